Context: an optimization exercise on an open-source flow, tuned for small area, a short achievable clock period and few clock cycles per item. The choices shown serve that exercise and are no tape-out recipe.
Where RTL was checked, it was by simulation tests only, not by an equivalence proof against the original.
Runs are listed by start time; runs that overlapped did not see each other's results, and the first one shown may already differ from the original design.
The series may have gaps, and a smaller design here may also do less where the tests do not look.
The RTL of runs 3, 4, 20 and 34 was laid out without a check of its function.
In runs 30, 31, 36 and 37 the design's own scripts or RTL, not TritonCTS, make the clock network.
The clock port is modelled as an ideal driver, which makes a skipped or thinned clock tree look cheaper than it is; a real chip needs a root buffer or a tree.
Power figures rest on the tool's default switching activity, not on a simulated workload.

File: flow/design.v
`timescale 1ns/10ps
module IOTDF( clk, rst, in_en, iot_in, fn_sel, busy, valid, iot_out);
    input          clk;
    input          rst;
    input          in_en;
    input  [7:0]   iot_in;
    input  [2:0]   fn_sel;
    output         busy;
    output         valid;
    output [127:0] iot_out;
    reg  [3:0]   cnt;       
    reg  [7:0]   d0;        
    reg  [7:0]   d1;        
    reg  [7:0]   d2;        
    reg          first;     
    reg          g_sel;     
    reg          f_sel;     
    reg          last;      
    reg          o_valid;
    reg  [127:0] o_data;
    assign busy    = 1'b0;
    assign valid   = o_valid;
    assign iot_out = o_data;
    wire start = (cnt == 4'd0);
    wire [11:0] t   = {4'd0, d0} * 12'd5 + {4'd0, d1} * 12'd9 + {4'd0, d2} * 12'd2 + 12'd8;
    wire [7:0]  fir = t[11:4];
    wire        p = o_data[0] & ~first;
    reg  [7:0]  gray;
    integer i;
    always @(*) begin
        gray[7] = p ^ d0[7];
        for (i = 6; i >= 0; i = i - 1) gray[i] = gray[i+1] ^ d0[i];
    end
    wire [7:0] res = ({8{g_sel}} & gray) | ({8{f_sel}} & fir);
    always @(posedge clk) begin
        d0    <= iot_in;
        d1    <= start ? 8'd0 : d0;
        d2    <= start ? 8'd0 : d1;
        first <= start;
        g_sel <= (fn_sel == 3'b001);
        f_sel <= (fn_sel == 3'b010);
        o_data <= {o_data[119:0], res};
        if (rst) begin
            cnt     <= 4'd0;
            last    <= 1'b0;
            o_valid <= 1'b0;
        end else begin
            if (in_en) cnt <= cnt + 4'd1;
            last    <= in_en & (cnt == 4'd15);
            o_valid <= last;
        end
    end
endmodule
File: flow/run.sh
#!/bin/bash
# synth_recipe.tcl (not shown) runs the flow's synth.tcl, then flattens the netlist and writes it again
# the make line also repeats each setting of config.mk as NAME=value (left out here)
make -C /OpenROAD-flow-scripts/flow DESIGN_CONFIG=/design/flow/config.mk WORK_HOME=/design/flow/orfs CLKGATE_MAP_FILE= SYNTH_SCRIPT=/design/flow/synth_recipe.tcl finish
File: flow/config.mk
export PLATFORM = sky130hd
export DESIGN_NAME = IOTDF
export DESIGN_NICKNAME = IOTDF
export VERILOG_FILES = /design/flow/design.v
export SDC_FILE = /design/flow/constraint.sdc
export NUM_CORES = 4
export LEC_CHECK = 0
export CAP_MARGIN = 20
export CORE_MARGIN = 2
export CORE_UTILIZATION = 40
export SLEW_MARGIN = 20
File: flow/constraint.sdc
create_clock -name core_clock -period 5.5 [get_ports {clk}]
set_input_delay 1.1000 -clock core_clock [delete_from_list [all_inputs] [get_ports {clk}]]
set_output_delay 1.1000 -clock core_clock [all_outputs]
set_load 0.01 [all_outputs]
==> flow_metrics.tcl, run 1 <==
set metrics [dict create \
    run_status "timing/DRC/antenna clean" \
    cts_inserted_buffers 17 \
    multi_input_area_mm2 0.00150 \
    layout_common_cells "161 x dfxtp_1, 142 x clkdlybuf4s50_1, 55 x inv_1, 35 x ha_1, 20 x fa_1" \
    cts_tree "done" \
    synth-edff-count 0 \
    synthCells 367 \
    first_pass_iters 4 \
    p_sw_uw 1080 \
    place_hpwl_mm 7.86 \
    async_flop_share_pct 0 \
    regArea_mm2 0.00322 \
    synthFlopType "dfxtp_1" \
    reg2reg_from "d0[2]$_DFF_P_" \
    clkSlewWorstSetupHoldPaths_ns 0.06 \
    area_delta_synth_final_pct 44.0 \
    p_per_area_mw_per_mm2 542 \
    drive_gt1_share_pct 6.36 \
    drv_slew 0 \
    ant_nets 0 \
    p_leak_uw 0.00300 \
    pwr-share-seq_pct 40.7 \
    power.total_uw 3850 \
    post-route-util_pct 59.2 \
    period_needed_ns 4.04 \
    grt_antenna_before_repair 0 \
    worst_slew_pin_slew_ns 0.742 \
    die_h_um 115 \
    via_per_inst 4.41 \
    min_to "o_data[28]$_DFF_P_" \
    worst_ep_required_time_ns 5.79 \
    synth_nets 436 \
    start_util_pct 41.1 \
    hold_depth 0 \
    end_kind "flip-flop" \
    drt-wirelength-per-cell_um 14.5 \
    first_iter_violations 128 \
    fmax_mhz 248 \
    clock_latency_ns 0.41 \
    io_pins 144 \
    cp_max_fo 6 \
    gp_congestion 0.802 \
    yosysWarningCount 1 \
    fin_tns_setup_ns 0 \
    grtUsageTotal_pct 15.8 \
    relSlewSlack_pct 50.5 \
    yosysSeqAreaShare_pct 65.2 \
    r2r_end "o_data[6]$_DFF_P_" \
    drv_cap 0 \
    dieArea_mm2 0.0133 \
    ys_types 40 \
    diodes 0 \
    post_cts_buffers 0 \
    combPwrFrac_pct 29.6 \
    critPathKind "reg -> reg" \
    vdd_drop_max_mv 0.260 \
    rsz0062_at_grt "no" \
    critPathLaunchType "flip-flop" \
    grt_pass1_vias 3038 \
    finalHoldViolations 0 \
    skew_ns 0.00573 \
    cts_buffer_depth 2 \
    finalCritPeriodShare_pct 73.4 \
    place_area_mm2 0.00653 \
    hold_path.class "reg -> reg" \
    cts_sinks 161 \
    grt_pass1_wl_mm 15.6 \
    fin_hold_ws_ns 0.342 \
    place.port_buffers 142 \
    vias 3006 \
    cts_resized 0 \
    gr-total-overflow 0 \
    avgSynthCellArea_um2 13.5 \
    cp_data_arrival_time_ns 4.33 \
    p_int_uw 2770 \
    ys_seq_elements 161 \
    die-width_um 115 \
    fin_nets 593 \
    n_fill_cell 1000 \
    grt_start_max_net_pins 18 \
    r2r_setup_slack_ns 1.46 \
    min-delay-start "o_data[20]$_DFF_P_" \
    rr_worst_depth 12 \
    switching_share_pct 28.0 \
    hold_buffers 0 \
    cts_max_level 4 \
    root_buffer "clkbuf_16" \
    row_count 40 \
    clkPwrFrac_pct 29.7 \
    drc 0 \
    stdcell_area_mm2 0.00711 \
    core_area_mm2 0.0120 \
    wl_mm 9.91 \
    setup_viol_count_final 0 \
    cp-startpoint "d0[2]$_DFF_P_" \
    layout_commonest_cell "dfxtp_1" \
    netlist_area_mm2 0.00494 \
]
## metrics by stage
stage	instances	worst slack, ns
3_3_place_gp	652	1.59
2_1_floorplan	367	1.74
6_report	682	1.46
5_1_grt	682	1.25
3_5_place_dp	652	1.50
4_1_cts	682	1.46
## worst max-delay path by stage
| stage | endpoint | slack, ns | depth (start not counted) |
|---|---|---|---|
| global route | o_data[7]$_DFF_P_ | 1.25 | 12 |
| floorplan | o_data[3]$_DFF_P_ | 1.74 | 15 |
| finish | o_data[6]$_DFF_P_ | 1.46 | 12 |
| global placement | o_data[3]$_DFF_P_ | 1.59 | 15 |
| CTS | o_data[7]$_DFF_P_ | 1.46 | 12 |
| detailed placement | o_data[7]$_DFF_P_ | 1.50 | 12 |
## worst max-delay path, stage by stage, from the launching register on
cell and delay, ns:
dfxtp_1 0.43, ha_1 0.28, fa_1 0.48, inv_1 0.06, fa_1 0.51, fa_1 0.55, inv_1 0.04, ha_1 0.30
inv_1 0.04, o21bai_1 0.36, a2111oi_4 0.17, or2_2 0.34, o311ai_0 0.35
## layout make-up
cell class / count / area share (%)
sequential: 161 / 45.3
multi-input combinational: 146 / 21.1
timing repair buffer: 142 / 20.0
clock buffer: 21 / 6.19
inverter: 56 / 2.96
tap: 147 / 2.59
clock inverter: 9 / 1.88
## sequential cells by signal, indices dropped and copies added (netlist names)
| signal | count |
|---|---|
| o_data | 128 |
| d2 | 8 |
| d1 | 8 |
| o_valid | 1 |
| d0 | 8 |
| cnt | 4 |
| f_sel | 1 |
| last | 1 |
| first | 1 |
| g_sel | 1 |
## power groups by stage
stage	sequential [uW]	clock [uW]	combinational, uW
detailed placement	1600	0	1150
finish	1570	1140	1140
CTS	1580	1170	1160
global placement	1580	0	1160
floorplan	1700	0	391
global route	1600	1220	1250
## cells in the mapped netlist (3+ instances only)
cell | number | area share, %
a21oi_1 | 4 | 0.41
clkbuf_1 | 3 | 0.23
dfxtp_1 | 161 | 65
fa_1 | 20 | 8.1
ha_1 | 35 | 8.9
inv_1 | 55 | 4.2
nand2_1 | 10 | 0.76
nor2_1 | 9 | 0.68
nor2b_1 | 16 | 2.0
nor3b_1 | 4 | 0.61
o21ai_0 | 6 | 0.61
o311ai_0 | 4 | 0.71
xnor2_1 | 7 | 1.2
xor2_1 | 5 | 0.89
## cell families (layout without fill, tap and decap cells)
group,count (synthesis),count (layout),share of synthesized area (%)
flip-flops,161,161,65.2
buffers and inverters,60,228,4.63
adder cells (fa/ha/maj),55,55,17.0
AND/OR/NAND/NOR,51,51,5.75
AO/OA/AOI/OAI,23,23,3.57
XOR/XNOR,15,15,3.57
other,1,1,0.0759
multiplexers,1,1,0.203
## routing by layer
layer,vias up,wire [um],global-route usage [%]
met5,-,0,0
met3,14,688,6.85
met2,98,5050,27.5
met1,1416,4030,17.2
met4,0,151,5.94
li1,1478,-,-
Testbench counts, summed over its fixed seeds: cycles 38,424, blocks 2,400.
==> inputs of run 2 (changes only) <==
--- a/flow/config.mk
+++ b/flow/config.mk
@@ -7,2 +7,3 @@
 export LEC_CHECK = 0
+export ABC_CLOCK_PERIOD_IN_PS = 2000
 export CAP_MARGIN = 20
@@ -10,2 +11,3 @@
 export CORE_UTILIZATION = 40
+export SETUP_SLACK_MARGIN = 3.3
 export SLEW_MARGIN = 20
==> run 2 against run 1 <==
  * Setup slack improved by 0.46 ns
  * Sequential power barely moved
  * Clock skew rose by 0.0051 ns
  * Via count rose by 3.7%
  * Non-clock buffer count rose by 22
  * Power rose by 3.7%
  * Count of clock-buffer cells in the layout fell by 1
  * Still clean
  * Clock power barely moved
==> flow_metrics.tcl, run 2 <==
set metrics [dict create \
    run_status "timing/DRC/antenna clean" \
    grt_antenna_before_repair 0 \
    ys_seq_elements 161 \
    cp_data_arrival_time_ns 3.89 \
    regMostFlops "o_data" \
    cts_max_level 4 \
    rsz0062_at_grt "yes" \
    async_flop_share_pct 0 \
    cts_tree "done" \
    fin_hold_ws_ns 0.342 \
    drc 0 \
    n_fill_cell 999 \
    hold_path.class "reg -> reg" \
    cts_inserted_buffers 17 \
    netlist_area_mm2 0.00494 \
    grtUsageTotal_pct 16.3 \
    synth_adder_area_share_pct 17.0 \
    end_kind "flip-flop" \
    io_pins 144 \
    wl_met2_mm 5.56 \
    vdd_drop_max_mv 0.259 \
    period_needed_ns 3.58 \
    first_pass_iters 4 \
    fin_tns_setup_ns 0 \
    yosysMostFrequentCell "dfxtp_1" \
    synth_mux_area_share_pct 0.203 \
    fin_nets 615 \
    start_util_pct 41.1 \
    first_iter_violations 92 \
    drt-wirelength-per-cell_um 14.9 \
    regArea_mm2 0.00326 \
    synth_area_leaders "dfxtp_1 65%, ha_1 8.9%, fa_1 8.1%" \
    avgSynthCellArea_um2 13.5 \
    synth_area_leader_cell "dfxtp_1" \
    finalHoldViolations 0 \
    layout_commonest_cell "dfxtp_1" \
    clock_latency_ns 0.41 \
    place_hpwl_mm 7.94 \
    synthFlopType "dfxtp_1" \
    row_count 40 \
    critPathKind "reg -> reg" \
    finalCritPeriodShare_pct 65.0 \
    layout_common_cells "148 x dfxtp_1, 127 x dlygate4sd2_1, 43 x inv_1, 24 x ha_1, 20 x fa_1" \
    dr_wl_met3_um 597 \
    vias 3116 \
    setup_viol_count_final 0 \
    hold_depth 0 \
    synth_nets 436 \
    worst_ep_required_time_ns 5.82 \
    p_per_area_mw_per_mm2 536 \
    ys_types 40 \
    drive_gt1_share_pct 19.7 \
    relSlewSlack_pct 50.0 \
    clkSlewWorstSetupHoldPaths_ns 0.07 \
    skew_ns 0.0108 \
    synth-edff-count 0 \
    die_h_um 115 \
    met1_length_mm 4.22 \
    largest_reg_flops 128 \
    fmax_mhz 280 \
    cp_max_fo 6 \
    cts_buffer_depth 2 \
    synth_top_area_share_pct 65.2 \
    hold_buffers 0 \
    worst_slew_pin_slew_ns 0.748 \
    yosysWarningCount 1 \
    ant_nets 0 \
    grt_start_max_net_pins 18 \
    root_buffer "clkbuf_16" \
    critPathLaunchType "flip-flop" \
    gr-total-overflow 0 \
    drv_slew 0 \
    grt_pass1_wl_mm 16.1 \
    synth_top_family_by_area "adder cells" \
    rr_worst_depth 13 \
    highest_layer "met4" \
    drv_cap 0 \
    gp_congestion 0.867 \
    diodes 0 \
    synth-simple-area-share_pct 5.75 \
    p_leak_uw 0.00370 \
    multi_input_area_mm2 0.00176 \
    yosysSeqAreaShare_pct 65.2 \
    wl_mm 10.5 \
    synthCells 367 \
    yosys-top-cells-count "161 x dfxtp_1, 55 x inv_1, 35 x ha_1" \
    core_area_mm2 0.0120 \
    dieArea_mm2 0.0133 \
    via_per_inst 4.41 \
    synth_xor_area_share_pct 3.57 \
    die-width_um 115 \
    place.port_buffers 142 \
    grt_pass1_vias 3181 \
    cts_sinks 161 \
    synth_compound_area_share_pct 3.57 \
    area_delta_synth_final_pct 51.0 \
]
run 2: cell counts after synthesis:
No cell type changed its count.
run 2: logic make-up (layout without fill, tap and decap cells):
group	after synthesis	after routing
AND/OR/NAND/NOR	51	51
flip-flops	161	161
XOR/XNOR	15	15
multiplexers	1	1
buffers and inverters	60	252
other	1	1
adder cells (fa/ha/maj)	55	55
AO/OA/AOI/OAI	23	23
run 2: final cells by class:
class	count	share of cell area [%]
Clock buffer	20	6.12
Clock inverter	12	1.96
Inverter	56	2.85
Multi-Input combinational cell	146	23.5
Sequential cell	161	43.7
Tap cell	147	2.47
Timing Repair Buffer	164	19.4
run 2: worst max-delay path, cell delays in order (launching register included):
cell	delay, ns
dfxtp_4	0.39
ha_4	0.20
fa_1	0.49
inv_2	0.04
fa_1	0.49
fa_1	0.55
inv_2	0.06
ha_4	0.27
inv_4	0.03
o21bai_4	0.17
a2111oi_4	0.09
buf_4	0.17
or2_4	0.29
o311ai_4	0.23
run 2: power by group:
group          leakage, uW  switching [uW]  total [uW]  internal (uW)
Clock             0.000291             467        1170            704
Sequential         0.00133             120        1560           1440
Combinational      0.00209             633        1270            633
Total              0.00370            1220        4000           2780
run 2: timing repair:
item	4_1_cts	5_1_grt
setup endpoints to repair	137	10
gates resized for setup	157	29
buffers inserted	8	14
pin swaps	8	14
run 2: path summary, 6_finish.rpt:
kind / slack [ns] / endpoint / start
max: 1.92 / o_data[7]$_DFF_P_ / d0[2]$_DFF_P_
min: 0.34 / o_data[87]$_DFF_P_ / o_data[79]$_DFF_P_
max reg2reg: 1.92 / o_data[7]$_DFF_P_ / d0[2]$_DFF_P_
min reg2reg: 0.34 / o_data[87]$_DFF_P_ / o_data[79]$_DFF_P_
run 2: stage by stage:
step / setup slack (ns) / power (uW) / utilization (%) / cell area (um2) / std cells
4_1_cts: 1.95 / 3920 / 60.5 / 7260 / 692
3_3_place_gp: 1.96 / 2820 / 55.3 / 6640 / 652
5_1_grt: 1.80 / 4230 / 62.1 / 7460 / 706
3_5_place_dp: 1.92 / 2840 / 55.3 / 6650 / 652
2_1_floorplan: 2.09 / 2160 / - / 5050 / 367
6_report: 1.92 / 4000 / 62.1 / 7460 / 706
run 2: per-layer routing:
layer  vias to the layer above  GRT usage, %
li1                       1518             -
met5                         -             0
met4                         0          6.67
met2                        99          28.9
met3                        10          5.90
met1                      1489          17.7
==> inputs of run 3 (changes only) <==
--- a/flow/design.v
+++ b/flow/design.v
@@ -13,3 +13,3 @@
     reg  [7:0]   d1;        
-    reg  [7:0]   d2;        
+    reg  [11:0]  s;         
     reg          first;     
@@ -24,4 +24,5 @@
     wire start = (cnt == 4'd0);
-    wire [11:0] t   = {4'd0, d0} * 12'd5 + {4'd0, d1} * 12'd9 + {4'd0, d2} * 12'd2 + 12'd8;
+    wire [11:0] t   = {4'd0, d0} * 12'd5 + s;
     wire [7:0]  fir = t[11:4];
+    wire [11:0] s_nxt = {4'd0, d0} * 12'd9 + {4'd0, d1} * 12'd2 + 12'd8;
     wire        p = o_data[0] & ~first;
@@ -37,3 +38,3 @@
         d1    <= start ? 8'd0 : d0;
-        d2    <= start ? 8'd0 : d1;
+        s     <= start ? 12'd8 : s_nxt;
         first <= start;
==> run 3 against run 2 <==
  * Highest routed layer unchanged
  * Global-route usage down 1.1 points
  * Count of clock-buffer cells in the layout grew 1
  * Still clean
  * Sequential power is 5% lower
  * Utilization fell by 0.53 points
  * Non-clock buffer count shrank 5
  * Die area rose by 1.5%
  * Cell area about the same
  * Critical path type unchanged
  * Critical path depth is 1 lower
==> flow_metrics.tcl, run 3 <==
set metrics [dict create \
    r2r_setup_slack_ns 2.58 \
    finalHoldViolations 0 \
    r2r_end "s[11]$_SDFF_PP0_" \
    layout_commonest_cell "dfxtp_1" \
    synth_top_area_share_pct 65.4 \
    critPathLaunchType "flip-flop" \
    synth_nets 450 \
    fin_nets 623 \
    fin_tns_setup_ns 0 \
    hold_buffers 0 \
    die_h_um 116 \
    setup_slack_ns 2.58 \
    grtUsageTotal_pct 15.3 \
    place.port_buffers 142 \
    setup_viol_count_final 0 \
    drc 0 \
    yosysMostFrequentCell "dfxtp_1" \
    layout_common_cells "155 x dfxtp_1, 123 x dlygate4sd2_1, 42 x inv_1, 34 x ha_1, 17 x clkbuf_16" \
    reg_top3 "o_data (128), s (11)" \
    period_needed_ns 2.92 \
    end_kind "flip-flop" \
    vias 3159 \
    start_util_pct 41.4 \
    instances_no_fill 734 \
    core_area_mm2 0.0121 \
    dieArea_mm2 0.0135 \
    rsz0062_at_grt "yes" \
    netlist_area_mm2 0.00502 \
    first_iter_violations 100 \
    finalCritPeriodShare_pct 53.1 \
    area_delta_synth_final_pct 48.6 \
    largest_reg_flops 128 \
    cp_slowest_cell "fa_1" \
    ys_seq_elements 164 \
    place_area_mm2 0.00678 \
    yosys-top-cells-count "164 x dfxtp_1, 47 x inv_1, 43 x ha_1" \
    yosysWarningCount 1 \
    grt_pass1_vias 3122 \
    ys_types 37 \
    synth_area_leaders "dfxtp_1 65%, ha_1 11%, fa_1 5.2%" \
    pre_cts_ws_ns 2.50 \
    cp_common_cell "o21ai_1" \
    critPathKind "reg -> reg" \
    gp_congestion 0.748 \
    clkSlewWorstSetupHoldPaths_ns 0.06 \
    async_flop_share_pct 0 \
    dpl.cell_count 686 \
    synthCells 380 \
    hold_path.class "reg -> reg" \
    grt_start_max_net_pins 21 \
    cp_slowest_stage_delay_ns 0.53 \
    crit_path_end "s[11]$_SDFF_PP0_" \
    cp-startpoint "d0[4]$_DFF_P_" \
    cp_data_arrival_time_ns 3.27 \
    synthFlopType "dfxtp_1" \
    fin_hold_ws_ns 0.340 \
    stdcell_area_mm2 0.00746 \
    row_count 40 \
    place_hpwl_mm 7.57 \
    worst_ep_required_time_ns 5.85 \
    drv_cap 0 \
    fmax_mhz 342 \
    gr-total-overflow 0 \
    diodes 0 \
    p_leak_uw 0.00374 \
    clock_latency_ns 0.41 \
    cts_max_level 4 \
    grt_antenna_before_repair 0 \
    synth_area_leader_cell "dfxtp_1" \
    ant_nets 0 \
    grt_pass1_wl_mm 15.2 \
    first_pass_iters 4 \
    cts_tree "done" \
    vdd_drop_max_mv 0.209 \
    rr_worst_depth 12 \
    cts_buffer_depth 2 \
    io_pins 144 \
    crit_chain "ha_4 > fa_1 > fa_1 > inv_2 > fa_2 > nor2b_2 > o21ai_1 > a21boi_1 > o21ai_1 > a21oi_2 > o21ai_1 > a21oi_1" \
    cp_max_fo 2 \
    drt-wirelength-per-cell_um 13.8 \
    skew_ns 0.00720 \
    drv_slew 0 \
    cts_sinks 164 \
    regMostFlops "o_data" \
    cts_inserted_buffers 17 \
    reg2reg_from "d0[4]$_DFF_P_" \
    p_per_area_mw_per_mm2 469 \
    drive_gt1_share_pct 18.4 \
    wl_mm 10.2 \
    yosysSeqAreaShare_pct 65.4 \
    via_per_inst 4.30 \
    die-width_um 116 \
    synth-edff-count 0 \
    run_status "timing/DRC/antenna clean" \
    root_buffer "clkbuf_16" \
    avgSynthCellArea_um2 13.2 \
]
run 3: changes by cell type after synthesis, moves of 5 or more:
cell | before | now
fa_1 | 20 | 13
nor2_1 | 9 | 15
a21oi_1 | 4 | 9
ha_1 | 35 | 43
nand2_1 | 10 | 5
inv_1 | 55 | 47
run 3: per-layer routing:
metal  GRT usage (%)  wire (um)  vias up
met4            6.19        146        0
met1            16.3       4210     1461
met5               0          0        -
met2            26.3       4900      115
met3            7.11        907       14
li1                -          -     1569
run 3: logic make-up after synthesis:
family / Yosys count / share of synthesized area (%)
xor gates and xnor gates: 21 / 4.56
adders and majority gates: 56 / 15.9
muxes: 1 / 0.200
other: 1 / 0.0747
buffers and inverters: 53 / 4.04
DFF: 164 / 65.4
and+or+nand+nor: 51 / 5.36
AOI/OAI and AO/OA: 33 / 4.41
run 3: critical path: cells and delay by family, from the launching register on:
family | cells | cell delay, ns
AND/OR/NAND/NOR | 1 | 0.13
adder cells (fa/ha/maj) | 4 | 1.55
AO/OA/AOI/OAI | 6 | 0.77
flip-flops | 1 | 0.35
buffers and inverters | 1 | 0.05
run 3: how the worst min path moves through the flow:
| stage | from | end | slack [ns] | cells after the start |
|---|---|---|---|---|
| 3_5_place_dp | o_data[60]$_DFF_P_ | o_data[68]$_DFF_P_ | 0.33 | 0 |
| 5_1_grt | o_data[51]$_DFF_P_ | o_data[59]$_DFF_P_ | 0.35 | 0 |
| 2_1_floorplan | o_data[92]$_DFF_P_ | o_data[100]$_DFF_P_ | 0.38 | 0 |
| 6_report | o_data[60]$_DFF_P_ | o_data[68]$_DFF_P_ | 0.34 | 0 |
| 4_1_cts | o_data[64]$_DFF_P_ | o_data[72]$_DFF_P_ | 0.34 | 0 |
| 3_3_place_gp | o_data[64]$_DFF_P_ | o_data[72]$_DFF_P_ | 0.33 | 0 |
run 3: final cells by class:
type | instances | area, um2
Multi-Input combinational cell | 163 | 1800
Tap cell | 168 | 210
Clock buffer | 21 | 470
Fill cell | 1021 | 4650
Timing Repair Buffer | 159 | 1390
Inverter | 48 | 180
Sequential cell | 164 | 3300
Clock inverter | 11 | 95.1
run 3: power breakdown:
part,switching [uW],internal [uW]
Combinational,455,469
Sequential,85.7,1390
Clock,477,624
run 3: timing repair:
item	CTS	global route
resized for setup	137	28
buffers inserted	6	10
gates cloned	0	0
pin swaps	14	14
setup endpoints to repair	145	22
run 3: metrics by stage:
stage | total power, uW | utilization [%]
2_1_floorplan | 1960 | -
3_3_place_gp | 2400 | 56.0
3_5_place_dp | 2420 | 56.0
4_1_cts | 3430 | 59.9
5_1_grt | 3700 | 61.6
6_report | 3500 | 61.6
==> inputs of run 4 (changes only) <==
==> flow/flow/run.sh (new file) <==
#!/bin/bash
# Standard ORFS layout, except that the port buffers the standard flow's flow inserts
# (one per input and output port) are the smallest buffer, buf_1.
set -euo pipefail
bash standard.sh BUFFER_PORTS_ARGS="-buffer_cell sky130_fd_sc_hd__buf_1" finish > standard.log 2>&1
==> flow/standard.sh (new file) <==
#!/bin/bash
# synth_recipe.tcl (not shown) runs the flow's synth.tcl, then flattens the netlist and writes it again
# the make line also repeats each setting of config.mk as NAME=value (left out here)
make -C /OpenROAD-flow-scripts/flow DESIGN_CONFIG=/design/flow/config.mk WORK_HOME=/design/flow/orfs CLKGATE_MAP_FILE= SYNTH_SCRIPT=/design/flow/synth_recipe.tcl "${@:-finish}"
removed: flow/run.sh
==> run 4 against run 3 <==
  * Still clean
  * Synthesized cell count did not move
  * Sequential power is essentially flat
  * Global-route usage fell by 0.81 points
  * Clock skew is 0.0012 ns higher
  * Area after synthesis is the same
  * Utilization shrank 6.1 points
  * Critical path depth did not move
  * Via count grew 0.70%
  * Register-to-register slack about the same
  * Routed wire length is 6.1% lower
  * Clock power increased by 5%
  * Critical path type unchanged
==> flow_metrics.tcl, run 4 <==
set metrics [dict create \
    synthFlopType "dfxtp_1" \
    hold_path.class "reg -> reg" \
    grt_start_max_net_pins 21 \
    layout_common_cells "155 x dfxtp_1, 142 x buf_1, 43 x inv_1, 35 x ha_1, 17 x clkbuf_16" \
    cp-startpoint "d0[4]$_DFF_P_" \
    row_count 40 \
    reg_top3 "o_data (128), s (11)" \
    async_flop_share_pct 0 \
    netlist_area_mm2 0.00502 \
    avgSynthCellArea_um2 13.2 \
    area_delta_synth_final_pct 33.9 \
    dieArea_mm2 0.0135 \
    cp_max_fo 3 \
    drv_slew 0 \
    core_area_mm2 0.0121 \
    run_status "timing/DRC/antenna clean" \
    grtUsageTotal_pct 14.5 \
    first_pass_iters 4 \
    drt-wirelength-per-cell_um 13.0 \
    grt_antenna_before_repair 0 \
    cts_max_level 4 \
    grt_pass1_vias 3116 \
    place.port_buffers 142 \
    yosysSeqAreaShare_pct 65.4 \
    synth_top_area_share_pct 65.4 \
    io_pins 144 \
    power.total_uw 3410 \
    yosys-top-cells-count "164 x dfxtp_1, 47 x inv_1, 43 x ha_1" \
    synth-edff-count 0 \
    first_iter_violations 124 \
    drive_gt1_share_pct 17.9 \
    via_per_inst 4.34 \
    place_hpwl_mm 6.87 \
    n_fill_cell 1039 \
    critPathLaunchType "flip-flop" \
    synth_area_leaders "dfxtp_1 65%, ha_1 11%, fa_1 5.2%" \
    yosysMostFrequentCell "dfxtp_1" \
    drv_cap 0 \
    root_buffer "clkbuf_16" \
    p_leak_uw 0.00289 \
    crit_chain "ha_4 > fa_1 > fa_1 > inv_2 > fa_2 > nor2b_4 > o21ai_2 > a21boi_2 > o21ai_2 > a21oi_2 > o21ai_1 > a21oi_1" \
    cts_sinks 164 \
    grt_pass1_wl_mm 14.6 \
    skew_ns 0.00841 \
    min-delay-start "o_data[21]$_DFF_P_" \
    cp_slowest_cell "fa_1" \
    cts_inserted_buffers 17 \
    rsz0062_at_grt "yes" \
    end_kind "flip-flop" \
    cts_tree "done" \
    clock_latency_ns 0.42 \
    hold_buffers 0 \
    synth_nets 450 \
    stdcell_area_mm2 0.00672 \
    layout_commonest_cell "dfxtp_1" \
    wl_mm 9.54 \
    die-width_um 116 \
    gr-total-overflow 0 \
    worst_ep_required_time_ns 5.85 \
    cp_slowest_stage_delay_ns 0.53 \
    ys_types 37 \
    place_area_mm2 0.00589 \
    setup_slack_ns 2.58 \
    drc 0 \
    cts_buffer_depth 2 \
    diodes 0 \
    fin_nets 622 \
    die_h_um 116 \
    synth_area_leader_cell "dfxtp_1" \
    finalCritPeriodShare_pct 53.1 \
    ant_nets 0 \
    reg2reg_from "d0[4]$_DFF_P_" \
    start_util_pct 41.4 \
    synthCells 380 \
    largest_reg_flops 128 \
    regMostFlops "o_data" \
    pre_cts_ws_ns 2.49 \
    ys_seq_elements 164 \
    gp_congestion 0.800 \
    yosysWarningCount 1 \
    finalHoldViolations 0 \
    clkSlewWorstSetupHoldPaths_ns 0.07 \
    vias 3181 \
    cp_data_arrival_time_ns 3.27 \
    period_needed_ns 2.92 \
    critPathKind "reg -> reg" \
    vdd_drop_max_mv 0.287 \
    fin_tns_setup_ns 0 \
    setup_viol_count_final 0 \
    p_per_area_mw_per_mm2 507 \
    fmax_mhz 342 \
]
## run 4: timing repair
item / in CTS / in global routing
setup endpoints to repair: 16 / 16
pin swaps: 24 / 12
resized for setup: 13 / 14
buffers inserted: 10 / 5
## run 4: logic make-up (layout without fill, tap and decap cells)
family | Yosys count | after routing | share of synthesized area [%]
flip-flops | 164 | 164 | 65.4
adder cells (fa/ha/maj) | 56 | 56 | 15.9
buffers and inverters | 53 | 238 | 4.04
AND/OR/NAND/NOR | 51 | 51 | 5.36
AO/OA/AOI/OAI | 33 | 33 | 4.41
XOR/XNOR | 21 | 21 | 4.56
other | 1 | 1 | 0.0747
multiplexers | 1 | 1 | 0.200
## run 4: path summary, 6_finish.rpt
path	to	slack, ns	cells past startpoint
max reg2reg	s[11]$_SDFF_PP0_	2.58	12
min reg2reg	o_data[29]$_DFF_P_	0.34	0
min	o_data[29]$_DFF_P_	0.34	0
max	s[11]$_SDFF_PP0_	2.58	12
## run 4: routing by layer
layer | track usage [%] | share of wire [%]
met5 | 0 | 0
met4 | 6.90 | 1.5
met3 | 6.75 | 8.2
met2 | 24.6 | 49
met1 | 15.2 | 41
## run 4: layout make-up
class | instances | area (um2) | area share [%]
repair buffers | 158 | 664 | 9.89
well taps | 168 | 210 | 3.13
flip-flops and latches | 164 | 3310 | 49.2
clock buffers | 19 | 453 | 6.74
multi-input cells | 163 | 1770 | 26.3
clock inverters | 13 | 136 | 2.03
inverters | 48 | 180 | 2.68
## run 4: where the power goes
| part | internal (uW) | total [uW] | switching, uW |
|---|---|---|---|
| Sequential | 1390 | 1490 | 96.5 |
| Clock | 661 | 1150 | 487 |
| Combinational | 344 | 771 | 427 |
## run 4: metrics by stage
stage,utilization (%),std cells,hold slack [ns]
final,55.5,733,0.341
after global routing,55.5,733,0.343
after floorplan,-,380,0.382
after CTS,54.6,728,0.346
after global placement,48.6,686,0.331
after detailed placement,48.6,686,0.333
## run 4: critical path: cells and delay by family (launching register included)
family	cells	cell delay [ns]
adder cells (fa/ha/maj)	4	1.57
AO/OA/AOI/OAI	6	0.73
flip-flops	1	0.36
AND/OR/NAND/NOR	1	0.14
buffers and inverters	1	0.05
==> inputs of run 5 (changes only) <==
--- a/flow/design.v
+++ b/flow/design.v
@@ -24,5 +24,17 @@
     wire start = (cnt == 4'd0);
-    wire [11:0] t   = {4'd0, d0} * 12'd5 + s;
+    wire [5:0] fs = d0[7:2] ^ d0[5:0] ^ s[7:2];
+    wire [5:0] fc = (d0[7:2] & d0[5:0]) | (d0[7:2] & s[7:2]) | (d0[5:0] & s[7:2]);
+    wire [1:0] hs = d0[7:6] ^ s[9:8];
+    wire [1:0] hc = d0[7:6] & s[9:8];
+    wire [11:0] tp = {s[11:10], hs, fs, d0[1:0]};
+    wire [11:0] tq = {1'b0, hc, fc, 1'b0, s[1:0]};
+    wire [11:0] t   = tp + tq;
     wire [7:0]  fir = t[11:4];
-    wire [11:0] s_nxt = {4'd0, d0} * 12'd9 + {4'd0, d1} * 12'd2 + 12'd8;
+    wire [4:0] us = d0[7:3] ^ d0[4:0] ^ d1[6:2];
+    wire [4:0] uc = (d0[7:3] & d0[4:0]) | (d0[7:3] & d1[6:2]) | (d0[4:0] & d1[6:2]);
+    wire       hus = d0[5] ^ d1[7];
+    wire       huc = d0[5] & d1[7];
+    wire [11:0] up = {1'b0, d0[7:6], hus, us, d0[2:0]};
+    wire [11:0] uq = {2'b00, huc, uc, 1'b1, d1[1:0], 1'b0};
+    wire [11:0] s_nxt = up + uq;
     wire        p = o_data[0] & ~first;
--- a/flow/config.mk
+++ b/flow/config.mk
@@ -11,3 +11,3 @@
 export CORE_UTILIZATION = 40
-export SETUP_SLACK_MARGIN = 3.3
+export SETUP_SLACK_MARGIN = 3.5
 export SLEW_MARGIN = 20
==> run 5 against run 4 <==
  * Hold slack worse by 0.0036 ns
  * Largest cell class unchanged
  * Largest power group unchanged
  * Combinational power grew 3.1%
  * Still clean on timing, DRC and antenna
  * Via count fell by 5.7%
  * Critical path depth fell by 4
  * Sequential power hardly changed
  * Cell count decreased by 9.1%
  * Global-route usage up 0.60 points
  * Highest routed layer unchanged
==> flow_metrics.tcl, run 5 <==
set metrics [dict create \
    pwr-share-seq_pct 44.9 \
    dieArea_mm2 0.0126 \
    drv_slew 0 \
    synth_top_area_share_pct 69.8 \
    grt_start_max_net_pins 17 \
    run_status "timing/DRC/antenna clean" \
    fin_nets 558 \
    die-width_um 112 \
    stdcell_area_mm2 0.00681 \
    largest_reg_flops 128 \
    cts_buffer_depth 2 \
    diodes 0 \
    skew_ns 0.00824 \
    r2r_setup_slack_ns 3.04 \
    end_kind "flip-flop" \
    hold_path.class "reg -> reg" \
    avgSynthCellArea_um2 14.1 \
    finalCritPeriodShare_pct 44.7 \
    place_hpwl_mm 6.70 \
    cp.depth 8 \
    gr-total-overflow 0 \
    yosysMostFrequentCell "dfxtp_1" \
    cts_max_level 4 \
    yosysWarningCount 1 \
    grtUsageTotal_pct 15.1 \
    drt-wirelength-per-cell_um 14.9 \
    r2r_end "s[10]$_SDFF_PP0_" \
    cts_inserted_buffers 17 \
    crit_path_end "s[10]$_SDFF_PP0_" \
    layout_common_cells "99 x dfxtp_2, 67 x buf_2, 58 x dfxtp_1, 44 x buf_6, 21 x buf_4" \
    ys_types 49 \
    rsz0062_at_grt "yes" \
    setup_viol_count_final 0 \
    synth_area_leaders "dfxtp_1 70%, ha_1 5.9%, fa_1 5.1%" \
    cts_sinks 164 \
    switching_share_pct 28.8 \
    root_buffer "clkbuf_16" \
    synthFlopType "dfxtp_1" \
    synthCells 333 \
    first_iter_violations 246 \
    combPwrFrac_pct 23.5 \
    vias 3000 \
    min-delay-start "o_data[28]$_DFF_P_" \
    via_per_inst 4.50 \
    yosysSeqAreaShare_pct 69.8 \
    synth_nets 381 \
    grt_antenna_before_repair 0 \
    place.port_buffers 142 \
    first_pass_iters 4 \
    post-route-util_pct 59.4 \
    critPathTopFamily "compound AO/OA/AOI/OAI gates" \
    drv_cap 0 \
    p_int_uw 2400 \
    area_delta_synth_final_pct 44.7 \
    synth-edff-count 0 \
    start_util_pct 41.0 \
    ys_seq_elements 164 \
    critPathKind "reg -> reg" \
    io_pins 144 \
    reg2reg_from "d0[0]$_DFF_P_" \
    wl_mm 9.93 \
    cts_tree "done" \
    cp_data_arrival_time_ns 2.76 \
    cp-startpoint "d0[0]$_DFF_P_" \
    layout_commonest_cell "dfxtp_2" \
    reg_top3 "o_data (128), s (11)" \
    async_flop_share_pct 0 \
    regMostFlops "o_data" \
    crit_chain "fa_1 > a211o_1 > a21o_1 > a21oi_2 > o21bai_1 > o21ba_2 > or4_1 > and4_1" \
    die_h_um 112 \
    core_area_mm2 0.0115 \
    drive_gt1_share_pct 61.2 \
    grt_pass1_vias 2896 \
    cp_slowest_cell "fa_1" \
    power.total_uw 3380 \
    clkSlewWorstSetupHoldPaths_ns 0.07 \
    netlist_area_mm2 0.00470 \
    vdd_drop_max_mv 0.436 \
    p_leak_uw 0.00317 \
    path_buf_inv 0 \
    p_per_area_mw_per_mm2 496 \
    clock_latency_ns 0.41 \
    fin_tns_setup_ns 0 \
    cp_max_fo 3 \
    period_needed_ns 2.46 \
    yosys-top-cells-count "164 x dfxtp_1, 22 x ha_1, 16 x nor2_1" \
    synth_area_leader_cell "dfxtp_1" \
    ant_nets 0 \
    cp_slowest_stage_delay_ns 0.50 \
    drc 0 \
    rr_worst_depth 8 \
    finalHoldViolations 0 \
    worst_ep_required_time_ns 5.80 \
    p_sw_uw 971 \
    row_count 39 \
    clkPwrFrac_pct 31.6 \
    fmax_mhz 407 \
    fin_hold_ws_ns 0.337 \
    gp_congestion 0.779 \
    place_area_mm2 0.00547 \
    critPathLaunchType "flip-flop" \
    grt_pass1_wl_mm 14.5 \
]
## run 5: layout make-up
class | count | area [um2]
repair buffers | 162 | 1120
multi-input cells | 150 | 1490
fillers | 898 | 4660
inverters | 15 | 56.3
flip-flops and latches | 164 | 3430
well taps | 143 | 179
clock inverters | 12 | 95.1
clock buffers | 20 | 437
## run 5: worst min-delay path by stage
| stage | endpoint | slack (ns) | depth (start not counted) |
|---|---|---|---|
| after floorplan | o_data[100]$_DFF_P_ | 0.38 | 0 |
| after global placement | o_data[104]$_DFF_P_ | 0.33 | 0 |
| after detailed placement | o_data[104]$_DFF_P_ | 0.33 | 0 |
| after CTS | o_data[63]$_DFF_P_ | 0.34 | 0 |
| after global routing | o_data[57]$_DFF_P_ | 0.34 | 0 |
| final | o_data[36]$_DFF_P_ | 0.34 | 0 |
## run 5: metal layers
metal / up-vias / track usage (%) / share of wire (%)
met4: 0 / 6.34 / 1.3
met5: - / 0 / 0
li1: 1467 / - / -
met2: 107 / 25.7 / 51
met3: 10 / 6.10 / 5.5
met1: 1416 / 16.7 / 42
## run 5: cell families (layout without fill, tap and decap cells)
group	after synthesis	after routing	synth area share, %
DFF	164	164	69.8
other	1	1	0.0797
muxes	2	2	0.426
adders and majority gates	34	34	11.0
xor gates and xnor gates	20	20	4.87
buffers and inverters	19	209	1.89
and+or+nand+nor	56	56	6.25
AOI/OAI and AO/OA	37	37	5.72
## run 5: power groups by stage
stage               registers [uW]  clock network (uW)  logic [uW]
floorplan                     1560                   0         318
global placement              1490                   0         585
detailed placement            1500                   0         584
CTS                           1480                1080         661
global route                  1540                1140         860
finish                        1520                1070         795
## run 5: stage by stage
stage                     cells  worst slack [ns]
final                       666              3.04
after global routing        666              2.97
after CTS                   658              3.06
after detailed placement    614              2.98
after floorplan             333              3.12
after global placement      614              3.02
## run 5: what timing repair did
item                                    in CTS  in global routing
gates resized for setup                    144                155
setup buffers                               12                  8
gates cloned                                 0                  0
pin swaps                                   10                 18
endpoints found under the setup margin     122                124
hold buffers                                 0                  0
## run 5: worst reg2reg max path, cell delays in order (launching register included)
cell and delay (ns):
dfxtp_2 0.34, fa_1 0.50, a211o_1 0.27, a21o_1 0.20, a21oi_2 0.14, o21bai_1 0.10, o21ba_2 0.22, or4_1 0.38
and4_1 0.20
Testbench counts for the RTL of run 5, summed over its fixed seeds: cycles 38,424, blocks 2,400.
==> inputs of run 6 (changes only) <==
--- a/flow/config.mk
+++ b/flow/config.mk
@@ -11,2 +11,3 @@
 export CORE_UTILIZATION = 40
+export CTS_BUF_LIST = sky130_fd_sc_hd__clkbuf_4 sky130_fd_sc_hd__clkbuf_8
 export SETUP_SLACK_MARGIN = 3.5
==> run 6 against run 5 <==
  * First-iteration DRC count is 26% lower
  * Combinational power up 19%
  * Global-route usage grew 1.9 points
  * Utilization is 5.1 points higher
  * Synthesized cell count unchanged
  * Clock skew is 0.014 ns higher
  * Sequential share of layout area decreased by 3.6 points
  * Count of clock-buffer cells in the layout is the same
  * Area after synthesis unchanged
  * Routed wire length increased by 15%
==> flow_metrics.tcl, run 6 <==
set metrics [dict create \
    run_status "timing/DRC/antenna clean" \
    skew_ns 0.0218 \
    largest_reg_flops 128 \
    yosysWarningCount 1 \
    cp_slowest_cell "fa_1" \
    place_hpwl_mm 6.70 \
    reg2reg_from "d0[4]$_DFF_P_" \
    vias 3130 \
    r2r_setup_slack_ns 3.04 \
    end_kind "flip-flop" \
    finalCritPeriodShare_pct 44.7 \
    area_delta_synth_final_pct 57.3 \
    die-width_um 112 \
    grtUsageTotal_pct 16.9 \
    async_flop_share_pct 0 \
    yosysSeqAreaShare_pct 69.8 \
    worst_ep_required_time_ns 5.83 \
    drc 0 \
    grt_start_max_net_pins 17 \
    dieArea_mm2 0.0126 \
    power.total_uw 3290 \
    synth_area_leaders "dfxtp_1 70%, ha_1 5.9%, fa_1 5.1%" \
    n_fill_cell 804 \
    dpl.cell_count 614 \
    grt_pass1_vias 3073 \
    cp-startpoint "d0[4]$_DFF_P_" \
    fmax_mhz 407 \
    drv_cap 0 \
    instances_no_fill 696 \
    io_pins 144 \
    synth_area_leader_cell "dfxtp_1" \
    p_leak_uw 0.00336 \
    crit_chain "fa_1 > ha_4 > a21o_1 > a21oi_2 > o21bai_1 > o21ba_2 > or4_1 > and4_1" \
    ys_seq_elements 164 \
    gp_congestion 0.779 \
    finalHoldViolations 0 \
    diodes 0 \
    rsz0062_at_grt "yes" \
    synth-edff-count 0 \
    yosysMostFrequentCell "dfxtp_1" \
    gr-total-overflow 0 \
    ys_types 49 \
    crit_path_end "s[10]$_SDFF_PP0_" \
    cts_buffer_depth 2 \
    post-route-util_pct 64.5 \
    cts_inserted_buffers 17 \
    critPathLaunchType "flip-flop" \
    drv_slew 0 \
    root_buffer "clkbuf_8" \
    place.port_buffers 142 \
    drt-wirelength-per-cell_um 16.5 \
    hold_path.class "reg -> reg" \
    layout_commonest_cell "dfxtp_2" \
    fin_tns_setup_ns 0 \
    clock_latency_ns 0.45 \
    synth_top_area_share_pct 69.8 \
    fin_nets 588 \
    drive_gt1_share_pct 68.9 \
    cp_slowest_stage_delay_ns 0.54 \
    period_needed_ns 2.46 \
    synth_nets 381 \
    vdd_drop_max_mv 0.360 \
    ant_nets 0 \
    die_h_um 112 \
    yosys-top-cells-count "164 x dfxtp_1, 22 x ha_1, 16 x nor2_1" \
    synthCells 333 \
    start_util_pct 41.0 \
    cp_max_fo 3 \
    first_iter_violations 182 \
    pre_cts_ws_ns 2.98 \
    cp_data_arrival_time_ns 2.79 \
    first_pass_iters 4 \
    via_per_inst 4.50 \
    wl_mm 11.5 \
    core_area_mm2 0.0115 \
    setup_viol_count_final 0 \
    cts_sinks 164 \
    clkSlewWorstSetupHoldPaths_ns 0.08 \
    cts_max_level 4 \
    critPathKind "reg -> reg" \
    r2r_end "s[10]$_SDFF_PP0_" \
    synthFlopType "dfxtp_1" \
    layout_common_cells "127 x dfxtp_2, 126 x buf_6, 47 x buf_4, 31 x dfxtp_1, 20 x ha_1" \
    avgSynthCellArea_um2 14.1 \
    reg_top3 "o_data (128), s (11)" \
    p_per_area_mw_per_mm2 445 \
    row_count 39 \
    grt_antenna_before_repair 0 \
    cts_tree "done" \
    grt_pass1_wl_mm 16.3 \
    netlist_area_mm2 0.00470 \
    setup_slack_ns 3.04 \
    rr_worst_depth 8 \
    regMostFlops "o_data" \
]
-- run 6: cell counts after synthesis --
No cell type changed its count.
-- run 6: area by class of cell --
cell class	instances	area [um2]	share of cell area [%]
sequential	164	3460	46.8
inverter	15	58.8	0.795
timing repair buffer	192	1870	25.2
multi-input combinational	150	1480	20.0
tap	143	179	2.42
clock buffer	20	256	3.47
clock inverter	12	95.1	1.29
-- run 6: how the worst min path moves through the flow --
stage	startpoint	endpoint	slack [ns]	cells after the start
floorplan	o_data[92]$_DFF_P_	o_data[100]$_DFF_P_	0.38	0
global placement	o_data[96]$_DFF_P_	o_data[104]$_DFF_P_	0.33	0
detailed placement	o_data[96]$_DFF_P_	o_data[104]$_DFF_P_	0.33	0
CTS	o_data[96]$_DFF_P_	o_data[104]$_DFF_P_	0.34	0
global route	o_data[32]$_DFF_P_	o_data[40]$_DFF_P_	0.35	0
finish	o_data[32]$_DFF_P_	o_data[40]$_DFF_P_	0.34	0
-- run 6: critical path: cells and delay by family (launching register included) --
kind            cells  cell delay [ns]
flops               1             0.36
fa+ha+maj           2             0.76
simple gates        2             0.58
compound gates      4             0.65
-- run 6: logic make-up (layout without fill, tap and decap cells) --
family / after synthesis / in the layout / share of synthesized area [%]
AND/OR/NAND/NOR: 56 / 56 / 6.25
adder cells (fa/ha/maj): 34 / 34 / 11.0
multiplexers: 2 / 2 / 0.426
buffers and inverters: 19 / 239 / 1.89
flip-flops: 164 / 164 / 69.8
other: 1 / 1 / 0.0797
AO/OA/AOI/OAI: 37 / 37 / 5.72
XOR/XNOR: 20 / 20 / 4.87
-- run 6: routing by layer --
metal / wire [um] / GRT usage [%] / part of all wire, %
met5: 0 / 0 / 0
met4: 101 / 5.37 / 0.88
met3: 714 / 6.53 / 6.2
met2: 6030 / 29.2 / 53
met1: 4610 / 19.4 / 40
-- run 6: stage by stage --
step	cell area [um2]	hold slack, ns
6_report	7400	0.342
5_1_grt	7400	0.345
4_1_cts	7110	0.340
3_5_place_dp	5470	0.333
3_3_place_gp	5470	0.332
2_1_floorplan	4790	0.382
-- run 6: power by group --
part           internal [uW]  total, uW  leakage [uW]  switching (uW)
Sequential              1410       1550       0.00140             141
Clock                    337        789      0.000181             452
Combinational            556        948       0.00178             392
Total                   2300       3290       0.00336             986
-- run 6: timing repair --
| action | in CTS | in global routing |
|---|---|---|
| setup buffers | 26 | 24 |
| hold buffers | 0 | 0 |
| pin swaps | 9 | 11 |
| resized for setup | 377 | 25 |
| setup endpoints to repair | 142 | 142 |
==> inputs of run 7 (changes only) <==
==> flow/flow/run.sh (replaced) <==
#!/bin/bash
# Standard ORFS layout, except that the port buffers the standard flow's flow inserts
# (one per input and output port) are the smallest buffer, buf_1.
set -euo pipefail
bash standard.sh ADDER_MAP_FILE= BUFFER_PORTS_ARGS="-buffer_cell sky130_fd_sc_hd__buf_1" finish > standard.log 2>&1
--- a/flow/config.mk
+++ b/flow/config.mk
@@ -11,4 +11,4 @@
 export CORE_UTILIZATION = 40
-export CTS_BUF_LIST = sky130_fd_sc_hd__clkbuf_4 sky130_fd_sc_hd__clkbuf_8
-export SETUP_SLACK_MARGIN = 3.5
+export CTS_BUF_LIST = sky130_fd_sc_hd__clkbuf_8
+export SETUP_SLACK_MARGIN = 3.0
 export SLEW_MARGIN = 20
==> run 7 against run 6 <==
  * Clock skew fell by 0.014 ns
  * Flip-flop and latch count did not move
  * Via count rose by 21%
  * Die area rose by 8.4%
  * Power fell by 10%
  * Sequential share of layout area rose by 2.9 points
  * Cell area fell by 10%
  * Maximum frequency fell by 16%
  * Clock power rose by 1%
  * Sequential power fell by 6%
  * Critical path type unchanged
  * Critical endpoint is now o_data[7]$_DFF_P_
==> flow_metrics.tcl, run 7 <==
set metrics [dict create \
    die_h_um 117 \
    area_delta_synth_final_pct 30.3 \
    vdd_drop_max_mv 0.147 \
    place_hpwl_mm 7.33 \
    hold_path.class "reg -> reg" \
    root_buffer "clkbuf_8" \
    cp_slowest_stage_delay_ns 0.45 \
    synth_top_family_by_area "compound AO/OA/AOI/OAI gates" \
    cts_tree "done" \
    synth_nets 453 \
    cp_common_cell "a211oi_2" \
    cts_buffer_depth 2 \
    cts_max_level 4 \
    first_iter_violations 220 \
    reg_top3 "o_data (128), s (11)" \
    fin_tns_setup_ns 0 \
    largest_reg_flops 128 \
    worst_slew_pin_slew_ns 0.825 \
    yosysMostFrequentCell "dfxtp_1" \
    synth_xor_area_share_pct 9.35 \
    grtUsageTotal_pct 16.0 \
    ant_nets 0 \
    via_per_inst 4.71 \
    fin_nets 631 \
    drv_cap 0 \
    clkSlewWorstSetupHoldPaths_ns 0.09 \
    critPathLaunchType "flip-flop" \
    drc 0 \
    synth-simple-area-share_pct 10.0 \
    critPathKind "reg -> reg" \
    r2r_setup_slack_ns 2.57 \
    synthFlopType "dfxtp_1" \
    relSlewSlack_pct 44.4 \
    synth_compound_area_share_pct 11.8 \
    min-delay-start "o_data[31]$_DFF_P_" \
    synthCells 439 \
    grt_pass1_vias 3558 \
    gr-total-overflow 0 \
    crit_chain "xnor3_2 > buf_6 > buf_6 > o22a_1 > o21ai_4 > a32oi_4 > a211oi_2 > a211oi_2 > a211oi_2 > nor3_1 > or4_1" \
    grt_start_max_net_pins 20 \
    hold_buffers 0 \
    n_fill_cell 1128 \
    layout_common_cells "152 x dfxtp_1, 142 x buf_1, 36 x xnor2_1, 28 x nor2_1, 28 x buf_4" \
    vias 3777 \
    grt_pass1_wl_mm 16.6 \
    io_pins 144 \
    cp_slowest_cell "xnor3_2" \
    yosys-top-cells-count "164 x dfxtp_1, 39 x xnor2_1, 30 x nor2_1" \
    gp_congestion 0.869 \
    synth_mux_area_share_pct 0 \
    grt_antenna_before_repair 0 \
    avgSynthCellArea_um2 11.6 \
    netlist_area_mm2 0.00511 \
    run_status "timing/DRC/antenna clean" \
    setup_viol_count_final 0 \
    period_needed_ns 2.93 \
    row_count 41 \
    cts_sinks 164 \
    r2r_end "o_data[7]$_DFF_P_" \
    dieArea_mm2 0.0137 \
    drt-wirelength-per-cell_um 14.0 \
    drive_gt1_share_pct 21.0 \
    die-width_um 117 \
    clock_latency_ns 0.45 \
    yosysWarningCount 1 \
    diodes 0 \
    p_leak_uw 0.00255 \
    p_per_area_mw_per_mm2 442 \
    wl_mm 11.2 \
    finalCritPeriodShare_pct 53.3 \
    fmax_mhz 341 \
    cp_data_arrival_time_ns 3.26 \
    cp_max_fo 6 \
    synth_area_leader_cell "dfxtp_1" \
    skew_ns 0.00809 \
    worst_ep_required_time_ns 5.83 \
    place.port_buffers 142 \
    ys_types 65 \
    rr_worst_depth 11 \
    async_flop_share_pct 0 \
    start_util_pct 40.7 \
    drv_slew 0 \
    min_to "o_data[39]$_DFF_P_" \
    synth-edff-count 0 \
    yosysSeqAreaShare_pct 64.2 \
    reg2reg_from "d0[2]$_DFF_P_" \
    finalHoldViolations 0 \
    synth_top_area_share_pct 64.2 \
    hold_depth 0 \
    first_pass_iters 4 \
    synth_adder_area_share_pct 2.20 \
    power.total_uw 2950 \
    cts_inserted_buffers 17 \
    layout_commonest_cell "dfxtp_1" \
    end_kind "flip-flop" \
    synth_area_leaders "dfxtp_1 64%, xnor2_1 6.7%, nor2_1 2.2%" \
    regMostFlops "o_data" \
    ys_seq_elements 164 \
    rsz0062_at_grt "yes" \
    core_area_mm2 0.0126 \
]
-- run 7: cell types whose count changed in the layout (fill, tap and decap cells not counted), moves of 20 or more --
cell / previous run / this run
buf_1: 13 / 142
ha_1: 20 / 0
buf_6: 126 / 9
dfxtp_1: 31 / 152
dfxtp_2: 127 / 7
xnor2_1: 8 / 36
-- run 7: cell type report --
class / instances / area [um2] / share of cell area [%]
flip-flops and latches: 164 / 3310 / 49.7
multi-input cells: 248 / 1900 / 28.5
repair buffers: 179 / 845 / 12.7
clock buffers: 18 / 248 / 3.72
well taps: 172 / 215 / 3.23
clock inverters: 14 / 116 / 1.75
inverters: 7 / 27.5 / 0.413
-- run 7: cell families (layout without fill, tap and decap cells) --
| logic type | after synthesis | after routing |
|---|---|---|
| other | 1 | 1 |
| XOR/XNOR | 52 | 52 |
| buffers and inverters | 27 | 218 |
| adder cells (fa/ha/maj) | 11 | 11 |
| AO/OA/AOI/OAI | 80 | 80 |
| flip-flops | 164 | 164 |
| AND/OR/NAND/NOR | 104 | 104 |
-- run 7: where the power goes --
part           internal [uW]  total [uW]  switching, uW  leakage [uW]
Clock                    338         797            459      0.000192
Combinational            316         688            372       0.00101
Sequential              1360        1460            105       0.00135
Total                   2010        2950            937       0.00255
-- run 7: stage by stage --
| step | hold slack, ns | instances | worst slack (ns) | area, um2 | util, % |
|---|---|---|---|---|---|
| floorplan | 0.382 | 439 | 2.82 | 5160 | - |
| global placement | 0.330 | 734 | 2.15 | 5820 | 46.3 |
| detailed placement | 0.335 | 734 | 2.08 | 5820 | 46.3 |
| CTS | 0.351 | 789 | 2.64 | 6510 | 51.8 |
| global route | 0.350 | 802 | 2.47 | 6660 | 53.0 |
| finish | 0.348 | 802 | 2.57 | 6660 | 53.0 |
-- run 7: repair_timing --
action	CTS	global route
buffers inserted	23	13
gates resized for setup	45	13
endpoints found under the setup margin	11	11
endpoints found under the hold margin	0	0
pin swaps	33	28
-- run 7: layer usage --
| metal | track usage [%] | wire [um] | up-vias |
|---|---|---|---|
| li1 | - | - | 1853 |
| met1 | 17.5 | 4620 | 1776 |
| met2 | 27.4 | 5630 | 133 |
| met3 | 6.13 | 796 | 15 |
| met4 | 7.29 | 166 | 0 |
| met5 | 0 | 0 | - |
-- run 7: how the worst max path moves through the flow --
| stage | startpoint | to | cells past startpoint |
|---|---|---|---|
| after floorplan | d1[0]$_SDFF_PP0_ | o_data[7]$_DFF_P_ | 12 |
| after global placement | d0[1]$_DFF_P_ | o_data[7]$_DFF_P_ | 11 |
| after detailed placement | d0[1]$_DFF_P_ | o_data[7]$_DFF_P_ | 11 |
| after CTS | s[4]$_SDFF_PP0_ | o_data[7]$_DFF_P_ | 10 |
| after global routing | d0[2]$_DFF_P_ | o_data[7]$_DFF_P_ | 11 |
| final | d0[2]$_DFF_P_ | o_data[7]$_DFF_P_ | 11 |
-- run 7: worst max-delay path, delay by kind of cell (launching register included) --
kind	cells	cell delay, ns
AO/OA/AOI/OAI	6	1.25
AND/OR/NAND/NOR	2	0.48
XOR/XNOR	1	0.45
flip-flops	1	0.38
buffers and inverters	2	0.25
==> inputs of run 8 (changes only) <==
==> flow/flow/run.sh (replaced) <==
#!/bin/bash
# Standard ORFS layout, except that the port buffers the standard flow's flow inserts
# (one per input and output port) are the smallest buffer, buf_1.
set -euo pipefail
bash standard.sh BUFFER_PORTS_ARGS="-buffer_cell sky130_fd_sc_hd__buf_1" finish > standard.log 2>&1
--- a/flow/config.mk
+++ b/flow/config.mk
@@ -11,3 +11,2 @@
 export CORE_UTILIZATION = 40
-export CTS_BUF_LIST = sky130_fd_sc_hd__clkbuf_8
 export SETUP_SLACK_MARGIN = 3.0
==> run 8 against run 7 <==
  * Still clean
  * Count of clock-buffer cells in the layout is 1 higher
  * Via count is 23% lower
  * Sequential share of layout area is 5.0 points higher
==> flow_metrics.tcl, run 8 <==
set metrics [dict create \
    rsz0062_at_grt "yes" \
    p_per_area_mw_per_mm2 515 \
    clock_latency_ns 0.42 \
    worst_ep_required_time_ns 5.81 \
    setup_viol_count_final 0 \
    place_hpwl_mm 6.35 \
    fin_tns_setup_ns 0 \
    avgSynthCellArea_um2 14.1 \
    synthCells 333 \
    vias 2907 \
    via_per_inst 4.47 \
    cts_inserted_buffers 17 \
    core_area_mm2 0.0115 \
    grtUsageTotal_pct 14.2 \
    n_fill_cell 1027 \
    async_flop_share_pct 0 \
    row_count 39 \
    gr-total-overflow 0 \
    period_needed_ns 2.47 \
    place.port_buffers 142 \
    clkSlewWorstSetupHoldPaths_ns 0.06 \
    start_util_pct 41.0 \
    drv_slew 0 \
    drt-wirelength-per-cell_um 13.4 \
    cts_sinks 164 \
    synth_adder_area_share_pct 11.0 \
    synth-edff-count 0 \
    critPathLaunchType "flip-flop" \
    critPathKind "reg -> reg" \
    netlist_area_mm2 0.00470 \
    multi_input_area_mm2 0.00140 \
    diodes 0 \
    synth_top_family_by_area "adder cells" \
    die-width_um 112 \
    regArea_mm2 0.00331 \
    drv_cap 0 \
    first_iter_violations 142 \
    largest_reg_flops 128 \
    synth_xor_area_share_pct 4.87 \
    yosys-top-cells-count "164 x dfxtp_1, 22 x ha_1, 16 x nor2_1" \
    die_h_um 112 \
    cp_max_fo 6 \
    cp_slowest_cell "fa_1" \
    synth_nets 381 \
    cp_slowest_stage_delay_ns 0.55 \
    synth_area_leader_cell "dfxtp_1" \
    root_buffer "clkbuf_16" \
    synth-simple-area-share_pct 6.25 \
    cts_buffer_depth 2 \
    finalHoldViolations 0 \
    finalCritPeriodShare_pct 44.9 \
    end_kind "flip-flop" \
    synth_mux_area_share_pct 0.426 \
    run_status "timing/DRC/antenna clean" \
    yosysSeqAreaShare_pct 69.8 \
    crit_chain "fa_1 > ha_4 > a21o_1 > a21oi_2 > o21bai_1 > o21ba_1 > or4_1 > and4_1" \
    grt_pass1_vias 2831 \
    synth_area_leaders "dfxtp_1 70%, ha_1 5.9%, fa_1 5.1%" \
    grt_pass1_wl_mm 13.7 \
    gp_congestion 0.844 \
    area_delta_synth_final_pct 28.6 \
    drc 0 \
    ant_nets 0 \
    grt_start_max_net_pins 17 \
    reg_top3 "o_data (128), s (11)" \
    drive_gt1_share_pct 12.6 \
    place_area_mm2 0.00539 \
    cp_data_arrival_time_ns 2.77 \
    layout_commonest_cell "dfxtp_1" \
    synth_top_area_share_pct 69.8 \
    p_leak_uw 0.00249 \
    regMostFlops "o_data" \
    grt_antenna_before_repair 0 \
    synth_compound_area_share_pct 5.72 \
    stdcell_area_mm2 0.00605 \
    synthFlopType "dfxtp_1" \
    ys_seq_elements 164 \
    cts_max_level 4 \
    ys_types 49 \
    first_pass_iters 4 \
    yosysWarningCount 1 \
    cts_tree "done" \
    fin_nets 543 \
    hold_path.class "reg -> reg" \
    fmax_mhz 405 \
    wl_mm 8.70 \
    vdd_drop_max_mv 0.376 \
    skew_ns 0.0113 \
    dieArea_mm2 0.0126 \
    layout_common_cells "156 x dfxtp_1, 142 x buf_1, 20 x ha_1, 17 x clkbuf_16, 16 x nor2_1" \
    yosysMostFrequentCell "dfxtp_1" \
    io_pins 144 \
]
## run 8: changes by cell type in the layout (fill, tap and decap cells not counted), sizes merged, moves of 7 or more
cell / previous run / this run
buf: 179 / 147
fa: 0 / 12
ha: 0 / 22
maj3: 11 / 0
nand2: 26 / 9
nand3: 9 / 2
nor2: 30 / 16
o21ai: 15 / 3
xnor2: 40 / 9
## run 8: metrics by stage
step / util (%) / worst slack [ns] / cells / power [uW] / hold WS [ns]
finish: 52.8 / 3.03 / 650 / 3120 / 0.343
global route: 52.8 / 2.94 / 650 / 3280 / 0.350
CTS: 52.1 / 2.95 / 648 / 3120 / 0.347
detailed placement: 47.0 / 2.80 / 614 / 2040 / 0.334
global placement: 47.0 / 2.88 / 614 / 2030 / 0.331
floorplan: - / 3.00 / 333 / 1840 / 0.382
## run 8: final timing paths
| check | start | endpoint | slack (ns) | depth (start not counted) |
|---|---|---|---|---|
| max | d0[1]$_DFF_P_ | s[10]$_SDFF_PP0_ | 3.03 | 8 |
| min | o_data[37]$_DFF_P_ | o_data[45]$_DFF_P_ | 0.34 | 0 |
| max reg2reg | d0[1]$_DFF_P_ | s[10]$_SDFF_PP0_ | 3.03 | 8 |
| min reg2reg | o_data[37]$_DFF_P_ | o_data[45]$_DFF_P_ | 0.34 | 0 |
## run 8: worst max-delay path: cells and delay by family (launching register included)
kind | cells | cell delay (ns)
adder cells (fa/ha/maj) | 2 | 0.77
AO/OA/AOI/OAI | 4 | 0.62
AND/OR/NAND/NOR | 2 | 0.58
flip-flops | 1 | 0.38
## run 8: area by class of cell
class / instances / share of cell area, %
clock buffer: 19 / 7.16
timing repair buffer: 147 / 9.43
sequential: 164 / 54.7
multi-input combinational: 150 / 23.2
tap: 143 / 2.96
clock inverter: 12 / 1.68
inverter: 15 / 0.931
## run 8: per-layer routing
layer	track usage, %	wire length (um)	vias to the layer above	share of wire (%)
met4	5.61	118	0	1.4
li1	-	-	1429	-
met1	15.6	3580	1357	41
met5	0	0	-	0
met2	24.2	4380	110	50
met3	6.32	627	11	7.2
## run 8: power by group
group          internal, uW  switching, uW
clock network           583            470
logic                   252            337
registers              1380           95.7
## run 8: what timing repair did
action / CTS / global route
setup buffers: 3 / 2
pin swaps: 3 / 7
gates resized for setup: 11 / 13
setup endpoints to repair: 8 / 8
hold endpoints to repair: 0 / 0
hold buffers: 0 / 0
## run 8: cells by family (layout without fill, tap and decap cells)
| family | after synthesis | count (layout) |
|---|---|---|
| AO/OA/AOI/OAI | 37 | 37 |
| buffers and inverters | 19 | 193 |
| adder cells (fa/ha/maj) | 34 | 34 |
| flip-flops | 164 | 164 |
| XOR/XNOR | 20 | 20 |
| multiplexers | 2 | 2 |
| other | 1 | 1 |
| AND/OR/NAND/NOR | 56 | 56 |
==> inputs of run 9 (changes only) <==
--- a/flow/config.mk
+++ b/flow/config.mk
@@ -11,2 +11,4 @@
 export CORE_UTILIZATION = 40
+export CTS_CLUSTER_DIAMETER = 100
+export CTS_CLUSTER_SIZE = 50
 export SETUP_SLACK_MARGIN = 3.0
==> run 9 against run 8 <==
  * Die area unchanged
  * Non-clock buffer count unchanged
  * Count of clock-buffer cells in the layout unchanged
  * Sequential power about the same
  * Setup slack unchanged
  * Global-route usage unchanged
  * Largest cell class unchanged
  * Largest power group unchanged
  * Highest routed layer unchanged
==> flow_metrics.tcl, run 9 <==
set metrics [dict create \
    synth_nets 381 \
    cts_buffer_depth 2 \
    cts_sinks 164 \
    row_count 39 \
    critPathLaunchType "flip-flop" \
    synthCells 333 \
    regMostFlops "o_data" \
    fmax_mhz 405 \
    ys_types 49 \
    rsz0062_at_grt "yes" \
    layout_common_cells "156 x dfxtp_1, 142 x buf_1, 20 x ha_1, 17 x clkbuf_16, 16 x nor2_1" \
    fin_hold_ws_ns 0.343 \
    clkSlewWorstSetupHoldPaths_ns 0.06 \
    synth_top_area_share_pct 69.8 \
    netlist_area_mm2 0.00470 \
    reg_top3 "o_data (128), s (11)" \
    period_needed_ns 2.47 \
    first_iter_violations 142 \
    multi_input_area_mm2 0.00140 \
    die-width_um 112 \
    p_sw_uw 903 \
    regArea_mm2 0.00331 \
    ant_nets 0 \
    async_flop_share_pct 0 \
    skew_ns 0.0113 \
    diodes 0 \
    n_fill_cell 1027 \
    area_delta_synth_final_pct 28.6 \
    switching_share_pct 29.0 \
    cp_data_arrival_time_ns 2.77 \
    dpl.cell_count 614 \
    cts_tree "done" \
    grt_start_max_net_pins 17 \
    fin_tns_setup_ns 0 \
    start_util_pct 41.0 \
    yosysWarningCount 1 \
    layout_commonest_cell "dfxtp_1" \
    hold_depth 0 \
    critPathKind "reg -> reg" \
    synth_area_leaders "dfxtp_1 70%, ha_1 5.9%, fa_1 5.1%" \
    gr-total-overflow 0 \
    yosys-top-cells-count "164 x dfxtp_1, 22 x ha_1, 16 x nor2_1" \
    drt-wirelength-per-cell_um 13.4 \
    worst_ep_required_time_ns 5.81 \
    io_pins 144 \
    dieArea_mm2 0.0126 \
    die_h_um 112 \
    drv_slew 0 \
    largest_reg_flops 128 \
    wl_mm 8.70 \
    cp_max_fo 6 \
    synth_area_leader_cell "dfxtp_1" \
    place.port_buffers 142 \
    clkPwrFrac_pct 33.8 \
    root_buffer "clkbuf_16" \
    vdd_drop_max_mv 0.376 \
    grt_antenna_before_repair 0 \
    ys_seq_elements 164 \
    avgSynthCellArea_um2 14.1 \
    setup_viol_count_final 0 \
    p_per_area_mw_per_mm2 515 \
    first_pass_iters 4 \
    finalHoldViolations 0 \
    grtUsageTotal_pct 14.2 \
    p_int_uw 2210 \
    run_status "timing/DRC/antenna clean" \
    vias 2907 \
    gp_congestion 0.844 \
    combPwrFrac_pct 18.9 \
    fin_nets 543 \
    drv_cap 0 \
    core_area_mm2 0.0115 \
    grt_pass1_vias 2831 \
    rr_worst_depth 8 \
    instances_no_fill 650 \
    hold_path.class "reg -> reg" \
    grt_pass1_wl_mm 13.7 \
    yosysSeqAreaShare_pct 69.8 \
    synth-edff-count 0 \
    drive_gt1_share_pct 12.6 \
    cts_max_level 4 \
    clock_latency_ns 0.42 \
    synthFlopType "dfxtp_1" \
    place_hpwl_mm 6.35 \
    yosysMostFrequentCell "dfxtp_1" \
    end_kind "flip-flop" \
    finalCritPeriodShare_pct 44.9 \
    drc 0 \
    cts_inserted_buffers 17 \
    via_per_inst 4.47 \
    p_leak_uw 0.00249 \
    pwr-share-seq_pct 47.3 \
]
run 9: cell counts in the layout (fill, tap and decap cells not counted):
Identical to the previous run, type by type.
run 9: logic make-up after synthesis:
kind of cell,Yosys count,share of synthesized area (%)
AO/OA/AOI/OAI,37,5.72
XOR/XNOR,20,4.87
adder cells (fa/ha/maj),34,11.0
buffers and inverters,19,1.89
flip-flops,164,69.8
multiplexers,2,0.426
other,1,0.0797
AND/OR/NAND/NOR,56,6.25
run 9: final cells by class:
class                   instances  share of cell area, %
repair buffers                147                   9.43
flip-flops and latches        164                   54.7
clock inverters                12                   1.68
well taps                     143                   2.96
inverters                      15                  0.931
multi-input cells             150                   23.2
clock buffers                  19                   7.16
run 9: critical path, stage by stage (launching register included):
cell      delay [ns]
dfxtp_4         0.38
fa_1            0.55
ha_4            0.22
a21o_1          0.17
a21oi_2         0.16
o21bai_1        0.09
o21ba_1         0.20
or4_1           0.38
and4_1          0.20
run 9: worst paths after layout:
kind | startpoint | end | slack, ns
min reg2reg | o_data[37]$_DFF_P_ | o_data[45]$_DFF_P_ | 0.34
max reg2reg | d0[1]$_DFF_P_ | s[10]$_SDFF_PP0_ | 3.03
max | d0[1]$_DFF_P_ | s[10]$_SDFF_PP0_ | 3.03
min | o_data[37]$_DFF_P_ | o_data[45]$_DFF_P_ | 0.34
run 9: power groups by stage:
stage / logic, uW / registers [uW] / clock network [uW]
floorplan: 276 / 1560 / 0
global placement: 535 / 1500 / 0
detailed placement: 536 / 1500 / 0
CTS: 554 / 1480 / 1080
global route: 647 / 1500 / 1130
finish: 589 / 1470 / 1050
run 9: metal layers:
metal / track usage [%] / vias up / wire length, um
met2: 24.2 / 110 / 4380
met4: 5.61 / 0 / 118
met1: 15.6 / 1357 / 3580
li1: - / 1429 / -
met5: 0 / - / 0
met3: 6.32 / 11 / 627
run 9: through the flow:
stage / setup slack (ns) / total power (uW) / area, um2 / util, %
global route: 2.94 / 3280 / 6050 / 52.8
finish: 3.03 / 3120 / 6050 / 52.8
floorplan: 3.00 / 1840 / 4710 / -
CTS: 2.95 / 3120 / 5980 / 52.1
global placement: 2.88 / 2030 / 5390 / 47.0
detailed placement: 2.80 / 2040 / 5390 / 47.0
run 9: repair_timing:
item | in CTS | in global routing
resized for setup | 11 | 13
buffers inserted | 3 | 2
hold buffers | 0 | 0
endpoints found under the setup margin | 8 | 8
pin swaps | 3 | 7
endpoints found under the hold margin | 0 | 0
==> inputs of run 10 (changes only) <==
--- a/flow/config.mk
+++ b/flow/config.mk
@@ -10,5 +10,3 @@
 export CORE_MARGIN = 2
-export CORE_UTILIZATION = 40
-export CTS_CLUSTER_DIAMETER = 100
-export CTS_CLUSTER_SIZE = 50
+export CORE_UTILIZATION = 65
 export SETUP_SLACK_MARGIN = 3.0
==> run 10 against run 9 <==
  * Clock skew decreased by 0.0015 ns
  * Power up 4.0%
  * Hold slack gained 0.0023 ns
  * Non-clock buffer count up 9
==> flow_metrics.tcl, run 10 <==
set metrics [dict create \
    io_pins 144 \
    gr-total-overflow 0 \
    dieArea_mm2 0.00793 \
    ys_types 49 \
    netlist_area_mm2 0.00470 \
    first_pass_iters 4 \
    combPwrFrac_pct 19.6 \
    grtUsageMet3_pct 7.57 \
    critPathKind "reg -> reg" \
    synth_area_leader_cell "dfxtp_1" \
    die-width_um 89.1 \
    period_needed_ns 2.53 \
    fin_tns_setup_ns 0 \
    gp_congestion 0.809 \
    ant_nets 0 \
    cts_inserted_buffers 17 \
    p_int_uw 2270 \
    run_status "timing/DRC/antenna clean" \
    grt_pass1_wl_mm 14.5 \
    avgSynthCellArea_um2 14.1 \
    finalHoldViolations 0 \
    synth_area_leaders "dfxtp_1 70%, ha_1 5.9%, fa_1 5.1%" \
    clkSlewWorstSetupHoldPaths_ns 0.07 \
    via_per_inst 4.95 \
    reg_top3 "o_data (128), s (11)" \
    setup_viol_count_final 0 \
    root_buffer "clkbuf_8" \
    async_flop_share_pct 0 \
    wl_mm 10.2 \
    grt_pass1_vias 2924 \
    rsz0062_at_grt "yes" \
    synth_top_area_share_pct 69.8 \
    power.total_uw 3240 \
    vias 3050 \
    regArea_mm2 0.00331 \
    synthCells 333 \
    diodes 0 \
    pwr-share-seq_pct 45.6 \
    cts_max_level 4 \
    p_sw_uw 975 \
    p_per_area_mw_per_mm2 530 \
    yosys-top-cells-count "164 x dfxtp_1, 22 x ha_1, 16 x nor2_1" \
    n_fill_cell 357 \
    fin_nets 552 \
    clock_latency_ns 0.51 \
    grtUsageMet2_pct 46.9 \
    worst_ep_required_time_ns 5.90 \
    cts_buffer_depth 2 \
    multi_input_area_mm2 0.00141 \
    first_iter_violations 102 \
    clkPwrFrac_pct 34.8 \
    ys_seq_elements 164 \
    die_h_um 89.1 \
    fmax_mhz 395 \
    grt.busiest_layer "met2" \
    cts_tree "done" \
    met1_usage_pct 25.5 \
    critPathLaunchType "flip-flop" \
    grt_antenna_before_repair 0 \
    layout_common_cells "156 x dfxtp_1, 142 x buf_1, 19 x ha_1, 16 x nor2_1, 16 x clkbuf_16" \
    core_area_mm2 0.00714 \
    yosysWarningCount 1 \
    synth_nets 381 \
    drive_gt1_share_pct 15.7 \
    drc 0 \
    place.port_buffers 142 \
    skew_ns 0.00972 \
    p_leak_uw 0.00254 \
    grtUsageTotal_pct 24.9 \
    drt-wirelength-per-cell_um 16.6 \
    regMostFlops "o_data" \
    drv_slew 0 \
    hold_buffers 0 \
    yosysMostFrequentCell "dfxtp_1" \
    hold_path.class "reg -> reg" \
    cp_max_fo 6 \
    layout_commonest_cell "dfxtp_1" \
    synthFlopType "dfxtp_1" \
    cp_data_arrival_time_ns 2.94 \
    start_util_pct 65.9 \
    switching_share_pct 30.1 \
    finalCritPeriodShare_pct 46.1 \
    vdd_drop_max_mv 0.339 \
    synth-edff-count 0 \
    drv_cap 0 \
    cts_sinks 164 \
    place_hpwl_mm 6.53 \
    grt_start_max_net_pins 18 \
    row_count 31 \
    end_kind "flip-flop" \
    yosysSeqAreaShare_pct 69.8 \
    area_delta_synth_final_pct 30.1 \
    largest_reg_flops 128 \
]
## run 10: cell counts after synthesis
No cell type changed its count.
## run 10: logic make-up (layout without fill, tap and decap cells)
family                   Yosys count  count (layout)  share of synthesized area [%]
AO/OA/AOI/OAI                     37              37                           5.72
buffers and inverters             19             203                           1.89
AND/OR/NAND/NOR                   56              56                           6.25
multiplexers                       2               2                          0.426
other                              1               1                         0.0797
adder cells (fa/ha/maj)           34              34                           11.0
flip-flops                       164             164                           69.8
XOR/XNOR                          20              20                           4.87
## run 10: per-layer routing
metal	wire [um]	share of wire, %
met1	3780	37
met4	199	2.0
met2	5630	55
met3	586	5.7
met5	0	0
## run 10: stage by stage
stage          instances  area (um2)  hold WS (ns)  util, %  setup slack [ns]
6_report             616        6120         0.345     85.8              2.97
5_1_grt              616        6120         0.347     85.8              2.86
4_1_cts              605        5990         0.347     84.0              3.01
3_5_place_dp         570        5330         0.335     74.7              2.81
3_3_place_gp         570        5330         0.333     74.7              2.89
2_1_floorplan        333        4710         0.382        -              3.00
## run 10: path summary, 6_finish.rpt
kind | slack, ns | cells past startpoint | start | to
max reg2reg | 2.97 | 8 | d0[3]$_DFF_P_ | s[10]$_SDFF_PP0_
max | 2.97 | 8 | d0[3]$_DFF_P_ | s[10]$_SDFF_PP0_
min | 0.35 | 0 | o_data[18]$_DFF_P_ | o_data[26]$_DFF_P_
min reg2reg | 0.35 | 0 | o_data[18]$_DFF_P_ | o_data[26]$_DFF_P_
## run 10: cell type report
class	instances	share of cell area, %
clock inverters	14	2.78
flip-flops and latches	164	54.0
well taps	99	2.02
inverters	15	0.920
repair buffers	156	10.4
clock buffers	18	6.83
multi-input cells	150	23.0
## run 10: repair_timing
| item | in CTS | in global routing |
|---|---|---|
| resized for setup | 15 | 15 |
| setup endpoints to repair | 10 | 9 |
| gates cloned | 0 | 0 |
| setup buffers | 3 | 11 |
| pin swaps | 2 | 13 |
## run 10: worst max-delay path, stage by stage (launching register included)
cell and delay, ns:
dfxtp_4 0.39, fa_2 0.46, a211o_1 0.27, a21o_1 0.19, a21oi_2 0.16, o21bai_1 0.12
o21ba_2 0.24, or4_4 0.41, and4_1 0.19
## run 10: power groups by stage
stage | Clock [uW] | Sequential [uW] | Combinational [uW]
CTS | 1140 | 1480 | 580
finish | 1130 | 1480 | 634
global placement | 0 | 1490 | 532
detailed placement | 0 | 1500 | 542
global route | 1190 | 1500 | 698
floorplan | 0 | 1560 | 276
==> inputs of run 11 (changes only) <==
==> flow/flow/run.sh (replaced) <==
#!/bin/bash
# The standard ORFS layout with two changes:
#  - synthesis maps all logic with ABC under a delay target (map -D) instead of
#    extracting full/half adder cells first (ADDER_MAP_FILE empty); sizing and
#    buffering are left to OpenROAD's repair steps;
#  - the port buffers are the smallest buffer, buf_1.
# Everything else (synthesis script, floorplan, placement, CTS, routing) is the
# standard flow. Each step's output goes to a log file in this folder.
set -euo pipefail
D=${ABC_D:-1400}
rm -rf scripts_synth
cp -r "$FLOW_HOME/scripts" scripts_synth
cat > scripts_synth/abc_speed.script <<EOS
strash
dch
map -D $D
topo
EOS
bash standard.sh SCRIPTS_DIR="$PWD/scripts_synth" ADDER_MAP_FILE= synth > synth.log 2>&1
bash standard.sh BUFFER_PORTS_ARGS="-buffer_cell sky130_fd_sc_hd__buf_1" finish > layout.log 2>&1
--- a/flow/config.mk
+++ b/flow/config.mk
@@ -10,3 +10,3 @@
 export CORE_MARGIN = 2
-export CORE_UTILIZATION = 65
+export CORE_UTILIZATION = 40
 export SETUP_SLACK_MARGIN = 3.0
==> run 11 against run 10 <==
  * Highest routed layer unchanged
  * Clock skew is 0.0024 ns lower
  * Largest power group unchanged
  * Still clean on timing, DRC and antenna
  * Utilization is 32 points lower
  * Largest cell class unchanged
  * Synthesized cell count is 32% higher
  * Via count is 14% higher
  * Sequential share of layout area is 0.61 points higher
  * Cell area is 1.5% lower
  * Critical path depth is 3 higher
  * Combinational power is 43% lower
  * Setup slack better by 0.11 ns
==> flow_metrics.tcl, run 11 <==
set metrics [dict create \
    vias 3487 \
    hold_buffers 0 \
    finalHoldViolations 0 \
    setup_viol_count_final 0 \
    die_h_um 111 \
    end_kind "flip-flop" \
    reg_top3 "o_data (128), s (11)" \
    drv_slew 0 \
    n_fill_cell 1048 \
    cts_inserted_buffers 17 \
    ys_seq_elements 164 \
    fin_tns_setup_ns 0 \
    grt_pass1_wl_mm 15.7 \
    io_pins 144 \
    worst_ep_required_time_ns 5.81 \
    ys_types 27 \
    first_pass_iters 4 \
    rsz0062_at_grt "yes" \
    yosysSeqAreaShare_pct 71.1 \
    layout_commonest_cell "dfxtp_1" \
    cts_sinks 164 \
    setup_slack_ns 3.08 \
    finalCritPeriodShare_pct 44.0 \
    yosysWarningCount 1 \
    synth_area_leaders "dfxtp_1 71%, nand2_1 4.6%, nor2_1 4.6%" \
    wl_mm 9.77 \
    p_per_area_mw_per_mm2 501 \
    hold_path.class "reg -> reg" \
    netlist_area_mm2 0.00461 \
    grt_start_max_net_pins 18 \
    critPathKind "reg -> reg" \
    cts_tree "done" \
    largest_reg_flops 128 \
    p_int_uw 2220 \
    cts_max_level 4 \
    gp_congestion 0.814 \
    cts_buffer_depth 2 \
    fin_nets 616 \
    combPwrFrac_pct 12.0 \
    clock_latency_ns 0.42 \
    cp_slowest_cell "o41ai_2" \
    p_leak_uw 0.00239 \
    yosysMostFrequentCell "dfxtp_1" \
    drc 0 \
    via_per_inst 4.61 \
    synthCells 440 \
    vdd_drop_max_mv 0.413 \
    yosys-top-cells-count "164 x dfxtp_1, 56 x nand2_1, 56 x nor2_1" \
    area_delta_synth_final_pct 30.7 \
    place.port_buffers 142 \
    grt_pass1_vias 3285 \
    drt-wirelength-per-cell_um 12.9 \
    gr-total-overflow 0 \
    start_util_pct 40.8 \
    crit_chain "nor2_1 > a21oi_1 > a22oi_1 > a21oi_1 > o41ai_2 > a21oi_1 > a21oi_1 > nand3_1 > nand3_1 > a21oi_1 > o22ai_1" \
    relSlewSlack_pct 36.6 \
    avgSynthCellArea_um2 10.5 \
    dieArea_mm2 0.0124 \
    clkPwrFrac_pct 41.9 \
    synth_top_area_share_pct 71.1 \
    skew_ns 0.00728 \
    synth_area_leader_cell "dfxtp_1" \
    regMostFlops "o_data" \
    cp_slowest_stage_delay_ns 0.41 \
    grtUsageTotal_pct 16.2 \
    critPathLaunchType "flip-flop" \
    root_buffer "clkbuf_16" \
    fmax_mhz 413 \
    cp_data_arrival_time_ns 2.73 \
    hold_depth 0 \
    async_flop_share_pct 0 \
    pwr-share-seq_pct 46.1 \
    drv_cap 0 \
    period_needed_ns 2.42 \
    die-width_um 111 \
    post-route-util_pct 53.3 \
    p_sw_uw 801 \
    layout_common_cells "157 x dfxtp_1, 142 x buf_1, 56 x nand2_1, 54 x nor2_1, 37 x clkinv_1" \
    pre_cts_ws_ns 2.76 \
    diodes 0 \
    switching_share_pct 26.5 \
    run_status "timing/DRC/antenna clean" \
    ant_nets 0 \
    synth-edff-count 0 \
    row_count 39 \
    cp_max_fo 15 \
    worst_slew_pin_slew_ns 0.944 \
    grt_antenna_before_repair 0 \
    clkSlewWorstSetupHoldPaths_ns 0.06 \
    cp_common_cell "a21oi_1" \
    core_area_mm2 0.0113 \
    synth_nets 454 \
    rr_worst_depth 11 \
    first_iter_violations 208 \
    drive_gt1_share_pct 9.28 \
    synthFlopType "dfxtp_1" \
    place_hpwl_mm 7.13 \
]
[run 11: final timing paths]
kind / start / end / slack (ns)
hold / removal: o_data[44]$_DFF_P_ / o_data[52]$_DFF_P_ / 0.34
hold reg to reg: o_data[44]$_DFF_P_ / o_data[52]$_DFF_P_ / 0.34
setup / recovery: d0[3]$_DFF_P_ / o_data[6]$_DFF_P_ / 3.08
setup reg to reg: d0[3]$_DFF_P_ / o_data[6]$_DFF_P_ / 3.08
[run 11: what timing repair did]
item | 4_1_cts | 5_1_grt
endpoints found under the hold margin | 0 | 0
setup endpoints to repair | 8 | 10
pin swaps | 0 | 1
resized for setup | 7 | 10
setup buffers | 0 | 2
[run 11: logic make-up (layout without fill, tap and decap cells)]
family | Yosys count | in the layout | synth area share [%]
flops | 164 | 164 | 71.1
simple gates | 155 | 155 | 14.2
compound gates | 61 | 61 | 7.51
buf+inv | 40 | 214 | 3.34
xor+xnor | 16 | 16 | 3.04
fa+ha+maj | 3 | 3 | 0.651
other cells | 1 | 1 | 0.0813
[run 11: final cells by class]
class / instances / area, um2 / area share [%]
Clock buffer: 17 / 425 / 7.05
Multi-Input combinational cell: 236 / 1220 / 20.3
Timing Repair Buffer: 144 / 548 / 9.09
Sequential cell: 164 / 3290 / 54.6
Tap cell: 143 / 179 / 2.97
Inverter: 39 / 150 / 2.49
Clock inverter: 14 / 213 / 3.53
[run 11: layer usage]
metal / up-vias / wire [um] / track usage, %
li1: 1749 / - / -
met1: 1594 / 4090 / 18.3
met2: 126 / 4730 / 26.6
met3: 18 / 734 / 6.86
met4: 0 / 218 / 7.41
met5: - / 0 / 0
[run 11: worst max-delay path, delay by kind of cell, from the launching register on]
family / cells / cell delay, ns
compound gates: 8 / 1.51
flops: 1 / 0.40
simple gates: 3 / 0.41
[run 11: power by group through the flow]
stage / clock [uW] / combinational, uW / sequential (uW)
after floorplan: 0 / 177 / 1460
after global placement: 0 / 352 / 1410
after detailed placement: 0 / 353 / 1420
after CTS: 1290 / 358 / 1400
after global routing: 1350 / 404 / 1410
final: 1270 / 362 / 1390
[run 11: through the flow]
stage	power, uW	hold slack [ns]	instance area (um2)	std cells
finish	3020	0.344	6030	757
global route	3160	0.344	6030	757
CTS	3040	0.347	5990	755
detailed placement	1770	0.335	5330	724
global placement	1770	0.331	5330	724
floorplan	1630	0.382	4610	440
==> inputs of run 12 (changes only) <==
--- a/flow/config.mk
+++ b/flow/config.mk
@@ -11,3 +11,3 @@
 export CORE_UTILIZATION = 40
-export SETUP_SLACK_MARGIN = 3.0
+export SETUP_SLACK_MARGIN = 3.3
 export SLEW_MARGIN = 20
==> run 12 against run 11 <==
  * Critical path depth stayed put
  * Maximum frequency is 14% higher
  * Die area stayed put
  * Flip-flop and latch count stayed put
  * Area after synthesis stayed put
  * Combinational power is about 20% higher
  * Via count is 4.0% higher
  * Hold slack better by 0.0013 ns
  * Sequential power hardly changed
  * Sequential share of layout area is 2.1 points lower
  * Register-to-register slack better by 0.30 ns
  * Clock power is 9% lower
==> flow_metrics.tcl, run 12 <==
set metrics [dict create \
    run_status "timing/DRC/antenna clean" \
    cts_buffer_depth 2 \
    p_leak_uw 0.00250 \
    ant_nets 0 \
    regArea_mm2 0.00331 \
    post-route-util_pct 55.8 \
    layout_commonest_cell "dfxtp_1" \
    vdd_drop_max_mv 0.352 \
    reg_top3 "o_data (128), s (11)" \
    rsz0062_at_grt "yes" \
    critPathTopFamily "compound AO/OA/AOI/OAI gates" \
    end_kind "flip-flop" \
    diodes 0 \
    period_needed_ns 2.12 \
    grt_pass1_wl_mm 15.6 \
    netlist_area_mm2 0.00461 \
    synth-edff-count 0 \
    grt_start_max_net_pins 18 \
    yosysWarningCount 1 \
    die_h_um 111 \
    cp_max_fo 6 \
    synth_area_leader_cell "dfxtp_1" \
    fmax_mhz 471 \
    first_pass_iters 4 \
    p_per_area_mw_per_mm2 470 \
    grtUsageTotal_pct 16.1 \
    yosysSeqAreaShare_pct 71.1 \
    synthFlopType "dfxtp_1" \
    clock_latency_ns 0.42 \
    critPathKind "reg -> reg" \
    cp_slowest_stage_delay_ns 0.38 \
    cts_tree "done" \
    fin_hold_ws_ns 0.345 \
    synth_area_leaders "dfxtp_1 71%, nand2_1 4.6%, nor2_1 4.6%" \
    worst_ep_required_time_ns 5.78 \
    grt_antenna_before_repair 0 \
    cp_slowest_cell "dfxtp_4" \
    fin_tns_setup_ns 0 \
    gr-total-overflow 0 \
    async_flop_share_pct 0 \
    die-width_um 111 \
    stdcell_area_mm2 0.00631 \
    grt.busiest_layer "met2" \
    start_util_pct 40.8 \
    synth_nets 454 \
    area_delta_synth_final_pct 36.8 \
    place_area_mm2 0.00534 \
    yosysMostFrequentCell "dfxtp_1" \
    cp_data_arrival_time_ns 2.40 \
    ys_seq_elements 164 \
    largest_reg_flops 128 \
    n_fill_cell 1000 \
    wl_mm 10.1 \
    finalCritPeriodShare_pct 38.6 \
    multi_input_area_mm2 0.00137 \
    synthCells 440 \
    synth_top_area_share_pct 71.1 \
    avgSynthCellArea_um2 10.5 \
    place.port_buffers 142 \
    dieArea_mm2 0.0124 \
    drc 0 \
    dpl.cell_count 725 \
    place_hpwl_mm 7.15 \
    vias 3628 \
    via_per_inst 4.66 \
    cts_sinks 164 \
    drt-wirelength-per-cell_um 13.0 \
    cts_inserted_buffers 17 \
    layout_common_cells "155 x dfxtp_1, 142 x buf_1, 51 x nand2_1, 48 x nor2_1, 35 x clkinv_1" \
    met1_usage_pct 18.1 \
    hold_path.class "reg -> reg" \
    setup_viol_count_final 0 \
    first_iter_violations 181 \
    yosys-top-cells-count "164 x dfxtp_1, 56 x nand2_1, 56 x nor2_1" \
    gp_congestion 0.817 \
    core_area_mm2 0.0113 \
    drv_slew 0 \
    skew_ns 0.00839 \
    io_pins 144 \
    drive_gt1_share_pct 18.0 \
    root_buffer "clkbuf_16" \
    finalHoldViolations 0 \
    instances_no_fill 778 \
    clkSlewWorstSetupHoldPaths_ns 0.07 \
    ys_types 27 \
    path_buf_inv 1 \
    regMostFlops "o_data" \
    grtUsageMet2_pct 27.2 \
    grtUsageMet3_pct 6.26 \
    drv_cap 0 \
    crit_chain "buf_4 > maj3_1 > o21a_2 > nor2_4 > a21oi_4 > a21oi_2 > nand3_2 > nand2_2 > a21oi_1 > o21ai_1 > nand2_1" \
    grt_pass1_vias 3258 \
    row_count 39 \
    critPathLaunchType "flip-flop" \
    cts_max_level 4 \
    fin_nets 636 \
]
## run 12: what timing repair did
| action | CTS | global route |
|---|---|---|
| resized for setup | 33 | 50 |
| endpoints found under the setup margin | 13 | 9 |
| pin swaps | 5 | 22 |
| hold buffers | 0 | 0 |
| setup buffers | 8 | 13 |
| hold endpoints to repair | 0 | 0 |
## run 12: final cells by class
cell class                 count  share of cell area, %
inverter                      39                   2.46
tap                          143                   2.83
multi-input combinational    236                   21.7
sequential                   164                   52.5
timing repair buffer         164                   11.2
clock buffer                  19                   7.17
clock inverter                13                   2.14
## run 12: cell families (layout without fill, tap and decap cells)
logic type,count (synthesis),in the layout,synth area share [%]
flip-flops,164,164,71.1
AND/OR/NAND/NOR,155,155,14.2
AO/OA/AOI/OAI,61,61,7.51
buffers and inverters,40,235,3.34
XOR/XNOR,16,16,3.04
adder cells (fa/ha/maj),3,3,0.651
other,1,1,0.0813
## run 12: worst reg2reg max path, cell delays in order, from the launching register on
cell,delay [ns]
dfxtp_4,0.38
buf_4,0.14
maj3_1,0.38
o21a_2,0.26
nor2_4,0.14
a21oi_4,0.06
a21oi_2,0.16
nand3_2,0.11
nand2_2,0.10
a21oi_1,0.06
o21ai_1,0.10
nand2_1,0.12
## run 12: path summary, 6_finish.rpt
kind,from,endpoint,slack [ns],depth (start not counted)
worst max-delay path,d0[4]$_DFF_P_,o_data[4]$_DFF_P_,3.38,11
worst min-delay path,o_data[109]$_DFF_P_,o_data[117]$_DFF_P_,0.34,0
worst max register to register,d0[4]$_DFF_P_,o_data[4]$_DFF_P_,3.38,11
worst min register to register,o_data[109]$_DFF_P_,o_data[117]$_DFF_P_,0.34,0
## run 12: stage by stage
| stage | worst slack (ns) | power, uW |
|---|---|---|
| global placement | 2.71 | 1770 |
| floorplan | 3.34 | 1640 |
| detailed placement | 2.68 | 1770 |
| finish | 3.38 | 2970 |
| global route | 3.24 | 3110 |
| CTS | 3.25 | 2950 |
## run 12: layer usage
layer | vias to the layer above | wire length, um | part of all wire, %
met2 | 127 | 5190 | 51
met5 | - | 0 | 0
met3 | 12 | 713 | 7.0
met1 | 1688 | 4080 | 40
li1 | 1801 | - | -
met4 | 0 | 164 | 1.6
## run 12: report_power, final
group	switching [uW]	internal (uW)	leakage, uW	total, uW
logic	266	167	0.000864	433
registers	70.6	1320	0.00135	1390
clock network	484	662	0.000283	1150
==> inputs of run 13 (changes only) <==
--- a/flow/config.mk
+++ b/flow/config.mk
@@ -11,3 +11,3 @@
 export CORE_UTILIZATION = 40
-export SETUP_SLACK_MARGIN = 3.3
+export SETUP_SLACK_MARGIN = 3.45
 export SLEW_MARGIN = 20
==> run 13 against run 12 <==
  * Combinational power grew 22%
  * Largest power group unchanged
  * Sequential power about the same
  * Critical path depth fell by 2
  * Largest cell class unchanged
  * Clock skew shrank 0.0035 ns
  * Flip-flop and latch count is the same
  * Non-clock buffer count increased by 12
  * Utilization is 3.3 points higher
  * First-iteration DRC count increased by 0.55%
  * Synthesized cell count unchanged
==> flow_metrics.tcl, run 13 <==
set metrics [dict create \
    run_status "timing/DRC/antenna clean" \
    clock_latency_ns 0.42 \
    synth_top_area_share_pct 71.1 \
    yosysMostFrequentCell "dfxtp_1" \
    fin_tns_setup_ns 0 \
    rsz0062_at_grt "yes" \
    drt-wirelength-per-cell_um 13.7 \
    fin_nets 648 \
    skew_ns 0.00488 \
    ant_nets 0 \
    hold_depth 0 \
    place.port_buffers 142 \
    synthCells 440 \
    die_h_um 111 \
    min_to "o_data[9]$_DFF_P_" \
    fin_hold_ws_ns 0.341 \
    drv_cap 0 \
    yosysSeqAreaShare_pct 71.1 \
    avgSynthCellArea_um2 10.5 \
    layout_common_cells "137 x dfxtp_1, 76 x clkbuf_2, 46 x nor2_1, 44 x buf_1, 42 x nand2_1" \
    cp_max_fo 6 \
    fmax_mhz 483 \
    area_delta_synth_final_pct 44.8 \
    start_util_pct 40.8 \
    via_per_inst 4.58 \
    netlist_area_mm2 0.00461 \
    pwr-share-seq_pct 46.3 \
    core_area_mm2 0.0113 \
    root_buffer "clkbuf_16" \
    cts_max_level 4 \
    rr_worst_depth 9 \
    switching_share_pct 28.4 \
    first_pass_iters 4 \
    hold_buffers 0 \
    largest_reg_flops 128 \
    dieArea_mm2 0.0124 \
    ys_seq_elements 164 \
    layout_commonest_cell "dfxtp_1" \
    min-delay-start "o_data[1]$_DFF_P_" \
    synth_area_leader_cell "dfxtp_1" \
    combPwrFrac_pct 17.6 \
    stdcell_area_mm2 0.00668 \
    grt_pass1_vias 3432 \
    vdd_drop_max_mv 0.415 \
    yosysWarningCount 1 \
    io_pins 144 \
    r2r_setup_slack_ns 3.43 \
    finalHoldViolations 0 \
    async_flop_share_pct 0 \
    reg_top3 "o_data (128), s (11)" \
    period_needed_ns 2.07 \
    gp_congestion 0.773 \
    post-route-util_pct 59.0 \
    cts_tree "done" \
    reg2reg_from "d0[4]$_DFF_P_" \
    row_count 39 \
    cts_sinks 164 \
    cts_inserted_buffers 17 \
    p_leak_uw 0.00292 \
    instances_no_fill 790 \
    grt_pass1_wl_mm 16.6 \
    first_iter_violations 182 \
    yosys-top-cells-count "164 x dfxtp_1, 56 x nand2_1, 56 x nor2_1" \
    cts_buffer_depth 2 \
    p_per_area_mw_per_mm2 451 \
    grt_antenna_before_repair 0 \
    synth_nets 454 \
    r2r_end "o_data[3]$_DFF_P_" \
    die-width_um 111 \
    place_hpwl_mm 7.05 \
    p_sw_uw 854 \
    critPathKind "reg -> reg" \
    critPathLaunchType "flip-flop" \
    drv_slew 0 \
    ys_types 27 \
    grtUsageTotal_pct 17.2 \
    synthFlopType "dfxtp_1" \
    cp_data_arrival_time_ns 2.36 \
    synth-edff-count 0 \
    p_int_uw 2160 \
    dpl.cell_count 725 \
    drc 0 \
    drive_gt1_share_pct 41.4 \
    synth_area_leaders "dfxtp_1 71%, nand2_1 4.6%, nor2_1 4.6%" \
    place_area_mm2 0.00535 \
    vias 3621 \
    grt_start_max_net_pins 18 \
    finalCritPeriodShare_pct 37.6 \
    clkSlewWorstSetupHoldPaths_ns 0.06 \
    clkPwrFrac_pct 36.1 \
    hold_path.class "reg -> reg" \
    end_kind "flip-flop" \
    regMostFlops "o_data" \
    diodes 0 \
    wl_mm 10.8 \
    worst_ep_required_time_ns 5.79 \
    gr-total-overflow 0 \
    setup_viol_count_final 0 \
]
-- run 13: layout make-up --
type	instances	area [um2]
clock inverters	11	91.3
fillers	947	4640
well taps	143	179
flip-flops and latches	164	3340
multi-input cells	236	1530
clock buffers	21	460
repair buffers	176	932
inverters	39	156
-- run 13: worst max path at each step --
stage               slack, ns  cells past startpoint           from                 to
CTS                      3.40                     13  d0[1]$_DFF_P_  o_data[4]$_DFF_P_
finish                   3.43                      9  d0[4]$_DFF_P_  o_data[3]$_DFF_P_
global route             3.34                     13  d0[1]$_DFF_P_  o_data[4]$_DFF_P_
floorplan                3.46                     11  d0[2]$_DFF_P_  o_data[6]$_DFF_P_
detailed placement       2.90                     12  d0[7]$_DFF_P_  o_data[0]$_DFF_P_
global placement         2.94                     11  d0[2]$_DFF_P_  o_data[4]$_DFF_P_
-- run 13: power groups by stage --
stage	clock, uW	combinational, uW	sequential [uW]
after global placement	0	355	1410
after global routing	1170	571	1410
after detailed placement	0	356	1420
final	1090	529	1390
after CTS	1120	418	1390
after floorplan	0	180	1460
-- run 13: kinds of logic (layout without fill, tap and decap cells) --
logic type	count (synthesis)	in the layout	share of synthesized area, %
adders and majority gates	3	3	0.651
DFF	164	164	71.1
and+or+nand+nor	155	155	14.2
buffers and inverters	40	247	3.34
AOI/OAI and AO/OA	61	61	7.51
xor gates and xnor gates	16	16	3.04
other	1	1	0.0813
-- run 13: repair_timing --
action	CTS	global route
resized for setup	70	167
setup endpoints to repair	32	102
pin swaps	18	37
buffers inserted	20	13
-- run 13: per-layer routing --
layer	track usage, %	vias up	wire [um]
met5	0	-	0
met2	29.4	129	5480
li1	-	1827	-
met4	6.67	0	163
met3	7.29	16	690
met1	19.2	1649	4510
-- run 13: worst max-delay path, stage by stage (launching register included) --
cell and delay, ns:
dfxtp_4 0.37, maj3_2 0.33, o21a_1 0.23, and2_4 0.18, nor2_4 0.16, nand2_2 0.09
o21ai_4 0.21, buf_4 0.15, xnor2_1 0.11, o22ai_1 0.12
-- run 13: metrics by stage --
| step | setup WS (ns) | power (uW) |
|---|---|---|
| finish | 3.43 | 3010 |
| global route | 3.34 | 3160 |
| CTS | 3.40 | 2930 |
| detailed placement | 2.90 | 1780 |
| global placement | 2.94 | 1770 |
| floorplan | 3.46 | 1640 |
==> inputs of run 14 (changes only) <==
--- a/flow/flow/run.sh
+++ b/flow/flow/run.sh
@@ -19,2 +19,2 @@
 bash standard.sh SCRIPTS_DIR="$PWD/scripts_synth" ADDER_MAP_FILE= synth > synth.log 2>&1
-bash standard.sh BUFFER_PORTS_ARGS="-buffer_cell sky130_fd_sc_hd__buf_1" finish > layout.log 2>&1
+bash standard.sh BUFFER_PORTS_ARGS="-buffer_cell sky130_fd_sc_hd__buf_1" CTS_ARGS="-sink_clustering_enable -repair_clock_nets -dont_use_dummy_load -sink_clustering_size 40 -sink_clustering_max_diameter 80" finish > layout.log 2>&1
--- a/flow/config.mk
+++ b/flow/config.mk
@@ -11,3 +11,3 @@
 export CORE_UTILIZATION = 40
-export SETUP_SLACK_MARGIN = 3.45
+export SETUP_SLACK_MARGIN = 3.3
 export SLEW_MARGIN = 20
==> run 14 against run 13 <==
  * Still clean
  * Count of clock-buffer cells in the layout fell by 4
  * Register-to-register slack got worse by 0.07 ns
  * Global-route usage fell by 1.3 points
  * Setup slack got worse by 0.074 ns
  * Die area did not move
  * Cell count fell by 4.1%
  * Hold slack got worse by 0.016 ns
  * Clock skew rose by 0.013 ns
  * Largest cell class unchanged
  * Largest power group unchanged
==> flow_metrics.tcl, run 14 <==
set metrics [dict create \
    ant_nets 0 \
    end_kind "flip-flop" \
    p_leak_uw 0.00240 \
    finalCritPeriodShare_pct 39.0 \
    area_delta_synth_final_pct 31.9 \
    cts_tree "done" \
    cts_sinks 164 \
    yosysWarningCount 1 \
    drc 0 \
    cp_max_fo 7 \
    fin_hold_ws_ns 0.326 \
    grt_pass1_vias 3236 \
    avgSynthCellArea_um2 10.5 \
    wl_mm 10.0 \
    worst_ep_required_time_ns 5.78 \
    hold_path.class "reg -> reg" \
    run_status "timing/DRC/antenna clean" \
    layout_commonest_cell "dfxtp_1" \
    synthCells 440 \
    core_area_mm2 0.0113 \
    clock_latency_ns 0.41 \
    drv_cap 0 \
    cp_slowest_stage_delay_ns 0.38 \
    die_h_um 111 \
    regMostFlops "o_data" \
    first_iter_violations 177 \
    place_hpwl_mm 7.15 \
    diodes 0 \
    synth_top_area_share_pct 71.1 \
    row_count 39 \
    dieArea_mm2 0.0124 \
    synth-edff-count 0 \
    gr-total-overflow 0 \
    synth_nets 454 \
    async_flop_share_pct 0 \
    yosys-top-cells-count "164 x dfxtp_1, 56 x nand2_1, 56 x nor2_1" \
    root_buffer "clkbuf_16" \
    fmax_mhz 466 \
    cp_slowest_cell "dfxtp_4" \
    ys_seq_elements 164 \
    critPathKind "reg -> reg" \
    grt_antenna_before_repair 0 \
    drv_slew 0 \
    place.port_buffers 142 \
    io_pins 144 \
    p_per_area_mw_per_mm2 448 \
    grt_pass1_wl_mm 15.4 \
    critPathLaunchType "flip-flop" \
    crit_chain "buf_6 > maj3_2 > o21a_1 > and2_4 > nor2_4 > nand2_1 > o21ai_2 > nand3_1 > nand2_1 > a21oi_1 > o21ai_1 > o21ai_1" \
    grtUsageTotal_pct 15.9 \
    die-width_um 111 \
    vdd_drop_max_mv 0.343 \
    yosysSeqAreaShare_pct 71.1 \
    fin_tns_setup_ns 0 \
    start_util_pct 40.8 \
    drt-wirelength-per-cell_um 13.2 \
    vias 3585 \
    netlist_area_mm2 0.00461 \
    cp_data_arrival_time_ns 2.43 \
    period_needed_ns 2.14 \
    drive_gt1_share_pct 14.5 \
    hold_buffers 0 \
    gp_congestion 0.817 \
    synth_area_leader_cell "dfxtp_1" \
    via_per_inst 4.73 \
    rsz0062_at_grt "yes" \
    synthFlopType "dfxtp_1" \
    setup_viol_count_final 0 \
    cts_buffer_depth 2 \
    first_pass_iters 4 \
    finalHoldViolations 0 \
    grt_start_max_net_pins 18 \
    yosysMostFrequentCell "dfxtp_1" \
    largest_reg_flops 128 \
    layout_common_cells "155 x dfxtp_1, 142 x buf_1, 51 x nand2_1, 50 x nor2_1, 35 x clkinv_1" \
    cts_inserted_buffers 17 \
    cts_max_level 4 \
    ys_types 27 \
    clkSlewWorstSetupHoldPaths_ns 0.06 \
    skew_ns 0.0179 \
    synth_area_leaders "dfxtp_1 71%, nand2_1 4.6%, nor2_1 4.6%" \
    fin_nets 631 \
    reg_top3 "o_data (128), s (11)" \
]
run 14: cell counts after synthesis:
No cell type changed its count.
run 14: metal layers:
| layer | global-route usage, % | part of all wire (%) |
|---|---|---|
| met5 | 0 | 0 |
| met4 | 6.67 | 2.3 |
| met3 | 6.26 | 7.3 |
| met2 | 27.4 | 51 |
| met1 | 17.6 | 40 |
run 14: area by class of cell:
| class | count | area, um2 |
|---|---|---|
| Fill cell | 1025 | 5230 |
| Sequential cell | 164 | 3310 |
| Multi-Input combinational cell | 236 | 1350 |
| Timing Repair Buffer | 159 | 668 |
| Clock buffer | 17 | 425 |
| Tap cell | 143 | 179 |
| Inverter | 39 | 155 |
run 14: what timing repair did:
item / CTS / global route
pin swaps: 4 / 17
setup endpoints to repair: 13 / 8
gates resized for setup: 37 / 36
buffers inserted: 7 / 9
cloned: 0 / 0
run 14: critical path, delay by kind of cell, from the launching register on:
kind / cells / cell delay [ns]
compound gates: 5 / 0.64
buf+inv: 1 / 0.14
flops: 1 / 0.38
fa+ha+maj: 1 / 0.31
simple gates: 5 / 0.55
run 14: power breakdown:
part	internal [uW]	switching (uW)	leakage, uW
Clock	535	379	0.000209
Combinational	160	262	0.000834
Sequential	1320	71.2	0.00135
Total	2020	712	0.00240
run 14: cell families after synthesis:
family          share of synthesized area [%]
buf+inv                                  3.34
compound gates                           7.51
other cells                            0.0813
xor+xnor                                 3.04
simple gates                             14.2
fa+ha+maj                               0.651
flops                                    71.1
run 14: per-stage QoR:
step	instance area, um2	worst slack [ns]	total power [uW]	instances	utilization [%]
floorplan	4630	3.34	1640	440	-
global placement	5340	2.71	1770	725	47.2
detailed placement	5340	2.68	1770	725	47.2
CTS	5910	3.25	2720	749	52.2
global route	6090	3.23	2870	758	53.8
finish	6090	3.36	2730	758	53.8
run 14: path summary, 6_finish.rpt:
check | from | to | slack, ns | depth (start not counted)
setup / recovery | d0[4]$_DFF_P_ | o_data[5]$_DFF_P_ | 3.36 | 12
hold reg to reg | o_data[11]$_DFF_P_ | o_data[19]$_DFF_P_ | 0.33 | 0
setup reg to reg | d0[4]$_DFF_P_ | o_data[5]$_DFF_P_ | 3.36 | 12
hold / removal | o_data[11]$_DFF_P_ | o_data[19]$_DFF_P_ | 0.33 | 0
==> inputs of run 15 (changes only) <==
--- a/flow/flow/run.sh
+++ b/flow/flow/run.sh
@@ -19,2 +19,2 @@
 bash standard.sh SCRIPTS_DIR="$PWD/scripts_synth" ADDER_MAP_FILE= synth > synth.log 2>&1
-bash standard.sh BUFFER_PORTS_ARGS="-buffer_cell sky130_fd_sc_hd__buf_1" CTS_ARGS="-sink_clustering_enable -repair_clock_nets -dont_use_dummy_load -sink_clustering_size 40 -sink_clustering_max_diameter 80" finish > layout.log 2>&1
+bash standard.sh BUFFER_PORTS_ARGS="-buffer_cell sky130_fd_sc_hd__buf_1" CTS_ARGS="-sink_clustering_enable -repair_clock_nets -dont_use_dummy_load -sink_clustering_size 40 -sink_clustering_max_diameter 80 -root_buf sky130_fd_sc_hd__clkbuf_16 -buf_list sky130_fd_sc_hd__clkbuf_8" finish > layout.log 2>&1
==> run 15 against run 14 <==
  * Still clean
  * Maximum frequency shrank 1.6%
  * Critical path depth increased by 2
  * Flip-flop and latch count unchanged
  * Non-clock buffer count increased by 9
  * Power is 10% lower
  * Register-to-register slack worse by 0.03 ns
  * Clock skew is 0.010 ns higher
  * Synthesized cell count stayed put
  * Cell count up 1.2%
  * Area after synthesis unchanged
  * Via count grew 0.36%
  * Clock power shrank 31%
  * Largest power group unchanged
==> flow_metrics.tcl, run 15 <==
set metrics [dict create \
    yosysWarningCount 1 \
    grt_pass1_wl_mm 15.0 \
    synth_nets 454 \
    synth_top_area_share_pct 71.1 \
    vias 3598 \
    drt-wirelength-per-cell_um 12.9 \
    place_hpwl_mm 7.15 \
    dieArea_mm2 0.0124 \
    core_area_mm2 0.0113 \
    finalCritPeriodShare_pct 39.6 \
    row_count 39 \
    p_leak_uw 0.00237 \
    critPathTopFamily "compound AO/OA/AOI/OAI gates" \
    regMostFlops "o_data" \
    gr-total-overflow 0 \
    fmax_mhz 459 \
    synth_area_leader_cell "dfxtp_1" \
    cts_tree "done" \
    clkSlewWorstSetupHoldPaths_ns 0.09 \
    min_to "o_data[19]$_DFF_P_" \
    yosysSeqAreaShare_pct 71.1 \
    avgSynthCellArea_um2 10.5 \
    cp_slowest_cell "dfxtp_4" \
    min-delay-start "o_data[11]$_DFF_P_" \
    area_delta_synth_final_pct 30.0 \
    pre_cts_ws_ns 2.68 \
    r2r_end "o_data[4]$_DFF_P_" \
    synthFlopType "dfxtp_1" \
    largest_reg_flops 128 \
    ys_types 27 \
    critPathLaunchType "flip-flop" \
    r2r_setup_slack_ns 3.32 \
    grt_start_max_net_pins 18 \
    grt_pass1_vias 3175 \
    hold_buffers 0 \
    grtUsageTotal_pct 15.6 \
    fin_hold_ws_ns 0.313 \
    place_area_mm2 0.00534 \
    hold_depth 0 \
    async_flop_share_pct 0 \
    cts_max_level 4 \
    finalHoldViolations 0 \
    rr_worst_depth 14 \
    die-width_um 111 \
    first_iter_violations 170 \
    drv_cap 0 \
    root_buffer "clkbuf_16" \
    ant_nets 0 \
    crit_chain "buf_4 > nor2_4 > a21oi_1 > a22oi_2 > a21oi_2 > o41ai_2 > buf_4 > a21oi_4 > a21oi_2 > nand3_2 > nand2_1 > a21oi_1 > o21ai_0 > nand2_1" \
    fin_nets 640 \
    cp_data_arrival_time_ns 2.40 \
    synth_area_leaders "dfxtp_1 71%, nand2_1 4.6%, nor2_1 4.6%" \
    io_pins 144 \
    gp_congestion 0.817 \
    hold_path.class "reg -> reg" \
    skew_ns 0.0281 \
    yosysMostFrequentCell "dfxtp_1" \
    cts_sinks 164 \
    layout_commonest_cell "dfxtp_1" \
    stdcell_area_mm2 0.00600 \
    ys_seq_elements 164 \
    start_util_pct 40.8 \
    netlist_area_mm2 0.00461 \
    rsz0062_at_grt "no" \
    p_per_area_mw_per_mm2 408 \
    cp_max_fo 7 \
    cts_inserted_buffers 17 \
    reg_top3 "o_data (128), s (11)" \
    reg2reg_from "d0[1]$_DFF_P_" \
    yosys-top-cells-count "164 x dfxtp_1, 56 x nand2_1, 56 x nor2_1" \
    clock_latency_ns 0.37 \
    n_fill_cell 1029 \
    run_status "timing/DRC/antenna clean" \
    drv_slew 0 \
    diodes 0 \
    period_needed_ns 2.18 \
    synthCells 440 \
    path_buf_inv 2 \
    place.port_buffers 142 \
    synth-edff-count 0 \
    fin_tns_setup_ns 0 \
    die_h_um 111 \
    layout_common_cells "155 x dfxtp_1, 142 x buf_1, 52 x nand2_1, 49 x nor2_1, 34 x clkinv_1" \
    drive_gt1_share_pct 16.8 \
    grt_antenna_before_repair 0 \
    vdd_drop_max_mv 0.245 \
    end_kind "flip-flop" \
    setup_viol_count_final 0 \
    cp_slowest_stage_delay_ns 0.38 \
    drc 0 \
    setup_slack_ns 3.32 \
    via_per_inst 4.69 \
    first_pass_iters 4 \
    worst_ep_required_time_ns 5.72 \
    critPathKind "reg -> reg" \
    cts_buffer_depth 2 \
    wl_mm 9.90 \
    post-route-util_pct 53.0 \
]
[run 15: cell counts after synthesis]
No cell type changed its count.
[run 15: layout make-up]
class                           count  area [um2]  share of cell area, %
Clock buffer                       17         245                   4.09
Inverter                           39         155                   2.59
Multi-Input combinational cell    236        1370                   22.9
Sequential cell                   164        3310                   55.2
Tap cell                          143         179                   2.98
Timing Repair Buffer              168         732                   12.2
[run 15: timing repair]
action / 4_1_cts / 5_1_grt
resized for setup: 31 / 50
setup endpoints to repair: 13 / 10
pin swaps: 2 / 20
setup buffers: 5 / 20
[run 15: through the flow]
| stage | total power (uW) | std cells |
|---|---|---|
| after global routing | 2580 | 767 |
| final | 2450 | 767 |
| after floorplan | 1640 | 440 |
| after global placement | 1770 | 725 |
| after detailed placement | 1770 | 725 |
| after CTS | 2430 | 747 |
[run 15: kinds of logic after synthesis]
logic type | synth area share (%)
DFF | 71.1
and+or+nand+nor | 14.2
AOI/OAI and AO/OA | 7.51
buffers and inverters | 3.34
xor gates and xnor gates | 3.04
adders and majority gates | 0.651
other | 0.0813
[run 15: where the power goes]
group	total (uW)	internal, uW	switching (uW)
clock network	630	291	339
registers	1390	1320	69.5
logic	430	164	266
total	2450	1770	674
[run 15: how the worst max path moves through the flow]
stage                  startpoint           endpoint  slack [ns]  cells past startpoint
finish              d0[1]$_DFF_P_  o_data[4]$_DFF_P_        3.32                     14
global placement    d0[2]$_DFF_P_  o_data[5]$_DFF_P_        2.71                     11
global route        d0[1]$_DFF_P_  o_data[6]$_DFF_P_        3.22                     13
floorplan           d0[6]$_DFF_P_  o_data[5]$_DFF_P_        3.34                     11
detailed placement  d0[2]$_DFF_P_  o_data[5]$_DFF_P_        2.68                     11
CTS                 d0[3]$_DFF_P_  o_data[4]$_DFF_P_        3.26                     13
[run 15: per-layer routing]
metal	part of all wire (%)	track usage (%)
met1	40	17.4
met2	49	26.3
met3	8.3	6.26
met4	2.4	7.00
met5	0	0
==> inputs of run 16 (changes only) <==
--- a/flow/flow/run.sh
+++ b/flow/flow/run.sh
@@ -19,2 +19,2 @@
 bash standard.sh SCRIPTS_DIR="$PWD/scripts_synth" ADDER_MAP_FILE= synth > synth.log 2>&1
-bash standard.sh BUFFER_PORTS_ARGS="-buffer_cell sky130_fd_sc_hd__buf_1" CTS_ARGS="-sink_clustering_enable -repair_clock_nets -dont_use_dummy_load -sink_clustering_size 40 -sink_clustering_max_diameter 80 -root_buf sky130_fd_sc_hd__clkbuf_16 -buf_list sky130_fd_sc_hd__clkbuf_8" finish > layout.log 2>&1
+bash standard.sh BUFFER_PORTS_ARGS="-buffer_cell sky130_fd_sc_hd__buf_1" CTS_ARGS="-sink_clustering_enable -repair_clock_nets -dont_use_dummy_load -sink_clustering_size 40 -sink_clustering_max_diameter 80 -root_buf sky130_fd_sc_hd__clkbuf_16 -buf_list \"sky130_fd_sc_hd__clkbuf_4 sky130_fd_sc_hd__clkbuf_8\"" finish > layout.log 2>&1
==> run 16 against run 15 <==
  * The flow now stops in clock tree synthesis
  * Synthesized cell count stayed put
  * Area after synthesis did not move
==> flow_metrics.tcl, run 16 <==
set metrics [dict create \
    row_count 39 \
    yosysMostFrequentCell "dfxtp_1" \
    gp_congestion 0.817 \
    synthFlopType "dfxtp_1" \
    synth_area_leader_cell "dfxtp_1" \
    synth_adder_area_share_pct 0.651 \
    place_hpwl_mm 7.15 \
    synth_mux_area_share_pct 0 \
    die_h_um 111 \
    place.port_buffers 142 \
    synth_top_area_share_pct 71.1 \
    io_pins 144 \
    yosys-top-cells-count "164 x dfxtp_1, 56 x nand2_1, 56 x nor2_1" \
    tool.error "[ERROR STA-0564] clock_tree_synthesis positional arguments not supported." \
    synth-simple-area-share_pct 14.2 \
    yosysSeqAreaShare_pct 71.1 \
    synth-edff-count 0 \
    synth_compound_area_share_pct 7.51 \
    async_flop_share_pct 0 \
    ys_types 27 \
    synthCells 440 \
    dpl.cell_count 725 \
    synth_xor_area_share_pct 3.04 \
    synth_nets 454 \
    synth_area_leaders "dfxtp_1 71%, nand2_1 4.6%, nor2_1 4.6%" \
    netlist_area_mm2 0.00461 \
    synth_top_family_by_area "simple AND/OR/NAND/NOR gates" \
    start_util_pct 40.8 \
    avgSynthCellArea_um2 10.5 \
    yosysWarningCount 1 \
    die-width_um 111 \
    haltStage "clock tree synthesis" \
    place_area_mm2 0.00534 \
    run_status "did not finish" \
    ys_seq_elements 164 \
]
## run 16: power by group through the flow
| stage | Sequential (uW) | Clock, uW | Combinational, uW |
|---|---|---|---|
| 2_1_floorplan | 1460 | 0 | 178 |
| 3_3_place_gp | 1410 | 0 | 353 |
| 3_5_place_dp | 1420 | 0 | 355 |
## run 16: cell families after synthesis
| family | Yosys count |
|---|---|
| flops | 164 |
| fa+ha+maj | 3 |
| simple gates | 155 |
| xor+xnor | 16 |
| compound gates | 61 |
| other cells | 1 |
| buf+inv | 40 |
## run 16: metrics by stage
stage | total power, uW | setup WS [ns]
floorplan | 1640 | 3.34
global placement | 1770 | 2.71
detailed placement | 1770 | 2.68
## run 16: worst min-delay path by stage
stage                             startpoint                  end  slack [ns]  depth (start not counted)
after detailed placement  o_data[26]$_DFF_P_   o_data[34]$_DFF_P_        0.33                          0
after global placement    o_data[48]$_DFF_P_   o_data[56]$_DFF_P_        0.33                          0
after floorplan           o_data[92]$_DFF_P_  o_data[100]$_DFF_P_        0.38                          0
==> inputs of run 17 (changes only) <==
--- a/flow/flow/run.sh
+++ b/flow/flow/run.sh
@@ -19,2 +19,2 @@
 bash standard.sh SCRIPTS_DIR="$PWD/scripts_synth" ADDER_MAP_FILE= synth > synth.log 2>&1
-bash standard.sh BUFFER_PORTS_ARGS="-buffer_cell sky130_fd_sc_hd__buf_1" CTS_ARGS="-sink_clustering_enable -repair_clock_nets -dont_use_dummy_load -sink_clustering_size 40 -sink_clustering_max_diameter 80 -root_buf sky130_fd_sc_hd__clkbuf_16 -buf_list \"sky130_fd_sc_hd__clkbuf_4 sky130_fd_sc_hd__clkbuf_8\"" finish > layout.log 2>&1
+bash standard.sh BUFFER_PORTS_ARGS="-buffer_cell sky130_fd_sc_hd__buf_1" CTS_ARGS="-sink_clustering_enable -repair_clock_nets -dont_use_dummy_load -sink_clustering_size 40 -sink_clustering_max_diameter 80" finish > layout.log 2>&1
--- a/flow/config.mk
+++ b/flow/config.mk
@@ -10,3 +10,3 @@
 export CORE_MARGIN = 2
-export CORE_UTILIZATION = 40
+export CORE_UTILIZATION = 60
 export SETUP_SLACK_MARGIN = 3.3
==> run 17 against run 16 <==
  * Now clean on timing, DRC and antenna
  * Synthesized cell count stayed put
  * Area after synthesis stayed put
==> flow_metrics.tcl, run 17 <==
set metrics [dict create \
    run_status "timing/DRC/antenna clean" \
    ys_types 27 \
    die_h_um 91.7 \
    reg_top3 "o_data (128), s (11)" \
    drive_gt1_share_pct 15.1 \
    cts_max_level 4 \
    synth_area_leaders "dfxtp_1 71%, nand2_1 4.6%, nor2_1 4.6%" \
    via_per_inst 5.02 \
    synthFlopType "dfxtp_1" \
    critPathLaunchType "flip-flop" \
    drv_slew 0 \
    p_leak_uw 0.00240 \
    synth_mux_area_share_pct 0 \
    synth-simple-area-share_pct 14.2 \
    min-delay-start "o_data[25]$_DFF_P_" \
    yosysSeqAreaShare_pct 71.1 \
    cp_max_fo 12 \
    drv_cap 0 \
    yosysMostFrequentCell "dfxtp_1" \
    regMostFlops "o_data" \
    synth_nets 454 \
    cp-startpoint "d0[4]$_DFF_P_" \
    synth_top_family_by_area "simple AND/OR/NAND/NOR gates" \
    avgSynthCellArea_um2 10.5 \
    gp_congestion 0.821 \
    reg2reg_from "d0[4]$_DFF_P_" \
    fin_tns_setup_ns 0 \
    yosysWarningCount 1 \
    gr-total-overflow 0 \
    clock_latency_ns 0.52 \
    critPathKind "reg -> reg" \
    place_area_mm2 0.00529 \
    cp_data_arrival_time_ns 2.58 \
    yosys-top-cells-count "164 x dfxtp_1, 56 x nand2_1, 56 x nor2_1" \
    p_per_area_mw_per_mm2 451 \
    cts_inserted_buffers 17 \
    drc 0 \
    clkSlewWorstSetupHoldPaths_ns 0.06 \
    place.port_buffers 142 \
    fin_nets 631 \
    grt_pass1_vias 3245 \
    layout_commonest_cell "dfxtp_1" \
    drt-wirelength-per-cell_um 15.1 \
    synth-edff-count 0 \
    synth_xor_area_share_pct 3.04 \
    root_buffer "clkbuf_8" \
    pre_cts_ws_ns 2.95 \
    largest_reg_flops 128 \
    layout_common_cells "155 x dfxtp_1, 140 x buf_1, 50 x nand2_1, 50 x nor2_1, 36 x clkinv_1" \
    rsz0062_at_grt "yes" \
    end_kind "flip-flop" \
    setup_viol_count_final 0 \
    cts_tree "done" \
    grtUsageTotal_pct 25.1 \
    fin_hold_ws_ns 0.320 \
    synthCells 440 \
    async_flop_share_pct 0 \
    synth_top_area_share_pct 71.1 \
    fmax_mhz 456 \
    netlist_area_mm2 0.00461 \
    grt_start_max_net_pins 18 \
    first_iter_violations 126 \
    dieArea_mm2 0.00841 \
    wl_mm 10.8 \
    synth_adder_area_share_pct 0.651 \
    skew_ns 0.0218 \
    synth_compound_area_share_pct 7.51 \
    worst_ep_required_time_ns 5.89 \
    row_count 31 \
    cts_buffer_depth 2 \
    grt_antenna_before_repair 0 \
    start_util_pct 62.9 \
    vdd_drop_max_mv 0.233 \
    die-width_um 91.7 \
    io_pins 144 \
    place_hpwl_mm 7.35 \
    cts_sinks 164 \
    area_delta_synth_final_pct 30.8 \
    grt_pass1_wl_mm 16.1 \
    ys_seq_elements 164 \
    finalCritPeriodShare_pct 39.9 \
    first_pass_iters 5 \
    diodes 0 \
    synth_area_leader_cell "dfxtp_1" \
    core_area_mm2 0.00733 \
    finalHoldViolations 0 \
    hold_path.class "reg -> reg" \
    period_needed_ns 2.20 \
    stdcell_area_mm2 0.00603 \
    vias 3581 \
    ant_nets 0 \
    setup_slack_ns 3.30 \
]
-- run 17: cell counts after synthesis --
No cell type changed its count.
-- run 17: critical path: stages, from the launching register on --
cell and delay (ns):
dfxtp_4 0.38, maj3_1 0.40, o21a_1 0.24, nor2_1 0.19, a21oi_2 0.08, buf_4 0.17, o21ai_4 0.18, nand3_2 0.08
nand2_2 0.09, a21oi_1 0.07, o21ai_1 0.11, o21ai_1 0.08
-- run 17: area by class of cell --
class / instances / area [um2]
Clock buffer: 17 / 414
Timing Repair Buffer: 159 / 667
Inverter: 39 / 150
Fill cell: 448 / 1300
Tap cell: 99 / 124
Multi-Input combinational cell: 236 / 1360
Sequential cell: 164 / 3320
-- run 17: path summary, 6_finish.rpt --
kind                        end  slack, ns  cells past startpoint
max           o_data[5]$_DFF_P_       3.30                     11
min          o_data[33]$_DFF_P_       0.32                      0
max reg2reg   o_data[5]$_DFF_P_       3.30                     11
min reg2reg  o_data[33]$_DFF_P_       0.32                      0
-- run 17: what timing repair did --
item | 4_1_cts | 5_1_grt
setup buffers | 5 | 11
hold buffers | 0 | 0
gates resized for setup | 23 | 52
pin swaps | 3 | 13
endpoints found under the setup margin | 14 | 12
-- run 17: kinds of logic after synthesis --
family	Yosys count
AOI/OAI and AO/OA	61
xor gates and xnor gates	16
adders and majority gates	3
buffers and inverters	40
DFF	164
other	1
and+or+nand+nor	155
-- run 17: per-layer routing --
| metal | share of wire, % | track usage, % | vias to the layer above |
|---|---|---|---|
| met5 | 0 | 0 | - |
| met1 | 40 | 28.1 | 1648 |
| met4 | 2.6 | 10.6 | 0 |
| met3 | 6.5 | 7.56 | 30 |
| met2 | 51 | 44.2 | 138 |
| li1 | - | - | 1765 |
-- run 17: report_power, final --
group	internal, uW	total [uW]	switching, uW
logic	159	434	275
registers	1320	1390	74.4
clock network	513	895	383
-- run 17: stage by stage --
step           total power (uW)  utilization [%]  instances
6_report                   2720             82.3        714
3_3_place_gp               1760             72.1        681
5_1_grt                    2830             82.3        714
2_1_floorplan              1640                -        440
4_1_cts                    2680             79.0        703
3_5_place_dp               1780             72.1        681
==> inputs of run 18 (changes only) <==
--- a/flow/flow/run.sh
+++ b/flow/flow/run.sh
@@ -19,2 +19,2 @@
 bash standard.sh SCRIPTS_DIR="$PWD/scripts_synth" ADDER_MAP_FILE= synth > synth.log 2>&1
-bash standard.sh BUFFER_PORTS_ARGS="-buffer_cell sky130_fd_sc_hd__buf_1" CTS_ARGS="-sink_clustering_enable -repair_clock_nets -dont_use_dummy_load -sink_clustering_size 40 -sink_clustering_max_diameter 80" finish > layout.log 2>&1
+bash standard.sh BUFFER_PORTS_ARGS="-buffer_cell sky130_fd_sc_hd__buf_1" CTS_ARGS="-sink_clustering_enable -repair_clock_nets -dont_use_dummy_load -sink_clustering_size 40 -sink_clustering_max_diameter 80 -root_buf sky130_fd_sc_hd__clkbuf_16 -buf_list {sky130_fd_sc_hd__clkbuf_4 sky130_fd_sc_hd__clkbuf_8}" finish > layout.log 2>&1
--- a/flow/config.mk
+++ b/flow/config.mk
@@ -10,3 +10,3 @@
 export CORE_MARGIN = 2
-export CORE_UTILIZATION = 60
+export CORE_UTILIZATION = 40
 export SETUP_SLACK_MARGIN = 3.3
==> run 18 against run 17 <==
  * Combinational power down 0.9%
  * Register-to-register slack better by 0.02 ns
  * Largest power group unchanged
  * Die area up 48%
  * Clock power down about 30%
  * First-iteration DRC count up 35%
  * Sequential power about the same
  * Flip-flop and latch count unchanged
  * Area after synthesis unchanged
==> flow_metrics.tcl, run 18 <==
set metrics [dict create \
    run_status "timing/DRC/antenna clean" \
    first_iter_violations 170 \
    cts_tree "done" \
    async_flop_share_pct 0 \
    grtUsageTotal_pct 15.6 \
    avgSynthCellArea_um2 10.5 \
    vdd_drop_max_mv 0.245 \
    setup_slack_ns 3.32 \
    cts_max_level 4 \
    io_pins 144 \
    cts_sinks 164 \
    synth_area_leader_cell "dfxtp_1" \
    root_buffer "clkbuf_16" \
    regMostFlops "o_data" \
    clkSlewWorstSetupHoldPaths_ns 0.09 \
    layout_common_cells "155 x dfxtp_1, 142 x buf_1, 52 x nand2_1, 49 x nor2_1, 34 x clkinv_1" \
    synthCells 440 \
    vias 3598 \
    period_needed_ns 2.18 \
    synthFlopType "dfxtp_1" \
    fin_tns_setup_ns 0 \
    place.port_buffers 142 \
    dieArea_mm2 0.0124 \
    place_area_mm2 0.00534 \
    hold_buffers 0 \
    drive_gt1_share_pct 16.8 \
    die_h_um 111 \
    rsz0062_at_grt "no" \
    gr-total-overflow 0 \
    clock_latency_ns 0.37 \
    met1_length_mm 3.97 \
    stdcell_area_mm2 0.00600 \
    drt-wirelength-per-cell_um 12.9 \
    fmax_mhz 459 \
    wl_met2_mm 4.87 \
    yosysWarningCount 1 \
    via_per_inst 4.69 \
    r2r_setup_slack_ns 3.32 \
    end_kind "flip-flop" \
    cp_max_fo 7 \
    synth-edff-count 0 \
    cp_slowest_cell "dfxtp_4" \
    finalHoldViolations 0 \
    largest_reg_flops 128 \
    ys_seq_elements 164 \
    yosysSeqAreaShare_pct 71.1 \
    layout_commonest_cell "dfxtp_1" \
    cts_buffer_depth 2 \
    ant_nets 0 \
    fin_hold_ws_ns 0.313 \
    cp_data_arrival_time_ns 2.40 \
    hold_path.class "reg -> reg" \
    place_hpwl_mm 7.15 \
    critPathKind "reg -> reg" \
    diodes 0 \
    fin_nets 640 \
    worst_ep_required_time_ns 5.72 \
    drv_slew 0 \
    core_area_mm2 0.0113 \
    first_pass_iters 4 \
    synth_nets 454 \
    grt_start_max_net_pins 18 \
    p_per_area_mw_per_mm2 408 \
    finalCritPeriodShare_pct 39.6 \
    grt_pass1_vias 3175 \
    ys_types 27 \
    highest_layer "met4" \
    crit_chain "buf_4 > nor2_4 > a21oi_1 > a22oi_2 > a21oi_2 > o41ai_2 > buf_4 > a21oi_4 > a21oi_2 > nand3_2 > nand2_1 > a21oi_1 > o21ai_0 > nand2_1" \
    skew_ns 0.0281 \
    dr_wl_met3_um 824 \
    setup_viol_count_final 0 \
    netlist_area_mm2 0.00461 \
    yosysMostFrequentCell "dfxtp_1" \
    cp_slowest_stage_delay_ns 0.38 \
    drv_cap 0 \
    row_count 39 \
    synth_top_area_share_pct 71.1 \
    yosys-top-cells-count "164 x dfxtp_1, 56 x nand2_1, 56 x nor2_1" \
    die-width_um 111 \
    start_util_pct 40.8 \
    p_leak_uw 0.00237 \
    drc 0 \
    gp_congestion 0.817 \
    pre_cts_ws_ns 2.68 \
    cts_inserted_buffers 17 \
    wl_mm 9.90 \
    grt_pass1_wl_mm 15.0 \
    reg_top3 "o_data (128), s (11)" \
    grt_antenna_before_repair 0 \
    critPathLaunchType "flip-flop" \
    area_delta_synth_final_pct 30.0 \
    synth_area_leaders "dfxtp_1 71%, nand2_1 4.6%, nor2_1 4.6%" \
]
[run 18: cell counts after synthesis]
No cell type changed its count.
[run 18: layer usage]
metal | track usage [%] | vias to the layer above
li1 | - | 1795
met1 | 17.4 | 1647
met2 | 26.3 | 138
met3 | 6.26 | 18
met4 | 7.00 | 0
met5 | 0 | -
[run 18: critical path, delay by kind of cell (launching register included)]
kind	cells	cell delay (ns)
AND/OR/NAND/NOR	4	0.42
flip-flops	1	0.38
buffers and inverters	2	0.32
AO/OA/AOI/OAI	8	0.91
[run 18: cell families (layout without fill, tap and decap cells)]
logic type,after synthesis,in the layout,share of synthesized area (%)
and+or+nand+nor,155,155,14.2
AOI/OAI and AO/OA,61,61,7.51
xor gates and xnor gates,16,16,3.04
adders and majority gates,3,3,0.651
other,1,1,0.0813
buffers and inverters,40,224,3.34
DFF,164,164,71.1
[run 18: repair_timing]
| item | 4_1_cts | 5_1_grt |
|---|---|---|
| endpoints found under the setup margin | 13 | 10 |
| pin swaps | 2 | 20 |
| setup buffers | 5 | 20 |
| gates resized for setup | 31 | 50 |
[run 18: path summary, 6_finish.rpt]
path,endpoint,cells after the start,start
max,o_data[4]$_DFF_P_,14,d0[1]$_DFF_P_
min,o_data[19]$_DFF_P_,0,o_data[11]$_DFF_P_
max reg2reg,o_data[4]$_DFF_P_,14,d0[1]$_DFF_P_
min reg2reg,o_data[19]$_DFF_P_,0,o_data[11]$_DFF_P_
[run 18: through the flow]
stage               power, uW  cells  utilization, %
CTS                      2430    747            50.4
floorplan                1640    440               -
detailed placement       1770    725            47.2
global placement         1770    725            47.2
global route             2580    767            53.0
finish                   2450    767            53.0
[run 18: layout make-up]
class | count | area [um2]
fillers | 1029 | 5320
flip-flops and latches | 164 | 3310
well taps | 143 | 179
inverters | 39 | 155
repair buffers | 168 | 732
multi-input cells | 236 | 1370
clock buffers | 17 | 245
[run 18: report_power, final]
part	internal, uW	total, uW	switching [uW]	leakage [uW]
logic	164	430	266	0.000886
clock network	291	630	339	0.000127
registers	1320	1390	69.5	0.00135
==> inputs of run 19 (changes only) <==
--- a/flow/config.mk
+++ b/flow/config.mk
@@ -11,3 +11,3 @@
 export CORE_UTILIZATION = 40
-export SETUP_SLACK_MARGIN = 3.3
+export SETUP_SLACK_MARGIN = 3.4
 export SLEW_MARGIN = 20
==> run 19 against run 18 <==
  * Still clean
  * Clock skew fell by 0.0093 ns
  * Cell count rose by 1.4%
  * Power rose by 2.3%
  * Count of clock-buffer cells in the layout did not move
  * Area after synthesis did not move
  * Sequential power barely moved
  * Cell area rose by 3.5%
  * Sequential share of layout area fell by 1.9 points
  * Critical path depth fell by 3
  * First-iteration DRC count fell by 18%
  * Critical path type unchanged
  * Critical endpoint is now o_data[5]$_DFF_P_
  * Largest power group unchanged
==> flow_metrics.tcl, run 19 <==
set metrics [dict create \
    run_status "timing/DRC/antenna clean" \
    first_iter_violations 139 \
    r2r_setup_slack_ns 3.44 \
    finalHoldViolations 0 \
    synth_top_area_share_pct 71.1 \
    hold_path.class "reg -> reg" \
    skew_ns 0.0187 \
    end_kind "flip-flop" \
    stdcell_area_mm2 0.00621 \
    vias 3595 \
    worst_ep_required_time_ns 5.74 \
    place_hpwl_mm 6.92 \
    die_h_um 111 \
    largest_reg_flops 128 \
    crit_chain "maj3_2 > o21a_1 > and2_4 > nor2_4 > nand2_2 > o21ai_4 > nand3_2 > nand2_2 > a21oi_1 > o21ai_1 > o21ai_1" \
    cts_max_level 4 \
    pre_cts_ws_ns 2.87 \
    cp_max_fo 6 \
    grt_start_max_net_pins 18 \
    grt_antenna_before_repair 0 \
    cp_slowest_cell "dfxtp_4" \
    ys_types 27 \
    drv_slew 0 \
    drc 0 \
    gp_congestion 0.762 \
    yosysSeqAreaShare_pct 71.1 \
    hold_buffers 0 \
    clock_latency_ns 0.36 \
    wl_mm 9.86 \
    clkSlewWorstSetupHoldPaths_ns 0.08 \
    min_to "o_data[50]$_DFF_P_" \
    grt_pass1_wl_mm 15.4 \
    rsz0062_at_grt "yes" \
    setup_slack_ns 3.44 \
    yosys-top-cells-count "164 x dfxtp_1, 56 x nand2_1, 56 x nor2_1" \
    cp_data_arrival_time_ns 2.30 \
    vdd_drop_max_mv 0.301 \
    async_flop_share_pct 0 \
    layout_commonest_cell "dfxtp_1" \
    period_needed_ns 2.06 \
    place_area_mm2 0.00534 \
    ys_seq_elements 164 \
    synth_area_leaders "dfxtp_1 71%, nand2_1 4.6%, nor2_1 4.6%" \
    netlist_area_mm2 0.00461 \
    synthFlopType "dfxtp_1" \
    finalCritPeriodShare_pct 37.4 \
    critPathLaunchType "flip-flop" \
    yosysMostFrequentCell "dfxtp_1" \
    via_per_inst 4.62 \
    gr-total-overflow 0 \
    drt-wirelength-per-cell_um 12.7 \
    io_pins 144 \
    row_count 39 \
    drv_cap 0 \
    setup_viol_count_final 0 \
    drive_gt1_share_pct 21.9 \
    fin_tns_setup_ns 0 \
    layout_common_cells "155 x dfxtp_1, 142 x buf_1, 46 x nor2_1, 43 x nand2_1, 36 x buf_4" \
    grtUsageTotal_pct 15.7 \
    place.port_buffers 142 \
    ant_nets 0 \
    regMostFlops "o_data" \
    reg2reg_from "d0[4]$_DFF_P_" \
    rr_worst_depth 11 \
    cts_tree "done" \
    grt_pass1_vias 3315 \
    p_leak_uw 0.00244 \
    synthCells 440 \
    reg_top3 "o_data (128), s (11)" \
    p_per_area_mw_per_mm2 403 \
    start_util_pct 40.8 \
    avgSynthCellArea_um2 10.5 \
    fmax_mhz 486 \
    hold_depth 0 \
    cts_inserted_buffers 17 \
    fin_nets 651 \
    cp_slowest_stage_delay_ns 0.37 \
    synth_area_leader_cell "dfxtp_1" \
    synth_nets 454 \
    r2r_end "o_data[5]$_DFF_P_" \
    critPathKind "reg -> reg" \
    first_pass_iters 4 \
    min-delay-start "o_data[42]$_DFF_P_" \
    cts_sinks 164 \
    synth-edff-count 0 \
    critPathTopFamily "compound AO/OA/AOI/OAI gates" \
    core_area_mm2 0.0113 \
    path_buf_inv 0 \
    dieArea_mm2 0.0124 \
    yosysWarningCount 1 \
    area_delta_synth_final_pct 34.6 \
    die-width_um 111 \
    root_buffer "clkbuf_16" \
    cts_buffer_depth 2 \
    diodes 0 \
]
==> run 19: cell count changes in the layout (fill, tap and decap cells not counted), moves of 3 or more <==
cell,before,now
o22ai_1,7,3
nand2_1,52,43
a21oi_2,7,12
buf_4,25,36
nor3_1,14,11
nor2_1,49,46
a21oi_1,17,10
o22ai_2,1,4
nand2_2,4,13
nor2_2,2,6
nor3_2,0,3
==> run 19: kinds of logic after synthesis <==
| logic type | count (synthesis) | synth area share (%) |
|---|---|---|
| AO/OA/AOI/OAI | 61 | 7.51 |
| XOR/XNOR | 16 | 3.04 |
| adder cells (fa/ha/maj) | 3 | 0.651 |
| buffers and inverters | 40 | 3.34 |
| flip-flops | 164 | 71.1 |
| other | 1 | 0.0813 |
| AND/OR/NAND/NOR | 155 | 14.2 |
==> run 19: report_power, final <==
part | internal (uW) | switching [uW]
registers | 1320 | 68.6
logic | 192 | 288
clock network | 291 | 345
total | 1800 | 702
==> run 19: area by class of cell <==
cell class,instances,area [um2]
Fill cell,996,5110
Sequential cell,164,3310
Timing Repair Buffer,179,815
Clock buffer,17,245
Tap cell,143,179
Inverter,39,154
Multi-Input combinational cell,236,1500
==> run 19: worst register-to-register path, delay by kind of cell (launching register included) <==
kind | cells | cell delay (ns)
compound gates | 5 | 0.67
simple gates | 5 | 0.55
flops | 1 | 0.37
fa+ha+maj | 1 | 0.33
==> run 19: worst max path at each step <==
stage | to | start | depth (start not counted) | slack (ns)
finish | o_data[5]$_DFF_P_ | d0[4]$_DFF_P_ | 11 | 3.44
global route | o_data[0]$_DFF_P_ | o_data[0]$_DFF_P_ | 12 | 3.35
CTS | o_data[5]$_DFF_P_ | d0[6]$_DFF_P_ | 11 | 3.35
detailed placement | o_data[4]$_DFF_P_ | d0[2]$_DFF_P_ | 11 | 2.87
global placement | o_data[4]$_DFF_P_ | d0[2]$_DFF_P_ | 11 | 2.91
floorplan | o_data[5]$_DFF_P_ | d0[6]$_DFF_P_ | 11 | 3.43
==> run 19: through the flow <==
step	hold WS (ns)	std cells	utilization, %	total power [uW]
final	0.332	778	54.9	2500
after floorplan	0.382	440	-	1640
after global routing	0.334	778	54.9	2640
after detailed placement	0.333	725	47.2	1770
after CTS	0.333	755	51.2	2460
after global placement	0.330	725	47.2	1770
==> run 19: routing by layer <==
| layer | vias to the layer above | global-route usage [%] | routed length, um |
|---|---|---|---|
| li1 | 1810 | - | - |
| met1 | 1637 | 17.9 | 4230 |
| met2 | 129 | 26.0 | 4820 |
| met3 | 19 | 6.31 | 630 |
| met4 | 0 | 7.49 | 176 |
| met5 | - | 0 | 0 |
==> run 19: what timing repair did <==
action | 4_1_cts | 5_1_grt
gates resized for setup | 38 | 72
pin swaps | 12 | 29
setup endpoints to repair | 14 | 13
setup buffers | 13 | 23
==> inputs of run 20 (changes only) <==
--- a/flow/design.v
+++ b/flow/design.v
@@ -12,3 +12,4 @@
     reg  [7:0]   d0;        
-    reg  [7:0]   d1;        
+    reg  [7:0]   e0;        
+    reg  [7:0]   e1;        
     reg  [11:0]  s;         
@@ -23,3 +24,4 @@
     assign iot_out = o_data;
-    wire start = (cnt == 4'd0);
+    wire ends = (cnt == 4'd15);    
+    wire clr  = ends | ~in_en;
     wire [5:0] fs = d0[7:2] ^ d0[5:0] ^ s[7:2];
@@ -32,8 +34,8 @@
     wire [7:0]  fir = t[11:4];
-    wire [4:0] us = d0[7:3] ^ d0[4:0] ^ d1[6:2];
-    wire [4:0] uc = (d0[7:3] & d0[4:0]) | (d0[7:3] & d1[6:2]) | (d0[4:0] & d1[6:2]);
-    wire       hus = d0[5] ^ d1[7];
-    wire       huc = d0[5] & d1[7];
-    wire [11:0] up = {1'b0, d0[7:6], hus, us, d0[2:0]};
-    wire [11:0] uq = {2'b00, huc, uc, 1'b1, d1[1:0], 1'b0};
+    wire [4:0] us = e0[7:3] ^ e0[4:0] ^ e1[6:2];
+    wire [4:0] uc = (e0[7:3] & e0[4:0]) | (e0[7:3] & e1[6:2]) | (e0[4:0] & e1[6:2]);
+    wire       hus = e0[5] ^ e1[7];
+    wire       huc = e0[5] & e1[7];
+    wire [11:0] up = {1'b0, e0[7:6], hus, us, e0[2:0]};
+    wire [11:0] uq = {2'b00, huc, uc, 1'b1, e1[1:0], 1'b0};
     wire [11:0] s_nxt = up + uq;
@@ -49,5 +51,6 @@
         d0    <= iot_in;
-        d1    <= start ? 8'd0 : d0;
-        s     <= start ? 12'd8 : s_nxt;
-        first <= start;
+        e0    <= clr ? 8'd0 : iot_in;
+        e1    <= clr ? 8'd0 : e0;
+        s     <= s_nxt;
+        first <= (cnt == 4'd0);
         g_sel <= (fn_sel == 3'b001);
@@ -61,3 +64,3 @@
             if (in_en) cnt <= cnt + 4'd1;
-            last    <= in_en & (cnt == 4'd15);
+            last    <= in_en & ends;
             o_valid <= last;
==> run 20 against run 19 <==
  * Still clean
  * Synthesized cell count increased by 11%
  * Global-route usage decreased by 0.47 points
  * Power increased by 5.0%
  * Clock power increased by 2%
  * Sequential share of layout area decreased by 1.5 points
  * Count of clock-buffer cells in the layout unchanged
  * Die area increased by 6.9%
  * First-iteration DRC count increased by 14%
  * Clock skew increased by 0.0045 ns
  * Cell area increased by 8.8%
  * Setup slack got worse by 0.024 ns
  * Register-to-register slack got worse by 0.02 ns
  * Largest cell class unchanged
==> flow_metrics.tcl, run 20 <==
set metrics [dict create \
    run_status "timing/DRC/antenna clean" \
    critPathKind "reg -> reg" \
    synth_area_leaders "dfxtp_1 70%, nand2_1 5.4%, nor2_1 4.8%" \
    reg_top3 "o_data (128), s (12)" \
    setup_viol_count_final 0 \
    finalCritPeriodShare_pct 37.8 \
    p_leak_uw 0.00264 \
    place_area_mm2 0.00569 \
    rr_worst_depth 15 \
    grt_start_max_net_pins 17 \
    grt_pass1_vias 3461 \
    netlist_area_mm2 0.00494 \
    drc 0 \
    switching_share_pct 28.5 \
    hold_depth 0 \
    layout_commonest_cell "dfxtp_1" \
    hold_path.class "reg -> reg" \
    first_pass_iters 4 \
    synth-edff-count 0 \
    dieArea_mm2 0.0133 \
    relSlewSlack_pct 63.8 \
    cp_max_fo 7 \
    io_pins 144 \
    cts_tree "done" \
    min-delay-start "o_data[69]$_DFF_P_" \
    drt-wirelength-per-cell_um 12.8 \
    die-width_um 115 \
    min_to "o_data[77]$_DFF_P_" \
    end_kind "flip-flop" \
    r2r_end "o_data[6]$_DFF_P_" \
    p_per_area_mw_per_mm2 389 \
    ys_types 30 \
    p_int_uw 1880 \
    vias 3845 \
    row_count 40 \
    place.port_buffers 142 \
    worst_ep_required_time_ns 5.78 \
    clock_latency_ns 0.37 \
    regMostFlops "o_data" \
    yosysMostFrequentCell "dfxtp_1" \
    vdd_drop_max_mv 0.167 \
    r2r_setup_slack_ns 3.42 \
    start_util_pct 41.0 \
    fin_nets 695 \
    yosysSeqAreaShare_pct 70.0 \
    clkPwrFrac_pct 24.8 \
    grt_pass1_wl_mm 15.6 \
    area_delta_synth_final_pct 36.6 \
    diodes 0 \
    hold_buffers 0 \
    cp_data_arrival_time_ns 2.36 \
    layout_common_cells "158 x dfxtp_1, 142 x buf_1, 54 x nand2_1, 47 x nor2_1, 45 x clkinv_1" \
    skew_ns 0.0233 \
    grt_antenna_before_repair 0 \
    gr-total-overflow 0 \
    critPathLaunchType "flip-flop" \
    yosys-top-cells-count "173 x dfxtp_1, 71 x nand2_1, 63 x nor2_1" \
    ant_nets 0 \
    gp_congestion 0.801 \
    wl_mm 10.8 \
    fmax_mhz 481 \
    cts_buffer_depth 2 \
    grtUsageTotal_pct 15.3 \
    cts_max_level 4 \
    yosysWarningCount 1 \
    combPwrFrac_pct 19.8 \
    synthCells 489 \
    via_per_inst 4.54 \
    place_hpwl_mm 7.51 \
    async_flop_share_pct 0 \
    synth_nets 503 \
    period_needed_ns 2.08 \
    finalHoldViolations 0 \
    pwr-share-seq_pct 55.4 \
    core_area_mm2 0.0121 \
    synth_area_leader_cell "dfxtp_1" \
    post-route-util_pct 56.0 \
    synth_top_area_share_pct 70.0 \
    drive_gt1_share_pct 24.2 \
    stdcell_area_mm2 0.00675 \
    p_sw_uw 748 \
    worst_slew_pin_slew_ns 0.542 \
    reg2reg_from "d0[3]$_DFF_P_" \
    first_iter_violations 159 \
    drv_slew 0 \
    cts_sinks 173 \
    avgSynthCellArea_um2 10.1 \
    clkSlewWorstSetupHoldPaths_ns 0.08 \
    largest_reg_flops 128 \
    fin_tns_setup_ns 0 \
    rsz0062_at_grt "yes" \
    cts_inserted_buffers 17 \
    synthFlopType "dfxtp_1" \
    drv_cap 0 \
    ys_seq_elements 173 \
    die_h_um 115 \
    root_buffer "clkbuf_16" \
    cp-startpoint "d0[3]$_DFF_P_" \
]
==> run 20: cell types whose count changed after synthesis, sizes merged, moves of 3 or more <==
| cell | delta |
|---|---|
| clkinv | +15 |
| nand2 | +15 |
| dfxtp | +9 |
| nor2 | +7 |
| o21ai | +7 |
| and2 | -4 |
| o22ai | -4 |
| a21oi | -3 |
| o21a | -3 |
| o21bai | +3 |
==> run 20: logic make-up (layout without fill, tap and decap cells) <==
group | count (synthesis) | in the layout | synth area share [%]
buffers and inverters | 55 | 245 | 4.25
xor gates and xnor gates | 17 | 17 | 3.01
and+or+nand+nor | 178 | 178 | 15.0
other | 1 | 1 | 0.0758
DFF | 173 | 173 | 70.0
AOI/OAI and AO/OA | 64 | 64 | 7.41
adders and majority gates | 1 | 1 | 0.202
==> run 20: critical path, stage by stage (launching register included) <==
cell and delay, ns:
dfxtp_4 0.43, nand2_4 0.06, nand2_2 0.07, o21ai_2 0.06, nand2_2 0.12, nand2_2 0.08, nor2_4 0.14, nor2_4 0.06
buf_6 0.13, a21oi_4 0.17, o31ai_4 0.10, nand2_1 0.09, nand4_1 0.13, a21oi_2 0.16, o21ai_1 0.08, o21ai_1 0.12
==> run 20: cell type report <==
type | instances | area (um2)
clock buffers | 17 | 245
fillers | 1080 | 5310
inverters | 54 | 205
multi-input cells | 261 | 1810
flip-flops and latches | 173 | 3500
well taps | 168 | 210
repair buffers | 174 | 785
==> run 20: routing by layer <==
metal	global-route usage (%)	wire length (um)	up-vias
met3	5.80	673	19
met1	16.7	4420	1763
met4	6.99	234	0
met5	0	0	-
li1	-	-	1943
met2	26.2	5520	120
==> run 20: how the worst max path moves through the flow <==
stage                     cells after the start  slack [ns]                end
final                                        15        3.42  o_data[6]$_DFF_P_
after floorplan                              11        3.40  o_data[7]$_DFF_P_
after global routing                         12        3.29  o_data[7]$_DFF_P_
after CTS                                    11        3.41  o_data[7]$_DFF_P_
after detailed placement                     12        2.94  o_data[4]$_DFF_P_
after global placement                       12        3.00  o_data[4]$_DFF_P_
==> run 20: timing repair <==
action | 4_1_cts | 5_1_grt
pin swaps | 10 | 57
resized for setup | 46 | 127
setup buffers | 8 | 24
setup endpoints to repair | 10 | 15
==> run 20: through the flow <==
| step | setup slack [ns] | instances | power (uW) | hold slack, ns |
|---|---|---|---|---|
| final | 3.42 | 847 | 2630 | 0.323 |
| after global routing | 3.29 | 847 | 2770 | 0.321 |
| after CTS | 3.41 | 823 | 2520 | 0.320 |
| after detailed placement | 2.94 | 798 | 1820 | 0.335 |
| after global placement | 3.00 | 798 | 1810 | 0.330 |
| after floorplan | 3.40 | 489 | 1680 | 0.368 |
==> run 20: power groups by stage <==
| stage | clock (uW) | sequential, uW | combinational, uW |
|---|---|---|---|
| after floorplan | 0 | 1520 | 161 |
| after global placement | 0 | 1480 | 331 |
| after global routing | 727 | 1470 | 569 |
| after detailed placement | 0 | 1480 | 333 |
| final | 651 | 1460 | 521 |
| after CTS | 678 | 1450 | 386 |
==> inputs of run 21 (changes only) <==
--- a/flow/design.v
+++ b/flow/design.v
@@ -12,4 +12,3 @@
     reg  [7:0]   d0;        
-    reg  [7:0]   e0;        
-    reg  [7:0]   e1;        
+    reg  [7:0]   d1;        
     reg  [11:0]  s;         
@@ -24,4 +23,3 @@
     assign iot_out = o_data;
-    wire ends = (cnt == 4'd15);    
-    wire clr  = ends | ~in_en;
+    wire start = (cnt == 4'd0);
     wire [5:0] fs = d0[7:2] ^ d0[5:0] ^ s[7:2];
@@ -34,8 +32,8 @@
     wire [7:0]  fir = t[11:4];
-    wire [4:0] us = e0[7:3] ^ e0[4:0] ^ e1[6:2];
-    wire [4:0] uc = (e0[7:3] & e0[4:0]) | (e0[7:3] & e1[6:2]) | (e0[4:0] & e1[6:2]);
-    wire       hus = e0[5] ^ e1[7];
-    wire       huc = e0[5] & e1[7];
-    wire [11:0] up = {1'b0, e0[7:6], hus, us, e0[2:0]};
-    wire [11:0] uq = {2'b00, huc, uc, 1'b1, e1[1:0], 1'b0};
+    wire [4:0] us = d0[7:3] ^ d0[4:0] ^ d1[6:2];
+    wire [4:0] uc = (d0[7:3] & d0[4:0]) | (d0[7:3] & d1[6:2]) | (d0[4:0] & d1[6:2]);
+    wire       hus = d0[5] ^ d1[7];
+    wire       huc = d0[5] & d1[7];
+    wire [11:0] up = {1'b0, d0[7:6], hus, us, d0[2:0]};
+    wire [11:0] uq = {2'b00, huc, uc, 1'b1, d1[1:0], 1'b0};
     wire [11:0] s_nxt = up + uq;
@@ -51,6 +49,5 @@
         d0    <= iot_in;
-        e0    <= clr ? 8'd0 : iot_in;
-        e1    <= clr ? 8'd0 : e0;
-        s     <= s_nxt;
-        first <= (cnt == 4'd0);
+        d1    <= start ? 8'd0 : d0;
+        s     <= start ? 12'd8 : s_nxt;
+        first <= start;
         g_sel <= (fn_sel == 3'b001);
@@ -64,3 +61,3 @@
             if (in_en) cnt <= cnt + 4'd1;
-            last    <= in_en & ends;
+            last    <= in_en & (cnt == 4'd15);
             o_valid <= last;
--- a/flow/config.mk
+++ b/flow/config.mk
@@ -9,5 +9,5 @@
 export CAP_MARGIN = 20
-export CORE_MARGIN = 2
-export CORE_UTILIZATION = 40
-export SETUP_SLACK_MARGIN = 3.4
+export CORE_AREA = 2.3 2.72 109.02 108.8
+export DIE_AREA = 0 0 111.405 111.405
+export SETUP_SLACK_MARGIN = 3.35
 export SLEW_MARGIN = 20
==> run 21 against run 20 <==
  * Maximum frequency fell by 2.5%
  * Critical path type unchanged
  * Area after synthesis shrank 6.7%
  * Die area shrank 6.5%
  * Cell area decreased by 10%
  * Power decreased by 5.8%
  * First-iteration DRC count rose by 12%
  * Count of clock-buffer cells in the layout unchanged
==> flow_metrics.tcl, run 21 <==
set metrics [dict create \
    yosysMostFrequentCell "dfxtp_1" \
    grt_antenna_before_repair 0 \
    fmax_mhz 468 \
    ys_seq_elements 164 \
    reg_top3 "o_data (128), s (11)" \
    core_area_mm2 0.0113 \
    p_per_area_mw_per_mm2 409 \
    synthCells 440 \
    rsz0062_at_grt "yes" \
    cts_inserted_buffers 17 \
    r2r_setup_slack_ns 3.36 \
    grt_pass1_vias 3235 \
    async_flop_share_pct 0 \
    synth-edff-count 0 \
    end_kind "flip-flop" \
    root_buffer "clkbuf_16" \
    drc 0 \
    drv_slew 0 \
    clkSlewWorstSetupHoldPaths_ns 0.09 \
    yosysWarningCount 1 \
    regMostFlops "o_data" \
    die-width_um 111 \
    finalHoldViolations 0 \
    min-delay-start "o_data[11]$_DFF_P_" \
    period_needed_ns 2.14 \
    fin_nets 641 \
    synth_area_leader_cell "dfxtp_1" \
    layout_common_cells "155 x dfxtp_1, 142 x buf_1, 48 x nor2_1, 47 x nand2_1, 34 x clkinv_1" \
    min_to "o_data[19]$_DFF_P_" \
    fin_hold_ws_ns 0.313 \
    gr-total-overflow 0 \
    cp_data_arrival_time_ns 2.37 \
    gp_congestion 0.817 \
    avgSynthCellArea_um2 10.5 \
    reg2reg_from "d0[4]$_DFF_P_" \
    via_per_inst 4.65 \
    n_fill_cell 1029 \
    hold_depth 0 \
    dieArea_mm2 0.0124 \
    cp_max_fo 7 \
    die_h_um 111 \
    grt_start_max_net_pins 18 \
    yosys-top-cells-count "164 x dfxtp_1, 56 x nand2_1, 56 x nor2_1" \
    finalCritPeriodShare_pct 38.8 \
    drive_gt1_share_pct 17.9 \
    row_count 39 \
    worst_ep_required_time_ns 5.74 \
    synth_area_leaders "dfxtp_1 71%, nand2_1 4.6%, nor2_1 4.6%" \
    vias 3575 \
    multi_input_area_mm2 0.00140 \
    run_status "timing/DRC/antenna clean" \
    r2r_end "o_data[5]$_DFF_P_" \
    layout_commonest_cell "dfxtp_1" \
    grt_pass1_wl_mm 15.2 \
    drv_cap 0 \
    regArea_mm2 0.00331 \
    drt-wirelength-per-cell_um 12.9 \
    critPathLaunchType "flip-flop" \
    synthFlopType "dfxtp_1" \
    cts_max_level 4 \
    clock_latency_ns 0.37 \
    yosysSeqAreaShare_pct 71.1 \
    start_util_pct 40.8 \
    netlist_area_mm2 0.00461 \
    synth_nets 454 \
    area_delta_synth_final_pct 31.3 \
    cts_sinks 164 \
    setup_viol_count_final 0 \
    synth_top_area_share_pct 71.1 \
    p_leak_uw 0.00238 \
    ant_nets 0 \
    rr_worst_depth 12 \
    cts_tree "done" \
    place_hpwl_mm 7.15 \
    critPathKind "reg -> reg" \
    wl_mm 9.93 \
    hold_path.class "reg -> reg" \
    fin_tns_setup_ns 0 \
    vdd_drop_max_mv 0.246 \
    dpl.cell_count 725 \
    grtUsageTotal_pct 15.8 \
    skew_ns 0.0283 \
    diodes 0 \
    largest_reg_flops 128 \
    power.total_uw 2480 \
    place.port_buffers 142 \
    instances_no_fill 768 \
    cts_buffer_depth 2 \
    ys_types 27 \
    first_iter_violations 178 \
    io_pins 144 \
    first_pass_iters 4 \
]
-- run 21: power breakdown --
group | switching, uW | internal [uW]
sequential | 71.0 | 1320
clock | 340 | 291
combinational | 273 | 184
total | 684 | 1790
-- run 21: area by class of cell --
class,instances,area share [%]
tap,143,2.95
inverter,39,2.56
clock buffer,17,4.05
sequential,164,54.7
multi-input combinational,236,23.1
timing repair buffer,169,12.6
-- run 21: cell families (layout without fill, tap and decap cells) --
group / Yosys count / in the layout / synth area share, %
compound gates: 61 / 61 / 7.51
xor+xnor: 16 / 16 / 3.04
fa+ha+maj: 3 / 3 / 0.651
buf+inv: 40 / 225 / 3.34
flops: 164 / 164 / 71.1
other cells: 1 / 1 / 0.0813
simple gates: 155 / 155 / 14.2
-- run 21: what timing repair did --
item | CTS | global route
pin swaps | 8 | 25
hold buffers | 0 | 0
setup endpoints to repair | 13 | 10
setup buffers | 13 | 13
resized for setup | 41 | 47
-- run 21: stage by stage --
stage	util, %	instance area, um2	setup WS [ns]
after global placement	47.2	5340	2.71
final	53.5	6060	3.36
after CTS	51.1	5790	3.34
after detailed placement	47.2	5340	2.68
after global routing	53.5	6060	3.26
after floorplan	-	4630	3.34
-- run 21: how the worst max path moves through the flow --
| stage | startpoint | endpoint | slack [ns] | cells after the start |
|---|---|---|---|---|
| CTS | d0[1]$_DFF_P_ | o_data[4]$_DFF_P_ | 3.34 | 13 |
| detailed placement | d0[2]$_DFF_P_ | o_data[5]$_DFF_P_ | 2.68 | 11 |
| global route | o_data[0]$_DFF_P_ | o_data[0]$_DFF_P_ | 3.26 | 12 |
| floorplan | d0[6]$_DFF_P_ | o_data[5]$_DFF_P_ | 3.34 | 11 |
| finish | d0[4]$_DFF_P_ | o_data[5]$_DFF_P_ | 3.36 | 12 |
| global placement | d0[2]$_DFF_P_ | o_data[5]$_DFF_P_ | 2.71 | 11 |
-- run 21: metal layers --
layer  vias up  wire length [um]  global-route usage (%)
met5         -                 0                       0
met4         0               198                    7.49
met3        14               719                    6.48
met2       128              4970                    26.6
met1      1633              4040                    17.5
li1       1800                 -                       -
-- run 21: critical path, stage by stage, from the launching register on --
cell and delay, ns:
dfxtp_4 0.38, buf_12 0.14, maj3_2 0.32, o21a_1 0.21
and2_4 0.15, nor2_4 0.13, nand2_2 0.06, o21ai_2 0.19
nand3_1 0.09, nand2_1 0.09, a21oi_1 0.06, o21ai_1 0.09
o21ai_1 0.11
Testbench counts for the RTL of run 21, summed over its fixed seeds: cycles 38,424, blocks 2,400.
==> inputs of run 22 (changes only) <==
--- a/flow/config.mk
+++ b/flow/config.mk
@@ -11,3 +11,3 @@
 export DIE_AREA = 0 0 111.405 111.405
-export SETUP_SLACK_MARGIN = 3.35
+export SETUP_SLACK_MARGIN = 3.55
 export SLEW_MARGIN = 20
==> run 22 against run 21 <==
  * Synthesized cell count stayed put
  * Combinational power rose by 44%
  * Highest routed layer unchanged
  * Critical path type unchanged
  * Register-to-register slack barely moved
  * Critical path depth did not move
  * Count of clock-buffer cells in the layout is the same
  * Flip-flop and latch count unchanged
  * Utilization is 11 points higher
  * Area after synthesis is the same
  * Routed wire length increased by 24%
  * Clock skew shrank 0.0013 ns
==> flow_metrics.tcl, run 22 <==
set metrics [dict create \
    run_status "timing/DRC/antenna clean" \
    cts_tree "done" \
    synth_area_leader_cell "dfxtp_1" \
    end_kind "flip-flop" \
    grt_pass1_wl_mm 16.7 \
    instances_no_fill 802 \
    drive_gt1_share_pct 63.0 \
    grt_start_max_net_pins 18 \
    largest_reg_flops 128 \
    skew_ns 0.0270 \
    yosysSeqAreaShare_pct 71.1 \
    path_buf_inv 2 \
    period_needed_ns 2.14 \
    drv_slew 0 \
    gr-total-overflow 0 \
    finalCritPeriodShare_pct 38.9 \
    regArea_mm2 0.00346 \
    fin_nets 675 \
    cp.depth 12 \
    place.port_buffers 142 \
    row_count 39 \
    synth_xor_area_share_pct 3.04 \
    ys_seq_elements 164 \
    yosys-top-cells-count "164 x dfxtp_1, 56 x nand2_1, 56 x nor2_1" \
    critPathLaunchType "flip-flop" \
    critPathTopFamily "compound AO/OA/AOI/OAI gates" \
    fin_tns_setup_ns 0 \
    synth_top_area_share_pct 71.1 \
    drt-wirelength-per-cell_um 15.3 \
    highest_layer "met4" \
    die_h_um 111 \
    clock_latency_ns 0.37 \
    fin_hold_ws_ns 0.313 \
    vias 3803 \
    place_hpwl_mm 7.29 \
    synth_compound_area_share_pct 7.51 \
    yosysMostFrequentCell "dfxtp_1" \
    regMostFlops "o_data" \
    ys_types 27 \
    synth_top_family_by_area "simple AND/OR/NAND/NOR gates" \
    p_per_area_mw_per_mm2 375 \
    via_per_inst 4.74 \
    r2r_setup_slack_ns 3.36 \
    diodes 0 \
    drc 0 \
    fmax_mhz 467 \
    netlist_area_mm2 0.00461 \
    synth_area_leaders "dfxtp_1 71%, nand2_1 4.6%, nor2_1 4.6%" \
    reg_top3 "o_data (128), s (11)" \
    root_buffer "clkbuf_16" \
    async_flop_share_pct 0 \
    avgSynthCellArea_um2 10.5 \
    core_area_mm2 0.0113 \
    rsz0062_at_grt "yes" \
    cp_max_fo 6 \
    r2r_end "o_data[7]$_DFF_P_" \
    start_util_pct 40.8 \
    cp_slowest_stage_delay_ns 0.41 \
    ant_nets 0 \
    cts_inserted_buffers 17 \
    synth_nets 454 \
    setup_viol_count_final 0 \
    area_delta_synth_final_pct 58.1 \
    vdd_drop_max_mv 0.292 \
    worst_ep_required_time_ns 5.77 \
    hold_path.class "reg -> reg" \
    grt_antenna_before_repair 0 \
    synthFlopType "dfxtp_1" \
    cts_buffer_depth 2 \
    met1_length_mm 4.82 \
    synth-simple-area-share_pct 14.2 \
    cp-startpoint "d0[3]$_DFF_P_" \
    yosysWarningCount 1 \
    rr_worst_depth 12 \
    dieArea_mm2 0.0124 \
    synth_mux_area_share_pct 0 \
    first_iter_violations 175 \
    n_fill_cell 838 \
    synthCells 440 \
    multi_input_area_mm2 0.00158 \
    first_pass_iters 5 \
    finalHoldViolations 0 \
    hold_buffers 0 \
    wl_mm 12.3 \
    io_pins 144 \
    grt_pass1_vias 3555 \
    gp_congestion 0.800 \
    dpl.cell_count 725 \
    crit_chain "buf_6 > nand2_1 > a21oi_2 > o22ai_2 > and2_4 > nor2_2 > nand2_1 > o21ai_2 > buf_4 > a21oi_4 > xor2_1 > o22ai_1" \
    cp_data_arrival_time_ns 2.41 \
    cts_sinks 164 \
    grtUsageTotal_pct 17.4 \
    synth_adder_area_share_pct 0.651 \
    reg2reg_from "d0[3]$_DFF_P_" \
    crit_path_end "o_data[7]$_DFF_P_" \
    layout_common_cells "115 x dfxtp_2, 87 x buf_6, 53 x buf_4, 45 x nor2_1" \
    cts_max_level 4 \
    cp_common_cell "nand2_1" \
    layout_commonest_cell "dfxtp_2" \
    synth-edff-count 0 \
    wl_met2_mm 6.48 \
    critPathKind "reg -> reg" \
    clkSlewWorstSetupHoldPaths_ns 0.09 \
    drv_cap 0 \
    dr_wl_met3_um 757 \
    p_leak_uw 0.00323 \
    cp_slowest_cell "dfxtp_4" \
    die-width_um 111 \
]
run 22: area by class of cell:
type / instances / share of cell area (%)
multi-input cells: 236 / 21.6
flip-flops and latches: 164 / 47.4
well taps: 143 / 2.45
inverters: 39 / 2.18
repair buffers: 203 / 22.9
clock buffers: 17 / 3.36
run 22: worst min-delay path by stage:
stage	endpoint	slack (ns)	depth (start not counted)	start
3_3_place_gp	o_data[96]$_DFF_P_	0.33	0	o_data[88]$_DFF_P_
4_1_cts	o_data[19]$_DFF_P_	0.31	0	o_data[11]$_DFF_P_
5_1_grt	o_data[19]$_DFF_P_	0.32	0	o_data[11]$_DFF_P_
3_5_place_dp	o_data[124]$_DFF_P_	0.33	0	o_data[116]$_DFF_P_
2_1_floorplan	o_data[100]$_DFF_P_	0.38	0	o_data[92]$_DFF_P_
6_report	o_data[19]$_DFF_P_	0.31	0	o_data[11]$_DFF_P_
run 22: per-layer routing:
metal  global-route usage (%)  vias up
met5                        0        -
met4                     6.42        0
met3                     6.53       17
met2                     31.1      148
met1                     18.7     1783
li1                         -     1855
run 22: repair_timing:
item / in CTS / in global routing
setup buffers: 39 / 21
endpoints found under the hold margin: 0 / 0
resized for setup: 236 / 204
endpoints found under the setup margin: 134 / 133
pin swaps: 25 / 37
run 22: kinds of logic after synthesis:
kind of cell             count (synthesis)
AO/OA/AOI/OAI                           61
XOR/XNOR                                16
adder cells (fa/ha/maj)                  3
buffers and inverters                   40
flip-flops                             164
other                                    1
AND/OR/NAND/NOR                        155
run 22: power by group:
group | internal, uW | leakage, uW | switching (uW) | total, uW
logic | 336 | 0.00170 | 320 | 656
clock network | 292 | 0.000127 | 360 | 652
registers | 1340 | 0.00140 | 90.6 | 1430
run 22: stage by stage:
step	total power, uW	area [um2]	setup WS (ns)	util (%)
after CTS	2560	6400	3.39	56.5
after global placement	1770	5380	3.10	47.5
after global routing	2870	7300	3.29	64.4
final	2740	7300	3.36	64.4
after detailed placement	1780	5380	3.06	47.5
after floorplan	1640	4660	3.55	-
==> inputs of run 23 (changes only) <==
--- a/flow/config.mk
+++ b/flow/config.mk
@@ -11,3 +11,3 @@
 export DIE_AREA = 0 0 111.405 111.405
-export SETUP_SLACK_MARGIN = 3.55
+export SETUP_SLACK_MARGIN = 3.5
 export SLEW_MARGIN = 20
==> run 23 against run 22 <==
  * Combinational power decreased by 24%
  * Area after synthesis unchanged
  * Maximum frequency increased by 4.9%
  * Die area unchanged
  * Critical path depth decreased by 2
  * Clock skew decreased by 0.0080 ns
  * Largest power group unchanged
==> flow_metrics.tcl, run 23 <==
set metrics [dict create \
    die-width_um 111 \
    cts_tree "done" \
    cts_max_level 4 \
    met1_usage_pct 18.7 \
    yosysMostFrequentCell "dfxtp_1" \
    path_buf_inv 1 \
    wl_mm 10.3 \
    grt_antenna_before_repair 0 \
    period_needed_ns 2.04 \
    grtUsageMet2_pct 27.0 \
    hold_buffers 0 \
    synth_nets 454 \
    synth_area_leader_cell "dfxtp_1" \
    drv_slew 0 \
    drive_gt1_share_pct 33.9 \
    cp_slowest_stage_delay_ns 0.38 \
    layout_commonest_cell "dfxtp_1" \
    finalCritPeriodShare_pct 37.1 \
    netlist_area_mm2 0.00461 \
    cp_data_arrival_time_ns 2.27 \
    first_pass_iters 4 \
    gr-total-overflow 0 \
    drv_cap 0 \
    synthFlopType "dfxtp_1" \
    drt-wirelength-per-cell_um 13.2 \
    diodes 0 \
    grt.busiest_layer "met2" \
    post-route-util_pct 56.3 \
    rsz0062_at_grt "yes" \
    p_per_area_mw_per_mm2 397 \
    synthCells 440 \
    synth_area_leaders "dfxtp_1 71%, nand2_1 4.6%, nor2_1 4.6%" \
    ant_nets 0 \
    rr_worst_depth 10 \
    yosys-top-cells-count "164 x dfxtp_1, 56 x nand2_1, 56 x nor2_1" \
    worst_ep_required_time_ns 5.72 \
    hold_depth 0 \
    cts_inserted_buffers 17 \
    ys_seq_elements 164 \
    critPathLaunchType "flip-flop" \
    clkSlewWorstSetupHoldPaths_ns 0.08 \
    row_count 39 \
    ys_types 27 \
    hold_path.class "reg -> reg" \
    core_area_mm2 0.0113 \
    grt_pass1_wl_mm 15.8 \
    setup_viol_count_final 0 \
    grtUsageMet3_pct 5.66 \
    pwr-share-seq_pct 55.1 \
    place_hpwl_mm 7.12 \
    vdd_drop_max_mv 0.271 \
    crit_chain "maj3_2 > o21a_1 > buf_4 > nor2_4 > nor2_4 > a21oi_1 > o21ai_2 > a21oi_1 > xor2_1 > o22ai_1" \
    layout_common_cells "146 x dfxtp_1, 80 x buf_1, 46 x nor2_1, 45 x clkbuf_2, 40 x nand2_1" \
    p_sw_uw 707 \
    reg_top3 "o_data (128), s (11)" \
    grt_pass1_vias 3372 \
    dieArea_mm2 0.0124 \
    end_kind "flip-flop" \
    run_status "timing/DRC/antenna clean" \
    place.port_buffers 142 \
    cp_slowest_cell "dfxtp_4" \
    finalHoldViolations 0 \
    setup_slack_ns 3.46 \
    switching_share_pct 28.0 \
    first_iter_violations 152 \
    async_flop_share_pct 0 \
    cp_max_fo 7 \
    fin_nets 654 \
    yosysSeqAreaShare_pct 71.1 \
    p_int_uw 1820 \
    via_per_inst 4.68 \
    root_buffer "clkbuf_16" \
    die_h_um 111 \
    critPathTopFamily "compound AO/OA/AOI/OAI gates" \
    fin_tns_setup_ns 0 \
    cts_sinks 164 \
    synth_top_area_share_pct 71.1 \
    p_leak_uw 0.00270 \
    clkPwrFrac_pct 25.3 \
    cts_buffer_depth 2 \
    skew_ns 0.0190 \
    yosysWarningCount 1 \
    critPathKind "reg -> reg" \
    cp.depth 10 \
    io_pins 144 \
    area_delta_synth_final_pct 38.1 \
    clock_latency_ns 0.37 \
    pre_cts_ws_ns 2.95 \
    fmax_mhz 490 \
    grtUsageTotal_pct 16.2 \
    synth-edff-count 0 \
    largest_reg_flops 128 \
    vias 3656 \
    combPwrFrac_pct 19.7 \
    start_util_pct 40.8 \
    grt_start_max_net_pins 18 \
    gp_congestion 0.790 \
    drc 0 \
    avgSynthCellArea_um2 10.5 \
    regMostFlops "o_data" \
]
[run 23: changes by cell type in the layout (fill, tap and decap cells not counted), moves of 3 or more]
cell	previous run	this run
buf_6	87	6
o21ai_1	3	6
buf_2	42	16
clkbuf_2	5	45
buf_4	53	34
o22ai_2	5	2
nand2_2	10	13
o22ai_1	3	6
nand3_4	3	0
buf_1	16	80
dfxtp_2	115	9
dfxtp_1	40	146
[run 23: logic make-up after synthesis]
family          count (synthesis)  share of synthesized area (%)
flops                         164                           71.1
simple gates                  155                           14.2
compound gates                 61                           7.51
buf+inv                        40                           3.34
xor+xnor                       16                           3.04
fa+ha+maj                       3                          0.651
other cells                     1                         0.0813
[run 23: metal layers]
layer	wire (um)	share of wire, %	vias up
li1	-	-	1813
met1	4230	41	1688
met2	5180	50	131
met3	659	6.4	24
met4	272	2.6	0
met5	0	0	-
[run 23: power by group through the flow]
stage          clock network (uW)  registers, uW  logic (uW)
2_1_floorplan                   0           1460         180
6_report                      638           1390         497
3_3_place_gp                    0           1410         354
3_5_place_dp                    0           1420         356
5_1_grt                       708           1410         539
4_1_cts                       662           1390         415
[run 23: repair_timing]
action	CTS	global route
setup buffers	22	17
hold endpoints to repair	0	0
resized for setup	80	106
setup endpoints to repair	30	61
pin swaps	14	26
[run 23: final timing paths]
kind,slack [ns],from,end
worst max-delay path,3.46,d0[4]$_DFF_P_,o_data[7]$_DFF_P_
worst min-delay path,0.33,o_data[31]$_DFF_P_,o_data[39]$_DFF_P_
worst max register to register,3.46,d0[4]$_DFF_P_,o_data[7]$_DFF_P_
worst min register to register,0.33,o_data[31]$_DFF_P_,o_data[39]$_DFF_P_
[run 23: metrics by stage]
stage	hold WS, ns	instance area [um2]	std cells	power (uW)
finish	0.327	6370	781	2530
global route	0.328	6370	781	2650
CTS	0.340	5970	764	2470
detailed placement	0.334	5350	725	1780
global placement	0.331	5350	725	1770
floorplan	0.382	4640	440	1640
[run 23: worst register-to-register path, delay by kind of cell, from the launching register on]
family	cells	cell delay, ns
AOI/OAI and AO/OA	5	0.74
DFF	1	0.38
xor gates and xnor gates	1	0.16
adders and majority gates	1	0.33
and+or+nand+nor	2	0.17
buffers and inverters	1	0.14
[run 23: layout make-up]
| cell class | instances | area [um2] |
|---|---|---|
| clock buffer | 17 | 245 |
| fill | 975 | 4950 |
| inverter | 39 | 159 |
| multi-input combinational | 236 | 1510 |
| sequential | 164 | 3330 |
| tap | 143 | 179 |
| timing repair buffer | 182 | 948 |
==> inputs of run 24 (changes only) <==
--- a/flow/config.mk
+++ b/flow/config.mk
@@ -11,3 +11,3 @@
 export DIE_AREA = 0 0 111.405 111.405
-export SETUP_SLACK_MARGIN = 3.5
+export SETUP_SLACK_MARGIN = 3.45
 export SLEW_MARGIN = 20
==> run 24 against run 23 <==
  * Still clean
  * Clock power hardly changed
  * Global-route usage is 0.25 points lower
  * Critical path depth is 1 higher
  * Die area stayed put
  * Sequential power hardly changed
  * Hold slack worse by 0.0057 ns
  * Clock skew is 0.0014 ns higher
  * Setup slack better by 0.040 ns
  * Utilization is 2.2 points lower
  * Cell area is 3.9% lower
  * Non-clock buffer count is 11 lower
  * Sequential share of layout area is 2.0 points higher
  * Largest power group unchanged
==> flow_metrics.tcl, run 24 <==
set metrics [dict create \
    run_status "timing/DRC/antenna clean" \
    gr-total-overflow 0 \
    synthFlopType "dfxtp_1" \
    cp_common_cell "o21ai_1" \
    via_per_inst 4.58 \
    synthCells 440 \
    drc 0 \
    critPathTopFamily "compound AO/OA/AOI/OAI gates" \
    fin_tns_setup_ns 0 \
    drt-wirelength-per-cell_um 12.9 \
    cts_tree "done" \
    hold_buffers 0 \
    fmax_mhz 500 \
    rsz0062_at_grt "yes" \
    drv_cap 0 \
    p_per_area_mw_per_mm2 407 \
    crit_chain "maj3_2 > o21a_1 > and2_4 > nor2_4 > nand2_2 > o21ai_4 > nand3_1 > nand2_1 > a21oi_1 > o21ai_1 > o21ai_1" \
    diodes 0 \
    finalHoldViolations 0 \
    yosysMostFrequentCell "dfxtp_1" \
    gp_congestion 0.773 \
    async_flop_share_pct 0 \
    skew_ns 0.0204 \
    ys_types 27 \
    p_leak_uw 0.00241 \
    cts_buffer_depth 2 \
    cp_data_arrival_time_ns 2.23 \
    power.total_uw 2490 \
    netlist_area_mm2 0.00461 \
    grt_start_max_net_pins 18 \
    synth_area_leader_cell "dfxtp_1" \
    fin_nets 643 \
    yosys-top-cells-count "164 x dfxtp_1, 56 x nand2_1, 56 x nor2_1" \
    cts_max_level 4 \
    core_area_mm2 0.0113 \
    die-width_um 111 \
    setup_viol_count_final 0 \
    vias 3530 \
    cts_sinks 164 \
    root_buffer "clkbuf_16" \
    vdd_drop_max_mv 0.283 \
    synth_nets 454 \
    pre_cts_ws_ns 2.90 \
    critPathLaunchType "flip-flop" \
    die_h_um 111 \
    grt_antenna_before_repair 0 \
    drv_slew 0 \
    drive_gt1_share_pct 20.4 \
    clock_latency_ns 0.37 \
    ys_seq_elements 164 \
    ant_nets 0 \
    worst_ep_required_time_ns 5.73 \
    place.port_buffers 142 \
    critPathKind "reg -> reg" \
    cp_max_fo 7 \
    cp_slowest_stage_delay_ns 0.37 \
    start_util_pct 40.8 \
    synth_area_leaders "dfxtp_1 71%, nand2_1 4.6%, nor2_1 4.6%" \
    synth-edff-count 0 \
    avgSynthCellArea_um2 10.5 \
    layout_commonest_cell "dfxtp_1" \
    path_buf_inv 0 \
    first_pass_iters 4 \
    io_pins 144 \
    grt_pass1_vias 3297 \
    first_iter_violations 135 \
    hold_path.class "reg -> reg" \
    area_delta_synth_final_pct 32.7 \
    clkSlewWorstSetupHoldPaths_ns 0.09 \
    setup_slack_ns 3.50 \
    place_hpwl_mm 7.05 \
    period_needed_ns 2.00 \
    yosysWarningCount 1 \
    finalCritPeriodShare_pct 36.4 \
    yosysSeqAreaShare_pct 71.1 \
    row_count 39 \
    reg_top3 "o_data (128), s (11)" \
    dieArea_mm2 0.0124 \
    wl_mm 9.94 \
    layout_common_cells "155 x dfxtp_1, 138 x buf_1, 46 x nor2_1, 44 x nand2_1, 33 x clkinv_1" \
    grtUsageTotal_pct 16.0 \
    n_fill_cell 995 \
    cts_inserted_buffers 17 \
    synth_top_area_share_pct 71.1 \
    cp_slowest_cell "dfxtp_4" \
    grt_pass1_wl_mm 15.7 \
    largest_reg_flops 128 \
    regMostFlops "o_data" \
    end_kind "flip-flop" \
]
run 24: cell counts after synthesis:
No cell type changed its count.
run 24: report_power, final:
group	internal, uW	switching [uW]	total, uW
clock	292	346	638
combinational	187	280	467
sequential	1320	69.8	1390
run 24: worst reg2reg max path, delay by kind of cell (launching register included):
| family | cells | cell delay [ns] |
|---|---|---|
| AOI/OAI and AO/OA | 5 | 0.63 |
| and+or+nand+nor | 5 | 0.57 |
| DFF | 1 | 0.37 |
| adders and majority gates | 1 | 0.33 |
run 24: cell type report:
type,count,area (um2),share of cell area (%)
Multi-Input combinational cell,236,1460,23.8
Clock buffer,17,245,4.01
Tap cell,143,179,2.92
Timing Repair Buffer,171,767,12.5
Inverter,39,158,2.58
Sequential cell,164,3320,54.2
run 24: final timing paths:
path | start | to | slack [ns] | depth (start not counted)
setup / recovery | d0[4]$_DFF_P_ | o_data[5]$_DFF_P_ | 3.50 | 11
setup reg to reg | d0[4]$_DFF_P_ | o_data[5]$_DFF_P_ | 3.50 | 11
hold reg to reg | o_data[25]$_DFF_P_ | o_data[33]$_DFF_P_ | 0.32 | 0
hold / removal | o_data[25]$_DFF_P_ | o_data[33]$_DFF_P_ | 0.32 | 0
run 24: repair_timing:
item / in CTS / in global routing
setup endpoints to repair: 15 / 16
setup buffers: 19 / 9
gates resized for setup: 48 / 59
pin swaps: 15 / 28
run 24: through the flow:
stage | cells | hold WS, ns | utilization, % | area [um2]
2_1_floorplan | 440 | 0.382 | - | 4640
3_3_place_gp | 725 | 0.332 | 47.2 | 5350
3_5_place_dp | 725 | 0.333 | 47.2 | 5350
4_1_cts | 761 | 0.326 | 52.0 | 5890
5_1_grt | 770 | 0.326 | 54.1 | 6120
6_report | 770 | 0.321 | 54.1 | 6120
run 24: layer usage:
| metal | vias up | share of wire (%) | GRT usage, % |
|---|---|---|---|
| met4 | 0 | 0.92 | 4.28 |
| li1 | 1796 | - | - |
| met5 | - | 0 | 0 |
| met2 | 115 | 50 | 27.1 |
| met1 | 1613 | 42 | 18.7 |
| met3 | 6 | 7.0 | 6.80 |
run 24: cell families after synthesis:
logic type,synth area share (%)
adders and majority gates,0.651
buffers and inverters,3.34
xor gates and xnor gates,3.04
and+or+nand+nor,14.2
other,0.0813
DFF,71.1
AOI/OAI and AO/OA,7.51
==> inputs of run 25 (changes only) <==
--- a/flow/config.mk
+++ b/flow/config.mk
@@ -11,2 +11,3 @@
 export DIE_AREA = 0 0 111.405 111.405
+export GPL_TIMING_DRIVEN = 1
 export SETUP_SLACK_MARGIN = 3.45
==> run 25 against run 24 <==
  * Power is the same
  * Sequential power about the same
  * Critical path depth unchanged
  * Hold slack is the same
  * Combinational power is essentially flat
  * Cell area unchanged
  * Highest routed layer unchanged
  * Clock skew stayed put
  * Largest cell class unchanged
  * Die area stayed put
  * Still clean
==> flow_metrics.tcl, run 25 <==
set metrics [dict create \
    pwr-share-seq_pct 55.7 \
    grt_pass1_wl_mm 15.7 \
    layout_common_cells "155 x dfxtp_1, 138 x buf_1, 46 x nor2_1, 44 x nand2_1, 33 x clkinv_1" \
    first_iter_violations 135 \
    p_int_uw 1800 \
    grt_start_max_net_pins 18 \
    via_per_inst 4.58 \
    synth_top_area_share_pct 71.1 \
    fin_nets 643 \
    synth_xor_area_share_pct 3.04 \
    cts_inserted_buffers 17 \
    path_buf_inv 0 \
    async_flop_share_pct 0 \
    p_sw_uw 695 \
    clkSlewWorstSetupHoldPaths_ns 0.09 \
    period_needed_ns 2.00 \
    gr-total-overflow 0 \
    drt-wirelength-per-cell_um 12.9 \
    clock_latency_ns 0.37 \
    synth_top_family_by_area "simple AND/OR/NAND/NOR gates" \
    layout_commonest_cell "dfxtp_1" \
    synth_nets 454 \
    n_fill_cell 995 \
    cp_common_cell "o21ai_1" \
    yosysMostFrequentCell "dfxtp_1" \
    place_hpwl_mm 7.05 \
    run_status "timing/DRC/antenna clean" \
    combPwrFrac_pct 18.7 \
    crit_chain "maj3_2 > o21a_1 > and2_4 > nor2_4 > nand2_2 > o21ai_4 > nand3_1 > nand2_1 > a21oi_1 > o21ai_1 > o21ai_1" \
    ant_nets 0 \
    cp_data_arrival_time_ns 2.23 \
    critPathKind "reg -> reg" \
    vdd_drop_max_mv 0.283 \
    switching_share_pct 27.9 \
    setup_viol_count_final 0 \
    drive_gt1_share_pct 20.4 \
    start_util_pct 40.8 \
    io_pins 144 \
    cts_max_level 4 \
    cts_tree "done" \
    drc 0 \
    cp_slowest_stage_delay_ns 0.37 \
    die_h_um 111 \
    synthFlopType "dfxtp_1" \
    drv_slew 0 \
    grt_antenna_before_repair 0 \
    gp_congestion 0.773 \
    critPathTopFamily "compound AO/OA/AOI/OAI gates" \
    stdcell_area_mm2 0.00612 \
    area_delta_synth_final_pct 32.7 \
    p_per_area_mw_per_mm2 407 \
    diodes 0 \
    rsz0062_at_grt "yes" \
    synth_compound_area_share_pct 7.51 \
    yosysWarningCount 1 \
    clkPwrFrac_pct 25.6 \
    yosys-top-cells-count "164 x dfxtp_1, 56 x nand2_1, 56 x nor2_1" \
    hold_path.class "reg -> reg" \
    root_buffer "clkbuf_16" \
    fmax_mhz 500 \
    synth_mux_area_share_pct 0 \
    synthCells 440 \
    cp_slowest_cell "dfxtp_4" \
    fin_tns_setup_ns 0 \
    p_leak_uw 0.00241 \
    cts_buffer_depth 2 \
    die-width_um 111 \
    grtUsageTotal_pct 16.0 \
    netlist_area_mm2 0.00461 \
    critPathLaunchType "flip-flop" \
    synth_area_leaders "dfxtp_1 71%, nand2_1 4.6%, nor2_1 4.6%" \
    row_count 39 \
    worst_ep_required_time_ns 5.73 \
    synth-edff-count 0 \
    ys_types 27 \
    core_area_mm2 0.0113 \
    drv_cap 0 \
    dieArea_mm2 0.0124 \
    place.port_buffers 142 \
    hold_buffers 0 \
    finalHoldViolations 0 \
    regMostFlops "o_data" \
    synth_adder_area_share_pct 0.651 \
    synth-simple-area-share_pct 14.2 \
    yosysSeqAreaShare_pct 71.1 \
    end_kind "flip-flop" \
    skew_ns 0.0204 \
    vias 3530 \
    avgSynthCellArea_um2 10.5 \
    cp_max_fo 7 \
    post-route-util_pct 54.1 \
    ys_seq_elements 164 \
    reg_top3 "o_data (128), s (11)" \
    grt_pass1_vias 3297 \
    synth_area_leader_cell "dfxtp_1" \
    largest_reg_flops 128 \
    wl_mm 9.94 \
    cts_sinks 164 \
    first_pass_iters 4 \
    place_area_mm2 0.00535 \
    finalCritPeriodShare_pct 36.4 \
]
## run 25: cells by family (layout without fill, tap and decap cells)
family / count (synthesis) / after routing
flip-flops: 164 / 164
AND/OR/NAND/NOR: 155 / 155
other: 1 / 1
XOR/XNOR: 16 / 16
adder cells (fa/ha/maj): 3 / 3
AO/OA/AOI/OAI: 61 / 61
buffers and inverters: 40 / 227
## run 25: through the flow
| stage | worst slack (ns) | hold slack (ns) | cells | total power [uW] |
|---|---|---|---|---|
| after floorplan | 3.46 | 0.382 | 440 | 1640 |
| after global placement | 2.94 | 0.332 | 725 | 1770 |
| after detailed placement | 2.90 | 0.333 | 725 | 1780 |
| after CTS | 3.42 | 0.326 | 761 | 2470 |
| after global routing | 3.39 | 0.326 | 770 | 2630 |
| final | 3.50 | 0.321 | 770 | 2490 |
## run 25: path summary, 6_finish.rpt
check	startpoint	endpoint	slack, ns	depth (start not counted)
min reg2reg	o_data[25]$_DFF_P_	o_data[33]$_DFF_P_	0.32	0
min	o_data[25]$_DFF_P_	o_data[33]$_DFF_P_	0.32	0
max	d0[4]$_DFF_P_	o_data[5]$_DFF_P_	3.50	11
max reg2reg	d0[4]$_DFF_P_	o_data[5]$_DFF_P_	3.50	11
## run 25: routing by layer
metal  GRT usage, %  vias to the layer above  wire, um
li1               -                     1796         -
met3           6.80                        6       693
met4           4.28                        0        91
met5              0                        -         0
met1           18.7                     1613      4220
met2           27.1                      115      4940
## run 25: layout make-up
cell class                      instances  area (um2)  area share [%]
Sequential cell                       164        3320            54.2
Multi-Input combinational cell        236        1460            23.8
Timing Repair Buffer                  171         767            12.5
Clock buffer                           17         245            4.01
Tap cell                              143         179            2.92
Inverter                               39         158            2.58
## run 25: timing repair
item	in CTS	in global routing
buffers inserted	19	9
gates resized for setup	48	59
cloned	0	0
setup endpoints to repair	15	16
pin swaps	15	28
## run 25: power groups by stage
stage               sequential (uW)  combinational [uW]  clock [uW]
floorplan                      1460                 180           0
global placement               1410                 355           0
detailed placement             1420                 356           0
CTS                            1390                 413         666
global route                   1410                 510         717
finish                         1390                 467         638
==> inputs of run 26 (changes only) <==
--- a/flow/config.mk
+++ b/flow/config.mk
@@ -11,3 +11,3 @@
 export DIE_AREA = 0 0 111.405 111.405
-export GPL_TIMING_DRIVEN = 1
+export PLACE_DENSITY = 0.75
 export SETUP_SLACK_MARGIN = 3.45
==> run 26 against run 25 <==
  * Non-clock buffer count rose by 1
  * Sequential share of layout area up 0.067 points
  * Critical endpoint unchanged
  * Flip-flop and latch count unchanged
  * Combinational power about the same
  * Cell area down 0.12%
  * Count of clock-buffer cells in the layout is the same
==> flow_metrics.tcl, run 26 <==
set metrics [dict create \
    largest_reg_flops 128 \
    reg_top3 "o_data (128), s (11)" \
    instances_no_fill 771 \
    area_delta_synth_final_pct 32.5 \
    setup_viol_count_final 0 \
    yosysWarningCount 1 \
    synth_area_leaders "dfxtp_1 71%, nand2_1 4.6%, nor2_1 4.6%" \
    yosysSeqAreaShare_pct 71.1 \
    hold_path.class "reg -> reg" \
    worst_ep_required_time_ns 5.74 \
    diodes 0 \
    fin_hold_ws_ns 0.321 \
    ys_seq_elements 164 \
    cts_sinks 164 \
    grt_start_max_net_pins 18 \
    dieArea_mm2 0.0124 \
    layout_commonest_cell "dfxtp_1" \
    fin_tns_setup_ns 0 \
    async_flop_share_pct 0 \
    cp_max_fo 11 \
    root_buffer "clkbuf_16" \
    vias 3687 \
    cts_max_level 4 \
    fin_nets 644 \
    finalHoldViolations 0 \
    cts_buffer_depth 2 \
    end_kind "flip-flop" \
    cts_tree "done" \
    stdcell_area_mm2 0.00611 \
    core_area_mm2 0.0113 \
    grt_pass1_wl_mm 16.3 \
    die_h_um 111 \
    fmax_mhz 471 \
    vdd_drop_max_mv 0.286 \
    run_status "timing/DRC/antenna clean" \
    clock_latency_ns 0.38 \
    netlist_area_mm2 0.00461 \
    place_hpwl_mm 7.15 \
    skew_ns 0.0218 \
    synth_area_leader_cell "dfxtp_1" \
    p_leak_uw 0.00244 \
    first_pass_iters 5 \
    ant_nets 0 \
    synth-edff-count 0 \
    io_pins 144 \
    yosysMostFrequentCell "dfxtp_1" \
    grt_antenna_before_repair 0 \
    first_iter_violations 253 \
    gr-total-overflow 0 \
    period_needed_ns 2.12 \
    synth_top_area_share_pct 71.1 \
    cp_data_arrival_time_ns 2.37 \
    critPathLaunchType "flip-flop" \
    drc 0 \
    layout_common_cells "153 x dfxtp_1, 131 x buf_1, 49 x nor2_1, 48 x nand2_1, 35 x clkinv_1" \
    row_count 39 \
    regMostFlops "o_data" \
    cts_inserted_buffers 17 \
    start_util_pct 40.8 \
    clkSlewWorstSetupHoldPaths_ns 0.08 \
    avgSynthCellArea_um2 10.5 \
    synthFlopType "dfxtp_1" \
    rsz0062_at_grt "yes" \
    wl_mm 10.5 \
    gp_congestion 0.809 \
    critPathKind "reg -> reg" \
    via_per_inst 4.78 \
    drive_gt1_share_pct 20.1 \
    synth_nets 454 \
    p_per_area_mw_per_mm2 409 \
    place_area_mm2 0.00535 \
    grtUsageTotal_pct 16.7 \
    drv_cap 0 \
    finalCritPeriodShare_pct 38.6 \
    grt_pass1_vias 3508 \
    synthCells 440 \
    power.total_uw 2500 \
    ys_types 27 \
    dpl.cell_count 725 \
    place.port_buffers 142 \
    die-width_um 111 \
    yosys-top-cells-count "164 x dfxtp_1, 56 x nand2_1, 56 x nor2_1" \
    drv_slew 0 \
    drt-wirelength-per-cell_um 13.6 \
]
-- run 26: final timing paths --
kind                           start            endpoint  slack, ns  cells past startpoint
setup / recovery       d0[6]$_DFF_P_   o_data[5]$_DFF_P_       3.38                     11
hold / removal    o_data[48]$_DFF_P_  o_data[56]$_DFF_P_       0.32                      0
setup reg to reg       d0[6]$_DFF_P_   o_data[5]$_DFF_P_       3.38                     11
hold reg to reg   o_data[48]$_DFF_P_  o_data[56]$_DFF_P_       0.32                      0
-- run 26: cell type report --
type | count | area [um2]
Timing Repair Buffer | 172 | 779
Tap cell | 143 | 179
Sequential cell | 164 | 3320
Inverter | 39 | 154
Clock buffer | 17 | 245
Fill cell | 967 | 5210
Multi-Input combinational cell | 236 | 1440
-- run 26: kinds of logic after synthesis --
| kind of cell | share of synthesized area, % |
|---|---|
| AO/OA/AOI/OAI | 7.51 |
| adder cells (fa/ha/maj) | 0.651 |
| buffers and inverters | 3.34 |
| flip-flops | 71.1 |
| other | 0.0813 |
| AND/OR/NAND/NOR | 14.2 |
| XOR/XNOR | 3.04 |
-- run 26: what timing repair did --
action | 4_1_cts | 5_1_grt
setup endpoints to repair | 15 | 24
buffers inserted | 20 | 9
pin swaps | 17 | 16
hold buffers | 0 | 0
gates resized for setup | 53 | 41
-- run 26: power breakdown --
part / internal (uW) / leakage [uW] / switching [uW] / total, uW
registers: 1320 / 0.00135 / 78.0 / 1400
clock network: 291 / 0.000127 / 346 / 637
logic: 187 / 0.000958 / 278 / 465
-- run 26: stage by stage --
stage               util (%)  worst slack [ns]
finish                  54.0              3.38
global route            54.0              3.28
CTS                     52.1              3.37
detailed placement      47.2              2.97
global placement        47.2              3.05
floorplan                  -              3.46
-- run 26: critical path: stages, from the launching register on --
cell and delay, ns:
dfxtp_4 0.39, maj3_2 0.35, o21a_1 0.23, and2_2 0.20
nor2_4 0.13, nand2_1 0.08, o21ai_2 0.20, nand3_1 0.11
nand2_1 0.09, a21oi_1 0.06, o21ai_0 0.08, o21ai_1 0.08
-- run 26: per-layer routing --
metal | wire length [um] | vias to the layer above | GRT usage (%)
met5 | 0 | - | 0
met4 | 291 | 0 | 7.33
met3 | 879 | 28 | 8.33
met2 | 5380 | 175 | 28.2
met1 | 3950 | 1688 | 17.7
li1 | - | 1796 | -
==> inputs of run 27 (changes only) <==
--- a/flow/flow/run.sh
+++ b/flow/flow/run.sh
@@ -19,2 +19,2 @@
 bash standard.sh SCRIPTS_DIR="$PWD/scripts_synth" ADDER_MAP_FILE= synth > synth.log 2>&1
-bash standard.sh BUFFER_PORTS_ARGS="-buffer_cell sky130_fd_sc_hd__buf_1" CTS_ARGS="-sink_clustering_enable -repair_clock_nets -dont_use_dummy_load -sink_clustering_size 40 -sink_clustering_max_diameter 80 -root_buf sky130_fd_sc_hd__clkbuf_16 -buf_list {sky130_fd_sc_hd__clkbuf_4 sky130_fd_sc_hd__clkbuf_8}" finish > layout.log 2>&1
+bash standard.sh BUFFER_PORTS_ARGS="-buffer_cell sky130_fd_sc_hd__buf_1" CTS_ARGS="-sink_clustering_enable -repair_clock_nets -dont_use_dummy_load -sink_clustering_size 30 -sink_clustering_max_diameter 150 -root_buf sky130_fd_sc_hd__clkbuf_16 -buf_list {sky130_fd_sc_hd__clkbuf_8 sky130_fd_sc_hd__clkbuf_16}" finish > layout.log 2>&1
--- a/flow/config.mk
+++ b/flow/config.mk
@@ -11,3 +11,2 @@
 export DIE_AREA = 0 0 111.405 111.405
-export PLACE_DENSITY = 0.75
 export SETUP_SLACK_MARGIN = 3.45
==> run 27 against run 26 <==
  * Largest cell class unchanged
  * Sequential power about the same
  * Cell area grew 5.1%
  * Area after synthesis is the same
  * First-iteration DRC count fell by 36%
  * Power rose by 12%
  * Critical path type is now reg -> out
  * Still clean on timing, DRC and antenna
  * Routed wire length down 0.17%
==> flow_metrics.tcl, run 27 <==
set metrics [dict create \
    run_status "timing/DRC/antenna clean" \
    synth_top_family_by_area "simple AND/OR/NAND/NOR gates" \
    layout_common_cells "152 x dfxtp_1, 94 x buf_1, 46 x nor2_1, 45 x nand2_1, 35 x clkbuf_2" \
    vias 3640 \
    grt_start_max_net_pins 18 \
    crit_chain "buf_1" \
    drv_slew 0 \
    cts_inserted_buffers 17 \
    row_count 39 \
    fin_tns_setup_ns 0 \
    drt-wirelength-per-cell_um 13.5 \
    vdd_drop_max_mv 0.387 \
    skew_ns 0.0126 \
    gr-total-overflow 0 \
    yosysMostFrequentCell "dfxtp_1" \
    root_buffer "clkbuf_16" \
    synth-edff-count 0 \
    combPwrFrac_pct 17.5 \
    synth_xor_area_share_pct 3.04 \
    instances_no_fill 777 \
    stdcell_area_mm2 0.00643 \
    via_per_inst 4.68 \
    cp_slowest_stage_delay_ns 0.35 \
    grt_pass1_vias 3378 \
    cts_tree "done" \
    reg_top3 "o_data (128), s (11)" \
    area_delta_synth_final_pct 39.3 \
    avgSynthCellArea_um2 10.5 \
    finalHoldViolations 0 \
    drive_gt1_share_pct 29.0 \
    gp_congestion 0.773 \
    ys_types 27 \
    place.port_buffers 142 \
    start_util_pct 40.8 \
    cts_buffer_depth 2 \
    grtUsageTotal_pct 16.6 \
    synthCells 440 \
    place_hpwl_mm 7.05 \
    netlist_area_mm2 0.00461 \
    ant_nets 0 \
    clkSlewWorstSetupHoldPaths_ns 0.06 \
    hold_path.class "reg -> reg" \
    switching_share_pct 26.4 \
    die_h_um 111 \
    ys_seq_elements 164 \
    synth_area_leader_cell "dfxtp_1" \
    place_area_mm2 0.00535 \
    core_area_mm2 0.0113 \
    critPathLaunchType "flip-flop" \
    cts_sinks 164 \
    end_kind "output port" \
    yosysSeqAreaShare_pct 71.1 \
    layout_commonest_cell "dfxtp_1" \
    regMostFlops "o_data" \
    synth_top_area_share_pct 71.1 \
    fin_nets 650 \
    dpl.cell_count 725 \
    drc 0 \
    p_per_area_mw_per_mm2 435 \
    critPathKind "reg -> out" \
    rsz0062_at_grt "yes" \
    yosys-top-cells-count "164 x dfxtp_1, 56 x nand2_1, 56 x nor2_1" \
    path_buf_inv 1 \
    yosysWarningCount 1 \
    setup_viol_count_final 0 \
    synth_compound_area_share_pct 7.51 \
    critPathTopFamily "flip-flops" \
    drv_cap 0 \
    wl_mm 10.5 \
    die-width_um 111 \
    synth_nets 454 \
    period_needed_ns 2.01 \
    p_leak_uw 0.00269 \
    grt_pass1_wl_mm 16.2 \
    first_pass_iters 5 \
    cp_data_arrival_time_ns 0.91 \
    diodes 0 \
    io_pins 144 \
    clock_latency_ns 0.41 \
    p_int_uw 2060 \
    dieArea_mm2 0.0124 \
    pwr-share-seq_pct 49.8 \
    synth_area_leaders "dfxtp_1 71%, nand2_1 4.6%, nor2_1 4.6%" \
    async_flop_share_pct 0 \
    cp_slowest_cell "dfxtp_1" \
    finalCritPeriodShare_pct 36.5 \
    synth-simple-area-share_pct 14.2 \
    first_iter_violations 161 \
    cts_max_level 4 \
    synthFlopType "dfxtp_1" \
    p_sw_uw 739 \
    cp_max_fo 2 \
    synth_mux_area_share_pct 0 \
    worst_ep_required_time_ns 4.40 \
    synth_adder_area_share_pct 0.651 \
    grt_antenna_before_repair 0 \
    clkPwrFrac_pct 32.8 \
    fmax_mhz 498 \
    largest_reg_flops 128 \
]
[run 27: changes by cell type in the layout (fill, tap and decap cells not counted), sizes merged]
cell and delta:
buf -19, clkbuf +25, clkinv -2, inv +2
[run 27: through the flow]
stage | power [uW] | hold WS, ns | util (%) | setup WS (ns)
final | 2800 | 0.329 | 56.8 | 3.49
after global routing | 2940 | 0.335 | 56.8 | 3.31
after CTS | 2750 | 0.335 | 53.8 | 3.41
after detailed placement | 1780 | 0.333 | 47.2 | 2.90
after global placement | 1770 | 0.332 | 47.2 | 2.94
after floorplan | 1640 | 0.382 | - | 3.46
[run 27: cell families (layout without fill, tap and decap cells)]
logic type      count (synthesis)  in the layout
buf+inv                        40            234
simple gates                  155            155
xor+xnor                       16             16
flops                         164            164
compound gates                 61             61
other cells                     1              1
fa+ha+maj                       3              3
[run 27: path summary, 6_finish.rpt]
path | startpoint | to | slack [ns] | cells past startpoint
max reg2reg | d0[6]$_DFF_P_ | o_data[5]$_DFF_P_ | 3.50 | 11
min | o_data[25]$_DFF_P_ | o_data[33]$_DFF_P_ | 0.33 | 0
min reg2reg | o_data[25]$_DFF_P_ | o_data[33]$_DFF_P_ | 0.33 | 0
max | o_data[86]$_DFF_P_ | iot_out[86] | 3.49 | 1
[run 27: cell type report]
type                            instances  area [um2]
Clock buffer                           17         425
Fill cell                             959        4890
Inverter                               39         155
Multi-Input combinational cell        236        1470
Sequential cell                       164        3320
Tap cell                              143         179
Timing Repair Buffer                  178         882
[run 27: power by group through the flow]
stage | clock network (uW) | logic (uW) | registers, uW
CTS | 945 | 414 | 1400
global placement | 0 | 355 | 1410
global route | 999 | 533 | 1410
floorplan | 0 | 180 | 1460
detailed placement | 0 | 356 | 1420
finish | 917 | 489 | 1390
[run 27: what timing repair did]
| action | 4_1_cts | 5_1_grt |
|---|---|---|
| resized for setup | 62 | 98 |
| endpoints found under the setup margin | 26 | 51 |
| setup buffers | 19 | 16 |
| pin swaps | 16 | 26 |
| endpoints found under the hold margin | 0 | 0 |
| hold buffers | 0 | 0 |
[run 27: per-layer routing]
metal  GRT usage (%)  wire length, um
met1            18.9             4280
met2            28.7             5300
met3            6.53              756
met4            5.68              150
met5               0                0
[run 27: worst reg2reg max path, cell delays in order, from the launching register on]
cell     delay [ns]
dfxtp_4        0.37
maj3_2         0.33
o21a_1         0.22
and2_4         0.16
nor2_4         0.14
nand2_1        0.08
o21ai_2        0.20
nand3_1        0.12
nand2_2        0.09
a21oi_2        0.05
o21ai_1        0.07
o21ai_1        0.08
==> inputs of run 28 (changes only) <==
--- a/flow/flow/run.sh
+++ b/flow/flow/run.sh
@@ -19,2 +19,2 @@
 bash standard.sh SCRIPTS_DIR="$PWD/scripts_synth" ADDER_MAP_FILE= synth > synth.log 2>&1
-bash standard.sh BUFFER_PORTS_ARGS="-buffer_cell sky130_fd_sc_hd__buf_1" CTS_ARGS="-sink_clustering_enable -repair_clock_nets -dont_use_dummy_load -sink_clustering_size 30 -sink_clustering_max_diameter 150 -root_buf sky130_fd_sc_hd__clkbuf_16 -buf_list {sky130_fd_sc_hd__clkbuf_8 sky130_fd_sc_hd__clkbuf_16}" finish > layout.log 2>&1
+bash standard.sh BUFFER_PORTS_ARGS="-buffer_cell sky130_fd_sc_hd__buf_1" CTS_ARGS="-sink_clustering_enable -repair_clock_nets -dont_use_dummy_load -sink_clustering_size 42 -sink_clustering_max_diameter 150 -sink_clustering_levels 1 -root_buf sky130_fd_sc_hd__clkbuf_16 -buf_list sky130_fd_sc_hd__clkbuf_16" finish > layout.log 2>&1
==> run 28 against run 27 <==
  * Synthesized cell count unchanged
  * Clock power about the same
  * Setup slack unchanged
  * Area after synthesis unchanged
  * Register-to-register slack about the same
  * Non-clock buffer count unchanged
  * Flip-flop and latch count unchanged
  * Still clean
  * Sequential share of layout area unchanged
==> flow_metrics.tcl, run 28 <==
set metrics [dict create \
    critPathLaunchType "flip-flop" \
    place.port_buffers 142 \
    pwr-share-seq_pct 49.8 \
    yosys-top-cells-count "164 x dfxtp_1, 56 x nand2_1, 56 x nor2_1" \
    critPathTopFamily "flip-flops" \
    io_pins 144 \
    synth_area_leaders "dfxtp_1 71%, nand2_1 4.6%, nor2_1 4.6%" \
    p_per_area_mw_per_mm2 435 \
    drv_cap 0 \
    grt_pass1_vias 3378 \
    critPathKind "reg -> out" \
    drive_gt1_share_pct 29.0 \
    clkPwrFrac_pct 32.8 \
    cp_max_fo 2 \
    worst_ep_required_time_ns 4.40 \
    fmax_mhz 498 \
    grt_start_max_net_pins 18 \
    synth_area_leader_cell "dfxtp_1" \
    gr-total-overflow 0 \
    path_buf_inv 1 \
    largest_reg_flops 128 \
    instances_no_fill 777 \
    drc 0 \
    clock_latency_ns 0.41 \
    cts_buffer_depth 2 \
    layout_common_cells "152 x dfxtp_1, 94 x buf_1, 46 x nor2_1, 45 x nand2_1, 35 x clkbuf_2" \
    row_count 39 \
    period_needed_ns 2.01 \
    via_per_inst 4.68 \
    ant_nets 0 \
    core_area_mm2 0.0113 \
    cp_slowest_cell "dfxtp_1" \
    wl_mm 10.5 \
    place_hpwl_mm 7.05 \
    hold_path.class "reg -> reg" \
    place_area_mm2 0.00535 \
    die_h_um 111 \
    dpl.cell_count 725 \
    fin_nets 650 \
    vias 3640 \
    ys_seq_elements 164 \
    p_int_uw 2060 \
    synth_nets 454 \
    p_leak_uw 0.00269 \
    area_delta_synth_final_pct 39.3 \
    crit_chain "buf_1" \
    end_kind "output port" \
    root_buffer "clkbuf_16" \
    first_iter_violations 161 \
    fin_tns_setup_ns 0 \
    cp_data_arrival_time_ns 0.91 \
    cts_tree "done" \
    yosysMostFrequentCell "dfxtp_1" \
    cts_max_level 4 \
    synthCells 440 \
    rsz0062_at_grt "yes" \
    regMostFlops "o_data" \
    pre_cts_ws_ns 2.90 \
    grt_antenna_before_repair 0 \
    start_util_pct 40.8 \
    grt_pass1_wl_mm 16.2 \
    yosysWarningCount 1 \
    vdd_drop_max_mv 0.387 \
    finalCritPeriodShare_pct 36.5 \
    dieArea_mm2 0.0124 \
    synth-edff-count 0 \
    drt-wirelength-per-cell_um 13.5 \
    post-route-util_pct 56.8 \
    setup_viol_count_final 0 \
    switching_share_pct 26.4 \
    finalHoldViolations 0 \
    cp_slowest_stage_delay_ns 0.35 \
    run_status "timing/DRC/antenna clean" \
    grtUsageTotal_pct 16.6 \
    hold_buffers 0 \
    yosysSeqAreaShare_pct 71.1 \
    avgSynthCellArea_um2 10.5 \
    clkSlewWorstSetupHoldPaths_ns 0.06 \
    reg_top3 "o_data (128), s (11)" \
    p_sw_uw 739 \
    netlist_area_mm2 0.00461 \
    first_pass_iters 5 \
    synthFlopType "dfxtp_1" \
    gp_congestion 0.773 \
    synth_top_area_share_pct 71.1 \
    async_flop_share_pct 0 \
    layout_commonest_cell "dfxtp_1" \
    combPwrFrac_pct 17.5 \
    skew_ns 0.0126 \
    drv_slew 0 \
    ys_types 27 \
    cts_inserted_buffers 17 \
    setup_slack_ns 3.49 \
    diodes 0 \
    cts_sinks 164 \
    stdcell_area_mm2 0.00643 \
    die-width_um 111 \
]
run 28: cell counts after synthesis:
Identical to the previous run, type by type.
run 28: logic make-up after synthesis:
logic type      Yosys count  synth area share (%)
buf+inv                  40                  3.34
flops                   164                  71.1
xor+xnor                 16                  3.04
simple gates            155                  14.2
compound gates           61                  7.51
fa+ha+maj                 3                 0.651
other cells               1                0.0813
run 28: what timing repair did:
item	CTS	global route
gates cloned	0	0
setup endpoints to repair	26	51
pin swaps	16	26
gates resized for setup	62	98
buffers inserted	19	16
run 28: area by class of cell:
type                    count  area, um2
fillers                   959       4890
flip-flops and latches    164       3320
multi-input cells         236       1470
repair buffers            178        882
clock buffers              17        425
well taps                 143        179
inverters                  39        155
run 28: worst paths after layout:
check,depth (start not counted),slack (ns),to,start
worst max-delay path,1,3.49,iot_out[86],o_data[86]$_DFF_P_
worst min-delay path,0,0.33,o_data[33]$_DFF_P_,o_data[25]$_DFF_P_
worst max register to register,11,3.50,o_data[5]$_DFF_P_,d0[6]$_DFF_P_
worst min register to register,0,0.33,o_data[33]$_DFF_P_,o_data[25]$_DFF_P_
run 28: power groups by stage:
stage	combinational (uW)	clock, uW	sequential [uW]
final	489	917	1390
after global routing	533	999	1410
after CTS	414	945	1400
after detailed placement	356	0	1420
after global placement	355	0	1410
after floorplan	180	0	1460
run 28: through the flow:
stage | power, uW | hold WS [ns]
5_1_grt | 2940 | 0.335
3_5_place_dp | 1780 | 0.333
6_report | 2800 | 0.329
2_1_floorplan | 1640 | 0.382
4_1_cts | 2750 | 0.335
3_3_place_gp | 1770 | 0.332
run 28: layer usage:
| metal | wire, um | GRT usage [%] |
|---|---|---|
| met5 | 0 | 0 |
| met3 | 756 | 6.53 |
| met4 | 150 | 5.68 |
| met1 | 4280 | 18.9 |
| met2 | 5300 | 28.7 |
==> inputs of run 29 (changes only) <==
==> flow/flow/run.sh (replaced) <==
#!/bin/bash
# The standard ORFS layout with three changes:
#  - synthesis maps all logic with ABC under a delay target (map -D) instead of
#    extracting full/half adder cells first (ADDER_MAP_FILE empty); sizing and
#    buffering are left to OpenROAD's repair steps;
#  - the port buffers are the smallest buffer, buf_1;
#  - the clock tree is one level of clkbuf_16 buffers (flow/clock_tree.tcl,
#    run as ORFS's PRE_CTS_TCL hook) instead of TritonCTS's two-level H-tree.
# Everything else (synthesis script, floorplan, placement, the repair steps in
# CTS, routing) is the standard flow. Each step's output goes to a log file in
# this folder.
set -euo pipefail
D=${ABC_D:-1400}
rm -rf scripts_synth
cp -r "$FLOW_HOME/scripts" scripts_synth
cat > scripts_synth/abc_speed.script <<EOS
strash
dch
map -D $D
topo
EOS
bash standard.sh SCRIPTS_DIR="$PWD/scripts_synth" ADDER_MAP_FILE= synth > synth.log 2>&1
bash standard.sh BUFFER_PORTS_ARGS="-buffer_cell sky130_fd_sc_hd__buf_1" PRE_CTS_TCL="$PWD/flow/clock_tree.tcl" finish > layout.log 2>&1
==> flow/flow/clock_tree.tcl (new file) <==
# Sourced by ORFS's cts.tcl before its clock_tree_synthesis call (PRE_CTS_TCL).
# Builds a one-level clock tree in place of TritonCTS's H-tree: the clock port
# drives CLOCK_TREE_BUFS clkbuf_16 buffers, and each buffer drives the flip-flop
# clock pins of one region of the die (the sinks split at their median x, then
# each half at its median y, and so on). Every flip-flop is one buffer away from
# the port, so the tree stays balanced; the buffers sit at their sinks' centroid
# and are legalized by the detailed placement that cts.tcl runs next.
set nbuf [expr {[info exists ::env(CLOCK_TREE_BUFS)] ? $::env(CLOCK_TREE_BUFS) : 4}]
set block [ord::get_db_block]
set db [ord::get_db]
set master [$db findMaster sky130_fd_sc_hd__clkbuf_16]
set clk_port [lindex [sta::get_ports [lindex [sta::all_clocks] 0]] 0]
set clknet [$block findNet clk]
if {$clknet eq "NULL"} { error "clock net clk not found" }

set sinks {}
foreach it [$clknet getITerms] {
  set inst [$it getInst]
  set bb [$inst getBBox]
  set x [expr {([$bb xMin] + [$bb xMax]) / 2}]
  set y [expr {([$bb yMin] + [$bb yMax]) / 2}]
  lappend sinks [list $it $x $y]
}
puts "clock_tree.tcl: [llength $sinks] sinks, $nbuf buffers"

# split a list of sinks into n groups of nearly equal size, alternating axes
proc split_sinks {sinks n axis} {
  if {$n <= 1} { return [list $sinks] }
  set idx [expr {$axis == 0 ? 1 : 2}]
  set sorted [lsort -integer -index $idx $sinks]
  set n1 [expr {$n / 2}]
  set k [expr {int(round([llength $sorted] * double($n1) / $n))}]
  set a [lrange $sorted 0 [expr {$k - 1}]]
  set b [lrange $sorted $k end]
  return [concat [split_sinks $a $n1 [expr {1 - $axis}]] [split_sinks $b [expr {$n - $n1}] [expr {1 - $axis}]]]
}
set groups [split_sinks $sinks $nbuf 0]

set i 0
foreach g $groups {
  set sx 0; set sy 0
  foreach s $g { incr sx [lindex $s 1]; incr sy [lindex $s 2] }
  set cx [expr {$sx / [llength $g]}]
  set cy [expr {$sy / [llength $g]}]
  set buf [odb::dbInst_create $block $master "clkbuf_root_$i"]
  set net [odb::dbNet_create $block "clknet_root_$i"]
  $net setSigType CLOCK
  foreach s $g {
    set it [lindex $s 0]
    $it disconnect
    $it connect $net
  }
  [$buf findITerm A] connect $clknet
  [$buf findITerm X] connect $net
  $buf setLocation [expr {$cx - [$master getWidth] / 2}] [expr {$cy - [$master getHeight] / 2}]
  $buf setPlacementStatus PLACED
  puts "clock_tree.tcl: buffer $i drives [llength $g] sinks at ([expr {$cx / 1000.0}], [expr {$cy / 1000.0}])"
  incr i
}
$clknet setSigType CLOCK

# cts.tcl calls clock_tree_synthesis next: the tree is built, so only switch
# timing to the propagated clock that the built tree now carries.
rename clock_tree_synthesis tritoncts_clock_tree_synthesis
proc clock_tree_synthesis {args} {
  puts "clock_tree.tcl: clock tree built before CTS; TritonCTS skipped"
  sta::network_changed
  set_propagated_clock [all_clocks]
}
==> run 29 against run 28 <==
  * The flow now stops in clock tree synthesis
  * Area after synthesis stayed put
  * Synthesized cell count stayed put
==> flow_metrics.tcl, run 29 <==
set metrics [dict create \
    run_status "did not finish" \
    haltStage "clock tree synthesis" \
    tool.error "[ERROR STA-0333] object '_c02a07543d7f0000_p_Clock' is not a port." \
    place_hpwl_mm 7.05 \
    synthFlopType "dfxtp_1" \
    place.port_buffers 142 \
    die-width_um 111 \
    synth_top_area_share_pct 71.1 \
    row_count 39 \
    synthCells 440 \
    yosys-top-cells-count "164 x dfxtp_1, 56 x nand2_1, 56 x nor2_1" \
    synth-edff-count 0 \
    netlist_area_mm2 0.00461 \
    ys_seq_elements 164 \
    io_pins 144 \
    synth_nets 454 \
    async_flop_share_pct 0 \
    avgSynthCellArea_um2 10.5 \
    gp_congestion 0.773 \
    synth_area_leader_cell "dfxtp_1" \
    dpl.cell_count 725 \
    yosysSeqAreaShare_pct 71.1 \
    die_h_um 111 \
    yosysMostFrequentCell "dfxtp_1" \
    yosysWarningCount 1 \
    synth_area_leaders "dfxtp_1 71%, nand2_1 4.6%, nor2_1 4.6%" \
    start_util_pct 40.8 \
    ys_types 27 \
]
run 29: cell counts after synthesis:
Identical to the previous run, type by type.
run 29: cell families after synthesis:
logic type               count (synthesis)  share of synthesized area, %
AO/OA/AOI/OAI                           61                          7.51
XOR/XNOR                                16                          3.04
adder cells (fa/ha/maj)                  3                         0.651
buffers and inverters                   40                          3.34
flip-flops                             164                          71.1
other                                    1                        0.0813
AND/OR/NAND/NOR                        155                          14.2
run 29: power groups by stage:
stage | sequential [uW] | clock [uW] | combinational, uW
3_5_place_dp | 1420 | 0 | 356
3_3_place_gp | 1410 | 0 | 355
2_1_floorplan | 1460 | 0 | 180
run 29: how the worst min path moves through the flow:
stage,start,to,slack [ns],depth (start not counted)
floorplan,o_data[92]$_DFF_P_,o_data[100]$_DFF_P_,0.38,0
global placement,o_data[32]$_DFF_P_,o_data[40]$_DFF_P_,0.33,0
detailed placement,o_data[25]$_DFF_P_,o_data[33]$_DFF_P_,0.33,0
run 29: through the flow:
step                      worst slack [ns]  hold WS [ns]  instance area [um2]  utilization, %  total power (uW)
after floorplan                       3.46         0.382                 4640               -              1640
after global placement                2.94         0.332                 5350            47.2              1770
after detailed placement              2.90         0.333                 5350            47.2              1780
==> inputs of run 30 (changes only) <==
--- a/flow/flow/run.sh
+++ b/flow/flow/run.sh
@@ -6,3 +6,3 @@
 #  - the port buffers are the smallest buffer, buf_1;
-#  - the clock tree is one level of clkbuf_16 buffers (flow/clock_tree.tcl,
+#  - the clock tree is two levels of clock buffers (flow/clock_tree.tcl,
 #    run as ORFS's PRE_CTS_TCL hook) instead of TritonCTS's two-level H-tree.
==> flow/flow/clock_tree.tcl (replaced) <==
set nleaf [expr {[info exists ::env(CLOCK_TREE_LEAVES)] ? $::env(CLOCK_TREE_LEAVES) : 8}]
set nroot [expr {[info exists ::env(CLOCK_TREE_ROOTS)] ? $::env(CLOCK_TREE_ROOTS) : 4}]
set leaf_cell [expr {[info exists ::env(CLOCK_TREE_LEAF_CELL)] ? $::env(CLOCK_TREE_LEAF_CELL) : "sky130_fd_sc_hd__clkbuf_16"}]
set root_cell [expr {[info exists ::env(CLOCK_TREE_ROOT_CELL)] ? $::env(CLOCK_TREE_ROOT_CELL) : "sky130_fd_sc_hd__clkbuf_8"}]
set block [ord::get_db_block]
set db [ord::get_db]
set clknet [$block findNet clk]
if {$clknet eq "NULL"} { error "clock net clk not found" }

proc center {inst} {
  set bb [$inst getBBox]
  return [list [expr {([$bb xMin] + [$bb xMax]) / 2}] [expr {([$bb yMin] + [$bb yMax]) / 2}]]
}

# split a list of {item x y} into n groups of nearly equal size: halve along
# the longer side of the group's bounding box, recursively
proc split_items {items n} {
  if {$n <= 1} { return [list $items] }
  set xs [lmap s $items {lindex $s 1}]
  set ys [lmap s $items {lindex $s 2}]
  set w [expr {[tcl::mathfunc::max {*}$xs] - [tcl::mathfunc::min {*}$xs]}]
  set h [expr {[tcl::mathfunc::max {*}$ys] - [tcl::mathfunc::min {*}$ys]}]
  set idx [expr {$w >= $h ? 1 : 2}]
  set sorted [lsort -integer -index $idx $items]
  set n1 [expr {$n / 2}]
  set k [expr {int(round([llength $sorted] * double($n1) / $n))}]
  return [concat [split_items [lrange $sorted 0 [expr {$k - 1}]] $n1] \
                 [split_items [lrange $sorted $k end] [expr {$n - $n1}]]]
}

# one buffer driving a group of {iterm x y}, placed at the group's centroid
proc drive_group {block master name group} {
  set sx 0; set sy 0
  foreach s $group { incr sx [lindex $s 1]; incr sy [lindex $s 2] }
  set cx [expr {$sx / [llength $group]}]
  set cy [expr {$sy / [llength $group]}]
  set buf [odb::dbInst_create $block $master $name]
  set net [odb::dbNet_create $block "${name}_net"]
  $net setSigType CLOCK
  foreach s $group {
    set it [lindex $s 0]
    $it disconnect
    $it connect $net
  }
  [$buf findITerm X] connect $net
  $buf setLocation [expr {$cx - [$master getWidth] / 2}] [expr {$cy - [$master getHeight] / 2}]
  $buf setPlacementStatus PLACED
  puts "clock_tree.tcl: $name drives [llength $group] pins at ([expr {$cx / 1000.0}], [expr {$cy / 1000.0}])"
  return [list [$buf findITerm A] $cx $cy]
}

set sinks {}
foreach it [$clknet getITerms] {
  lappend sinks [concat [list $it] [center [$it getInst]]]
}
puts "clock_tree.tcl: [llength $sinks] sinks, $nroot roots, $nleaf leaves"

set leaf_master [$db findMaster $leaf_cell]
set root_master [$db findMaster $root_cell]
set leaves {}
set i 0
foreach g [split_items $sinks $nleaf] {
  set a [drive_group $block $leaf_master "clkbuf_leaf_$i" $g]
  [lindex $a 0] connect $clknet
  lappend leaves $a
  incr i
}
set i 0
foreach g [split_items $leaves $nroot] {
  set a [drive_group $block $root_master "clkbuf_root_$i" $g]
  [lindex $a 0] connect $clknet
  incr i
}
$clknet setSigType CLOCK

# cts.tcl calls clock_tree_synthesis next: the tree is built, so only switch
# timing to the propagated clock that the built tree now carries.
rename clock_tree_synthesis tritoncts_clock_tree_synthesis
proc clock_tree_synthesis {args} {
  puts "clock_tree.tcl: clock tree built before CTS; TritonCTS skipped"
  set_propagated_clock [all_clocks]
}
--- a/flow/config.mk
+++ b/flow/config.mk
@@ -11,3 +11,3 @@
 export DIE_AREA = 0 0 111.405 111.405
-export SETUP_SLACK_MARGIN = 3.45
+export SETUP_SLACK_MARGIN = 3.52
 export SLEW_MARGIN = 20
==> run 30 against run 29 <==
  * Area after synthesis stayed put
  * Synthesized cell count stayed put
  * The run now finishes clean
==> flow_metrics.tcl, run 30 <==
set metrics [dict create \
    run_status "timing/DRC/antenna clean" \
    vdd_drop_max_mv 0.299 \
    clock_latency_ns 0.30 \
    start_util_pct 40.8 \
    cp_max_fo 7 \
    core_area_mm2 0.0113 \
    place.port_buffers 142 \
    layout_commonest_cell "dfxtp_1" \
    drv_cap 0 \
    synthFlopType "dfxtp_1" \
    critPathKind "reg -> reg" \
    synth-edff-count 0 \
    fin_hold_ws_ns 0.352 \
    hold_buffers 0 \
    synth_area_leader_cell "dfxtp_1" \
    gr-total-overflow 0 \
    die-width_um 111 \
    hold_path.class "reg -> reg" \
    ys_seq_elements 164 \
    ys_types 27 \
    place_hpwl_mm 7.04 \
    layout_common_cells "154 x dfxtp_1, 142 x buf_1, 45 x nor2_1, 38 x nand2_1, 33 x clkinv_1" \
    switching_share_pct 27.8 \
    area_delta_synth_final_pct 38.4 \
    largest_reg_flops 128 \
    worst_ep_required_time_ns 5.67 \
    fin_nets 646 \
    ant_nets 0 \
    skew_ns 0.0188 \
    combPwrFrac_pct 20.1 \
    yosysSeqAreaShare_pct 71.1 \
    via_per_inst 4.66 \
    grt_start_max_net_pins 22 \
    period_needed_ns 2.04 \
    die_h_um 111 \
    drive_gt1_share_pct 23.2 \
    first_pass_iters 4 \
    critPathLaunchType "flip-flop" \
    first_iter_violations 175 \
    vias 3601 \
    grtUsageTotal_pct 14.9 \
    io_pins 144 \
    pre_cts_ws_ns 3.03 \
    setup_viol_count_final 0 \
    gp_congestion 0.816 \
    fmax_mhz 491 \
    drc 0 \
    row_count 39 \
    p_int_uw 1850 \
    finalCritPeriodShare_pct 37.0 \
    instances_no_fill 773 \
    diodes 0 \
    dpl.cell_count 725 \
    synthCells 440 \
    regMostFlops "o_data" \
    p_sw_uw 714 \
    grt_pass1_vias 3336 \
    netlist_area_mm2 0.00461 \
    n_fill_cell 977 \
    yosys-top-cells-count "164 x dfxtp_1, 56 x nand2_1, 56 x nor2_1" \
    clkPwrFrac_pct 25.8 \
    end_kind "flip-flop" \
    p_leak_uw 0.00250 \
    pwr-share-seq_pct 54.1 \
    drt-wirelength-per-cell_um 13.4 \
    cp_data_arrival_time_ns 2.20 \
    synth_top_area_share_pct 71.1 \
    dieArea_mm2 0.0124 \
    setup_slack_ns 3.46 \
    grt_pass1_wl_mm 15.7 \
    grt_antenna_before_repair 0 \
    yosysWarningCount 1 \
    reg_top3 "o_data (128), s (11)" \
    fin_tns_setup_ns 0 \
    wl_mm 10.4 \
    async_flop_share_pct 0 \
    post-route-util_pct 56.4 \
    clkSlewWorstSetupHoldPaths_ns 0.08 \
    synth_nets 454 \
    drv_slew 0 \
    avgSynthCellArea_um2 10.5 \
    synth_area_leaders "dfxtp_1 71%, nand2_1 4.6%, nor2_1 4.6%" \
    finalHoldViolations 0 \
    rsz0062_at_grt "yes" \
    yosysMostFrequentCell "dfxtp_1" \
    p_per_area_mw_per_mm2 402 \
]
run 30: worst paths after layout:
| path | startpoint | endpoint | slack, ns | cells after the start |
|---|---|---|---|---|
| worst min-delay path | o_data[113]$_DFF_P_ | o_data[121]$_DFF_P_ | 0.35 | 0 |
| worst max-delay path | d0[4]$_DFF_P_ | o_data[7]$_DFF_P_ | 3.46 | 10 |
| worst max register to register | d0[4]$_DFF_P_ | o_data[7]$_DFF_P_ | 3.46 | 10 |
| worst min register to register | o_data[113]$_DFF_P_ | o_data[121]$_DFF_P_ | 0.35 | 0 |
run 30: worst max-delay path, stage by stage (launching register included):
cell and delay [ns]:
dfxtp_4 0.38, maj3_2 0.32, o21a_1 0.23, nor2_4 0.15, nor2_4 0.06, a21oi_2 0.18
o21ai_4 0.09, buf_4 0.14, a21oi_2 0.13, xor2_1 0.15, o22ai_1 0.08
run 30: area by class of cell:
cell class | count | area [um2] | share of cell area (%)
repair buffers | 179 | 850 | 13.3
flip-flops and latches | 164 | 3320 | 52.0
inverters | 39 | 156 | 2.45
plain buffers | 12 | 255 | 4.00
well taps | 143 | 179 | 2.80
multi-input cells | 236 | 1630 | 25.5
run 30: cells by family (layout without fill, tap and decap cells):
group,after synthesis,after routing,share of synthesized area (%)
AO/OA/AOI/OAI,61,61,7.51
XOR/XNOR,16,16,3.04
adder cells (fa/ha/maj),3,3,0.651
buffers and inverters,40,230,3.34
flip-flops,164,164,71.1
other,1,1,0.0813
AND/OR/NAND/NOR,155,155,14.2
run 30: metal layers:
metal | track usage, % | wire length, um
met1 | 18.3 | 4310
met2 | 27.6 | 5260
met3 | 2.45 | 659
met4 | 2.80 | 159
met5 | 0 | 0
run 30: through the flow:
step	total power, uW	instance area, um2
after global placement	1770	5350
after global routing	2690	6380
after floorplan	1640	4640
after detailed placement	1780	5350
final	2570	6380
after CTS	2480	5930
run 30: power groups by stage:
stage          Clock [uW]  Combinational, uW  Sequential, uW
5_1_grt               726                559            1410
6_report              662                516            1390
3_3_place_gp            0                353            1410
4_1_cts               682                413            1390
2_1_floorplan           0                180            1460
3_5_place_dp            0                354            1420
run 30: what timing repair did:
| item | CTS | global route |
|---|---|---|
| setup endpoints to repair | 14 | 13 |
| resized for setup | 49 | 86 |
| pin swaps | 14 | 40 |
| cloned | 0 | 0 |
| setup buffers | 21 | 15 |
==> inputs of run 31 (changes only) <==
--- a/flow/config.mk
+++ b/flow/config.mk
@@ -11,3 +11,3 @@
 export DIE_AREA = 0 0 111.405 111.405
-export SETUP_SLACK_MARGIN = 3.52
+export SETUP_SLACK_MARGIN = 3.45
 export SLEW_MARGIN = 20
==> run 31 against run 30 <==
  * Clock skew is 0.013 ns lower
  * Routed wire length fell by 3.3%
  * Power decreased by 1.6%
  * Highest routed layer unchanged
  * Critical path depth up 1
  * Synthesized cell count did not move
  * Critical endpoint is now o_data[5]$_DFF_P_
  * Hold slack worse by 0.0023 ns
  * Setup slack improved by 0.0020 ns
==> flow_metrics.tcl, run 31 <==
set metrics [dict create \
    dieArea_mm2 0.0124 \
    place_hpwl_mm 7.05 \
    drt-wirelength-per-cell_um 13.1 \
    switching_share_pct 27.4 \
    finalHoldViolations 0 \
    path_buf_inv 0 \
    largest_reg_flops 128 \
    fin_nets 640 \
    end_kind "flip-flop" \
    synth_top_area_share_pct 71.1 \
    run_status "timing/DRC/antenna clean" \
    drive_gt1_share_pct 20.5 \
    clkSlewWorstSetupHoldPaths_ns 0.08 \
    hold_buffers 0 \
    synth_area_leader_cell "dfxtp_1" \
    drv_slew 0 \
    reg2reg_from "d0[4]$_DFF_P_" \
    dpl.cell_count 725 \
    gr-total-overflow 0 \
    ys_seq_elements 164 \
    instances_no_fill 767 \
    p_int_uw 1840 \
    synth_area_leaders "dfxtp_1 71%, nand2_1 4.6%, nor2_1 4.6%" \
    power.total_uw 2530 \
    place.port_buffers 142 \
    vdd_drop_max_mv 0.293 \
    row_count 39 \
    p_leak_uw 0.00242 \
    drc 0 \
    core_area_mm2 0.0113 \
    setup_viol_count_final 0 \
    place_area_mm2 0.00535 \
    clkPwrFrac_pct 25.9 \
    hold_path.class "reg -> reg" \
    die_h_um 111 \
    layout_commonest_cell "dfxtp_1" \
    synth-edff-count 0 \
    cp_slowest_cell "dfxtp_4" \
    io_pins 144 \
    yosysWarningCount 1 \
    avgSynthCellArea_um2 10.5 \
    r2r_setup_slack_ns 3.47 \
    worst_ep_required_time_ns 5.67 \
    grt_pass1_vias 3313 \
    finalCritPeriodShare_pct 37.0 \
    r2r_end "o_data[5]$_DFF_P_" \
    first_pass_iters 4 \
    area_delta_synth_final_pct 34.3 \
    cp_slowest_stage_delay_ns 0.37 \
    crit_chain "maj3_2 > o21a_1 > and2_4 > nor2_4 > nand2_2 > o21ai_4 > nand3_2 > nand2_2 > a21oi_2 > o21ai_1 > o21ai_1" \
    pwr-share-seq_pct 54.9 \
    yosysMostFrequentCell "dfxtp_1" \
    p_per_area_mw_per_mm2 408 \
    synth_nets 454 \
    stdcell_area_mm2 0.00620 \
    async_flop_share_pct 0 \
    diodes 0 \
    hold_depth 0 \
    combPwrFrac_pct 19.2 \
    layout_common_cells "155 x dfxtp_1, 142 x buf_1, 46 x nor2_1, 43 x nand2_1, 34 x clkinv_1" \
    gp_congestion 0.773 \
    rr_worst_depth 11 \
    via_per_inst 4.57 \
    reg_top3 "o_data (128), s (11)" \
    synthFlopType "dfxtp_1" \
    grt_antenna_before_repair 0 \
    grt_pass1_wl_mm 15.6 \
    start_util_pct 40.8 \
    netlist_area_mm2 0.00461 \
    pre_cts_ws_ns 2.90 \
    cp_data_arrival_time_ns 2.21 \
    period_needed_ns 2.03 \
    ant_nets 0 \
    grt_start_max_net_pins 22 \
    fmax_mhz 492 \
    min_to "o_data[33]$_DFF_P_" \
    cp_max_fo 6 \
    regMostFlops "o_data" \
    vias 3506 \
    yosysSeqAreaShare_pct 71.1 \
    die-width_um 111 \
    ys_types 27 \
    p_sw_uw 691 \
    rsz0062_at_grt "yes" \
    first_iter_violations 127 \
    grtUsageTotal_pct 14.8 \
    drv_cap 0 \
    min-delay-start "o_data[25]$_DFF_P_" \
    skew_ns 0.00622 \
    fin_tns_setup_ns 0 \
    critPathKind "reg -> reg" \
    critPathLaunchType "flip-flop" \
    synthCells 440 \
    wl_mm 10.1 \
    yosys-top-cells-count "164 x dfxtp_1, 56 x nand2_1, 56 x nor2_1" \
    clock_latency_ns 0.28 \
    critPathTopFamily "compound AO/OA/AOI/OAI gates" \
    setup_slack_ns 3.47 \
    n_fill_cell 993 \
]
run 31: cell counts after synthesis:
No cell type changed its count.
run 31: logic make-up (layout without fill, tap and decap cells):
kind of cell | Yosys count | after routing | share of synthesized area (%)
buf+inv | 40 | 224 | 3.34
flops | 164 | 164 | 71.1
compound gates | 61 | 61 | 7.51
fa+ha+maj | 3 | 3 | 0.651
other cells | 1 | 1 | 0.0813
xor+xnor | 16 | 16 | 3.04
simple gates | 155 | 155 | 14.2
run 31: layout make-up:
type / count / area [um2] / area share [%]
inverters: 39 / 159 / 2.56
flip-flops and latches: 164 / 3320 / 53.5
plain buffers: 12 / 255 / 4.12
multi-input cells: 236 / 1520 / 24.5
well taps: 143 / 179 / 2.89
repair buffers: 173 / 769 / 12.4
run 31: timing repair:
item                                    CTS  global route
endpoints found under the setup margin   14            13
resized for setup                        50            60
pin swaps                                18            30
setup buffers                            22             8
gates cloned                              0             0
hold endpoints to repair                  0             0
run 31: worst max-delay path by stage:
stage	endpoint	slack (ns)	depth (start not counted)	startpoint
global route	s[10]$_SDFF_PP0_	3.35	14	d0[3]$_DFF_P_
detailed placement	o_data[0]$_DFF_P_	2.90	12	d0[7]$_DFF_P_
finish	o_data[5]$_DFF_P_	3.47	11	d0[4]$_DFF_P_
CTS	o_data[4]$_DFF_P_	3.40	13	d0[1]$_DFF_P_
floorplan	o_data[6]$_DFF_P_	3.46	11	d0[2]$_DFF_P_
global placement	o_data[4]$_DFF_P_	2.94	11	d0[2]$_DFF_P_
run 31: per-layer routing:
metal / up-vias / global-route usage (%) / part of all wire, %
met5: - / 0 / 0
met4: 0 / 2.22 / 1.6
met3: 12 / 2.45 / 6.4
met2: 119 / 27.5 / 50
met1: 1582 / 18.4 / 42
li1: 1793 / - / -
run 31: per-stage QoR:
stage | util, % | hold slack (ns)
floorplan | - | 0.382
global placement | 47.2 | 0.332
detailed placement | 47.2 | 0.333
CTS | 52.4 | 0.350
global route | 54.7 | 0.353
finish | 54.7 | 0.350
run 31: power groups by stage:
stage | sequential [uW] | combinational, uW | clock (uW)
final | 1390 | 486 | 654
after global routing | 1400 | 528 | 722
after CTS | 1390 | 418 | 674
after detailed placement | 1420 | 356 | 0
after global placement | 1410 | 355 | 0
after floorplan | 1460 | 180 | 0
==> inputs of run 32 (changes only) <==
==> flow/flow/run.sh (replaced) <==
#!/bin/bash
# The standard ORFS layout with two changes:
#  - synthesis maps all logic with ABC under a delay target (map -D) instead of
#    extracting full/half adder cells first (ADDER_MAP_FILE empty); sizing and
#    buffering are left to OpenROAD's repair steps;
#  - the port buffers are the smallest buffer, buf_1.
# Everything else (synthesis script, floorplan, placement, CTS, routing) is the
# standard flow. Each step's output goes to a log file in this folder.
set -euo pipefail
D=${ABC_D:-1250}
rm -rf scripts_synth
cp -r "$FLOW_HOME/scripts" scripts_synth
cat > scripts_synth/abc_speed.script <<EOS
strash
dch
map -D $D
topo
EOS
bash standard.sh SCRIPTS_DIR="$PWD/scripts_synth" ADDER_MAP_FILE= synth > synth.log 2>&1
bash standard.sh BUFFER_PORTS_ARGS="-buffer_cell sky130_fd_sc_hd__buf_1" CTS_ARGS="-sink_clustering_enable -repair_clock_nets -dont_use_dummy_load -sink_clustering_size 40 -sink_clustering_max_diameter 80 -root_buf sky130_fd_sc_hd__clkbuf_16 -buf_list {sky130_fd_sc_hd__clkbuf_4 sky130_fd_sc_hd__clkbuf_8}" finish > layout.log 2>&1
removed: flow/flow/clock_tree.tcl
==> run 32 against run 31 <==
  * Cell area is 0.48% lower
  * Sequential power hardly changed
  * Setup slack worse by 0.064 ns
  * Area after synthesis is 3.4% higher
==> flow_metrics.tcl, run 32 <==
set metrics [dict create \
    run_status "timing/DRC/antenna clean" \
    post-route-util_pct 54.5 \
    cts_inserted_buffers 17 \
    worst_ep_required_time_ns 5.72 \
    synth-edff-count 0 \
    cp_data_arrival_time_ns 2.32 \
    wl_mm 11.0 \
    finalHoldViolations 0 \
    skew_ns 0.0262 \
    dieArea_mm2 0.0124 \
    grt_antenna_before_repair 0 \
    drv_cap 0 \
    critPathLaunchType "flip-flop" \
    rsz0062_at_grt "yes" \
    via_per_inst 4.81 \
    drc 0 \
    gp_congestion 0.857 \
    critPathKind "reg -> reg" \
    fmax_mhz 477 \
    synth_area_leader_cell "dfxtp_1" \
    start_util_pct 42.1 \
    power.total_uw 2460 \
    row_count 39 \
    r2r_setup_slack_ns 3.40 \
    largest_reg_flops 128 \
    fin_nets 688 \
    synth_top_area_share_pct 68.8 \
    fin_tns_setup_ns 0 \
    cp_max_fo 6 \
    drive_gt1_share_pct 17.4 \
    cts_sinks 164 \
    root_buffer "clkbuf_16" \
    die-width_um 111 \
    drv_slew 0 \
    synth_area_leaders "dfxtp_1 69%, nand2_1 6.1%, nor2_1 5.0%" \
    finalCritPeriodShare_pct 38.1 \
    place_hpwl_mm 7.81 \
    synthCells 491 \
    async_flop_share_pct 0 \
    die_h_um 111 \
    hold_buffers 0 \
    hold_path.class "reg -> reg" \
    period_needed_ns 2.10 \
    core_area_mm2 0.0113 \
    cts_buffer_depth 2 \
    first_pass_iters 4 \
    area_delta_synth_final_pct 29.3 \
    vias 3917 \
    grtUsageTotal_pct 17.3 \
    grt_start_max_net_pins 18 \
    grt_pass1_vias 3707 \
    place.port_buffers 142 \
    grt_pass1_wl_mm 17.0 \
    p_leak_uw 0.00245 \
    diodes 0 \
    setup_viol_count_final 0 \
    clock_latency_ns 0.37 \
    cts_max_level 4 \
    yosysSeqAreaShare_pct 68.8 \
    p_per_area_mw_per_mm2 399 \
    yosysMostFrequentCell "dfxtp_1" \
    clkSlewWorstSetupHoldPaths_ns 0.08 \
    cts_tree "done" \
    avgSynthCellArea_um2 9.71 \
    io_pins 144 \
    place_area_mm2 0.00549 \
    synthFlopType "dfxtp_1" \
    reg_top3 "o_data (128), s (11)" \
    stdcell_area_mm2 0.00617 \
    synth_nets 505 \
    netlist_area_mm2 0.00477 \
    gr-total-overflow 0 \
    ant_nets 0 \
    yosys-top-cells-count "164 x dfxtp_1, 78 x nand2_1, 64 x nor2_1" \
    vdd_drop_max_mv 0.298 \
    drt-wirelength-per-cell_um 13.6 \
    first_iter_violations 145 \
    ys_seq_elements 164 \
    regMostFlops "o_data" \
    end_kind "flip-flop" \
    ys_types 29 \
    yosysWarningCount 1 \
    layout_common_cells "155 x dfxtp_1, 139 x buf_1, 71 x nand2_1, 51 x nor2_1, 43 x clkinv_1" \
    layout_commonest_cell "dfxtp_1" \
]
-- run 32: cell types whose count changed after synthesis, sizes merged, moves of 4 or more --
cell,delta
a21oi,+4
clkinv,+11
nand2,+22
nand3,+11
nor2,+8
o21ai,+10
xor2,-8
-- run 32: final cells by class --
class | instances | area [um2]
tap | 143 | 179
clock buffer | 17 | 245
fill | 1054 | 5150
sequential | 164 | 3310
inverter | 50 | 204
timing repair buffer | 165 | 718
multi-input combinational | 276 | 1510
-- run 32: power by group --
part / internal, uW / total (uW) / leakage, uW / switching (uW)
Combinational: 166 / 441 / 0.000969 / 275
Sequential: 1310 / 1380 / 0.00135 / 67.7
Clock: 292 / 643 / 0.000127 / 351
-- run 32: metal layers --
metal / routed length [um] / GRT usage, % / vias to the layer above / share of wire [%]
met4: 231 / 6.75 / 0 / 2.1
met2: 5380 / 29.2 / 154 / 49
met3: 769 / 6.21 / 24 / 7.0
met1: 4670 / 20.0 / 1793 / 42
met5: 0 / 0 / - / 0
li1: - / - / 1946 / -
-- run 32: critical path, stage by stage (launching register included) --
cell	delay, ns
dfxtp_4	0.36
buf_6	0.13
buf_4	0.14
o21ai_4	0.22
nand2_2	0.12
nand2_1	0.07
nor2_1	0.07
nor2_2	0.17
nand2_2	0.09
o21ai_4	0.18
nand3_1	0.09
nand2_1	0.09
a21oi_1	0.06
o21ai_1	0.08
nand2_1	0.09
-- run 32: per-stage QoR --
stage          worst slack (ns)  hold slack [ns]  std cells
2_1_floorplan              3.47            0.382        491
5_1_grt                    3.29            0.314        815
3_3_place_gp               2.94            0.330        776
6_report                   3.40            0.317        815
4_1_cts                    3.43            0.316        793
3_5_place_dp               2.89            0.334        776
-- run 32: worst paths after layout --
| kind | cells after the start | to | from |
|---|---|---|---|
| max | 14 | o_data[5]$_DFF_P_ | d0[3]$_DFF_P_ |
| max reg2reg | 14 | o_data[5]$_DFF_P_ | d0[3]$_DFF_P_ |
| min | 0 | o_data[13]$_DFF_P_ | o_data[5]$_DFF_P_ |
| min reg2reg | 0 | o_data[13]$_DFF_P_ | o_data[5]$_DFF_P_ |
-- run 32: logic make-up (layout without fill, tap and decap cells) --
| logic type | Yosys count | after routing | synth area share [%] |
|---|---|---|---|
| buffers and inverters | 51 | 232 | 4.09 |
| AO/OA/AOI/OAI | 73 | 73 | 8.58 |
| XOR/XNOR | 5 | 5 | 0.918 |
| flip-flops | 164 | 164 | 68.8 |
| AND/OR/NAND/NOR | 197 | 197 | 17.5 |
| other | 1 | 1 | 0.0786 |
-- run 32: timing repair --
action | 4_1_cts | 5_1_grt
resized for setup | 29 | 79
pin swaps | 0 | 21
setup buffers | 0 | 22
setup endpoints to repair | 15 | 15
endpoints found under the hold margin | 0 | 0
==> inputs of run 33 (changes only) <==
--- a/flow/flow/run.sh
+++ b/flow/flow/run.sh
@@ -9,3 +9,3 @@
 set -euo pipefail
-D=${ABC_D:-1250}
+D=${ABC_D:-1600}
 rm -rf scripts_synth
==> run 33 against run 32 <==
  * Utilization shrank 0.23 points
  * Clock power about the same
  * Count of clock-buffer cells in the layout is the same
  * Sequential share of layout area grew 0.27 points
  * Via count decreased by 11%
  * Combinational power about the same
  * Routed wire length fell by 12%
  * Largest power group unchanged
  * Non-clock buffer count up 6
==> flow_metrics.tcl, run 33 <==
set metrics [dict create \
    die-width_um 111 \
    dpl.cell_count 727 \
    first_pass_iters 4 \
    grt_start_max_net_pins 18 \
    fin_nets 645 \
    wl_mm 9.77 \
    rsz0062_at_grt "yes" \
    place_hpwl_mm 6.80 \
    finalHoldViolations 0 \
    skew_ns 0.0235 \
    grt_antenna_before_repair 0 \
    clkSlewWorstSetupHoldPaths_ns 0.08 \
    avgSynthCellArea_um2 10.4 \
    clock_latency_ns 0.37 \
    reg_top3 "o_data (128), s (11)" \
    vias 3496 \
    root_buffer "clkbuf_16" \
    yosysSeqAreaShare_pct 71.6 \
    gr-total-overflow 0 \
    synth_top_area_share_pct 71.6 \
    fin_tns_setup_ns 0 \
    fmax_mhz 454 \
    yosysWarningCount 1 \
    synthCells 442 \
    layout_common_cells "155 x dfxtp_1, 136 x buf_1, 50 x nand2_1, 47 x nor2_1, 35 x clkinv_1" \
    largest_reg_flops 128 \
    critPathKind "reg -> reg" \
    io_pins 144 \
    dieArea_mm2 0.0124 \
    drive_gt1_share_pct 20.5 \
    n_fill_cell 1004 \
    synth-edff-count 0 \
    drt-wirelength-per-cell_um 12.7 \
    worst_ep_required_time_ns 5.75 \
    grt_pass1_vias 3200 \
    via_per_inst 4.53 \
    critPathLaunchType "flip-flop" \
    synth_area_leader_cell "dfxtp_1" \
    grt_pass1_wl_mm 15.1 \
    ant_nets 0 \
    vdd_drop_max_mv 0.286 \
    fin_hold_ws_ns 0.322 \
    critPathTopFamily "compound AO/OA/AOI/OAI gates" \
    setup_viol_count_final 0 \
    cp_max_fo 8 \
    path_buf_inv 0 \
    regMostFlops "o_data" \
    async_flop_share_pct 0 \
    cts_inserted_buffers 17 \
    p_per_area_mw_per_mm2 402 \
    core_area_mm2 0.0113 \
    area_delta_synth_final_pct 33.9 \
    period_needed_ns 2.20 \
    drv_slew 0 \
    ys_seq_elements 164 \
    synthFlopType "dfxtp_1" \
    crit_chain "a21oi_4 > a21oi_4 > a21oi_2 > nor2_1 > nand3b_1 > o21ai_2 > a21boi_2 > nand2_1 > nand2_2 > o21ai_4 > nand3_2 > nand2_1 > a21oi_1 > o21ai_1 > o21ai_1" \
    row_count 39 \
    p_leak_uw 0.00244 \
    grtUsageTotal_pct 15.5 \
    cp_data_arrival_time_ns 2.45 \
    drv_cap 0 \
    power.total_uw 2470 \
    yosysMostFrequentCell "dfxtp_1" \
    cp_slowest_stage_delay_ns 0.39 \
    cts_max_level 4 \
    cts_tree "done" \
    start_util_pct 40.5 \
    diodes 0 \
    layout_commonest_cell "dfxtp_1" \
    post-route-util_pct 54.2 \
    cts_buffer_depth 2 \
    gp_congestion 0.790 \
    yosys-top-cells-count "164 x dfxtp_1, 60 x nand2_1, 55 x nor2_1" \
    drc 0 \
    finalCritPeriodShare_pct 40.0 \
    synth_area_leaders "dfxtp_1 72%, nand2_1 4.9%, nor2_1 4.5%" \
    netlist_area_mm2 0.00459 \
    hold_path.class "reg -> reg" \
    run_status "timing/DRC/antenna clean" \
    ys_types 24 \
    synth_nets 456 \
    cts_sinks 164 \
    first_iter_violations 186 \
    cp_slowest_cell "dfxtp_4" \
    place.port_buffers 142 \
    instances_no_fill 772 \
    die_h_um 111 \
    end_kind "flip-flop" \
]
-- run 33: worst paths after layout --
check / startpoint / endpoint / slack, ns / cells after the start
hold / removal: o_data[10]$_DFF_P_ / o_data[18]$_DFF_P_ / 0.32 / 0
setup reg to reg: d0[3]$_DFF_P_ / o_data[5]$_DFF_P_ / 3.30 / 15
setup / recovery: d0[3]$_DFF_P_ / o_data[5]$_DFF_P_ / 3.30 / 15
hold reg to reg: o_data[10]$_DFF_P_ / o_data[18]$_DFF_P_ / 0.32 / 0
-- run 33: report_power, final --
part / internal [uW] / leakage (uW) / switching [uW] / total [uW]
Combinational: 171 / 0.000957 / 269 / 440
Clock: 292 / 0.000127 / 352 / 644
Sequential: 1320 / 0.00135 / 70.7 / 1390
Total: 1780 / 0.00244 / 692 / 2470
-- run 33: final cells by class --
class / instances / area (um2) / area share, %
sequential: 164 / 3320 / 54.0
timing repair buffer: 171 / 772 / 12.6
multi-input combinational: 236 / 1460 / 23.8
clock buffer: 17 / 245 / 3.99
inverter: 41 / 166 / 2.71
tap: 143 / 179 / 2.91
-- run 33: cells by family (layout without fill, tap and decap cells) --
| logic type | after synthesis | in the layout | synth area share [%] |
|---|---|---|---|
| flops | 164 | 164 | 71.6 |
| simple gates | 151 | 151 | 13.8 |
| compound gates | 68 | 68 | 7.91 |
| buf+inv | 42 | 229 | 3.52 |
| xor+xnor | 14 | 14 | 2.67 |
| fa+ha+maj | 2 | 2 | 0.437 |
| other cells | 1 | 1 | 0.0818 |
-- run 33: worst reg2reg max path: cells and delay by family, from the launching register on --
| family | cells | cell delay (ns) |
|---|---|---|
| and+or+nand+nor | 6 | 0.62 |
| DFF | 1 | 0.39 |
| AOI/OAI and AO/OA | 9 | 1.08 |
-- run 33: through the flow --
step / setup WS [ns] / instance area (um2)
floorplan: 3.45 / 4610
global placement: 2.95 / 5330
detailed placement: 2.98 / 5330
CTS: 3.35 / 5840
global route: 3.20 / 6140
finish: 3.30 / 6140
-- run 33: repair_timing --
item	4_1_cts	5_1_grt
buffers inserted	16	12
resized for setup	49	59
hold buffers	0	0
pin swaps	14	30
setup endpoints to repair	12	19
-- run 33: routing by layer --
metal  wire [um]  vias to the layer above  part of all wire (%)  global-route usage [%]
met4         128                        0                   1.3                    5.60
met5           0                        -                     0                       0
met1        3990                     1578                    41                    17.3
met3         678                       13                   6.9                    6.70
met2        4980                      122                    51                    26.7
li1            -                     1783                     -                       -
==> inputs of run 34 (changes only) <==
--- a/flow/design.v
+++ b/flow/design.v
@@ -14,3 +14,2 @@
     reg  [11:0]  s;         
-    reg          first;     
     reg          g_sel;     
@@ -24,2 +23,3 @@
     wire start = (cnt == 4'd0);
+    wire first = (cnt == 4'd1);    
     wire [5:0] fs = d0[7:2] ^ d0[5:0] ^ s[7:2];
@@ -51,3 +51,2 @@
         s     <= start ? 12'd8 : s_nxt;
-        first <= start;
         g_sel <= (fn_sel == 3'b001);
--- a/flow/flow/run.sh
+++ b/flow/flow/run.sh
@@ -9,3 +9,3 @@
 set -euo pipefail
-D=${ABC_D:-1600}
+D=${ABC_D:-1400}
 rm -rf scripts_synth
==> run 34 against run 33 <==
  * Highest routed layer unchanged
  * Via count is 16% higher
  * Count of clock-buffer cells in the layout stayed put
  * Combinational power is 27% higher
  * Clock skew is 0.0018 ns higher
  * Die area stayed put
  * First-iteration DRC count is 23% lower
  * Cell count is 9.5% higher
  * Still clean
  * Routed wire length is 19% higher
  * Synthesized cell count is 11% higher
  * Utilization is 4.8 points higher
==> flow_metrics.tcl, run 34 <==
set metrics [dict create \
    critPathLaunchType "flip-flop" \
    layout_commonest_cell "dfxtp_1" \
    die_h_um 111 \
    worst_ep_required_time_ns 5.74 \
    rr_worst_depth 11 \
    end_kind "flip-flop" \
    largest_reg_flops 128 \
    gp_congestion 0.898 \
    cts_sinks 163 \
    drv_cap 0 \
    cp_data_arrival_time_ns 2.38 \
    drv_slew 0 \
    reg2reg_from "d0[3]$_DFF_P_" \
    synth_top_area_share_pct 68.3 \
    start_util_pct 42.2 \
    finalCritPeriodShare_pct 38.8 \
    p_leak_uw 0.00264 \
    yosysSeqAreaShare_pct 68.3 \
    place_hpwl_mm 7.78 \
    ant_nets 0 \
    clock_latency_ns 0.37 \
    cts_max_level 4 \
    first_iter_violations 144 \
    n_fill_cell 978 \
    first_pass_iters 4 \
    core_area_mm2 0.0113 \
    grt_pass1_vias 3785 \
    skew_ns 0.0253 \
    pre_cts_ws_ns 2.96 \
    rsz0062_at_grt "yes" \
    synthFlopType "dfxtp_1" \
    grt_start_max_net_pins 17 \
    regMostFlops "o_data" \
    cts_buffer_depth 2 \
    multi_input_area_mm2 0.00179 \
    min-delay-start "o_data[47]$_DFF_P_" \
    finalHoldViolations 0 \
    clkSlewWorstSetupHoldPaths_ns 0.09 \
    drive_gt1_share_pct 26.6 \
    drt-wirelength-per-cell_um 13.7 \
    gr-total-overflow 0 \
    cp_slowest_cell "dfxtp_4" \
    netlist_area_mm2 0.00478 \
    cp_common_cell "a21oi_2" \
    ys_types 26 \
    row_count 39 \
    wl_mm 11.6 \
    synth_area_leader_cell "dfxtp_1" \
    r2r_setup_slack_ns 3.37 \
    yosysMostFrequentCell "dfxtp_1" \
    fin_nets 718 \
    vdd_drop_max_mv 0.342 \
    r2r_end "s[10]$_SDFF_PN0_" \
    synth_area_leaders "dfxtp_1 68%, nand2_1 6.3%, nor2_1 4.9%" \
    drc 0 \
    via_per_inst 4.81 \
    avgSynthCellArea_um2 9.71 \
    hold_path.class "reg -> reg" \
    yosysWarningCount 1 \
    vias 4068 \
    fin_tns_setup_ns 0 \
    place.port_buffers 142 \
    cp_max_fo 8 \
    grt_pass1_wl_mm 17.6 \
    cp_slowest_stage_delay_ns 0.39 \
    cts_tree "done" \
    dpl.cell_count 777 \
    dieArea_mm2 0.0124 \
    run_status "timing/DRC/antenna clean" \
    instances_no_fill 845 \
    crit_chain "buf_8 > nor3_4 > o22ai_4 > xor2_4 > a21boi_2 > o21a_1 > nor2_2 > nor2_2 > a21oi_2 > a21oi_2 > a21oi_2" \
    period_needed_ns 2.13 \
    cts_inserted_buffers 17 \
    setup_slack_ns 3.37 \
    critPathTopFamily "compound AO/OA/AOI/OAI gates" \
    io_pins 144 \
    yosys-top-cells-count "163 x dfxtp_1, 80 x nand2_1, 62 x nor2_1" \
    min_to "o_data[55]$_DFF_P_" \
    synth-edff-count 0 \
    ys_seq_elements 163 \
    async_flop_share_pct 0 \
    path_buf_inv 1 \
    grt_antenna_before_repair 0 \
    synth_nets 506 \
    power.total_uw 2570 \
    layout_common_cells "149 x dfxtp_1, 137 x buf_1, 68 x nand2_1, 44 x buf_4, 42 x nor2_1" \
    die-width_um 111 \
    reg_top3 "o_data (128), s (11)" \
    p_per_area_mw_per_mm2 384 \
    synthCells 492 \
    root_buffer "clkbuf_16" \
    setup_viol_count_final 0 \
    critPathKind "reg -> reg" \
    fmax_mhz 468 \
    diodes 0 \
    hold_depth 0 \
    grtUsageTotal_pct 17.9 \
    regArea_mm2 0.00330 \
    post-route-util_pct 59.1 \
    area_delta_synth_final_pct 39.9 \
]
-- run 34: repair_timing --
item | CTS | global route
pin swaps | 26 | 35
gates resized for setup | 80 | 83
hold buffers | 0 | 0
endpoints found under the setup margin | 13 | 19
setup buffers | 32 | 19
-- run 34: metrics by stage --
stage / hold WS [ns] / instance area [um2]
2_1_floorplan: 0.382 / 4810
3_3_place_gp: 0.331 / 5520
3_5_place_dp: 0.333 / 5520
4_1_cts: 0.323 / 6270
5_1_grt: 0.320 / 6690
6_report: 0.317 / 6690
-- run 34: kinds of logic after synthesis --
kind of cell | Yosys count | share of synthesized area [%]
buffers and inverters | 51 | 4.08
xor gates and xnor gates | 13 | 2.38
AOI/OAI and AO/OA | 77 | 9.01
and+or+nand+nor | 187 | 16.2
other | 1 | 0.0785
DFF | 163 | 68.3
-- run 34: layout make-up --
cell class	instances	area share (%)
Sequential cell	163	49.3
Tap cell	143	2.67
Multi-Input combinational cell	278	26.7
Clock buffer	17	3.67
Timing Repair Buffer	194	14.4
Inverter	50	3.16
-- run 34: worst max path at each step --
stage          depth (start not counted)          start           endpoint
4_1_cts                               13  d0[4]$_DFF_P_    s[6]$_SDFF_PN0_
5_1_grt                               14  d0[3]$_DFF_P_   s[10]$_SDFF_PN0_
2_1_floorplan                         12  d0[3]$_DFF_P_  o_data[5]$_DFF_P_
6_report                              11  d0[3]$_DFF_P_   s[10]$_SDFF_PN0_
3_3_place_gp                          14  d0[4]$_DFF_P_   s[10]$_SDFF_PN0_
3_5_place_dp                          14  d0[4]$_DFF_P_   s[10]$_SDFF_PN0_
-- run 34: per-layer routing --
metal  global-route usage, %  vias to the layer above  share of wire [%]
met5                       0                        -                  0
met4                    8.15                        0                2.4
met3                    6.59                       26                6.9
met2                    29.8                      153                 50
met1                    20.7                     1869                 41
li1                        -                     2020                  -
-- run 34: where the power goes --
part	switching [uW]	total, uW	leakage [uW]	internal (uW)
combinational	336	557	0.00116	221
sequential	71.4	1380	0.00135	1310
clock	341	632	0.000127	291
total	748	2570	0.00264	1820
==> inputs of run 35 (changes only) <==
--- a/flow/design.v
+++ b/flow/design.v
@@ -14,2 +14,3 @@
     reg  [11:0]  s;         
+    reg          first;     
     reg          g_sel;     
@@ -23,3 +24,2 @@
     wire start = (cnt == 4'd0);
-    wire first = (cnt == 4'd1);    
     wire [5:0] fs = d0[7:2] ^ d0[5:0] ^ s[7:2];
@@ -51,2 +51,3 @@
         s     <= start ? 12'd8 : s_nxt;
+        first <= start;
         g_sel <= (fn_sel == 3'b001);
--- a/flow/flow/run.sh
+++ b/flow/flow/run.sh
@@ -19,2 +19,2 @@
 bash standard.sh SCRIPTS_DIR="$PWD/scripts_synth" ADDER_MAP_FILE= synth > synth.log 2>&1
-bash standard.sh BUFFER_PORTS_ARGS="-buffer_cell sky130_fd_sc_hd__buf_1" CTS_ARGS="-sink_clustering_enable -repair_clock_nets -dont_use_dummy_load -sink_clustering_size 40 -sink_clustering_max_diameter 80 -root_buf sky130_fd_sc_hd__clkbuf_16 -buf_list {sky130_fd_sc_hd__clkbuf_4 sky130_fd_sc_hd__clkbuf_8}" finish > layout.log 2>&1
+bash standard.sh RECOVER_POWER=100 BUFFER_PORTS_ARGS="-buffer_cell sky130_fd_sc_hd__buf_1" CTS_ARGS="-sink_clustering_enable -repair_clock_nets -dont_use_dummy_load -sink_clustering_size 40 -sink_clustering_max_diameter 80 -root_buf sky130_fd_sc_hd__clkbuf_16 -buf_list {sky130_fd_sc_hd__clkbuf_4 sky130_fd_sc_hd__clkbuf_8}" finish > layout.log 2>&1
==> run 35 against run 34 <==
  * Still clean on timing, DRC and antenna
  * Sequential power about the same
  * Flip-flop and latch count up 1
  * Register-to-register slack worse by 0.38 ns
  * Cell count down 8.9%
  * Combinational power down about 20%
  * Cell area down 10%
  * Routed wire length down 14%
  * Via count down 13%
  * Power down 3.8%
  * Count of clock-buffer cells in the layout unchanged
  * Die area unchanged
  * Critical path type unchanged
  * Largest power group unchanged
  * Highest routed layer unchanged
==> flow_metrics.tcl, run 35 <==
set metrics [dict create \
    period_needed_ns 2.52 \
    first_pass_iters 4 \
    fmax_mhz 397 \
    reg2reg_from "d0[4]$_DFF_P_" \
    drc 0 \
    cp_data_arrival_time_ns 2.80 \
    cp_slowest_stage_delay_ns 0.48 \
    grt_start_max_net_pins 18 \
    yosysMostFrequentCell "dfxtp_1" \
    cp_max_fo 7 \
    setup_viol_count_final 0 \
    min_to "o_data[33]$_DFF_P_" \
    grtUsageTotal_pct 16.0 \
    synth_top_area_share_pct 71.1 \
    pwr-share-seq_pct 56.1 \
    grt_pass1_wl_mm 15.7 \
    io_pins 144 \
    vdd_drop_max_mv 0.283 \
    ant_nets 0 \
    drt-wirelength-per-cell_um 13.0 \
    cts_buffer_depth 2 \
    grt_antenna_before_repair 0 \
    cts_max_level 4 \
    combPwrFrac_pct 18.0 \
    avgSynthCellArea_um2 10.5 \
    r2r_end "s[10]$_SDFF_PP0_" \
    cp_slowest_cell "dfxtp_1" \
    hold_path.class "reg -> reg" \
    setup_slack_ns 2.98 \
    fin_tns_setup_ns 0 \
    run_status "timing/DRC/antenna clean" \
    pre_cts_ws_ns 2.90 \
    synthCells 440 \
    p_per_area_mw_per_mm2 411 \
    diodes 0 \
    fin_hold_ws_ns 0.322 \
    critPathKind "reg -> reg" \
    dpl.cell_count 725 \
    instances_no_fill 770 \
    finalHoldViolations 0 \
    fin_nets 643 \
    switching_share_pct 27.7 \
    crit_chain "clkbuf_1 > nand2_1 > a21oi_1 > o21ai_0 > a21o_2 > nand2_1 > a21oi_4 > a21oi_1 > nand2_2 > a31oi_1 > o21ai_2 > a21oi_1" \
    async_flop_share_pct 0 \
    min-delay-start "o_data[25]$_DFF_P_" \
    cts_tree "done" \
    root_buffer "clkbuf_16" \
    regMostFlops "o_data" \
    clkSlewWorstSetupHoldPaths_ns 0.09 \
    p_leak_uw 0.00237 \
    layout_commonest_cell "dfxtp_1" \
    synthFlopType "dfxtp_1" \
    p_int_uw 1790 \
    drv_cap 0 \
    rsz0062_at_grt "yes" \
    clock_latency_ns 0.37 \
    yosys-top-cells-count "164 x dfxtp_1, 56 x nand2_1, 56 x nor2_1" \
    vias 3534 \
    hold_buffers 0 \
    largest_reg_flops 128 \
    synth_area_leaders "dfxtp_1 71%, nand2_1 4.6%, nor2_1 4.6%" \
    p_sw_uw 685 \
    wl_mm 10.0 \
    gr-total-overflow 0 \
    drv_slew 0 \
    critPathTopFamily "compound AO/OA/AOI/OAI gates" \
    row_count 39 \
    synth-edff-count 0 \
    grt_pass1_vias 3297 \
    skew_ns 0.0202 \
    netlist_area_mm2 0.00461 \
    gp_congestion 0.773 \
    worst_slew_pin_slew_ns 0.759 \
    n_fill_cell 1020 \
    core_area_mm2 0.0113 \
    area_delta_synth_final_pct 30.4 \
    path_buf_inv 1 \
    relSlewSlack_pct 49.4 \
    ys_types 27 \
    place.port_buffers 142 \
    worst_ep_required_time_ns 5.78 \
    ys_seq_elements 164 \
    rr_worst_depth 12 \
    yosysWarningCount 1 \
    dieArea_mm2 0.0124 \
    end_kind "flip-flop" \
    reg_top3 "o_data (128), s (11)" \
    finalCritPeriodShare_pct 45.8 \
    first_iter_violations 162 \
    synth_area_leader_cell "dfxtp_1" \
    layout_common_cells "157 x dfxtp_1, 137 x buf_1, 49 x nor2_1, 45 x nand2_1, 33 x clkinv_1" \
    hold_depth 0 \
    via_per_inst 4.59 \
    yosysSeqAreaShare_pct 71.1 \
    r2r_setup_slack_ns 2.98 \
    place_hpwl_mm 7.05 \
    cts_sinks 164 \
    die-width_um 111 \
    start_util_pct 40.8 \
    drive_gt1_share_pct 17.1 \
    cts_inserted_buffers 17 \
    clkPwrFrac_pct 25.8 \
    cp_common_cell "a21oi_1" \
    critPathLaunchType "flip-flop" \
    synth_nets 454 \
    die_h_um 111 \
]
## run 35: per-stage QoR
| step | total power [uW] | util [%] | cell area, um2 |
|---|---|---|---|
| 2_1_floorplan | 1640 | - | 4640 |
| 3_3_place_gp | 1770 | 47.2 | 5350 |
| 3_5_place_dp | 1780 | 47.2 | 5350 |
| 4_1_cts | 2470 | 52.0 | 5890 |
| 5_1_grt | 2610 | 53.1 | 6020 |
| 6_report | 2470 | 53.1 | 6020 |
## run 35: layer usage
layer	vias up	track usage (%)	part of all wire [%]
met5	-	0	0
met4	0	4.28	0.86
met3	6	6.80	6.9
met2	110	27.1	49
met1	1625	18.7	43
li1	1793	-	-
## run 35: logic make-up (layout without fill, tap and decap cells)
logic type / count (synthesis) / after routing / share of synthesized area (%)
xor+xnor: 16 / 16 / 3.04
buf+inv: 40 / 227 / 3.34
fa+ha+maj: 3 / 3 / 0.651
simple gates: 155 / 155 / 14.2
other cells: 1 / 1 / 0.0813
flops: 164 / 164 / 71.1
compound gates: 61 / 61 / 7.51
## run 35: what timing repair did
action / 4_1_cts / 5_1_grt
endpoints found under the hold margin: 0 / 0
cloned: 0 / 0
gates resized for setup: 48 / 59
endpoints found under the setup margin: 15 / 16
pin swaps: 15 / 28
setup buffers: 19 / 9
## run 35: how the worst max path moves through the flow
stage | start | endpoint | slack (ns) | cells past startpoint
global placement | d0[2]$_DFF_P_ | o_data[4]$_DFF_P_ | 2.94 | 11
detailed placement | d0[7]$_DFF_P_ | o_data[0]$_DFF_P_ | 2.90 | 12
floorplan | d0[2]$_DFF_P_ | o_data[6]$_DFF_P_ | 3.46 | 11
global route | d0[4]$_DFF_P_ | s[10]$_SDFF_PP0_ | 2.76 | 12
finish | d0[4]$_DFF_P_ | s[10]$_SDFF_PP0_ | 2.98 | 12
CTS | d0[1]$_DFF_P_ | o_data[4]$_DFF_P_ | 3.42 | 13
## run 35: cell type report
| cell class | instances | area [um2] | area share (%) |
|---|---|---|---|
| well taps | 143 | 179 | 2.97 |
| flip-flops and latches | 164 | 3310 | 55.0 |
| inverters | 39 | 158 | 2.62 |
| repair buffers | 171 | 754 | 12.5 |
| multi-input cells | 236 | 1370 | 22.8 |
| clock buffers | 17 | 245 | 4.08 |
## run 35: power groups by stage
stage / Sequential (uW) / Combinational, uW / Clock, uW
finish: 1390 / 446 / 638
global route: 1410 / 487 / 717
CTS: 1390 / 413 / 666
detailed placement: 1420 / 356 / 0
global placement: 1410 / 355 / 0
floorplan: 1460 / 180 / 0
Testbench counts for the RTL of run 35, summed over its fixed seeds: cycles 38,424, blocks 2,400.
==> inputs of run 36 (changes only) <==
==> flow/flow/run.sh (replaced) <==
#!/bin/bash
# The standard ORFS layout with three changes:
#  - synthesis maps all logic with ABC under a delay target (map -D) instead of
#    extracting full/half adder cells first (ADDER_MAP_FILE empty); sizing and
#    buffering are left to OpenROAD's repair steps;
#  - the port buffers are the smallest buffer, buf_1;
#  - the clock tree is two levels of clock buffers (flow/clock_tree.tcl,
#    run as ORFS's PRE_CTS_TCL hook) instead of TritonCTS's two-level H-tree.
# Everything else (synthesis script, floorplan, placement, the repair steps in
# CTS, routing) is the standard flow. Each step's output goes to a log file in
# this folder.
set -euo pipefail
D=${ABC_D:-1400}
rm -rf scripts_synth
cp -r "$FLOW_HOME/scripts" scripts_synth
cat > scripts_synth/abc_speed.script <<EOS
strash
dch
map -D $D
topo
EOS
bash standard.sh SCRIPTS_DIR="$PWD/scripts_synth" ADDER_MAP_FILE= synth > synth.log 2>&1
bash standard.sh BUFFER_PORTS_ARGS="-buffer_cell sky130_fd_sc_hd__buf_1" PRE_CTS_TCL="$PWD/flow/clock_tree.tcl" finish > layout.log 2>&1
==> flow/flow/clock_tree.tcl (new file) <==
set nleaf [expr {[info exists ::env(CLOCK_TREE_LEAVES)] ? $::env(CLOCK_TREE_LEAVES) : 12}]
set nroot [expr {[info exists ::env(CLOCK_TREE_ROOTS)] ? $::env(CLOCK_TREE_ROOTS) : 4}]
set leaf_cell [expr {[info exists ::env(CLOCK_TREE_LEAF_CELL)] ? $::env(CLOCK_TREE_LEAF_CELL) : "sky130_fd_sc_hd__clkbuf_8"}]
set root_cell [expr {[info exists ::env(CLOCK_TREE_ROOT_CELL)] ? $::env(CLOCK_TREE_ROOT_CELL) : "sky130_fd_sc_hd__clkbuf_8"}]
set block [ord::get_db_block]
set db [ord::get_db]
set clknet [$block findNet clk]
if {$clknet eq "NULL"} { error "clock net clk not found" }

proc center {inst} {
  set bb [$inst getBBox]
  return [list [expr {([$bb xMin] + [$bb xMax]) / 2}] [expr {([$bb yMin] + [$bb yMax]) / 2}]]
}

# split a list of {item x y} into n groups of nearly equal size: halve along
# the longer side of the group's bounding box, recursively
proc split_items {items n} {
  if {$n <= 1} { return [list $items] }
  set xs [lmap s $items {lindex $s 1}]
  set ys [lmap s $items {lindex $s 2}]
  set w [expr {[tcl::mathfunc::max {*}$xs] - [tcl::mathfunc::min {*}$xs]}]
  set h [expr {[tcl::mathfunc::max {*}$ys] - [tcl::mathfunc::min {*}$ys]}]
  set idx [expr {$w >= $h ? 1 : 2}]
  set sorted [lsort -integer -index $idx $items]
  set n1 [expr {$n / 2}]
  set k [expr {int(round([llength $sorted] * double($n1) / $n))}]
  return [concat [split_items [lrange $sorted 0 [expr {$k - 1}]] $n1] \
                 [split_items [lrange $sorted $k end] [expr {$n - $n1}]]]
}

# one buffer driving a group of {iterm x y}, placed at the group's centroid
proc drive_group {block master name group} {
  set sx 0; set sy 0
  foreach s $group { incr sx [lindex $s 1]; incr sy [lindex $s 2] }
  set cx [expr {$sx / [llength $group]}]
  set cy [expr {$sy / [llength $group]}]
  set buf [odb::dbInst_create $block $master $name]
  set net [odb::dbNet_create $block "${name}_net"]
  $net setSigType CLOCK
  foreach s $group {
    set it [lindex $s 0]
    $it disconnect
    $it connect $net
  }
  [$buf findITerm X] connect $net
  $buf setLocation [expr {$cx - [$master getWidth] / 2}] [expr {$cy - [$master getHeight] / 2}]
  $buf setPlacementStatus PLACED
  puts "clock_tree.tcl: $name drives [llength $group] pins at ([expr {$cx / 1000.0}], [expr {$cy / 1000.0}])"
  return [list [$buf findITerm A] $cx $cy]
}

set sinks {}
foreach it [$clknet getITerms] {
  lappend sinks [concat [list $it] [center [$it getInst]]]
}
puts "clock_tree.tcl: [llength $sinks] sinks, $nroot roots, $nleaf leaves"

set leaf_master [$db findMaster $leaf_cell]
set root_master [$db findMaster $root_cell]
set leaves {}
set i 0
foreach g [split_items $sinks $nleaf] {
  set a [drive_group $block $leaf_master "clkbuf_leaf_$i" $g]
  [lindex $a 0] connect $clknet
  lappend leaves $a
  incr i
}
set i 0
foreach g [split_items $leaves $nroot] {
  set a [drive_group $block $root_master "clkbuf_root_$i" $g]
  [lindex $a 0] connect $clknet
  incr i
}
$clknet setSigType CLOCK

# cts.tcl calls clock_tree_synthesis next: the tree is built, so only switch
# timing to the propagated clock that the built tree now carries.
rename clock_tree_synthesis tritoncts_clock_tree_synthesis
proc clock_tree_synthesis {args} {
  puts "clock_tree.tcl: clock tree built before CTS; TritonCTS skipped"
  set_propagated_clock [all_clocks]
}
==> run 36 against run 35 <==
  * Cell area is 3.0% higher
  * Power is 0.52% higher
  * Highest routed layer unchanged
  * Critical path type unchanged
  * Critical path depth is 2 higher
  * Sequential power hardly changed
  * Routed wire length is 3.7% higher
==> flow_metrics.tcl, run 36 <==
set metrics [dict create \
    place_area_mm2 0.00535 \
    grtUsageTotal_pct 14.9 \
    critPathKind "reg -> reg" \
    p_int_uw 1780 \
    clock_latency_ns 0.29 \
    synth_mux_area_share_pct 0 \
    p_leak_uw 0.00242 \
    pwr-share-seq_pct 55.9 \
    row_count 39 \
    ys_types 27 \
    p_per_area_mw_per_mm2 401 \
    gr-total-overflow 0 \
    netlist_area_mm2 0.00461 \
    min-delay-start "o_data[52]$_DFF_P_" \
    via_per_inst 4.61 \
    area_delta_synth_final_pct 34.2 \
    grt_start_max_net_pins 18 \
    hold_buffers 0 \
    regMostFlops "o_data" \
    vias 3567 \
    layout_commonest_cell "dfxtp_1" \
    yosysSeqAreaShare_pct 71.1 \
    drt-wirelength-per-cell_um 13.4 \
    finalHoldViolations 0 \
    wl_mm 10.4 \
    pre_cts_ws_ns 2.90 \
    run_status "timing/DRC/antenna clean" \
    skew_ns 0.0269 \
    largest_reg_flops 128 \
    grt_pass1_vias 3313 \
    die-width_um 111 \
    async_flop_share_pct 0 \
    stdcell_area_mm2 0.00619 \
    setup_viol_count_final 0 \
    reg_top3 "o_data (128), s (11)" \
    switching_share_pct 28.2 \
    first_iter_violations 150 \
    drive_gt1_share_pct 21.7 \
    grt_antenna_before_repair 0 \
    synth_adder_area_share_pct 0.651 \
    critPathLaunchType "flip-flop" \
    synth_top_area_share_pct 71.1 \
    die_h_um 111 \
    rsz0062_at_grt "yes" \
    layout_common_cells "155 x dfxtp_1, 142 x buf_1, 47 x nor2_1, 40 x nand2_1, 35 x clkinv_1" \
    setup_slack_ns 3.40 \
    fmax_mhz 476 \
    clkPwrFrac_pct 23.8 \
    place.port_buffers 142 \
    worst_ep_required_time_ns 5.71 \
    reg2reg_from "d0[3]$_DFF_P_" \
    dieArea_mm2 0.0124 \
    synth-simple-area-share_pct 14.2 \
    r2r_setup_slack_ns 3.40 \
    avgSynthCellArea_um2 10.5 \
    fin_nets 647 \
    finalCritPeriodShare_pct 38.2 \
    place_hpwl_mm 7.05 \
    synth_xor_area_share_pct 3.04 \
    synth-edff-count 0 \
    gp_congestion 0.773 \
    grt_pass1_wl_mm 15.7 \
    combPwrFrac_pct 20.3 \
    synth_area_leaders "dfxtp_1 71%, nand2_1 4.6%, nor2_1 4.6%" \
    synth_top_family_by_area "simple AND/OR/NAND/NOR gates" \
    synthFlopType "dfxtp_1" \
    clkSlewWorstSetupHoldPaths_ns 0.08 \
    ant_nets 0 \
    end_kind "flip-flop" \
    yosysMostFrequentCell "dfxtp_1" \
    start_util_pct 40.8 \
    vdd_drop_max_mv 0.262 \
    p_sw_uw 701 \
    first_pass_iters 4 \
    synth_nets 454 \
    io_pins 144 \
    synthCells 440 \
    drv_slew 0 \
    core_area_mm2 0.0113 \
    synth_compound_area_share_pct 7.51 \
    cp_data_arrival_time_ns 2.31 \
    ys_seq_elements 164 \
    cp-startpoint "d0[3]$_DFF_P_" \
    yosysWarningCount 1 \
    period_needed_ns 2.10 \
    diodes 0 \
    synth_area_leader_cell "dfxtp_1" \
    drc 0 \
    drv_cap 0 \
    hold_path.class "reg -> reg" \
    cp_max_fo 6 \
    yosys-top-cells-count "164 x dfxtp_1, 56 x nand2_1, 56 x nor2_1" \
    fin_tns_setup_ns 0 \
]
==> run 36: metrics by stage <==
| stage | hold WS [ns] | power, uW | utilization (%) | cells |
|---|---|---|---|---|
| after detailed placement | 0.333 | 1780 | 47.2 | 725 |
| after global placement | 0.332 | 1770 | 47.2 | 725 |
| after global routing | 0.353 | 2610 | 54.7 | 774 |
| after floorplan | 0.382 | 1640 | - | 440 |
| after CTS | 0.346 | 2410 | 52.1 | 760 |
| final | 0.350 | 2480 | 54.7 | 774 |
==> run 36: critical path, stage by stage (launching register included) <==
cell     delay (ns)
dfxtp_4        0.42
buf_6          0.14
nand2_2        0.06
nand2_1        0.07
o21a_1         0.17
o22ai_2        0.09
nor2_2         0.17
nand2_2        0.08
nand2_2        0.10
a21oi_4        0.07
a21oi_2        0.18
nand2_2        0.10
a31oi_4        0.17
o21ai_2        0.06
a21oi_1        0.11
==> run 36: metal layers <==
layer | GRT usage, % | vias up | share of wire, %
li1 | - | 1807 | -
met1 | 18.7 | 1635 | 42
met2 | 27.2 | 115 | 50
met3 | 2.89 | 10 | 6.4
met4 | 2.30 | 0 | 1.2
met5 | 0 | - | 0
==> run 36: layout make-up <==
type,instances,area (um2)
tap,143,179
multi-input combinational,236,1510
fill,989,5130
inverter,39,153
buffer,16,220
timing repair buffer,176,816
sequential,164,3310
==> run 36: cells by family after synthesis <==
| family | after synthesis |
|---|---|
| AOI/OAI and AO/OA | 61 |
| xor gates and xnor gates | 16 |
| adders and majority gates | 3 |
| buffers and inverters | 40 |
| DFF | 164 |
| other | 1 |
| and+or+nand+nor | 155 |
==> run 36: path summary, 6_finish.rpt <==
kind,cells past startpoint,endpoint
max,14,s[10]$_SDFF_PP0_
min,0,o_data[60]$_DFF_P_
max reg2reg,14,s[10]$_SDFF_PP0_
min reg2reg,0,o_data[60]$_DFF_P_
==> run 36: power groups by stage <==
stage / clock network (uW) / registers (uW) / logic, uW
2_1_floorplan: 0 / 1460 / 180
3_3_place_gp: 0 / 1410 / 355
3_5_place_dp: 0 / 1420 / 356
4_1_cts: 607 / 1390 / 417
5_1_grt: 660 / 1410 / 546
6_report: 592 / 1390 / 503
==> run 36: repair_timing <==
| item | in CTS | in global routing |
|---|---|---|
| pin swaps | 20 | 33 |
| gates resized for setup | 52 | 58 |
| setup buffers | 19 | 14 |
| endpoints found under the setup margin | 14 | 13 |
==> inputs of run 37 (changes only) <==
--- a/flow/flow/clock_tree.tcl
+++ b/flow/flow/clock_tree.tcl
@@ -1,4 +1,4 @@
-set nleaf [expr {[info exists ::env(CLOCK_TREE_LEAVES)] ? $::env(CLOCK_TREE_LEAVES) : 12}]
+set nleaf [expr {[info exists ::env(CLOCK_TREE_LEAVES)] ? $::env(CLOCK_TREE_LEAVES) : 20}]
 set nroot [expr {[info exists ::env(CLOCK_TREE_ROOTS)] ? $::env(CLOCK_TREE_ROOTS) : 4}]
-set leaf_cell [expr {[info exists ::env(CLOCK_TREE_LEAF_CELL)] ? $::env(CLOCK_TREE_LEAF_CELL) : "sky130_fd_sc_hd__clkbuf_8"}]
+set leaf_cell [expr {[info exists ::env(CLOCK_TREE_LEAF_CELL)] ? $::env(CLOCK_TREE_LEAF_CELL) : "sky130_fd_sc_hd__clkbuf_4"}]
 set root_cell [expr {[info exists ::env(CLOCK_TREE_ROOT_CELL)] ? $::env(CLOCK_TREE_ROOT_CELL) : "sky130_fd_sc_hd__clkbuf_8"}]
==> run 37 against run 36 <==
  * Highest routed layer unchanged
  * Power fell by 1.7%
  * Utilization down 0.28 points
  * Flip-flop and latch count unchanged
  * Synthesized cell count unchanged
  * Maximum frequency up 1.1%
  * Clock skew shrank 0.0022 ns
  * Combinational power is 2% lower
  * Routed wire length fell by 2.9%
  * Critical path depth fell by 4
  * Sequential power about the same
  * Setup slack improved by 0.022 ns
  * Global-route usage hardly changed
==> flow_metrics.tcl, run 37 <==
set metrics [dict create \
    p_sw_uw 691 \
    ys_types 27 \
    reg2reg_from "d0[4]$_DFF_P_" \
    setup_slack_ns 3.42 \
    critPathLaunchType "flip-flop" \
    p_int_uw 1750 \
    pwr-share-seq_pct 56.8 \
    cp_data_arrival_time_ns 2.29 \
    io_pins 144 \
    drc 0 \
    cp_max_fo 6 \
    period_needed_ns 2.08 \
    area_delta_synth_final_pct 33.5 \
    layout_common_cells "155 x dfxtp_1, 142 x buf_1, 45 x nor2_1, 42 x nand2_1, 31 x clkinv_1" \
    critPathKind "reg -> reg" \
    synthCells 440 \
    skew_ns 0.0247 \
    combPwrFrac_pct 20.1 \
    min-delay-start "o_data[49]$_DFF_P_" \
    layout_commonest_cell "dfxtp_1" \
    end_kind "flip-flop" \
    setup_viol_count_final 0 \
    clock_latency_ns 0.30 \
    multi_input_area_mm2 0.00150 \
    run_status "timing/DRC/antenna clean" \
    drv_cap 0 \
    clkSlewWorstSetupHoldPaths_ns 0.10 \
    avgSynthCellArea_um2 10.5 \
    netlist_area_mm2 0.00461 \
    yosysMostFrequentCell "dfxtp_1" \
    grt_antenna_before_repair 0 \
    cp-startpoint "d0[4]$_DFF_P_" \
    cp_common_cell "nor2_4" \
    drv_slew 0 \
    row_count 39 \
    place.port_buffers 142 \
    place_area_mm2 0.00535 \
    grt_pass1_wl_mm 15.8 \
    reg_top3 "o_data (128), s (11)" \
    synth-edff-count 0 \
    grtUsageTotal_pct 14.9 \
    core_area_mm2 0.0113 \
    ant_nets 0 \
    vias 3582 \
    fmax_mhz 481 \
    crit_chain "maj3_2 > o21a_1 > buf_6 > nor2_4 > nor2_4 > a21oi_2 > o21ai_4 > buf_4 > xnor2_2 > o22ai_1" \
    die-width_um 111 \
    wl_mm 10.1 \
    p_leak_uw 0.00243 \
    synth_nets 454 \
    synth_top_area_share_pct 71.1 \
    synth_area_leader_cell "dfxtp_1" \
    switching_share_pct 28.3 \
    yosysWarningCount 1 \
    synthFlopType "dfxtp_1" \
    worst_ep_required_time_ns 5.71 \
    regMostFlops "o_data" \
    die_h_um 111 \
    fin_nets 654 \
    place_hpwl_mm 7.05 \
    n_fill_cell 993 \
    largest_reg_flops 128 \
    cp_slowest_stage_delay_ns 0.39 \
    ys_seq_elements 164 \
    fin_tns_setup_ns 0 \
    hold_buffers 0 \
    rsz0062_at_grt "yes" \
    start_util_pct 40.8 \
    finalHoldViolations 0 \
    finalCritPeriodShare_pct 37.8 \
    fin_hold_ws_ns 0.338 \
    yosysSeqAreaShare_pct 71.1 \
    gr-total-overflow 0 \
    pre_cts_ws_ns 2.90 \
    drt-wirelength-per-cell_um 12.9 \
    cp_slowest_cell "dfxtp_4" \
    stdcell_area_mm2 0.00616 \
    async_flop_share_pct 0 \
    first_pass_iters 4 \
    path_buf_inv 2 \
    clkPwrFrac_pct 23.1 \
    drive_gt1_share_pct 22.9 \
    grt_pass1_vias 3410 \
    p_per_area_mw_per_mm2 396 \
    regArea_mm2 0.00332 \
    synth_area_leaders "dfxtp_1 71%, nand2_1 4.6%, nor2_1 4.6%" \
    critPathTopFamily "compound AO/OA/AOI/OAI gates" \
    yosys-top-cells-count "164 x dfxtp_1, 56 x nand2_1, 56 x nor2_1" \
    vdd_drop_max_mv 0.330 \
    grt_start_max_net_pins 18 \
    dieArea_mm2 0.0124 \
    first_iter_violations 170 \
    via_per_inst 4.59 \
    diodes 0 \
    hold_path.class "reg -> reg" \
    gp_congestion 0.773 \
]
==> run 37: path summary, 6_finish.rpt <==
path / to / slack, ns / cells after the start
worst max-delay path: o_data[3]$_DFF_P_ / 3.42 / 10
worst min register to register: o_data[57]$_DFF_P_ / 0.34 / 0
worst min-delay path: o_data[57]$_DFF_P_ / 0.34 / 0
worst max register to register: o_data[3]$_DFF_P_ / 3.42 / 10
==> run 37: repair_timing <==
| item | in CTS | in global routing |
|---|---|---|
| setup endpoints to repair | 14 | 13 |
| pin swaps | 17 | 33 |
| buffers inserted | 22 | 10 |
| resized for setup | 42 | 67 |
==> run 37: stage by stage <==
stage               power, uW  util [%]  std cells
global route             2580      54.4        781
global placement         1770      47.2        725
detailed placement       1780      47.2        725
floorplan                1640         -        440
finish                   2440      54.4        781
CTS                      2400      51.9        771
==> run 37: power groups by stage <==
stage | logic (uW) | registers, uW | clock network [uW]
2_1_floorplan | 180 | 1460 | 0
3_3_place_gp | 355 | 1410 | 0
3_5_place_dp | 356 | 1420 | 0
4_1_cts | 416 | 1390 | 591
5_1_grt | 533 | 1400 | 642
6_report | 491 | 1390 | 565
==> run 37: cell type report <==
class,instances,area share (%)
Multi-Input combinational cell,236,24.4
Sequential cell,164,53.8
Inverter,39,2.54
Tap cell,143,2.90
Timing Repair Buffer,175,13.0
Buffer,24,3.33
==> run 37: cell families after synthesis <==
group | Yosys count | synth area share [%]
flops | 164 | 71.1
simple gates | 155 | 14.2
compound gates | 61 | 7.51
buf+inv | 40 | 3.34
xor+xnor | 16 | 3.04
fa+ha+maj | 3 | 0.651
other cells | 1 | 0.0813
==> run 37: layer usage <==
layer | up-vias | global-route usage, % | wire length (um)
li1 | 1814 | - | -
met1 | 1625 | 18.4 | 4170
met2 | 129 | 27.1 | 5030
met3 | 14 | 3.16 | 725
met4 | 0 | 2.88 | 144
met5 | - | 0 | 0
==> inputs of run 38 (changes only) <==
==> flow/flow/run.sh (replaced) <==
#!/bin/bash
# The standard ORFS layout with two changes:
#  - synthesis maps all logic with ABC under a delay target (map -D) instead of
#    extracting full/half adder cells first (ADDER_MAP_FILE empty); sizing and
#    buffering are left to OpenROAD's repair steps;
#  - the port buffers are the smallest buffer, buf_1.
# Everything else (synthesis script, floorplan, placement, CTS, routing) is the
# standard flow. Each step's output goes to a log file in this folder.
set -euo pipefail
D=${ABC_D:-1400}
rm -rf scripts_synth
cp -r "$FLOW_HOME/scripts" scripts_synth
cat > scripts_synth/abc_speed.script <<EOS
strash
dch
map -D $D
topo
EOS
bash standard.sh SCRIPTS_DIR="$PWD/scripts_synth" ADDER_MAP_FILE= synth > synth.log 2>&1
bash standard.sh BUFFER_PORTS_ARGS="-buffer_cell sky130_fd_sc_hd__buf_1" CTS_ARGS="-sink_clustering_enable -repair_clock_nets -dont_use_dummy_load -sink_clustering_size 40 -sink_clustering_max_diameter 80 -root_buf sky130_fd_sc_hd__clkbuf_16 -buf_list {sky130_fd_sc_hd__clkbuf_4 sky130_fd_sc_hd__clkbuf_8}" finish > layout.log 2>&1
--- a/flow/config.mk
+++ b/flow/config.mk
@@ -11,3 +11,3 @@
 export DIE_AREA = 0 0 111.405 111.405
-export SETUP_SLACK_MARGIN = 3.45
+export SETUP_SLACK_MARGIN = 3.48
 export SLEW_MARGIN = 20
removed: flow/flow/clock_tree.tcl
==> run 38 against run 37 <==
  * Still clean on timing, DRC and antenna
  * Combinational power increased by 2%
  * Setup slack got worse by 0.026 ns
  * Power rose by 3.5%
  * Cell area is 2.6% higher
  * Sequential share of layout area down 1.3 points
  * Largest cell class unchanged
==> flow_metrics.tcl, run 38 <==
set metrics [dict create \
    reg_top3 "o_data (128), s (11)" \
    fmax_mhz 475 \
    clkSlewWorstSetupHoldPaths_ns 0.06 \
    start_util_pct 40.8 \
    p_per_area_mw_per_mm2 400 \
    crit_chain "buf_6 > buf_6 > nand2_4 > nand2_1 > o21a_1 > o22ai_2 > nor2_2 > nand2_2 > nand2_4 > a21oi_4 > a21oi_2 > nand2_2 > a31oi_4 > o21ai_2 > a21oi_1" \
    vdd_drop_max_mv 0.273 \
    avgSynthCellArea_um2 10.5 \
    netlist_area_mm2 0.00461 \
    die-width_um 111 \
    gp_congestion 0.790 \
    cts_max_level 4 \
    post-route-util_pct 55.8 \
    clkPwrFrac_pct 25.2 \
    grtUsageTotal_pct 16.3 \
    critPathTopFamily "compound AO/OA/AOI/OAI gates" \
    row_count 39 \
    yosys-top-cells-count "164 x dfxtp_1, 56 x nand2_1, 56 x nor2_1" \
    n_fill_cell 1001 \
    instances_no_fill 785 \
    path_buf_inv 2 \
    skew_ns 0.0180 \
    synthFlopType "dfxtp_1" \
    synth_area_leader_cell "dfxtp_1" \
    drv_cap 0 \
    cts_buffer_depth 2 \
    place_area_mm2 0.00535 \
    drt-wirelength-per-cell_um 13.4 \
    hold_path.class "reg -> reg" \
    io_pins 144 \
    via_per_inst 4.65 \
    cp_max_fo 5 \
    critPathLaunchType "flip-flop" \
    switching_share_pct 28.1 \
    yosysWarningCount 1 \
    grt_start_max_net_pins 18 \
    core_area_mm2 0.0113 \
    synthCells 440 \
    dieArea_mm2 0.0124 \
    ant_nets 0 \
    place_hpwl_mm 7.12 \
    layout_common_cells "154 x dfxtp_1, 114 x buf_1, 49 x nor2_1, 41 x nand2_1, 38 x buf_4" \
    combPwrFrac_pct 19.8 \
    worst_ep_required_time_ns 5.78 \
    gr-total-overflow 0 \
    root_buffer "clkbuf_16" \
    stdcell_area_mm2 0.00632 \
    regMostFlops "o_data" \
    largest_reg_flops 128 \
    grt_pass1_vias 3356 \
    yosysSeqAreaShare_pct 71.1 \
    synth_nets 454 \
    fin_nets 658 \
    ys_seq_elements 164 \
    wl_mm 10.5 \
    first_iter_violations 106 \
    drv_slew 0 \
    period_needed_ns 2.10 \
    end_kind "flip-flop" \
    die_h_um 111 \
    clock_latency_ns 0.37 \
    cp_slowest_cell "dfxtp_4" \
    finalCritPeriodShare_pct 38.2 \
    cts_inserted_buffers 17 \
    fin_tns_setup_ns 0 \
    layout_commonest_cell "dfxtp_1" \
    drc 0 \
    diodes 0 \
    setup_viol_count_final 0 \
    place.port_buffers 142 \
    area_delta_synth_final_pct 37.0 \
    p_sw_uw 711 \
    synth_top_area_share_pct 71.1 \
    p_leak_uw 0.00258 \
    run_status "timing/DRC/antenna clean" \
    grt_pass1_wl_mm 15.8 \
    hold_buffers 0 \
    finalHoldViolations 0 \
    cts_sinks 164 \
    first_pass_iters 4 \
    grt_antenna_before_repair 0 \
    vias 3649 \
    multi_input_area_mm2 0.00150 \
    critPathKind "reg -> reg" \
    rsz0062_at_grt "yes" \
    cp_slowest_stage_delay_ns 0.38 \
    cts_tree "done" \
    power.total_uw 2530 \
    yosysMostFrequentCell "dfxtp_1" \
    regArea_mm2 0.00332 \
    p_int_uw 1810 \
    synth-edff-count 0 \
    async_flop_share_pct 0 \
    drive_gt1_share_pct 26.9 \
    cp_data_arrival_time_ns 2.39 \
    synth_area_leaders "dfxtp_1 71%, nand2_1 4.6%, nor2_1 4.6%" \
    ys_types 27 \
    pwr-share-seq_pct 55.0 \
    dpl.cell_count 725 \
]
[run 38: kinds of logic (layout without fill, tap and decap cells)]
kind of cell | Yosys count | after routing | synth area share (%)
adders and majority gates | 3 | 3 | 0.651
and+or+nand+nor | 155 | 155 | 14.2
xor gates and xnor gates | 16 | 16 | 3.04
DFF | 164 | 164 | 71.1
other | 1 | 1 | 0.0813
buffers and inverters | 40 | 242 | 3.34
AOI/OAI and AO/OA | 61 | 61 | 7.51
[run 38: power groups by stage]
stage / Combinational [uW] / Clock, uW / Sequential (uW)
finish: 499 / 638 / 1390
global route: 539 / 708 / 1410
CTS: 414 / 662 / 1390
detailed placement: 356 / 0 / 1420
global placement: 354 / 0 / 1410
floorplan: 180 / 0 / 1460
[run 38: final cells by class]
type / instances / share of cell area, %
inverters: 39 / 2.49
clock buffers: 17 / 3.88
well taps: 143 / 2.83
flip-flops and latches: 164 / 52.5
multi-input cells: 236 / 23.7
repair buffers: 186 / 14.6
[run 38: layer usage]
metal	share of wire (%)	track usage, %
met1	40	18.7
met2	50	26.7
met3	6.7	5.82
met4	2.9	8.89
met5	0	0
[run 38: timing repair]
item,4_1_cts,5_1_grt
setup endpoints to repair,22,34
buffers inserted,21,22
resized for setup,61,78
pin swaps,10,31
[run 38: path summary, 6_finish.rpt]
check / cells past startpoint / endpoint / slack [ns] / startpoint
worst max-delay path: 15 / s[10]$_SDFF_PP0_ / 3.40 / d0[3]$_DFF_P_
worst min-delay path: 0 / o_data[48]$_DFF_P_ / 0.34 / o_data[40]$_DFF_P_
worst max register to register: 15 / s[10]$_SDFF_PP0_ / 3.40 / d0[3]$_DFF_P_
worst min register to register: 0 / o_data[48]$_DFF_P_ / 0.34 / o_data[40]$_DFF_P_
[run 38: worst reg2reg max path: cells and delay by family, from the launching register on]
kind	cells	cell delay, ns
compound gates	7	0.92
simple gates	6	0.53
flops	1	0.38
buf+inv	2	0.21
[run 38: stage by stage]
stage / hold WS (ns) / worst slack [ns]
2_1_floorplan: 0.382 / 3.49
3_3_place_gp: 0.331 / 2.94
3_5_place_dp: 0.334 / 2.95
4_1_cts: 0.340 / 3.37
5_1_grt: 0.335 / 3.25
6_report: 0.335 / 3.40
==> inputs of run 39 (changes only) <==
--- a/flow/config.mk
+++ b/flow/config.mk
@@ -11,3 +11,3 @@
 export DIE_AREA = 0 0 111.405 111.405
-export SETUP_SLACK_MARGIN = 3.48
+export SETUP_SLACK_MARGIN = 3.42
 export SLEW_MARGIN = 20
==> run 39 against run 38 <==
  * Still clean
  * Cell area fell by 2.1%
  * Setup slack improved by 0.056 ns
  * Cell count fell by 1.3%
  * Routed wire length fell by 5.8%
  * Combinational power fell by 4.8%
  * Maximum frequency rose by 2.7%
  * Critical endpoint is now o_data[5]$_DFF_P_
==> flow_metrics.tcl, run 39 <==
set metrics [dict create \
    grt_pass1_wl_mm 15.5 \
    place.port_buffers 142 \
    multi_input_area_mm2 0.00149 \
    p_per_area_mw_per_mm2 404 \
    ant_nets 0 \
    row_count 39 \
    rr_worst_depth 11 \
    diodes 0 \
    yosysWarningCount 1 \
    setup_slack_ns 3.45 \
    synth_area_leader_cell "dfxtp_1" \
    critPathKind "reg -> reg" \
    finalHoldViolations 0 \
    combPwrFrac_pct 19.0 \
    grt_antenna_before_repair 0 \
    setup_viol_count_final 0 \
    drt-wirelength-per-cell_um 12.8 \
    via_per_inst 4.68 \
    drc 0 \
    layout_common_cells "155 x dfxtp_1, 142 x buf_1, 46 x nor2_1, 45 x nand2_1, 32 x clkinv_1" \
    skew_ns 0.0181 \
    synth_nets 454 \
    io_pins 144 \
    core_area_mm2 0.0113 \
    clkPwrFrac_pct 25.5 \
    gp_congestion 0.762 \
    synth_top_area_share_pct 71.1 \
    cts_max_level 4 \
    first_iter_violations 140 \
    clkSlewWorstSetupHoldPaths_ns 0.08 \
    clock_latency_ns 0.37 \
    wl_mm 9.89 \
    grt_start_max_net_pins 18 \
    min_to "o_data[50]$_DFF_P_" \
    root_buffer "clkbuf_16" \
    r2r_end "o_data[5]$_DFF_P_" \
    yosys-top-cells-count "164 x dfxtp_1, 56 x nand2_1, 56 x nor2_1" \
    hold_buffers 0 \
    dieArea_mm2 0.0124 \
    cts_sinks 164 \
    ys_types 27 \
    netlist_area_mm2 0.00461 \
    regMostFlops "o_data" \
    p_sw_uw 700 \
    place_hpwl_mm 6.92 \
    p_int_uw 1800 \
    synth-edff-count 0 \
    run_status "timing/DRC/antenna clean" \
    drv_cap 0 \
    reg_top3 "o_data (128), s (11)" \
    drv_slew 0 \
    die-width_um 111 \
    ys_seq_elements 164 \
    cts_tree "done" \
    first_pass_iters 4 \
    yosysSeqAreaShare_pct 71.1 \
    vias 3624 \
    end_kind "flip-flop" \
    pre_cts_ws_ns 2.87 \
    min-delay-start "o_data[42]$_DFF_P_" \
    p_leak_uw 0.00244 \
    critPathLaunchType "flip-flop" \
    finalCritPeriodShare_pct 37.2 \
    grtUsageTotal_pct 15.9 \
    area_delta_synth_final_pct 34.1 \
    drive_gt1_share_pct 21.0 \
    synth_area_leaders "dfxtp_1 71%, nand2_1 4.6%, nor2_1 4.6%" \
    cts_inserted_buffers 17 \
    vdd_drop_max_mv 0.301 \
    cts_buffer_depth 2 \
    fmax_mhz 488 \
    pwr-share-seq_pct 55.5 \
    fin_hold_ws_ns 0.331 \
    synthFlopType "dfxtp_1" \
    period_needed_ns 2.05 \
    hold_depth 0 \
    gr-total-overflow 0 \
    hold_path.class "reg -> reg" \
    grt_pass1_vias 3354 \
    fin_tns_setup_ns 0 \
    reg2reg_from "d0[6]$_DFF_P_" \
    n_fill_cell 996 \
    regArea_mm2 0.00332 \
    cp_max_fo 5 \
    avgSynthCellArea_um2 10.5 \
    fin_nets 648 \
    yosysMostFrequentCell "dfxtp_1" \
    async_flop_share_pct 0 \
    layout_commonest_cell "dfxtp_1" \
    die_h_um 111 \
    synthCells 440 \
    r2r_setup_slack_ns 3.45 \
    cp_data_arrival_time_ns 2.28 \
    rsz0062_at_grt "yes" \
    largest_reg_flops 128 \
    start_util_pct 40.8 \
    switching_share_pct 28.0 \
    worst_ep_required_time_ns 5.74 \
]
run 39: cell types whose count changed in the layout (fill, tap and decap cells not counted), sizes merged:
cell / change
clkbuf: -20
inv: +2
clkinv: -2
buf: +10
run 39: how the worst max path moves through the flow:
stage | startpoint | to | slack, ns
floorplan | d0[6]$_DFF_P_ | o_data[5]$_DFF_P_ | 3.43
CTS | d0[1]$_DFF_P_ | o_data[4]$_DFF_P_ | 3.39
detailed placement | d0[2]$_DFF_P_ | o_data[4]$_DFF_P_ | 2.87
global route | d0[3]$_DFF_P_ | o_data[5]$_DFF_P_ | 3.39
global placement | d0[2]$_DFF_P_ | o_data[4]$_DFF_P_ | 2.91
finish | d0[6]$_DFF_P_ | o_data[5]$_DFF_P_ | 3.45
run 39: cell type report:
cell class,instances,share of cell area [%]
inverter,39,2.53
multi-input combinational,236,24.0
clock buffer,17,3.96
tap,143,2.89
sequential,164,53.6
timing repair buffer,176,13.0
run 39: metal layers:
layer  up-vias  GRT usage, %  wire (um)  part of all wire (%)
li1       1806             -          -                     -
met1      1677          17.8       4190                    42
met2       127          26.3       4980                    50
met3        14          6.37        585                   5.9
met4         0          7.65        127                   1.3
met5         -             0          0                     0
run 39: critical path, stage by stage (launching register included):
cell and delay [ns]:
dfxtp_4 0.37, maj3_2 0.33, o21a_1 0.19, and2_2 0.19, nor2_4 0.16, nand2_2 0.08
o21ai_4 0.18, nand3_1 0.08, nand2_1 0.10, a21oi_1 0.06, o21ai_0 0.08, o21ai_1 0.11
run 39: power by group through the flow:
stage / clock (uW) / sequential (uW) / combinational, uW
after CTS: 671 / 1390 / 399
final: 636 / 1390 / 475
after global routing: 711 / 1400 / 519
after detailed placement: 0 / 1420 / 356
after global placement: 0 / 1410 / 354
after floorplan: 0 / 1460 / 179
run 39: timing repair:
| item | CTS | global route |
|---|---|---|
| gates resized for setup | 45 | 65 |
| endpoints found under the setup margin | 15 | 13 |
| pin swaps | 12 | 23 |
| buffers inserted | 14 | 19 |
| cloned | 0 | 0 |
run 39: logic make-up after synthesis:
family	Yosys count	share of synthesized area [%]
XOR/XNOR	16	3.04
flip-flops	164	71.1
other	1	0.0813
buffers and inverters	40	3.34
adder cells (fa/ha/maj)	3	0.651
AO/OA/AOI/OAI	61	7.51
AND/OR/NAND/NOR	155	14.2
run 39: through the flow:
step | utilization, % | total power (uW) | cell area, um2 | instances
final | 54.6 | 2500 | 6190 | 775
after global routing | 54.6 | 2630 | 6190 | 775
after floorplan | - | 1640 | 4630 | 440
after CTS | 51.5 | 2460 | 5830 | 756
after detailed placement | 47.2 | 1770 | 5340 | 725
after global placement | 47.2 | 1770 | 5340 | 725
==> inputs of run 40 (changes only) <==
--- a/flow/flow/run.sh
+++ b/flow/flow/run.sh
@@ -1,3 +1,3 @@
 #!/bin/bash
-# The standard ORFS layout with two changes:
+# The standard ORFS layout with three changes:
 #  - synthesis maps all logic with ABC under a delay target (map -D) instead of
@@ -5,4 +5,6 @@
 #    buffering are left to OpenROAD's repair steps;
-#  - the port buffers are the smallest buffer, buf_1.
-# Everything else (synthesis script, floorplan, placement, CTS, routing) is the
+#  - the port buffers are the smallest buffer, buf_1;
+#  - CTS uses clkbuf_4/clkbuf_8 for the tree under a clkbuf_16 root and
+#    inserts no dummy loads.
+# Everything else (synthesis script, floorplan, placement, routing) is the
 # standard flow. Each step's output goes to a log file in this folder.
--- a/flow/config.mk
+++ b/flow/config.mk
@@ -11,3 +11,3 @@
 export DIE_AREA = 0 0 111.405 111.405
-export SETUP_SLACK_MARGIN = 3.42
+export SETUP_SLACK_MARGIN = 3.45
 export SLEW_MARGIN = 20
==> run 40 against run 39 <==
  * Global-route usage is 0.14 points higher
  * Die area stayed put
  * Register-to-register slack better by 0.05 ns
  * Critical endpoint unchanged
  * Highest routed layer unchanged
  * Largest cell class unchanged
  * Still clean
==> flow_metrics.tcl, run 40 <==
set metrics [dict create \
    fin_tns_setup_ns 0 \
    async_flop_share_pct 0 \
    die_h_um 111 \
    period_needed_ns 2.00 \
    vdd_drop_max_mv 0.283 \
    io_pins 144 \
    synth-edff-count 0 \
    min-delay-start "o_data[25]$_DFF_P_" \
    area_delta_synth_final_pct 32.7 \
    synthCells 440 \
    r2r_setup_slack_ns 3.50 \
    yosysWarningCount 1 \
    yosys-top-cells-count "164 x dfxtp_1, 56 x nand2_1, 56 x nor2_1" \
    first_pass_iters 4 \
    grt_pass1_vias 3297 \
    netlist_area_mm2 0.00461 \
    run_status "timing/DRC/antenna clean" \
    synth_area_leader_cell "dfxtp_1" \
    skew_ns 0.0204 \
    cp_max_fo 7 \
    yosysMostFrequentCell "dfxtp_1" \
    drv_slew 0 \
    drc 0 \
    place.port_buffers 142 \
    cp_data_arrival_time_ns 2.23 \
    drv_cap 0 \
    r2r_end "o_data[5]$_DFF_P_" \
    synth_nets 454 \
    layout_common_cells "155 x dfxtp_1, 138 x buf_1, 46 x nor2_1, 44 x nand2_1, 33 x clkinv_1" \
    wl_mm 9.94 \
    reg_top3 "o_data (128), s (11)" \
    grt_pass1_wl_mm 15.7 \
    critPathLaunchType "flip-flop" \
    gr-total-overflow 0 \
    finalHoldViolations 0 \
    start_util_pct 40.8 \
    p_leak_uw 0.00241 \
    ys_seq_elements 164 \
    setup_slack_ns 3.50 \
    core_area_mm2 0.0113 \
    drt-wirelength-per-cell_um 12.9 \
    avgSynthCellArea_um2 10.5 \
    reg2reg_from "d0[4]$_DFF_P_" \
    power.total_uw 2490 \
    diodes 0 \
    grt_antenna_before_repair 0 \
    gp_congestion 0.773 \
    pre_cts_ws_ns 2.90 \
    setup_viol_count_final 0 \
    ys_types 27 \
    first_iter_violations 135 \
    hold_depth 0 \
    synth_area_leaders "dfxtp_1 71%, nand2_1 4.6%, nor2_1 4.6%" \
    regMostFlops "o_data" \
    end_kind "flip-flop" \
    instances_no_fill 770 \
    hold_buffers 0 \
    grtUsageTotal_pct 16.0 \
    vias 3530 \
    finalCritPeriodShare_pct 36.4 \
    fin_hold_ws_ns 0.321 \
    rsz0062_at_grt "yes" \
    clock_latency_ns 0.37 \
    critPathKind "reg -> reg" \
    place_hpwl_mm 7.05 \
    cts_max_level 4 \
    synth_top_area_share_pct 71.1 \
    die-width_um 111 \
    dpl.cell_count 725 \
    largest_reg_flops 128 \
    drive_gt1_share_pct 20.4 \
    cts_sinks 164 \
    synthFlopType "dfxtp_1" \
    cts_buffer_depth 2 \
    min_to "o_data[33]$_DFF_P_" \
    rr_worst_depth 11 \
    fin_nets 643 \
    p_per_area_mw_per_mm2 407 \
    via_per_inst 4.58 \
    grt_start_max_net_pins 18 \
    dieArea_mm2 0.0124 \
    cts_inserted_buffers 17 \
    yosysSeqAreaShare_pct 71.1 \
    row_count 39 \
    fmax_mhz 500 \
    ant_nets 0 \
    cts_tree "done" \
    worst_ep_required_time_ns 5.73 \
    layout_commonest_cell "dfxtp_1" \
    hold_path.class "reg -> reg" \
    root_buffer "clkbuf_16" \
    clkSlewWorstSetupHoldPaths_ns 0.09 \
]
run 40: changes by cell type in the layout (fill, tap and decap cells not counted), moves of 3 or more:
cell / before / now
clkbuf_2: 0 / 3
buf_1: 142 / 138
nand3_2: 7 / 4
o21ai_0: 8 / 4
nand3_1: 12 / 15
buf_4: 30 / 26
o21ai_1: 5 / 8
run 40: stage by stage:
stage / instance area, um2 / utilization, %
after floorplan: 4640 / -
after global placement: 5350 / 47.2
after detailed placement: 5350 / 47.2
after CTS: 5890 / 52.0
after global routing: 6120 / 54.1
final: 6120 / 54.1
run 40: worst max path at each step:
stage | slack (ns) | startpoint | end
after global routing | 3.39 | d0[3]$_DFF_P_ | o_data[5]$_DFF_P_
after CTS | 3.42 | d0[1]$_DFF_P_ | o_data[4]$_DFF_P_
after detailed placement | 2.90 | d0[7]$_DFF_P_ | o_data[0]$_DFF_P_
final | 3.50 | d0[4]$_DFF_P_ | o_data[5]$_DFF_P_
after floorplan | 3.46 | d0[2]$_DFF_P_ | o_data[6]$_DFF_P_
after global placement | 2.94 | d0[2]$_DFF_P_ | o_data[4]$_DFF_P_
run 40: layout make-up:
| type | count | area (um2) |
|---|---|---|
| fill | 995 | 5200 |
| sequential | 164 | 3320 |
| multi-input combinational | 236 | 1460 |
| timing repair buffer | 171 | 767 |
| clock buffer | 17 | 245 |
| tap | 143 | 179 |
| inverter | 39 | 158 |
run 40: metal layers:
layer	vias up	global-route usage (%)	part of all wire (%)
li1	1796	-	-
met1	1613	18.7	42
met2	115	27.1	50
met3	6	6.80	7.0
met4	0	4.28	0.92
met5	-	0	0
run 40: logic make-up after synthesis:
logic type               count (synthesis)  share of synthesized area (%)
flip-flops                             164                           71.1
other                                    1                         0.0813
adder cells (fa/ha/maj)                  3                          0.651
buffers and inverters                   40                           3.34
AO/OA/AOI/OAI                           61                           7.51
XOR/XNOR                                16                           3.04
AND/OR/NAND/NOR                        155                           14.2
run 40: timing repair:
| item | 4_1_cts | 5_1_grt |
|---|---|---|
| endpoints found under the setup margin | 15 | 16 |
| buffers inserted | 19 | 9 |
| pin swaps | 15 | 28 |
| resized for setup | 48 | 59 |
| hold endpoints to repair | 0 | 0 |
run 40: where the power goes:
| part | total [uW] | internal, uW | switching [uW] |
|---|---|---|---|
| clock | 638 | 292 | 346 |
| sequential | 1390 | 1320 | 69.8 |
| combinational | 467 | 187 | 280 |
| total | 2490 | 1800 | 695 |
run 40: worst max-delay path, cell delays in order, from the launching register on:
cell	delay, ns
dfxtp_4	0.37
maj3_2	0.33
o21a_1	0.21
and2_4	0.15
nor2_4	0.15
nand2_2	0.09
o21ai_4	0.19
nand3_1	0.09
nand2_1	0.09
a21oi_1	0.07
o21ai_1	0.07
o21ai_1	0.08
==> inputs of run 41 (changes only) <==
--- a/flow/config.mk
+++ b/flow/config.mk
@@ -9,4 +9,4 @@
 export CAP_MARGIN = 20
-export CORE_AREA = 2.3 2.72 109.02 108.8
-export DIE_AREA = 0 0 111.405 111.405
+export CORE_AREA = 2.3 2.72 97.65 97.45
+export DIE_AREA = 0 0 100.05 100.05
 export SETUP_SLACK_MARGIN = 3.45
==> run 41 against run 40 <==
  * Still clean
  * Clock skew grew 0.013 ns
  * Flip-flop and latch count unchanged
  * Clock power decreased by 0.6%
  * Count of clock-buffer cells in the layout unchanged
  * Area after synthesis is the same
  * Non-clock buffer count grew 4
  * Combinational power up 2%
  * Largest cell class unchanged
==> flow_metrics.tcl, run 41 <==
set metrics [dict create \
    drv_slew 0 \
    grtUsageTotal_pct 20.0 \
    drc 0 \
    grt_pass1_vias 3292 \
    cts_max_level 4 \
    hold_path.class "reg -> reg" \
    vdd_drop_max_mv 0.182 \
    cp_slowest_stage_delay_ns 0.38 \
    yosysWarningCount 1 \
    cp_data_arrival_time_ns 2.32 \
    reg_top3 "o_data (128), s (11)" \
    power.total_uw 2500 \
    cp_max_fo 5 \
    p_per_area_mw_per_mm2 409 \
    synthCells 440 \
    skew_ns 0.0337 \
    drive_gt1_share_pct 20.4 \
    fmax_mhz 476 \
    yosysSeqAreaShare_pct 71.1 \
    worst_ep_required_time_ns 5.72 \
    drv_cap 0 \
    hold_depth 0 \
    layout_commonest_cell "dfxtp_1" \
    first_pass_iters 4 \
    critPathTopFamily "simple AND/OR/NAND/NOR gates" \
    dieArea_mm2 0.0100 \
    yosys-top-cells-count "164 x dfxtp_1, 56 x nand2_1, 56 x nor2_1" \
    min_to "o_data[71]$_DFF_P_" \
    synth-edff-count 0 \
    drt-wirelength-per-cell_um 14.1 \
    run_status "timing/DRC/antenna clean" \
    fin_tns_setup_ns 0 \
    finalHoldViolations 0 \
    finalCritPeriodShare_pct 38.2 \
    cp_slowest_cell "dfxtp_4" \
    synth_nets 454 \
    largest_reg_flops 128 \
    start_util_pct 52.4 \
    ys_seq_elements 164 \
    first_iter_violations 119 \
    crit_chain "buf_6 > nor3_1 > o22ai_2 > and2_4 > nor2_2 > nand2_2 > o21ai_4 > nand3_1 > nand2_1 > a21oi_1 > o21ai_2 > o21ai_1" \
    p_leak_uw 0.00243 \
    setup_viol_count_final 0 \
    dpl.cell_count 690 \
    regMostFlops "o_data" \
    critPathKind "reg -> reg" \
    place.port_buffers 142 \
    wl_mm 10.4 \
    grt_start_max_net_pins 19 \
    netlist_area_mm2 0.00461 \
    ys_types 27 \
    layout_common_cells "155 x dfxtp_1, 140 x buf_1, 47 x nor2_1, 43 x nand2_1, 34 x clkinv_1" \
    fin_nets 647 \
    synthFlopType "dfxtp_1" \
    r2r_end "o_data[5]$_DFF_P_" \
    synth_area_leader_cell "dfxtp_1" \
    avgSynthCellArea_um2 10.5 \
    rr_worst_depth 12 \
    vias 3581 \
    critPathLaunchType "flip-flop" \
    end_kind "flip-flop" \
    cts_inserted_buffers 17 \
    die-width_um 100 \
    synth_area_leaders "dfxtp_1 71%, nand2_1 4.6%, nor2_1 4.6%" \
    yosysMostFrequentCell "dfxtp_1" \
    reg2reg_from "d0[3]$_DFF_P_" \
    path_buf_inv 1 \
    cts_buffer_depth 2 \
    via_per_inst 4.85 \
    clock_latency_ns 0.37 \
    gp_congestion 0.797 \
    cts_sinks 164 \
    synth_top_area_share_pct 71.1 \
    clkSlewWorstSetupHoldPaths_ns 0.09 \
    grt_antenna_before_repair 0 \
    io_pins 144 \
    gr-total-overflow 0 \
    cts_tree "done" \
    place_hpwl_mm 7.17 \
    grt_pass1_wl_mm 15.5 \
    r2r_setup_slack_ns 3.40 \
    period_needed_ns 2.10 \
    row_count 34 \
    async_flop_share_pct 0 \
    rsz0062_at_grt "yes" \
    area_delta_synth_final_pct 32.3 \
    diodes 0 \
    root_buffer "clkbuf_16" \
    core_area_mm2 0.00881 \
    instances_no_fill 739 \
    min-delay-start "o_data[63]$_DFF_P_" \
    ant_nets 0 \
    die_h_um 100 \
]
run 41: logic make-up (layout without fill, tap and decap cells):
logic type | after synthesis | after routing | synth area share, %
AND/OR/NAND/NOR | 155 | 155 | 14.2
flip-flops | 164 | 164 | 71.1
adder cells (fa/ha/maj) | 3 | 3 | 0.651
AO/OA/AOI/OAI | 61 | 61 | 7.51
buffers and inverters | 40 | 231 | 3.34
XOR/XNOR | 16 | 16 | 3.04
other | 1 | 1 | 0.0813
run 41: per-stage QoR:
step / util, % / setup WS, ns / instance area [um2] / hold slack [ns]
2_1_floorplan: - / 3.46 / 4640 / 0.382
3_3_place_gp: 60.2 / 2.92 / 5310 / 0.330
3_5_place_dp: 60.2 / 2.85 / 5310 / 0.334
4_1_cts: 66.4 / 3.39 / 5840 / 0.313
5_1_grt: 69.4 / 3.31 / 6110 / 0.314
6_report: 69.4 / 3.40 / 6110 / 0.307
run 41: layout make-up:
| cell class | instances | area [um2] |
|---|---|---|
| clock buffers | 17 | 245 |
| fillers | 724 | 2700 |
| inverters | 39 | 155 |
| multi-input cells | 236 | 1450 |
| flip-flops and latches | 164 | 3320 |
| well taps | 108 | 135 |
| repair buffers | 175 | 803 |
run 41: power breakdown:
part	switching [uW]	leakage (uW)	internal [uW]	total (uW)
clock	342	0.000127	292	634
combinational	287	0.000954	188	476
sequential	69.9	0.00135	1320	1390
run 41: layer usage:
metal	wire (um)	global-route usage (%)	part of all wire, %
met2	5420	36.5	52
met4	118	6.11	1.1
met3	580	6.34	5.6
met1	4290	22.1	41
met5	0	0	0
run 41: repair_timing:
action,CTS,global route
endpoints found under the setup margin,15,15
resized for setup,45,52
hold buffers,0,0
gates cloned,0,0
pin swaps,11,26
buffers inserted,17,15
run 41: worst max path at each step:
stage                              from           endpoint  slack [ns]  depth (start not counted)
after global routing      d0[3]$_DFF_P_   s[10]$_SDFF_PP0_        3.31                         14
after detailed placement  d0[2]$_DFF_P_  o_data[5]$_DFF_P_        2.85                         11
after floorplan           d0[2]$_DFF_P_  o_data[6]$_DFF_P_        3.46                         11
after CTS                 d0[1]$_DFF_P_  o_data[5]$_DFF_P_        3.39                         12
final                     d0[3]$_DFF_P_  o_data[5]$_DFF_P_        3.40                         12
after global placement    d0[2]$_DFF_P_  o_data[5]$_DFF_P_        2.92                         11
==> inputs of run 42 (changes only) <==
--- a/flow/config.mk
+++ b/flow/config.mk
@@ -9,4 +9,4 @@
 export CAP_MARGIN = 20
-export CORE_AREA = 2.3 2.72 97.65 97.45
-export DIE_AREA = 0 0 100.05 100.05
+export CORE_AREA = 2.3 2.72 92.82 92.62
+export DIE_AREA = 0 0 95.22 95.22
 export SETUP_SLACK_MARGIN = 3.45
==> run 42 against run 41 <==
  * Still clean on timing, DRC and antenna
  * Flip-flop and latch count stayed put
  * Maximum frequency is 3.3% lower
  * First-iteration DRC count is 28% lower
  * Hold slack better by 0.020 ns
  * Sequential power hardly changed
  * Setup slack worse by 0.073 ns
  * Clock skew is 0.0039 ns lower
  * Cell area is 0.43% higher
  * Utilization is 6.4 points higher
  * Die area is 9.4% lower
  * Global-route usage is 2.3 points higher
  * Highest routed layer unchanged
==> flow_metrics.tcl, run 42 <==
set metrics [dict create \
    run_status "timing/DRC/antenna clean" \
    regArea_mm2 0.00331 \
    vdd_drop_max_mv 0.189 \
    fin_nets 647 \
    avgSynthCellArea_um2 10.5 \
    regMostFlops "o_data" \
    grtUsageTotal_pct 22.2 \
    drc 0 \
    layout_commonest_cell "dfxtp_1" \
    gp_congestion 0.763 \
    p_per_area_mw_per_mm2 412 \
    ys_types 27 \
    p_leak_uw 0.00245 \
    r2r_end "o_data[5]$_DFF_P_" \
    rr_worst_depth 11 \
    setup_viol_count_final 0 \
    core_area_mm2 0.00809 \
    reg2reg_from "d0[6]$_DFF_P_" \
    synthCells 440 \
    synth_top_area_share_pct 71.1 \
    skew_ns 0.0298 \
    place_hpwl_mm 7.16 \
    hold_depth 0 \
    reg_top3 "o_data (128), s (11)" \
    synth_nets 454 \
    first_pass_iters 4 \
    cts_sinks 164 \
    stdcell_area_mm2 0.00613 \
    n_fill_cell 580 \
    grt_pass1_wl_mm 15.1 \
    yosysWarningCount 1 \
    gr-total-overflow 0 \
    yosys-top-cells-count "164 x dfxtp_1, 56 x nand2_1, 56 x nor2_1" \
    grt_start_max_net_pins 18 \
    post-route-util_pct 75.8 \
    finalCritPeriodShare_pct 39.5 \
    grt_pass1_vias 3131 \
    rsz0062_at_grt "yes" \
    layout_common_cells "155 x dfxtp_1, 135 x buf_1, 47 x nor2_1, 45 x nand2_1, 34 x clkinv_1" \
    synth-edff-count 0 \
    grt_antenna_before_repair 0 \
    async_flop_share_pct 0 \
    cp_data_arrival_time_ns 2.44 \
    synth_area_leader_cell "dfxtp_1" \
    synthFlopType "dfxtp_1" \
    ant_nets 0 \
    root_buffer "clkbuf_16" \
    dieArea_mm2 0.00907 \
    first_iter_violations 86 \
    vias 3552 \
    netlist_area_mm2 0.00461 \
    place_area_mm2 0.00530 \
    area_delta_synth_final_pct 32.9 \
    critPathLaunchType "flip-flop" \
    ys_seq_elements 164 \
    end_kind "flip-flop" \
    period_needed_ns 2.17 \
    row_count 33 \
    yosysSeqAreaShare_pct 71.1 \
    finalHoldViolations 0 \
    drv_slew 0 \
    drive_gt1_share_pct 21.1 \
    multi_input_area_mm2 0.00148 \
    cts_inserted_buffers 17 \
    place.port_buffers 142 \
    synth_area_leaders "dfxtp_1 71%, nand2_1 4.6%, nor2_1 4.6%" \
    critPathKind "reg -> reg" \
    via_per_inst 4.83 \
    cts_buffer_depth 2 \
    clock_latency_ns 0.37 \
    worst_ep_required_time_ns 5.77 \
    hold_buffers 0 \
    fmax_mhz 460 \
    cts_tree "done" \
    r2r_setup_slack_ns 3.33 \
    cp_max_fo 11 \
    largest_reg_flops 128 \
    start_util_pct 57.0 \
    fin_tns_setup_ns 0 \
    drv_cap 0 \
    wl_mm 10.5 \
    clkSlewWorstSetupHoldPaths_ns 0.10 \
    cts_max_level 4 \
    io_pins 144 \
    min_to "o_data[76]$_DFF_P_" \
    drt-wirelength-per-cell_um 14.2 \
    die-width_um 95.2 \
    yosysMostFrequentCell "dfxtp_1" \
    min-delay-start "o_data[68]$_DFF_P_" \
    die_h_um 95.2 \
    diodes 0 \
    hold_path.class "reg -> reg" \
]
-- run 42: cell counts after synthesis --
Identical to the previous run, type by type.
-- run 42: cell type report --
cell class                      instances  area share, %
Clock buffer                           17           4.00
Inverter                               39           2.51
Multi-Input combinational cell        236           24.2
Sequential cell                       164           54.0
Tap cell                              105           2.14
Timing Repair Buffer                  175           13.1
-- run 42: worst max path at each step --
stage | from | to | depth (start not counted)
4_1_cts | d0[3]$_DFF_P_ | o_data[5]$_DFF_P_ | 13
3_5_place_dp | d0[7]$_DFF_P_ | o_data[0]$_DFF_P_ | 12
2_1_floorplan | d0[2]$_DFF_P_ | o_data[6]$_DFF_P_ | 11
3_3_place_gp | d0[7]$_DFF_P_ | o_data[0]$_DFF_P_ | 12
5_1_grt | d0[6]$_DFF_P_ | o_data[5]$_DFF_P_ | 11
6_report | d0[6]$_DFF_P_ | o_data[5]$_DFF_P_ | 11
-- run 42: stage by stage --
stage	std cells	setup slack [ns]	power [uW]	hold WS (ns)
final	736	3.33	2530	0.327
after global routing	736	3.24	2650	0.329
after CTS	719	3.41	2460	0.329
after detailed placement	687	2.91	1780	0.333
after global placement	687	2.92	1770	0.331
after floorplan	440	3.46	1640	0.382
-- run 42: layer usage --
metal	vias up	global-route usage, %	part of all wire (%)
li1	1802	-	-
met1	1630	24.9	40
met2	114	39.4	52
met3	6	8.62	6.9
met4	0	5.92	0.64
met5	-	0	0
-- run 42: kinds of logic after synthesis --
group / share of synthesized area (%)
flip-flops: 71.1
XOR/XNOR: 3.04
other: 0.0813
AND/OR/NAND/NOR: 14.2
buffers and inverters: 3.34
adder cells (fa/ha/maj): 0.651
AO/OA/AOI/OAI: 7.51
-- run 42: worst max-delay path, stage by stage (launching register included) --
cell and delay, ns:
dfxtp_4 0.41, maj3_2 0.34, o21a_1 0.19, and2_2 0.19
nor2_4 0.16, nand2_1 0.11, o21ai_4 0.21, nand3_1 0.13
nand2_2 0.10, buf_4 0.11, o21ai_2 0.04, o21ai_1 0.09
-- run 42: where the power goes --
part | leakage [uW] | total (uW) | internal (uW) | switching (uW)
sequential | 0.00135 | 1390 | 1320 | 74.9
combinational | 0.000973 | 489 | 199 | 290
clock | 0.000127 | 644 | 292 | 352
total | 0.00245 | 2530 | 1810 | 717
-- run 42: what timing repair did --
action	CTS	global route
buffers inserted	15	17
pin swaps	11	32
gates cloned	0	0
resized for setup	45	62
endpoints found under the setup margin	14	20
==> inputs of run 43 (changes only) <==
--- a/flow/config.mk
+++ b/flow/config.mk
@@ -9,4 +9,4 @@
 export CAP_MARGIN = 20
-export CORE_AREA = 2.3 2.72 92.82 92.62
-export DIE_AREA = 0 0 95.22 95.22
+export CORE_AREA = 2.3 2.72 117.66 117.46
+export DIE_AREA = 0 0 120.06 120.06
 export SETUP_SLACK_MARGIN = 3.45
==> run 43 against run 42 <==
  * Still clean on timing, DRC and antenna
  * Sequential power barely moved
  * Synthesized cell count is the same
  * Setup slack worse by 0.011 ns
  * Cell area grew 3.7%
  * Clock skew is 0.0022 ns lower
  * Maximum frequency fell by 0.48%
  * Critical path depth rose by 4
  * Register-to-register slack about the same
  * Cell count up 11%
  * Critical path type unchanged
  * Largest cell class unchanged
==> flow_metrics.tcl, run 43 <==
set metrics [dict create \
    vias 3687 \
    core_area_mm2 0.0131 \
    largest_reg_flops 128 \
    synth_nets 454 \
    ant_nets 0 \
    clock_latency_ns 0.37 \
    yosysWarningCount 1 \
    p_per_area_mw_per_mm2 400 \
    regMostFlops "o_data" \
    end_kind "flip-flop" \
    stdcell_area_mm2 0.00636 \
    grt_antenna_before_repair 0 \
    cts_inserted_buffers 17 \
    place_area_mm2 0.00539 \
    setup_slack_ns 3.31 \
    first_pass_iters 4 \
    cp_data_arrival_time_ns 2.43 \
    layout_commonest_cell "dfxtp_1" \
    hold_path.class "reg -> reg" \
    fmax_mhz 458 \
    start_util_pct 35.1 \
    async_flop_share_pct 0 \
    n_fill_cell 1227 \
    reg_top3 "o_data (128), s (11)" \
    cp_max_fo 6 \
    avgSynthCellArea_um2 10.5 \
    run_status "timing/DRC/antenna clean" \
    period_needed_ns 2.19 \
    layout_common_cells "154 x dfxtp_1, 134 x buf_1, 49 x nor2_1, 43 x nand2_1, 40 x buf_4" \
    finalHoldViolations 0 \
    fin_tns_setup_ns 0 \
    critPathKind "reg -> reg" \
    area_delta_synth_final_pct 37.8 \
    instances_no_fill 820 \
    power.total_uw 2550 \
    cts_buffer_depth 2 \
    fin_nets 660 \
    yosysMostFrequentCell "dfxtp_1" \
    yosys-top-cells-count "164 x dfxtp_1, 56 x nand2_1, 56 x nor2_1" \
    hold_buffers 0 \
    drive_gt1_share_pct 23.9 \
    place_hpwl_mm 7.40 \
    grtUsageTotal_pct 14.3 \
    grt_pass1_vias 3382 \
    p_leak_uw 0.00253 \
    via_per_inst 4.50 \
    cts_sinks 164 \
    gr-total-overflow 0 \
    yosysSeqAreaShare_pct 71.1 \
    grt_start_max_net_pins 18 \
    root_buffer "clkbuf_16" \
    synth_area_leader_cell "dfxtp_1" \
    skew_ns 0.0276 \
    die-width_um 120 \
    dpl.cell_count 758 \
    drc 0 \
    synthFlopType "dfxtp_1" \
    synth-edff-count 0 \
    drv_slew 0 \
    critPathLaunchType "flip-flop" \
    die_h_um 120 \
    diodes 0 \
    synth_area_leaders "dfxtp_1 71%, nand2_1 4.6%, nor2_1 4.6%" \
    vdd_drop_max_mv 0.177 \
    wl_mm 11.0 \
    synthCells 440 \
    synth_top_area_share_pct 71.1 \
    grt_pass1_wl_mm 15.8 \
    dieArea_mm2 0.0144 \
    drt-wirelength-per-cell_um 13.4 \
    io_pins 144 \
    ys_types 27 \
    gp_congestion 0.817 \
    first_iter_violations 167 \
    clkSlewWorstSetupHoldPaths_ns 0.08 \
    rsz0062_at_grt "yes" \
    netlist_area_mm2 0.00461 \
    cts_max_level 4 \
    finalCritPeriodShare_pct 39.7 \
    place.port_buffers 142 \
    worst_ep_required_time_ns 5.75 \
    cts_tree "done" \
    setup_viol_count_final 0 \
    drv_cap 0 \
    pre_cts_ws_ns 2.88 \
    ys_seq_elements 164 \
    row_count 42 \
]
run 43: critical path, stage by stage (launching register included):
cell and delay [ns]:
dfxtp_4 0.40, buf_6 0.13, nand3_2 0.07, a22oi_2 0.23, buf_4 0.16, buf_6 0.08
nand2_2 0.04, o41ai_2 0.05, buf_4 0.19, a21oi_4 0.08, a21oi_2 0.18, nand3_2 0.11
nand3_2 0.12, nand3_2 0.09, nand2_2 0.10, o22ai_2 0.06
run 43: through the flow:
| stage | hold WS (ns) | utilization (%) |
|---|---|---|
| 2_1_floorplan | 0.382 | - |
| 3_3_place_gp | 0.333 | 41.0 |
| 3_5_place_dp | 0.335 | 41.0 |
| 4_1_cts | 0.318 | 45.8 |
| 5_1_grt | 0.324 | 48.4 |
| 6_report | 0.318 | 48.4 |
run 43: layout make-up:
class | instances | area [um2] | share of cell area, %
tap | 176 | 220 | 3.46
sequential | 164 | 3320 | 52.1
clock buffer | 17 | 245 | 3.86
multi-input combinational | 236 | 1510 | 23.7
inverter | 39 | 154 | 2.42
timing repair buffer | 188 | 920 | 14.5
run 43: logic make-up after synthesis:
family                     after synthesis  share of synthesized area [%]
xor gates and xnor gates                16                           3.04
adders and majority gates                3                          0.651
buffers and inverters                   40                           3.34
DFF                                    164                           71.1
and+or+nand+nor                        155                           14.2
other                                    1                         0.0813
AOI/OAI and AO/OA                       61                           7.51
run 43: layer usage:
layer  GRT usage [%]  vias to the layer above  wire length, um
met1            14.8                     1690             4240
met2            25.0                      146             5690
li1                -                     1827                -
met3            6.04                       24              862
met4            6.54                        0              226
met5               0                        -                0
run 43: final timing paths:
path                                          from                   to  slack (ns)  cells past startpoint
worst max-delay path                 d0[3]$_DFF_P_    o_data[6]$_DFF_P_        3.31                     15
worst min-delay path            o_data[98]$_DFF_P_  o_data[106]$_DFF_P_        0.32                      0
worst max register to register       d0[3]$_DFF_P_    o_data[6]$_DFF_P_        3.31                     15
worst min register to register  o_data[98]$_DFF_P_  o_data[106]$_DFF_P_        0.32                      0
run 43: where the power goes:
part / switching [uW] / internal (uW) / total [uW]
registers: 79.0 / 1320 / 1400
clock network: 345 / 292 / 636
logic: 297 / 216 / 513
run 43: what timing repair did:
item	4_1_cts	5_1_grt
buffers inserted	27	18
endpoints found under the hold margin	0	0
resized for setup	57	58
setup endpoints to repair	15	22
pin swaps	15	28
==> inputs of run 44 (changes only) <==
--- a/flow/config.mk
+++ b/flow/config.mk
@@ -9,4 +9,4 @@
 export CAP_MARGIN = 20
-export CORE_AREA = 2.3 2.72 117.66 117.46
-export DIE_AREA = 0 0 120.06 120.06
+export CORE_AREA = 2.3 2.72 103.86 103.66
+export DIE_AREA = 0 0 106.26 106.26
 export SETUP_SLACK_MARGIN = 3.45
==> run 44 against run 43 <==
  * Still clean on timing, DRC and antenna
  * Synthesized cell count unchanged
  * First-iteration DRC count decreased by 31%
  * Sequential share of layout area increased by 1.6 points
  * Cell count shrank 6.5%
  * Critical endpoint is now o_data[5]$_DFF_P_
  * Combinational power fell by 8.2%
  * Non-clock buffer count down 13
  * Clock power about the same
  * Utilization rose by 12 points
==> flow_metrics.tcl, run 44 <==
set metrics [dict create \
    layout_common_cells "155 x dfxtp_1, 135 x buf_1, 48 x nor2_1, 41 x nand2_1, 34 x clkinv_1" \
    power.total_uw 2500 \
    vdd_drop_max_mv 0.205 \
    n_fill_cell 882 \
    critPathKind "reg -> reg" \
    area_delta_synth_final_pct 33.6 \
    grt_pass1_wl_mm 15.1 \
    r2r_setup_slack_ns 3.35 \
    yosysMostFrequentCell "dfxtp_1" \
    rsz0062_at_grt "yes" \
    hold_path.class "reg -> reg" \
    hold_buffers 0 \
    reg2reg_from "d0[4]$_DFF_P_" \
    synth_area_leaders "dfxtp_1 71%, nand2_1 4.6%, nor2_1 4.6%" \
    dieArea_mm2 0.0113 \
    post-route-util_pct 60.6 \
    synth_nets 454 \
    p_leak_uw 0.00245 \
    pwr-share-seq_pct 55.7 \
    cts_tree "done" \
    combPwrFrac_pct 18.9 \
    cp_data_arrival_time_ns 2.39 \
    place.port_buffers 142 \
    vias 3599 \
    yosysWarningCount 1 \
    fmax_mhz 466 \
    grtUsageTotal_pct 17.8 \
    cp_max_fo 5 \
    die_h_um 106 \
    cts_inserted_buffers 17 \
    cts_buffer_depth 2 \
    synthCells 440 \
    clkSlewWorstSetupHoldPaths_ns 0.08 \
    cts_max_level 4 \
    p_int_uw 1800 \
    first_iter_violations 115 \
    regMostFlops "o_data" \
    synthFlopType "dfxtp_1" \
    cp-startpoint "d0[4]$_DFF_P_" \
    die-width_um 106 \
    async_flop_share_pct 0 \
    grt_pass1_vias 3256 \
    run_status "timing/DRC/antenna clean" \
    grt_start_max_net_pins 18 \
    min-delay-start "o_data[22]$_DFF_P_" \
    fin_nets 647 \
    p_per_area_mw_per_mm2 405 \
    instances_no_fill 767 \
    setup_viol_count_final 0 \
    row_count 37 \
    start_util_pct 45.3 \
    finalHoldViolations 0 \
    period_needed_ns 2.15 \
    ys_seq_elements 164 \
    gp_congestion 0.804 \
    synth_area_leader_cell "dfxtp_1" \
    gr-total-overflow 0 \
    largest_reg_flops 128 \
    end_kind "flip-flop" \
    first_pass_iters 4 \
    switching_share_pct 28.0 \
    skew_ns 0.0176 \
    layout_commonest_cell "dfxtp_1" \
    clock_latency_ns 0.37 \
    fin_tns_setup_ns 0 \
    fin_hold_ws_ns 0.330 \
    yosys-top-cells-count "164 x dfxtp_1, 56 x nand2_1, 56 x nor2_1" \
    critPathLaunchType "flip-flop" \
    diodes 0 \
    drc 0 \
    drt-wirelength-per-cell_um 13.1 \
    synth-edff-count 0 \
    avgSynthCellArea_um2 10.5 \
    ys_types 27 \
    yosysSeqAreaShare_pct 71.1 \
    root_buffer "clkbuf_16" \
    drv_slew 0 \
    finalCritPeriodShare_pct 39.0 \
    core_area_mm2 0.0102 \
    drive_gt1_share_pct 21.4 \
    io_pins 144 \
    dpl.cell_count 718 \
    netlist_area_mm2 0.00461 \
    reg_top3 "o_data (128), s (11)" \
    p_sw_uw 699 \
    ant_nets 0 \
    place_hpwl_mm 6.83 \
    drv_cap 0 \
    cts_sinks 164 \
    via_per_inst 4.69 \
    worst_ep_required_time_ns 5.75 \
    clkPwrFrac_pct 25.5 \
    grt_antenna_before_repair 0 \
    synth_top_area_share_pct 71.1 \
    wl_mm 10.1 \
]
[run 44: cell counts after synthesis]
No cell type changed its count.
[run 44: area by class of cell]
| type | count | area (um2) | area share [%] |
|---|---|---|---|
| flip-flops and latches | 164 | 3310 | 53.7 |
| repair buffers | 175 | 810 | 13.1 |
| clock buffers | 17 | 245 | 3.98 |
| multi-input cells | 236 | 1470 | 23.9 |
| well taps | 136 | 170 | 2.76 |
| inverters | 39 | 155 | 2.52 |
[run 44: cell families after synthesis]
| logic type | count (synthesis) | share of synthesized area [%] |
|---|---|---|
| and+or+nand+nor | 155 | 14.2 |
| AOI/OAI and AO/OA | 61 | 7.51 |
| DFF | 164 | 71.1 |
| other | 1 | 0.0813 |
| buffers and inverters | 40 | 3.34 |
| xor gates and xnor gates | 16 | 3.04 |
| adders and majority gates | 3 | 0.651 |
[run 44: path summary, 6_finish.rpt]
kind	end	depth (start not counted)
worst max-delay path	o_data[5]$_DFF_P_	12
worst min-delay path	o_data[30]$_DFF_P_	0
worst max register to register	o_data[5]$_DFF_P_	12
worst min register to register	o_data[30]$_DFF_P_	0
[run 44: per-stage QoR]
stage	area, um2	setup slack (ns)
3_3_place_gp	5340	2.89
3_5_place_dp	5340	2.85
6_report	6170	3.35
5_1_grt	6170	3.24
4_1_cts	5880	3.36
2_1_floorplan	4640	3.46
[run 44: power by group through the flow]
stage / registers [uW] / logic (uW) / clock network, uW
6_report: 1390 / 471 / 636
5_1_grt: 1410 / 515 / 709
4_1_cts: 1390 / 404 / 660
3_5_place_dp: 1420 / 354 / 0
3_3_place_gp: 1410 / 354 / 0
2_1_floorplan: 1460 / 180 / 0
[run 44: what timing repair did]
action	CTS	global route
setup buffers	18	14
pin swaps	17	33
hold endpoints to repair	0	0
resized for setup	48	61
endpoints found under the setup margin	15	20
[run 44: critical path, cell delays in order, from the launching register on]
cell and delay [ns]:
dfxtp_4 0.36, buf_6 0.13, maj3_2 0.31, o21a_1 0.22, and2_4 0.15, nor2_4 0.15, nand2_2 0.09, o21ai_4 0.22
nand3_2 0.10, nand2_2 0.08, a21oi_1 0.06, o21ai_1 0.08, o21ai_1 0.10
[run 44: layer usage]
metal / global-route usage [%] / up-vias / wire, um
met1: 18.9 / 1636 / 3990
li1: - / 1806 / -
met4: 7.71 / 0 / 251
met2: 30.4 / 134 / 4990
met3: 8.09 / 23 / 816
met5: 0 / - / 0

-- port drivers added, routing unchanged --
Ports are ideal in the flow. The routed layouts listed here were re-timed in OpenROAD. Step 1: set_driving_cell puts a clkbuf_16 on clk and a buf_2 on each other input, an assumption about the parent block. Step 2 adds t to the input delays and takes it off the output delays; t is the mean of the earliest and latest rising clock arrival at the registers after step 1. Input paths then give back, and output paths get back, about the clock's delay inside the block. Three values: ideal, step 1, step 2; two values: the first two.
run	t (ns)	setup WS [ns]	hold slack, ns	pins driven straight from the clock port
run 1	0.446	1.465 / 1.465 / 1.465	0.342 / 0.342 / 0.342	1
run 2	0.447	1.923 / 1.923 / 1.923	0.342 / 0.342 / 0.342	1
run 3	0.449	2.578 / 2.578 / 2.578	0.340 / 0.340 / 0.340	1
run 4	0.450	2.579 / 2.579 / 2.579	0.341 / 0.341 / 0.341	1
run 5	0.443	3.041 / 3.041 / 3.041	0.337 / 0.337 / 0.337	1
run 6	0.469	3.043 / 3.043 / 3.043	0.342 / 0.342 / 0.342	1
run 7	0.474	2.566 / 2.566 / 2.566	0.348 / 0.348 / 0.348	1
run 8	0.453	3.033 / 3.033 / 3.033	0.343 / 0.343 / 0.343	1
run 9	0.453	3.033 / 3.033 / 3.033	0.343 / 0.343 / 0.343	1
run 10	0.536	2.966 / 2.966 / 2.966	0.345 / 0.345 / 0.345	1
run 11	0.455	3.081 / 3.081 / 3.081	0.344 / 0.344 / 0.344	1
run 12	0.452	3.379 / 3.379 / 3.379	0.345 / 0.345 / 0.345	1
run 13	0.457	3.429 / 3.429 / 3.429	0.341 / 0.341 / 0.341	1
run 14	0.441	3.355 / 3.355 / 3.355	0.326 / 0.326 / 0.326	1
run 15	0.396	3.322 / 3.322 / 3.322	0.313 / 0.313 / 0.313	1
run 17	0.541	3.305 / 3.305 / 3.305	0.320 / 0.320 / 0.320	1
run 18	0.396	3.322 / 3.322 / 3.322	0.313 / 0.313 / 0.313	1
run 19	0.394	3.443 / 3.443 / 3.443	0.332 / 0.332 / 0.332	1
run 20	0.400	3.419 / 3.419 / 3.419	0.323 / 0.323 / 0.323	1
run 21	0.396	3.365 / 3.365 / 3.365	0.313 / 0.313 / 0.313	1
run 22	0.396	3.358 / 3.358 / 3.358	0.313 / 0.313 / 0.313	1
run 23	0.396	3.459 / 3.459 / 3.459	0.327 / 0.327 / 0.327	1
run 24	0.387	3.499 / 3.471 / 3.499	0.321 / 0.321 / 0.321	1
run 25	0.387	3.499 / 3.471 / 3.499	0.321 / 0.321 / 0.321	1
run 26	0.403	3.375 / 3.375 / 3.375	0.321 / 0.321 / 0.321	1
run 27	0.438	3.493 / 3.456 / 3.500	0.329 / 0.329 / 0.329	1
run 28	0.438	3.493 / 3.456 / 3.500	0.329 / 0.329 / 0.329	1
run 30	0.358	3.464 / 3.464 / 3.464	0.352 / 0.352 / 0.352	4
run 31	0.348	3.466 / 3.466 / 3.466	0.350 / 0.350 / 0.350	4
run 32	0.396	3.402 / 3.402 / 3.402	0.317 / 0.317 / 0.317	1
run 33	0.393	3.300 / 3.300 / 3.300	0.322 / 0.322 / 0.322	1
run 34	0.398	3.365 / 3.365 / 3.365	0.317 / 0.316 / 0.316	1
run 35	0.386	2.982 / 2.982 / 2.982	0.322 / 0.322 / 0.322	1
run 36	0.351	3.400 / 3.400 / 3.400	0.350 / 0.350 / 0.350	4
run 37	0.357	3.422 / 3.422 / 3.422	0.338 / 0.338 / 0.338	4
run 38	0.396	3.396 / 3.396 / 3.396	0.335 / 0.335 / 0.335	1
run 39	0.395	3.452 / 3.452 / 3.452	0.331 / 0.331 / 0.331	1
run 40	0.387	3.499 / 3.471 / 3.499	0.321 / 0.321 / 0.321	1
run 41	0.387	3.398 / 3.398 / 3.398	0.307 / 0.307 / 0.307	1
run 42	0.392	3.325 / 3.325 / 3.325	0.327 / 0.327 / 0.327	1
run 43	0.394	3.315 / 3.315 / 3.315	0.318 / 0.318 / 0.318	1
run 44	0.397	3.354 / 3.354 / 3.354	0.330 / 0.330 / 0.330	1
After both steps setup and hold are still met in every run listed.
